What follows belongs to an exercise in optimizing a design on an open flow for small area; a production flow would make more cautious choices. At most, simulation tests tie the RTL to the original design; equivalence was not proved. Order is by start time. A run may have started before the one above it ended, and the first run may already hold edits. The series may have gaps, and a smaller design here may also do less where the tests do not look. Only the layout flow was run in runs 4 and 7; the RTL was not checked for function there. Power is estimated from default activity; no workload was simulated.

**design/flow/config.mk**
```make
export PLATFORM = sky130hd
export DESIGN_NAME = ALU_STAGE
export DESIGN_NICKNAME = ALU_STAGE
export VERILOG_FILES = /design/flow/design.v
export SDC_FILE = /design/flow/constraint.sdc
export NUM_CORES = 4
export LEC_CHECK = 0
export CAP_MARGIN = 20
export CORE_MARGIN = 2
export CORE_UTILIZATION = 40
export SLEW_MARGIN = 20
```
**design/flow/constraint.sdc**
```tcl
create_clock -name core_clock -period 4.0 [get_ports {clock_in}]
set_input_delay 0.8000 -clock core_clock [delete_from_list [all_inputs] [get_ports {clock_in}]]
set_output_delay 0.8000 -clock core_clock [all_outputs]
set_load 0.01 [all_outputs]
```
**design/flow/design.v**
```verilog
module ALU_STAGE (
  input clock_in,
  input [31:0] a_in,
  input [31:0] b_in,
  input [3:0] uop_in,
  output [31:0] result_out
);
reg [31:0] a_q;
reg [31:0] b_q;
reg [3:0] uop_q;
reg [31:0] result_q;
wire [31:0] alu_result;
ALU #(.DATA_WIDTH(32)) alu0 (
  .a_data_in(a_q),
  .b_data_in(b_q),
  .uop_in(uop_q),
  .result_out(alu_result)
);
always @(posedge clock_in) begin
  a_q <= a_in;
  b_q <= b_in;
  uop_q <= uop_in;
  result_q <= alu_result;
end
assign result_out = result_q;
endmodule

module ALU
  #(parameter DATA_WIDTH = 32)(
    input [DATA_WIDTH-1:0]  a_data_in,  
    input [DATA_WIDTH-1:0]  b_data_in,  
    input [3:0]             uop_in,
    output reg [DATA_WIDTH-1:0] result_out
);
always@(*) begin
  case(uop_in)
    4'b0000: result_out = a_data_in + b_data_in;
    4'b0001: result_out = a_data_in - b_data_in;
    4'b0010: result_out = a_data_in|b_data_in;
    4'b0011: result_out = a_data_in&b_data_in;
    4'b0100: result_out = a_data_in^b_data_in;
    4'b1000: result_out = a_data_in;
    4'b1001: result_out = b_data_in;
    4'b1010: result_out = ($signed(a_data_in)<$signed(b_data_in))?32'd1:32'd0;
    4'b1011: result_out = (a_data_in<b_data_in)?32'd1:32'd0;
    4'b1101: result_out = $signed(a_data_in) >>> b_data_in[4:0];
    4'b1110: result_out = a_data_in >> b_data_in[4:0];
    4'b1111: result_out = a_data_in << b_data_in[4:0];
    default: result_out = 32'h00000000;
  endcase
end
endmodule
```
**design/flow/run.sh**
```bash
#!/bin/bash
# synth_recipe.tcl (not shown) runs the flow's synth.tcl, then flattens the netlist and writes it again
# the make line also repeats each setting of config.mk as NAME=value (left out here)
make -C /OpenROAD-flow-scripts/flow DESIGN_CONFIG=/design/flow/config.mk WORK_HOME=/design/flow/orfs CLKGATE_MAP_FILE= SYNTH_SCRIPT=/design/flow/synth_recipe.tcl finish
```
==> flow_metrics.tcl, run 1 <==
set metrics [dict create \
    fin_crit_period_ns 3.61 \
    regArea_mm2 0.00201 \
    dr_total_vias 11800 \
    avgSynthCellArea_um2 7.59 \
    clk-insertion-delay-late_ns 0.38 \
    dp_hpwl_um 35100 \
    synthesis.area_mm2 0.0108 \
    area_growth_syn_to_layout_pct 16.6 \
    ctsHtreeMaxLevel 3 \
    timing.reg2reg.worst_path_depth 12 \
    cts.root.buffer_cell "clkbuf_16" \
    cts_num_sinks 100 \
    cts_repair_resizes 0 \
    rsz0062_at_grt "false" \
    drt-initial-drc-count 1404 \
    dpl_worst_slack_ns 0.490 \
    cts_setup_buffers 0 \
    timing_hold_violations_final 0 \
    post_route_cells_drive_above_1_share 0.103 \
    synthFlopType "dfxtp_1" \
    final_worst_path_period_share 0.902 \
    grt_overflow_total 0 \
    drc_errors 0 \
    path_common_cell "nor2_1" \
    tightest_slew_ns 0.899 \
    cts-buffers-inserted 9 \
    wire_per_inst_um 24.9 \
    cts_buffer_depth 2 \
    worstPathCellList "inv_1 -> ha_1 -> nor2_1 -> o311ai_1 -> a31oi_1 -> a32oi_1 -> and4_1 -> nor2_1 -> a211o_1 -> o41ai_1 -> mux2i_1 -> o21ai_1" \
    synth-seq-cells 100 \
    wirelength_routed_um 45800 \
    max_freq_mhz 277 \
    crit_slowest_cell "dfxtp_1" \
    die_h_um 168 \
    grt_use_total 0.319 \
    number_of_nets_at_the_end_of_the_flow 1663 \
    cell_variety_after_synth 89 \
    pin_count_of_the_biggest_net_entering_global_routing 67 \
    placement.cell_area_mm2 0.0123 \
    timing.critical_path.required_ns 4.28 \
    design.die.area_mm2 0.0284 \
    holdBufCountCts 0 \
    die_w_um 168 \
    postLayoutSetupSlackWorst_ns 0.390 \
    clock_skew_ns 0.0118 \
    grt_antenna_before_repair 3 \
    synth_enable_flop_cells 0 \
    ant_nets 0 \
    cts_tree "yes" \
    timing_worst_setup_path_type "flop to flop" \
    number_of_global_route_vias_before_repair 11100 \
    fraction_of_synthesis_flops_using_an_asynchronous_set_or_reset_pin 0 \
    worstHoldPathCells 2 \
    leakage_nw 5.26 \
    critPathMaxFanout 8 \
    grt_first_pass_wirelength_um 68300 \
    biggest_cell_delay_along_the_critical_path_ns 0.49 \
    result_of_the_run "timing/DRC/antenna clean" \
    power-per-cell-area_mw_per_mm2 279 \
    floorplan.core_area_mm2 0.0267 \
    yosysWarnings 2 \
    critPathLaunchType "flop" \
    hold_class "flop to flop" \
    initial_utilization 0.405 \
    vias_per_cell 6.41 \
    power.ir.vdd_worst_mv 0.169 \
    finalSetupViolations 0 \
    clk_pin_slew_ns 0.08 \
    synth.yosys.seq_area_share 0.185 \
    postSynthCellCount 1425 \
    final_area_mm2 0.0126 \
    total_power_mw 3.52 \
    gp_routability_congestion 1.02 \
    arrival_ns 3.89 \
    multi_input_area_mm2 0.00809 \
    syn-num-nets 1595 \
    mostFrequentLayoutCells "176 x nor2_1, 131 x o21ai_0, 119 x nand2_1, 111 x a21oi_1, 100 x clkdlybuf4s50_1" \
    drv.max_cap_violation_count 0 \
    drt_pass_1_iters 5 \
    slew-limit-headroom 0.400 \
    floorplan.rows 60 \
    worst_setup_path_end_kind "flop" \
    mostFrequentLayoutCell "nor2_1" \
    port_buffers 100 \
    final_max_slew_viol_count 0 \
    tns_ns 0 \
    rrSetupSlack_ns 0.39 \
    num_io_pins 101 \
    nFillCells 2701 \
]
==> cells by family (layout without fill, tap and decap cells) <==
logic type,after synthesis,after routing,synth area share
XOR/XNOR,4,4,0.00324
flip-flops,100,100,0.185
multiplexers,93,93,0.137
buffers and inverters,193,266,0.0695
adder cells (fa/ha/maj),101,101,0.118
AND/OR/NAND/NOR,441,441,0.184
other,0,2,0
AO/OA/AOI/OAI,493,493,0.302
==> synthesized netlist by cell type (20+ instances only) <==
library cell	n	area, µm²
dfxtp_1	100	2000
nand2_1	119	447
inv_1	86	323
nor2_1	177	664
a221oi_1	26	228
clkbuf_1	76	285
a22oi_1	31	233
a21oi_1	111	556
ha_1	99	1240
mux4_2	43	968
nor3_1	29	145
nand3_1	26	130
o21ai_0	131	656
mux2i_1	38	380
a21o_1	20	150
a211oi_1	22	165
==> worst max-delay path, delay by kind of cell (launching register included) <==
kind | cells | cell delay [ns]
compound gates | 6 | 1.85
buf+inv | 1 | 0.08
simple gates | 3 | 0.53
flops | 1 | 0.49
fa+ha+maj | 1 | 0.43
mux | 1 | 0.14
==> area by class of cell <==
class | instances | area share
Multi-Input combinational cell | 1132 | 0.641
Sequential cell | 100 | 0.159
Timing Repair Buffer | 162 | 0.116
Tap cell | 341 | 0.0338
Inverter | 88 | 0.0262
Clock buffer | 10 | 0.0190
Clock inverter | 6 | 0.00357
Antenna cell | 2 | 0.000397
==> flip-flops by register name (all words and copies together) (netlist names) <==
name / count
result_q: 32
b_q: 32
a_q: 32
uop_q: 4
==> worst paths after layout <==
check | from | end
max | a_q[2] | result_q[30]
min | b_q[8] | result_q[8]
max reg2reg | a_q[2] | result_q[30]
min reg2reg | b_q[8] | result_q[8]
==> routing by layer <==
| metal | wire length, µm | track usage | vias to the layer above |
|---|---|---|---|
| met3 | 5300 | 0.0990 | 95 |
| met5 | 0 | 0 | - |
| met2 | 19300 | 0.468 | 631 |
| li1 | - | - | 5396 |
| met4 | 1550 | 0.119 | 0 |
| met1 | 19600 | 0.437 | 5677 |
==> metrics by stage <==
stage / instances / util / hold WS [ns]
after floorplan: 1425 / - / 0.509
after global placement: 1823 / 0.461 / 0.548
after detailed placement: 1823 / 0.461 / 0.561
after CTS: 1839 / 0.472 / 0.578
after global routing: 1839 / 0.472 / 0.623
final: 1841 / 0.472 / 0.578
==> power by group <==
group	switching [mW]	internal [mW]	leakage, nW
clock	0.453	0.446	0.144
combinational	0.851	0.606	4.27
sequential	0.0750	1.09	0.843
==> inputs of run 2 (changes only) <==
==> design/flow/design.v (replaced) <==
module ALU_STAGE (
  input clock_in,
  input [31:0] a_in,
  input [31:0] b_in,
  input [3:0] uop_in,
  output [31:0] result_out
);
reg [31:0] a_q;
reg [31:0] b_q;
reg [3:0] uop_q;
reg [31:0] result_q;
wire [31:0] alu_result;
ALU #(.DATA_WIDTH(32)) alu0 (
  .a_data_in(a_q),
  .b_data_in(b_q),
  .uop_in(uop_q),
  .result_out(alu_result)
);
always @(posedge clock_in) begin
  a_q <= a_in;
  b_q <= b_in;
  uop_q <= uop_in;
  result_q <= alu_result;
end
assign result_out = result_q;
endmodule

module ALU
  #(parameter DATA_WIDTH = 32)(
    input [DATA_WIDTH-1:0]  a_data_in,
    input [DATA_WIDTH-1:0]  b_data_in,
    input [3:0]             uop_in,
    output [DATA_WIDTH-1:0] result_out
);
wire [31:0] a = a_data_in;
wire [31:0] b = b_data_in;
wire [3:0] u = uop_in;
wire sub   = (u == 4'b0001) | (u[3:1] == 3'b101);
wire arith = (u[3:1] == 3'b000) | (u[3:1] == 3'b101);
wire e_p   = (u[3:1] == 3'b000) | (u == 4'b0010) | (u == 4'b0100);   
wire e_g   = (u == 4'b0010) | (u == 4'b0011);
wire e_b   = (u == 4'b1001);
wire e_sh  = (u[3:2] == 2'b11) & (u[1:0] != 2'b00) | (u == 4'b1000);
wire lft   = (u == 4'b1111);
wire rgt   = (u[3:2] == 2'b11) & (u[1:0] != 2'b00) & ~u[1] | (u == 4'b1110);
wire fill  = (u == 4'b1101) & a[31];
wire e_lts = (u == 4'b1010);
wire e_ltu = (u == 4'b1011);
wire [4:0] sa = b[4:0] & {5{(u[3:2] == 2'b11)}};
wire [31:0] bx = b ^ {32{sub}};
wire [31:0] p = a ^ bx;
wire [31:0] g = a & bx;
wire [31:0] ga = g & {32{arith}};
wire [32:0] c;
assign c[0] = sub;
wire gg0_0 = ga[0];
wire gg0_1 = ga[1] | (p[1] & gg0_0);
wire GG0 = gg0_1;
wire PP0 = &p[1:0];
wire gg1_0 = ga[2];
wire gg1_1 = ga[3] | (p[3] & gg1_0);
wire GG1 = gg1_1;
wire PP1 = &p[3:2];
wire gg2_0 = ga[4];
wire gg2_1 = ga[5] | (p[5] & gg2_0);
wire GG2 = gg2_1;
wire PP2 = &p[5:4];
wire gg3_0 = ga[6];
wire gg3_1 = ga[7] | (p[7] & gg3_0);
wire GG3 = gg3_1;
wire PP3 = &p[7:6];
wire gg4_0 = ga[8];
wire gg4_1 = ga[9] | (p[9] & gg4_0);
wire GG4 = gg4_1;
wire PP4 = &p[9:8];
wire gg5_0 = ga[10];
wire gg5_1 = ga[11] | (p[11] & gg5_0);
wire GG5 = gg5_1;
wire PP5 = &p[11:10];
wire gg6_0 = ga[12];
wire gg6_1 = ga[13] | (p[13] & gg6_0);
wire GG6 = gg6_1;
wire PP6 = &p[13:12];
wire gg7_0 = ga[14];
wire gg7_1 = ga[15] | (p[15] & gg7_0);
wire GG7 = gg7_1;
wire PP7 = &p[15:14];
wire gg8_0 = ga[16];
wire gg8_1 = ga[17] | (p[17] & gg8_0);
wire GG8 = gg8_1;
wire PP8 = &p[17:16];
wire gg9_0 = ga[18];
wire gg9_1 = ga[19] | (p[19] & gg9_0);
wire GG9 = gg9_1;
wire PP9 = &p[19:18];
wire gg10_0 = ga[20];
wire gg10_1 = ga[21] | (p[21] & gg10_0);
wire GG10 = gg10_1;
wire PP10 = &p[21:20];
wire gg11_0 = ga[22];
wire gg11_1 = ga[23] | (p[23] & gg11_0);
wire GG11 = gg11_1;
wire PP11 = &p[23:22];
wire gg12_0 = ga[24];
wire gg12_1 = ga[25] | (p[25] & gg12_0);
wire GG12 = gg12_1;
wire PP12 = &p[25:24];
wire gg13_0 = ga[26];
wire gg13_1 = ga[27] | (p[27] & gg13_0);
wire GG13 = gg13_1;
wire PP13 = &p[27:26];
wire gg14_0 = ga[28];
wire gg14_1 = ga[29] | (p[29] & gg14_0);
wire GG14 = gg14_1;
wire PP14 = &p[29:28];
wire gg15_0 = ga[30];
wire gg15_1 = ga[31] | (p[31] & gg15_0);
wire GG15 = gg15_1;
wire PP15 = &p[31:30];
wire GGm1 = c[0];
wire xg1 = (GG0 | (PP0 & c[0]));
wire xp1 = (PP0 & 1'b0);
wire xg2 = (GG1 | (PP1 & xg1));
wire xp2 = (PP1 & xp1);
wire xg3 = (GG2 | (PP2 & xg2));
wire xp3 = (PP2 & xp2);
wire xg4 = (GG3 | (PP3 & xg3));
wire xp4 = (PP3 & xp3);
wire xg5 = (GG4 | (PP4 & xg4));
wire xp5 = (PP4 & xp4);
wire xg6 = (GG5 | (PP5 & xg5));
wire xp6 = (PP5 & xp5);
wire xg7 = (GG6 | (PP6 & xg6));
wire xp7 = (PP6 & xp6);
wire xg8 = (GG7 | (PP7 & xg7));
wire xp8 = (PP7 & xp7);
wire xg9 = (GG8 | (PP8 & xg8));
wire xp9 = (PP8 & xp8);
wire xg10 = (GG9 | (PP9 & xg9));
wire xp10 = (PP9 & xp9);
wire xg11 = (GG10 | (PP10 & xg10));
wire xp11 = (PP10 & xp10);
wire xg12 = (GG11 | (PP11 & xg11));
wire xp12 = (PP11 & xp11);
wire xg13 = (GG12 | (PP12 & xg12));
wire xp13 = (PP12 & xp12);
wire xg14 = (GG13 | (PP13 & xg13));
wire xp14 = (PP13 & xp13);
wire xg15 = (GG14 | (PP14 & xg14));
wire xp15 = (PP14 & xp14);
wire xg16 = (GG15 | (PP15 & xg15));
wire xp16 = (PP15 & xp15);
wire C0 = c[0];
assign c[1] = ga[0] | (p[0] & c[0]);
wire C1 = xg1;
assign c[2] = C1;
assign c[3] = ga[2] | (p[2] & c[2]);
wire C2 = xg2;
assign c[4] = C2;
assign c[5] = ga[4] | (p[4] & c[4]);
wire C3 = xg3;
assign c[6] = C3;
assign c[7] = ga[6] | (p[6] & c[6]);
wire C4 = xg4;
assign c[8] = C4;
assign c[9] = ga[8] | (p[8] & c[8]);
wire C5 = xg5;
assign c[10] = C5;
assign c[11] = ga[10] | (p[10] & c[10]);
wire C6 = xg6;
assign c[12] = C6;
assign c[13] = ga[12] | (p[12] & c[12]);
wire C7 = xg7;
assign c[14] = C7;
assign c[15] = ga[14] | (p[14] & c[14]);
wire C8 = xg8;
assign c[16] = C8;
assign c[17] = ga[16] | (p[16] & c[16]);
wire C9 = xg9;
assign c[18] = C9;
assign c[19] = ga[18] | (p[18] & c[18]);
wire C10 = xg10;
assign c[20] = C10;
assign c[21] = ga[20] | (p[20] & c[20]);
wire C11 = xg11;
assign c[22] = C11;
assign c[23] = ga[22] | (p[22] & c[22]);
wire C12 = xg12;
assign c[24] = C12;
assign c[25] = ga[24] | (p[24] & c[24]);
wire C13 = xg13;
assign c[26] = C13;
assign c[27] = ga[26] | (p[26] & c[26]);
wire C14 = xg14;
assign c[28] = C14;
assign c[29] = ga[28] | (p[28] & c[28]);
wire C15 = xg15;
assign c[30] = C15;
assign c[31] = ga[30] | (p[30] & c[30]);
assign c[32] = xg16;
wire [31:0] ca = c[31:0];
wire ltu = ~c[32];
wire lts = ~c[32] ^ a[31] ^ b[31];
wire [31:0] l0 = a;
wire [31:0] l1;
assign l1[0] = sa[0] ? (lft ? 1'b0 : l0[1]) : l0[0];
assign l1[1] = sa[0] ? (lft ? l0[0] : l0[2]) : l0[1];
assign l1[2] = sa[0] ? (lft ? l0[1] : l0[3]) : l0[2];
assign l1[3] = sa[0] ? (lft ? l0[2] : l0[4]) : l0[3];
assign l1[4] = sa[0] ? (lft ? l0[3] : l0[5]) : l0[4];
assign l1[5] = sa[0] ? (lft ? l0[4] : l0[6]) : l0[5];
assign l1[6] = sa[0] ? (lft ? l0[5] : l0[7]) : l0[6];
assign l1[7] = sa[0] ? (lft ? l0[6] : l0[8]) : l0[7];
assign l1[8] = sa[0] ? (lft ? l0[7] : l0[9]) : l0[8];
assign l1[9] = sa[0] ? (lft ? l0[8] : l0[10]) : l0[9];
assign l1[10] = sa[0] ? (lft ? l0[9] : l0[11]) : l0[10];
assign l1[11] = sa[0] ? (lft ? l0[10] : l0[12]) : l0[11];
assign l1[12] = sa[0] ? (lft ? l0[11] : l0[13]) : l0[12];
assign l1[13] = sa[0] ? (lft ? l0[12] : l0[14]) : l0[13];
assign l1[14] = sa[0] ? (lft ? l0[13] : l0[15]) : l0[14];
assign l1[15] = sa[0] ? (lft ? l0[14] : l0[16]) : l0[15];
assign l1[16] = sa[0] ? (lft ? l0[15] : l0[17]) : l0[16];
assign l1[17] = sa[0] ? (lft ? l0[16] : l0[18]) : l0[17];
assign l1[18] = sa[0] ? (lft ? l0[17] : l0[19]) : l0[18];
assign l1[19] = sa[0] ? (lft ? l0[18] : l0[20]) : l0[19];
assign l1[20] = sa[0] ? (lft ? l0[19] : l0[21]) : l0[20];
assign l1[21] = sa[0] ? (lft ? l0[20] : l0[22]) : l0[21];
assign l1[22] = sa[0] ? (lft ? l0[21] : l0[23]) : l0[22];
assign l1[23] = sa[0] ? (lft ? l0[22] : l0[24]) : l0[23];
assign l1[24] = sa[0] ? (lft ? l0[23] : l0[25]) : l0[24];
assign l1[25] = sa[0] ? (lft ? l0[24] : l0[26]) : l0[25];
assign l1[26] = sa[0] ? (lft ? l0[25] : l0[27]) : l0[26];
assign l1[27] = sa[0] ? (lft ? l0[26] : l0[28]) : l0[27];
assign l1[28] = sa[0] ? (lft ? l0[27] : l0[29]) : l0[28];
assign l1[29] = sa[0] ? (lft ? l0[28] : l0[30]) : l0[29];
assign l1[30] = sa[0] ? (lft ? l0[29] : l0[31]) : l0[30];
assign l1[31] = sa[0] ? (lft ? l0[30] : fill) : l0[31];
wire [31:0] l2;
assign l2[0] = sa[1] ? (lft ? 1'b0 : l1[2]) : l1[0];
assign l2[1] = sa[1] ? (lft ? 1'b0 : l1[3]) : l1[1];
assign l2[2] = sa[1] ? (lft ? l1[0] : l1[4]) : l1[2];
assign l2[3] = sa[1] ? (lft ? l1[1] : l1[5]) : l1[3];
assign l2[4] = sa[1] ? (lft ? l1[2] : l1[6]) : l1[4];
assign l2[5] = sa[1] ? (lft ? l1[3] : l1[7]) : l1[5];
assign l2[6] = sa[1] ? (lft ? l1[4] : l1[8]) : l1[6];
assign l2[7] = sa[1] ? (lft ? l1[5] : l1[9]) : l1[7];
assign l2[8] = sa[1] ? (lft ? l1[6] : l1[10]) : l1[8];
assign l2[9] = sa[1] ? (lft ? l1[7] : l1[11]) : l1[9];
assign l2[10] = sa[1] ? (lft ? l1[8] : l1[12]) : l1[10];
assign l2[11] = sa[1] ? (lft ? l1[9] : l1[13]) : l1[11];
assign l2[12] = sa[1] ? (lft ? l1[10] : l1[14]) : l1[12];
assign l2[13] = sa[1] ? (lft ? l1[11] : l1[15]) : l1[13];
assign l2[14] = sa[1] ? (lft ? l1[12] : l1[16]) : l1[14];
assign l2[15] = sa[1] ? (lft ? l1[13] : l1[17]) : l1[15];
assign l2[16] = sa[1] ? (lft ? l1[14] : l1[18]) : l1[16];
assign l2[17] = sa[1] ? (lft ? l1[15] : l1[19]) : l1[17];
assign l2[18] = sa[1] ? (lft ? l1[16] : l1[20]) : l1[18];
assign l2[19] = sa[1] ? (lft ? l1[17] : l1[21]) : l1[19];
assign l2[20] = sa[1] ? (lft ? l1[18] : l1[22]) : l1[20];
assign l2[21] = sa[1] ? (lft ? l1[19] : l1[23]) : l1[21];
assign l2[22] = sa[1] ? (lft ? l1[20] : l1[24]) : l1[22];
assign l2[23] = sa[1] ? (lft ? l1[21] : l1[25]) : l1[23];
assign l2[24] = sa[1] ? (lft ? l1[22] : l1[26]) : l1[24];
assign l2[25] = sa[1] ? (lft ? l1[23] : l1[27]) : l1[25];
assign l2[26] = sa[1] ? (lft ? l1[24] : l1[28]) : l1[26];
assign l2[27] = sa[1] ? (lft ? l1[25] : l1[29]) : l1[27];
assign l2[28] = sa[1] ? (lft ? l1[26] : l1[30]) : l1[28];
assign l2[29] = sa[1] ? (lft ? l1[27] : l1[31]) : l1[29];
assign l2[30] = sa[1] ? (lft ? l1[28] : fill) : l1[30];
assign l2[31] = sa[1] ? (lft ? l1[29] : fill) : l1[31];
wire [31:0] l3;
assign l3[0] = sa[2] ? (lft ? 1'b0 : l2[4]) : l2[0];
assign l3[1] = sa[2] ? (lft ? 1'b0 : l2[5]) : l2[1];
assign l3[2] = sa[2] ? (lft ? 1'b0 : l2[6]) : l2[2];
assign l3[3] = sa[2] ? (lft ? 1'b0 : l2[7]) : l2[3];
assign l3[4] = sa[2] ? (lft ? l2[0] : l2[8]) : l2[4];
assign l3[5] = sa[2] ? (lft ? l2[1] : l2[9]) : l2[5];
assign l3[6] = sa[2] ? (lft ? l2[2] : l2[10]) : l2[6];
assign l3[7] = sa[2] ? (lft ? l2[3] : l2[11]) : l2[7];
assign l3[8] = sa[2] ? (lft ? l2[4] : l2[12]) : l2[8];
assign l3[9] = sa[2] ? (lft ? l2[5] : l2[13]) : l2[9];
assign l3[10] = sa[2] ? (lft ? l2[6] : l2[14]) : l2[10];
assign l3[11] = sa[2] ? (lft ? l2[7] : l2[15]) : l2[11];
assign l3[12] = sa[2] ? (lft ? l2[8] : l2[16]) : l2[12];
assign l3[13] = sa[2] ? (lft ? l2[9] : l2[17]) : l2[13];
assign l3[14] = sa[2] ? (lft ? l2[10] : l2[18]) : l2[14];
assign l3[15] = sa[2] ? (lft ? l2[11] : l2[19]) : l2[15];
assign l3[16] = sa[2] ? (lft ? l2[12] : l2[20]) : l2[16];
assign l3[17] = sa[2] ? (lft ? l2[13] : l2[21]) : l2[17];
assign l3[18] = sa[2] ? (lft ? l2[14] : l2[22]) : l2[18];
assign l3[19] = sa[2] ? (lft ? l2[15] : l2[23]) : l2[19];
assign l3[20] = sa[2] ? (lft ? l2[16] : l2[24]) : l2[20];
assign l3[21] = sa[2] ? (lft ? l2[17] : l2[25]) : l2[21];
assign l3[22] = sa[2] ? (lft ? l2[18] : l2[26]) : l2[22];
assign l3[23] = sa[2] ? (lft ? l2[19] : l2[27]) : l2[23];
assign l3[24] = sa[2] ? (lft ? l2[20] : l2[28]) : l2[24];
assign l3[25] = sa[2] ? (lft ? l2[21] : l2[29]) : l2[25];
assign l3[26] = sa[2] ? (lft ? l2[22] : l2[30]) : l2[26];
assign l3[27] = sa[2] ? (lft ? l2[23] : l2[31]) : l2[27];
assign l3[28] = sa[2] ? (lft ? l2[24] : fill) : l2[28];
assign l3[29] = sa[2] ? (lft ? l2[25] : fill) : l2[29];
assign l3[30] = sa[2] ? (lft ? l2[26] : fill) : l2[30];
assign l3[31] = sa[2] ? (lft ? l2[27] : fill) : l2[31];
wire [31:0] l4;
assign l4[0] = sa[3] ? (lft ? 1'b0 : l3[8]) : l3[0];
assign l4[1] = sa[3] ? (lft ? 1'b0 : l3[9]) : l3[1];
assign l4[2] = sa[3] ? (lft ? 1'b0 : l3[10]) : l3[2];
assign l4[3] = sa[3] ? (lft ? 1'b0 : l3[11]) : l3[3];
assign l4[4] = sa[3] ? (lft ? 1'b0 : l3[12]) : l3[4];
assign l4[5] = sa[3] ? (lft ? 1'b0 : l3[13]) : l3[5];
assign l4[6] = sa[3] ? (lft ? 1'b0 : l3[14]) : l3[6];
assign l4[7] = sa[3] ? (lft ? 1'b0 : l3[15]) : l3[7];
assign l4[8] = sa[3] ? (lft ? l3[0] : l3[16]) : l3[8];
assign l4[9] = sa[3] ? (lft ? l3[1] : l3[17]) : l3[9];
assign l4[10] = sa[3] ? (lft ? l3[2] : l3[18]) : l3[10];
assign l4[11] = sa[3] ? (lft ? l3[3] : l3[19]) : l3[11];
assign l4[12] = sa[3] ? (lft ? l3[4] : l3[20]) : l3[12];
assign l4[13] = sa[3] ? (lft ? l3[5] : l3[21]) : l3[13];
assign l4[14] = sa[3] ? (lft ? l3[6] : l3[22]) : l3[14];
assign l4[15] = sa[3] ? (lft ? l3[7] : l3[23]) : l3[15];
assign l4[16] = sa[3] ? (lft ? l3[8] : l3[24]) : l3[16];
assign l4[17] = sa[3] ? (lft ? l3[9] : l3[25]) : l3[17];
assign l4[18] = sa[3] ? (lft ? l3[10] : l3[26]) : l3[18];
assign l4[19] = sa[3] ? (lft ? l3[11] : l3[27]) : l3[19];
assign l4[20] = sa[3] ? (lft ? l3[12] : l3[28]) : l3[20];
assign l4[21] = sa[3] ? (lft ? l3[13] : l3[29]) : l3[21];
assign l4[22] = sa[3] ? (lft ? l3[14] : l3[30]) : l3[22];
assign l4[23] = sa[3] ? (lft ? l3[15] : l3[31]) : l3[23];
assign l4[24] = sa[3] ? (lft ? l3[16] : fill) : l3[24];
assign l4[25] = sa[3] ? (lft ? l3[17] : fill) : l3[25];
assign l4[26] = sa[3] ? (lft ? l3[18] : fill) : l3[26];
assign l4[27] = sa[3] ? (lft ? l3[19] : fill) : l3[27];
assign l4[28] = sa[3] ? (lft ? l3[20] : fill) : l3[28];
assign l4[29] = sa[3] ? (lft ? l3[21] : fill) : l3[29];
assign l4[30] = sa[3] ? (lft ? l3[22] : fill) : l3[30];
assign l4[31] = sa[3] ? (lft ? l3[23] : fill) : l3[31];
wire [31:0] l5;
assign l5[0] = sa[4] ? (lft ? 1'b0 : l4[16]) : l4[0];
assign l5[1] = sa[4] ? (lft ? 1'b0 : l4[17]) : l4[1];
assign l5[2] = sa[4] ? (lft ? 1'b0 : l4[18]) : l4[2];
assign l5[3] = sa[4] ? (lft ? 1'b0 : l4[19]) : l4[3];
assign l5[4] = sa[4] ? (lft ? 1'b0 : l4[20]) : l4[4];
assign l5[5] = sa[4] ? (lft ? 1'b0 : l4[21]) : l4[5];
assign l5[6] = sa[4] ? (lft ? 1'b0 : l4[22]) : l4[6];
assign l5[7] = sa[4] ? (lft ? 1'b0 : l4[23]) : l4[7];
assign l5[8] = sa[4] ? (lft ? 1'b0 : l4[24]) : l4[8];
assign l5[9] = sa[4] ? (lft ? 1'b0 : l4[25]) : l4[9];
assign l5[10] = sa[4] ? (lft ? 1'b0 : l4[26]) : l4[10];
assign l5[11] = sa[4] ? (lft ? 1'b0 : l4[27]) : l4[11];
assign l5[12] = sa[4] ? (lft ? 1'b0 : l4[28]) : l4[12];
assign l5[13] = sa[4] ? (lft ? 1'b0 : l4[29]) : l4[13];
assign l5[14] = sa[4] ? (lft ? 1'b0 : l4[30]) : l4[14];
assign l5[15] = sa[4] ? (lft ? 1'b0 : l4[31]) : l4[15];
assign l5[16] = sa[4] ? (lft ? l4[0] : fill) : l4[16];
assign l5[17] = sa[4] ? (lft ? l4[1] : fill) : l4[17];
assign l5[18] = sa[4] ? (lft ? l4[2] : fill) : l4[18];
assign l5[19] = sa[4] ? (lft ? l4[3] : fill) : l4[19];
assign l5[20] = sa[4] ? (lft ? l4[4] : fill) : l4[20];
assign l5[21] = sa[4] ? (lft ? l4[5] : fill) : l4[21];
assign l5[22] = sa[4] ? (lft ? l4[6] : fill) : l4[22];
assign l5[23] = sa[4] ? (lft ? l4[7] : fill) : l4[23];
assign l5[24] = sa[4] ? (lft ? l4[8] : fill) : l4[24];
assign l5[25] = sa[4] ? (lft ? l4[9] : fill) : l4[25];
assign l5[26] = sa[4] ? (lft ? l4[10] : fill) : l4[26];
assign l5[27] = sa[4] ? (lft ? l4[11] : fill) : l4[27];
assign l5[28] = sa[4] ? (lft ? l4[12] : fill) : l4[28];
assign l5[29] = sa[4] ? (lft ? l4[13] : fill) : l4[29];
assign l5[30] = sa[4] ? (lft ? l4[14] : fill) : l4[30];
assign l5[31] = sa[4] ? (lft ? l4[15] : fill) : l4[31];
wire [31:0] sh = l5;
wire [31:0] res = ((p ^ ca) & {32{e_p}}) | (g & {32{e_g}}) | (sh & {32{e_sh}}) | (b & {32{e_b}});
assign result_out = {res[31:1], res[0] | (e_lts & lts) | (e_ltu & ltu)};
endmodule
--- a/design/flow/config.mk
+++ b/design/flow/config.mk
@@ -6,4 +6,5 @@
 export NUM_CORES = 4
 export LEC_CHECK = 0
+export ABC_AREA = 1
 export CAP_MARGIN = 20
 export CORE_MARGIN = 2
==> flow_metrics.tcl, run 2 <==
set metrics [dict create \
    die_h_um 138 \
    floorplan.rows 49 \
    yosys.cell_count.top_type "nand2_1" \
    tightest_slew_ns 0.787 \
    dp_hpwl_um 19700 \
    num_antenna_cells 0 \
    leakage_nw 4.02 \
    power-per-cell-area_mw_per_mm2 331 \
    holdBufCountCts 0 \
    slew-limit-headroom 0.469 \
    syn-num-nets 1191 \
    die_w_um 138 \
    port_buffers 100 \
    worst_setup_path_end_kind "flop" \
    dpl_worst_slack_ns 0.0362 \
    drt-initial-drc-count 837 \
    max_freq_mhz 257 \
    biggest_cell_delay_along_the_critical_path_ns 0.37 \
    postSynthCellCount 1075 \
    share_seq_of_total_power 0.381 \
    dp_cells 1381 \
    clock_skew_ns 0.00561 \
    cell_variety_after_synth 36 \
    synth_enable_flop_cells 0 \
    tns_ns 0 \
    cts_num_sinks 100 \
    timing.reg2reg.worst_path_depth 43 \
    design.die.area_mm2 0.0191 \
    timing_worst_setup_path_type "flop to flop" \
    synth-seq-cells 100 \
    result_of_the_run "timing/DRC/antenna clean" \
    drt_pass_1_iters 5 \
    mostFrequentLayoutCell "nand2_1" \
    area_growth_syn_to_layout_pct 25.9 \
    final_max_slew_viol_count 0 \
    fin_cells 1409 \
    timing_hold_violations_final 0 \
    number_of_global_route_vias_before_repair 7321 \
    cell_internal_pwr_mw 2.01 \
    multi_input_area_mm2 0.00454 \
    synthesis.area_mm2 0.00721 \
    power.ir.vdd_worst_mv 0.269 \
    fraction_of_post_synthesis_cell_area_in_the_top_cell_type_by_area 0.278 \
    vias_per_cell 5.65 \
    cts.root.buffer_cell "clkbuf_16" \
    crit-reg2reg-capture "result_q[31]" \
    pin_count_of_the_biggest_net_entering_global_routing 59 \
    synthFlopType "dfxtp_1" \
    highest-signal-layer "met4" \
    yosysWarnings 1 \
    clk-insertion-delay-late_ns 0.35 \
    ant_nets 0 \
    critPathLaunchType "flop" \
    synth_largest_area_cell "dfxtp_1" \
    power.combinational.fraction 0.325 \
    met3WireLength_um 2150 \
    ctsHtreeMaxLevel 3 \
    drv.max_cap_violation_count 0 \
    cts-buffers-inserted 9 \
    regArea_mm2 0.00201 \
    fin_crit_period_ns 3.89 \
    wire_per_inst_um 18.5 \
    p_clk_frac 0.294 \
    floorplan.core_area_mm2 0.0178 \
    netSwitchingFraction 0.332 \
    synth.yosys.seq_area_share 0.278 \
    nFillCells 1752 \
    grt_first_pass_wirelength_um 41300 \
    gp_routability_congestion 0.973 \
    grt_antenna_before_repair 0 \
    rrSetupSlack_ns 0.11 \
    cts_buffer_depth 2 \
    mostFrequentLayoutCells "179 x nand2_1, 153 x o21ai_0, 131 x inv_1, 100 x clkdlybuf4s50_1, 96 x dfxtp_1" \
    arrival_ns 4.15 \
    wirelength_routed_um 26100 \
    crit-reg2reg-launch "uop_q[3]" \
    grt_overflow_total 0 \
    fraction_of_synthesis_flops_using_an_asynchronous_set_or_reset_pin 0 \
    avgSynthCellArea_um2 6.71 \
    postLayoutSetupSlackWorst_ns 0.115 \
    crit_slowest_cell "dfxtp_4" \
    total_met2_wirelength_after_detailed_routing_um 11600 \
    synth.top_cells.by_count "189 x nand2_1, 161 x o21ai_0, 134 x inv_1, 100 x dfxtp_1, 95 x a21oi_1" \
    final_worst_path_period_share 0.971 \
    finalSetupViolations 0 \
    grt_use_total 0.271 \
    number_of_nets_at_the_end_of_the_flow 1291 \
    initial_utilization 0.404 \
    routedLengthMet1_um 11600 \
    path_common_cell "nand2_2" \
    worstHoldPathCells 2 \
    rsz0062_at_grt "true" \
    clk_pin_slew_ns 0.06 \
    largestRegisters "a_q (32), b_q (32), result_q (32)" \
    hold_startpoint "b_q[14]" \
    dr_total_vias 7961 \
    timing.critical_path.required_ns 4.26 \
    netlist_top_cells_area "dfxtp_1 28%, o21ai_0 11%, nand2_1 9.8%" \
    power_switching_mw 0.996 \
    num_io_pins 101 \
    timing.hold.worst_endpoint "result_q[14]" \
    drc_errors 0 \
    post_route_cells_drive_above_1_share 0.108 \
    hold_class "flop to flop" \
    critPathMaxFanout 4 \
    cts_tree "yes" \
]
==> run 2: cell families after synthesis <==
family	share of synthesized area
AO/OA/AOI/OAI	0.313
XOR/XNOR	0.0401
adder cells (fa/ha/maj)	0.0816
buffers and inverters	0.109
flip-flops	0.278
AND/OR/NAND/NOR	0.178
==> run 2: repair_timing <==
item | CTS | global route
setup buffers | 0 | 12
setup endpoints to repair | 0 | 13
resized for setup | 0 | 41
==> run 2: metrics by stage <==
| stage | util | total power [mW] | hold slack [ns] | area [µm²] |
|---|---|---|---|---|
| detailed placement | 0.480 | 2.08 | 0.500 | 8570 |
| floorplan | - | 1.69 | 0.471 | 7210 |
| CTS | 0.497 | 2.97 | 0.522 | 8870 |
| finish | 0.509 | 3.00 | 0.515 | 9080 |
| global placement | 0.480 | 2.08 | 0.490 | 8570 |
| global route | 0.509 | 3.17 | 0.541 | 9080 |
==> run 2: power by group through the flow <==
stage               combinational (mW)  clock (mW)  sequential, mW
floorplan                        0.517           0            1.17
finish                           0.975       0.882            1.14
CTS                              0.922       0.908            1.14
global placement                 0.917           0            1.17
detailed placement               0.913           0            1.16
global route                      1.08       0.940            1.15
==> run 2: critical path: cells and delay by family (launching register included) <==
| kind | cells | cell delay, ns |
|---|---|---|
| AO/OA/AOI/OAI | 3 | 0.27 |
| XOR/XNOR | 1 | 0.15 |
| adder cells (fa/ha/maj) | 2 | 0.45 |
| buffers and inverters | 2 | 0.08 |
| flip-flops | 1 | 0.37 |
| AND/OR/NAND/NOR | 35 | 2.49 |
==> run 2: how the worst max path moves through the flow <==
stage | startpoint | end | cells past startpoint
finish | uop_q[3] | result_q[31] | 43
floorplan | uop_q[0] | result_q[31] | 44
CTS | uop_q[2] | result_q[31] | 42
global route | uop_q[3] | result_q[31] | 43
detailed placement | uop_q[2] | result_q[31] | 42
global placement | uop_q[2] | result_q[31] | 42
==> run 2: metal layers <==
layer | global-route usage | up-vias
met5 | 0 | -
met1 | 0.398 | 3619
met2 | 0.409 | 410
li1 | - | 3880
met3 | 0.0364 | 52
met4 | 0.0918 | 0
==> run 2: layout make-up <==
cell class / count / area share
multi-input combinational: 774 / 0.500
tap: 229 / 0.0316
clock buffer: 10 / 0.0263
clock inverter: 6 / 0.00689
sequential: 100 / 0.222
inverter: 139 / 0.0580
timing repair buffer: 151 / 0.155
==> inputs of run 3 (changes only) <==
--- a/design/flow/design.v
+++ b/design/flow/design.v
@@ -121,34 +121,68 @@
 wire xg1 = (GG0 | (PP0 & c[0]));
 wire xp1 = (PP0 & 1'b0);
-wire xg2 = (GG1 | (PP1 & xg1));
-wire xp2 = (PP1 & xp1);
-wire xg3 = (GG2 | (PP2 & xg2));
-wire xp3 = (PP2 & xp2);
-wire xg4 = (GG3 | (PP3 & xg3));
-wire xp4 = (PP3 & xp3);
-wire xg5 = (GG4 | (PP4 & xg4));
-wire xp5 = (PP4 & xp4);
-wire xg6 = (GG5 | (PP5 & xg5));
-wire xp6 = (PP5 & xp5);
-wire xg7 = (GG6 | (PP6 & xg6));
-wire xp7 = (PP6 & xp6);
-wire xg8 = (GG7 | (PP7 & xg7));
-wire xp8 = (PP7 & xp7);
-wire xg9 = (GG8 | (PP8 & xg8));
-wire xp9 = (PP8 & xp8);
-wire xg10 = (GG9 | (PP9 & xg9));
-wire xp10 = (PP9 & xp9);
-wire xg11 = (GG10 | (PP10 & xg10));
-wire xp11 = (PP10 & xp10);
-wire xg12 = (GG11 | (PP11 & xg11));
-wire xp12 = (PP11 & xp11);
-wire xg13 = (GG12 | (PP12 & xg12));
-wire xp13 = (PP12 & xp12);
-wire xg14 = (GG13 | (PP13 & xg13));
-wire xp14 = (PP13 & xp13);
-wire xg15 = (GG14 | (PP14 & xg14));
-wire xp15 = (PP14 & xp14);
-wire xg16 = (GG15 | (PP15 & xg15));
-wire xp16 = (PP15 & xp15);
+wire xg2 = (GG2 | (PP2 & GG1));
+wire xp2 = (PP2 & PP1);
+wire xg3 = (GG4 | (PP4 & GG3));
+wire xp3 = (PP4 & PP3);
+wire xg4 = (GG6 | (PP6 & GG5));
+wire xp4 = (PP6 & PP5);
+wire xg5 = (GG8 | (PP8 & GG7));
+wire xp5 = (PP8 & PP7);
+wire xg6 = (GG10 | (PP10 & GG9));
+wire xp6 = (PP10 & PP9);
+wire xg7 = (GG12 | (PP12 & GG11));
+wire xp7 = (PP12 & PP11);
+wire xg8 = (GG14 | (PP14 & GG13));
+wire xp8 = (PP14 & PP13);
+wire xg9 = (GG1 | (PP1 & xg1));
+wire xp9 = (PP1 & xp1);
+wire xg10 = (xg2 | (xp2 & xg1));
+wire xp10 = (xp2 & xp1);
+wire xg11 = (GG5 | (PP5 & xg3));
+wire xp11 = (PP5 & xp3);
+wire xg12 = (xg4 | (xp4 & xg3));
+wire xp12 = (xp4 & xp3);
+wire xg13 = (GG9 | (PP9 & xg5));
+wire xp13 = (PP9 & xp5);
+wire xg14 = (xg6 | (xp6 & xg5));
+wire xp14 = (xp6 & xp5);
+wire xg15 = (GG13 | (PP13 & xg7));
+wire xp15 = (PP13 & xp7);
+wire xg16 = (xg8 | (xp8 & xg7));
+wire xp16 = (xp8 & xp7);
+wire xg17 = (GG3 | (PP3 & xg10));
+wire xp17 = (PP3 & xp10);
+wire xg18 = (xg3 | (xp3 & xg10));
+wire xp18 = (xp3 & xp10);
+wire xg19 = (xg11 | (xp11 & xg10));
+wire xp19 = (xp11 & xp10);
+wire xg20 = (xg12 | (xp12 & xg10));
+wire xp20 = (xp12 & xp10);
+wire xg21 = (GG11 | (PP11 & xg14));
+wire xp21 = (PP11 & xp14);
+wire xg22 = (xg7 | (xp7 & xg14));
+wire xp22 = (xp7 & xp14);
+wire xg23 = (xg15 | (xp15 & xg14));
+wire xp23 = (xp15 & xp14);
+wire xg24 = (xg16 | (xp16 & xg14));
+wire xp24 = (xp16 & xp14);
+wire xg25 = (GG7 | (PP7 & xg20));
+wire xp25 = (PP7 & xp20);
+wire xg26 = (xg5 | (xp5 & xg20));
+wire xp26 = (xp5 & xp20);
+wire xg27 = (xg13 | (xp13 & xg20));
+wire xp27 = (xp13 & xp20);
+wire xg28 = (xg14 | (xp14 & xg20));
+wire xp28 = (xp14 & xp20);
+wire xg29 = (xg21 | (xp21 & xg20));
+wire xp29 = (xp21 & xp20);
+wire xg30 = (xg22 | (xp22 & xg20));
+wire xp30 = (xp22 & xp20);
+wire xg31 = (xg23 | (xp23 & xg20));
+wire xp31 = (xp23 & xp20);
+wire xg32 = (xg24 | (xp24 & xg20));
+wire xp32 = (xp24 & xp20);
+wire xg33 = (GG15 | (PP15 & xg32));
+wire xp33 = (PP15 & xp32);
 wire C0 = c[0];
 assign c[1] = ga[0] | (p[0] & c[0]);
@@ -156,47 +190,47 @@
 assign c[2] = C1;
 assign c[3] = ga[2] | (p[2] & c[2]);
-wire C2 = xg2;
+wire C2 = xg9;
 assign c[4] = C2;
 assign c[5] = ga[4] | (p[4] & c[4]);
-wire C3 = xg3;
+wire C3 = xg10;
 assign c[6] = C3;
 assign c[7] = ga[6] | (p[6] & c[6]);
-wire C4 = xg4;
+wire C4 = xg17;
 assign c[8] = C4;
 assign c[9] = ga[8] | (p[8] & c[8]);
-wire C5 = xg5;
+wire C5 = xg18;
 assign c[10] = C5;
 assign c[11] = ga[10] | (p[10] & c[10]);
-wire C6 = xg6;
+wire C6 = xg19;
 assign c[12] = C6;
 assign c[13] = ga[12] | (p[12] & c[12]);
-wire C7 = xg7;
+wire C7 = xg20;
 assign c[14] = C7;
 assign c[15] = ga[14] | (p[14] & c[14]);
-wire C8 = xg8;
+wire C8 = xg25;
 assign c[16] = C8;
 assign c[17] = ga[16] | (p[16] & c[16]);
-wire C9 = xg9;
+wire C9 = xg26;
 assign c[18] = C9;
 assign c[19] = ga[18] | (p[18] & c[18]);
-wire C10 = xg10;
+wire C10 = xg27;
 assign c[20] = C10;
 assign c[21] = ga[20] | (p[20] & c[20]);
-wire C11 = xg11;
+wire C11 = xg28;
 assign c[22] = C11;
 assign c[23] = ga[22] | (p[22] & c[22]);
-wire C12 = xg12;
+wire C12 = xg29;
 assign c[24] = C12;
 assign c[25] = ga[24] | (p[24] & c[24]);
-wire C13 = xg13;
+wire C13 = xg30;
 assign c[26] = C13;
 assign c[27] = ga[26] | (p[26] & c[26]);
-wire C14 = xg14;
+wire C14 = xg31;
 assign c[28] = C14;
 assign c[29] = ga[28] | (p[28] & c[28]);
-wire C15 = xg15;
+wire C15 = xg32;
 assign c[30] = C15;
 assign c[31] = ga[30] | (p[30] & c[30]);
-assign c[32] = xg16;
+assign c[32] = xg33;
 wire [31:0] ca = c[31:0];
 wire ltu = ~c[32];
--- a/design/flow/config.mk
+++ b/design/flow/config.mk
@@ -9,4 +9,4 @@
 export CAP_MARGIN = 20
 export CORE_MARGIN = 2
-export CORE_UTILIZATION = 40
+export CORE_UTILIZATION = 65
 export SLEW_MARGIN = 20
==> flow_metrics.tcl, run 3 <==
set metrics [dict create \
    vias_per_cell 6.22 \
    multi_input_area_mm2 0.00508 \
    ctsHtreeMaxLevel 3 \
    num_io_pins 101 \
    hold_class "flop to flop" \
    cts_setup_buffers 0 \
    worst_setup_path_end_kind "flop" \
    synth.top_cells.by_count "497 x nand2_1, 100 x dfxtp_1, 98 x nand3_1, 94 x inv_1, 81 x a21oi_1" \
    floorplan.rows 39 \
    post_route_cells_drive_above_1_share 0.0639 \
    rsz0062_at_grt "false" \
    holdBufCountCts 0 \
    avgSynthCellArea_um2 6.20 \
    pin_count_of_the_biggest_net_entering_global_routing 43 \
    synth_enable_flop_cells 0 \
    cts.root.buffer_cell "clkbuf_16" \
    nFillCells 886 \
    critPathLaunch "uop_q[3]" \
    cts_buffer_depth 2 \
    synth.yosys.seq_area_share 0.257 \
    tightest_slew_ns 1.03 \
    synth_largest_area_cell "dfxtp_1" \
    grt_use_total 0.442 \
    drt-initial-drc-count 1342 \
    synthFlopType "dfxtp_1" \
    netlist_top_cells_area "dfxtp_1 26%, nand2_1 24%, ha_1 7.6%" \
    tns_ns 0 \
    die_w_um 113 \
    synthesis.area_mm2 0.00778 \
    drc_errors 0 \
    die_h_um 113 \
    mostFrequentLayoutCells "497 x nand2_1, 100 x dfxtp_1, 100 x clkdlybuf4s50_1, 98 x nand3_1, 94 x inv_1" \
    fin_cells 1473 \
    yosysWarnings 1 \
    timing_hold_violations_final 0 \
    num_antenna_cells 0 \
    critPathLaunchType "flop" \
    gp_routability_congestion 1.01 \
    cell_variety_after_synth 41 \
    port_buffers 100 \
    slew-limit-headroom 0.310 \
    cts-buffers-inserted 9 \
    crit-reg2reg-launch "uop_q[3]" \
    power-per-cell-area_mw_per_mm2 339 \
    clk_pin_slew_ns 0.07 \
    fin_crit_period_ns 3.70 \
    grt_first_pass_wirelength_um 43900 \
    wire_per_inst_um 19.2 \
    critPathMaxFanout 28 \
    mostFrequentLayoutCell "nand2_1" \
    final_worst_path_period_share 0.925 \
    syn-num-nets 1370 \
    final_util 0.788 \
    largestRegisters "a_q (32), b_q (32), result_q (32)" \
    ant_nets 0 \
    leakage_nw 4.27 \
    clk-insertion-delay-late_ns 0.37 \
    design.die.area_mm2 0.0129 \
    arrival_ns 3.94 \
    postSynthCellCount 1254 \
    max_freq_mhz 270 \
    dp_hpwl_um 20800 \
    regArea_mm2 0.00200 \
    floorplan.core_area_mm2 0.0116 \
    result_of_the_run "timing/DRC/antenna clean" \
    total_power_mw 3.09 \
    yosys.cell_count.top_type "nand2_1" \
    initial_utilization 0.673 \
    wirelength_routed_um 28300 \
    area_growth_syn_to_layout_pct 17.1 \
    finalSetupViolations 0 \
    synth-seq-cells 100 \
    fraction_of_post_synthesis_cell_area_in_the_top_cell_type_by_area 0.257 \
    cts_num_sinks 100 \
    number_of_global_route_vias_before_repair 8496 \
    dr_total_vias 9160 \
    hold_startpoint "b_q[16]" \
    final_max_slew_viol_count 0 \
    cts_tree "yes" \
    fraction_of_synthesis_flops_using_an_asynchronous_set_or_reset_pin 0 \
    number_of_nets_at_the_end_of_the_flow 1441 \
    timing.critical_path.required_ns 4.24 \
    drt_pass_1_iters 6 \
    power.ir.vdd_worst_mv 0.298 \
    timing_worst_setup_path_type "flop to flop" \
    grt_antenna_before_repair 0 \
    grt_overflow_total 0 \
    rrSetupSlack_ns 0.30 \
    drv.max_cap_violation_count 0 \
    dp_cells 1457 \
    clock_skew_ns 0.0151 \
]
==> run 3: cell count changes after synthesis, moves of 22 or more <==
cell / delta
buf_2: +22
clkbuf_1: -27
inv_1: -40
nand2_1: +308
nand3_1: +81
nor2_1: -36
o2111ai_1: -26
o21ai_0: -98
o21ai_1: +25
==> run 3: per-stage QoR <==
| stage | hold WS, ns | setup slack, ns | cell area, µm² |
|---|---|---|---|
| after CTS | 0.531 | 0.310 | 9110 |
| after floorplan | 0.460 | 0.379 | 7780 |
| after global routing | 0.557 | 0.0132 | 9110 |
| final | 0.527 | 0.301 | 9110 |
| after global placement | 0.492 | 0.508 | 8800 |
| after detailed placement | 0.514 | 0.377 | 8800 |
==> run 3: cell families after synthesis <==
logic type | Yosys count | synth area share
and+or+nand+nor | 700 | 0.384
DFF | 100 | 0.257
xor gates and xnor gates | 34 | 0.0383
AOI/OAI and AO/OA | 213 | 0.153
adders and majority gates | 47 | 0.0756
buffers and inverters | 160 | 0.0912
==> run 3: final cells by class <==
class                   count  share of cell area
clock inverters             6             0.00893
multi-input cells         994               0.557
flip-flops and latches    100               0.220
clock buffers              10              0.0251
repair buffers            121               0.129
well taps                 143              0.0196
inverters                  99              0.0408
==> run 3: final timing paths <==
path | endpoint | depth (start not counted)
max | result_q[20] | 19
min | result_q[16] | 2
max reg2reg | result_q[20] | 19
min reg2reg | result_q[16] | 2
==> run 3: timing repair <==
action / in CTS / in global routing
hold endpoints to repair: 0 / 0
resized for setup: 0 / 1
setup endpoints to repair: 0 / 2
==> run 3: metal layers <==
| layer | global-route usage | share of wire |
|---|---|---|
| met5 | 0 | 0 |
| met4 | 0.254 | 0.065 |
| met3 | 0.121 | 0.13 |
| met2 | 0.700 | 0.44 |
| met1 | 0.542 | 0.36 |
==> run 3: report_power, final <==
part / switching [mW] / total [mW] / internal, mW
clock network: 0.438 / 0.936 / 0.498
registers: 0.0712 / 1.16 / 1.09
logic: 0.596 / 1.00 / 0.404
total: 1.11 / 3.09 / 1.99
==> run 3: worst max-delay path, stage by stage, from the launching register on <==
cell and delay [ns]:
dfxtp_1 0.48, nand3_1 0.16, nand2_2 0.10, inv_1 0.07, nor2_4 0.19, buf_12 0.27, xor2_1 0.18, ha_1 0.30
a21oi_1 0.20, o21ai_0 0.12, nand2_1 0.07, o21ai_0 0.08, inv_1 0.07, nand2_2 0.11, nand2_1 0.08, nand2_1 0.08
a32o_1 0.23, ha_1 0.30, a221oi_1 0.36, o21ai_1 0.12
==> inputs of run 4 (changes only) <==
==> design/flow/design.v (replaced) <==
module ALU_STAGE (
  input clock_in,
  input [31:0] a_in,
  input [31:0] b_in,
  input [3:0] uop_in,
  output [31:0] result_out
);
reg [31:0] a_q;
reg [31:0] b_q;
reg [3:0] uop_q;
reg [31:0] result_q;
wire [31:0] alu_result;
ALU #(.DATA_WIDTH(32)) alu0 (
  .a_data_in(a_q),
  .b_data_in(b_q),
  .uop_in(uop_q),
  .result_out(alu_result)
);
always @(posedge clock_in) begin
  a_q <= a_in;
  b_q <= b_in;
  uop_q <= uop_in;
  result_q <= alu_result;
end
assign result_out = result_q;
endmodule

module alu_a21oi(input a1, input a2, input b1, output y);
  assign y = ~((a1 & a2) | b1);
endmodule
module alu_a221oi(input a1, input a2, input b1, input b2, input c1, output y);
  assign y = ~((a1 & a2) | (b1 & b2) | c1);
endmodule
module alu_a222oi(input a1, input a2, input b1, input b2, input c1, input c2, output y);
  assign y = ~((a1 & a2) | (b1 & b2) | (c1 & c2));
endmodule
module alu_a22oi(input a1, input a2, input b1, input b2, output y);
  assign y = ~((a1 & a2) | (b1 & b2));
endmodule
module alu_a32oi(input a1, input a2, input a3, input b1, input b2, output y);
  assign y = ~((a1 & a2 & a3) | (b1 & b2));
endmodule
module alu_and3(input a, input b, input c, output y);
  assign y = a & b & c;
endmodule
module alu_inv(input a, output y);
  assign y = ~a;
endmodule
module alu_nand2(input a, input b, output y);
  assign y = ~(a & b);
endmodule
module alu_nand2b(input an, input b, output y);
  assign y = an | ~b;
endmodule
module alu_nand3(input a, input b, input c, output y);
  assign y = ~(a & b & c);
endmodule
module alu_nand4(input a, input b, input c, input d, output y);
  assign y = ~(a & b & c & d);
endmodule
module alu_nand4bb(input an, input bn, input c, input d, output y);
  assign y = an | bn | ~c | ~d;
endmodule
module alu_nor2(input a, input b, output y);
  assign y = ~(a | b);
endmodule
module alu_nor2b(input a, input bn, output y);
  assign y = ~a & bn;
endmodule
module alu_nor4bb(input a, input b, input cn, input dn, output y);
  assign y = ~a & ~b & cn & dn;
endmodule
module alu_o21ai(input a1, input a2, input b1, output y);
  assign y = ~((a1 | a2) & b1);
endmodule
module alu_xnor2(input a, input b, output y);
  assign y = ~(a ^ b);
endmodule
module alu_xor2(input a, input b, output y);
  assign y = a ^ b;
endmodule
module ALU
  #(parameter DATA_WIDTH = 32)(
    input [DATA_WIDTH-1:0]  a_data_in,
    input [DATA_WIDTH-1:0]  b_data_in,
    input [3:0]             uop_in,
    output [DATA_WIDTH-1:0] result_out
);
wire [31:0] a = a_data_in;
wire [31:0] b = b_data_in;
wire [3:0] u = uop_in;
wire sub   = (u == 4'b0001) | (u == 4'b1010) | (u == 4'b1011);
wire arith = (u == 4'b0000) | sub;
wire e_s   = (u == 4'b0000) | (u == 4'b0001) | (u == 4'b0010) | (u == 4'b0100);
wire e_and = (u == 4'b0011);
wire e_b   = (u == 4'b1001);
wire shop  = (u == 4'b1101) | (u == 4'b1110) | (u == 4'b1111);
wire pass  = (u == 4'b1000) | (u == 4'b0010);
wire lft   = (u == 4'b1111);
wire rgt   = (u == 4'b1101) | (u == 4'b1110);
wire fill  = (u == 4'b1101) & a[31];
wire [4:0] sa = b[4:0];
wire n0 = ~(sa[0] & shop);
wire l0 = sa[0] & lft;
wire r0 = sa[0] & rgt;
wire fr0 = fill & r0;
wire frn0 = ~fill & r0;
wire n1 = ~(sa[1] & shop);
wire l1 = sa[1] & lft;
wire r1 = sa[1] & rgt;
wire fr1 = fill & r1;
wire frn1 = ~fill & r1;
wire n2 = ~(sa[2] & shop);
wire l2 = sa[2] & lft;
wire r2 = sa[2] & rgt;
wire fr2 = fill & r2;
wire frn2 = ~fill & r2;
wire n3 = ~(sa[3] & shop);
wire l3 = sa[3] & lft;
wire r3 = sa[3] & rgt;
wire fr3 = fill & r3;
wire frn3 = ~fill & r3;
wire n4 = (shop | pass) & ~(sa[4] & shop);
wire l4 = sa[4] & lft;
wire r4 = sa[4] & rgt;
wire fr4 = fill & r4;
wire frn4 = ~fill & r4;
wire c32 = ~n_a21oi_29;
wire ltu = ~c32;
wire lts = ~c32 ^ a[31] ^ b[31];
wire lt_n = ~(((u == 4'b1010) & lts) | ((u == 4'b1011) & ltu));
wire bx0;
wire p0;
wire g0;
wire bx1;
wire pn1;
wire gn1;
wire bx2;
wire pn2;
wire gn2;
wire bx3;
wire p3;
wire g3;
wire bx4;
wire pn4;
wire gn4;
wire bx5;
wire p5;
wire g5;
wire bx6;
wire p6;
wire g6;
wire bx7;
wire pn7;
wire gn7;
wire bx8;
wire p8;
wire g8;
wire bx9;
wire pn9;
wire gn9;
wire bx10;
wire p10;
wire g10;
wire bx11;
wire pn11;
wire gn11;
wire bx12;
wire pn12;
wire gn12;
wire bx13;
wire p13;
wire g13;
wire bx14;
wire pn14;
wire gn14;
wire bx15;
wire p15;
wire g15;
wire bx16;
wire pn16;
wire gn16;
wire bx17;
wire p17;
wire g17;
wire bx18;
wire pn18;
wire gn18;
wire bx19;
wire p19;
wire g19;
wire bx20;
wire p20;
wire g20;
wire bx21;
wire pn21;
wire gn21;
wire bx22;
wire p22;
wire g22;
wire bx23;
wire pn23;
wire gn23;
wire bx24;
wire p24;
wire g24;
wire bx25;
wire pn25;
wire gn25;
wire bx26;
wire pn26;
wire gn26;
wire bx27;
wire p27;
wire g27;
wire bx28;
wire pn28;
wire gn28;
wire bx29;
wire p29;
wire g29;
wire bx30;
wire p30;
wire g30;
wire bx31;
wire pn31;
wire gn31;
wire n_a21oi_1;
wire g0_n;
wire n_o21ai_1;
wire n_nor2b_1;
wire n_a21oi_2;
wire n_o21ai_2;
wire n_a21oi_3;
wire n_o21ai_3;
wire g2_t;
wire n_a21oi_4;
wire n_o21ai_4;
wire n_a21oi_5;
wire n_nand4bb_1;
wire n_o21ai_5;
wire n_a21oi_6;
wire n_o21ai_6;
wire n_a21oi_7;
wire n_o21ai_7;
wire n_a21oi_8;
wire g6_n;
wire n_o21ai_8;
wire n_a21oi_9;
wire n_o21ai_9;
wire n_a21oi_10;
wire n_o21ai_10;
wire n_nand4bb_2;
wire n_nand2b_1;
wire n_nor2_1;
wire n_a21oi_11;
wire n_o21ai_11;
wire n_a21oi_12;
wire n_o21ai_12;
wire n_a21oi_13;
wire n_o21ai_13;
wire n_a21oi_14;
wire n_o21ai_14;
wire g12_t;
wire n_a21oi_15;
wire n_o21ai_15;
wire n_a21oi_16;
wire n_o21ai_16;
wire n_a21oi_17;
wire n_o21ai_17;
wire n_a21oi_18;
wire n_nor4bb_1;
wire n_nor4bb_2;
wire n_nand2_1;
wire n_o21ai_18;
wire n_a21oi_19;
wire n_o21ai_19;
wire n_a21oi_20;
wire n_o21ai_20;
wire n_a21oi_21;
wire g20_n;
wire n_o21ai_21;
wire n_a21oi_22;
wire n_o21ai_22;
wire n_a21oi_23;
wire n_o21ai_23;
wire n_nand4bb_3;
wire n_nand2b_2;
wire n_nor2_2;
wire n_a21oi_24;
wire n_o21ai_24;
wire n_a21oi_25;
wire n_o21ai_25;
wire g26_t;
wire n_a21oi_26;
wire n_o21ai_26;
wire n_a21oi_27;
wire n_nand4bb_4;
wire n_o21ai_27;
wire n_a21oi_28;
wire g30_n;
wire n_o21ai_28;
wire n_nor2b_2;
wire n_a21oi_29;
wire s0;
wire s1;
wire s2;
wire s3;
wire s4;
wire s5;
wire s6;
wire s7;
wire s8;
wire s9;
wire s10;
wire s11;
wire s12;
wire s13;
wire s14;
wire s15;
wire s16;
wire s17;
wire s18;
wire s19;
wire s20;
wire s21;
wire s22;
wire s23;
wire s24;
wire s25;
wire s26;
wire s27;
wire s28;
wire s29;
wire s30;
wire s31;
wire sh0_0;
wire sh0_1;
wire sh0_2;
wire sh0_3;
wire sh0_4;
wire sh0_5;
wire sh0_6;
wire sh0_7;
wire sh0_8;
wire sh0_9;
wire sh0_10;
wire sh0_11;
wire sh0_12;
wire sh0_13;
wire sh0_14;
wire sh0_15;
wire sh0_16;
wire sh0_17;
wire sh0_18;
wire sh0_19;
wire sh0_20;
wire sh0_21;
wire sh0_22;
wire sh0_23;
wire sh0_24;
wire sh0_25;
wire sh0_26;
wire sh0_27;
wire sh0_28;
wire sh0_29;
wire sh0_30;
wire sh0_31;
wire sh1_0;
wire sh1_1;
wire sh1_2;
wire sh1_3;
wire sh1_4;
wire sh1_5;
wire sh1_6;
wire sh1_7;
wire sh1_8;
wire sh1_9;
wire sh1_10;
wire sh1_11;
wire sh1_12;
wire sh1_13;
wire sh1_14;
wire sh1_15;
wire sh1_16;
wire sh1_17;
wire sh1_18;
wire sh1_19;
wire sh1_20;
wire sh1_21;
wire sh1_22;
wire sh1_23;
wire sh1_24;
wire sh1_25;
wire sh1_26;
wire sh1_27;
wire sh1_28;
wire sh1_29;
wire sh1_30;
wire sh1_31;
wire sh2_0;
wire sh2_1;
wire sh2_2;
wire sh2_3;
wire sh2_4;
wire sh2_5;
wire sh2_6;
wire sh2_7;
wire sh2_8;
wire sh2_9;
wire sh2_10;
wire sh2_11;
wire sh2_12;
wire sh2_13;
wire sh2_14;
wire sh2_15;
wire sh2_16;
wire sh2_17;
wire sh2_18;
wire sh2_19;
wire sh2_20;
wire sh2_21;
wire sh2_22;
wire sh2_23;
wire sh2_24;
wire sh2_25;
wire sh2_26;
wire sh2_27;
wire sh2_28;
wire sh2_29;
wire sh2_30;
wire sh2_31;
wire sh3_0;
wire sh3_1;
wire sh3_2;
wire sh3_3;
wire sh3_4;
wire sh3_5;
wire sh3_6;
wire sh3_7;
wire sh3_8;
wire sh3_9;
wire sh3_10;
wire sh3_11;
wire sh3_12;
wire sh3_13;
wire sh3_14;
wire sh3_15;
wire sh3_16;
wire sh3_17;
wire sh3_18;
wire sh3_19;
wire sh3_20;
wire sh3_21;
wire sh3_22;
wire sh3_23;
wire sh3_24;
wire sh3_25;
wire sh3_26;
wire sh3_27;
wire sh3_28;
wire sh3_29;
wire sh3_30;
wire sh3_31;
wire sh4_0;
wire sh4_1;
wire sh4_2;
wire sh4_3;
wire sh4_4;
wire sh4_5;
wire sh4_6;
wire sh4_7;
wire sh4_8;
wire sh4_9;
wire sh4_10;
wire sh4_11;
wire sh4_12;
wire sh4_13;
wire sh4_14;
wire sh4_15;
wire sh4_16;
wire sh4_17;
wire sh4_18;
wire sh4_19;
wire sh4_20;
wire sh4_21;
wire sh4_22;
wire sh4_23;
wire sh4_24;
wire sh4_25;
wire sh4_26;
wire sh4_27;
wire sh4_28;
wire sh4_29;
wire sh4_30;
wire sh4_31;
wire an0;
wire tn0;
wire y0;
wire an1;
wire tn1;
wire y1;
wire an2;
wire tn2;
wire y2;
wire an3;
wire tn3;
wire y3;
wire an4;
wire tn4;
wire y4;
wire an5;
wire tn5;
wire y5;
wire an6;
wire tn6;
wire y6;
wire an7;
wire tn7;
wire y7;
wire an8;
wire tn8;
wire y8;
wire an9;
wire tn9;
wire y9;
wire an10;
wire tn10;
wire y10;
wire an11;
wire tn11;
wire y11;
wire an12;
wire tn12;
wire y12;
wire an13;
wire tn13;
wire y13;
wire an14;
wire tn14;
wire y14;
wire an15;
wire tn15;
wire y15;
wire an16;
wire tn16;
wire y16;
wire an17;
wire tn17;
wire y17;
wire an18;
wire tn18;
wire y18;
wire an19;
wire tn19;
wire y19;
wire an20;
wire tn20;
wire y20;
wire an21;
wire tn21;
wire y21;
wire an22;
wire tn22;
wire y22;
wire an23;
wire tn23;
wire y23;
wire an24;
wire tn24;
wire y24;
wire an25;
wire tn25;
wire y25;
wire an26;
wire tn26;
wire y26;
wire an27;
wire tn27;
wire y27;
wire an28;
wire tn28;
wire y28;
wire an29;
wire tn29;
wire y29;
wire an30;
wire tn30;
wire y30;
wire an31;
wire tn31;
wire y31;
alu_xor2 u_bx0 (.a(b[0]), .b(sub), .y(bx0));
alu_xor2 u_p0 (.a(a[0]), .b(bx0), .y(p0));
alu_and3 u_g0 (.a(a[0]), .b(bx0), .c(arith), .y(g0));
alu_xor2 u_bx1 (.a(b[1]), .b(sub), .y(bx1));
alu_xnor2 u_pn1 (.a(a[1]), .b(bx1), .y(pn1));
alu_nand3 u_gn1 (.a(a[1]), .b(bx1), .c(arith), .y(gn1));
alu_xor2 u_bx2 (.a(b[2]), .b(sub), .y(bx2));
alu_xnor2 u_pn2 (.a(a[2]), .b(bx2), .y(pn2));
alu_nand3 u_gn2 (.a(a[2]), .b(bx2), .c(arith), .y(gn2));
alu_xor2 u_bx3 (.a(b[3]), .b(sub), .y(bx3));
alu_xor2 u_p3 (.a(a[3]), .b(bx3), .y(p3));
alu_and3 u_g3 (.a(a[3]), .b(bx3), .c(arith), .y(g3));
alu_xor2 u_bx4 (.a(b[4]), .b(sub), .y(bx4));
alu_xnor2 u_pn4 (.a(a[4]), .b(bx4), .y(pn4));
alu_nand3 u_gn4 (.a(a[4]), .b(bx4), .c(arith), .y(gn4));
alu_xor2 u_bx5 (.a(b[5]), .b(sub), .y(bx5));
alu_xor2 u_p5 (.a(a[5]), .b(bx5), .y(p5));
alu_and3 u_g5 (.a(a[5]), .b(bx5), .c(arith), .y(g5));
alu_xor2 u_bx6 (.a(b[6]), .b(sub), .y(bx6));
alu_xor2 u_p6 (.a(a[6]), .b(bx6), .y(p6));
alu_and3 u_g6 (.a(a[6]), .b(bx6), .c(arith), .y(g6));
alu_xor2 u_bx7 (.a(b[7]), .b(sub), .y(bx7));
alu_xnor2 u_pn7 (.a(a[7]), .b(bx7), .y(pn7));
alu_nand3 u_gn7 (.a(a[7]), .b(bx7), .c(arith), .y(gn7));
alu_xor2 u_bx8 (.a(b[8]), .b(sub), .y(bx8));
alu_xor2 u_p8 (.a(a[8]), .b(bx8), .y(p8));
alu_and3 u_g8 (.a(a[8]), .b(bx8), .c(arith), .y(g8));
alu_xor2 u_bx9 (.a(b[9]), .b(sub), .y(bx9));
alu_xnor2 u_pn9 (.a(a[9]), .b(bx9), .y(pn9));
alu_nand3 u_gn9 (.a(a[9]), .b(bx9), .c(arith), .y(gn9));
alu_xor2 u_bx10 (.a(b[10]), .b(sub), .y(bx10));
alu_xor2 u_p10 (.a(a[10]), .b(bx10), .y(p10));
alu_and3 u_g10 (.a(a[10]), .b(bx10), .c(arith), .y(g10));
alu_xor2 u_bx11 (.a(b[11]), .b(sub), .y(bx11));
alu_xnor2 u_pn11 (.a(a[11]), .b(bx11), .y(pn11));
alu_nand3 u_gn11 (.a(a[11]), .b(bx11), .c(arith), .y(gn11));
alu_xor2 u_bx12 (.a(b[12]), .b(sub), .y(bx12));
alu_xnor2 u_pn12 (.a(a[12]), .b(bx12), .y(pn12));
alu_nand3 u_gn12 (.a(a[12]), .b(bx12), .c(arith), .y(gn12));
alu_xor2 u_bx13 (.a(b[13]), .b(sub), .y(bx13));
alu_xor2 u_p13 (.a(a[13]), .b(bx13), .y(p13));
alu_and3 u_g13 (.a(a[13]), .b(bx13), .c(arith), .y(g13));
alu_xor2 u_bx14 (.a(b[14]), .b(sub), .y(bx14));
alu_xnor2 u_pn14 (.a(a[14]), .b(bx14), .y(pn14));
alu_nand3 u_gn14 (.a(a[14]), .b(bx14), .c(arith), .y(gn14));
alu_xor2 u_bx15 (.a(b[15]), .b(sub), .y(bx15));
alu_xor2 u_p15 (.a(a[15]), .b(bx15), .y(p15));
alu_and3 u_g15 (.a(a[15]), .b(bx15), .c(arith), .y(g15));
alu_xor2 u_bx16 (.a(b[16]), .b(sub), .y(bx16));
alu_xnor2 u_pn16 (.a(a[16]), .b(bx16), .y(pn16));
alu_nand3 u_gn16 (.a(a[16]), .b(bx16), .c(arith), .y(gn16));
alu_xor2 u_bx17 (.a(b[17]), .b(sub), .y(bx17));
alu_xor2 u_p17 (.a(a[17]), .b(bx17), .y(p17));
alu_and3 u_g17 (.a(a[17]), .b(bx17), .c(arith), .y(g17));
alu_xor2 u_bx18 (.a(b[18]), .b(sub), .y(bx18));
alu_xnor2 u_pn18 (.a(a[18]), .b(bx18), .y(pn18));
alu_nand3 u_gn18 (.a(a[18]), .b(bx18), .c(arith), .y(gn18));
alu_xor2 u_bx19 (.a(b[19]), .b(sub), .y(bx19));
alu_xor2 u_p19 (.a(a[19]), .b(bx19), .y(p19));
alu_and3 u_g19 (.a(a[19]), .b(bx19), .c(arith), .y(g19));
alu_xor2 u_bx20 (.a(b[20]), .b(sub), .y(bx20));
alu_xor2 u_p20 (.a(a[20]), .b(bx20), .y(p20));
alu_and3 u_g20 (.a(a[20]), .b(bx20), .c(arith), .y(g20));
alu_xor2 u_bx21 (.a(b[21]), .b(sub), .y(bx21));
alu_xnor2 u_pn21 (.a(a[21]), .b(bx21), .y(pn21));
alu_nand3 u_gn21 (.a(a[21]), .b(bx21), .c(arith), .y(gn21));
alu_xor2 u_bx22 (.a(b[22]), .b(sub), .y(bx22));
alu_xor2 u_p22 (.a(a[22]), .b(bx22), .y(p22));
alu_and3 u_g22 (.a(a[22]), .b(bx22), .c(arith), .y(g22));
alu_xor2 u_bx23 (.a(b[23]), .b(sub), .y(bx23));
alu_xnor2 u_pn23 (.a(a[23]), .b(bx23), .y(pn23));
alu_nand3 u_gn23 (.a(a[23]), .b(bx23), .c(arith), .y(gn23));
alu_xor2 u_bx24 (.a(b[24]), .b(sub), .y(bx24));
alu_xor2 u_p24 (.a(a[24]), .b(bx24), .y(p24));
alu_and3 u_g24 (.a(a[24]), .b(bx24), .c(arith), .y(g24));
alu_xor2 u_bx25 (.a(b[25]), .b(sub), .y(bx25));
alu_xnor2 u_pn25 (.a(a[25]), .b(bx25), .y(pn25));
alu_nand3 u_gn25 (.a(a[25]), .b(bx25), .c(arith), .y(gn25));
alu_xor2 u_bx26 (.a(b[26]), .b(sub), .y(bx26));
alu_xnor2 u_pn26 (.a(a[26]), .b(bx26), .y(pn26));
alu_nand3 u_gn26 (.a(a[26]), .b(bx26), .c(arith), .y(gn26));
alu_xor2 u_bx27 (.a(b[27]), .b(sub), .y(bx27));
alu_xor2 u_p27 (.a(a[27]), .b(bx27), .y(p27));
alu_and3 u_g27 (.a(a[27]), .b(bx27), .c(arith), .y(g27));
alu_xor2 u_bx28 (.a(b[28]), .b(sub), .y(bx28));
alu_xnor2 u_pn28 (.a(a[28]), .b(bx28), .y(pn28));
alu_nand3 u_gn28 (.a(a[28]), .b(bx28), .c(arith), .y(gn28));
alu_xor2 u_bx29 (.a(b[29]), .b(sub), .y(bx29));
alu_xor2 u_p29 (.a(a[29]), .b(bx29), .y(p29));
alu_and3 u_g29 (.a(a[29]), .b(bx29), .c(arith), .y(g29));
alu_xor2 u_bx30 (.a(b[30]), .b(sub), .y(bx30));
alu_xor2 u_p30 (.a(a[30]), .b(bx30), .y(p30));
alu_and3 u_g30 (.a(a[30]), .b(bx30), .c(arith), .y(g30));
alu_xor2 u_bx31 (.a(b[31]), .b(sub), .y(bx31));
alu_xnor2 u_pn31 (.a(a[31]), .b(bx31), .y(pn31));
alu_nand3 u_gn31 (.a(a[31]), .b(bx31), .c(arith), .y(gn31));
alu_a21oi u_n_a21oi_1 (.a1(p0), .a2(sub), .b1(g0), .y(n_a21oi_1));
alu_inv u_g0_n (.a(g0), .y(g0_n));
alu_o21ai u_n_o21ai_1 (.a1(pn1), .a2(g0_n), .b1(gn1), .y(n_o21ai_1));
alu_nor2b u_n_nor2b_1 (.a(pn1), .bn(p0), .y(n_nor2b_1));
alu_a21oi u_n_a21oi_2 (.a1(n_nor2b_1), .a2(sub), .b1(n_o21ai_1), .y(n_a21oi_2));
alu_o21ai u_n_o21ai_2 (.a1(pn2), .a2(n_a21oi_2), .b1(gn2), .y(n_o21ai_2));
alu_a21oi u_n_a21oi_3 (.a1(p3), .a2(n_o21ai_2), .b1(g3), .y(n_a21oi_3));
alu_o21ai u_n_o21ai_3 (.a1(pn4), .a2(n_a21oi_3), .b1(gn4), .y(n_o21ai_3));
alu_inv u_g2_t (.a(gn2), .y(g2_t));
alu_a21oi u_n_a21oi_4 (.a1(p3), .a2(g2_t), .b1(g3), .y(n_a21oi_4));
alu_o21ai u_n_o21ai_4 (.a1(pn4), .a2(n_a21oi_4), .b1(gn4), .y(n_o21ai_4));
alu_a21oi u_n_a21oi_5 (.a1(p5), .a2(n_o21ai_4), .b1(g5), .y(n_a21oi_5));
alu_nand4bb u_n_nand4bb_1 (.an(pn2), .bn(pn4), .c(p3), .d(p5), .y(n_nand4bb_1));
alu_o21ai u_n_o21ai_5 (.a1(n_nand4bb_1), .a2(n_a21oi_2), .b1(n_a21oi_5), .y(n_o21ai_5));
alu_a21oi u_n_a21oi_6 (.a1(p6), .a2(n_o21ai_5), .b1(g6), .y(n_a21oi_6));
alu_o21ai u_n_o21ai_6 (.a1(pn7), .a2(n_a21oi_6), .b1(gn7), .y(n_o21ai_6));
alu_a21oi u_n_a21oi_7 (.a1(p8), .a2(n_o21ai_6), .b1(g8), .y(n_a21oi_7));
alu_o21ai u_n_o21ai_7 (.a1(pn9), .a2(n_a21oi_7), .b1(gn9), .y(n_o21ai_7));
alu_a21oi u_n_a21oi_8 (.a1(p10), .a2(n_o21ai_7), .b1(g10), .y(n_a21oi_8));
alu_inv u_g6_n (.a(g6), .y(g6_n));
alu_o21ai u_n_o21ai_8 (.a1(pn7), .a2(g6_n), .b1(gn7), .y(n_o21ai_8));
alu_a21oi u_n_a21oi_9 (.a1(p8), .a2(n_o21ai_8), .b1(g8), .y(n_a21oi_9));
alu_o21ai u_n_o21ai_9 (.a1(pn9), .a2(n_a21oi_9), .b1(gn9), .y(n_o21ai_9));
alu_a21oi u_n_a21oi_10 (.a1(p10), .a2(n_o21ai_9), .b1(g10), .y(n_a21oi_10));
alu_o21ai u_n_o21ai_10 (.a1(pn11), .a2(n_a21oi_10), .b1(gn11), .y(n_o21ai_10));
alu_nand4bb u_n_nand4bb_2 (.an(pn7), .bn(pn9), .c(p6), .d(p8), .y(n_nand4bb_2));
alu_nand2b u_n_nand2b_1 (.an(pn11), .b(p10), .y(n_nand2b_1));
alu_nor2 u_n_nor2_1 (.a(n_nand4bb_2), .b(n_nand2b_1), .y(n_nor2_1));
alu_a21oi u_n_a21oi_11 (.a1(n_nor2_1), .a2(n_o21ai_5), .b1(n_o21ai_10), .y(n_a21oi_11));
alu_o21ai u_n_o21ai_11 (.a1(pn12), .a2(n_a21oi_11), .b1(gn12), .y(n_o21ai_11));
alu_a21oi u_n_a21oi_12 (.a1(p13), .a2(n_o21ai_11), .b1(g13), .y(n_a21oi_12));
alu_o21ai u_n_o21ai_12 (.a1(pn14), .a2(n_a21oi_12), .b1(gn14), .y(n_o21ai_12));
alu_a21oi u_n_a21oi_13 (.a1(p15), .a2(n_o21ai_12), .b1(g15), .y(n_a21oi_13));
alu_o21ai u_n_o21ai_13 (.a1(pn16), .a2(n_a21oi_13), .b1(gn16), .y(n_o21ai_13));
alu_a21oi u_n_a21oi_14 (.a1(p17), .a2(n_o21ai_13), .b1(g17), .y(n_a21oi_14));
alu_o21ai u_n_o21ai_14 (.a1(pn18), .a2(n_a21oi_14), .b1(gn18), .y(n_o21ai_14));
alu_inv u_g12_t (.a(gn12), .y(g12_t));
alu_a21oi u_n_a21oi_15 (.a1(p13), .a2(g12_t), .b1(g13), .y(n_a21oi_15));
alu_o21ai u_n_o21ai_15 (.a1(pn14), .a2(n_a21oi_15), .b1(gn14), .y(n_o21ai_15));
alu_a21oi u_n_a21oi_16 (.a1(p15), .a2(n_o21ai_15), .b1(g15), .y(n_a21oi_16));
alu_o21ai u_n_o21ai_16 (.a1(pn16), .a2(n_a21oi_16), .b1(gn16), .y(n_o21ai_16));
alu_a21oi u_n_a21oi_17 (.a1(p17), .a2(n_o21ai_16), .b1(g17), .y(n_a21oi_17));
alu_o21ai u_n_o21ai_17 (.a1(pn18), .a2(n_a21oi_17), .b1(gn18), .y(n_o21ai_17));
alu_a21oi u_n_a21oi_18 (.a1(p19), .a2(n_o21ai_17), .b1(g19), .y(n_a21oi_18));
alu_nor4bb u_n_nor4bb_1 (.a(pn12), .b(pn14), .cn(p13), .dn(p15), .y(n_nor4bb_1));
alu_nor4bb u_n_nor4bb_2 (.a(pn16), .b(pn18), .cn(p17), .dn(p19), .y(n_nor4bb_2));
alu_nand2 u_n_nand2_1 (.a(n_nor4bb_1), .b(n_nor4bb_2), .y(n_nand2_1));
alu_o21ai u_n_o21ai_18 (.a1(n_nand2_1), .a2(n_a21oi_11), .b1(n_a21oi_18), .y(n_o21ai_18));
alu_a21oi u_n_a21oi_19 (.a1(p20), .a2(n_o21ai_18), .b1(g20), .y(n_a21oi_19));
alu_o21ai u_n_o21ai_19 (.a1(pn21), .a2(n_a21oi_19), .b1(gn21), .y(n_o21ai_19));
alu_a21oi u_n_a21oi_20 (.a1(p22), .a2(n_o21ai_19), .b1(g22), .y(n_a21oi_20));
alu_o21ai u_n_o21ai_20 (.a1(pn23), .a2(n_a21oi_20), .b1(gn23), .y(n_o21ai_20));
alu_a21oi u_n_a21oi_21 (.a1(p24), .a2(n_o21ai_20), .b1(g24), .y(n_a21oi_21));
alu_inv u_g20_n (.a(g20), .y(g20_n));
alu_o21ai u_n_o21ai_21 (.a1(pn21), .a2(g20_n), .b1(gn21), .y(n_o21ai_21));
alu_a21oi u_n_a21oi_22 (.a1(p22), .a2(n_o21ai_21), .b1(g22), .y(n_a21oi_22));
alu_o21ai u_n_o21ai_22 (.a1(pn23), .a2(n_a21oi_22), .b1(gn23), .y(n_o21ai_22));
alu_a21oi u_n_a21oi_23 (.a1(p24), .a2(n_o21ai_22), .b1(g24), .y(n_a21oi_23));
alu_o21ai u_n_o21ai_23 (.a1(pn25), .a2(n_a21oi_23), .b1(gn25), .y(n_o21ai_23));
alu_nand4bb u_n_nand4bb_3 (.an(pn21), .bn(pn23), .c(p20), .d(p22), .y(n_nand4bb_3));
alu_nand2b u_n_nand2b_2 (.an(pn25), .b(p24), .y(n_nand2b_2));
alu_nor2 u_n_nor2_2 (.a(n_nand4bb_3), .b(n_nand2b_2), .y(n_nor2_2));
alu_a21oi u_n_a21oi_24 (.a1(n_nor2_2), .a2(n_o21ai_18), .b1(n_o21ai_23), .y(n_a21oi_24));
alu_o21ai u_n_o21ai_24 (.a1(pn26), .a2(n_a21oi_24), .b1(gn26), .y(n_o21ai_24));
alu_a21oi u_n_a21oi_25 (.a1(p27), .a2(n_o21ai_24), .b1(g27), .y(n_a21oi_25));
alu_o21ai u_n_o21ai_25 (.a1(pn28), .a2(n_a21oi_25), .b1(gn28), .y(n_o21ai_25));
alu_inv u_g26_t (.a(gn26), .y(g26_t));
alu_a21oi u_n_a21oi_26 (.a1(p27), .a2(g26_t), .b1(g27), .y(n_a21oi_26));
alu_o21ai u_n_o21ai_26 (.a1(pn28), .a2(n_a21oi_26), .b1(gn28), .y(n_o21ai_26));
alu_a21oi u_n_a21oi_27 (.a1(p29), .a2(n_o21ai_26), .b1(g29), .y(n_a21oi_27));
alu_nand4bb u_n_nand4bb_4 (.an(pn26), .bn(pn28), .c(p27), .d(p29), .y(n_nand4bb_4));
alu_o21ai u_n_o21ai_27 (.a1(n_nand4bb_4), .a2(n_a21oi_24), .b1(n_a21oi_27), .y(n_o21ai_27));
alu_a21oi u_n_a21oi_28 (.a1(p30), .a2(n_o21ai_27), .b1(g30), .y(n_a21oi_28));
alu_inv u_g30_n (.a(g30), .y(g30_n));
alu_o21ai u_n_o21ai_28 (.a1(pn31), .a2(g30_n), .b1(gn31), .y(n_o21ai_28));
alu_nor2b u_n_nor2b_2 (.a(pn31), .bn(p30), .y(n_nor2b_2));
alu_a21oi u_n_a21oi_29 (.a1(n_nor2b_2), .a2(n_o21ai_27), .b1(n_o21ai_28), .y(n_a21oi_29));
alu_xor2 u_s0 (.a(p0), .b(sub), .y(s0));
alu_xor2 u_s1 (.a(pn1), .b(n_a21oi_1), .y(s1));
alu_xor2 u_s2 (.a(pn2), .b(n_a21oi_2), .y(s2));
alu_xor2 u_s3 (.a(p3), .b(n_o21ai_2), .y(s3));
alu_xor2 u_s4 (.a(pn4), .b(n_a21oi_3), .y(s4));
alu_xor2 u_s5 (.a(p5), .b(n_o21ai_3), .y(s5));
alu_xor2 u_s6 (.a(p6), .b(n_o21ai_5), .y(s6));
alu_xor2 u_s7 (.a(pn7), .b(n_a21oi_6), .y(s7));
alu_xor2 u_s8 (.a(p8), .b(n_o21ai_6), .y(s8));
alu_xor2 u_s9 (.a(pn9), .b(n_a21oi_7), .y(s9));
alu_xor2 u_s10 (.a(p10), .b(n_o21ai_7), .y(s10));
alu_xor2 u_s11 (.a(pn11), .b(n_a21oi_8), .y(s11));
alu_xor2 u_s12 (.a(pn12), .b(n_a21oi_11), .y(s12));
alu_xor2 u_s13 (.a(p13), .b(n_o21ai_11), .y(s13));
alu_xor2 u_s14 (.a(pn14), .b(n_a21oi_12), .y(s14));
alu_xor2 u_s15 (.a(p15), .b(n_o21ai_12), .y(s15));
alu_xor2 u_s16 (.a(pn16), .b(n_a21oi_13), .y(s16));
alu_xor2 u_s17 (.a(p17), .b(n_o21ai_13), .y(s17));
alu_xor2 u_s18 (.a(pn18), .b(n_a21oi_14), .y(s18));
alu_xor2 u_s19 (.a(p19), .b(n_o21ai_14), .y(s19));
alu_xor2 u_s20 (.a(p20), .b(n_o21ai_18), .y(s20));
alu_xor2 u_s21 (.a(pn21), .b(n_a21oi_19), .y(s21));
alu_xor2 u_s22 (.a(p22), .b(n_o21ai_19), .y(s22));
alu_xor2 u_s23 (.a(pn23), .b(n_a21oi_20), .y(s23));
alu_xor2 u_s24 (.a(p24), .b(n_o21ai_20), .y(s24));
alu_xor2 u_s25 (.a(pn25), .b(n_a21oi_21), .y(s25));
alu_xor2 u_s26 (.a(pn26), .b(n_a21oi_24), .y(s26));
alu_xor2 u_s27 (.a(p27), .b(n_o21ai_24), .y(s27));
alu_xor2 u_s28 (.a(pn28), .b(n_a21oi_25), .y(s28));
alu_xor2 u_s29 (.a(p29), .b(n_o21ai_25), .y(s29));
alu_xor2 u_s30 (.a(p30), .b(n_o21ai_27), .y(s30));
alu_xor2 u_s31 (.a(pn31), .b(n_a21oi_28), .y(s31));
alu_a22oi u_sh0_0 (.a1(a[0]), .a2(n0), .b1(a[1]), .b2(r0), .y(sh0_0));
alu_a222oi u_sh0_1 (.a1(a[1]), .a2(n0), .b1(a[0]), .b2(l0), .c1(a[2]), .c2(r0), .y(sh0_1));
alu_a222oi u_sh0_2 (.a1(a[2]), .a2(n0), .b1(a[1]), .b2(l0), .c1(a[3]), .c2(r0), .y(sh0_2));
alu_a222oi u_sh0_3 (.a1(a[3]), .a2(n0), .b1(a[2]), .b2(l0), .c1(a[4]), .c2(r0), .y(sh0_3));
alu_a222oi u_sh0_4 (.a1(a[4]), .a2(n0), .b1(a[3]), .b2(l0), .c1(a[5]), .c2(r0), .y(sh0_4));
alu_a222oi u_sh0_5 (.a1(a[5]), .a2(n0), .b1(a[4]), .b2(l0), .c1(a[6]), .c2(r0), .y(sh0_5));
alu_a222oi u_sh0_6 (.a1(a[6]), .a2(n0), .b1(a[5]), .b2(l0), .c1(a[7]), .c2(r0), .y(sh0_6));
alu_a222oi u_sh0_7 (.a1(a[7]), .a2(n0), .b1(a[6]), .b2(l0), .c1(a[8]), .c2(r0), .y(sh0_7));
alu_a222oi u_sh0_8 (.a1(a[8]), .a2(n0), .b1(a[7]), .b2(l0), .c1(a[9]), .c2(r0), .y(sh0_8));
alu_a222oi u_sh0_9 (.a1(a[9]), .a2(n0), .b1(a[8]), .b2(l0), .c1(a[10]), .c2(r0), .y(sh0_9));
alu_a222oi u_sh0_10 (.a1(a[10]), .a2(n0), .b1(a[9]), .b2(l0), .c1(a[11]), .c2(r0), .y(sh0_10));
alu_a222oi u_sh0_11 (.a1(a[11]), .a2(n0), .b1(a[10]), .b2(l0), .c1(a[12]), .c2(r0), .y(sh0_11));
alu_a222oi u_sh0_12 (.a1(a[12]), .a2(n0), .b1(a[11]), .b2(l0), .c1(a[13]), .c2(r0), .y(sh0_12));
alu_a222oi u_sh0_13 (.a1(a[13]), .a2(n0), .b1(a[12]), .b2(l0), .c1(a[14]), .c2(r0), .y(sh0_13));
alu_a222oi u_sh0_14 (.a1(a[14]), .a2(n0), .b1(a[13]), .b2(l0), .c1(a[15]), .c2(r0), .y(sh0_14));
alu_a222oi u_sh0_15 (.a1(a[15]), .a2(n0), .b1(a[14]), .b2(l0), .c1(a[16]), .c2(r0), .y(sh0_15));
alu_a222oi u_sh0_16 (.a1(a[16]), .a2(n0), .b1(a[15]), .b2(l0), .c1(a[17]), .c2(r0), .y(sh0_16));
alu_a222oi u_sh0_17 (.a1(a[17]), .a2(n0), .b1(a[16]), .b2(l0), .c1(a[18]), .c2(r0), .y(sh0_17));
alu_a222oi u_sh0_18 (.a1(a[18]), .a2(n0), .b1(a[17]), .b2(l0), .c1(a[19]), .c2(r0), .y(sh0_18));
alu_a222oi u_sh0_19 (.a1(a[19]), .a2(n0), .b1(a[18]), .b2(l0), .c1(a[20]), .c2(r0), .y(sh0_19));
alu_a222oi u_sh0_20 (.a1(a[20]), .a2(n0), .b1(a[19]), .b2(l0), .c1(a[21]), .c2(r0), .y(sh0_20));
alu_a222oi u_sh0_21 (.a1(a[21]), .a2(n0), .b1(a[20]), .b2(l0), .c1(a[22]), .c2(r0), .y(sh0_21));
alu_a222oi u_sh0_22 (.a1(a[22]), .a2(n0), .b1(a[21]), .b2(l0), .c1(a[23]), .c2(r0), .y(sh0_22));
alu_a222oi u_sh0_23 (.a1(a[23]), .a2(n0), .b1(a[22]), .b2(l0), .c1(a[24]), .c2(r0), .y(sh0_23));
alu_a222oi u_sh0_24 (.a1(a[24]), .a2(n0), .b1(a[23]), .b2(l0), .c1(a[25]), .c2(r0), .y(sh0_24));
alu_a222oi u_sh0_25 (.a1(a[25]), .a2(n0), .b1(a[24]), .b2(l0), .c1(a[26]), .c2(r0), .y(sh0_25));
alu_a222oi u_sh0_26 (.a1(a[26]), .a2(n0), .b1(a[25]), .b2(l0), .c1(a[27]), .c2(r0), .y(sh0_26));
alu_a222oi u_sh0_27 (.a1(a[27]), .a2(n0), .b1(a[26]), .b2(l0), .c1(a[28]), .c2(r0), .y(sh0_27));
alu_a222oi u_sh0_28 (.a1(a[28]), .a2(n0), .b1(a[27]), .b2(l0), .c1(a[29]), .c2(r0), .y(sh0_28));
alu_a222oi u_sh0_29 (.a1(a[29]), .a2(n0), .b1(a[28]), .b2(l0), .c1(a[30]), .c2(r0), .y(sh0_29));
alu_a222oi u_sh0_30 (.a1(a[30]), .a2(n0), .b1(a[29]), .b2(l0), .c1(a[31]), .c2(r0), .y(sh0_30));
alu_a221oi u_sh0_31 (.a1(a[31]), .a2(n0), .b1(a[30]), .b2(l0), .c1(fr0), .y(sh0_31));
alu_a221oi u_sh1_0 (.a1(sh0_0), .a2(n1), .b1(sh0_2), .b2(r1), .c1(l1), .y(sh1_0));
alu_a221oi u_sh1_1 (.a1(sh0_1), .a2(n1), .b1(sh0_3), .b2(r1), .c1(l1), .y(sh1_1));
alu_a222oi u_sh1_2 (.a1(sh0_2), .a2(n1), .b1(sh0_0), .b2(l1), .c1(sh0_4), .c2(r1), .y(sh1_2));
alu_a222oi u_sh1_3 (.a1(sh0_3), .a2(n1), .b1(sh0_1), .b2(l1), .c1(sh0_5), .c2(r1), .y(sh1_3));
alu_a222oi u_sh1_4 (.a1(sh0_4), .a2(n1), .b1(sh0_2), .b2(l1), .c1(sh0_6), .c2(r1), .y(sh1_4));
alu_a222oi u_sh1_5 (.a1(sh0_5), .a2(n1), .b1(sh0_3), .b2(l1), .c1(sh0_7), .c2(r1), .y(sh1_5));
alu_a222oi u_sh1_6 (.a1(sh0_6), .a2(n1), .b1(sh0_4), .b2(l1), .c1(sh0_8), .c2(r1), .y(sh1_6));
alu_a222oi u_sh1_7 (.a1(sh0_7), .a2(n1), .b1(sh0_5), .b2(l1), .c1(sh0_9), .c2(r1), .y(sh1_7));
alu_a222oi u_sh1_8 (.a1(sh0_8), .a2(n1), .b1(sh0_6), .b2(l1), .c1(sh0_10), .c2(r1), .y(sh1_8));
alu_a222oi u_sh1_9 (.a1(sh0_9), .a2(n1), .b1(sh0_7), .b2(l1), .c1(sh0_11), .c2(r1), .y(sh1_9));
alu_a222oi u_sh1_10 (.a1(sh0_10), .a2(n1), .b1(sh0_8), .b2(l1), .c1(sh0_12), .c2(r1), .y(sh1_10));
alu_a222oi u_sh1_11 (.a1(sh0_11), .a2(n1), .b1(sh0_9), .b2(l1), .c1(sh0_13), .c2(r1), .y(sh1_11));
alu_a222oi u_sh1_12 (.a1(sh0_12), .a2(n1), .b1(sh0_10), .b2(l1), .c1(sh0_14), .c2(r1), .y(sh1_12));
alu_a222oi u_sh1_13 (.a1(sh0_13), .a2(n1), .b1(sh0_11), .b2(l1), .c1(sh0_15), .c2(r1), .y(sh1_13));
alu_a222oi u_sh1_14 (.a1(sh0_14), .a2(n1), .b1(sh0_12), .b2(l1), .c1(sh0_16), .c2(r1), .y(sh1_14));
alu_a222oi u_sh1_15 (.a1(sh0_15), .a2(n1), .b1(sh0_13), .b2(l1), .c1(sh0_17), .c2(r1), .y(sh1_15));
alu_a222oi u_sh1_16 (.a1(sh0_16), .a2(n1), .b1(sh0_14), .b2(l1), .c1(sh0_18), .c2(r1), .y(sh1_16));
alu_a222oi u_sh1_17 (.a1(sh0_17), .a2(n1), .b1(sh0_15), .b2(l1), .c1(sh0_19), .c2(r1), .y(sh1_17));
alu_a222oi u_sh1_18 (.a1(sh0_18), .a2(n1), .b1(sh0_16), .b2(l1), .c1(sh0_20), .c2(r1), .y(sh1_18));
alu_a222oi u_sh1_19 (.a1(sh0_19), .a2(n1), .b1(sh0_17), .b2(l1), .c1(sh0_21), .c2(r1), .y(sh1_19));
alu_a222oi u_sh1_20 (.a1(sh0_20), .a2(n1), .b1(sh0_18), .b2(l1), .c1(sh0_22), .c2(r1), .y(sh1_20));
alu_a222oi u_sh1_21 (.a1(sh0_21), .a2(n1), .b1(sh0_19), .b2(l1), .c1(sh0_23), .c2(r1), .y(sh1_21));
alu_a222oi u_sh1_22 (.a1(sh0_22), .a2(n1), .b1(sh0_20), .b2(l1), .c1(sh0_24), .c2(r1), .y(sh1_22));
alu_a222oi u_sh1_23 (.a1(sh0_23), .a2(n1), .b1(sh0_21), .b2(l1), .c1(sh0_25), .c2(r1), .y(sh1_23));
alu_a222oi u_sh1_24 (.a1(sh0_24), .a2(n1), .b1(sh0_22), .b2(l1), .c1(sh0_26), .c2(r1), .y(sh1_24));
alu_a222oi u_sh1_25 (.a1(sh0_25), .a2(n1), .b1(sh0_23), .b2(l1), .c1(sh0_27), .c2(r1), .y(sh1_25));
alu_a222oi u_sh1_26 (.a1(sh0_26), .a2(n1), .b1(sh0_24), .b2(l1), .c1(sh0_28), .c2(r1), .y(sh1_26));
alu_a222oi u_sh1_27 (.a1(sh0_27), .a2(n1), .b1(sh0_25), .b2(l1), .c1(sh0_29), .c2(r1), .y(sh1_27));
alu_a222oi u_sh1_28 (.a1(sh0_28), .a2(n1), .b1(sh0_26), .b2(l1), .c1(sh0_30), .c2(r1), .y(sh1_28));
alu_a222oi u_sh1_29 (.a1(sh0_29), .a2(n1), .b1(sh0_27), .b2(l1), .c1(sh0_31), .c2(r1), .y(sh1_29));
alu_a221oi u_sh1_30 (.a1(sh0_30), .a2(n1), .b1(sh0_28), .b2(l1), .c1(frn1), .y(sh1_30));
alu_a221oi u_sh1_31 (.a1(sh0_31), .a2(n1), .b1(sh0_29), .b2(l1), .c1(frn1), .y(sh1_31));
alu_a22oi u_sh2_0 (.a1(sh1_0), .a2(n2), .b1(sh1_4), .b2(r2), .y(sh2_0));
alu_a22oi u_sh2_1 (.a1(sh1_1), .a2(n2), .b1(sh1_5), .b2(r2), .y(sh2_1));
alu_a22oi u_sh2_2 (.a1(sh1_2), .a2(n2), .b1(sh1_6), .b2(r2), .y(sh2_2));
alu_a22oi u_sh2_3 (.a1(sh1_3), .a2(n2), .b1(sh1_7), .b2(r2), .y(sh2_3));
alu_a222oi u_sh2_4 (.a1(sh1_4), .a2(n2), .b1(sh1_0), .b2(l2), .c1(sh1_8), .c2(r2), .y(sh2_4));
alu_a222oi u_sh2_5 (.a1(sh1_5), .a2(n2), .b1(sh1_1), .b2(l2), .c1(sh1_9), .c2(r2), .y(sh2_5));
alu_a222oi u_sh2_6 (.a1(sh1_6), .a2(n2), .b1(sh1_2), .b2(l2), .c1(sh1_10), .c2(r2), .y(sh2_6));
alu_a222oi u_sh2_7 (.a1(sh1_7), .a2(n2), .b1(sh1_3), .b2(l2), .c1(sh1_11), .c2(r2), .y(sh2_7));
alu_a222oi u_sh2_8 (.a1(sh1_8), .a2(n2), .b1(sh1_4), .b2(l2), .c1(sh1_12), .c2(r2), .y(sh2_8));
alu_a222oi u_sh2_9 (.a1(sh1_9), .a2(n2), .b1(sh1_5), .b2(l2), .c1(sh1_13), .c2(r2), .y(sh2_9));
alu_a222oi u_sh2_10 (.a1(sh1_10), .a2(n2), .b1(sh1_6), .b2(l2), .c1(sh1_14), .c2(r2), .y(sh2_10));
alu_a222oi u_sh2_11 (.a1(sh1_11), .a2(n2), .b1(sh1_7), .b2(l2), .c1(sh1_15), .c2(r2), .y(sh2_11));
alu_a222oi u_sh2_12 (.a1(sh1_12), .a2(n2), .b1(sh1_8), .b2(l2), .c1(sh1_16), .c2(r2), .y(sh2_12));
alu_a222oi u_sh2_13 (.a1(sh1_13), .a2(n2), .b1(sh1_9), .b2(l2), .c1(sh1_17), .c2(r2), .y(sh2_13));
alu_a222oi u_sh2_14 (.a1(sh1_14), .a2(n2), .b1(sh1_10), .b2(l2), .c1(sh1_18), .c2(r2), .y(sh2_14));
alu_a222oi u_sh2_15 (.a1(sh1_15), .a2(n2), .b1(sh1_11), .b2(l2), .c1(sh1_19), .c2(r2), .y(sh2_15));
alu_a222oi u_sh2_16 (.a1(sh1_16), .a2(n2), .b1(sh1_12), .b2(l2), .c1(sh1_20), .c2(r2), .y(sh2_16));
alu_a222oi u_sh2_17 (.a1(sh1_17), .a2(n2), .b1(sh1_13), .b2(l2), .c1(sh1_21), .c2(r2), .y(sh2_17));
alu_a222oi u_sh2_18 (.a1(sh1_18), .a2(n2), .b1(sh1_14), .b2(l2), .c1(sh1_22), .c2(r2), .y(sh2_18));
alu_a222oi u_sh2_19 (.a1(sh1_19), .a2(n2), .b1(sh1_15), .b2(l2), .c1(sh1_23), .c2(r2), .y(sh2_19));
alu_a222oi u_sh2_20 (.a1(sh1_20), .a2(n2), .b1(sh1_16), .b2(l2), .c1(sh1_24), .c2(r2), .y(sh2_20));
alu_a222oi u_sh2_21 (.a1(sh1_21), .a2(n2), .b1(sh1_17), .b2(l2), .c1(sh1_25), .c2(r2), .y(sh2_21));
alu_a222oi u_sh2_22 (.a1(sh1_22), .a2(n2), .b1(sh1_18), .b2(l2), .c1(sh1_26), .c2(r2), .y(sh2_22));
alu_a222oi u_sh2_23 (.a1(sh1_23), .a2(n2), .b1(sh1_19), .b2(l2), .c1(sh1_27), .c2(r2), .y(sh2_23));
alu_a222oi u_sh2_24 (.a1(sh1_24), .a2(n2), .b1(sh1_20), .b2(l2), .c1(sh1_28), .c2(r2), .y(sh2_24));
alu_a222oi u_sh2_25 (.a1(sh1_25), .a2(n2), .b1(sh1_21), .b2(l2), .c1(sh1_29), .c2(r2), .y(sh2_25));
alu_a222oi u_sh2_26 (.a1(sh1_26), .a2(n2), .b1(sh1_22), .b2(l2), .c1(sh1_30), .c2(r2), .y(sh2_26));
alu_a222oi u_sh2_27 (.a1(sh1_27), .a2(n2), .b1(sh1_23), .b2(l2), .c1(sh1_31), .c2(r2), .y(sh2_27));
alu_a221oi u_sh2_28 (.a1(sh1_28), .a2(n2), .b1(sh1_24), .b2(l2), .c1(fr2), .y(sh2_28));
alu_a221oi u_sh2_29 (.a1(sh1_29), .a2(n2), .b1(sh1_25), .b2(l2), .c1(fr2), .y(sh2_29));
alu_a221oi u_sh2_30 (.a1(sh1_30), .a2(n2), .b1(sh1_26), .b2(l2), .c1(fr2), .y(sh2_30));
alu_a221oi u_sh2_31 (.a1(sh1_31), .a2(n2), .b1(sh1_27), .b2(l2), .c1(fr2), .y(sh2_31));
alu_a221oi u_sh3_0 (.a1(sh2_0), .a2(n3), .b1(sh2_8), .b2(r3), .c1(l3), .y(sh3_0));
alu_a221oi u_sh3_1 (.a1(sh2_1), .a2(n3), .b1(sh2_9), .b2(r3), .c1(l3), .y(sh3_1));
alu_a221oi u_sh3_2 (.a1(sh2_2), .a2(n3), .b1(sh2_10), .b2(r3), .c1(l3), .y(sh3_2));
alu_a221oi u_sh3_3 (.a1(sh2_3), .a2(n3), .b1(sh2_11), .b2(r3), .c1(l3), .y(sh3_3));
alu_a221oi u_sh3_4 (.a1(sh2_4), .a2(n3), .b1(sh2_12), .b2(r3), .c1(l3), .y(sh3_4));
alu_a221oi u_sh3_5 (.a1(sh2_5), .a2(n3), .b1(sh2_13), .b2(r3), .c1(l3), .y(sh3_5));
alu_a221oi u_sh3_6 (.a1(sh2_6), .a2(n3), .b1(sh2_14), .b2(r3), .c1(l3), .y(sh3_6));
alu_a221oi u_sh3_7 (.a1(sh2_7), .a2(n3), .b1(sh2_15), .b2(r3), .c1(l3), .y(sh3_7));
alu_a222oi u_sh3_8 (.a1(sh2_8), .a2(n3), .b1(sh2_0), .b2(l3), .c1(sh2_16), .c2(r3), .y(sh3_8));
alu_a222oi u_sh3_9 (.a1(sh2_9), .a2(n3), .b1(sh2_1), .b2(l3), .c1(sh2_17), .c2(r3), .y(sh3_9));
alu_a222oi u_sh3_10 (.a1(sh2_10), .a2(n3), .b1(sh2_2), .b2(l3), .c1(sh2_18), .c2(r3), .y(sh3_10));
alu_a222oi u_sh3_11 (.a1(sh2_11), .a2(n3), .b1(sh2_3), .b2(l3), .c1(sh2_19), .c2(r3), .y(sh3_11));
alu_a222oi u_sh3_12 (.a1(sh2_12), .a2(n3), .b1(sh2_4), .b2(l3), .c1(sh2_20), .c2(r3), .y(sh3_12));
alu_a222oi u_sh3_13 (.a1(sh2_13), .a2(n3), .b1(sh2_5), .b2(l3), .c1(sh2_21), .c2(r3), .y(sh3_13));
alu_a222oi u_sh3_14 (.a1(sh2_14), .a2(n3), .b1(sh2_6), .b2(l3), .c1(sh2_22), .c2(r3), .y(sh3_14));
alu_a222oi u_sh3_15 (.a1(sh2_15), .a2(n3), .b1(sh2_7), .b2(l3), .c1(sh2_23), .c2(r3), .y(sh3_15));
alu_a222oi u_sh3_16 (.a1(sh2_16), .a2(n3), .b1(sh2_8), .b2(l3), .c1(sh2_24), .c2(r3), .y(sh3_16));
alu_a222oi u_sh3_17 (.a1(sh2_17), .a2(n3), .b1(sh2_9), .b2(l3), .c1(sh2_25), .c2(r3), .y(sh3_17));
alu_a222oi u_sh3_18 (.a1(sh2_18), .a2(n3), .b1(sh2_10), .b2(l3), .c1(sh2_26), .c2(r3), .y(sh3_18));
alu_a222oi u_sh3_19 (.a1(sh2_19), .a2(n3), .b1(sh2_11), .b2(l3), .c1(sh2_27), .c2(r3), .y(sh3_19));
alu_a222oi u_sh3_20 (.a1(sh2_20), .a2(n3), .b1(sh2_12), .b2(l3), .c1(sh2_28), .c2(r3), .y(sh3_20));
alu_a222oi u_sh3_21 (.a1(sh2_21), .a2(n3), .b1(sh2_13), .b2(l3), .c1(sh2_29), .c2(r3), .y(sh3_21));
alu_a222oi u_sh3_22 (.a1(sh2_22), .a2(n3), .b1(sh2_14), .b2(l3), .c1(sh2_30), .c2(r3), .y(sh3_22));
alu_a222oi u_sh3_23 (.a1(sh2_23), .a2(n3), .b1(sh2_15), .b2(l3), .c1(sh2_31), .c2(r3), .y(sh3_23));
alu_a221oi u_sh3_24 (.a1(sh2_24), .a2(n3), .b1(sh2_16), .b2(l3), .c1(frn3), .y(sh3_24));
alu_a221oi u_sh3_25 (.a1(sh2_25), .a2(n3), .b1(sh2_17), .b2(l3), .c1(frn3), .y(sh3_25));
alu_a221oi u_sh3_26 (.a1(sh2_26), .a2(n3), .b1(sh2_18), .b2(l3), .c1(frn3), .y(sh3_26));
alu_a221oi u_sh3_27 (.a1(sh2_27), .a2(n3), .b1(sh2_19), .b2(l3), .c1(frn3), .y(sh3_27));
alu_a221oi u_sh3_28 (.a1(sh2_28), .a2(n3), .b1(sh2_20), .b2(l3), .c1(frn3), .y(sh3_28));
alu_a221oi u_sh3_29 (.a1(sh2_29), .a2(n3), .b1(sh2_21), .b2(l3), .c1(frn3), .y(sh3_29));
alu_a221oi u_sh3_30 (.a1(sh2_30), .a2(n3), .b1(sh2_22), .b2(l3), .c1(frn3), .y(sh3_30));
alu_a221oi u_sh3_31 (.a1(sh2_31), .a2(n3), .b1(sh2_23), .b2(l3), .c1(frn3), .y(sh3_31));
alu_a22oi u_sh4_0 (.a1(sh3_0), .a2(n4), .b1(sh3_16), .b2(r4), .y(sh4_0));
alu_a22oi u_sh4_1 (.a1(sh3_1), .a2(n4), .b1(sh3_17), .b2(r4), .y(sh4_1));
alu_a22oi u_sh4_2 (.a1(sh3_2), .a2(n4), .b1(sh3_18), .b2(r4), .y(sh4_2));
alu_a22oi u_sh4_3 (.a1(sh3_3), .a2(n4), .b1(sh3_19), .b2(r4), .y(sh4_3));
alu_a22oi u_sh4_4 (.a1(sh3_4), .a2(n4), .b1(sh3_20), .b2(r4), .y(sh4_4));
alu_a22oi u_sh4_5 (.a1(sh3_5), .a2(n4), .b1(sh3_21), .b2(r4), .y(sh4_5));
alu_a22oi u_sh4_6 (.a1(sh3_6), .a2(n4), .b1(sh3_22), .b2(r4), .y(sh4_6));
alu_a22oi u_sh4_7 (.a1(sh3_7), .a2(n4), .b1(sh3_23), .b2(r4), .y(sh4_7));
alu_a22oi u_sh4_8 (.a1(sh3_8), .a2(n4), .b1(sh3_24), .b2(r4), .y(sh4_8));
alu_a22oi u_sh4_9 (.a1(sh3_9), .a2(n4), .b1(sh3_25), .b2(r4), .y(sh4_9));
alu_a22oi u_sh4_10 (.a1(sh3_10), .a2(n4), .b1(sh3_26), .b2(r4), .y(sh4_10));
alu_a22oi u_sh4_11 (.a1(sh3_11), .a2(n4), .b1(sh3_27), .b2(r4), .y(sh4_11));
alu_a22oi u_sh4_12 (.a1(sh3_12), .a2(n4), .b1(sh3_28), .b2(r4), .y(sh4_12));
alu_a22oi u_sh4_13 (.a1(sh3_13), .a2(n4), .b1(sh3_29), .b2(r4), .y(sh4_13));
alu_a22oi u_sh4_14 (.a1(sh3_14), .a2(n4), .b1(sh3_30), .b2(r4), .y(sh4_14));
alu_a22oi u_sh4_15 (.a1(sh3_15), .a2(n4), .b1(sh3_31), .b2(r4), .y(sh4_15));
alu_a221oi u_sh4_16 (.a1(sh3_16), .a2(n4), .b1(sh3_0), .b2(l4), .c1(fr4), .y(sh4_16));
alu_a221oi u_sh4_17 (.a1(sh3_17), .a2(n4), .b1(sh3_1), .b2(l4), .c1(fr4), .y(sh4_17));
alu_a221oi u_sh4_18 (.a1(sh3_18), .a2(n4), .b1(sh3_2), .b2(l4), .c1(fr4), .y(sh4_18));
alu_a221oi u_sh4_19 (.a1(sh3_19), .a2(n4), .b1(sh3_3), .b2(l4), .c1(fr4), .y(sh4_19));
alu_a221oi u_sh4_20 (.a1(sh3_20), .a2(n4), .b1(sh3_4), .b2(l4), .c1(fr4), .y(sh4_20));
alu_a221oi u_sh4_21 (.a1(sh3_21), .a2(n4), .b1(sh3_5), .b2(l4), .c1(fr4), .y(sh4_21));
alu_a221oi u_sh4_22 (.a1(sh3_22), .a2(n4), .b1(sh3_6), .b2(l4), .c1(fr4), .y(sh4_22));
alu_a221oi u_sh4_23 (.a1(sh3_23), .a2(n4), .b1(sh3_7), .b2(l4), .c1(fr4), .y(sh4_23));
alu_a221oi u_sh4_24 (.a1(sh3_24), .a2(n4), .b1(sh3_8), .b2(l4), .c1(fr4), .y(sh4_24));
alu_a221oi u_sh4_25 (.a1(sh3_25), .a2(n4), .b1(sh3_9), .b2(l4), .c1(fr4), .y(sh4_25));
alu_a221oi u_sh4_26 (.a1(sh3_26), .a2(n4), .b1(sh3_10), .b2(l4), .c1(fr4), .y(sh4_26));
alu_a221oi u_sh4_27 (.a1(sh3_27), .a2(n4), .b1(sh3_11), .b2(l4), .c1(fr4), .y(sh4_27));
alu_a221oi u_sh4_28 (.a1(sh3_28), .a2(n4), .b1(sh3_12), .b2(l4), .c1(fr4), .y(sh4_28));
alu_a221oi u_sh4_29 (.a1(sh3_29), .a2(n4), .b1(sh3_13), .b2(l4), .c1(fr4), .y(sh4_29));
alu_a221oi u_sh4_30 (.a1(sh3_30), .a2(n4), .b1(sh3_14), .b2(l4), .c1(fr4), .y(sh4_30));
alu_a221oi u_sh4_31 (.a1(sh3_31), .a2(n4), .b1(sh3_15), .b2(l4), .c1(fr4), .y(sh4_31));
alu_nand2 u_an0 (.a(s0), .b(e_s), .y(an0));
alu_a32oi u_tn0 (.a1(a[0]), .a2(b[0]), .a3(e_and), .b1(b[0]), .b2(e_b), .y(tn0));
alu_nand4 u_y0 (.a(an0), .b(tn0), .c(sh4_0), .d(lt_n), .y(y0));
alu_nand2 u_an1 (.a(s1), .b(e_s), .y(an1));
alu_a32oi u_tn1 (.a1(a[1]), .a2(b[1]), .a3(e_and), .b1(b[1]), .b2(e_b), .y(tn1));
alu_nand3 u_y1 (.a(an1), .b(tn1), .c(sh4_1), .y(y1));
alu_nand2 u_an2 (.a(s2), .b(e_s), .y(an2));
alu_a32oi u_tn2 (.a1(a[2]), .a2(b[2]), .a3(e_and), .b1(b[2]), .b2(e_b), .y(tn2));
alu_nand3 u_y2 (.a(an2), .b(tn2), .c(sh4_2), .y(y2));
alu_nand2 u_an3 (.a(s3), .b(e_s), .y(an3));
alu_a32oi u_tn3 (.a1(a[3]), .a2(b[3]), .a3(e_and), .b1(b[3]), .b2(e_b), .y(tn3));
alu_nand3 u_y3 (.a(an3), .b(tn3), .c(sh4_3), .y(y3));
alu_nand2 u_an4 (.a(s4), .b(e_s), .y(an4));
alu_a32oi u_tn4 (.a1(a[4]), .a2(b[4]), .a3(e_and), .b1(b[4]), .b2(e_b), .y(tn4));
alu_nand3 u_y4 (.a(an4), .b(tn4), .c(sh4_4), .y(y4));
alu_nand2 u_an5 (.a(s5), .b(e_s), .y(an5));
alu_a32oi u_tn5 (.a1(a[5]), .a2(b[5]), .a3(e_and), .b1(b[5]), .b2(e_b), .y(tn5));
alu_nand3 u_y5 (.a(an5), .b(tn5), .c(sh4_5), .y(y5));
alu_nand2 u_an6 (.a(s6), .b(e_s), .y(an6));
alu_a32oi u_tn6 (.a1(a[6]), .a2(b[6]), .a3(e_and), .b1(b[6]), .b2(e_b), .y(tn6));
alu_nand3 u_y6 (.a(an6), .b(tn6), .c(sh4_6), .y(y6));
alu_nand2 u_an7 (.a(s7), .b(e_s), .y(an7));
alu_a32oi u_tn7 (.a1(a[7]), .a2(b[7]), .a3(e_and), .b1(b[7]), .b2(e_b), .y(tn7));
alu_nand3 u_y7 (.a(an7), .b(tn7), .c(sh4_7), .y(y7));
alu_nand2 u_an8 (.a(s8), .b(e_s), .y(an8));
alu_a32oi u_tn8 (.a1(a[8]), .a2(b[8]), .a3(e_and), .b1(b[8]), .b2(e_b), .y(tn8));
alu_nand3 u_y8 (.a(an8), .b(tn8), .c(sh4_8), .y(y8));
alu_nand2 u_an9 (.a(s9), .b(e_s), .y(an9));
alu_a32oi u_tn9 (.a1(a[9]), .a2(b[9]), .a3(e_and), .b1(b[9]), .b2(e_b), .y(tn9));
alu_nand3 u_y9 (.a(an9), .b(tn9), .c(sh4_9), .y(y9));
alu_nand2 u_an10 (.a(s10), .b(e_s), .y(an10));
alu_a32oi u_tn10 (.a1(a[10]), .a2(b[10]), .a3(e_and), .b1(b[10]), .b2(e_b), .y(tn10));
alu_nand3 u_y10 (.a(an10), .b(tn10), .c(sh4_10), .y(y10));
alu_nand2 u_an11 (.a(s11), .b(e_s), .y(an11));
alu_a32oi u_tn11 (.a1(a[11]), .a2(b[11]), .a3(e_and), .b1(b[11]), .b2(e_b), .y(tn11));
alu_nand3 u_y11 (.a(an11), .b(tn11), .c(sh4_11), .y(y11));
alu_nand2 u_an12 (.a(s12), .b(e_s), .y(an12));
alu_a32oi u_tn12 (.a1(a[12]), .a2(b[12]), .a3(e_and), .b1(b[12]), .b2(e_b), .y(tn12));
alu_nand3 u_y12 (.a(an12), .b(tn12), .c(sh4_12), .y(y12));
alu_nand2 u_an13 (.a(s13), .b(e_s), .y(an13));
alu_a32oi u_tn13 (.a1(a[13]), .a2(b[13]), .a3(e_and), .b1(b[13]), .b2(e_b), .y(tn13));
alu_nand3 u_y13 (.a(an13), .b(tn13), .c(sh4_13), .y(y13));
alu_nand2 u_an14 (.a(s14), .b(e_s), .y(an14));
alu_a32oi u_tn14 (.a1(a[14]), .a2(b[14]), .a3(e_and), .b1(b[14]), .b2(e_b), .y(tn14));
alu_nand3 u_y14 (.a(an14), .b(tn14), .c(sh4_14), .y(y14));
alu_nand2 u_an15 (.a(s15), .b(e_s), .y(an15));
alu_a32oi u_tn15 (.a1(a[15]), .a2(b[15]), .a3(e_and), .b1(b[15]), .b2(e_b), .y(tn15));
alu_nand3 u_y15 (.a(an15), .b(tn15), .c(sh4_15), .y(y15));
alu_nand2 u_an16 (.a(s16), .b(e_s), .y(an16));
alu_a32oi u_tn16 (.a1(a[16]), .a2(b[16]), .a3(e_and), .b1(b[16]), .b2(e_b), .y(tn16));
alu_nand3 u_y16 (.a(an16), .b(tn16), .c(sh4_16), .y(y16));
alu_nand2 u_an17 (.a(s17), .b(e_s), .y(an17));
alu_a32oi u_tn17 (.a1(a[17]), .a2(b[17]), .a3(e_and), .b1(b[17]), .b2(e_b), .y(tn17));
alu_nand3 u_y17 (.a(an17), .b(tn17), .c(sh4_17), .y(y17));
alu_nand2 u_an18 (.a(s18), .b(e_s), .y(an18));
alu_a32oi u_tn18 (.a1(a[18]), .a2(b[18]), .a3(e_and), .b1(b[18]), .b2(e_b), .y(tn18));
alu_nand3 u_y18 (.a(an18), .b(tn18), .c(sh4_18), .y(y18));
alu_nand2 u_an19 (.a(s19), .b(e_s), .y(an19));
alu_a32oi u_tn19 (.a1(a[19]), .a2(b[19]), .a3(e_and), .b1(b[19]), .b2(e_b), .y(tn19));
alu_nand3 u_y19 (.a(an19), .b(tn19), .c(sh4_19), .y(y19));
alu_nand2 u_an20 (.a(s20), .b(e_s), .y(an20));
alu_a32oi u_tn20 (.a1(a[20]), .a2(b[20]), .a3(e_and), .b1(b[20]), .b2(e_b), .y(tn20));
alu_nand3 u_y20 (.a(an20), .b(tn20), .c(sh4_20), .y(y20));
alu_nand2 u_an21 (.a(s21), .b(e_s), .y(an21));
alu_a32oi u_tn21 (.a1(a[21]), .a2(b[21]), .a3(e_and), .b1(b[21]), .b2(e_b), .y(tn21));
alu_nand3 u_y21 (.a(an21), .b(tn21), .c(sh4_21), .y(y21));
alu_nand2 u_an22 (.a(s22), .b(e_s), .y(an22));
alu_a32oi u_tn22 (.a1(a[22]), .a2(b[22]), .a3(e_and), .b1(b[22]), .b2(e_b), .y(tn22));
alu_nand3 u_y22 (.a(an22), .b(tn22), .c(sh4_22), .y(y22));
alu_nand2 u_an23 (.a(s23), .b(e_s), .y(an23));
alu_a32oi u_tn23 (.a1(a[23]), .a2(b[23]), .a3(e_and), .b1(b[23]), .b2(e_b), .y(tn23));
alu_nand3 u_y23 (.a(an23), .b(tn23), .c(sh4_23), .y(y23));
alu_nand2 u_an24 (.a(s24), .b(e_s), .y(an24));
alu_a32oi u_tn24 (.a1(a[24]), .a2(b[24]), .a3(e_and), .b1(b[24]), .b2(e_b), .y(tn24));
alu_nand3 u_y24 (.a(an24), .b(tn24), .c(sh4_24), .y(y24));
alu_nand2 u_an25 (.a(s25), .b(e_s), .y(an25));
alu_a32oi u_tn25 (.a1(a[25]), .a2(b[25]), .a3(e_and), .b1(b[25]), .b2(e_b), .y(tn25));
alu_nand3 u_y25 (.a(an25), .b(tn25), .c(sh4_25), .y(y25));
alu_nand2 u_an26 (.a(s26), .b(e_s), .y(an26));
alu_a32oi u_tn26 (.a1(a[26]), .a2(b[26]), .a3(e_and), .b1(b[26]), .b2(e_b), .y(tn26));
alu_nand3 u_y26 (.a(an26), .b(tn26), .c(sh4_26), .y(y26));
alu_nand2 u_an27 (.a(s27), .b(e_s), .y(an27));
alu_a32oi u_tn27 (.a1(a[27]), .a2(b[27]), .a3(e_and), .b1(b[27]), .b2(e_b), .y(tn27));
alu_nand3 u_y27 (.a(an27), .b(tn27), .c(sh4_27), .y(y27));
alu_nand2 u_an28 (.a(s28), .b(e_s), .y(an28));
alu_a32oi u_tn28 (.a1(a[28]), .a2(b[28]), .a3(e_and), .b1(b[28]), .b2(e_b), .y(tn28));
alu_nand3 u_y28 (.a(an28), .b(tn28), .c(sh4_28), .y(y28));
alu_nand2 u_an29 (.a(s29), .b(e_s), .y(an29));
alu_a32oi u_tn29 (.a1(a[29]), .a2(b[29]), .a3(e_and), .b1(b[29]), .b2(e_b), .y(tn29));
alu_nand3 u_y29 (.a(an29), .b(tn29), .c(sh4_29), .y(y29));
alu_nand2 u_an30 (.a(s30), .b(e_s), .y(an30));
alu_a32oi u_tn30 (.a1(a[30]), .a2(b[30]), .a3(e_and), .b1(b[30]), .b2(e_b), .y(tn30));
alu_nand3 u_y30 (.a(an30), .b(tn30), .c(sh4_30), .y(y30));
alu_nand2 u_an31 (.a(s31), .b(e_s), .y(an31));
alu_a32oi u_tn31 (.a1(a[31]), .a2(b[31]), .a3(e_and), .b1(b[31]), .b2(e_b), .y(tn31));
alu_nand3 u_y31 (.a(an31), .b(tn31), .c(sh4_31), .y(y31));
assign result_out = {y31, y30, y29, y28, y27, y26, y25, y24, y23, y22, y21, y20, y19, y18, y17, y16, y15, y14, y13, y12, y11, y10, y9, y8, y7, y6, y5, y4, y3, y2, y1, y0};
endmodule
==> design/flow/flow/run.sh (new file) <==
#!/bin/bash
# Layout flow: the standard ORFS flow (standard.sh: synthesis through final
# layout, unchanged synthesis), with these changes made through ORFS's own
# variables and step hooks:
#  - ports are buffered with sky130_fd_sc_hd__buf_1 (buffer_ports -buffer_cell)
#    instead of the clock-delay buffer buffer_ports picks by itself;
#  - before floorplanning, flow/downsize.tcl gives every combinational cell
#    its smallest drive strength, so that timing repair upsizes only where needed;
#  - clock tree built without dummy loads (CTS_ARGS);
#  - power recovery after global routing (RECOVER_POWER).
# Each step's full log is in orfs/logs/; make's own output is in standard.log.
set -euo pipefail
cd "$(dirname "$0")/.."
WORK=$PWD
export BUFFER_PORTS_ARGS="-buffer_cell sky130_fd_sc_hd__buf_1"
export PRE_FLOORPLAN_TCL="$WORK/flow/downsize.tcl"
export CTS_ARGS="-sink_clustering_enable -repair_clock_nets -dont_use_dummy_load"
export RECOVER_POWER=100
bash standard.sh > "$WORK/standard.log" 2>&1
==> design/flow/flow/downsize.tcl (new file) <==
# Replace every combinational cell by the smallest-area cell of the same family
# (same function and pins, other drive strength), so that timing repair only
# upsizes where it must. Flip-flops keep their cells.
set block [ord::get_db_block]
set db [ord::get_db]
set masters {}
foreach lib [$db getLibs] {
  foreach m [$lib getMasters] { dict set masters [$m getName] $m }
}
set n 0
foreach inst [$block getInsts] {
  set mname [[$inst getMaster] getName]
  if {![regexp {^(sky130_fd_sc_hd__[a-z0-9]+)_([0-9]+)$} $mname -> base drive]} { continue }
  if {[regexp {df|dl|sdf|edf|tap|fill|decap|conb|clkbuf|clkinv|clkdly|dlygate|dlymetal|buf_|lpflow|probe|diode} $base]} { continue }
  set best $mname
  set best_area [expr {[[$inst getMaster] getWidth] * [[$inst getMaster] getHeight]}]
  foreach d {0 1 2} {
    set cand "${base}_$d"
    if {$cand eq $mname || ![dict exists $masters $cand]} { continue }
    set lc [get_lib_cells -quiet */$cand]
    if {$lc eq ""} { continue }
    if {[get_property $lc dont_use]} { continue }
    set m [dict get $masters $cand]
    set a [expr {[$m getWidth] * [$m getHeight]}]
    if {$a < $best_area} { set best $cand; set best_area $a }
  }
  if {$best ne $mname} {
    replace_cell [get_cells [$inst getName]] [get_lib_cells */$best]
    incr n
  }
}
puts "downsize: replaced $n cells"
==> design/flow/standard.sh (new file) <==
#!/bin/bash
# synth_recipe.tcl (not shown) runs the flow's synth.tcl, then flattens the netlist and writes it again
# the make line also repeats each setting of config.mk as NAME=value (left out here)
make -C /OpenROAD-flow-scripts/flow DESIGN_CONFIG=/design/flow/config.mk WORK_HOME=/design/flow/orfs CLKGATE_MAP_FILE= SYNTH_SCRIPT=/design/flow/synth_recipe.tcl "${@:-finish}"
--- a/design/flow/config.mk
+++ b/design/flow/config.mk
@@ -6,7 +6,8 @@
 export NUM_CORES = 4
 export LEC_CHECK = 0
-export ABC_AREA = 1
 export CAP_MARGIN = 20
 export CORE_MARGIN = 2
-export CORE_UTILIZATION = 65
+export CORE_UTILIZATION = 40
 export SLEW_MARGIN = 20
+export SYNTH_HIERARCHICAL = 1
+export SYNTH_MINIMUM_KEEP_SIZE = 0
removed: design/flow/run.sh
==> flow_metrics.tcl, run 4 <==
set metrics [dict create \
    result_of_the_run "timing/DRC/antenna clean" \
    num_io_pins 101 \
    post_route_cells_drive_above_1_share 0.156 \
    postSynthCellCount 647 \
    hold_ws_ns 0.501 \
    gp_routability_congestion 0.889 \
    die_w_um 126 \
    dp_hpwl_um 15300 \
    floorplan.core_area_mm2 0.0145 \
    critPathMaxFanout 10 \
    finalSetupViolations 0 \
    mostFrequentLayoutCell "buf_1" \
    final_area_mm2 0.00748 \
    tightest_slew_ns 1.09 \
    cts_tree "yes" \
    timing_hold_violations_final 0 \
    grt_antenna_before_repair 0 \
    port_buffers 100 \
    design.die.area_mm2 0.0158 \
    cts_num_sinks 100 \
    clk_pin_slew_ns 0.06 \
    ctsHtreeMaxLevel 3 \
    final_max_slew_viol_count 0 \
    mostFrequentLayoutCells "100 x buf_1, 98 x a222oi_1, 98 x dfxtp_1, 73 x xor2_1, 73 x buf_4" \
    clk-insertion-delay-late_ns 0.35 \
    yosysWarnings 7 \
    fin_cells 993 \
    total_power_mw 2.76 \
    dr_total_vias 6709 \
    hold_class "flop to flop" \
    critPathLaunchType "flop" \
    initial_utilization 0.408 \
    wirelength_routed_um 21600 \
    timing.critical_path.required_ns 4.22 \
    max_freq_mhz 266 \
    number_of_nets_at_the_end_of_the_flow 880 \
    cts.root.buffer_cell "clkbuf_16" \
    tns_ns 0 \
    power.ir.vdd_worst_mv 0.243 \
    power-per-cell-area_mw_per_mm2 370 \
    largestRegisters "a_q (32), b_q (32), result_q (32)" \
    slew-limit-headroom 0.269 \
    drc_errors 0 \
    drt_pass_1_iters 17 \
    floorplan.rows 44 \
    fin_crit_period_ns 3.75 \
    num_antenna_cells 0 \
    drt-initial-drc-count 1112 \
    worst_setup_path_end_kind "flop" \
    cts-buffers-inserted 9 \
    die_h_um 126 \
    number_of_global_route_vias_before_repair 5986 \
    timing_worst_setup_path_type "flop to flop" \
    grt_use_total 0.260 \
    grt_first_pass_wirelength_um 32500 \
    vias_per_cell 6.76 \
    ant_nets 0 \
    leakage_nw 2.79 \
    postLayoutSetupSlackWorst_ns 0.246 \
    final_util 0.517 \
    syn-num-nets 716 \
    clock_skew_ns 0.00710 \
    pin_count_of_the_biggest_net_entering_global_routing 33 \
    wire_per_inst_um 21.7 \
    cts_buffer_depth 2 \
    grt_overflow_total 0 \
    arrival_ns 3.98 \
    final_worst_path_period_share 0.939 \
    dp_cells 978 \
    placement.cell_area_mm2 0.00713 \
    dpl_worst_slack_ns 0.103 \
    drv.max_cap_violation_count 0 \
    holdBufCountCts 0 \
]
## run 4: critical path, stage by stage (launching register included)
cell       delay [ns]
dfxtp_4          0.40
nor2b_2          0.26
nor4_4           0.06
buf_4            0.15
buf_4            0.15
clkbuf_16        0.18
xor2_2           0.19
nand3_1          0.10
inv_1            0.05
a21oi_1          0.13
o21ai_1          0.11
a21oi_2          0.16
o21ai_2          0.09
a21oi_2          0.23
buf_4            0.16
o21ai_2          0.06
a21oi_2          0.18
o21ai_2          0.10
a21oi_2          0.19
o21ai_2          0.09
a21oi_2          0.19
o21ai_1          0.10
xor2_1           0.16
nand2_1          0.07
nand3_1          0.06
## run 4: final timing paths
path                            startpoint      endpoint  slack [ns]  cells past startpoint
worst max register to register    uop_q[1]  result_q[19]        0.25                     24
worst min register to register     b_q[25]  result_q[25]        0.50                      2
worst min-delay path               b_q[25]  result_q[25]        0.50                      2
worst max-delay path              uop_q[1]  result_q[19]        0.25                     24
## run 4: area by class of cell
cell class | count | area, µm²
repair buffers | 189 | 1060
inverters | 10 | 37.5
well taps | 184 | 230
multi-input cells | 501 | 3920
fillers | 1396 | 7000
flip-flops and latches | 100 | 2010
clock buffers | 9 | 225
## run 4: power by group
part           switching [mW]  internal [mW]
clock network           0.334          0.396
registers              0.0731           1.09
logic                   0.487          0.382
total                   0.894           1.87
## run 4: what timing repair did
item                       CTS  global route
setup buffers                0             4
gates resized for setup      0            16
setup endpoints to repair    0             9
## run 4: layer usage
layer / GRT usage / vias up / routed length (µm)
met1: 0.349 / 3256 / 9030
met3: 0.0501 / 37 / 1890
li1: - / 3050 / -
met2: 0.423 / 366 / 10200
met5: 0 / - / 0
met4: 0.0797 / 0 / 468
==> inputs of run 5 (changes only) <==
==> design/flow/design.v: back to that of run 2 <==
--- a/design/flow/config.mk
+++ b/design/flow/config.mk
@@ -6,8 +6,7 @@
 export NUM_CORES = 4
 export LEC_CHECK = 0
+export ABC_AREA = 1
 export CAP_MARGIN = 20
 export CORE_MARGIN = 2
 export CORE_UTILIZATION = 40
 export SLEW_MARGIN = 20
-export SYNTH_HIERARCHICAL = 1
-export SYNTH_MINIMUM_KEEP_SIZE = 0
==> flow_metrics.tcl, run 5 <==
set metrics [dict create \
    hold_ws_ns 0.507 \
    drt-initial-drc-count 873 \
    num_io_pins 101 \
    nFillCells 1825 \
    die_h_um 137 \
    gp_routability_congestion 0.955 \
    drv.max_cap_violation_count 0 \
    crit_path_end "result_q[31]" \
    cts_num_sinks 100 \
    grt_antenna_before_repair 0 \
    mostFrequentLayoutCells "188 x nand2_1, 155 x o21ai_0, 133 x inv_1, 100 x buf_1, 96 x dfxtp_1" \
    critPathLaunchType "flop" \
    drt_pass_1_iters 6 \
    hold_class "flop to flop" \
    mostFrequentLayoutCell "nand2_1" \
    dr_total_vias 7996 \
    cts_buffer_depth 2 \
    floorplan.core_area_mm2 0.0174 \
    fin_crit_period_ns 3.86 \
    final_worst_path_period_share 0.965 \
    arrival_ns 4.06 \
    number_of_global_route_vias_before_repair 7081 \
    port_buffers 100 \
    syn-num-nets 1191 \
    power-per-cell-area_mw_per_mm2 327 \
    tightest_slew_ns 0.970 \
    leakage_nw 3.78 \
    max_freq_mhz 259 \
    total_power_mw 2.75 \
    vias_per_cell 5.67 \
    clock_skew_ns 0.0164 \
    timing_hold_violations_final 0 \
    grt_first_pass_wirelength_um 39900 \
    number_of_nets_at_the_end_of_the_flow 1304 \
    pin_count_of_the_biggest_net_entering_global_routing 76 \
    placement.cell_area_mm2 0.00796 \
    biggest_cell_delay_along_the_critical_path_ns 0.37 \
    crit-reg2reg-capture "result_q[31]" \
    cts-buffers-inserted 9 \
    final_max_slew_viol_count 0 \
    power.ir.vdd_worst_mv 0.262 \
    wire_per_inst_um 18.9 \
    final_area_mm2 0.00843 \
    critPathLaunch "uop_q[3]" \
    floorplan.rows 48 \
    num_antenna_cells 0 \
    timing.critical_path.required_ns 4.20 \
    post_route_cells_drive_above_1_share 0.103 \
    rsz0062_at_grt "true" \
    crit_slowest_cell "dfxtp_4" \
    postSynthCellCount 1075 \
    crit-reg2reg-launch "uop_q[3]" \
    largestRegisters "a_q (32), b_q (32), result_q (32)" \
    yosysWarnings 1 \
    finalSetupViolations 0 \
    cts.root.buffer_cell "clkbuf_16" \
    ctsHtreeMaxLevel 3 \
    timing_worst_setup_path_type "flop to flop" \
    initial_utilization 0.409 \
    grt_overflow_total 0 \
    clk-insertion-delay-late_ns 0.36 \
    rrSetupSlack_ns 0.14 \
    grt_use_total 0.280 \
    worst_setup_path_end_kind "flop" \
    holdBufCountCts 0 \
    wirelength_routed_um 26600 \
    path_common_cell "nand2_2" \
    critPathMaxFanout 4 \
    timing.reg2reg.worst_path_depth 42 \
    ant_nets 0 \
    result_of_the_run "timing/DRC/antenna clean" \
    cts_tree "yes" \
    design.die.area_mm2 0.0188 \
    drc_errors 0 \
    tns_ns 0 \
    clk_pin_slew_ns 0.06 \
    die_w_um 137 \
    dp_hpwl_um 20300 \
    final_util 0.485 \
    slew-limit-headroom 0.352 \
]
-- run 5: power breakdown --
part	internal [mW]	switching [mW]	leakage, nW	total (mW)
Combinational	0.320	0.556	2.82	0.877
Sequential	1.09	0.0657	0.842	1.15
Clock	0.396	0.326	0.111	0.722
Total	1.80	0.948	3.78	2.75
-- run 5: per-stage QoR --
stage | setup slack (ns) | std cells
CTS | 0.000110 | 1401
global placement | 0.0800 | 1392
detailed placement | -0.0000537 | 1392
finish | 0.139 | 1411
global route | -0.186 | 1411
floorplan | 0.151 | 1075
-- run 5: how the worst min path moves through the flow --
| stage | start | endpoint | cells past startpoint |
|---|---|---|---|
| floorplan | b_q[22] | result_q[22] | 2 |
| global placement | b_q[28] | result_q[28] | 2 |
| detailed placement | b_q[28] | result_q[28] | 2 |
| CTS | b_q[16] | result_q[16] | 2 |
| global route | b_in[0] | b_q[0] | 1 |
| finish | b_q[16] | result_q[16] | 2 |
-- run 5: critical path, delay by kind of cell, from the launching register on --
family,cells,cell delay (ns)
adders and majority gates,2,0.44
DFF,1,0.37
AOI/OAI and AO/OA,2,0.23
xor gates and xnor gates,1,0.15
buffers and inverters,2,0.07
and+or+nand+nor,35,2.41
-- run 5: layer usage --
metal / GRT usage / part of all wire / up-vias
met5: 0 / 0 / -
met4: 0.115 / 0.032 / 0
met3: 0.0533 / 0.083 / 46
met2: 0.426 / 0.45 / 385
met1: 0.388 / 0.44 / 3676
li1: - / - / 3889
-- run 5: cell type report --
| cell class | instances | area (µm²) | area share |
|---|---|---|---|
| Multi-Input combinational cell | 774 | 4510 | 0.535 |
| Sequential cell | 100 | 2010 | 0.239 |
| Timing Repair Buffer | 164 | 872 | 0.104 |
| Inverter | 139 | 522 | 0.0619 |
| Tap cell | 225 | 282 | 0.0334 |
| Clock buffer | 9 | 225 | 0.0267 |
-- run 5: repair_timing --
item                                    in CTS  in global routing
setup buffers                                0                 10
endpoints found under the setup margin       1                  8
gates resized for setup                      7                 50
pin swaps                                    2                 34
==> inputs of run 6 (changes only) <==
==> design/flow/design.v (replaced) <==
module ALU_STAGE (
  input clock_in,
  input [31:0] a_in,
  input [31:0] b_in,
  input [3:0] uop_in,
  output [31:0] result_out
);
reg [31:0] a_q;
reg [31:0] b_q;
reg [3:0] uop_q;
reg [31:0] result_q;
wire [31:0] alu_result;
ALU #(.DATA_WIDTH(32)) alu0 (
  .a_data_in(a_q),
  .b_data_in(b_q),
  .uop_in(uop_q),
  .result_out(alu_result)
);
always @(posedge clock_in) begin
  a_q <= a_in;
  b_q <= b_in;
  uop_q <= uop_in;
  result_q <= alu_result;
end
assign result_out = result_q;
endmodule

module alu_a21oi(input a1, input a2, input b1, output y);
  assign y = ~((a1 & a2) | b1);
endmodule
module alu_a221oi(input a1, input a2, input b1, input b2, input c1, output y);
  assign y = ~((a1 & a2) | (b1 & b2) | c1);
endmodule
module alu_a222oi(input a1, input a2, input b1, input b2, input c1, input c2, output y);
  assign y = ~((a1 & a2) | (b1 & b2) | (c1 & c2));
endmodule
module alu_a22oi(input a1, input a2, input b1, input b2, output y);
  assign y = ~((a1 & a2) | (b1 & b2));
endmodule
module alu_a32oi(input a1, input a2, input a3, input b1, input b2, output y);
  assign y = ~((a1 & a2 & a3) | (b1 & b2));
endmodule
module alu_and3(input a, input b, input c, output y);
  assign y = a & b & c;
endmodule
module alu_inv(input a, output y);
  assign y = ~a;
endmodule
module alu_nand2(input a, input b, output y);
  assign y = ~(a & b);
endmodule
module alu_nand3(input a, input b, input c, output y);
  assign y = ~(a & b & c);
endmodule
module alu_nand4(input a, input b, input c, input d, output y);
  assign y = ~(a & b & c & d);
endmodule
module alu_nor2(input a, input b, output y);
  assign y = ~(a | b);
endmodule
module alu_o21ai(input a1, input a2, input b1, output y);
  assign y = ~((a1 | a2) & b1);
endmodule
module alu_xnor2(input a, input b, output y);
  assign y = ~(a ^ b);
endmodule
module alu_xor2(input a, input b, output y);
  assign y = a ^ b;
endmodule
module ALU
  #(parameter DATA_WIDTH = 32)(
    input [DATA_WIDTH-1:0]  a_data_in,
    input [DATA_WIDTH-1:0]  b_data_in,
    input [3:0]             uop_in,
    output [DATA_WIDTH-1:0] result_out
);
wire [31:0] a = a_data_in;
wire [31:0] b = b_data_in;
wire [3:0] u = uop_in;
wire sub   = (u == 4'b0001) | (u == 4'b1010) | (u == 4'b1011);
wire arith = (u == 4'b0000) | sub;
wire e_s   = (u == 4'b0000) | (u == 4'b0001) | (u == 4'b0010) | (u == 4'b0100);
wire e_and = (u == 4'b0011);
wire e_b   = (u == 4'b1001);
wire shop  = (u == 4'b1101) | (u == 4'b1110) | (u == 4'b1111);
wire pass  = (u == 4'b1000) | (u == 4'b0010);
wire lft   = (u == 4'b1111);
wire rgt   = (u == 4'b1101) | (u == 4'b1110);
wire fill  = (u == 4'b1101) & a[31];
wire [4:0] sa = b[4:0];
wire n0 = ~(sa[0] & shop);
wire l0 = sa[0] & lft;
wire r0 = sa[0] & rgt;
wire fr0 = fill & r0;
wire frn0 = ~fill & r0;
wire n1 = ~(sa[1] & shop);
wire l1 = sa[1] & lft;
wire r1 = sa[1] & rgt;
wire fr1 = fill & r1;
wire frn1 = ~fill & r1;
wire n2 = ~(sa[2] & shop);
wire l2 = sa[2] & lft;
wire r2 = sa[2] & rgt;
wire fr2 = fill & r2;
wire frn2 = ~fill & r2;
wire n3 = ~(sa[3] & shop);
wire l3 = sa[3] & lft;
wire r3 = sa[3] & rgt;
wire fr3 = fill & r3;
wire frn3 = ~fill & r3;
wire n4 = (shop | pass) & ~(sa[4] & shop);
wire l4 = sa[4] & lft;
wire r4 = sa[4] & rgt;
wire fr4 = fill & r4;
wire frn4 = ~fill & r4;
wire c32 = ~n_a21oi_32;
wire ltu = ~c32;
wire lts = ~c32 ^ a[31] ^ b[31];
wire lt_n = ~(((u == 4'b1010) & lts) | ((u == 4'b1011) & ltu));
wire bx0;
wire p0;
wire g0;
wire bx1;
wire p1;
wire g1;
wire bx2;
wire p2;
wire g2;
wire bx3;
wire p3;
wire g3;
wire bx4;
wire pn4;
wire gn4;
wire bx5;
wire p5;
wire g5;
wire bx6;
wire p6;
wire g6;
wire bx7;
wire pn7;
wire gn7;
wire bx8;
wire p8;
wire g8;
wire bx9;
wire p9;
wire g9;
wire bx10;
wire p10;
wire g10;
wire bx11;
wire pn11;
wire gn11;
wire bx12;
wire p12;
wire g12;
wire bx13;
wire pn13;
wire gn13;
wire bx14;
wire p14;
wire g14;
wire bx15;
wire p15;
wire g15;
wire bx16;
wire pn16;
wire gn16;
wire bx17;
wire p17;
wire g17;
wire bx18;
wire pn18;
wire gn18;
wire bx19;
wire p19;
wire g19;
wire bx20;
wire p20;
wire g20;
wire bx21;
wire p21;
wire g21;
wire bx22;
wire pn22;
wire gn22;
wire bx23;
wire p23;
wire g23;
wire bx24;
wire pn24;
wire gn24;
wire bx25;
wire p25;
wire g25;
wire bx26;
wire p26;
wire g26;
wire bx27;
wire pn27;
wire gn27;
wire bx28;
wire p28;
wire g28;
wire bx29;
wire p29;
wire g29;
wire bx30;
wire p30;
wire g30;
wire bx31;
wire pn31;
wire gn31;
wire n_a21oi_1;
wire n_a21oi_2;
wire n_nand2_1;
wire C0_n;
wire n_o21ai_1;
wire n_a21oi_3;
wire n_a21oi_4;
wire n_nand2_2;
wire C1_n;
wire n_o21ai_2;
wire n_o21ai_3;
wire n_nor2_1;
wire n_a21oi_5;
wire C2_t;
wire n_a21oi_6;
wire n_a21oi_7;
wire n_nand2_3;
wire n_o21ai_4;
wire n_o21ai_5;
wire n_nor2_2;
wire n_a21oi_8;
wire n_a21oi_9;
wire n_nand2_4;
wire n_o21ai_6;
wire n_a21oi_10;
wire n_a21oi_11;
wire n_nand2_5;
wire C3_n;
wire n_o21ai_7;
wire n_o21ai_8;
wire n_nor2_3;
wire n_a21oi_12;
wire n_a21oi_13;
wire n_nand2_6;
wire n_o21ai_9;
wire n_o21ai_10;
wire n_nor2_4;
wire n_a21oi_14;
wire C4_t;
wire n_a21oi_15;
wire n_a21oi_16;
wire n_nand2_7;
wire n_o21ai_11;
wire n_o21ai_12;
wire n_nor2_5;
wire n_a21oi_17;
wire n_a21oi_18;
wire n_nand2_8;
wire n_o21ai_13;
wire n_o21ai_14;
wire n_nor2_6;
wire n_a21oi_19;
wire n_a21oi_20;
wire n_nand2_9;
wire n_o21ai_15;
wire n_a21oi_21;
wire n_a21oi_22;
wire n_nand2_10;
wire C5_n;
wire n_o21ai_16;
wire n_o21ai_17;
wire n_nor2_7;
wire n_a21oi_23;
wire n_a21oi_24;
wire n_nand2_11;
wire n_o21ai_18;
wire n_o21ai_19;
wire n_nor2_8;
wire n_a21oi_25;
wire C6_t;
wire n_a21oi_26;
wire n_a21oi_27;
wire n_nand2_12;
wire n_o21ai_20;
wire n_o21ai_21;
wire n_nor2_9;
wire n_a21oi_28;
wire n_a21oi_29;
wire n_nand2_13;
wire n_o21ai_22;
wire n_a21oi_30;
wire n_a21oi_31;
wire n_nand2_14;
wire C7_n;
wire n_o21ai_23;
wire n_o21ai_24;
wire n_nor2_10;
wire n_a21oi_32;
wire s0;
wire s1;
wire s2;
wire s3;
wire s4;
wire s5;
wire s6;
wire s7;
wire s8;
wire s9;
wire s10;
wire s11;
wire s12;
wire s13;
wire s14;
wire s15;
wire s16;
wire s17;
wire s18;
wire s19;
wire s20;
wire s21;
wire s22;
wire s23;
wire s24;
wire s25;
wire s26;
wire s27;
wire s28;
wire s29;
wire s30;
wire s31;
wire sh0_0;
wire sh0_1;
wire sh0_2;
wire sh0_3;
wire sh0_4;
wire sh0_5;
wire sh0_6;
wire sh0_7;
wire sh0_8;
wire sh0_9;
wire sh0_10;
wire sh0_11;
wire sh0_12;
wire sh0_13;
wire sh0_14;
wire sh0_15;
wire sh0_16;
wire sh0_17;
wire sh0_18;
wire sh0_19;
wire sh0_20;
wire sh0_21;
wire sh0_22;
wire sh0_23;
wire sh0_24;
wire sh0_25;
wire sh0_26;
wire sh0_27;
wire sh0_28;
wire sh0_29;
wire sh0_30;
wire sh0_31;
wire sh1_0;
wire sh1_1;
wire sh1_2;
wire sh1_3;
wire sh1_4;
wire sh1_5;
wire sh1_6;
wire sh1_7;
wire sh1_8;
wire sh1_9;
wire sh1_10;
wire sh1_11;
wire sh1_12;
wire sh1_13;
wire sh1_14;
wire sh1_15;
wire sh1_16;
wire sh1_17;
wire sh1_18;
wire sh1_19;
wire sh1_20;
wire sh1_21;
wire sh1_22;
wire sh1_23;
wire sh1_24;
wire sh1_25;
wire sh1_26;
wire sh1_27;
wire sh1_28;
wire sh1_29;
wire sh1_30;
wire sh1_31;
wire sh2_0;
wire sh2_1;
wire sh2_2;
wire sh2_3;
wire sh2_4;
wire sh2_5;
wire sh2_6;
wire sh2_7;
wire sh2_8;
wire sh2_9;
wire sh2_10;
wire sh2_11;
wire sh2_12;
wire sh2_13;
wire sh2_14;
wire sh2_15;
wire sh2_16;
wire sh2_17;
wire sh2_18;
wire sh2_19;
wire sh2_20;
wire sh2_21;
wire sh2_22;
wire sh2_23;
wire sh2_24;
wire sh2_25;
wire sh2_26;
wire sh2_27;
wire sh2_28;
wire sh2_29;
wire sh2_30;
wire sh2_31;
wire sh3_0;
wire sh3_1;
wire sh3_2;
wire sh3_3;
wire sh3_4;
wire sh3_5;
wire sh3_6;
wire sh3_7;
wire sh3_8;
wire sh3_9;
wire sh3_10;
wire sh3_11;
wire sh3_12;
wire sh3_13;
wire sh3_14;
wire sh3_15;
wire sh3_16;
wire sh3_17;
wire sh3_18;
wire sh3_19;
wire sh3_20;
wire sh3_21;
wire sh3_22;
wire sh3_23;
wire sh3_24;
wire sh3_25;
wire sh3_26;
wire sh3_27;
wire sh3_28;
wire sh3_29;
wire sh3_30;
wire sh3_31;
wire sh4_0;
wire sh4_1;
wire sh4_2;
wire sh4_3;
wire sh4_4;
wire sh4_5;
wire sh4_6;
wire sh4_7;
wire sh4_8;
wire sh4_9;
wire sh4_10;
wire sh4_11;
wire sh4_12;
wire sh4_13;
wire sh4_14;
wire sh4_15;
wire sh4_16;
wire sh4_17;
wire sh4_18;
wire sh4_19;
wire sh4_20;
wire sh4_21;
wire sh4_22;
wire sh4_23;
wire sh4_24;
wire sh4_25;
wire sh4_26;
wire sh4_27;
wire sh4_28;
wire sh4_29;
wire sh4_30;
wire sh4_31;
wire an0;
wire tn0;
wire y0;
wire an1;
wire tn1;
wire y1;
wire an2;
wire tn2;
wire y2;
wire an3;
wire tn3;
wire y3;
wire an4;
wire tn4;
wire y4;
wire an5;
wire tn5;
wire y5;
wire an6;
wire tn6;
wire y6;
wire an7;
wire tn7;
wire y7;
wire an8;
wire tn8;
wire y8;
wire an9;
wire tn9;
wire y9;
wire an10;
wire tn10;
wire y10;
wire an11;
wire tn11;
wire y11;
wire an12;
wire tn12;
wire y12;
wire an13;
wire tn13;
wire y13;
wire an14;
wire tn14;
wire y14;
wire an15;
wire tn15;
wire y15;
wire an16;
wire tn16;
wire y16;
wire an17;
wire tn17;
wire y17;
wire an18;
wire tn18;
wire y18;
wire an19;
wire tn19;
wire y19;
wire an20;
wire tn20;
wire y20;
wire an21;
wire tn21;
wire y21;
wire an22;
wire tn22;
wire y22;
wire an23;
wire tn23;
wire y23;
wire an24;
wire tn24;
wire y24;
wire an25;
wire tn25;
wire y25;
wire an26;
wire tn26;
wire y26;
wire an27;
wire tn27;
wire y27;
wire an28;
wire tn28;
wire y28;
wire an29;
wire tn29;
wire y29;
wire an30;
wire tn30;
wire y30;
wire an31;
wire tn31;
wire y31;
alu_xor2 u_bx0 (.a(b[0]), .b(sub), .y(bx0));
alu_xor2 u_p0 (.a(a[0]), .b(bx0), .y(p0));
alu_and3 u_g0 (.a(a[0]), .b(bx0), .c(arith), .y(g0));
alu_xor2 u_bx1 (.a(b[1]), .b(sub), .y(bx1));
alu_xor2 u_p1 (.a(a[1]), .b(bx1), .y(p1));
alu_and3 u_g1 (.a(a[1]), .b(bx1), .c(arith), .y(g1));
alu_xor2 u_bx2 (.a(b[2]), .b(sub), .y(bx2));
alu_xor2 u_p2 (.a(a[2]), .b(bx2), .y(p2));
alu_and3 u_g2 (.a(a[2]), .b(bx2), .c(arith), .y(g2));
alu_xor2 u_bx3 (.a(b[3]), .b(sub), .y(bx3));
alu_xor2 u_p3 (.a(a[3]), .b(bx3), .y(p3));
alu_and3 u_g3 (.a(a[3]), .b(bx3), .c(arith), .y(g3));
alu_xor2 u_bx4 (.a(b[4]), .b(sub), .y(bx4));
alu_xnor2 u_pn4 (.a(a[4]), .b(bx4), .y(pn4));
alu_nand3 u_gn4 (.a(a[4]), .b(bx4), .c(arith), .y(gn4));
alu_xor2 u_bx5 (.a(b[5]), .b(sub), .y(bx5));
alu_xor2 u_p5 (.a(a[5]), .b(bx5), .y(p5));
alu_and3 u_g5 (.a(a[5]), .b(bx5), .c(arith), .y(g5));
alu_xor2 u_bx6 (.a(b[6]), .b(sub), .y(bx6));
alu_xor2 u_p6 (.a(a[6]), .b(bx6), .y(p6));
alu_and3 u_g6 (.a(a[6]), .b(bx6), .c(arith), .y(g6));
alu_xor2 u_bx7 (.a(b[7]), .b(sub), .y(bx7));
alu_xnor2 u_pn7 (.a(a[7]), .b(bx7), .y(pn7));
alu_nand3 u_gn7 (.a(a[7]), .b(bx7), .c(arith), .y(gn7));
alu_xor2 u_bx8 (.a(b[8]), .b(sub), .y(bx8));
alu_xor2 u_p8 (.a(a[8]), .b(bx8), .y(p8));
alu_and3 u_g8 (.a(a[8]), .b(bx8), .c(arith), .y(g8));
alu_xor2 u_bx9 (.a(b[9]), .b(sub), .y(bx9));
alu_xor2 u_p9 (.a(a[9]), .b(bx9), .y(p9));
alu_and3 u_g9 (.a(a[9]), .b(bx9), .c(arith), .y(g9));
alu_xor2 u_bx10 (.a(b[10]), .b(sub), .y(bx10));
alu_xor2 u_p10 (.a(a[10]), .b(bx10), .y(p10));
alu_and3 u_g10 (.a(a[10]), .b(bx10), .c(arith), .y(g10));
alu_xor2 u_bx11 (.a(b[11]), .b(sub), .y(bx11));
alu_xnor2 u_pn11 (.a(a[11]), .b(bx11), .y(pn11));
alu_nand3 u_gn11 (.a(a[11]), .b(bx11), .c(arith), .y(gn11));
alu_xor2 u_bx12 (.a(b[12]), .b(sub), .y(bx12));
alu_xor2 u_p12 (.a(a[12]), .b(bx12), .y(p12));
alu_and3 u_g12 (.a(a[12]), .b(bx12), .c(arith), .y(g12));
alu_xor2 u_bx13 (.a(b[13]), .b(sub), .y(bx13));
alu_xnor2 u_pn13 (.a(a[13]), .b(bx13), .y(pn13));
alu_nand3 u_gn13 (.a(a[13]), .b(bx13), .c(arith), .y(gn13));
alu_xor2 u_bx14 (.a(b[14]), .b(sub), .y(bx14));
alu_xor2 u_p14 (.a(a[14]), .b(bx14), .y(p14));
alu_and3 u_g14 (.a(a[14]), .b(bx14), .c(arith), .y(g14));
alu_xor2 u_bx15 (.a(b[15]), .b(sub), .y(bx15));
alu_xor2 u_p15 (.a(a[15]), .b(bx15), .y(p15));
alu_and3 u_g15 (.a(a[15]), .b(bx15), .c(arith), .y(g15));
alu_xor2 u_bx16 (.a(b[16]), .b(sub), .y(bx16));
alu_xnor2 u_pn16 (.a(a[16]), .b(bx16), .y(pn16));
alu_nand3 u_gn16 (.a(a[16]), .b(bx16), .c(arith), .y(gn16));
alu_xor2 u_bx17 (.a(b[17]), .b(sub), .y(bx17));
alu_xor2 u_p17 (.a(a[17]), .b(bx17), .y(p17));
alu_and3 u_g17 (.a(a[17]), .b(bx17), .c(arith), .y(g17));
alu_xor2 u_bx18 (.a(b[18]), .b(sub), .y(bx18));
alu_xnor2 u_pn18 (.a(a[18]), .b(bx18), .y(pn18));
alu_nand3 u_gn18 (.a(a[18]), .b(bx18), .c(arith), .y(gn18));
alu_xor2 u_bx19 (.a(b[19]), .b(sub), .y(bx19));
alu_xor2 u_p19 (.a(a[19]), .b(bx19), .y(p19));
alu_and3 u_g19 (.a(a[19]), .b(bx19), .c(arith), .y(g19));
alu_xor2 u_bx20 (.a(b[20]), .b(sub), .y(bx20));
alu_xor2 u_p20 (.a(a[20]), .b(bx20), .y(p20));
alu_and3 u_g20 (.a(a[20]), .b(bx20), .c(arith), .y(g20));
alu_xor2 u_bx21 (.a(b[21]), .b(sub), .y(bx21));
alu_xor2 u_p21 (.a(a[21]), .b(bx21), .y(p21));
alu_and3 u_g21 (.a(a[21]), .b(bx21), .c(arith), .y(g21));
alu_xor2 u_bx22 (.a(b[22]), .b(sub), .y(bx22));
alu_xnor2 u_pn22 (.a(a[22]), .b(bx22), .y(pn22));
alu_nand3 u_gn22 (.a(a[22]), .b(bx22), .c(arith), .y(gn22));
alu_xor2 u_bx23 (.a(b[23]), .b(sub), .y(bx23));
alu_xor2 u_p23 (.a(a[23]), .b(bx23), .y(p23));
alu_and3 u_g23 (.a(a[23]), .b(bx23), .c(arith), .y(g23));
alu_xor2 u_bx24 (.a(b[24]), .b(sub), .y(bx24));
alu_xnor2 u_pn24 (.a(a[24]), .b(bx24), .y(pn24));
alu_nand3 u_gn24 (.a(a[24]), .b(bx24), .c(arith), .y(gn24));
alu_xor2 u_bx25 (.a(b[25]), .b(sub), .y(bx25));
alu_xor2 u_p25 (.a(a[25]), .b(bx25), .y(p25));
alu_and3 u_g25 (.a(a[25]), .b(bx25), .c(arith), .y(g25));
alu_xor2 u_bx26 (.a(b[26]), .b(sub), .y(bx26));
alu_xor2 u_p26 (.a(a[26]), .b(bx26), .y(p26));
alu_and3 u_g26 (.a(a[26]), .b(bx26), .c(arith), .y(g26));
alu_xor2 u_bx27 (.a(b[27]), .b(sub), .y(bx27));
alu_xnor2 u_pn27 (.a(a[27]), .b(bx27), .y(pn27));
alu_nand3 u_gn27 (.a(a[27]), .b(bx27), .c(arith), .y(gn27));
alu_xor2 u_bx28 (.a(b[28]), .b(sub), .y(bx28));
alu_xor2 u_p28 (.a(a[28]), .b(bx28), .y(p28));
alu_and3 u_g28 (.a(a[28]), .b(bx28), .c(arith), .y(g28));
alu_xor2 u_bx29 (.a(b[29]), .b(sub), .y(bx29));
alu_xor2 u_p29 (.a(a[29]), .b(bx29), .y(p29));
alu_and3 u_g29 (.a(a[29]), .b(bx29), .c(arith), .y(g29));
alu_xor2 u_bx30 (.a(b[30]), .b(sub), .y(bx30));
alu_xor2 u_p30 (.a(a[30]), .b(bx30), .y(p30));
alu_and3 u_g30 (.a(a[30]), .b(bx30), .c(arith), .y(g30));
alu_xor2 u_bx31 (.a(b[31]), .b(sub), .y(bx31));
alu_xnor2 u_pn31 (.a(a[31]), .b(bx31), .y(pn31));
alu_nand3 u_gn31 (.a(a[31]), .b(bx31), .c(arith), .y(gn31));
alu_a21oi u_n_a21oi_1 (.a1(p0), .a2(sub), .b1(g0), .y(n_a21oi_1));
alu_a21oi u_n_a21oi_2 (.a1(p1), .a2(g0), .b1(g1), .y(n_a21oi_2));
alu_nand2 u_n_nand2_1 (.a(p1), .b(p0), .y(n_nand2_1));
alu_inv u_C0_n (.a(sub), .y(C0_n));
alu_o21ai u_n_o21ai_1 (.a1(n_nand2_1), .a2(C0_n), .b1(n_a21oi_2), .y(n_o21ai_1));
alu_a21oi u_n_a21oi_3 (.a1(p2), .a2(n_o21ai_1), .b1(g2), .y(n_a21oi_3));
alu_a21oi u_n_a21oi_4 (.a1(p3), .a2(g2), .b1(g3), .y(n_a21oi_4));
alu_nand2 u_n_nand2_2 (.a(p3), .b(p2), .y(n_nand2_2));
alu_inv u_C1_n (.a(n_o21ai_1), .y(C1_n));
alu_o21ai u_n_o21ai_2 (.a1(n_nand2_2), .a2(C1_n), .b1(n_a21oi_4), .y(n_o21ai_2));
alu_o21ai u_n_o21ai_3 (.a1(pn4), .a2(n_a21oi_4), .b1(gn4), .y(n_o21ai_3));
alu_nor2 u_n_nor2_1 (.a(pn4), .b(n_nand2_2), .y(n_nor2_1));
alu_a21oi u_n_a21oi_5 (.a1(n_nor2_1), .a2(n_o21ai_1), .b1(n_o21ai_3), .y(n_a21oi_5));
alu_inv u_C2_t (.a(n_a21oi_5), .y(C2_t));
alu_a21oi u_n_a21oi_6 (.a1(p5), .a2(C2_t), .b1(g5), .y(n_a21oi_6));
alu_a21oi u_n_a21oi_7 (.a1(p6), .a2(g5), .b1(g6), .y(n_a21oi_7));
alu_nand2 u_n_nand2_3 (.a(p6), .b(p5), .y(n_nand2_3));
alu_o21ai u_n_o21ai_4 (.a1(n_nand2_3), .a2(n_a21oi_5), .b1(n_a21oi_7), .y(n_o21ai_4));
alu_o21ai u_n_o21ai_5 (.a1(pn7), .a2(n_a21oi_7), .b1(gn7), .y(n_o21ai_5));
alu_nor2 u_n_nor2_2 (.a(pn7), .b(n_nand2_3), .y(n_nor2_2));
alu_a21oi u_n_a21oi_8 (.a1(n_nor2_2), .a2(C2_t), .b1(n_o21ai_5), .y(n_a21oi_8));
alu_a21oi u_n_a21oi_9 (.a1(p8), .a2(n_o21ai_5), .b1(g8), .y(n_a21oi_9));
alu_nand2 u_n_nand2_4 (.a(p8), .b(n_nor2_2), .y(n_nand2_4));
alu_o21ai u_n_o21ai_6 (.a1(n_nand2_4), .a2(n_a21oi_5), .b1(n_a21oi_9), .y(n_o21ai_6));
alu_a21oi u_n_a21oi_10 (.a1(p9), .a2(n_o21ai_6), .b1(g9), .y(n_a21oi_10));
alu_a21oi u_n_a21oi_11 (.a1(p10), .a2(g9), .b1(g10), .y(n_a21oi_11));
alu_nand2 u_n_nand2_5 (.a(p10), .b(p9), .y(n_nand2_5));
alu_inv u_C3_n (.a(n_o21ai_6), .y(C3_n));
alu_o21ai u_n_o21ai_7 (.a1(n_nand2_5), .a2(C3_n), .b1(n_a21oi_11), .y(n_o21ai_7));
alu_o21ai u_n_o21ai_8 (.a1(pn11), .a2(n_a21oi_11), .b1(gn11), .y(n_o21ai_8));
alu_nor2 u_n_nor2_3 (.a(pn11), .b(n_nand2_5), .y(n_nor2_3));
alu_a21oi u_n_a21oi_12 (.a1(n_nor2_3), .a2(n_o21ai_6), .b1(n_o21ai_8), .y(n_a21oi_12));
alu_a21oi u_n_a21oi_13 (.a1(p12), .a2(n_o21ai_8), .b1(g12), .y(n_a21oi_13));
alu_nand2 u_n_nand2_6 (.a(p12), .b(n_nor2_3), .y(n_nand2_6));
alu_o21ai u_n_o21ai_9 (.a1(n_nand2_6), .a2(C3_n), .b1(n_a21oi_13), .y(n_o21ai_9));
alu_o21ai u_n_o21ai_10 (.a1(pn13), .a2(n_a21oi_13), .b1(gn13), .y(n_o21ai_10));
alu_nor2 u_n_nor2_4 (.a(pn13), .b(n_nand2_6), .y(n_nor2_4));
alu_a21oi u_n_a21oi_14 (.a1(n_nor2_4), .a2(n_o21ai_6), .b1(n_o21ai_10), .y(n_a21oi_14));
alu_inv u_C4_t (.a(n_a21oi_14), .y(C4_t));
alu_a21oi u_n_a21oi_15 (.a1(p14), .a2(C4_t), .b1(g14), .y(n_a21oi_15));
alu_a21oi u_n_a21oi_16 (.a1(p15), .a2(g14), .b1(g15), .y(n_a21oi_16));
alu_nand2 u_n_nand2_7 (.a(p15), .b(p14), .y(n_nand2_7));
alu_o21ai u_n_o21ai_11 (.a1(n_nand2_7), .a2(n_a21oi_14), .b1(n_a21oi_16), .y(n_o21ai_11));
alu_o21ai u_n_o21ai_12 (.a1(pn16), .a2(n_a21oi_16), .b1(gn16), .y(n_o21ai_12));
alu_nor2 u_n_nor2_5 (.a(pn16), .b(n_nand2_7), .y(n_nor2_5));
alu_a21oi u_n_a21oi_17 (.a1(n_nor2_5), .a2(C4_t), .b1(n_o21ai_12), .y(n_a21oi_17));
alu_a21oi u_n_a21oi_18 (.a1(p17), .a2(n_o21ai_12), .b1(g17), .y(n_a21oi_18));
alu_nand2 u_n_nand2_8 (.a(p17), .b(n_nor2_5), .y(n_nand2_8));
alu_o21ai u_n_o21ai_13 (.a1(n_nand2_8), .a2(n_a21oi_14), .b1(n_a21oi_18), .y(n_o21ai_13));
alu_o21ai u_n_o21ai_14 (.a1(pn18), .a2(n_a21oi_18), .b1(gn18), .y(n_o21ai_14));
alu_nor2 u_n_nor2_6 (.a(pn18), .b(n_nand2_8), .y(n_nor2_6));
alu_a21oi u_n_a21oi_19 (.a1(n_nor2_6), .a2(C4_t), .b1(n_o21ai_14), .y(n_a21oi_19));
alu_a21oi u_n_a21oi_20 (.a1(p19), .a2(n_o21ai_14), .b1(g19), .y(n_a21oi_20));
alu_nand2 u_n_nand2_9 (.a(p19), .b(n_nor2_6), .y(n_nand2_9));
alu_o21ai u_n_o21ai_15 (.a1(n_nand2_9), .a2(n_a21oi_14), .b1(n_a21oi_20), .y(n_o21ai_15));
alu_a21oi u_n_a21oi_21 (.a1(p20), .a2(n_o21ai_15), .b1(g20), .y(n_a21oi_21));
alu_a21oi u_n_a21oi_22 (.a1(p21), .a2(g20), .b1(g21), .y(n_a21oi_22));
alu_nand2 u_n_nand2_10 (.a(p21), .b(p20), .y(n_nand2_10));
alu_inv u_C5_n (.a(n_o21ai_15), .y(C5_n));
alu_o21ai u_n_o21ai_16 (.a1(n_nand2_10), .a2(C5_n), .b1(n_a21oi_22), .y(n_o21ai_16));
alu_o21ai u_n_o21ai_17 (.a1(pn22), .a2(n_a21oi_22), .b1(gn22), .y(n_o21ai_17));
alu_nor2 u_n_nor2_7 (.a(pn22), .b(n_nand2_10), .y(n_nor2_7));
alu_a21oi u_n_a21oi_23 (.a1(n_nor2_7), .a2(n_o21ai_15), .b1(n_o21ai_17), .y(n_a21oi_23));
alu_a21oi u_n_a21oi_24 (.a1(p23), .a2(n_o21ai_17), .b1(g23), .y(n_a21oi_24));
alu_nand2 u_n_nand2_11 (.a(p23), .b(n_nor2_7), .y(n_nand2_11));
alu_o21ai u_n_o21ai_18 (.a1(n_nand2_11), .a2(C5_n), .b1(n_a21oi_24), .y(n_o21ai_18));
alu_o21ai u_n_o21ai_19 (.a1(pn24), .a2(n_a21oi_24), .b1(gn24), .y(n_o21ai_19));
alu_nor2 u_n_nor2_8 (.a(pn24), .b(n_nand2_11), .y(n_nor2_8));
alu_a21oi u_n_a21oi_25 (.a1(n_nor2_8), .a2(n_o21ai_15), .b1(n_o21ai_19), .y(n_a21oi_25));
alu_inv u_C6_t (.a(n_a21oi_25), .y(C6_t));
alu_a21oi u_n_a21oi_26 (.a1(p25), .a2(C6_t), .b1(g25), .y(n_a21oi_26));
alu_a21oi u_n_a21oi_27 (.a1(p26), .a2(g25), .b1(g26), .y(n_a21oi_27));
alu_nand2 u_n_nand2_12 (.a(p26), .b(p25), .y(n_nand2_12));
alu_o21ai u_n_o21ai_20 (.a1(n_nand2_12), .a2(n_a21oi_25), .b1(n_a21oi_27), .y(n_o21ai_20));
alu_o21ai u_n_o21ai_21 (.a1(pn27), .a2(n_a21oi_27), .b1(gn27), .y(n_o21ai_21));
alu_nor2 u_n_nor2_9 (.a(pn27), .b(n_nand2_12), .y(n_nor2_9));
alu_a21oi u_n_a21oi_28 (.a1(n_nor2_9), .a2(C6_t), .b1(n_o21ai_21), .y(n_a21oi_28));
alu_a21oi u_n_a21oi_29 (.a1(p28), .a2(n_o21ai_21), .b1(g28), .y(n_a21oi_29));
alu_nand2 u_n_nand2_13 (.a(p28), .b(n_nor2_9), .y(n_nand2_13));
alu_o21ai u_n_o21ai_22 (.a1(n_nand2_13), .a2(n_a21oi_25), .b1(n_a21oi_29), .y(n_o21ai_22));
alu_a21oi u_n_a21oi_30 (.a1(p29), .a2(n_o21ai_22), .b1(g29), .y(n_a21oi_30));
alu_a21oi u_n_a21oi_31 (.a1(p30), .a2(g29), .b1(g30), .y(n_a21oi_31));
alu_nand2 u_n_nand2_14 (.a(p30), .b(p29), .y(n_nand2_14));
alu_inv u_C7_n (.a(n_o21ai_22), .y(C7_n));
alu_o21ai u_n_o21ai_23 (.a1(n_nand2_14), .a2(C7_n), .b1(n_a21oi_31), .y(n_o21ai_23));
alu_o21ai u_n_o21ai_24 (.a1(pn31), .a2(n_a21oi_31), .b1(gn31), .y(n_o21ai_24));
alu_nor2 u_n_nor2_10 (.a(pn31), .b(n_nand2_14), .y(n_nor2_10));
alu_a21oi u_n_a21oi_32 (.a1(n_nor2_10), .a2(n_o21ai_22), .b1(n_o21ai_24), .y(n_a21oi_32));
alu_xor2 u_s0 (.a(p0), .b(sub), .y(s0));
alu_xnor2 u_s1 (.a(p1), .b(n_a21oi_1), .y(s1));
alu_xor2 u_s2 (.a(p2), .b(n_o21ai_1), .y(s2));
alu_xnor2 u_s3 (.a(p3), .b(n_a21oi_3), .y(s3));
alu_xnor2 u_s4 (.a(pn4), .b(n_o21ai_2), .y(s4));
alu_xnor2 u_s5 (.a(p5), .b(n_a21oi_5), .y(s5));
alu_xnor2 u_s6 (.a(p6), .b(n_a21oi_6), .y(s6));
alu_xnor2 u_s7 (.a(pn7), .b(n_o21ai_4), .y(s7));
alu_xnor2 u_s8 (.a(p8), .b(n_a21oi_8), .y(s8));
alu_xor2 u_s9 (.a(p9), .b(n_o21ai_6), .y(s9));
alu_xnor2 u_s10 (.a(p10), .b(n_a21oi_10), .y(s10));
alu_xnor2 u_s11 (.a(pn11), .b(n_o21ai_7), .y(s11));
alu_xnor2 u_s12 (.a(p12), .b(n_a21oi_12), .y(s12));
alu_xnor2 u_s13 (.a(pn13), .b(n_o21ai_9), .y(s13));
alu_xnor2 u_s14 (.a(p14), .b(n_a21oi_14), .y(s14));
alu_xnor2 u_s15 (.a(p15), .b(n_a21oi_15), .y(s15));
alu_xnor2 u_s16 (.a(pn16), .b(n_o21ai_11), .y(s16));
alu_xnor2 u_s17 (.a(p17), .b(n_a21oi_17), .y(s17));
alu_xnor2 u_s18 (.a(pn18), .b(n_o21ai_13), .y(s18));
alu_xnor2 u_s19 (.a(p19), .b(n_a21oi_19), .y(s19));
alu_xor2 u_s20 (.a(p20), .b(n_o21ai_15), .y(s20));
alu_xnor2 u_s21 (.a(p21), .b(n_a21oi_21), .y(s21));
alu_xnor2 u_s22 (.a(pn22), .b(n_o21ai_16), .y(s22));
alu_xnor2 u_s23 (.a(p23), .b(n_a21oi_23), .y(s23));
alu_xnor2 u_s24 (.a(pn24), .b(n_o21ai_18), .y(s24));
alu_xnor2 u_s25 (.a(p25), .b(n_a21oi_25), .y(s25));
alu_xnor2 u_s26 (.a(p26), .b(n_a21oi_26), .y(s26));
alu_xnor2 u_s27 (.a(pn27), .b(n_o21ai_20), .y(s27));
alu_xnor2 u_s28 (.a(p28), .b(n_a21oi_28), .y(s28));
alu_xor2 u_s29 (.a(p29), .b(n_o21ai_22), .y(s29));
alu_xnor2 u_s30 (.a(p30), .b(n_a21oi_30), .y(s30));
alu_xnor2 u_s31 (.a(pn31), .b(n_o21ai_23), .y(s31));
alu_a22oi u_sh0_0 (.a1(a[0]), .a2(n0), .b1(a[1]), .b2(r0), .y(sh0_0));
alu_a222oi u_sh0_1 (.a1(a[1]), .a2(n0), .b1(a[0]), .b2(l0), .c1(a[2]), .c2(r0), .y(sh0_1));
alu_a222oi u_sh0_2 (.a1(a[2]), .a2(n0), .b1(a[1]), .b2(l0), .c1(a[3]), .c2(r0), .y(sh0_2));
alu_a222oi u_sh0_3 (.a1(a[3]), .a2(n0), .b1(a[2]), .b2(l0), .c1(a[4]), .c2(r0), .y(sh0_3));
alu_a222oi u_sh0_4 (.a1(a[4]), .a2(n0), .b1(a[3]), .b2(l0), .c1(a[5]), .c2(r0), .y(sh0_4));
alu_a222oi u_sh0_5 (.a1(a[5]), .a2(n0), .b1(a[4]), .b2(l0), .c1(a[6]), .c2(r0), .y(sh0_5));
alu_a222oi u_sh0_6 (.a1(a[6]), .a2(n0), .b1(a[5]), .b2(l0), .c1(a[7]), .c2(r0), .y(sh0_6));
alu_a222oi u_sh0_7 (.a1(a[7]), .a2(n0), .b1(a[6]), .b2(l0), .c1(a[8]), .c2(r0), .y(sh0_7));
alu_a222oi u_sh0_8 (.a1(a[8]), .a2(n0), .b1(a[7]), .b2(l0), .c1(a[9]), .c2(r0), .y(sh0_8));
alu_a222oi u_sh0_9 (.a1(a[9]), .a2(n0), .b1(a[8]), .b2(l0), .c1(a[10]), .c2(r0), .y(sh0_9));
alu_a222oi u_sh0_10 (.a1(a[10]), .a2(n0), .b1(a[9]), .b2(l0), .c1(a[11]), .c2(r0), .y(sh0_10));
alu_a222oi u_sh0_11 (.a1(a[11]), .a2(n0), .b1(a[10]), .b2(l0), .c1(a[12]), .c2(r0), .y(sh0_11));
alu_a222oi u_sh0_12 (.a1(a[12]), .a2(n0), .b1(a[11]), .b2(l0), .c1(a[13]), .c2(r0), .y(sh0_12));
alu_a222oi u_sh0_13 (.a1(a[13]), .a2(n0), .b1(a[12]), .b2(l0), .c1(a[14]), .c2(r0), .y(sh0_13));
alu_a222oi u_sh0_14 (.a1(a[14]), .a2(n0), .b1(a[13]), .b2(l0), .c1(a[15]), .c2(r0), .y(sh0_14));
alu_a222oi u_sh0_15 (.a1(a[15]), .a2(n0), .b1(a[14]), .b2(l0), .c1(a[16]), .c2(r0), .y(sh0_15));
alu_a222oi u_sh0_16 (.a1(a[16]), .a2(n0), .b1(a[15]), .b2(l0), .c1(a[17]), .c2(r0), .y(sh0_16));
alu_a222oi u_sh0_17 (.a1(a[17]), .a2(n0), .b1(a[16]), .b2(l0), .c1(a[18]), .c2(r0), .y(sh0_17));
alu_a222oi u_sh0_18 (.a1(a[18]), .a2(n0), .b1(a[17]), .b2(l0), .c1(a[19]), .c2(r0), .y(sh0_18));
alu_a222oi u_sh0_19 (.a1(a[19]), .a2(n0), .b1(a[18]), .b2(l0), .c1(a[20]), .c2(r0), .y(sh0_19));
alu_a222oi u_sh0_20 (.a1(a[20]), .a2(n0), .b1(a[19]), .b2(l0), .c1(a[21]), .c2(r0), .y(sh0_20));
alu_a222oi u_sh0_21 (.a1(a[21]), .a2(n0), .b1(a[20]), .b2(l0), .c1(a[22]), .c2(r0), .y(sh0_21));
alu_a222oi u_sh0_22 (.a1(a[22]), .a2(n0), .b1(a[21]), .b2(l0), .c1(a[23]), .c2(r0), .y(sh0_22));
alu_a222oi u_sh0_23 (.a1(a[23]), .a2(n0), .b1(a[22]), .b2(l0), .c1(a[24]), .c2(r0), .y(sh0_23));
alu_a222oi u_sh0_24 (.a1(a[24]), .a2(n0), .b1(a[23]), .b2(l0), .c1(a[25]), .c2(r0), .y(sh0_24));
alu_a222oi u_sh0_25 (.a1(a[25]), .a2(n0), .b1(a[24]), .b2(l0), .c1(a[26]), .c2(r0), .y(sh0_25));
alu_a222oi u_sh0_26 (.a1(a[26]), .a2(n0), .b1(a[25]), .b2(l0), .c1(a[27]), .c2(r0), .y(sh0_26));
alu_a222oi u_sh0_27 (.a1(a[27]), .a2(n0), .b1(a[26]), .b2(l0), .c1(a[28]), .c2(r0), .y(sh0_27));
alu_a222oi u_sh0_28 (.a1(a[28]), .a2(n0), .b1(a[27]), .b2(l0), .c1(a[29]), .c2(r0), .y(sh0_28));
alu_a222oi u_sh0_29 (.a1(a[29]), .a2(n0), .b1(a[28]), .b2(l0), .c1(a[30]), .c2(r0), .y(sh0_29));
alu_a222oi u_sh0_30 (.a1(a[30]), .a2(n0), .b1(a[29]), .b2(l0), .c1(a[31]), .c2(r0), .y(sh0_30));
alu_a221oi u_sh0_31 (.a1(a[31]), .a2(n0), .b1(a[30]), .b2(l0), .c1(fr0), .y(sh0_31));
alu_a221oi u_sh1_0 (.a1(sh0_0), .a2(n1), .b1(sh0_2), .b2(r1), .c1(l1), .y(sh1_0));
alu_a221oi u_sh1_1 (.a1(sh0_1), .a2(n1), .b1(sh0_3), .b2(r1), .c1(l1), .y(sh1_1));
alu_a222oi u_sh1_2 (.a1(sh0_2), .a2(n1), .b1(sh0_0), .b2(l1), .c1(sh0_4), .c2(r1), .y(sh1_2));
alu_a222oi u_sh1_3 (.a1(sh0_3), .a2(n1), .b1(sh0_1), .b2(l1), .c1(sh0_5), .c2(r1), .y(sh1_3));
alu_a222oi u_sh1_4 (.a1(sh0_4), .a2(n1), .b1(sh0_2), .b2(l1), .c1(sh0_6), .c2(r1), .y(sh1_4));
alu_a222oi u_sh1_5 (.a1(sh0_5), .a2(n1), .b1(sh0_3), .b2(l1), .c1(sh0_7), .c2(r1), .y(sh1_5));
alu_a222oi u_sh1_6 (.a1(sh0_6), .a2(n1), .b1(sh0_4), .b2(l1), .c1(sh0_8), .c2(r1), .y(sh1_6));
alu_a222oi u_sh1_7 (.a1(sh0_7), .a2(n1), .b1(sh0_5), .b2(l1), .c1(sh0_9), .c2(r1), .y(sh1_7));
alu_a222oi u_sh1_8 (.a1(sh0_8), .a2(n1), .b1(sh0_6), .b2(l1), .c1(sh0_10), .c2(r1), .y(sh1_8));
alu_a222oi u_sh1_9 (.a1(sh0_9), .a2(n1), .b1(sh0_7), .b2(l1), .c1(sh0_11), .c2(r1), .y(sh1_9));
alu_a222oi u_sh1_10 (.a1(sh0_10), .a2(n1), .b1(sh0_8), .b2(l1), .c1(sh0_12), .c2(r1), .y(sh1_10));
alu_a222oi u_sh1_11 (.a1(sh0_11), .a2(n1), .b1(sh0_9), .b2(l1), .c1(sh0_13), .c2(r1), .y(sh1_11));
alu_a222oi u_sh1_12 (.a1(sh0_12), .a2(n1), .b1(sh0_10), .b2(l1), .c1(sh0_14), .c2(r1), .y(sh1_12));
alu_a222oi u_sh1_13 (.a1(sh0_13), .a2(n1), .b1(sh0_11), .b2(l1), .c1(sh0_15), .c2(r1), .y(sh1_13));
alu_a222oi u_sh1_14 (.a1(sh0_14), .a2(n1), .b1(sh0_12), .b2(l1), .c1(sh0_16), .c2(r1), .y(sh1_14));
alu_a222oi u_sh1_15 (.a1(sh0_15), .a2(n1), .b1(sh0_13), .b2(l1), .c1(sh0_17), .c2(r1), .y(sh1_15));
alu_a222oi u_sh1_16 (.a1(sh0_16), .a2(n1), .b1(sh0_14), .b2(l1), .c1(sh0_18), .c2(r1), .y(sh1_16));
alu_a222oi u_sh1_17 (.a1(sh0_17), .a2(n1), .b1(sh0_15), .b2(l1), .c1(sh0_19), .c2(r1), .y(sh1_17));
alu_a222oi u_sh1_18 (.a1(sh0_18), .a2(n1), .b1(sh0_16), .b2(l1), .c1(sh0_20), .c2(r1), .y(sh1_18));
alu_a222oi u_sh1_19 (.a1(sh0_19), .a2(n1), .b1(sh0_17), .b2(l1), .c1(sh0_21), .c2(r1), .y(sh1_19));
alu_a222oi u_sh1_20 (.a1(sh0_20), .a2(n1), .b1(sh0_18), .b2(l1), .c1(sh0_22), .c2(r1), .y(sh1_20));
alu_a222oi u_sh1_21 (.a1(sh0_21), .a2(n1), .b1(sh0_19), .b2(l1), .c1(sh0_23), .c2(r1), .y(sh1_21));
alu_a222oi u_sh1_22 (.a1(sh0_22), .a2(n1), .b1(sh0_20), .b2(l1), .c1(sh0_24), .c2(r1), .y(sh1_22));
alu_a222oi u_sh1_23 (.a1(sh0_23), .a2(n1), .b1(sh0_21), .b2(l1), .c1(sh0_25), .c2(r1), .y(sh1_23));
alu_a222oi u_sh1_24 (.a1(sh0_24), .a2(n1), .b1(sh0_22), .b2(l1), .c1(sh0_26), .c2(r1), .y(sh1_24));
alu_a222oi u_sh1_25 (.a1(sh0_25), .a2(n1), .b1(sh0_23), .b2(l1), .c1(sh0_27), .c2(r1), .y(sh1_25));
alu_a222oi u_sh1_26 (.a1(sh0_26), .a2(n1), .b1(sh0_24), .b2(l1), .c1(sh0_28), .c2(r1), .y(sh1_26));
alu_a222oi u_sh1_27 (.a1(sh0_27), .a2(n1), .b1(sh0_25), .b2(l1), .c1(sh0_29), .c2(r1), .y(sh1_27));
alu_a222oi u_sh1_28 (.a1(sh0_28), .a2(n1), .b1(sh0_26), .b2(l1), .c1(sh0_30), .c2(r1), .y(sh1_28));
alu_a222oi u_sh1_29 (.a1(sh0_29), .a2(n1), .b1(sh0_27), .b2(l1), .c1(sh0_31), .c2(r1), .y(sh1_29));
alu_a221oi u_sh1_30 (.a1(sh0_30), .a2(n1), .b1(sh0_28), .b2(l1), .c1(frn1), .y(sh1_30));
alu_a221oi u_sh1_31 (.a1(sh0_31), .a2(n1), .b1(sh0_29), .b2(l1), .c1(frn1), .y(sh1_31));
alu_a22oi u_sh2_0 (.a1(sh1_0), .a2(n2), .b1(sh1_4), .b2(r2), .y(sh2_0));
alu_a22oi u_sh2_1 (.a1(sh1_1), .a2(n2), .b1(sh1_5), .b2(r2), .y(sh2_1));
alu_a22oi u_sh2_2 (.a1(sh1_2), .a2(n2), .b1(sh1_6), .b2(r2), .y(sh2_2));
alu_a22oi u_sh2_3 (.a1(sh1_3), .a2(n2), .b1(sh1_7), .b2(r2), .y(sh2_3));
alu_a222oi u_sh2_4 (.a1(sh1_4), .a2(n2), .b1(sh1_0), .b2(l2), .c1(sh1_8), .c2(r2), .y(sh2_4));
alu_a222oi u_sh2_5 (.a1(sh1_5), .a2(n2), .b1(sh1_1), .b2(l2), .c1(sh1_9), .c2(r2), .y(sh2_5));
alu_a222oi u_sh2_6 (.a1(sh1_6), .a2(n2), .b1(sh1_2), .b2(l2), .c1(sh1_10), .c2(r2), .y(sh2_6));
alu_a222oi u_sh2_7 (.a1(sh1_7), .a2(n2), .b1(sh1_3), .b2(l2), .c1(sh1_11), .c2(r2), .y(sh2_7));
alu_a222oi u_sh2_8 (.a1(sh1_8), .a2(n2), .b1(sh1_4), .b2(l2), .c1(sh1_12), .c2(r2), .y(sh2_8));
alu_a222oi u_sh2_9 (.a1(sh1_9), .a2(n2), .b1(sh1_5), .b2(l2), .c1(sh1_13), .c2(r2), .y(sh2_9));
alu_a222oi u_sh2_10 (.a1(sh1_10), .a2(n2), .b1(sh1_6), .b2(l2), .c1(sh1_14), .c2(r2), .y(sh2_10));
alu_a222oi u_sh2_11 (.a1(sh1_11), .a2(n2), .b1(sh1_7), .b2(l2), .c1(sh1_15), .c2(r2), .y(sh2_11));
alu_a222oi u_sh2_12 (.a1(sh1_12), .a2(n2), .b1(sh1_8), .b2(l2), .c1(sh1_16), .c2(r2), .y(sh2_12));
alu_a222oi u_sh2_13 (.a1(sh1_13), .a2(n2), .b1(sh1_9), .b2(l2), .c1(sh1_17), .c2(r2), .y(sh2_13));
alu_a222oi u_sh2_14 (.a1(sh1_14), .a2(n2), .b1(sh1_10), .b2(l2), .c1(sh1_18), .c2(r2), .y(sh2_14));
alu_a222oi u_sh2_15 (.a1(sh1_15), .a2(n2), .b1(sh1_11), .b2(l2), .c1(sh1_19), .c2(r2), .y(sh2_15));
alu_a222oi u_sh2_16 (.a1(sh1_16), .a2(n2), .b1(sh1_12), .b2(l2), .c1(sh1_20), .c2(r2), .y(sh2_16));
alu_a222oi u_sh2_17 (.a1(sh1_17), .a2(n2), .b1(sh1_13), .b2(l2), .c1(sh1_21), .c2(r2), .y(sh2_17));
alu_a222oi u_sh2_18 (.a1(sh1_18), .a2(n2), .b1(sh1_14), .b2(l2), .c1(sh1_22), .c2(r2), .y(sh2_18));
alu_a222oi u_sh2_19 (.a1(sh1_19), .a2(n2), .b1(sh1_15), .b2(l2), .c1(sh1_23), .c2(r2), .y(sh2_19));
alu_a222oi u_sh2_20 (.a1(sh1_20), .a2(n2), .b1(sh1_16), .b2(l2), .c1(sh1_24), .c2(r2), .y(sh2_20));
alu_a222oi u_sh2_21 (.a1(sh1_21), .a2(n2), .b1(sh1_17), .b2(l2), .c1(sh1_25), .c2(r2), .y(sh2_21));
alu_a222oi u_sh2_22 (.a1(sh1_22), .a2(n2), .b1(sh1_18), .b2(l2), .c1(sh1_26), .c2(r2), .y(sh2_22));
alu_a222oi u_sh2_23 (.a1(sh1_23), .a2(n2), .b1(sh1_19), .b2(l2), .c1(sh1_27), .c2(r2), .y(sh2_23));
alu_a222oi u_sh2_24 (.a1(sh1_24), .a2(n2), .b1(sh1_20), .b2(l2), .c1(sh1_28), .c2(r2), .y(sh2_24));
alu_a222oi u_sh2_25 (.a1(sh1_25), .a2(n2), .b1(sh1_21), .b2(l2), .c1(sh1_29), .c2(r2), .y(sh2_25));
alu_a222oi u_sh2_26 (.a1(sh1_26), .a2(n2), .b1(sh1_22), .b2(l2), .c1(sh1_30), .c2(r2), .y(sh2_26));
alu_a222oi u_sh2_27 (.a1(sh1_27), .a2(n2), .b1(sh1_23), .b2(l2), .c1(sh1_31), .c2(r2), .y(sh2_27));
alu_a221oi u_sh2_28 (.a1(sh1_28), .a2(n2), .b1(sh1_24), .b2(l2), .c1(fr2), .y(sh2_28));
alu_a221oi u_sh2_29 (.a1(sh1_29), .a2(n2), .b1(sh1_25), .b2(l2), .c1(fr2), .y(sh2_29));
alu_a221oi u_sh2_30 (.a1(sh1_30), .a2(n2), .b1(sh1_26), .b2(l2), .c1(fr2), .y(sh2_30));
alu_a221oi u_sh2_31 (.a1(sh1_31), .a2(n2), .b1(sh1_27), .b2(l2), .c1(fr2), .y(sh2_31));
alu_a221oi u_sh3_0 (.a1(sh2_0), .a2(n3), .b1(sh2_8), .b2(r3), .c1(l3), .y(sh3_0));
alu_a221oi u_sh3_1 (.a1(sh2_1), .a2(n3), .b1(sh2_9), .b2(r3), .c1(l3), .y(sh3_1));
alu_a221oi u_sh3_2 (.a1(sh2_2), .a2(n3), .b1(sh2_10), .b2(r3), .c1(l3), .y(sh3_2));
alu_a221oi u_sh3_3 (.a1(sh2_3), .a2(n3), .b1(sh2_11), .b2(r3), .c1(l3), .y(sh3_3));
alu_a221oi u_sh3_4 (.a1(sh2_4), .a2(n3), .b1(sh2_12), .b2(r3), .c1(l3), .y(sh3_4));
alu_a221oi u_sh3_5 (.a1(sh2_5), .a2(n3), .b1(sh2_13), .b2(r3), .c1(l3), .y(sh3_5));
alu_a221oi u_sh3_6 (.a1(sh2_6), .a2(n3), .b1(sh2_14), .b2(r3), .c1(l3), .y(sh3_6));
alu_a221oi u_sh3_7 (.a1(sh2_7), .a2(n3), .b1(sh2_15), .b2(r3), .c1(l3), .y(sh3_7));
alu_a222oi u_sh3_8 (.a1(sh2_8), .a2(n3), .b1(sh2_0), .b2(l3), .c1(sh2_16), .c2(r3), .y(sh3_8));
alu_a222oi u_sh3_9 (.a1(sh2_9), .a2(n3), .b1(sh2_1), .b2(l3), .c1(sh2_17), .c2(r3), .y(sh3_9));
alu_a222oi u_sh3_10 (.a1(sh2_10), .a2(n3), .b1(sh2_2), .b2(l3), .c1(sh2_18), .c2(r3), .y(sh3_10));
alu_a222oi u_sh3_11 (.a1(sh2_11), .a2(n3), .b1(sh2_3), .b2(l3), .c1(sh2_19), .c2(r3), .y(sh3_11));
alu_a222oi u_sh3_12 (.a1(sh2_12), .a2(n3), .b1(sh2_4), .b2(l3), .c1(sh2_20), .c2(r3), .y(sh3_12));
alu_a222oi u_sh3_13 (.a1(sh2_13), .a2(n3), .b1(sh2_5), .b2(l3), .c1(sh2_21), .c2(r3), .y(sh3_13));
alu_a222oi u_sh3_14 (.a1(sh2_14), .a2(n3), .b1(sh2_6), .b2(l3), .c1(sh2_22), .c2(r3), .y(sh3_14));
alu_a222oi u_sh3_15 (.a1(sh2_15), .a2(n3), .b1(sh2_7), .b2(l3), .c1(sh2_23), .c2(r3), .y(sh3_15));
alu_a222oi u_sh3_16 (.a1(sh2_16), .a2(n3), .b1(sh2_8), .b2(l3), .c1(sh2_24), .c2(r3), .y(sh3_16));
alu_a222oi u_sh3_17 (.a1(sh2_17), .a2(n3), .b1(sh2_9), .b2(l3), .c1(sh2_25), .c2(r3), .y(sh3_17));
alu_a222oi u_sh3_18 (.a1(sh2_18), .a2(n3), .b1(sh2_10), .b2(l3), .c1(sh2_26), .c2(r3), .y(sh3_18));
alu_a222oi u_sh3_19 (.a1(sh2_19), .a2(n3), .b1(sh2_11), .b2(l3), .c1(sh2_27), .c2(r3), .y(sh3_19));
alu_a222oi u_sh3_20 (.a1(sh2_20), .a2(n3), .b1(sh2_12), .b2(l3), .c1(sh2_28), .c2(r3), .y(sh3_20));
alu_a222oi u_sh3_21 (.a1(sh2_21), .a2(n3), .b1(sh2_13), .b2(l3), .c1(sh2_29), .c2(r3), .y(sh3_21));
alu_a222oi u_sh3_22 (.a1(sh2_22), .a2(n3), .b1(sh2_14), .b2(l3), .c1(sh2_30), .c2(r3), .y(sh3_22));
alu_a222oi u_sh3_23 (.a1(sh2_23), .a2(n3), .b1(sh2_15), .b2(l3), .c1(sh2_31), .c2(r3), .y(sh3_23));
alu_a221oi u_sh3_24 (.a1(sh2_24), .a2(n3), .b1(sh2_16), .b2(l3), .c1(frn3), .y(sh3_24));
alu_a221oi u_sh3_25 (.a1(sh2_25), .a2(n3), .b1(sh2_17), .b2(l3), .c1(frn3), .y(sh3_25));
alu_a221oi u_sh3_26 (.a1(sh2_26), .a2(n3), .b1(sh2_18), .b2(l3), .c1(frn3), .y(sh3_26));
alu_a221oi u_sh3_27 (.a1(sh2_27), .a2(n3), .b1(sh2_19), .b2(l3), .c1(frn3), .y(sh3_27));
alu_a221oi u_sh3_28 (.a1(sh2_28), .a2(n3), .b1(sh2_20), .b2(l3), .c1(frn3), .y(sh3_28));
alu_a221oi u_sh3_29 (.a1(sh2_29), .a2(n3), .b1(sh2_21), .b2(l3), .c1(frn3), .y(sh3_29));
alu_a221oi u_sh3_30 (.a1(sh2_30), .a2(n3), .b1(sh2_22), .b2(l3), .c1(frn3), .y(sh3_30));
alu_a221oi u_sh3_31 (.a1(sh2_31), .a2(n3), .b1(sh2_23), .b2(l3), .c1(frn3), .y(sh3_31));
alu_a22oi u_sh4_0 (.a1(sh3_0), .a2(n4), .b1(sh3_16), .b2(r4), .y(sh4_0));
alu_a22oi u_sh4_1 (.a1(sh3_1), .a2(n4), .b1(sh3_17), .b2(r4), .y(sh4_1));
alu_a22oi u_sh4_2 (.a1(sh3_2), .a2(n4), .b1(sh3_18), .b2(r4), .y(sh4_2));
alu_a22oi u_sh4_3 (.a1(sh3_3), .a2(n4), .b1(sh3_19), .b2(r4), .y(sh4_3));
alu_a22oi u_sh4_4 (.a1(sh3_4), .a2(n4), .b1(sh3_20), .b2(r4), .y(sh4_4));
alu_a22oi u_sh4_5 (.a1(sh3_5), .a2(n4), .b1(sh3_21), .b2(r4), .y(sh4_5));
alu_a22oi u_sh4_6 (.a1(sh3_6), .a2(n4), .b1(sh3_22), .b2(r4), .y(sh4_6));
alu_a22oi u_sh4_7 (.a1(sh3_7), .a2(n4), .b1(sh3_23), .b2(r4), .y(sh4_7));
alu_a22oi u_sh4_8 (.a1(sh3_8), .a2(n4), .b1(sh3_24), .b2(r4), .y(sh4_8));
alu_a22oi u_sh4_9 (.a1(sh3_9), .a2(n4), .b1(sh3_25), .b2(r4), .y(sh4_9));
alu_a22oi u_sh4_10 (.a1(sh3_10), .a2(n4), .b1(sh3_26), .b2(r4), .y(sh4_10));
alu_a22oi u_sh4_11 (.a1(sh3_11), .a2(n4), .b1(sh3_27), .b2(r4), .y(sh4_11));
alu_a22oi u_sh4_12 (.a1(sh3_12), .a2(n4), .b1(sh3_28), .b2(r4), .y(sh4_12));
alu_a22oi u_sh4_13 (.a1(sh3_13), .a2(n4), .b1(sh3_29), .b2(r4), .y(sh4_13));
alu_a22oi u_sh4_14 (.a1(sh3_14), .a2(n4), .b1(sh3_30), .b2(r4), .y(sh4_14));
alu_a22oi u_sh4_15 (.a1(sh3_15), .a2(n4), .b1(sh3_31), .b2(r4), .y(sh4_15));
alu_a221oi u_sh4_16 (.a1(sh3_16), .a2(n4), .b1(sh3_0), .b2(l4), .c1(fr4), .y(sh4_16));
alu_a221oi u_sh4_17 (.a1(sh3_17), .a2(n4), .b1(sh3_1), .b2(l4), .c1(fr4), .y(sh4_17));
alu_a221oi u_sh4_18 (.a1(sh3_18), .a2(n4), .b1(sh3_2), .b2(l4), .c1(fr4), .y(sh4_18));
alu_a221oi u_sh4_19 (.a1(sh3_19), .a2(n4), .b1(sh3_3), .b2(l4), .c1(fr4), .y(sh4_19));
alu_a221oi u_sh4_20 (.a1(sh3_20), .a2(n4), .b1(sh3_4), .b2(l4), .c1(fr4), .y(sh4_20));
alu_a221oi u_sh4_21 (.a1(sh3_21), .a2(n4), .b1(sh3_5), .b2(l4), .c1(fr4), .y(sh4_21));
alu_a221oi u_sh4_22 (.a1(sh3_22), .a2(n4), .b1(sh3_6), .b2(l4), .c1(fr4), .y(sh4_22));
alu_a221oi u_sh4_23 (.a1(sh3_23), .a2(n4), .b1(sh3_7), .b2(l4), .c1(fr4), .y(sh4_23));
alu_a221oi u_sh4_24 (.a1(sh3_24), .a2(n4), .b1(sh3_8), .b2(l4), .c1(fr4), .y(sh4_24));
alu_a221oi u_sh4_25 (.a1(sh3_25), .a2(n4), .b1(sh3_9), .b2(l4), .c1(fr4), .y(sh4_25));
alu_a221oi u_sh4_26 (.a1(sh3_26), .a2(n4), .b1(sh3_10), .b2(l4), .c1(fr4), .y(sh4_26));
alu_a221oi u_sh4_27 (.a1(sh3_27), .a2(n4), .b1(sh3_11), .b2(l4), .c1(fr4), .y(sh4_27));
alu_a221oi u_sh4_28 (.a1(sh3_28), .a2(n4), .b1(sh3_12), .b2(l4), .c1(fr4), .y(sh4_28));
alu_a221oi u_sh4_29 (.a1(sh3_29), .a2(n4), .b1(sh3_13), .b2(l4), .c1(fr4), .y(sh4_29));
alu_a221oi u_sh4_30 (.a1(sh3_30), .a2(n4), .b1(sh3_14), .b2(l4), .c1(fr4), .y(sh4_30));
alu_a221oi u_sh4_31 (.a1(sh3_31), .a2(n4), .b1(sh3_15), .b2(l4), .c1(fr4), .y(sh4_31));
alu_nand2 u_an0 (.a(s0), .b(e_s), .y(an0));
alu_a32oi u_tn0 (.a1(a[0]), .a2(b[0]), .a3(e_and), .b1(b[0]), .b2(e_b), .y(tn0));
alu_nand4 u_y0 (.a(an0), .b(tn0), .c(sh4_0), .d(lt_n), .y(y0));
alu_nand2 u_an1 (.a(s1), .b(e_s), .y(an1));
alu_a32oi u_tn1 (.a1(a[1]), .a2(b[1]), .a3(e_and), .b1(b[1]), .b2(e_b), .y(tn1));
alu_nand3 u_y1 (.a(an1), .b(tn1), .c(sh4_1), .y(y1));
alu_nand2 u_an2 (.a(s2), .b(e_s), .y(an2));
alu_a32oi u_tn2 (.a1(a[2]), .a2(b[2]), .a3(e_and), .b1(b[2]), .b2(e_b), .y(tn2));
alu_nand3 u_y2 (.a(an2), .b(tn2), .c(sh4_2), .y(y2));
alu_nand2 u_an3 (.a(s3), .b(e_s), .y(an3));
alu_a32oi u_tn3 (.a1(a[3]), .a2(b[3]), .a3(e_and), .b1(b[3]), .b2(e_b), .y(tn3));
alu_nand3 u_y3 (.a(an3), .b(tn3), .c(sh4_3), .y(y3));
alu_nand2 u_an4 (.a(s4), .b(e_s), .y(an4));
alu_a32oi u_tn4 (.a1(a[4]), .a2(b[4]), .a3(e_and), .b1(b[4]), .b2(e_b), .y(tn4));
alu_nand3 u_y4 (.a(an4), .b(tn4), .c(sh4_4), .y(y4));
alu_nand2 u_an5 (.a(s5), .b(e_s), .y(an5));
alu_a32oi u_tn5 (.a1(a[5]), .a2(b[5]), .a3(e_and), .b1(b[5]), .b2(e_b), .y(tn5));
alu_nand3 u_y5 (.a(an5), .b(tn5), .c(sh4_5), .y(y5));
alu_nand2 u_an6 (.a(s6), .b(e_s), .y(an6));
alu_a32oi u_tn6 (.a1(a[6]), .a2(b[6]), .a3(e_and), .b1(b[6]), .b2(e_b), .y(tn6));
alu_nand3 u_y6 (.a(an6), .b(tn6), .c(sh4_6), .y(y6));
alu_nand2 u_an7 (.a(s7), .b(e_s), .y(an7));
alu_a32oi u_tn7 (.a1(a[7]), .a2(b[7]), .a3(e_and), .b1(b[7]), .b2(e_b), .y(tn7));
alu_nand3 u_y7 (.a(an7), .b(tn7), .c(sh4_7), .y(y7));
alu_nand2 u_an8 (.a(s8), .b(e_s), .y(an8));
alu_a32oi u_tn8 (.a1(a[8]), .a2(b[8]), .a3(e_and), .b1(b[8]), .b2(e_b), .y(tn8));
alu_nand3 u_y8 (.a(an8), .b(tn8), .c(sh4_8), .y(y8));
alu_nand2 u_an9 (.a(s9), .b(e_s), .y(an9));
alu_a32oi u_tn9 (.a1(a[9]), .a2(b[9]), .a3(e_and), .b1(b[9]), .b2(e_b), .y(tn9));
alu_nand3 u_y9 (.a(an9), .b(tn9), .c(sh4_9), .y(y9));
alu_nand2 u_an10 (.a(s10), .b(e_s), .y(an10));
alu_a32oi u_tn10 (.a1(a[10]), .a2(b[10]), .a3(e_and), .b1(b[10]), .b2(e_b), .y(tn10));
alu_nand3 u_y10 (.a(an10), .b(tn10), .c(sh4_10), .y(y10));
alu_nand2 u_an11 (.a(s11), .b(e_s), .y(an11));
alu_a32oi u_tn11 (.a1(a[11]), .a2(b[11]), .a3(e_and), .b1(b[11]), .b2(e_b), .y(tn11));
alu_nand3 u_y11 (.a(an11), .b(tn11), .c(sh4_11), .y(y11));
alu_nand2 u_an12 (.a(s12), .b(e_s), .y(an12));
alu_a32oi u_tn12 (.a1(a[12]), .a2(b[12]), .a3(e_and), .b1(b[12]), .b2(e_b), .y(tn12));
alu_nand3 u_y12 (.a(an12), .b(tn12), .c(sh4_12), .y(y12));
alu_nand2 u_an13 (.a(s13), .b(e_s), .y(an13));
alu_a32oi u_tn13 (.a1(a[13]), .a2(b[13]), .a3(e_and), .b1(b[13]), .b2(e_b), .y(tn13));
alu_nand3 u_y13 (.a(an13), .b(tn13), .c(sh4_13), .y(y13));
alu_nand2 u_an14 (.a(s14), .b(e_s), .y(an14));
alu_a32oi u_tn14 (.a1(a[14]), .a2(b[14]), .a3(e_and), .b1(b[14]), .b2(e_b), .y(tn14));
alu_nand3 u_y14 (.a(an14), .b(tn14), .c(sh4_14), .y(y14));
alu_nand2 u_an15 (.a(s15), .b(e_s), .y(an15));
alu_a32oi u_tn15 (.a1(a[15]), .a2(b[15]), .a3(e_and), .b1(b[15]), .b2(e_b), .y(tn15));
alu_nand3 u_y15 (.a(an15), .b(tn15), .c(sh4_15), .y(y15));
alu_nand2 u_an16 (.a(s16), .b(e_s), .y(an16));
alu_a32oi u_tn16 (.a1(a[16]), .a2(b[16]), .a3(e_and), .b1(b[16]), .b2(e_b), .y(tn16));
alu_nand3 u_y16 (.a(an16), .b(tn16), .c(sh4_16), .y(y16));
alu_nand2 u_an17 (.a(s17), .b(e_s), .y(an17));
alu_a32oi u_tn17 (.a1(a[17]), .a2(b[17]), .a3(e_and), .b1(b[17]), .b2(e_b), .y(tn17));
alu_nand3 u_y17 (.a(an17), .b(tn17), .c(sh4_17), .y(y17));
alu_nand2 u_an18 (.a(s18), .b(e_s), .y(an18));
alu_a32oi u_tn18 (.a1(a[18]), .a2(b[18]), .a3(e_and), .b1(b[18]), .b2(e_b), .y(tn18));
alu_nand3 u_y18 (.a(an18), .b(tn18), .c(sh4_18), .y(y18));
alu_nand2 u_an19 (.a(s19), .b(e_s), .y(an19));
alu_a32oi u_tn19 (.a1(a[19]), .a2(b[19]), .a3(e_and), .b1(b[19]), .b2(e_b), .y(tn19));
alu_nand3 u_y19 (.a(an19), .b(tn19), .c(sh4_19), .y(y19));
alu_nand2 u_an20 (.a(s20), .b(e_s), .y(an20));
alu_a32oi u_tn20 (.a1(a[20]), .a2(b[20]), .a3(e_and), .b1(b[20]), .b2(e_b), .y(tn20));
alu_nand3 u_y20 (.a(an20), .b(tn20), .c(sh4_20), .y(y20));
alu_nand2 u_an21 (.a(s21), .b(e_s), .y(an21));
alu_a32oi u_tn21 (.a1(a[21]), .a2(b[21]), .a3(e_and), .b1(b[21]), .b2(e_b), .y(tn21));
alu_nand3 u_y21 (.a(an21), .b(tn21), .c(sh4_21), .y(y21));
alu_nand2 u_an22 (.a(s22), .b(e_s), .y(an22));
alu_a32oi u_tn22 (.a1(a[22]), .a2(b[22]), .a3(e_and), .b1(b[22]), .b2(e_b), .y(tn22));
alu_nand3 u_y22 (.a(an22), .b(tn22), .c(sh4_22), .y(y22));
alu_nand2 u_an23 (.a(s23), .b(e_s), .y(an23));
alu_a32oi u_tn23 (.a1(a[23]), .a2(b[23]), .a3(e_and), .b1(b[23]), .b2(e_b), .y(tn23));
alu_nand3 u_y23 (.a(an23), .b(tn23), .c(sh4_23), .y(y23));
alu_nand2 u_an24 (.a(s24), .b(e_s), .y(an24));
alu_a32oi u_tn24 (.a1(a[24]), .a2(b[24]), .a3(e_and), .b1(b[24]), .b2(e_b), .y(tn24));
alu_nand3 u_y24 (.a(an24), .b(tn24), .c(sh4_24), .y(y24));
alu_nand2 u_an25 (.a(s25), .b(e_s), .y(an25));
alu_a32oi u_tn25 (.a1(a[25]), .a2(b[25]), .a3(e_and), .b1(b[25]), .b2(e_b), .y(tn25));
alu_nand3 u_y25 (.a(an25), .b(tn25), .c(sh4_25), .y(y25));
alu_nand2 u_an26 (.a(s26), .b(e_s), .y(an26));
alu_a32oi u_tn26 (.a1(a[26]), .a2(b[26]), .a3(e_and), .b1(b[26]), .b2(e_b), .y(tn26));
alu_nand3 u_y26 (.a(an26), .b(tn26), .c(sh4_26), .y(y26));
alu_nand2 u_an27 (.a(s27), .b(e_s), .y(an27));
alu_a32oi u_tn27 (.a1(a[27]), .a2(b[27]), .a3(e_and), .b1(b[27]), .b2(e_b), .y(tn27));
alu_nand3 u_y27 (.a(an27), .b(tn27), .c(sh4_27), .y(y27));
alu_nand2 u_an28 (.a(s28), .b(e_s), .y(an28));
alu_a32oi u_tn28 (.a1(a[28]), .a2(b[28]), .a3(e_and), .b1(b[28]), .b2(e_b), .y(tn28));
alu_nand3 u_y28 (.a(an28), .b(tn28), .c(sh4_28), .y(y28));
alu_nand2 u_an29 (.a(s29), .b(e_s), .y(an29));
alu_a32oi u_tn29 (.a1(a[29]), .a2(b[29]), .a3(e_and), .b1(b[29]), .b2(e_b), .y(tn29));
alu_nand3 u_y29 (.a(an29), .b(tn29), .c(sh4_29), .y(y29));
alu_nand2 u_an30 (.a(s30), .b(e_s), .y(an30));
alu_a32oi u_tn30 (.a1(a[30]), .a2(b[30]), .a3(e_and), .b1(b[30]), .b2(e_b), .y(tn30));
alu_nand3 u_y30 (.a(an30), .b(tn30), .c(sh4_30), .y(y30));
alu_nand2 u_an31 (.a(s31), .b(e_s), .y(an31));
alu_a32oi u_tn31 (.a1(a[31]), .a2(b[31]), .a3(e_and), .b1(b[31]), .b2(e_b), .y(tn31));
alu_nand3 u_y31 (.a(an31), .b(tn31), .c(sh4_31), .y(y31));
assign result_out = {y31, y30, y29, y28, y27, y26, y25, y24, y23, y22, y21, y20, y19, y18, y17, y16, y15, y14, y13, y12, y11, y10, y9, y8, y7, y6, y5, y4, y3, y2, y1, y0};
endmodule
==> design/flow/flow/run.sh (replaced) <==
#!/bin/bash
# Layout flow: the standard ORFS flow (standard.sh: synthesis through final
# layout, unchanged synthesis), with these changes made through ORFS's own
# variables and step hooks:
#  - ports are buffered with sky130_fd_sc_hd__buf_1 (buffer_ports -buffer_cell)
#    instead of the clock-delay buffer buffer_ports picks by itself;
#  - before floorplanning, flow/downsize.tcl removes the buffers synthesis
#    inserted and gives every combinational cell its smallest drive strength,
#    so that timing repair upsizes only where needed (with GPL_TIMING_DRIVEN 0
#    global placement does not remove those buffers itself);
#  - clock tree built without dummy loads, from clkbuf_4 leaves and a clkbuf_8
#    root instead of clkbuf_16 (CTS_ARGS).
# Each step's full log is in orfs/logs/; make's own output is in standard.log.
set -euo pipefail
cd "$(dirname "$0")/.."
WORK=$PWD
export BUFFER_PORTS_ARGS="-buffer_cell sky130_fd_sc_hd__buf_1"
export PRE_FLOORPLAN_TCL="$WORK/flow/downsize.tcl"
export CTS_ARGS="-sink_clustering_enable -repair_clock_nets -dont_use_dummy_load -buf_list {sky130_fd_sc_hd__clkbuf_4 sky130_fd_sc_hd__clkbuf_8} -root_buf sky130_fd_sc_hd__clkbuf_8 -sink_clustering_buffer sky130_fd_sc_hd__clkbuf_4"
bash standard.sh > "$WORK/standard.log" 2>&1
--- a/design/flow/flow/downsize.tcl
+++ b/design/flow/flow/downsize.tcl
@@ -1,5 +1,6 @@
-# Replace every combinational cell by the smallest-area cell of the same family
+# Remove the buffers synthesis inserted, then replace every combinational cell by the smallest-area cell of the same family
 # (same function and pins, other drive strength), so that timing repair only
 # upsizes where it must. Flip-flops keep their cells.
+remove_buffers
 set block [ord::get_db_block]
 set db [ord::get_db]
--- a/design/flow/config.mk
+++ b/design/flow/config.mk
@@ -6,7 +6,9 @@
 export NUM_CORES = 4
 export LEC_CHECK = 0
-export ABC_AREA = 1
 export CAP_MARGIN = 20
 export CORE_MARGIN = 2
 export CORE_UTILIZATION = 40
+export GPL_TIMING_DRIVEN = 0
 export SLEW_MARGIN = 20
+export SYNTH_HIERARCHICAL = 1
+export SYNTH_MINIMUM_KEEP_SIZE = 0
==> flow_metrics.tcl, run 6 <==
set metrics [dict create \
    power.combinational.fraction 0.334 \
    clk_pin_slew_ns 0.08 \
    netSwitchingFraction 0.345 \
    dpl_worst_slack_ns -1.47 \
    postLayoutSetupSlackWorst_ns 0.240 \
    path_common_cell "a222oi_1" \
    biggest_cell_delay_along_the_critical_path_ns 0.60 \
    worstPathCellList "o211a_1 -> nand2_8 -> a21oi_4 -> a222oi_1 -> a222oi_1 -> a222oi_1 -> a221oi_1 -> a221oi_2 -> nand3_1" \
    crit_slowest_cell "a222oi_1" \
    number_of_nets_at_the_end_of_the_flow 823 \
    post_route_cells_drive_above_1_share 0.0957 \
    crit-reg2reg-capture "result_q[24]" \
    grt_antenna_before_repair 0 \
    die_w_um 124 \
    timing.reg2reg.worst_path_depth 9 \
    timing_worst_setup_path_type "flop to flop" \
    fin_crit_period_ns 3.76 \
    p_clk_frac 0.201 \
    rsz0062_at_grt "false" \
    mostFrequentLayoutCell "buf_1" \
    mostFrequentLayoutCells "100 x buf_1, 98 x a222oi_1, 96 x dfxtp_1, 59 x xor2_1, 51 x nand2_1" \
    dp_hpwl_um 13400 \
    dr_total_vias 6282 \
    power.ir.vdd_worst_mv 0.236 \
    grt_use_met1 0.333 \
    grt_use_total 0.253 \
    drv.max_cap_violation_count 0 \
    vias_per_cell 6.74 \
    critPathLaunchType "flop" \
    yosysWarnings 7 \
    synthesis.area_mm2 0.00574 \
    ant_nets 0 \
    power_switching_mw 0.864 \
    num_antenna_cells 0 \
    grt.met3_usage 0.0636 \
    floorplan.rows 43 \
    power-per-cell-area_mw_per_mm2 360 \
    final_max_slew_viol_count 0 \
    wirelength_routed_um 19900 \
    wire_per_inst_um 21.3 \
    critPathMaxFanout 36 \
    cts.root.buffer_cell "clkbuf_8" \
    dp_cells 902 \
    result_of_the_run "timing/DRC/antenna clean" \
    max_freq_mhz 266 \
    area_growth_syn_to_layout_pct 21.1 \
    timing_hold_violations_final 0 \
    cts_tree "yes" \
    die_h_um 124 \
    gp_routability_congestion 0.900 \
    drc_errors 0 \
    worstHoldPathCells 1 \
    leakage_nw 2.46 \
    tightest_slew_ns 1.03 \
    grt_first_pass_wirelength_um 29700 \
    syn-num-nets 685 \
    cts-buffers-inserted 9 \
    timing.critical_path.required_ns 4.26 \
    share_seq_of_total_power 0.465 \
    drt-initial-drc-count 1060 \
    timing.hold.worst_endpoint "uop_q[1]" \
    final_area_mm2 0.00696 \
    number_of_global_route_vias_before_repair 5340 \
    num_io_pins 101 \
    design.die.area_mm2 0.0153 \
    placement.cell_area_mm2 0.00649 \
    cell_internal_pwr_mw 1.64 \
    grt_overflow_total 0 \
    port_buffers 100 \
    crit-reg2reg-launch "uop_q[0]" \
    avgSynthCellArea_um2 9.33 \
    cts_buffer_depth 2 \
    clk-insertion-delay-late_ns 0.39 \
    postSynthCellCount 616 \
    final_worst_path_period_share 0.940 \
    worst_setup_path_end_kind "flop" \
    drt_pass_1_iters 15 \
    slew-limit-headroom 0.312 \
    floorplan.core_area_mm2 0.0139 \
    ctsHtreeMaxLevel 3 \
    rrSetupSlack_ns 0.24 \
    cts_num_sinks 100 \
    largestRegisters "a_q (32), b_q (32), result_q (32)" \
    fin_cells 932 \
    initial_utilization 0.412 \
    clock_skew_ns 0.0106 \
    pin_count_of_the_biggest_net_entering_global_routing 36 \
    nFillCells 1342 \
    arrival_ns 4.02 \
    final_util 0.499 \
    grt.met2_usage 0.402 \
    finalSetupViolations 0 \
    hold_class "primary input to flop" \
    hold_startpoint "uop_in[1]" \
    top_usage_layer "met2" \
]
-- run 6: worst max-delay path by stage --
stage	startpoint	end	slack [ns]	depth (start not counted)
after global placement	uop_q[0]	result_q[15]	-1.30	9
after CTS	uop_q[1]	result_q[0]	-0.02	17
after floorplan	uop_q[1]	result_q[0]	-0.07	17
after global routing	uop_q[3]	result_q[0]	0.008	18
final	uop_q[0]	result_q[24]	0.24	9
after detailed placement	uop_q[1]	result_q[0]	-1.47	17
-- run 6: critical path, delay by kind of cell, from the launching register on --
| family | cells | cell delay [ns] |
|---|---|---|
| flops | 1 | 0.44 |
| simple gates | 2 | 0.41 |
| compound gates | 7 | 2.77 |
-- run 6: layer usage --
layer  wire length, µm  share of wire  vias to the layer above
li1                  -              -                     2936
met2              9170           0.46                      306
met3              1720          0.086                       31
met4               450          0.023                        0
met1              8550           0.43                     3009
met5                 0              0                        -
-- run 6: layout make-up --
class	instances	area [µm²]	share of cell area
Sequential cell	100	2010	0.289
Tap cell	180	225	0.0324
Multi-Input combinational cell	509	3980	0.572
Clock buffer	9	124	0.0178
Timing Repair Buffer	123	576	0.0827
Inverter	11	41.3	0.00594
-- run 6: power groups by stage --
stage,logic [mW],clock network (mW),registers [mW]
after floorplan,0.534,0,1.20
after global placement,0.749,0,1.18
after detailed placement,0.763,0,1.18
after CTS,0.786,0.522,1.17
after global routing,0.912,0.556,1.18
final,0.837,0.504,1.16
-- run 6: what timing repair did --
| item | CTS | global route |
|---|---|---|
| resized for setup | 15 | 17 |
| cloned | 3 | 1 |
| buffers inserted | 3 | 14 |
| pin swaps | 2 | 10 |
| endpoints found under the setup margin | 32 | 32 |
| hold buffers | 0 | 0 |
-- run 6: per-stage QoR --
stage | setup TNS [ns] | power [mW] | hold slack [ns]
final | 0 | 2.51 | 0.496
after global routing | 0 | 2.65 | 0.476
after CTS | -0.0200 | 2.47 | 0.479
after detailed placement | -26.81 | 1.95 | 0.495
after global placement | -37.37 | 1.93 | 0.495
after floorplan | -0.0677 | 1.73 | 0.475
==> inputs of run 7 (changes only) <==
==> design/flow/design.v (replaced) <==
module ALU_STAGE (
  input clock_in,
  input [31:0] a_in,
  input [31:0] b_in,
  input [3:0] uop_in,
  output [31:0] result_out
);
reg [31:0] a_q;
reg [31:0] b_q;
reg [3:0] uop_q;
reg [31:0] result_q;
wire [31:0] alu_result;
ALU #(.DATA_WIDTH(32)) alu0 (
  .a_data_in(a_q),
  .b_data_in(b_q),
  .uop_in(uop_q),
  .result_out(alu_result)
);
always @(posedge clock_in) begin
  a_q <= a_in;
  b_q <= b_in;
  uop_q <= uop_in;
  result_q <= alu_result;
end
assign result_out = result_q;
endmodule

--- a/design/flow/config.mk
+++ b/design/flow/config.mk
@@ -8,6 +8,7 @@
 export CAP_MARGIN = 20
 export CORE_MARGIN = 2
-export CORE_UTILIZATION = 40
+export CORE_UTILIZATION = 55
 export GPL_TIMING_DRIVEN = 0
+export PLACE_DENSITY = 0.65
 export SLEW_MARGIN = 20
 export SYNTH_HIERARCHICAL = 1
==> flow_metrics.tcl, run 7 <==
set metrics [dict create \
    result_of_the_run "stopped before the end" \
    last-stage-reached "Yosys front end" \
    run.stop_error "ERROR: Module `\\ALU' referenced in module `\\ALU_STAGE' in cell `\\alu0' is not part of the design." \
    yosysWarnings 0 \
]
==> inputs of run 8 (changes only) <==
==> design/flow/design.v (replaced) <==
module ALU_STAGE (
  input clock_in,
  input [31:0] a_in,
  input [31:0] b_in,
  input [3:0] uop_in,
  output [31:0] result_out
);
reg [31:0] a_q;
reg [31:0] b_q;
reg [3:0] uop_q;
reg [31:0] result_q;
wire [31:0] alu_result;
ALU #(.DATA_WIDTH(32)) alu0 (
  .a_data_in(a_q),
  .b_data_in(b_q),
  .uop_in(uop_q),
  .result_out(alu_result)
);
always @(posedge clock_in) begin
  a_q <= a_in;
  b_q <= b_in;
  uop_q <= uop_in;
  result_q <= alu_result;
end
assign result_out = result_q;
endmodule

module alu_a21oi(input a1, input a2, input b1, output y);
  assign y = ~((a1 & a2) | b1);
endmodule
module alu_a221oi(input a1, input a2, input b1, input b2, input c1, output y);
  assign y = ~((a1 & a2) | (b1 & b2) | c1);
endmodule
module alu_a222oi(input a1, input a2, input b1, input b2, input c1, input c2, output y);
  assign y = ~((a1 & a2) | (b1 & b2) | (c1 & c2));
endmodule
module alu_a22oi(input a1, input a2, input b1, input b2, output y);
  assign y = ~((a1 & a2) | (b1 & b2));
endmodule
module alu_a32oi(input a1, input a2, input a3, input b1, input b2, output y);
  assign y = ~((a1 & a2 & a3) | (b1 & b2));
endmodule
module alu_and3(input a, input b, input c, output y);
  assign y = a & b & c;
endmodule
module alu_inv(input a, output y);
  assign y = ~a;
endmodule
module alu_nand2(input a, input b, output y);
  assign y = ~(a & b);
endmodule
module alu_nand3(input a, input b, input c, output y);
  assign y = ~(a & b & c);
endmodule
module alu_nand4(input a, input b, input c, input d, output y);
  assign y = ~(a & b & c & d);
endmodule
module alu_nor2(input a, input b, output y);
  assign y = ~(a | b);
endmodule
module alu_o21ai(input a1, input a2, input b1, output y);
  assign y = ~((a1 | a2) & b1);
endmodule
module alu_xnor2(input a, input b, output y);
  assign y = ~(a ^ b);
endmodule
module alu_xor2(input a, input b, output y);
  assign y = a ^ b;
endmodule
module ALU
  #(parameter DATA_WIDTH = 32)(
    input [DATA_WIDTH-1:0]  a_data_in,
    input [DATA_WIDTH-1:0]  b_data_in,
    input [3:0]             uop_in,
    output [DATA_WIDTH-1:0] result_out
);
wire [31:0] a = a_data_in;
wire [31:0] b = b_data_in;
wire [3:0] u = uop_in;
wire sub   = u[3] | u[0];
wire arith = ~u[2] & (u[3] | ~u[1]);
wire e_s   = (u == 4'b0000) | (u == 4'b0001) | (u == 4'b0010) | (u == 4'b0100);
wire e_and = (u == 4'b0011);
wire e_b   = (u == 4'b1001);
wire shop  = (u == 4'b1101) | (u == 4'b1110) | (u == 4'b1111);
wire pass  = (u == 4'b1000) | (u == 4'b0010);
wire lft   = (u == 4'b1111);
wire rgt   = (u == 4'b1101) | (u == 4'b1110);
wire fill  = (u == 4'b1101) & a[31];
wire fill_l = a[31] & ~u[1];
wire [4:0] sa = b[4:0];
wire n0 = ~(sa[0] & u[3] & u[2]);
wire l0 = sa[0] & u[1] & u[0];
wire r0 = sa[0] & u[2] & ~(u[1] & u[0]);
wire fr0 = fill_l & r0;
wire frn0 = ~fill_l & r0;
wire n1 = ~(sa[1] & u[3] & u[2]);
wire l1 = sa[1] & u[1] & u[0];
wire r1 = sa[1] & u[2] & ~(u[1] & u[0]);
wire fr1 = fill_l & r1;
wire frn1 = ~fill_l & r1;
wire n2 = ~(sa[2] & u[3] & u[2]);
wire l2 = sa[2] & u[1] & u[0];
wire r2 = sa[2] & u[2] & ~(u[1] & u[0]);
wire fr2 = fill_l & r2;
wire frn2 = ~fill_l & r2;
wire n3 = ~(sa[3] & u[3] & u[2]);
wire l3 = sa[3] & u[1] & u[0];
wire r3 = sa[3] & u[2] & ~(u[1] & u[0]);
wire fr3 = fill_l & r3;
wire frn3 = ~fill_l & r3;
wire n4 = (shop | pass) & ~(sa[4] & shop);
wire l4 = sa[4] & lft;
wire r4 = sa[4] & rgt;
wire fr4 = fill & r4;
wire frn4 = ~fill & r4;
wire c32 = n_o21ai_32;
wire ltu = ~c32;
wire lts = ~c32 ^ a[31] ^ b[31];
wire lt_n = ~(((u == 4'b1010) & lts) | ((u == 4'b1011) & ltu));
wire bx0;
wire pn0;
wire gn0;
wire bx1;
wire pn1;
wire gn1;
wire bx2;
wire pn2;
wire gn2;
wire bx3;
wire pn3;
wire gn3;
wire bx4;
wire p4;
wire g4;
wire bx5;
wire pn5;
wire gn5;
wire bx6;
wire pn6;
wire gn6;
wire bx7;
wire p7;
wire g7;
wire bx8;
wire pn8;
wire gn8;
wire bx9;
wire pn9;
wire gn9;
wire bx10;
wire pn10;
wire gn10;
wire bx11;
wire p11;
wire g11;
wire bx12;
wire pn12;
wire gn12;
wire bx13;
wire p13;
wire g13;
wire bx14;
wire pn14;
wire gn14;
wire bx15;
wire pn15;
wire gn15;
wire bx16;
wire p16;
wire g16;
wire bx17;
wire pn17;
wire gn17;
wire bx18;
wire p18;
wire g18;
wire bx19;
wire pn19;
wire gn19;
wire bx20;
wire pn20;
wire gn20;
wire bx21;
wire pn21;
wire gn21;
wire bx22;
wire p22;
wire g22;
wire bx23;
wire pn23;
wire gn23;
wire bx24;
wire p24;
wire g24;
wire bx25;
wire pn25;
wire gn25;
wire bx26;
wire pn26;
wire gn26;
wire bx27;
wire p27;
wire g27;
wire bx28;
wire pn28;
wire gn28;
wire bx29;
wire pn29;
wire gn29;
wire bx30;
wire pn30;
wire gn30;
wire bx31;
wire p31;
wire g31;
wire C0_n;
wire n_o21ai_1;
wire n_o21ai_2;
wire n_nor2_1;
wire n_a21oi_1;
wire n_o21ai_3;
wire n_o21ai_4;
wire n_nor2_2;
wire C1_t;
wire n_a21oi_2;
wire n_a21oi_3;
wire n_nand2_1;
wire n_o21ai_5;
wire C2_n;
wire n_o21ai_6;
wire n_o21ai_7;
wire n_nor2_3;
wire n_a21oi_4;
wire n_a21oi_5;
wire n_nand2_2;
wire n_o21ai_8;
wire n_o21ai_9;
wire n_nor2_4;
wire n_a21oi_6;
wire n_o21ai_10;
wire n_o21ai_11;
wire n_nor2_5;
wire C3_t;
wire n_a21oi_7;
wire n_a21oi_8;
wire n_nand2_3;
wire n_o21ai_12;
wire n_o21ai_13;
wire n_nor2_6;
wire n_a21oi_9;
wire n_a21oi_10;
wire n_nand2_4;
wire n_o21ai_14;
wire C4_n;
wire n_o21ai_15;
wire n_o21ai_16;
wire n_nor2_7;
wire n_a21oi_11;
wire n_a21oi_12;
wire n_nand2_5;
wire n_o21ai_17;
wire n_o21ai_18;
wire n_nor2_8;
wire n_a21oi_13;
wire n_a21oi_14;
wire n_nand2_6;
wire n_o21ai_19;
wire n_o21ai_20;
wire n_nor2_9;
wire n_a21oi_15;
wire n_o21ai_21;
wire n_o21ai_22;
wire n_nor2_10;
wire C5_t;
wire n_a21oi_16;
wire n_a21oi_17;
wire n_nand2_7;
wire n_o21ai_23;
wire n_o21ai_24;
wire n_nor2_11;
wire n_a21oi_18;
wire n_a21oi_19;
wire n_nand2_8;
wire n_o21ai_25;
wire C6_n;
wire n_o21ai_26;
wire n_o21ai_27;
wire n_nor2_12;
wire n_a21oi_20;
wire n_a21oi_21;
wire n_nand2_9;
wire n_o21ai_28;
wire n_o21ai_29;
wire n_nor2_13;
wire n_a21oi_22;
wire n_o21ai_30;
wire n_o21ai_31;
wire n_nor2_14;
wire C7_t;
wire n_a21oi_23;
wire n_a21oi_24;
wire n_nand2_10;
wire n_o21ai_32;
wire s0;
wire s1;
wire s2;
wire s3;
wire s4;
wire s5;
wire s6;
wire s7;
wire s8;
wire s9;
wire s10;
wire s11;
wire s12;
wire s13;
wire s14;
wire s15;
wire s16;
wire s17;
wire s18;
wire s19;
wire s20;
wire s21;
wire s22;
wire s23;
wire s24;
wire s25;
wire s26;
wire s27;
wire s28;
wire s29;
wire s30;
wire s31;
wire sh0_0;
wire sh0_1;
wire sh0_2;
wire sh0_3;
wire sh0_4;
wire sh0_5;
wire sh0_6;
wire sh0_7;
wire sh0_8;
wire sh0_9;
wire sh0_10;
wire sh0_11;
wire sh0_12;
wire sh0_13;
wire sh0_14;
wire sh0_15;
wire sh0_16;
wire sh0_17;
wire sh0_18;
wire sh0_19;
wire sh0_20;
wire sh0_21;
wire sh0_22;
wire sh0_23;
wire sh0_24;
wire sh0_25;
wire sh0_26;
wire sh0_27;
wire sh0_28;
wire sh0_29;
wire sh0_30;
wire sh0_31;
wire sh1_0;
wire sh1_1;
wire sh1_2;
wire sh1_3;
wire sh1_4;
wire sh1_5;
wire sh1_6;
wire sh1_7;
wire sh1_8;
wire sh1_9;
wire sh1_10;
wire sh1_11;
wire sh1_12;
wire sh1_13;
wire sh1_14;
wire sh1_15;
wire sh1_16;
wire sh1_17;
wire sh1_18;
wire sh1_19;
wire sh1_20;
wire sh1_21;
wire sh1_22;
wire sh1_23;
wire sh1_24;
wire sh1_25;
wire sh1_26;
wire sh1_27;
wire sh1_28;
wire sh1_29;
wire sh1_30;
wire sh1_31;
wire sh2_0;
wire sh2_1;
wire sh2_2;
wire sh2_3;
wire sh2_4;
wire sh2_5;
wire sh2_6;
wire sh2_7;
wire sh2_8;
wire sh2_9;
wire sh2_10;
wire sh2_11;
wire sh2_12;
wire sh2_13;
wire sh2_14;
wire sh2_15;
wire sh2_16;
wire sh2_17;
wire sh2_18;
wire sh2_19;
wire sh2_20;
wire sh2_21;
wire sh2_22;
wire sh2_23;
wire sh2_24;
wire sh2_25;
wire sh2_26;
wire sh2_27;
wire sh2_28;
wire sh2_29;
wire sh2_30;
wire sh2_31;
wire sh3_0;
wire sh3_1;
wire sh3_2;
wire sh3_3;
wire sh3_4;
wire sh3_5;
wire sh3_6;
wire sh3_7;
wire sh3_8;
wire sh3_9;
wire sh3_10;
wire sh3_11;
wire sh3_12;
wire sh3_13;
wire sh3_14;
wire sh3_15;
wire sh3_16;
wire sh3_17;
wire sh3_18;
wire sh3_19;
wire sh3_20;
wire sh3_21;
wire sh3_22;
wire sh3_23;
wire sh3_24;
wire sh3_25;
wire sh3_26;
wire sh3_27;
wire sh3_28;
wire sh3_29;
wire sh3_30;
wire sh3_31;
wire sh4_0;
wire sh4_1;
wire sh4_2;
wire sh4_3;
wire sh4_4;
wire sh4_5;
wire sh4_6;
wire sh4_7;
wire sh4_8;
wire sh4_9;
wire sh4_10;
wire sh4_11;
wire sh4_12;
wire sh4_13;
wire sh4_14;
wire sh4_15;
wire sh4_16;
wire sh4_17;
wire sh4_18;
wire sh4_19;
wire sh4_20;
wire sh4_21;
wire sh4_22;
wire sh4_23;
wire sh4_24;
wire sh4_25;
wire sh4_26;
wire sh4_27;
wire sh4_28;
wire sh4_29;
wire sh4_30;
wire sh4_31;
wire an0;
wire tn0;
wire y0;
wire an1;
wire tn1;
wire y1;
wire an2;
wire tn2;
wire y2;
wire an3;
wire tn3;
wire y3;
wire an4;
wire tn4;
wire y4;
wire an5;
wire tn5;
wire y5;
wire an6;
wire tn6;
wire y6;
wire an7;
wire tn7;
wire y7;
wire an8;
wire tn8;
wire y8;
wire an9;
wire tn9;
wire y9;
wire an10;
wire tn10;
wire y10;
wire an11;
wire tn11;
wire y11;
wire an12;
wire tn12;
wire y12;
wire an13;
wire tn13;
wire y13;
wire an14;
wire tn14;
wire y14;
wire an15;
wire tn15;
wire y15;
wire an16;
wire tn16;
wire y16;
wire an17;
wire tn17;
wire y17;
wire an18;
wire tn18;
wire y18;
wire an19;
wire tn19;
wire y19;
wire an20;
wire tn20;
wire y20;
wire an21;
wire tn21;
wire y21;
wire an22;
wire tn22;
wire y22;
wire an23;
wire tn23;
wire y23;
wire an24;
wire tn24;
wire y24;
wire an25;
wire tn25;
wire y25;
wire an26;
wire tn26;
wire y26;
wire an27;
wire tn27;
wire y27;
wire an28;
wire tn28;
wire y28;
wire an29;
wire tn29;
wire y29;
wire an30;
wire tn30;
wire y30;
wire an31;
wire tn31;
wire y31;
alu_xor2 u_bx0 (.a(b[0]), .b(sub), .y(bx0));
alu_xnor2 u_pn0 (.a(a[0]), .b(bx0), .y(pn0));
alu_nand3 u_gn0 (.a(a[0]), .b(bx0), .c(arith), .y(gn0));
alu_xor2 u_bx1 (.a(b[1]), .b(sub), .y(bx1));
alu_xnor2 u_pn1 (.a(a[1]), .b(bx1), .y(pn1));
alu_nand3 u_gn1 (.a(a[1]), .b(bx1), .c(arith), .y(gn1));
alu_xor2 u_bx2 (.a(b[2]), .b(sub), .y(bx2));
alu_xnor2 u_pn2 (.a(a[2]), .b(bx2), .y(pn2));
alu_nand3 u_gn2 (.a(a[2]), .b(bx2), .c(arith), .y(gn2));
alu_xor2 u_bx3 (.a(b[3]), .b(sub), .y(bx3));
alu_xnor2 u_pn3 (.a(a[3]), .b(bx3), .y(pn3));
alu_nand3 u_gn3 (.a(a[3]), .b(bx3), .c(arith), .y(gn3));
alu_xor2 u_bx4 (.a(b[4]), .b(sub), .y(bx4));
alu_xor2 u_p4 (.a(a[4]), .b(bx4), .y(p4));
alu_and3 u_g4 (.a(a[4]), .b(bx4), .c(arith), .y(g4));
alu_xor2 u_bx5 (.a(b[5]), .b(sub), .y(bx5));
alu_xnor2 u_pn5 (.a(a[5]), .b(bx5), .y(pn5));
alu_nand3 u_gn5 (.a(a[5]), .b(bx5), .c(arith), .y(gn5));
alu_xor2 u_bx6 (.a(b[6]), .b(sub), .y(bx6));
alu_xnor2 u_pn6 (.a(a[6]), .b(bx6), .y(pn6));
alu_nand3 u_gn6 (.a(a[6]), .b(bx6), .c(arith), .y(gn6));
alu_xor2 u_bx7 (.a(b[7]), .b(sub), .y(bx7));
alu_xor2 u_p7 (.a(a[7]), .b(bx7), .y(p7));
alu_and3 u_g7 (.a(a[7]), .b(bx7), .c(arith), .y(g7));
alu_xor2 u_bx8 (.a(b[8]), .b(sub), .y(bx8));
alu_xnor2 u_pn8 (.a(a[8]), .b(bx8), .y(pn8));
alu_nand3 u_gn8 (.a(a[8]), .b(bx8), .c(arith), .y(gn8));
alu_xor2 u_bx9 (.a(b[9]), .b(sub), .y(bx9));
alu_xnor2 u_pn9 (.a(a[9]), .b(bx9), .y(pn9));
alu_nand3 u_gn9 (.a(a[9]), .b(bx9), .c(arith), .y(gn9));
alu_xor2 u_bx10 (.a(b[10]), .b(sub), .y(bx10));
alu_xnor2 u_pn10 (.a(a[10]), .b(bx10), .y(pn10));
alu_nand3 u_gn10 (.a(a[10]), .b(bx10), .c(arith), .y(gn10));
alu_xor2 u_bx11 (.a(b[11]), .b(sub), .y(bx11));
alu_xor2 u_p11 (.a(a[11]), .b(bx11), .y(p11));
alu_and3 u_g11 (.a(a[11]), .b(bx11), .c(arith), .y(g11));
alu_xor2 u_bx12 (.a(b[12]), .b(sub), .y(bx12));
alu_xnor2 u_pn12 (.a(a[12]), .b(bx12), .y(pn12));
alu_nand3 u_gn12 (.a(a[12]), .b(bx12), .c(arith), .y(gn12));
alu_xor2 u_bx13 (.a(b[13]), .b(sub), .y(bx13));
alu_xor2 u_p13 (.a(a[13]), .b(bx13), .y(p13));
alu_and3 u_g13 (.a(a[13]), .b(bx13), .c(arith), .y(g13));
alu_xor2 u_bx14 (.a(b[14]), .b(sub), .y(bx14));
alu_xnor2 u_pn14 (.a(a[14]), .b(bx14), .y(pn14));
alu_nand3 u_gn14 (.a(a[14]), .b(bx14), .c(arith), .y(gn14));
alu_xor2 u_bx15 (.a(b[15]), .b(sub), .y(bx15));
alu_xnor2 u_pn15 (.a(a[15]), .b(bx15), .y(pn15));
alu_nand3 u_gn15 (.a(a[15]), .b(bx15), .c(arith), .y(gn15));
alu_xor2 u_bx16 (.a(b[16]), .b(sub), .y(bx16));
alu_xor2 u_p16 (.a(a[16]), .b(bx16), .y(p16));
alu_and3 u_g16 (.a(a[16]), .b(bx16), .c(arith), .y(g16));
alu_xor2 u_bx17 (.a(b[17]), .b(sub), .y(bx17));
alu_xnor2 u_pn17 (.a(a[17]), .b(bx17), .y(pn17));
alu_nand3 u_gn17 (.a(a[17]), .b(bx17), .c(arith), .y(gn17));
alu_xor2 u_bx18 (.a(b[18]), .b(sub), .y(bx18));
alu_xor2 u_p18 (.a(a[18]), .b(bx18), .y(p18));
alu_and3 u_g18 (.a(a[18]), .b(bx18), .c(arith), .y(g18));
alu_xor2 u_bx19 (.a(b[19]), .b(sub), .y(bx19));
alu_xnor2 u_pn19 (.a(a[19]), .b(bx19), .y(pn19));
alu_nand3 u_gn19 (.a(a[19]), .b(bx19), .c(arith), .y(gn19));
alu_xor2 u_bx20 (.a(b[20]), .b(sub), .y(bx20));
alu_xnor2 u_pn20 (.a(a[20]), .b(bx20), .y(pn20));
alu_nand3 u_gn20 (.a(a[20]), .b(bx20), .c(arith), .y(gn20));
alu_xor2 u_bx21 (.a(b[21]), .b(sub), .y(bx21));
alu_xnor2 u_pn21 (.a(a[21]), .b(bx21), .y(pn21));
alu_nand3 u_gn21 (.a(a[21]), .b(bx21), .c(arith), .y(gn21));
alu_xor2 u_bx22 (.a(b[22]), .b(sub), .y(bx22));
alu_xor2 u_p22 (.a(a[22]), .b(bx22), .y(p22));
alu_and3 u_g22 (.a(a[22]), .b(bx22), .c(arith), .y(g22));
alu_xor2 u_bx23 (.a(b[23]), .b(sub), .y(bx23));
alu_xnor2 u_pn23 (.a(a[23]), .b(bx23), .y(pn23));
alu_nand3 u_gn23 (.a(a[23]), .b(bx23), .c(arith), .y(gn23));
alu_xor2 u_bx24 (.a(b[24]), .b(sub), .y(bx24));
alu_xor2 u_p24 (.a(a[24]), .b(bx24), .y(p24));
alu_and3 u_g24 (.a(a[24]), .b(bx24), .c(arith), .y(g24));
alu_xor2 u_bx25 (.a(b[25]), .b(sub), .y(bx25));
alu_xnor2 u_pn25 (.a(a[25]), .b(bx25), .y(pn25));
alu_nand3 u_gn25 (.a(a[25]), .b(bx25), .c(arith), .y(gn25));
alu_xor2 u_bx26 (.a(b[26]), .b(sub), .y(bx26));
alu_xnor2 u_pn26 (.a(a[26]), .b(bx26), .y(pn26));
alu_nand3 u_gn26 (.a(a[26]), .b(bx26), .c(arith), .y(gn26));
alu_xor2 u_bx27 (.a(b[27]), .b(sub), .y(bx27));
alu_xor2 u_p27 (.a(a[27]), .b(bx27), .y(p27));
alu_and3 u_g27 (.a(a[27]), .b(bx27), .c(arith), .y(g27));
alu_xor2 u_bx28 (.a(b[28]), .b(sub), .y(bx28));
alu_xnor2 u_pn28 (.a(a[28]), .b(bx28), .y(pn28));
alu_nand3 u_gn28 (.a(a[28]), .b(bx28), .c(arith), .y(gn28));
alu_xor2 u_bx29 (.a(b[29]), .b(sub), .y(bx29));
alu_xnor2 u_pn29 (.a(a[29]), .b(bx29), .y(pn29));
alu_nand3 u_gn29 (.a(a[29]), .b(bx29), .c(arith), .y(gn29));
alu_xor2 u_bx30 (.a(b[30]), .b(sub), .y(bx30));
alu_xnor2 u_pn30 (.a(a[30]), .b(bx30), .y(pn30));
alu_nand3 u_gn30 (.a(a[30]), .b(bx30), .c(arith), .y(gn30));
alu_xor2 u_bx31 (.a(b[31]), .b(sub), .y(bx31));
alu_xor2 u_p31 (.a(a[31]), .b(bx31), .y(p31));
alu_and3 u_g31 (.a(a[31]), .b(bx31), .c(arith), .y(g31));
alu_inv u_C0_n (.a(sub), .y(C0_n));
alu_o21ai u_n_o21ai_1 (.a1(pn0), .a2(C0_n), .b1(gn0), .y(n_o21ai_1));
alu_o21ai u_n_o21ai_2 (.a1(pn1), .a2(gn0), .b1(gn1), .y(n_o21ai_2));
alu_nor2 u_n_nor2_1 (.a(pn1), .b(pn0), .y(n_nor2_1));
alu_a21oi u_n_a21oi_1 (.a1(n_nor2_1), .a2(sub), .b1(n_o21ai_2), .y(n_a21oi_1));
alu_o21ai u_n_o21ai_3 (.a1(pn2), .a2(n_a21oi_1), .b1(gn2), .y(n_o21ai_3));
alu_o21ai u_n_o21ai_4 (.a1(pn3), .a2(gn2), .b1(gn3), .y(n_o21ai_4));
alu_nor2 u_n_nor2_2 (.a(pn3), .b(pn2), .y(n_nor2_2));
alu_inv u_C1_t (.a(n_a21oi_1), .y(C1_t));
alu_a21oi u_n_a21oi_2 (.a1(n_nor2_2), .a2(C1_t), .b1(n_o21ai_4), .y(n_a21oi_2));
alu_a21oi u_n_a21oi_3 (.a1(p4), .a2(n_o21ai_4), .b1(g4), .y(n_a21oi_3));
alu_nand2 u_n_nand2_1 (.a(p4), .b(n_nor2_2), .y(n_nand2_1));
alu_o21ai u_n_o21ai_5 (.a1(n_nand2_1), .a2(n_a21oi_1), .b1(n_a21oi_3), .y(n_o21ai_5));
alu_inv u_C2_n (.a(n_o21ai_5), .y(C2_n));
alu_o21ai u_n_o21ai_6 (.a1(pn5), .a2(C2_n), .b1(gn5), .y(n_o21ai_6));
alu_o21ai u_n_o21ai_7 (.a1(pn6), .a2(gn5), .b1(gn6), .y(n_o21ai_7));
alu_nor2 u_n_nor2_3 (.a(pn6), .b(pn5), .y(n_nor2_3));
alu_a21oi u_n_a21oi_4 (.a1(n_nor2_3), .a2(n_o21ai_5), .b1(n_o21ai_7), .y(n_a21oi_4));
alu_a21oi u_n_a21oi_5 (.a1(p7), .a2(n_o21ai_7), .b1(g7), .y(n_a21oi_5));
alu_nand2 u_n_nand2_2 (.a(p7), .b(n_nor2_3), .y(n_nand2_2));
alu_o21ai u_n_o21ai_8 (.a1(n_nand2_2), .a2(C2_n), .b1(n_a21oi_5), .y(n_o21ai_8));
alu_o21ai u_n_o21ai_9 (.a1(pn8), .a2(n_a21oi_5), .b1(gn8), .y(n_o21ai_9));
alu_nor2 u_n_nor2_4 (.a(pn8), .b(n_nand2_2), .y(n_nor2_4));
alu_a21oi u_n_a21oi_6 (.a1(n_nor2_4), .a2(n_o21ai_5), .b1(n_o21ai_9), .y(n_a21oi_6));
alu_o21ai u_n_o21ai_10 (.a1(pn9), .a2(n_a21oi_6), .b1(gn9), .y(n_o21ai_10));
alu_o21ai u_n_o21ai_11 (.a1(pn10), .a2(gn9), .b1(gn10), .y(n_o21ai_11));
alu_nor2 u_n_nor2_5 (.a(pn10), .b(pn9), .y(n_nor2_5));
alu_inv u_C3_t (.a(n_a21oi_6), .y(C3_t));
alu_a21oi u_n_a21oi_7 (.a1(n_nor2_5), .a2(C3_t), .b1(n_o21ai_11), .y(n_a21oi_7));
alu_a21oi u_n_a21oi_8 (.a1(p11), .a2(n_o21ai_11), .b1(g11), .y(n_a21oi_8));
alu_nand2 u_n_nand2_3 (.a(p11), .b(n_nor2_5), .y(n_nand2_3));
alu_o21ai u_n_o21ai_12 (.a1(n_nand2_3), .a2(n_a21oi_6), .b1(n_a21oi_8), .y(n_o21ai_12));
alu_o21ai u_n_o21ai_13 (.a1(pn12), .a2(n_a21oi_8), .b1(gn12), .y(n_o21ai_13));
alu_nor2 u_n_nor2_6 (.a(pn12), .b(n_nand2_3), .y(n_nor2_6));
alu_a21oi u_n_a21oi_9 (.a1(n_nor2_6), .a2(C3_t), .b1(n_o21ai_13), .y(n_a21oi_9));
alu_a21oi u_n_a21oi_10 (.a1(p13), .a2(n_o21ai_13), .b1(g13), .y(n_a21oi_10));
alu_nand2 u_n_nand2_4 (.a(p13), .b(n_nor2_6), .y(n_nand2_4));
alu_o21ai u_n_o21ai_14 (.a1(n_nand2_4), .a2(n_a21oi_6), .b1(n_a21oi_10), .y(n_o21ai_14));
alu_inv u_C4_n (.a(n_o21ai_14), .y(C4_n));
alu_o21ai u_n_o21ai_15 (.a1(pn14), .a2(C4_n), .b1(gn14), .y(n_o21ai_15));
alu_o21ai u_n_o21ai_16 (.a1(pn15), .a2(gn14), .b1(gn15), .y(n_o21ai_16));
alu_nor2 u_n_nor2_7 (.a(pn15), .b(pn14), .y(n_nor2_7));
alu_a21oi u_n_a21oi_11 (.a1(n_nor2_7), .a2(n_o21ai_14), .b1(n_o21ai_16), .y(n_a21oi_11));
alu_a21oi u_n_a21oi_12 (.a1(p16), .a2(n_o21ai_16), .b1(g16), .y(n_a21oi_12));
alu_nand2 u_n_nand2_5 (.a(p16), .b(n_nor2_7), .y(n_nand2_5));
alu_o21ai u_n_o21ai_17 (.a1(n_nand2_5), .a2(C4_n), .b1(n_a21oi_12), .y(n_o21ai_17));
alu_o21ai u_n_o21ai_18 (.a1(pn17), .a2(n_a21oi_12), .b1(gn17), .y(n_o21ai_18));
alu_nor2 u_n_nor2_8 (.a(pn17), .b(n_nand2_5), .y(n_nor2_8));
alu_a21oi u_n_a21oi_13 (.a1(n_nor2_8), .a2(n_o21ai_14), .b1(n_o21ai_18), .y(n_a21oi_13));
alu_a21oi u_n_a21oi_14 (.a1(p18), .a2(n_o21ai_18), .b1(g18), .y(n_a21oi_14));
alu_nand2 u_n_nand2_6 (.a(p18), .b(n_nor2_8), .y(n_nand2_6));
alu_o21ai u_n_o21ai_19 (.a1(n_nand2_6), .a2(C4_n), .b1(n_a21oi_14), .y(n_o21ai_19));
alu_o21ai u_n_o21ai_20 (.a1(pn19), .a2(n_a21oi_14), .b1(gn19), .y(n_o21ai_20));
alu_nor2 u_n_nor2_9 (.a(pn19), .b(n_nand2_6), .y(n_nor2_9));
alu_a21oi u_n_a21oi_15 (.a1(n_nor2_9), .a2(n_o21ai_14), .b1(n_o21ai_20), .y(n_a21oi_15));
alu_o21ai u_n_o21ai_21 (.a1(pn20), .a2(n_a21oi_15), .b1(gn20), .y(n_o21ai_21));
alu_o21ai u_n_o21ai_22 (.a1(pn21), .a2(gn20), .b1(gn21), .y(n_o21ai_22));
alu_nor2 u_n_nor2_10 (.a(pn21), .b(pn20), .y(n_nor2_10));
alu_inv u_C5_t (.a(n_a21oi_15), .y(C5_t));
alu_a21oi u_n_a21oi_16 (.a1(n_nor2_10), .a2(C5_t), .b1(n_o21ai_22), .y(n_a21oi_16));
alu_a21oi u_n_a21oi_17 (.a1(p22), .a2(n_o21ai_22), .b1(g22), .y(n_a21oi_17));
alu_nand2 u_n_nand2_7 (.a(p22), .b(n_nor2_10), .y(n_nand2_7));
alu_o21ai u_n_o21ai_23 (.a1(n_nand2_7), .a2(n_a21oi_15), .b1(n_a21oi_17), .y(n_o21ai_23));
alu_o21ai u_n_o21ai_24 (.a1(pn23), .a2(n_a21oi_17), .b1(gn23), .y(n_o21ai_24));
alu_nor2 u_n_nor2_11 (.a(pn23), .b(n_nand2_7), .y(n_nor2_11));
alu_a21oi u_n_a21oi_18 (.a1(n_nor2_11), .a2(C5_t), .b1(n_o21ai_24), .y(n_a21oi_18));
alu_a21oi u_n_a21oi_19 (.a1(p24), .a2(n_o21ai_24), .b1(g24), .y(n_a21oi_19));
alu_nand2 u_n_nand2_8 (.a(p24), .b(n_nor2_11), .y(n_nand2_8));
alu_o21ai u_n_o21ai_25 (.a1(n_nand2_8), .a2(n_a21oi_15), .b1(n_a21oi_19), .y(n_o21ai_25));
alu_inv u_C6_n (.a(n_o21ai_25), .y(C6_n));
alu_o21ai u_n_o21ai_26 (.a1(pn25), .a2(C6_n), .b1(gn25), .y(n_o21ai_26));
alu_o21ai u_n_o21ai_27 (.a1(pn26), .a2(gn25), .b1(gn26), .y(n_o21ai_27));
alu_nor2 u_n_nor2_12 (.a(pn26), .b(pn25), .y(n_nor2_12));
alu_a21oi u_n_a21oi_20 (.a1(n_nor2_12), .a2(n_o21ai_25), .b1(n_o21ai_27), .y(n_a21oi_20));
alu_a21oi u_n_a21oi_21 (.a1(p27), .a2(n_o21ai_27), .b1(g27), .y(n_a21oi_21));
alu_nand2 u_n_nand2_9 (.a(p27), .b(n_nor2_12), .y(n_nand2_9));
alu_o21ai u_n_o21ai_28 (.a1(n_nand2_9), .a2(C6_n), .b1(n_a21oi_21), .y(n_o21ai_28));
alu_o21ai u_n_o21ai_29 (.a1(pn28), .a2(n_a21oi_21), .b1(gn28), .y(n_o21ai_29));
alu_nor2 u_n_nor2_13 (.a(pn28), .b(n_nand2_9), .y(n_nor2_13));
alu_a21oi u_n_a21oi_22 (.a1(n_nor2_13), .a2(n_o21ai_25), .b1(n_o21ai_29), .y(n_a21oi_22));
alu_o21ai u_n_o21ai_30 (.a1(pn29), .a2(n_a21oi_22), .b1(gn29), .y(n_o21ai_30));
alu_o21ai u_n_o21ai_31 (.a1(pn30), .a2(gn29), .b1(gn30), .y(n_o21ai_31));
alu_nor2 u_n_nor2_14 (.a(pn30), .b(pn29), .y(n_nor2_14));
alu_inv u_C7_t (.a(n_a21oi_22), .y(C7_t));
alu_a21oi u_n_a21oi_23 (.a1(n_nor2_14), .a2(C7_t), .b1(n_o21ai_31), .y(n_a21oi_23));
alu_a21oi u_n_a21oi_24 (.a1(p31), .a2(n_o21ai_31), .b1(g31), .y(n_a21oi_24));
alu_nand2 u_n_nand2_10 (.a(p31), .b(n_nor2_14), .y(n_nand2_10));
alu_o21ai u_n_o21ai_32 (.a1(n_nand2_10), .a2(n_a21oi_22), .b1(n_a21oi_24), .y(n_o21ai_32));
alu_xnor2 u_s0 (.a(pn0), .b(sub), .y(s0));
alu_xnor2 u_s1 (.a(pn1), .b(n_o21ai_1), .y(s1));
alu_xor2 u_s2 (.a(pn2), .b(n_a21oi_1), .y(s2));
alu_xnor2 u_s3 (.a(pn3), .b(n_o21ai_3), .y(s3));
alu_xnor2 u_s4 (.a(p4), .b(n_a21oi_2), .y(s4));
alu_xnor2 u_s5 (.a(pn5), .b(n_o21ai_5), .y(s5));
alu_xnor2 u_s6 (.a(pn6), .b(n_o21ai_6), .y(s6));
alu_xnor2 u_s7 (.a(p7), .b(n_a21oi_4), .y(s7));
alu_xnor2 u_s8 (.a(pn8), .b(n_o21ai_8), .y(s8));
alu_xor2 u_s9 (.a(pn9), .b(n_a21oi_6), .y(s9));
alu_xnor2 u_s10 (.a(pn10), .b(n_o21ai_10), .y(s10));
alu_xnor2 u_s11 (.a(p11), .b(n_a21oi_7), .y(s11));
alu_xnor2 u_s12 (.a(pn12), .b(n_o21ai_12), .y(s12));
alu_xnor2 u_s13 (.a(p13), .b(n_a21oi_9), .y(s13));
alu_xnor2 u_s14 (.a(pn14), .b(n_o21ai_14), .y(s14));
alu_xnor2 u_s15 (.a(pn15), .b(n_o21ai_15), .y(s15));
alu_xnor2 u_s16 (.a(p16), .b(n_a21oi_11), .y(s16));
alu_xnor2 u_s17 (.a(pn17), .b(n_o21ai_17), .y(s17));
alu_xnor2 u_s18 (.a(p18), .b(n_a21oi_13), .y(s18));
alu_xnor2 u_s19 (.a(pn19), .b(n_o21ai_19), .y(s19));
alu_xor2 u_s20 (.a(pn20), .b(n_a21oi_15), .y(s20));
alu_xnor2 u_s21 (.a(pn21), .b(n_o21ai_21), .y(s21));
alu_xnor2 u_s22 (.a(p22), .b(n_a21oi_16), .y(s22));
alu_xnor2 u_s23 (.a(pn23), .b(n_o21ai_23), .y(s23));
alu_xnor2 u_s24 (.a(p24), .b(n_a21oi_18), .y(s24));
alu_xnor2 u_s25 (.a(pn25), .b(n_o21ai_25), .y(s25));
alu_xnor2 u_s26 (.a(pn26), .b(n_o21ai_26), .y(s26));
alu_xnor2 u_s27 (.a(p27), .b(n_a21oi_20), .y(s27));
alu_xnor2 u_s28 (.a(pn28), .b(n_o21ai_28), .y(s28));
alu_xor2 u_s29 (.a(pn29), .b(n_a21oi_22), .y(s29));
alu_xnor2 u_s30 (.a(pn30), .b(n_o21ai_30), .y(s30));
alu_xnor2 u_s31 (.a(p31), .b(n_a21oi_23), .y(s31));
alu_a22oi u_sh0_0 (.a1(a[0]), .a2(n0), .b1(a[1]), .b2(r0), .y(sh0_0));
alu_a222oi u_sh0_1 (.a1(a[1]), .a2(n0), .b1(a[0]), .b2(l0), .c1(a[2]), .c2(r0), .y(sh0_1));
alu_a222oi u_sh0_2 (.a1(a[2]), .a2(n0), .b1(a[1]), .b2(l0), .c1(a[3]), .c2(r0), .y(sh0_2));
alu_a222oi u_sh0_3 (.a1(a[3]), .a2(n0), .b1(a[2]), .b2(l0), .c1(a[4]), .c2(r0), .y(sh0_3));
alu_a222oi u_sh0_4 (.a1(a[4]), .a2(n0), .b1(a[3]), .b2(l0), .c1(a[5]), .c2(r0), .y(sh0_4));
alu_a222oi u_sh0_5 (.a1(a[5]), .a2(n0), .b1(a[4]), .b2(l0), .c1(a[6]), .c2(r0), .y(sh0_5));
alu_a222oi u_sh0_6 (.a1(a[6]), .a2(n0), .b1(a[5]), .b2(l0), .c1(a[7]), .c2(r0), .y(sh0_6));
alu_a222oi u_sh0_7 (.a1(a[7]), .a2(n0), .b1(a[6]), .b2(l0), .c1(a[8]), .c2(r0), .y(sh0_7));
alu_a222oi u_sh0_8 (.a1(a[8]), .a2(n0), .b1(a[7]), .b2(l0), .c1(a[9]), .c2(r0), .y(sh0_8));
alu_a222oi u_sh0_9 (.a1(a[9]), .a2(n0), .b1(a[8]), .b2(l0), .c1(a[10]), .c2(r0), .y(sh0_9));
alu_a222oi u_sh0_10 (.a1(a[10]), .a2(n0), .b1(a[9]), .b2(l0), .c1(a[11]), .c2(r0), .y(sh0_10));
alu_a222oi u_sh0_11 (.a1(a[11]), .a2(n0), .b1(a[10]), .b2(l0), .c1(a[12]), .c2(r0), .y(sh0_11));
alu_a222oi u_sh0_12 (.a1(a[12]), .a2(n0), .b1(a[11]), .b2(l0), .c1(a[13]), .c2(r0), .y(sh0_12));
alu_a222oi u_sh0_13 (.a1(a[13]), .a2(n0), .b1(a[12]), .b2(l0), .c1(a[14]), .c2(r0), .y(sh0_13));
alu_a222oi u_sh0_14 (.a1(a[14]), .a2(n0), .b1(a[13]), .b2(l0), .c1(a[15]), .c2(r0), .y(sh0_14));
alu_a222oi u_sh0_15 (.a1(a[15]), .a2(n0), .b1(a[14]), .b2(l0), .c1(a[16]), .c2(r0), .y(sh0_15));
alu_a222oi u_sh0_16 (.a1(a[16]), .a2(n0), .b1(a[15]), .b2(l0), .c1(a[17]), .c2(r0), .y(sh0_16));
alu_a222oi u_sh0_17 (.a1(a[17]), .a2(n0), .b1(a[16]), .b2(l0), .c1(a[18]), .c2(r0), .y(sh0_17));
alu_a222oi u_sh0_18 (.a1(a[18]), .a2(n0), .b1(a[17]), .b2(l0), .c1(a[19]), .c2(r0), .y(sh0_18));
alu_a222oi u_sh0_19 (.a1(a[19]), .a2(n0), .b1(a[18]), .b2(l0), .c1(a[20]), .c2(r0), .y(sh0_19));
alu_a222oi u_sh0_20 (.a1(a[20]), .a2(n0), .b1(a[19]), .b2(l0), .c1(a[21]), .c2(r0), .y(sh0_20));
alu_a222oi u_sh0_21 (.a1(a[21]), .a2(n0), .b1(a[20]), .b2(l0), .c1(a[22]), .c2(r0), .y(sh0_21));
alu_a222oi u_sh0_22 (.a1(a[22]), .a2(n0), .b1(a[21]), .b2(l0), .c1(a[23]), .c2(r0), .y(sh0_22));
alu_a222oi u_sh0_23 (.a1(a[23]), .a2(n0), .b1(a[22]), .b2(l0), .c1(a[24]), .c2(r0), .y(sh0_23));
alu_a222oi u_sh0_24 (.a1(a[24]), .a2(n0), .b1(a[23]), .b2(l0), .c1(a[25]), .c2(r0), .y(sh0_24));
alu_a222oi u_sh0_25 (.a1(a[25]), .a2(n0), .b1(a[24]), .b2(l0), .c1(a[26]), .c2(r0), .y(sh0_25));
alu_a222oi u_sh0_26 (.a1(a[26]), .a2(n0), .b1(a[25]), .b2(l0), .c1(a[27]), .c2(r0), .y(sh0_26));
alu_a222oi u_sh0_27 (.a1(a[27]), .a2(n0), .b1(a[26]), .b2(l0), .c1(a[28]), .c2(r0), .y(sh0_27));
alu_a222oi u_sh0_28 (.a1(a[28]), .a2(n0), .b1(a[27]), .b2(l0), .c1(a[29]), .c2(r0), .y(sh0_28));
alu_a222oi u_sh0_29 (.a1(a[29]), .a2(n0), .b1(a[28]), .b2(l0), .c1(a[30]), .c2(r0), .y(sh0_29));
alu_a222oi u_sh0_30 (.a1(a[30]), .a2(n0), .b1(a[29]), .b2(l0), .c1(a[31]), .c2(r0), .y(sh0_30));
alu_a221oi u_sh0_31 (.a1(a[31]), .a2(n0), .b1(a[30]), .b2(l0), .c1(fr0), .y(sh0_31));
alu_a221oi u_sh1_0 (.a1(sh0_0), .a2(n1), .b1(sh0_2), .b2(r1), .c1(l1), .y(sh1_0));
alu_a221oi u_sh1_1 (.a1(sh0_1), .a2(n1), .b1(sh0_3), .b2(r1), .c1(l1), .y(sh1_1));
alu_a222oi u_sh1_2 (.a1(sh0_2), .a2(n1), .b1(sh0_0), .b2(l1), .c1(sh0_4), .c2(r1), .y(sh1_2));
alu_a222oi u_sh1_3 (.a1(sh0_3), .a2(n1), .b1(sh0_1), .b2(l1), .c1(sh0_5), .c2(r1), .y(sh1_3));
alu_a222oi u_sh1_4 (.a1(sh0_4), .a2(n1), .b1(sh0_2), .b2(l1), .c1(sh0_6), .c2(r1), .y(sh1_4));
alu_a222oi u_sh1_5 (.a1(sh0_5), .a2(n1), .b1(sh0_3), .b2(l1), .c1(sh0_7), .c2(r1), .y(sh1_5));
alu_a222oi u_sh1_6 (.a1(sh0_6), .a2(n1), .b1(sh0_4), .b2(l1), .c1(sh0_8), .c2(r1), .y(sh1_6));
alu_a222oi u_sh1_7 (.a1(sh0_7), .a2(n1), .b1(sh0_5), .b2(l1), .c1(sh0_9), .c2(r1), .y(sh1_7));
alu_a222oi u_sh1_8 (.a1(sh0_8), .a2(n1), .b1(sh0_6), .b2(l1), .c1(sh0_10), .c2(r1), .y(sh1_8));
alu_a222oi u_sh1_9 (.a1(sh0_9), .a2(n1), .b1(sh0_7), .b2(l1), .c1(sh0_11), .c2(r1), .y(sh1_9));
alu_a222oi u_sh1_10 (.a1(sh0_10), .a2(n1), .b1(sh0_8), .b2(l1), .c1(sh0_12), .c2(r1), .y(sh1_10));
alu_a222oi u_sh1_11 (.a1(sh0_11), .a2(n1), .b1(sh0_9), .b2(l1), .c1(sh0_13), .c2(r1), .y(sh1_11));
alu_a222oi u_sh1_12 (.a1(sh0_12), .a2(n1), .b1(sh0_10), .b2(l1), .c1(sh0_14), .c2(r1), .y(sh1_12));
alu_a222oi u_sh1_13 (.a1(sh0_13), .a2(n1), .b1(sh0_11), .b2(l1), .c1(sh0_15), .c2(r1), .y(sh1_13));
alu_a222oi u_sh1_14 (.a1(sh0_14), .a2(n1), .b1(sh0_12), .b2(l1), .c1(sh0_16), .c2(r1), .y(sh1_14));
alu_a222oi u_sh1_15 (.a1(sh0_15), .a2(n1), .b1(sh0_13), .b2(l1), .c1(sh0_17), .c2(r1), .y(sh1_15));
alu_a222oi u_sh1_16 (.a1(sh0_16), .a2(n1), .b1(sh0_14), .b2(l1), .c1(sh0_18), .c2(r1), .y(sh1_16));
alu_a222oi u_sh1_17 (.a1(sh0_17), .a2(n1), .b1(sh0_15), .b2(l1), .c1(sh0_19), .c2(r1), .y(sh1_17));
alu_a222oi u_sh1_18 (.a1(sh0_18), .a2(n1), .b1(sh0_16), .b2(l1), .c1(sh0_20), .c2(r1), .y(sh1_18));
alu_a222oi u_sh1_19 (.a1(sh0_19), .a2(n1), .b1(sh0_17), .b2(l1), .c1(sh0_21), .c2(r1), .y(sh1_19));
alu_a222oi u_sh1_20 (.a1(sh0_20), .a2(n1), .b1(sh0_18), .b2(l1), .c1(sh0_22), .c2(r1), .y(sh1_20));
alu_a222oi u_sh1_21 (.a1(sh0_21), .a2(n1), .b1(sh0_19), .b2(l1), .c1(sh0_23), .c2(r1), .y(sh1_21));
alu_a222oi u_sh1_22 (.a1(sh0_22), .a2(n1), .b1(sh0_20), .b2(l1), .c1(sh0_24), .c2(r1), .y(sh1_22));
alu_a222oi u_sh1_23 (.a1(sh0_23), .a2(n1), .b1(sh0_21), .b2(l1), .c1(sh0_25), .c2(r1), .y(sh1_23));
alu_a222oi u_sh1_24 (.a1(sh0_24), .a2(n1), .b1(sh0_22), .b2(l1), .c1(sh0_26), .c2(r1), .y(sh1_24));
alu_a222oi u_sh1_25 (.a1(sh0_25), .a2(n1), .b1(sh0_23), .b2(l1), .c1(sh0_27), .c2(r1), .y(sh1_25));
alu_a222oi u_sh1_26 (.a1(sh0_26), .a2(n1), .b1(sh0_24), .b2(l1), .c1(sh0_28), .c2(r1), .y(sh1_26));
alu_a222oi u_sh1_27 (.a1(sh0_27), .a2(n1), .b1(sh0_25), .b2(l1), .c1(sh0_29), .c2(r1), .y(sh1_27));
alu_a222oi u_sh1_28 (.a1(sh0_28), .a2(n1), .b1(sh0_26), .b2(l1), .c1(sh0_30), .c2(r1), .y(sh1_28));
alu_a222oi u_sh1_29 (.a1(sh0_29), .a2(n1), .b1(sh0_27), .b2(l1), .c1(sh0_31), .c2(r1), .y(sh1_29));
alu_a221oi u_sh1_30 (.a1(sh0_30), .a2(n1), .b1(sh0_28), .b2(l1), .c1(frn1), .y(sh1_30));
alu_a221oi u_sh1_31 (.a1(sh0_31), .a2(n1), .b1(sh0_29), .b2(l1), .c1(frn1), .y(sh1_31));
alu_a22oi u_sh2_0 (.a1(sh1_0), .a2(n2), .b1(sh1_4), .b2(r2), .y(sh2_0));
alu_a22oi u_sh2_1 (.a1(sh1_1), .a2(n2), .b1(sh1_5), .b2(r2), .y(sh2_1));
alu_a22oi u_sh2_2 (.a1(sh1_2), .a2(n2), .b1(sh1_6), .b2(r2), .y(sh2_2));
alu_a22oi u_sh2_3 (.a1(sh1_3), .a2(n2), .b1(sh1_7), .b2(r2), .y(sh2_3));
alu_a222oi u_sh2_4 (.a1(sh1_4), .a2(n2), .b1(sh1_0), .b2(l2), .c1(sh1_8), .c2(r2), .y(sh2_4));
alu_a222oi u_sh2_5 (.a1(sh1_5), .a2(n2), .b1(sh1_1), .b2(l2), .c1(sh1_9), .c2(r2), .y(sh2_5));
alu_a222oi u_sh2_6 (.a1(sh1_6), .a2(n2), .b1(sh1_2), .b2(l2), .c1(sh1_10), .c2(r2), .y(sh2_6));
alu_a222oi u_sh2_7 (.a1(sh1_7), .a2(n2), .b1(sh1_3), .b2(l2), .c1(sh1_11), .c2(r2), .y(sh2_7));
alu_a222oi u_sh2_8 (.a1(sh1_8), .a2(n2), .b1(sh1_4), .b2(l2), .c1(sh1_12), .c2(r2), .y(sh2_8));
alu_a222oi u_sh2_9 (.a1(sh1_9), .a2(n2), .b1(sh1_5), .b2(l2), .c1(sh1_13), .c2(r2), .y(sh2_9));
alu_a222oi u_sh2_10 (.a1(sh1_10), .a2(n2), .b1(sh1_6), .b2(l2), .c1(sh1_14), .c2(r2), .y(sh2_10));
alu_a222oi u_sh2_11 (.a1(sh1_11), .a2(n2), .b1(sh1_7), .b2(l2), .c1(sh1_15), .c2(r2), .y(sh2_11));
alu_a222oi u_sh2_12 (.a1(sh1_12), .a2(n2), .b1(sh1_8), .b2(l2), .c1(sh1_16), .c2(r2), .y(sh2_12));
alu_a222oi u_sh2_13 (.a1(sh1_13), .a2(n2), .b1(sh1_9), .b2(l2), .c1(sh1_17), .c2(r2), .y(sh2_13));
alu_a222oi u_sh2_14 (.a1(sh1_14), .a2(n2), .b1(sh1_10), .b2(l2), .c1(sh1_18), .c2(r2), .y(sh2_14));
alu_a222oi u_sh2_15 (.a1(sh1_15), .a2(n2), .b1(sh1_11), .b2(l2), .c1(sh1_19), .c2(r2), .y(sh2_15));
alu_a222oi u_sh2_16 (.a1(sh1_16), .a2(n2), .b1(sh1_12), .b2(l2), .c1(sh1_20), .c2(r2), .y(sh2_16));
alu_a222oi u_sh2_17 (.a1(sh1_17), .a2(n2), .b1(sh1_13), .b2(l2), .c1(sh1_21), .c2(r2), .y(sh2_17));
alu_a222oi u_sh2_18 (.a1(sh1_18), .a2(n2), .b1(sh1_14), .b2(l2), .c1(sh1_22), .c2(r2), .y(sh2_18));
alu_a222oi u_sh2_19 (.a1(sh1_19), .a2(n2), .b1(sh1_15), .b2(l2), .c1(sh1_23), .c2(r2), .y(sh2_19));
alu_a222oi u_sh2_20 (.a1(sh1_20), .a2(n2), .b1(sh1_16), .b2(l2), .c1(sh1_24), .c2(r2), .y(sh2_20));
alu_a222oi u_sh2_21 (.a1(sh1_21), .a2(n2), .b1(sh1_17), .b2(l2), .c1(sh1_25), .c2(r2), .y(sh2_21));
alu_a222oi u_sh2_22 (.a1(sh1_22), .a2(n2), .b1(sh1_18), .b2(l2), .c1(sh1_26), .c2(r2), .y(sh2_22));
alu_a222oi u_sh2_23 (.a1(sh1_23), .a2(n2), .b1(sh1_19), .b2(l2), .c1(sh1_27), .c2(r2), .y(sh2_23));
alu_a222oi u_sh2_24 (.a1(sh1_24), .a2(n2), .b1(sh1_20), .b2(l2), .c1(sh1_28), .c2(r2), .y(sh2_24));
alu_a222oi u_sh2_25 (.a1(sh1_25), .a2(n2), .b1(sh1_21), .b2(l2), .c1(sh1_29), .c2(r2), .y(sh2_25));
alu_a222oi u_sh2_26 (.a1(sh1_26), .a2(n2), .b1(sh1_22), .b2(l2), .c1(sh1_30), .c2(r2), .y(sh2_26));
alu_a222oi u_sh2_27 (.a1(sh1_27), .a2(n2), .b1(sh1_23), .b2(l2), .c1(sh1_31), .c2(r2), .y(sh2_27));
alu_a221oi u_sh2_28 (.a1(sh1_28), .a2(n2), .b1(sh1_24), .b2(l2), .c1(fr2), .y(sh2_28));
alu_a221oi u_sh2_29 (.a1(sh1_29), .a2(n2), .b1(sh1_25), .b2(l2), .c1(fr2), .y(sh2_29));
alu_a221oi u_sh2_30 (.a1(sh1_30), .a2(n2), .b1(sh1_26), .b2(l2), .c1(fr2), .y(sh2_30));
alu_a221oi u_sh2_31 (.a1(sh1_31), .a2(n2), .b1(sh1_27), .b2(l2), .c1(fr2), .y(sh2_31));
alu_a221oi u_sh3_0 (.a1(sh2_0), .a2(n3), .b1(sh2_8), .b2(r3), .c1(l3), .y(sh3_0));
alu_a221oi u_sh3_1 (.a1(sh2_1), .a2(n3), .b1(sh2_9), .b2(r3), .c1(l3), .y(sh3_1));
alu_a221oi u_sh3_2 (.a1(sh2_2), .a2(n3), .b1(sh2_10), .b2(r3), .c1(l3), .y(sh3_2));
alu_a221oi u_sh3_3 (.a1(sh2_3), .a2(n3), .b1(sh2_11), .b2(r3), .c1(l3), .y(sh3_3));
alu_a221oi u_sh3_4 (.a1(sh2_4), .a2(n3), .b1(sh2_12), .b2(r3), .c1(l3), .y(sh3_4));
alu_a221oi u_sh3_5 (.a1(sh2_5), .a2(n3), .b1(sh2_13), .b2(r3), .c1(l3), .y(sh3_5));
alu_a221oi u_sh3_6 (.a1(sh2_6), .a2(n3), .b1(sh2_14), .b2(r3), .c1(l3), .y(sh3_6));
alu_a221oi u_sh3_7 (.a1(sh2_7), .a2(n3), .b1(sh2_15), .b2(r3), .c1(l3), .y(sh3_7));
alu_a222oi u_sh3_8 (.a1(sh2_8), .a2(n3), .b1(sh2_0), .b2(l3), .c1(sh2_16), .c2(r3), .y(sh3_8));
alu_a222oi u_sh3_9 (.a1(sh2_9), .a2(n3), .b1(sh2_1), .b2(l3), .c1(sh2_17), .c2(r3), .y(sh3_9));
alu_a222oi u_sh3_10 (.a1(sh2_10), .a2(n3), .b1(sh2_2), .b2(l3), .c1(sh2_18), .c2(r3), .y(sh3_10));
alu_a222oi u_sh3_11 (.a1(sh2_11), .a2(n3), .b1(sh2_3), .b2(l3), .c1(sh2_19), .c2(r3), .y(sh3_11));
alu_a222oi u_sh3_12 (.a1(sh2_12), .a2(n3), .b1(sh2_4), .b2(l3), .c1(sh2_20), .c2(r3), .y(sh3_12));
alu_a222oi u_sh3_13 (.a1(sh2_13), .a2(n3), .b1(sh2_5), .b2(l3), .c1(sh2_21), .c2(r3), .y(sh3_13));
alu_a222oi u_sh3_14 (.a1(sh2_14), .a2(n3), .b1(sh2_6), .b2(l3), .c1(sh2_22), .c2(r3), .y(sh3_14));
alu_a222oi u_sh3_15 (.a1(sh2_15), .a2(n3), .b1(sh2_7), .b2(l3), .c1(sh2_23), .c2(r3), .y(sh3_15));
alu_a222oi u_sh3_16 (.a1(sh2_16), .a2(n3), .b1(sh2_8), .b2(l3), .c1(sh2_24), .c2(r3), .y(sh3_16));
alu_a222oi u_sh3_17 (.a1(sh2_17), .a2(n3), .b1(sh2_9), .b2(l3), .c1(sh2_25), .c2(r3), .y(sh3_17));
alu_a222oi u_sh3_18 (.a1(sh2_18), .a2(n3), .b1(sh2_10), .b2(l3), .c1(sh2_26), .c2(r3), .y(sh3_18));
alu_a222oi u_sh3_19 (.a1(sh2_19), .a2(n3), .b1(sh2_11), .b2(l3), .c1(sh2_27), .c2(r3), .y(sh3_19));
alu_a222oi u_sh3_20 (.a1(sh2_20), .a2(n3), .b1(sh2_12), .b2(l3), .c1(sh2_28), .c2(r3), .y(sh3_20));
alu_a222oi u_sh3_21 (.a1(sh2_21), .a2(n3), .b1(sh2_13), .b2(l3), .c1(sh2_29), .c2(r3), .y(sh3_21));
alu_a222oi u_sh3_22 (.a1(sh2_22), .a2(n3), .b1(sh2_14), .b2(l3), .c1(sh2_30), .c2(r3), .y(sh3_22));
alu_a222oi u_sh3_23 (.a1(sh2_23), .a2(n3), .b1(sh2_15), .b2(l3), .c1(sh2_31), .c2(r3), .y(sh3_23));
alu_a221oi u_sh3_24 (.a1(sh2_24), .a2(n3), .b1(sh2_16), .b2(l3), .c1(frn3), .y(sh3_24));
alu_a221oi u_sh3_25 (.a1(sh2_25), .a2(n3), .b1(sh2_17), .b2(l3), .c1(frn3), .y(sh3_25));
alu_a221oi u_sh3_26 (.a1(sh2_26), .a2(n3), .b1(sh2_18), .b2(l3), .c1(frn3), .y(sh3_26));
alu_a221oi u_sh3_27 (.a1(sh2_27), .a2(n3), .b1(sh2_19), .b2(l3), .c1(frn3), .y(sh3_27));
alu_a221oi u_sh3_28 (.a1(sh2_28), .a2(n3), .b1(sh2_20), .b2(l3), .c1(frn3), .y(sh3_28));
alu_a221oi u_sh3_29 (.a1(sh2_29), .a2(n3), .b1(sh2_21), .b2(l3), .c1(frn3), .y(sh3_29));
alu_a221oi u_sh3_30 (.a1(sh2_30), .a2(n3), .b1(sh2_22), .b2(l3), .c1(frn3), .y(sh3_30));
alu_a221oi u_sh3_31 (.a1(sh2_31), .a2(n3), .b1(sh2_23), .b2(l3), .c1(frn3), .y(sh3_31));
alu_a22oi u_sh4_0 (.a1(sh3_0), .a2(n4), .b1(sh3_16), .b2(r4), .y(sh4_0));
alu_a22oi u_sh4_1 (.a1(sh3_1), .a2(n4), .b1(sh3_17), .b2(r4), .y(sh4_1));
alu_a22oi u_sh4_2 (.a1(sh3_2), .a2(n4), .b1(sh3_18), .b2(r4), .y(sh4_2));
alu_a22oi u_sh4_3 (.a1(sh3_3), .a2(n4), .b1(sh3_19), .b2(r4), .y(sh4_3));
alu_a22oi u_sh4_4 (.a1(sh3_4), .a2(n4), .b1(sh3_20), .b2(r4), .y(sh4_4));
alu_a22oi u_sh4_5 (.a1(sh3_5), .a2(n4), .b1(sh3_21), .b2(r4), .y(sh4_5));
alu_a22oi u_sh4_6 (.a1(sh3_6), .a2(n4), .b1(sh3_22), .b2(r4), .y(sh4_6));
alu_a22oi u_sh4_7 (.a1(sh3_7), .a2(n4), .b1(sh3_23), .b2(r4), .y(sh4_7));
alu_a22oi u_sh4_8 (.a1(sh3_8), .a2(n4), .b1(sh3_24), .b2(r4), .y(sh4_8));
alu_a22oi u_sh4_9 (.a1(sh3_9), .a2(n4), .b1(sh3_25), .b2(r4), .y(sh4_9));
alu_a22oi u_sh4_10 (.a1(sh3_10), .a2(n4), .b1(sh3_26), .b2(r4), .y(sh4_10));
alu_a22oi u_sh4_11 (.a1(sh3_11), .a2(n4), .b1(sh3_27), .b2(r4), .y(sh4_11));
alu_a22oi u_sh4_12 (.a1(sh3_12), .a2(n4), .b1(sh3_28), .b2(r4), .y(sh4_12));
alu_a22oi u_sh4_13 (.a1(sh3_13), .a2(n4), .b1(sh3_29), .b2(r4), .y(sh4_13));
alu_a22oi u_sh4_14 (.a1(sh3_14), .a2(n4), .b1(sh3_30), .b2(r4), .y(sh4_14));
alu_a22oi u_sh4_15 (.a1(sh3_15), .a2(n4), .b1(sh3_31), .b2(r4), .y(sh4_15));
alu_a221oi u_sh4_16 (.a1(sh3_16), .a2(n4), .b1(sh3_0), .b2(l4), .c1(fr4), .y(sh4_16));
alu_a221oi u_sh4_17 (.a1(sh3_17), .a2(n4), .b1(sh3_1), .b2(l4), .c1(fr4), .y(sh4_17));
alu_a221oi u_sh4_18 (.a1(sh3_18), .a2(n4), .b1(sh3_2), .b2(l4), .c1(fr4), .y(sh4_18));
alu_a221oi u_sh4_19 (.a1(sh3_19), .a2(n4), .b1(sh3_3), .b2(l4), .c1(fr4), .y(sh4_19));
alu_a221oi u_sh4_20 (.a1(sh3_20), .a2(n4), .b1(sh3_4), .b2(l4), .c1(fr4), .y(sh4_20));
alu_a221oi u_sh4_21 (.a1(sh3_21), .a2(n4), .b1(sh3_5), .b2(l4), .c1(fr4), .y(sh4_21));
alu_a221oi u_sh4_22 (.a1(sh3_22), .a2(n4), .b1(sh3_6), .b2(l4), .c1(fr4), .y(sh4_22));
alu_a221oi u_sh4_23 (.a1(sh3_23), .a2(n4), .b1(sh3_7), .b2(l4), .c1(fr4), .y(sh4_23));
alu_a221oi u_sh4_24 (.a1(sh3_24), .a2(n4), .b1(sh3_8), .b2(l4), .c1(fr4), .y(sh4_24));
alu_a221oi u_sh4_25 (.a1(sh3_25), .a2(n4), .b1(sh3_9), .b2(l4), .c1(fr4), .y(sh4_25));
alu_a221oi u_sh4_26 (.a1(sh3_26), .a2(n4), .b1(sh3_10), .b2(l4), .c1(fr4), .y(sh4_26));
alu_a221oi u_sh4_27 (.a1(sh3_27), .a2(n4), .b1(sh3_11), .b2(l4), .c1(fr4), .y(sh4_27));
alu_a221oi u_sh4_28 (.a1(sh3_28), .a2(n4), .b1(sh3_12), .b2(l4), .c1(fr4), .y(sh4_28));
alu_a221oi u_sh4_29 (.a1(sh3_29), .a2(n4), .b1(sh3_13), .b2(l4), .c1(fr4), .y(sh4_29));
alu_a221oi u_sh4_30 (.a1(sh3_30), .a2(n4), .b1(sh3_14), .b2(l4), .c1(fr4), .y(sh4_30));
alu_a221oi u_sh4_31 (.a1(sh3_31), .a2(n4), .b1(sh3_15), .b2(l4), .c1(fr4), .y(sh4_31));
alu_nand2 u_an0 (.a(s0), .b(e_s), .y(an0));
alu_a32oi u_tn0 (.a1(a[0]), .a2(b[0]), .a3(e_and), .b1(b[0]), .b2(e_b), .y(tn0));
alu_nand4 u_y0 (.a(an0), .b(tn0), .c(sh4_0), .d(lt_n), .y(y0));
alu_nand2 u_an1 (.a(s1), .b(e_s), .y(an1));
alu_a32oi u_tn1 (.a1(a[1]), .a2(b[1]), .a3(e_and), .b1(b[1]), .b2(e_b), .y(tn1));
alu_nand3 u_y1 (.a(an1), .b(tn1), .c(sh4_1), .y(y1));
alu_nand2 u_an2 (.a(s2), .b(e_s), .y(an2));
alu_a32oi u_tn2 (.a1(a[2]), .a2(b[2]), .a3(e_and), .b1(b[2]), .b2(e_b), .y(tn2));
alu_nand3 u_y2 (.a(an2), .b(tn2), .c(sh4_2), .y(y2));
alu_nand2 u_an3 (.a(s3), .b(e_s), .y(an3));
alu_a32oi u_tn3 (.a1(a[3]), .a2(b[3]), .a3(e_and), .b1(b[3]), .b2(e_b), .y(tn3));
alu_nand3 u_y3 (.a(an3), .b(tn3), .c(sh4_3), .y(y3));
alu_nand2 u_an4 (.a(s4), .b(e_s), .y(an4));
alu_a32oi u_tn4 (.a1(a[4]), .a2(b[4]), .a3(e_and), .b1(b[4]), .b2(e_b), .y(tn4));
alu_nand3 u_y4 (.a(an4), .b(tn4), .c(sh4_4), .y(y4));
alu_nand2 u_an5 (.a(s5), .b(e_s), .y(an5));
alu_a32oi u_tn5 (.a1(a[5]), .a2(b[5]), .a3(e_and), .b1(b[5]), .b2(e_b), .y(tn5));
alu_nand3 u_y5 (.a(an5), .b(tn5), .c(sh4_5), .y(y5));
alu_nand2 u_an6 (.a(s6), .b(e_s), .y(an6));
alu_a32oi u_tn6 (.a1(a[6]), .a2(b[6]), .a3(e_and), .b1(b[6]), .b2(e_b), .y(tn6));
alu_nand3 u_y6 (.a(an6), .b(tn6), .c(sh4_6), .y(y6));
alu_nand2 u_an7 (.a(s7), .b(e_s), .y(an7));
alu_a32oi u_tn7 (.a1(a[7]), .a2(b[7]), .a3(e_and), .b1(b[7]), .b2(e_b), .y(tn7));
alu_nand3 u_y7 (.a(an7), .b(tn7), .c(sh4_7), .y(y7));
alu_nand2 u_an8 (.a(s8), .b(e_s), .y(an8));
alu_a32oi u_tn8 (.a1(a[8]), .a2(b[8]), .a3(e_and), .b1(b[8]), .b2(e_b), .y(tn8));
alu_nand3 u_y8 (.a(an8), .b(tn8), .c(sh4_8), .y(y8));
alu_nand2 u_an9 (.a(s9), .b(e_s), .y(an9));
alu_a32oi u_tn9 (.a1(a[9]), .a2(b[9]), .a3(e_and), .b1(b[9]), .b2(e_b), .y(tn9));
alu_nand3 u_y9 (.a(an9), .b(tn9), .c(sh4_9), .y(y9));
alu_nand2 u_an10 (.a(s10), .b(e_s), .y(an10));
alu_a32oi u_tn10 (.a1(a[10]), .a2(b[10]), .a3(e_and), .b1(b[10]), .b2(e_b), .y(tn10));
alu_nand3 u_y10 (.a(an10), .b(tn10), .c(sh4_10), .y(y10));
alu_nand2 u_an11 (.a(s11), .b(e_s), .y(an11));
alu_a32oi u_tn11 (.a1(a[11]), .a2(b[11]), .a3(e_and), .b1(b[11]), .b2(e_b), .y(tn11));
alu_nand3 u_y11 (.a(an11), .b(tn11), .c(sh4_11), .y(y11));
alu_nand2 u_an12 (.a(s12), .b(e_s), .y(an12));
alu_a32oi u_tn12 (.a1(a[12]), .a2(b[12]), .a3(e_and), .b1(b[12]), .b2(e_b), .y(tn12));
alu_nand3 u_y12 (.a(an12), .b(tn12), .c(sh4_12), .y(y12));
alu_nand2 u_an13 (.a(s13), .b(e_s), .y(an13));
alu_a32oi u_tn13 (.a1(a[13]), .a2(b[13]), .a3(e_and), .b1(b[13]), .b2(e_b), .y(tn13));
alu_nand3 u_y13 (.a(an13), .b(tn13), .c(sh4_13), .y(y13));
alu_nand2 u_an14 (.a(s14), .b(e_s), .y(an14));
alu_a32oi u_tn14 (.a1(a[14]), .a2(b[14]), .a3(e_and), .b1(b[14]), .b2(e_b), .y(tn14));
alu_nand3 u_y14 (.a(an14), .b(tn14), .c(sh4_14), .y(y14));
alu_nand2 u_an15 (.a(s15), .b(e_s), .y(an15));
alu_a32oi u_tn15 (.a1(a[15]), .a2(b[15]), .a3(e_and), .b1(b[15]), .b2(e_b), .y(tn15));
alu_nand3 u_y15 (.a(an15), .b(tn15), .c(sh4_15), .y(y15));
alu_nand2 u_an16 (.a(s16), .b(e_s), .y(an16));
alu_a32oi u_tn16 (.a1(a[16]), .a2(b[16]), .a3(e_and), .b1(b[16]), .b2(e_b), .y(tn16));
alu_nand3 u_y16 (.a(an16), .b(tn16), .c(sh4_16), .y(y16));
alu_nand2 u_an17 (.a(s17), .b(e_s), .y(an17));
alu_a32oi u_tn17 (.a1(a[17]), .a2(b[17]), .a3(e_and), .b1(b[17]), .b2(e_b), .y(tn17));
alu_nand3 u_y17 (.a(an17), .b(tn17), .c(sh4_17), .y(y17));
alu_nand2 u_an18 (.a(s18), .b(e_s), .y(an18));
alu_a32oi u_tn18 (.a1(a[18]), .a2(b[18]), .a3(e_and), .b1(b[18]), .b2(e_b), .y(tn18));
alu_nand3 u_y18 (.a(an18), .b(tn18), .c(sh4_18), .y(y18));
alu_nand2 u_an19 (.a(s19), .b(e_s), .y(an19));
alu_a32oi u_tn19 (.a1(a[19]), .a2(b[19]), .a3(e_and), .b1(b[19]), .b2(e_b), .y(tn19));
alu_nand3 u_y19 (.a(an19), .b(tn19), .c(sh4_19), .y(y19));
alu_nand2 u_an20 (.a(s20), .b(e_s), .y(an20));
alu_a32oi u_tn20 (.a1(a[20]), .a2(b[20]), .a3(e_and), .b1(b[20]), .b2(e_b), .y(tn20));
alu_nand3 u_y20 (.a(an20), .b(tn20), .c(sh4_20), .y(y20));
alu_nand2 u_an21 (.a(s21), .b(e_s), .y(an21));
alu_a32oi u_tn21 (.a1(a[21]), .a2(b[21]), .a3(e_and), .b1(b[21]), .b2(e_b), .y(tn21));
alu_nand3 u_y21 (.a(an21), .b(tn21), .c(sh4_21), .y(y21));
alu_nand2 u_an22 (.a(s22), .b(e_s), .y(an22));
alu_a32oi u_tn22 (.a1(a[22]), .a2(b[22]), .a3(e_and), .b1(b[22]), .b2(e_b), .y(tn22));
alu_nand3 u_y22 (.a(an22), .b(tn22), .c(sh4_22), .y(y22));
alu_nand2 u_an23 (.a(s23), .b(e_s), .y(an23));
alu_a32oi u_tn23 (.a1(a[23]), .a2(b[23]), .a3(e_and), .b1(b[23]), .b2(e_b), .y(tn23));
alu_nand3 u_y23 (.a(an23), .b(tn23), .c(sh4_23), .y(y23));
alu_nand2 u_an24 (.a(s24), .b(e_s), .y(an24));
alu_a32oi u_tn24 (.a1(a[24]), .a2(b[24]), .a3(e_and), .b1(b[24]), .b2(e_b), .y(tn24));
alu_nand3 u_y24 (.a(an24), .b(tn24), .c(sh4_24), .y(y24));
alu_nand2 u_an25 (.a(s25), .b(e_s), .y(an25));
alu_a32oi u_tn25 (.a1(a[25]), .a2(b[25]), .a3(e_and), .b1(b[25]), .b2(e_b), .y(tn25));
alu_nand3 u_y25 (.a(an25), .b(tn25), .c(sh4_25), .y(y25));
alu_nand2 u_an26 (.a(s26), .b(e_s), .y(an26));
alu_a32oi u_tn26 (.a1(a[26]), .a2(b[26]), .a3(e_and), .b1(b[26]), .b2(e_b), .y(tn26));
alu_nand3 u_y26 (.a(an26), .b(tn26), .c(sh4_26), .y(y26));
alu_nand2 u_an27 (.a(s27), .b(e_s), .y(an27));
alu_a32oi u_tn27 (.a1(a[27]), .a2(b[27]), .a3(e_and), .b1(b[27]), .b2(e_b), .y(tn27));
alu_nand3 u_y27 (.a(an27), .b(tn27), .c(sh4_27), .y(y27));
alu_nand2 u_an28 (.a(s28), .b(e_s), .y(an28));
alu_a32oi u_tn28 (.a1(a[28]), .a2(b[28]), .a3(e_and), .b1(b[28]), .b2(e_b), .y(tn28));
alu_nand3 u_y28 (.a(an28), .b(tn28), .c(sh4_28), .y(y28));
alu_nand2 u_an29 (.a(s29), .b(e_s), .y(an29));
alu_a32oi u_tn29 (.a1(a[29]), .a2(b[29]), .a3(e_and), .b1(b[29]), .b2(e_b), .y(tn29));
alu_nand3 u_y29 (.a(an29), .b(tn29), .c(sh4_29), .y(y29));
alu_nand2 u_an30 (.a(s30), .b(e_s), .y(an30));
alu_a32oi u_tn30 (.a1(a[30]), .a2(b[30]), .a3(e_and), .b1(b[30]), .b2(e_b), .y(tn30));
alu_nand3 u_y30 (.a(an30), .b(tn30), .c(sh4_30), .y(y30));
alu_nand2 u_an31 (.a(s31), .b(e_s), .y(an31));
alu_a32oi u_tn31 (.a1(a[31]), .a2(b[31]), .a3(e_and), .b1(b[31]), .b2(e_b), .y(tn31));
alu_nand3 u_y31 (.a(an31), .b(tn31), .c(sh4_31), .y(y31));
assign result_out = {y31, y30, y29, y28, y27, y26, y25, y24, y23, y22, y21, y20, y19, y18, y17, y16, y15, y14, y13, y12, y11, y10, y9, y8, y7, y6, y5, y4, y3, y2, y1, y0};
endmodule
--- a/design/flow/config.mk
+++ b/design/flow/config.mk
@@ -8,7 +8,6 @@
 export CAP_MARGIN = 20
 export CORE_MARGIN = 2
-export CORE_UTILIZATION = 55
+export CORE_UTILIZATION = 40
 export GPL_TIMING_DRIVEN = 0
-export PLACE_DENSITY = 0.65
 export SLEW_MARGIN = 20
 export SYNTH_HIERARCHICAL = 1
==> flow_metrics.tcl, run 8 <==
set metrics [dict create \
    result_of_the_run "timing/DRC/antenna clean" \
    leakage_nw 2.28 \
    number_of_global_route_vias_before_repair 5488 \
    final_worst_path_period_share 0.959 \
    ant_nets 0 \
    mostFrequentLayoutCell "buf_1" \
    drv.max_cap_violation_count 0 \
    final_util 0.491 \
    arrival_ns 4.15 \
    wirelength_routed_um 19600 \
    drt-initial-drc-count 1059 \
    grt.met2_usage 0.386 \
    cts_buffer_depth 2 \
    cts_num_sinks 100 \
    floorplan.rows 43 \
    timing_worst_setup_path_type "flop to flop" \
    top_usage_layer "met2" \
    hold_class "primary input to flop" \
    num_io_pins 101 \
    holdBufCountCts 0 \
    slew-limit-headroom 0.231 \
    power-per-cell-area_mw_per_mm2 369 \
    nFillCells 1345 \
    dp_hpwl_um 13700 \
    rsz0062_at_grt "true" \
    synthesis.area_mm2 0.00573 \
    multi_input_area_mm2 0.00387 \
    power.combinational.fraction 0.338 \
    area_growth_syn_to_layout_pct 19.4 \
    share_seq_of_total_power 0.463 \
    netSwitchingFraction 0.349 \
    drt_pass_1_iters 20 \
    critPathLaunchType "flop" \
    grt_first_pass_wirelength_um 29500 \
    cell_internal_pwr_mw 1.64 \
    die_w_um 124 \
    power.ir.vdd_worst_mv 0.225 \
    design.die.area_mm2 0.0153 \
    cts-buffers-inserted 9 \
    avgSynthCellArea_um2 9.28 \
    wire_per_inst_um 21.2 \
    grt_use_total 0.253 \
    gp_routability_congestion 0.873 \
    pin_count_of_the_biggest_net_entering_global_routing 33 \
    initial_utilization 0.411 \
    number_of_nets_at_the_end_of_the_flow 819 \
    crit-reg2reg-capture "result_q[0]" \
    yosysWarnings 7 \
    worst_setup_path_end_kind "flop" \
    vias_per_cell 6.84 \
    cts.root.buffer_cell "clkbuf_8" \
    ctsHtreeMaxLevel 3 \
    grt.met3_usage 0.0476 \
    hold_startpoint "a_in[29]" \
    clk_pin_slew_ns 0.08 \
    largestRegisters "a_q (32), b_q (32), result_q (32)" \
    grt_use_met1 0.352 \
    post_route_cells_drive_above_1_share 0.0842 \
    floorplan.core_area_mm2 0.0139 \
    timing.critical_path.required_ns 4.31 \
    final_max_slew_viol_count 0 \
    cts_tree "yes" \
    critPathMaxFanout 16 \
    finalSetupViolations 0 \
    max_freq_mhz 261 \
    timing_hold_violations_final 0 \
    port_buffers 100 \
    power_switching_mw 0.882 \
    die_h_um 124 \
    mostFrequentLayoutCells "100 x buf_1, 98 x a222oi_1, 96 x dfxtp_1, 54 x nand3_1, 51 x xnor2_1" \
    timing.hold.worst_endpoint "a_q[29]" \
    grt_overflow_total 0 \
    postSynthCellCount 617 \
    crit-reg2reg-launch "uop_q[0]" \
    critPathLaunch "uop_q[0]" \
    regArea_mm2 0.00201 \
    p_clk_frac 0.199 \
    drc_errors 0 \
    grt_antenna_before_repair 0 \
    tightest_slew_ns 1.15 \
    fin_crit_period_ns 3.84 \
    rrSetupSlack_ns 0.16 \
    dr_total_vias 6345 \
    syn-num-nets 686 \
    clk-insertion-delay-late_ns 0.38 \
    worstHoldPathCells 1 \
    timing.reg2reg.worst_path_depth 18 \
    hold_ws_ns 0.501 \
    num_antenna_cells 0 \
    clock_skew_ns 0.00964 \
]
-- run 8: power groups by stage --
stage / Sequential, mW / Combinational, mW / Clock (mW)
6_report: 1.17 / 0.854 / 0.502
5_1_grt: 1.18 / 0.924 / 0.562
4_1_cts: 1.17 / 0.815 / 0.522
3_5_place_dp: 1.19 / 0.797 / 0
3_3_place_gp: 1.18 / 0.779 / 0
2_1_floorplan: 1.20 / 0.558 / 0
-- run 8: cell type report --
cell class                      instances  share of cell area
Multi-Input combinational cell        510               0.567
Timing Repair Buffer                  120              0.0833
Tap cell                              180              0.0329
Clock buffer                            9              0.0181
Sequential cell                       100               0.294
Inverter                                9             0.00494
-- run 8: critical path, stage by stage (launching register included) --
cell	delay, ns
dfxtp_4	0.42
or2_4	0.31
buf_12	0.15
buf_12	0.14
buf_4	0.16
xor2_1	0.25
nand3_1	0.14
o21ai_1	0.21
a21oi_1	0.11
o21ai_1	0.18
a21oi_1	0.12
o21ai_2	0.18
a21oi_4	0.08
o21ai_4	0.26
a21oi_4	0.11
o21ai_1	0.17
nor3_1	0.06
or4b_1	0.55
nand4_1	0.13
-- run 8: through the flow --
stage                     area [µm²]  setup TNS [ns]  std cells  setup WS [ns]  power, mW
after floorplan                 5730               0        617         0.0776       1.76
after global placement          6330          -15.31        897          -1.06       1.96
after detailed placement        6480          -15.72        907          -1.14       1.99
after CTS                       6700         -0.0985        922        -0.0985       2.51
after global routing            6840         -0.0744        928        -0.0416       2.67
final                           6840               0        928          0.165       2.53
-- run 8: what timing repair did --
action	in CTS	in global routing
pin swaps	3	9
gates resized for setup	11	13
endpoints found under the hold margin	0	0
buffers inserted	4	6
endpoints found under the setup margin	32	15
gates cloned	2	0
-- run 8: worst max-delay path by stage --
stage	end	slack, ns	cells after the start
after floorplan	result_q[0]	0.08	15
after detailed placement	result_q[0]	-1.14	15
after CTS	result_q[0]	-0.1	15
after global routing	result_q[0]	-0.04	17
after global placement	result_q[0]	-1.06	15
final	result_q[0]	0.16	18
-- run 8: layer usage --
metal,wire [µm],share of wire
met5,0,0
met4,474,0.024
met3,1960,0.10
met2,8820,0.45
met1,8400,0.43
==> inputs of run 9 (changes only) <==
--- a/design/flow/design.v
+++ b/design/flow/design.v
@@ -198,15 +198,15 @@
 wire gn25;
 wire bx26;
-wire pn26;
-wire gn26;
+wire p26;
+wire g26;
 wire bx27;
-wire p27;
-wire g27;
+wire pn27;
+wire gn27;
 wire bx28;
 wire pn28;
 wire gn28;
 wire bx29;
-wire pn29;
-wire gn29;
+wire p29;
+wire g29;
 wire bx30;
 wire pn30;
@@ -284,22 +284,23 @@
 wire n_nand2_8;
 wire n_o21ai_25;
-wire C6_n;
 wire n_o21ai_26;
-wire n_o21ai_27;
 wire n_nor2_12;
 wire n_a21oi_20;
 wire n_a21oi_21;
 wire n_nand2_9;
+wire n_o21ai_27;
+wire C6_n;
 wire n_o21ai_28;
 wire n_o21ai_29;
 wire n_nor2_13;
 wire n_a21oi_22;
+wire n_a21oi_23;
+wire n_nand2_10;
 wire n_o21ai_30;
 wire n_o21ai_31;
 wire n_nor2_14;
-wire C7_t;
-wire n_a21oi_23;
 wire n_a21oi_24;
-wire n_nand2_10;
+wire n_a21oi_25;
+wire n_nand2_11;
 wire n_o21ai_32;
 wire s0;
@@ -670,15 +671,15 @@
 alu_nand3 u_gn25 (.a(a[25]), .b(bx25), .c(arith), .y(gn25));
 alu_xor2 u_bx26 (.a(b[26]), .b(sub), .y(bx26));
-alu_xnor2 u_pn26 (.a(a[26]), .b(bx26), .y(pn26));
-alu_nand3 u_gn26 (.a(a[26]), .b(bx26), .c(arith), .y(gn26));
+alu_xor2 u_p26 (.a(a[26]), .b(bx26), .y(p26));
+alu_and3 u_g26 (.a(a[26]), .b(bx26), .c(arith), .y(g26));
 alu_xor2 u_bx27 (.a(b[27]), .b(sub), .y(bx27));
-alu_xor2 u_p27 (.a(a[27]), .b(bx27), .y(p27));
-alu_and3 u_g27 (.a(a[27]), .b(bx27), .c(arith), .y(g27));
+alu_xnor2 u_pn27 (.a(a[27]), .b(bx27), .y(pn27));
+alu_nand3 u_gn27 (.a(a[27]), .b(bx27), .c(arith), .y(gn27));
 alu_xor2 u_bx28 (.a(b[28]), .b(sub), .y(bx28));
 alu_xnor2 u_pn28 (.a(a[28]), .b(bx28), .y(pn28));
 alu_nand3 u_gn28 (.a(a[28]), .b(bx28), .c(arith), .y(gn28));
 alu_xor2 u_bx29 (.a(b[29]), .b(sub), .y(bx29));
-alu_xnor2 u_pn29 (.a(a[29]), .b(bx29), .y(pn29));
-alu_nand3 u_gn29 (.a(a[29]), .b(bx29), .c(arith), .y(gn29));
+alu_xor2 u_p29 (.a(a[29]), .b(bx29), .y(p29));
+alu_and3 u_g29 (.a(a[29]), .b(bx29), .c(arith), .y(g29));
 alu_xor2 u_bx30 (.a(b[30]), .b(sub), .y(bx30));
 alu_xnor2 u_pn30 (.a(a[30]), .b(bx30), .y(pn30));
@@ -756,23 +757,24 @@
 alu_nand2 u_n_nand2_8 (.a(p24), .b(n_nor2_11), .y(n_nand2_8));
 alu_o21ai u_n_o21ai_25 (.a1(n_nand2_8), .a2(n_a21oi_15), .b1(n_a21oi_19), .y(n_o21ai_25));
-alu_inv u_C6_n (.a(n_o21ai_25), .y(C6_n));
-alu_o21ai u_n_o21ai_26 (.a1(pn25), .a2(C6_n), .b1(gn25), .y(n_o21ai_26));
-alu_o21ai u_n_o21ai_27 (.a1(pn26), .a2(gn25), .b1(gn26), .y(n_o21ai_27));
-alu_nor2 u_n_nor2_12 (.a(pn26), .b(pn25), .y(n_nor2_12));
-alu_a21oi u_n_a21oi_20 (.a1(n_nor2_12), .a2(n_o21ai_25), .b1(n_o21ai_27), .y(n_a21oi_20));
-alu_a21oi u_n_a21oi_21 (.a1(p27), .a2(n_o21ai_27), .b1(g27), .y(n_a21oi_21));
-alu_nand2 u_n_nand2_9 (.a(p27), .b(n_nor2_12), .y(n_nand2_9));
-alu_o21ai u_n_o21ai_28 (.a1(n_nand2_9), .a2(C6_n), .b1(n_a21oi_21), .y(n_o21ai_28));
-alu_o21ai u_n_o21ai_29 (.a1(pn28), .a2(n_a21oi_21), .b1(gn28), .y(n_o21ai_29));
-alu_nor2 u_n_nor2_13 (.a(pn28), .b(n_nand2_9), .y(n_nor2_13));
-alu_a21oi u_n_a21oi_22 (.a1(n_nor2_13), .a2(n_o21ai_25), .b1(n_o21ai_29), .y(n_a21oi_22));
-alu_o21ai u_n_o21ai_30 (.a1(pn29), .a2(n_a21oi_22), .b1(gn29), .y(n_o21ai_30));
-alu_o21ai u_n_o21ai_31 (.a1(pn30), .a2(gn29), .b1(gn30), .y(n_o21ai_31));
-alu_nor2 u_n_nor2_14 (.a(pn30), .b(pn29), .y(n_nor2_14));
-alu_inv u_C7_t (.a(n_a21oi_22), .y(C7_t));
-alu_a21oi u_n_a21oi_23 (.a1(n_nor2_14), .a2(C7_t), .b1(n_o21ai_31), .y(n_a21oi_23));
-alu_a21oi u_n_a21oi_24 (.a1(p31), .a2(n_o21ai_31), .b1(g31), .y(n_a21oi_24));
-alu_nand2 u_n_nand2_10 (.a(p31), .b(n_nor2_14), .y(n_nand2_10));
-alu_o21ai u_n_o21ai_32 (.a1(n_nand2_10), .a2(n_a21oi_22), .b1(n_a21oi_24), .y(n_o21ai_32));
+alu_o21ai u_n_o21ai_26 (.a1(pn25), .a2(n_a21oi_19), .b1(gn25), .y(n_o21ai_26));
+alu_nor2 u_n_nor2_12 (.a(pn25), .b(n_nand2_8), .y(n_nor2_12));
+alu_a21oi u_n_a21oi_20 (.a1(n_nor2_12), .a2(C5_t), .b1(n_o21ai_26), .y(n_a21oi_20));
+alu_a21oi u_n_a21oi_21 (.a1(p26), .a2(n_o21ai_26), .b1(g26), .y(n_a21oi_21));
+alu_nand2 u_n_nand2_9 (.a(p26), .b(n_nor2_12), .y(n_nand2_9));
+alu_o21ai u_n_o21ai_27 (.a1(n_nand2_9), .a2(n_a21oi_15), .b1(n_a21oi_21), .y(n_o21ai_27));
+alu_inv u_C6_n (.a(n_o21ai_27), .y(C6_n));
+alu_o21ai u_n_o21ai_28 (.a1(pn27), .a2(C6_n), .b1(gn27), .y(n_o21ai_28));
+alu_o21ai u_n_o21ai_29 (.a1(pn28), .a2(gn27), .b1(gn28), .y(n_o21ai_29));
+alu_nor2 u_n_nor2_13 (.a(pn28), .b(pn27), .y(n_nor2_13));
+alu_a21oi u_n_a21oi_22 (.a1(n_nor2_13), .a2(n_o21ai_27), .b1(n_o21ai_29), .y(n_a21oi_22));
+alu_a21oi u_n_a21oi_23 (.a1(p29), .a2(n_o21ai_29), .b1(g29), .y(n_a21oi_23));
+alu_nand2 u_n_nand2_10 (.a(p29), .b(n_nor2_13), .y(n_nand2_10));
+alu_o21ai u_n_o21ai_30 (.a1(n_nand2_10), .a2(C6_n), .b1(n_a21oi_23), .y(n_o21ai_30));
+alu_o21ai u_n_o21ai_31 (.a1(pn30), .a2(n_a21oi_23), .b1(gn30), .y(n_o21ai_31));
+alu_nor2 u_n_nor2_14 (.a(pn30), .b(n_nand2_10), .y(n_nor2_14));
+alu_a21oi u_n_a21oi_24 (.a1(n_nor2_14), .a2(n_o21ai_27), .b1(n_o21ai_31), .y(n_a21oi_24));
+alu_a21oi u_n_a21oi_25 (.a1(p31), .a2(n_o21ai_31), .b1(g31), .y(n_a21oi_25));
+alu_nand2 u_n_nand2_11 (.a(p31), .b(n_nor2_14), .y(n_nand2_11));
+alu_o21ai u_n_o21ai_32 (.a1(n_nand2_11), .a2(C6_n), .b1(n_a21oi_25), .y(n_o21ai_32));
 alu_xnor2 u_s0 (.a(pn0), .b(sub), .y(s0));
 alu_xnor2 u_s1 (.a(pn1), .b(n_o21ai_1), .y(s1));
@@ -801,10 +803,10 @@
 alu_xnor2 u_s24 (.a(p24), .b(n_a21oi_18), .y(s24));
 alu_xnor2 u_s25 (.a(pn25), .b(n_o21ai_25), .y(s25));
-alu_xnor2 u_s26 (.a(pn26), .b(n_o21ai_26), .y(s26));
-alu_xnor2 u_s27 (.a(p27), .b(n_a21oi_20), .y(s27));
+alu_xnor2 u_s26 (.a(p26), .b(n_a21oi_20), .y(s26));
+alu_xnor2 u_s27 (.a(pn27), .b(n_o21ai_27), .y(s27));
 alu_xnor2 u_s28 (.a(pn28), .b(n_o21ai_28), .y(s28));
-alu_xor2 u_s29 (.a(pn29), .b(n_a21oi_22), .y(s29));
+alu_xnor2 u_s29 (.a(p29), .b(n_a21oi_22), .y(s29));
 alu_xnor2 u_s30 (.a(pn30), .b(n_o21ai_30), .y(s30));
-alu_xnor2 u_s31 (.a(p31), .b(n_a21oi_23), .y(s31));
+alu_xnor2 u_s31 (.a(p31), .b(n_a21oi_24), .y(s31));
 alu_a22oi u_sh0_0 (.a1(a[0]), .a2(n0), .b1(a[1]), .b2(r0), .y(sh0_0));
 alu_a222oi u_sh0_1 (.a1(a[1]), .a2(n0), .b1(a[0]), .b2(l0), .c1(a[2]), .c2(r0), .y(sh0_1));
==> flow_metrics.tcl, run 9 <==
set metrics [dict create \
    result_of_the_run "timing/DRC/antenna clean" \
    power-per-cell-area_mw_per_mm2 373 \
    cts-buffers-inserted 9 \
    hold_class "primary input to flop" \
    floorplan.core_area_mm2 0.0139 \
    dpl_worst_slack_ns -1.51 \
    largestRegisters "a_q (32), b_q (32), result_q (32)" \
    number_of_nets_at_the_end_of_the_flow 820 \
    worstPathCellList "nand2_1 -> and3_2 -> a222oi_1 -> a222oi_1 -> a222oi_1 -> a222oi_1 -> a221oi_1 -> nand3_1" \
    grt_overflow_total 0 \
    die_w_um 124 \
    die_h_um 124 \
    crit_slowest_cell "a222oi_1" \
    clk_pin_slew_ns 0.09 \
    tightest_slew_ns 1.16 \
    area_growth_syn_to_layout_pct 18.8 \
    nFillCells 1341 \
    ctsHtreeMaxLevel 3 \
    wire_per_inst_um 22.0 \
    top_usage_layer "met2" \
    biggest_cell_delay_along_the_critical_path_ns 0.62 \
    leakage_nw 2.26 \
    grt.met3_usage 0.0485 \
    grt_use_met1 0.360 \
    rsz0062_at_grt "false" \
    holdBufCountCts 0 \
    arrival_ns 4.13 \
    worst_setup_path_end_kind "flop" \
    avgSynthCellArea_um2 9.27 \
    num_io_pins 101 \
    path_common_cell "a222oi_1" \
    critPathLaunchType "flop" \
    dr_total_vias 6418 \
    fin_crit_period_ns 3.88 \
    tns_ns 0 \
    critical_path.top_delay_family "compound AO/OA/AOI/OAI gates" \
    yosysWarnings 7 \
    critPathMaxFanout 31 \
    number_of_global_route_vias_before_repair 5557 \
    grt_use_total 0.265 \
    total_power_mw 2.54 \
    initial_utilization 0.411 \
    wirelength_routed_um 20400 \
    timing_hold_violations_final 0 \
    cts_num_sinks 100 \
    floorplan.rows 43 \
    gp_routability_congestion 0.967 \
    mostFrequentLayoutCells "100 x buf_1, 98 x a222oi_1, 96 x dfxtp_1, 53 x nand3_1, 52 x xnor2_1" \
    drt_pass_1_iters 21 \
    design.die.area_mm2 0.0153 \
    cts.root.buffer_cell "clkbuf_8" \
    finalSetupViolations 0 \
    power.ir.vdd_worst_mv 0.250 \
    path_buf_inv 0 \
    clock_skew_ns 0.0186 \
    dp_cells 908 \
    final_max_slew_viol_count 0 \
    timing.critical_path.required_ns 4.25 \
    clk-insertion-delay-late_ns 0.39 \
    pin_count_of_the_biggest_net_entering_global_routing 33 \
    timing_worst_setup_path_type "flop to flop" \
    ant_nets 0 \
    vias_per_cell 6.91 \
    cts_tree "yes" \
    synthesis.area_mm2 0.00573 \
    drv.max_cap_violation_count 0 \
    mostFrequentLayoutCell "buf_1" \
    syn-num-nets 687 \
    max_freq_mhz 258 \
    postSynthCellCount 618 \
    grt_antenna_before_repair 0 \
    num_antenna_cells 0 \
    postLayoutSetupSlackWorst_ns 0.121 \
    port_buffers 100 \
    drt-initial-drc-count 1159 \
    drc_errors 0 \
    slew-limit-headroom 0.226 \
    fin_cells 929 \
    grt.met2_usage 0.421 \
    dp_hpwl_um 14300 \
    final_worst_path_period_share 0.970 \
    cts_buffer_depth 2 \
    grt_first_pass_wirelength_um 30900 \
    post_route_cells_drive_above_1_share 0.0828 \
]
-- run 9: cell type report --
| cell class | instances | area, µm² | area share |
|---|---|---|---|
| multi-input cells | 512 | 3860 | 0.567 |
| flip-flops and latches | 100 | 2010 | 0.295 |
| repair buffers | 120 | 557 | 0.0818 |
| well taps | 180 | 225 | 0.0331 |
| clock buffers | 9 | 124 | 0.0182 |
| inverters | 8 | 30.0 | 0.00441 |
-- run 9: power by group --
group / leakage, nW / switching [mW] / internal (mW)
combinational: 1.36 / 0.510 / 0.348
sequential: 0.842 / 0.0790 / 1.09
clock: 0.0647 / 0.309 / 0.202
-- run 9: worst register-to-register path, delay by kind of cell, from the launching register on --
kind,cells,cell delay [ns]
flip-flops,1,0.50
AO/OA/AOI/OAI,5,2.38
AND/OR/NAND/NOR,3,0.87
-- run 9: final timing paths --
path                            slack [ns]  cells past startpoint  startpoint      endpoint
worst max register to register        0.12                      8    uop_q[1]  result_q[19]
worst max-delay path                  0.12                      8    uop_q[1]  result_q[19]
worst min-delay path                  0.49                      1     a_in[7]        a_q[7]
worst min register to register        0.51                      2     b_q[26]  result_q[26]
-- run 9: repair_timing --
item                                    4_1_cts  5_1_grt
buffers inserted                              6        4
gates resized for setup                      20        5
pin swaps                                     3        2
endpoints found under the setup margin       32       29
cloned                                        2        0
-- run 9: routing by layer --
layer / share of wire / vias up / wire (µm)
met5: 0 / - / 0
met4: 0.026 / 0 / 523
met3: 0.096 / 35 / 1960
met2: 0.45 / 385 / 9240
met1: 0.43 / 3064 / 8700
li1: - / 2934 / -
-- run 9: per-stage QoR --
| stage | cell area, µm² | utilization | hold slack [ns] |
|---|---|---|---|
| 2_1_floorplan | 5740 | - | 0.475 |
| 3_3_place_gp | 6340 | 0.455 | 0.498 |
| 3_5_place_dp | 6490 | 0.466 | 0.495 |
| 4_1_cts | 6760 | 0.485 | 0.483 |
| 5_1_grt | 6810 | 0.489 | 0.478 |
| 6_report | 6810 | 0.489 | 0.493 |

[separate check: timing with driven ports]
No port has a modelled driver above. Below, the same layouts with a new extraction and two added sets of constraints. Step 1 assumes that a clkbuf_16 drives the clock port and a buf_2 every other input. Step 2, shift: input delay + t, output delay - t, t = (earliest + latest rising clock arrival at the registers) / 2. This alone moves slack from input paths to output paths. a / b / c = no drivers / after step 1 / after step 2; a / b = the first two.
run | shift t [ns] | setup WS [ns] | slew at the worst register clock pin (ns) | worst slew at a driven data input, ns
run 1 | 0.423 | 0.390 / 0.390 / 0.390 | 0.08 / 0.08 | 0.04
run 2 | 0.395 | 0.115 / 0.115 / 0.115 | 0.07 / 0.07 | 0.06
run 3 | 0.407 | 0.301 / 0.301 / 0.301 | 0.08 / 0.08 | 0.07
run 4 | 0.388 | 0.246 / 0.246 / 0.246 | 0.06 / 0.06 | 0.03
run 5 | 0.393 | 0.139 / 0.139 / 0.139 | 0.07 / 0.07 | 0.05
run 6 | 0.419 | 0.240 / 0.240 / 0.240 | 0.08 / 0.08 | 0.04
run 8 | 0.415 | 0.165 / 0.165 / 0.165 | 0.08 / 0.08 | 0.03
run 9 | 0.419 | 0.121 / 0.121 / 0.121 | 0.09 / 0.09 | 0.04
After both steps every run listed still meets setup and hold.
